This design comes from an exercise in tuning for small area on the open sky130 flow, not from production work. Function was checked by simulation only, so behaviour that the tests miss may differ from the original. Order is by start time. A run may have started before the one above it ended, and the first run may already hold edits. Not every run is shown, and edits may drop behaviour that the tests do not exercise. Power and IR drop assume default switching activity.

==> flow/design.v <==
module HalfAdder 
  (
   A,
   B,
   sum,
   carry
   );
  input  A;
  input  B;
  output sum;
  output carry;
  assign sum   = A ^ B;   
  assign carry = A & B;   
endmodule  
module FullAdder (input a, b, c, output sum, cout);
  wire w1, w2, w3;
  HalfAdder HA1 (a, b, w2, w1);
  HalfAdder HA2 (w2, c, sum, w3);
  assign cout = w1 | w3; 
endmodule
module WallaceTreeMult(
	input clk,
	input rst,
    input [15:0] P1_in,
    input [13:0] P2_in,
    input [11:0] P3_in,
    input [9:0] P4_in,
    output reg [15:0] Out
);
    reg [15:0] P1, P1_double;
    reg [13:0] P2, P2_double;
    reg [11:0] P3, P3_double;
    reg [9:0] P4, P4_double;
    wire [15:0] sum;
    wire [16:0] carries;  
    wire [15:0] arg1, arg2;
   always @(posedge clk or negedge rst) begin
    	if(!rst) begin
    		P1 <= 0;
    		P2 <= 0;
    		P3 <= 0;
    		P4 <= 0;
    		Out <= 0;
    	end
    	else begin
    		P1 <= P1_in;
    		P2 <= P2_in;
    		P3 <= P3_in;
    		P4 <= P4_in;
    		Out <= sum;
    	end
    end
    reg HA1_sum_reg, HA1_carry_reg, HA1_sum_double_reg, HA1_carry_double_reg;
    wire HA1_sum, HA1_carry;
    reg HA_2_1_sum_reg, HA_2_1_carry_reg;
    wire HA_2_1_sum, HA_2_1_carry;
    wire [10:0] FA_sum;
    reg [10:0] FA_sum_reg;
    wire [10:0] FA_carry;
    reg [10:0] FA_carry_reg;
    wire FA1_sum, FA2_sum, FA3_sum, FA4_sum, FA5_sum, FA6_sum, FA7_sum, FA8_sum, FA9_sum, FA10_sum;
    wire FA1_carry, FA2_carry, FA3_carry, FA4_carry, FA5_carry, FA6_carry, FA7_carry, FA8_carry, FA9_carry, FA10_carry;
    wire FA11_sum, FA11_carry;
    wire [8:0] FA_2_sum;
    wire [8:0] FA_2_carry;
    wire FA_2_1_sum, FA_2_1_carry;
    wire FA_2_2_sum, FA_2_2_carry;
    wire FA_2_3_sum, FA_2_3_carry;
    wire FA_2_4_sum, FA_2_4_carry;
    wire FA_2_5_sum, FA_2_5_carry;
    wire FA_2_6_sum, FA_2_6_carry;
    wire FA_2_7_sum, FA_2_7_carry;
    wire FA_2_8_sum, FA_2_8_carry;
    wire FA_2_9_sum, FA_2_9_carry;
    HalfAdder HA1 (P1[4], P2[2], HA1_sum, HA1_carry);
    FullAdder FA1 (P1[5], P2[3], P3[1], FA_sum[0], FA_carry[0]);
    FullAdder FA2 (P1[6], P2[4], P3[2], FA_sum[1], FA_carry[1]);
    FullAdder FA3 (P1[7], P2[5], P3[3], FA_sum[2],FA_carry[2]);
    FullAdder FA4 (P1[8], P2[6], P3[4], FA_sum[3], FA_carry[3]);
    FullAdder FA5 (P1[9], P2[7], P3[5], FA_sum[4], FA_carry[4]);
    FullAdder FA6 (P1[10], P2[8], P3[6], FA_sum[5], FA_carry[5]);
    FullAdder FA7 (P1[11], P2[9], P3[7], FA_sum[6],FA_carry[6]);
    FullAdder FA8 (P1[12], P2[10], P3[8], FA_sum[7], FA_carry[7]);
    FullAdder FA9 (P1[13], P2[11], P3[9], FA_sum[8], FA_carry[8]);
    FullAdder FA10 (P1[14], P2[12], P3[10], FA_sum[9], FA_carry[9]);
    FullAdder FA11 (P1[15], P2[13], P3[11], FA_sum[10], FA_carry[10]);
	always @(posedge clk or negedge rst) begin
		if(!rst) begin
			FA_sum_reg <= 0;
			FA_carry_reg <= 0;
			HA1_sum_reg <= 0;
			HA1_carry_reg <= 0;
			P1_double <= 0;
			P2_double <= 0;
			P3_double <= 0;
			P4_double <= 0;
		end
		else begin
			P1_double <= P1;
			P2_double <= P2;
			P3_double <= P3;
			P4_double <= P4;
			FA_sum_reg <= FA_sum;
			FA_carry_reg <= FA_carry;
			HA1_sum_reg <= HA1_sum;
			HA1_carry_reg <= HA1_carry;
		end
	end
    HalfAdder HA_2_1  (FA_sum_reg[1],  FA_carry_reg[0],  HA_2_1_sum, HA_2_1_carry);
    FullAdder FA_2_1  (FA_sum_reg[2],  FA_carry_reg[1],  P4_double[1], FA_2_sum[0],  FA_2_carry[0]);
    FullAdder FA_2_2  (FA_sum_reg[3],  FA_carry_reg[2],  P4_double[2], FA_2_sum[1],  FA_2_carry[1]);
    FullAdder FA_2_3  (FA_sum_reg[4],  FA_carry_reg[3],  P4_double[3], FA_2_sum[2],  FA_2_carry[2]);
    FullAdder FA_2_4  (FA_sum_reg[5],  FA_carry_reg[4],  P4_double[4], FA_2_sum[3],  FA_2_carry[3]);
    FullAdder FA_2_5  (FA_sum_reg[6],  FA_carry_reg[5],  P4_double[5], FA_2_sum[4],  FA_2_carry[4]);
    FullAdder FA_2_6  (FA_sum_reg[7],  FA_carry_reg[6],  P4_double[6], FA_2_sum[5],  FA_2_carry[5]);
    FullAdder FA_2_7  (FA_sum_reg[8],  FA_carry_reg[7],  P4_double[7], FA_2_sum[6],  FA_2_carry[6]);
    FullAdder FA_2_8  (FA_sum_reg[9],  FA_carry_reg[8],  P4_double[8], FA_2_sum[7],  FA_2_carry[7]);
    FullAdder FA_2_9  (FA_sum_reg[10], FA_carry_reg[9],  P4_double[9], FA_2_sum[8],  FA_2_carry[8]);
    assign arg1 = {FA_2_sum[8:0], HA_2_1_sum, FA_sum_reg[0], HA1_sum_reg, P1_double[3:0]};
    assign arg2 = {FA_2_carry[7:0], HA_2_1_carry, P4_double[0], HA1_carry_reg, P3_double[0], P2_double[1:0], 2'b0};
    assign carries[0] = 1'b0;
    genvar i;
    generate
      for (i = 0; i < 16; i = i + 1) begin: cpa_loop
        assign sum[i] = arg1[i] ^ arg2[i] ^ carries[i];
        assign carries[i+1] = (arg1[i] & arg2[i]) | (arg1[i] & carries[i]) | (arg2[i] & carries[i]);
      end
    endgenerate
endmodule
module radix4_booth_multiplier #(parameter N = 8) (
    input  signed [N-1:0] a,   
    input  signed [N-1:0] b,   
    input clk, 
    input rst,
    output reg signed [2*N-1:0] Prod  
);
    localparam NUM_PARTIALS = (N + 2) / 2;  
    reg signed [N-1:0] a_reg, b_reg;
    reg signed [2*N:0] partial_products [NUM_PARTIALS-1:0];  
    wire signed [2*N+1:0] accum;  
    wire [N+3:0] Q;
    wire signed [N:0] neg_A;
    wire signed [N:0] x2_A;
    wire signed [N+1:0] x2_neg_A;
    wire signed [N+1:0] x3_A;
    wire signed [N+1:0] x3_neg_A;
    wire signed [N+1:0] x4_A;
    wire signed [N+1:0] x4_neg_A;
    wire signed [N-1:0] A,B;
    wire signed [2*N-1:0] Product;
    integer i;
	always @(*) begin
		for (i = 0; i < NUM_PARTIALS; i = i + 1) begin : booth_encoding
			if (!rst) begin
				partial_products[i] = 0;
			end else begin
				case ({Q[2*i+2], Q[2*i+1], Q[2*i]})
					3'b000, 3'b111: partial_products[i] = 0;
					3'b001, 3'b010: partial_products[i] = {{(2*N+1-N){A[N-1]}}, A};        
					3'b011        : partial_products[i] = {{(2*N+1-(N+1)){x2_A[N]}}, x2_A};   
					3'b100        : partial_products[i] = {{(2*N+1-(N+2)){x2_neg_A[N+1]}}, x2_neg_A};    
					3'b101, 3'b110: partial_products[i] = {{(2*N+1-(N+1)){neg_A[N]}}, neg_A};  
					default:        partial_products[i] = 0;
				endcase
			end
		end
	end
	always @(posedge clk or negedge rst) begin
		if(!rst) begin
			Prod <= 0;
			a_reg <= 0;
			b_reg <= 0;
		end
		else begin
			Prod <= Product;
			a_reg <= a;
			b_reg <= b;
		end
	end
	 WallaceTreeMult mult(
	 	.clk(clk),
	 	.rst(rst),
		.P1_in(partial_products[0][15:0]),
		.P2_in(partial_products[1][13:0]),
		.P3_in(partial_products[2][11:0]),
		.P4_in(partial_products[3][9:0]),
		.Out(Product)
    );
    assign Q = {{3{B[N-1]}},B[N-1:0],1'b0};
    assign A = a_reg;
    assign B = b_reg;
    assign neg_A = ~{A[N-1], A} + 1'b1;  
    assign x2_A = {A[N-1], A} << 1;   
    assign x3_A = ({{2{A[N-1]}}, A} << 1) + {{2{A[N-1]}}, A};  
    assign x4_A = {{2{A[N-1]}}, A} << 2;   
    assign x2_neg_A = (~{{2{A[N-1]}}, A} + 1'b1) << 1;   
    assign x3_neg_A = x2_neg_A + {neg_A[N], neg_A}; 
    assign x4_neg_A = (~{{2{A[N-1]}}, A} + 1'b1) << 2;   
endmodule
module PE #(parameter DATA_WIDTH = 8)(
    input [DATA_WIDTH-1:0] a, b, 
    input clk, rst,
    output reg [DATA_WIDTH-1:0] c, d,
    output reg [2*DATA_WIDTH-1:0] C_out
);
	wire [2*DATA_WIDTH-1:0] multi;
	always @(posedge clk or negedge rst) begin
		if(!rst) begin
			C_out <= 0;
			c <= 0;
			d <= 0;
		end
		else begin
			C_out <= C_out + multi;
			c <= a;
			d <= b;
		end
	end
	radix4_booth_multiplier #(.N(DATA_WIDTH)) mul(
		.a(a),
		.b(b),
		.clk(clk),
		.rst(rst),
		.Prod(multi)
	);
endmodule
module SystolicArray #(parameter SIZE = 4, parameter DATA_WIDTH = 8)(
    input [SIZE*DATA_WIDTH-1:0] A,
    input [SIZE*DATA_WIDTH-1:0] B,
    input clk,
    input rst,
    output reg done,
    output reg [SIZE*SIZE*2*DATA_WIDTH-1:0] C
);
wire [(SIZE*SIZE)*DATA_WIDTH-1:0] c;
wire [(SIZE*SIZE)*DATA_WIDTH-1:0] d;
wire [(SIZE*SIZE)*2*DATA_WIDTH-1:0] C_out;
reg [31:0] count;   
reg [SIZE*DATA_WIDTH -1:0] A_reg, B_reg;
genvar i,j;
generate
	for(i = 0;i <SIZE;i = i+1) begin
		for(j = 0; j< SIZE; j = j+1) begin
			if(i == 0 && j == 0) begin
				PE #(
				.DATA_WIDTH(DATA_WIDTH)
				) p(
				.a(A_reg[0 +: DATA_WIDTH]),
				.b(B_reg[0 +: DATA_WIDTH]),
				.c(c[0 +: DATA_WIDTH]),
				.d(d[0 +: DATA_WIDTH]),
				.clk(clk),
				.rst(rst),
				.C_out(C_out[0 +: (2*DATA_WIDTH)])
				);
			end
			else if(i == 0) begin
				PE #(
				.DATA_WIDTH(DATA_WIDTH)
				) p(
				.a(c[(i*SIZE+(j-1))*DATA_WIDTH +: DATA_WIDTH]),
				.b(B_reg[j*DATA_WIDTH +: DATA_WIDTH]),
				.c(c[(i*SIZE+j)*DATA_WIDTH +: DATA_WIDTH]),
				.d(d[(i*SIZE+j)*DATA_WIDTH +: DATA_WIDTH]),
				.clk(clk),
				.rst(rst),
				.C_out(C_out[(i*SIZE+j)*2*DATA_WIDTH +: (2*DATA_WIDTH)])
				);
			end
			else if(j == 0) begin
				PE #(
				.DATA_WIDTH(DATA_WIDTH)
				) p(
				.a(A_reg[i*DATA_WIDTH +: DATA_WIDTH]),
				.b(d[((i-1)*SIZE+j)*DATA_WIDTH +: DATA_WIDTH]),
				.c(c[(i*SIZE+j)*DATA_WIDTH +: DATA_WIDTH]),
				.d(d[(i*SIZE+j)*DATA_WIDTH +: DATA_WIDTH]),
				.clk(clk),
				.rst(rst),
				.C_out(C_out[(i*SIZE+j)*2*DATA_WIDTH +: (2*DATA_WIDTH)])
				);
			end
			else begin
				PE #(
				.DATA_WIDTH(DATA_WIDTH)
				) p(
				.a(c[(i*SIZE+(j-1))*DATA_WIDTH +: DATA_WIDTH]),
				.b(d[((i-1)*SIZE+j)*DATA_WIDTH +: DATA_WIDTH]),
				.c(c[(i*SIZE+j)*DATA_WIDTH +: DATA_WIDTH]),
				.d(d[(i*SIZE+j)*DATA_WIDTH +: DATA_WIDTH]),
				.clk(clk),
				.rst(rst),
				.C_out(C_out[(i*SIZE+j)*2*DATA_WIDTH +: (2*DATA_WIDTH)])
				);
			end
		end
	end
endgenerate
always @(posedge clk or negedge rst) begin
	if(!rst) begin
		C <= 0;
		A_reg <= 0;
		B_reg <= 0;
	end
	else begin
		A_reg <= A;
		B_reg <= B;
		C <= C_out;
	end
end
always @(posedge clk or negedge rst) begin
    if (!rst) begin
        done <= 0;
        count <= 0;
    end else begin
        if (count == (2*SIZE+1)) begin
            done <= 1;
        end else begin
            done <= 0;
            count <= count + 1;
        end
    end
end
endmodule
==> flow/run.sh <==
#!/bin/bash
# synth_recipe.tcl (not shown) runs the flow's synth.tcl, then flattens the netlist and writes it again
# the make line also repeats each setting of config.mk as NAME=value (left out here)
make -C /OpenROAD-flow-scripts/flow DESIGN_CONFIG=/design/flow/config.mk WORK_HOME=/design/flow/orfs CLKGATE_MAP_FILE= SYNTH_SCRIPT=/design/flow/synth_recipe.tcl finish
==> flow/config.mk <==
export PLATFORM = sky130hd
export DESIGN_NAME = SystolicArray
export DESIGN_NICKNAME = SystolicArray
export VERILOG_FILES = /design/flow/design.v
export SDC_FILE = /design/flow/constraint.sdc
export NUM_CORES = 4
export LEC_CHECK = 0
export CAP_MARGIN = 20
export CORE_MARGIN = 2
export CORE_UTILIZATION = 40
export PLACE_DENSITY = 0.6
export SETUP_SLACK_MARGIN = 0.2
export SLEW_MARGIN = 20
==> flow/constraint.sdc <==
create_clock -name core_clock -period 6.0 [get_ports {clk}]
set_input_delay 1.2000 -clock core_clock [delete_from_list [all_inputs] [get_ports {clk}]]
set_output_delay 1.2000 -clock core_clock [all_outputs]
set_load 0.01 [all_outputs]
==> run summary, run 1 <==
drt drc 0; hold_buf cts 0; internal power about 40 mW; Final Hold Violating Endpoints 0; Setup CP Type reg2reg; DRT met1 WL between 100000 and 150000 um; Root Buffer clkbuf_16; initial core utilization about two fifths; core area about 280000 um^2; fin crit period 5.62 ns; power share of the clock group approximately a third; Reg2Reg Capture Point genblk1[0].genblk1[0].genblk1.p.mul.mult.Out[15]; highest clock rate 178 MHz; PnR worst setup slack 0.383 ns; dominant delay contributor by cell family on the critical path adder cells; port bufs 322; DP HPWL 193000 um; Worst Reg-to-Reg Cells 17; Avg Cell Area, Syn about 12 um^2; top cells by area, synth dfrtp_1, fa_1, ha_1; RSZ-0062 raised after global routing yes; Async SR Flop Fraction 100%; Final setup viols 0; sequential fraction of the synthesis area 57.5%; crit end category flip-flop; metal2 WL 133000 um; Largest register FFs ~260; vias roughly 74000; Synth warnings 6; TritonCTS Buffers ~290; Mapped Cells between 9000 and 10000; Die Wd about 540 um; hold_ws about 0.22 ns; CP required 6.75 ns; sequential power share a little over two fifths; Net Count, Synth a little over 10000; total length of routed wires about 280000 um; status no timing/DRC/antenna violations; unique cell type count in the Yosys netlist 87; synth-to-layout area growth 14.8%; critical path fanouts, max 1; max layer used met5; DIE AREA 288000 um^2; H-tree depth 5; CP arrival roughly 6.4 ns; hold crit path type in2async; metal3 WL about 15000 um; Final nets between 10000 and 15000; CTS tree built; clock tree buffer depth 4; Worst path max stage delay 0.45 ns; Comb pwr share 26.6%; gr ovfl total 0; post-DR wirelength/cell just over 20 um; Reg with most FFs C; post-layout util between 40% and 50%; VDD IR-drop max about 0.00033 V; number of flops mapped to enable cells by yosys 0; Die Y between 500 and 600 um; Crit path buffers/inverters 2; Max-Cap Viols 0; CP max stage cell fa_1; P_leak around 59 nW; GRT Total Usage around a fifth; DR pass1 iterations 6; GP Congestion ~0.9; Synth area leader dfrtp_1; clk slew on worst S/H paths roughly 0.060 ns; fin. max-slew vios 0; sw frac 31.3%; Via-to-Cell Ratio ~5.4; 1st-iter DRT viols 7131; Commonest cells post-synth dfrtp_1, nor2_1, nand2_1; number of global-route vias before repair between 70000 and 80000; share of the synthesized area in the top cell type between 50% and 60%; Sw Pwr ~18 mW; Slew HR around a quarter; share of layout cells above drive strength 1 7.23%; maximum number of pins on one net before global-route repair 181; most frequent cell after synthesis dfrtp_1; fin area roughly 130000 um^2; r2r setup slk 0.38 ns; first-pass GRT wire length about 440000 um; Slew @ Worst Pin ~1.1 ns; setup bufs post-CTS 0; Placement Setup Slack ~0.013 ns; CTS Sinks about 2600; I/O pins about 320; setup TNS 0 ns; Synth Flop Type dfrtp_1; Post-DP Area roughly 120000 um^2; PD cells ~440 nW/um^2; row count about 200; Setup Skew between 0.06 and 0.07 ns; CP Cell Sequence ha_1 -> fa_1 -> fa_1 -> fa_1 -> inv_1 -> fa_2 -> fa_1 -> inv_1 -> fa_2 -> fa_2 -> fa_2 -> fa_2 -> fa_2 -> fa_1 -> fa_1 -> xor2_1 -> xnor2_1; Antenna Nets Post-Route 0; Cell Area, Synth between 100000 and 150000 um^2; final period utilization between 90% and 100%; clock latency on the worst-skew pair roughly 0.9 ns; FF+latch count, synth 2609; CP Launch Type flip-flop; initial antenna violation count 9; Fill cells between 20000 and 30000
metal layers:
layer	up-vias	global-route usage (%)
li1	33200	-
met1	37400	26.9
met2	2472	31.3
met3	511	2.77
met4	2	6.56
met5	-	0
worst register-to-register path, stage by stage, from the launching register on:
cell and delay (ns):
dfrtp_1 0.36, ha_1 0.21, fa_1 0.39, fa_1 0.40
fa_1 0.37, inv_1 0.08, fa_2 0.22, fa_1 0.18
inv_1 0.06, fa_2 0.40, fa_2 0.41, fa_2 0.41
fa_2 0.40, fa_2 0.40, fa_1 0.45, fa_1 0.44
xor2_1 0.17, xnor2_1 0.13
power groups by stage:
stage | Combinational, mW | Clock (mW) | Sequential [mW]
final | 15.4 | 18.1 | 24.2
after floorplan | 10.2 | 0 | 23.6
after global placement | 14.7 | 0 | 24.6
after detailed placement | 15.3 | 0 | 24.6
after CTS | 15.4 | 18.7 | 24.4
after global routing | 17.3 | 19.5 | 24.7
what timing repair did:
| item | in CTS | in global routing |
|---|---|---|
| gates cloned | 0 | 0 |
| gates resized for setup | 32 | 44 |
| pin swaps | 3 | 12 |
| endpoints found under the setup margin | 13 | 13 |
kinds of logic (layout without fill, tap and decap cells):
kind of cell / count (synthesis) / in the layout / synth area share, %
DFF: 2609 / 2609 / 57.5
and+or+nand+nor: 2244 / 2244 / 9.19
AOI/OAI and AO/OA: 2235 / 2235 / 12.5
buffers and inverters: 907 / 1301 / 3.08
adders and majority gates: 802 / 802 / 12.0
xor gates and xnor gates: 603 / 603 / 4.65
muxes: 124 / 124 / 1.13
other: 0 / 7 / 0
per-stage QoR:
step	cells	power [mW]
final	13700	57.7
after global routing	13700	61.4
after floorplan	9524	33.8
after detailed placement	13200	39.9
after global placement	13200	39.3
after CTS	13700	58.5
placed cells by master (no fill, tap or decap), types with 44 or more instances in the layout:
| master | Yosys | layout |
|---|---|---|
| fa_1 | 480 | 405 |
| buf_4 | 9 | 65 |
| and2_1 | 49 | 49 |
| clkdlybuf4s50_1 | 0 | 321 |
| clkbuf_8 | 0 | 54 |
| xor2_1 | 225 | 225 |
| mux2i_1 | 93 | 93 |
| o21a_1 | 44 | 44 |
| or3_1 | 52 | 52 |
| o21ai_0 | 535 | 535 |
| and3_1 | 106 | 106 |
| o22ai_1 | 82 | 82 |
| a22oi_1 | 124 | 124 |
| xnor2_1 | 378 | 378 |
| nand2_1 | 638 | 638 |
| nand2b_1 | 95 | 95 |
| fa_2 | 0 | 75 |
| inv_1 | 376 | 375 |
| o221ai_1 | 49 | 49 |
| a21o_1 | 90 | 90 |
| nor2_1 | 741 | 741 |
| ha_1 | 322 | 322 |
| clkbuf_16 | 0 | 285 |
| clkinv_2 | 0 | 45 |
| a211oi_1 | 137 | 137 |
| a221oi_1 | 148 | 148 |
| a31oi_1 | 120 | 120 |
| nor3_1 | 157 | 157 |
| nor2b_1 | 93 | 93 |
| o211ai_1 | 44 | 44 |
| nand3_1 | 135 | 135 |
| a21oi_1 | 615 | 615 |
| dfrtp_1 | 2609 | 2609 |
how the worst max path moves through the flow:
stage	from	end	depth (start not counted)
6_report	flip-flop	genblk1[0].genblk1[0].genblk1.p.mul.mult.Out[15]	17
5_1_grt	flip-flop	flip-flop	17
3_5_place_dp	flip-flop	genblk1[0].genblk1[0].genblk1.p.mul.mult.Out[15]	17
2_1_floorplan	flip-flop	genblk1[0].genblk1[0].genblk1.p.mul.mult.Out[15]	17
3_3_place_gp	flip-flop	flip-flop	17
4_1_cts	flip-flop	flip-flop	17
area by class of cell:
cell class / instances / area, um^2 / share of cell area (%)
flip-flops and latches: 2609 / 65300 / 50.0
multi-input cells: 6008 / 45000 / 34.5
clock buffers: 382 / 8040 / 6.16
well taps: 3743 / 4680 / 3.59
repair buffers: 403 / 4050 / 3.10
clock inverters: 127 / 1920 / 1.47
inverters: 389 / 1470 / 1.12
diodes: 7 / 17.5 / 0.0134
## Run 2: large edit since run 1, in outline
flow/design.v: 324 -> 3298 lines; modules unchanged: 0
  HalfAdder: edited, 14 -> 4 lines
  FullAdder: edited, 6 -> 4 lines
  BoothSel: new, 3 lines
  SystolicArray: edited, 98 -> 3287 lines, shown in part
  removed: WallaceTreeMult, radix4_booth_multiplier, PE
==> module HalfAdder as of run 2 <==
module HalfAdder (input a, input b, output s, output co);
  assign s = a ^ b;
  assign co = a & b;
endmodule
==> module FullAdder as of run 2 <==
module FullAdder (input a, input b, input c, output s, output co);
  assign s = a ^ b ^ c;
  assign co = (a & b) | (a & c) | (b & c);
endmodule
==> module BoothSel as of run 2 <==
module BoothSel (input one, input two, input neg, input x1, input x0, output p);
  assign p = ((one & x1) | (two & x0)) ^ neg;
endmodule
==> module SystolicArray as of run 2, first 46 of 3287 lines <==
module SystolicArray #(parameter SIZE = 4, parameter DATA_WIDTH = 8)(
    input [SIZE*DATA_WIDTH-1:0] A,
    input [SIZE*DATA_WIDTH-1:0] B,
    input clk,
    input rst,
    output done,
    output [SIZE*SIZE*2*DATA_WIDTH-1:0] C
);
reg [79:0] ad0, ad1, ad2, ad3, bd0, bd1, bd2, bd3;
always @(posedge clk) begin
    ad0 <= {ad0[71:0], A[7:0]};   ad1 <= {ad1[71:0], A[15:8]};
    ad2 <= {ad2[71:0], A[23:16]}; ad3 <= {ad3[71:0], A[31:24]};
    bd0 <= {bd0[71:0], B[7:0]};   bd1 <= {bd1[71:0], B[15:8]};
    bd2 <= {bd2[71:0], B[23:16]}; bd3 <= {bd3[71:0], B[31:24]};
end
reg [10:1] T;
always @(posedge clk or negedge rst) begin
    if (!rst) T <= 10'd0;
    else T <= {T[9:1], 1'b1};
end
assign done = T[10];
wire [3:0] v = T[10:7];
reg [15:0] pe00_acc;
wire [15:0] pe00_sum;
wire [7:0] pe00_a = ad0[55:48];
wire [7:0] pe00_b = bd0[55:48];
always @(posedge clk or negedge rst)
    if (!rst) pe00_acc <= 16'd0; else pe00_acc <= pe00_sum;
assign C[15:0] = pe00_acc;
wire pe00_p1 = (pe00_a[0] & pe00_b[0] & v[0]);
wire pe00_p2 = (pe00_a[0] & pe00_b[1] & v[0]);
wire pe00_p3 = (pe00_a[0] & pe00_b[2] & v[0]);
wire pe00_p4 = (pe00_a[0] & pe00_b[3] & v[0]);
wire pe00_p5 = (pe00_a[0] & pe00_b[4] & v[0]);
wire pe00_p6 = (pe00_a[0] & pe00_b[5] & v[0]);
wire pe00_p7 = (pe00_a[0] & pe00_b[6] & v[0]);
wire pe00_p8 = ~(pe00_a[0] & pe00_b[7] & v[0]);
wire pe00_p9 = (pe00_a[1] & pe00_b[0] & v[0]);
wire pe00_p10 = (pe00_a[1] & pe00_b[1] & v[0]);
wire pe00_p11 = (pe00_a[1] & pe00_b[2] & v[0]);
wire pe00_p12 = (pe00_a[1] & pe00_b[3] & v[0]);
wire pe00_p13 = (pe00_a[1] & pe00_b[4] & v[0]);
wire pe00_p14 = (pe00_a[1] & pe00_b[5] & v[0]);
wire pe00_p15 = (pe00_a[1] & pe00_b[6] & v[0]);
wire pe00_p16 = ~(pe00_a[1] & pe00_b[7] & v[0]);
wire pe00_p17 = (pe00_a[2] & pe00_b[0] & v[0]);
--- a/flow/config.mk
+++ b/flow/config.mk
@@ -13 +13,2 @@
 export SLEW_MARGIN = 20
+export SYNTH_HIERARCHICAL = 1
==> run 2 against run 1 <==
- total power down 36%
- fmax fell by 0.43%
- hold slack improved by 0.098 ns
- critical path type unchanged
- largest cell class is now multi-input gates
- largest power group is now combinational cells
==> run summary, run 2 <==
area occupied by multi-input gates 30200 um^2 (-33%); status no timing/DRC/antenna violations; reg-to-reg startpoint T[10]; hold path depth 0; Slew @ Worst Pin 0.670 ns (-0.455 ns); Synth warnings 7 (+1); VDD IR-drop max 0.000428 V (+29%); unique cell type count in the Yosys netlist 35 (-60%); Synth Flop Type dfxtp_1; CTS Sinks 906 (-65%); Setup CP Type reg2reg; Setup Skew 0.0440 ns (-0.0197 ns); number of global-route vias before repair 33100 (-56%); fin. max-slew vios 0 (unchanged); Placement Setup Slack 0.117 ns (+0.105 ns); CP Launch Type flip-flop; hold_ws 0.320 ns (+0.0978 ns); maximum number of pins on one net before global-route repair 87 (-52%); top cells by area, synth fa_1, dfxtp_1, dfrtp_1; first-pass GRT wire length 192000 um (-56%); Die Wd 359 um (-33%); FF+latch area 19500 um^2 (-70%); total length of routed wires 120000 um (-57%); hold path startpoint bd2[45]; FF+latch count, synth 906 (-65%); r2r setup slk 0.36 ns (-0.02 ns); CTS tree built; critical path fanouts, max 11 (+10); RSZ-0062 raised after global routing yes; drt drc 0 (unchanged); internal power 21.8 mW (-45%); CP arrival 6.28 ns (-0.09 ns); P_leak 28.1 nW (-53%); clk slew on worst S/H paths 0.06 ns (about the same); highest clock rate 177 MHz (-0.43%); DP HPWL 90300 um (-53%); port bufs 322 (unchanged); initial core utilization 40.3% (about the same); Hold EP bd2[53]; sequential fraction of the synthesis area 38.5% (-19 points); H-tree depth 3 (-2); Antenna Nets Post-Route 0 (unchanged); Cell Area, Synth 50500 um^2 (-56%); post-DR wirelength/cell 20.4 um (+0.39%); Net Count, Synth 4985 (-52%); most frequent cells in the layout fa_1, and3_1, dfxtp_1; PD cells 619 nW/um^2 (+40%); sequential power share 24.3% (-18 points); clock tree buffer depth 3 (-1); Async SR Flop Fraction 29.4% (-71 points); synth-to-layout area growth 18.2%; TritonCTS Buffers 99 (-65%); DR pass1 iterations 5 (-1); Reg2Reg Capture Point pe23_acc[14]; number of flops mapped to enable cells by yosys 0 (unchanged); Avg Cell Area, Syn 13.4 um^2 (+12%); commonest non-fill, non-tap cell in the layout fa_1; Max-Cap Viols 0 (unchanged); Post-DP Area 55800 um^2 (-54%); Mapped Cells 3767 (-60%); power share of the clock group 17.3% (-14 points); final period utilization 94.0% (+0.40 points); core area 125000 um^2 (-56%); gr ovfl total 0 (unchanged); fin crit period 5.64 ns (+0.0241 ns); Fill cells 11000 (-56%); row count 130 (-33%); crit end category flip-flop; share of the synthesized area in the top cell type 36.1% (-21 points); initial antenna violation count 2 (-7); Final setup viols 0 (unchanged); Worst Reg-to-Reg Cells 19 (+2); share of layout cells above drive strength 1 6.60% (-0.63 points); clock latency on the worst-skew pair 0.72 ns (-0.18 ns); Final nets 5361 (-49%); crit path from T[10]; GP Congestion 0.877 (-2.8%); GRT Total Usage 19.0% (-0.34 points); most frequent cell after synthesis fa_1; Slew HR 55.4% (+30 points); Via-to-Cell Ratio 5.17 (-4.0%); Commonest cells post-synth fa_1, and3_1, dfxtp_1; hold crit path type reg2reg; Root Buffer clkbuf_16; setup TNS 0 ns (unchanged); 1st-iter DRT viols 1878 (-74%); Comb pwr share 58.4% (+32 points); DIE AREA 129000 um^2 (-55%); Synth area leader fa_1; PnR worst setup slack 0.359 ns (-0.0241 ns); Die Y 359 um (-33%); vias 30400 (-59%); I/O pins 323 (unchanged); Sw Pwr 15.1 mW (-16%); Final Hold Violating Endpoints 0 (unchanged); CP required 6.64 ns (-0.11 ns); fin area 59700 um^2 (-54%); sw frac 40.9% (+9.7 points)
-- run 2: cell types whose count changed after synthesis, sizes merged, moves of 212 or more --
cell	previous run	this run
dfrtp	2609	266
xnor2	378	65
a21oi	615	78
xor2	225	13
inv	378	122
dfxtp	0	640
o21ai	537	25
and3	106	816
clkbuf	441	112
fa	480	912
nor2	741	26
nand2	638	126
-- run 2: power by group through the flow --
stage                     clock (mW)  sequential (mW)  combinational, mW
after CTS                       6.60             9.04               21.6
after global routing            6.84             9.15               24.6
after floorplan                    0             8.96               15.1
final                           6.39             8.96               21.6
after detailed placement           0             9.14               21.4
after global placement             0             9.16               21.0
-- run 2: logic make-up after synthesis --
family                     synth area share (%)
muxes                                    0.0396
adders and majority gates                  42.1
buffers and inverters                      1.83
xor gates and xnor gates                   1.35
other                                   0.00742
AOI/OAI and AO/OA                          2.35
DFF                                        38.5
and+or+nand+nor                            13.8
-- run 2: repair_timing --
action,4_1_cts,5_1_grt
pin swaps,0,1
gates cloned,0,2
hold buffers,0,0
setup buffers,5,9
endpoints found under the setup margin,3,18
resized for setup,0,28
-- run 2: metrics by stage --
step	instances	util (%)	power, mW
after floorplan	3767	-	24.1
after global placement	5676	44.5	30.1
after detailed placement	5676	44.5	30.5
after CTS	5866	47.4	37.3
after global routing	5877	47.6	40.6
final	5879	47.6	36.9
-- run 2: how the worst max path moves through the flow --
stage	endpoint	slack (ns)	cells after the start
finish	pe23_acc[14]	0.36	19
global route	pe03_acc[14]	0.18	18
CTS	pe22_acc[14]	0.22	17
detailed placement	pe31_acc[14]	0.12	17
global placement	pe30_acc[14]	0.24	17
floorplan	pe13_acc[14]	0.33	19
-- run 2: layout make-up --
class	count	share of cell area, %
multi-input combinational	2617	50.6
sequential	906	32.6
timing repair buffer	397	6.66
clock buffer	127	4.74
tap	1650	3.46
clock inverter	58	1.17
inverter	122	0.767
antenna	2	0.00839
-- run 2: per-layer routing --
metal  global-route usage [%]  routed length, um  vias up
li1                         -                  -    13500
met1                     25.4              51600    16000
met2                     31.5              58700      756
met3                     3.81               6740      147
met4                     5.45               3020        0
met5                        0                  0        -
-- run 2: worst max-delay path, stage by stage, from the launching register on --
cell and delay, ns:
dfrtp_4 0.51, buf_12 0.15, buf_4 0.13, buf_4 0.15
and3_1 0.15, ha_1 0.28, fa_1 0.46, fa_2 0.36
fa_1 0.38, fa_1 0.39, fa_1 0.39, fa_2 0.36
fa_2 0.34, fa_1 0.40, inv_1 0.08, fa_1 0.20
nor2b_1 0.06, o31a_1 0.27, or4_1 0.41, nand3_1 0.09
-- run 2: Yosys stat by module (local to each module, per instance) --
module / cells / times used
SystolicArray: 2759 / 1
FullAdder: 1 / 880
HalfAdder: 1 / 128
==> run 3, diff against run 2 <==
--- a/flow/design.v
+++ b/flow/design.v
@@ -233,6 +233,30 @@
 FullAdder pe00_s193_fa(.a(pe00_c160), .b(pe00_s161), .c(pe00_c192), .s(pe00_s193), .co(pe00_c194));
-assign pe00_sum[7:0] = {pe00_s193, pe00_s191, pe00_s189, pe00_s187, pe00_s185, pe00_s183, pe00_s181, pe00_s179};
-wire [7:0] pe00_ux = {pe00_c176, pe00_c174, pe00_c172, pe00_c170, pe00_c168, pe00_c166, pe00_c164, pe00_c162};
-wire [7:0] pe00_uy = {pe00_s177, pe00_s175, pe00_s173, pe00_s171, pe00_s169, pe00_s167, pe00_s165, pe00_s163};
-assign pe00_sum[15:8] = pe00_ux + pe00_uy + pe00_c194;
+wire pe00_s195, pe00_c196;
+FullAdder pe00_s195_fa(.a(pe00_c162), .b(pe00_s163), .c(pe00_c194), .s(pe00_s195), .co(pe00_c196));
+wire pe00_s197, pe00_c198;
+FullAdder pe00_s197_fa(.a(pe00_c164), .b(pe00_s165), .c(pe00_c196), .s(pe00_s197), .co(pe00_c198));
+assign pe00_sum[9:0] = {pe00_s197, pe00_s195, pe00_s193, pe00_s191, pe00_s189, pe00_s187, pe00_s185, pe00_s183, pe00_s181, pe00_s179};
+wire [5:0] pe00_ux = {pe00_c176, pe00_c174, pe00_c172, pe00_c170, pe00_c168, pe00_c166};
+wire [5:0] pe00_uy = {pe00_s177, pe00_s175, pe00_s173, pe00_s171, pe00_s169, pe00_s167};
+wire pe00_s199, pe00_c200;
+HalfAdder pe00_s199_ha(.a(pe00_c166), .b(pe00_s167), .s(pe00_s199), .co(pe00_c200));
+wire pe00_s201, pe00_c202;
+FullAdder pe00_s201_fa(.a(pe00_c168), .b(pe00_s169), .c(pe00_c200), .s(pe00_s201), .co(pe00_c202));
+wire pe00_s203, pe00_c204;
+FullAdder pe00_s203_fa(.a(pe00_s171), .b(pe00_c170), .c(pe00_c202), .s(pe00_s203), .co(pe00_c204));
+wire pe00_s205, pe00_c206;
+FullAdder pe00_s205_fa(.a(pe00_s173), .b(pe00_c172), .c(pe00_c204), .s(pe00_s205), .co(pe00_c206));
+wire pe00_s207, pe00_c208;
+FullAdder pe00_s207_fa(.a(pe00_s175), .b(pe00_c174), .c(pe00_c206), .s(pe00_s207), .co(pe00_c208));
+wire pe00_s209 = pe00_s177 ^ pe00_c176 ^ pe00_c208;
+wire pe00_q211 = pe00_s199 & pe00_s201;
+wire pe00_q212 = pe00_q211 & pe00_s203;
+wire pe00_q213 = pe00_q212 & pe00_s205;
+wire pe00_q214 = pe00_q213 & pe00_s207;
+assign pe00_sum[10] = pe00_s199 ^ pe00_c198;
+assign pe00_sum[11] = pe00_s201 ^ (pe00_c198 & pe00_s199);
+assign pe00_sum[12] = pe00_s203 ^ (pe00_c198 & pe00_q211);
+assign pe00_sum[13] = pe00_s205 ^ (pe00_c198 & pe00_q212);
+assign pe00_sum[14] = pe00_s207 ^ (pe00_c198 & pe00_q213);
+assign pe00_sum[15] = pe00_s209 ^ (pe00_c198 & pe00_q214);
 reg [15:0] pe01_acc;
@@ -437,6 +461,30 @@
 FullAdder pe01_s193_fa(.a(pe01_c160), .b(pe01_s161), .c(pe01_c192), .s(pe01_s193), .co(pe01_c194));
-assign pe01_sum[7:0] = {pe01_s193, pe01_s191, pe01_s189, pe01_s187, pe01_s185, pe01_s183, pe01_s181, pe01_s179};
-wire [7:0] pe01_ux = {pe01_c176, pe01_c174, pe01_c172, pe01_c170, pe01_c168, pe01_c166, pe01_c164, pe01_c162};
-wire [7:0] pe01_uy = {pe01_s177, pe01_s175, pe01_s173, pe01_s171, pe01_s169, pe01_s167, pe01_s165, pe01_s163};
-assign pe01_sum[15:8] = pe01_ux + pe01_uy + pe01_c194;
+wire pe01_s195, pe01_c196;
+FullAdder pe01_s195_fa(.a(pe01_c162), .b(pe01_s163), .c(pe01_c194), .s(pe01_s195), .co(pe01_c196));
+wire pe01_s197, pe01_c198;
+FullAdder pe01_s197_fa(.a(pe01_c164), .b(pe01_s165), .c(pe01_c196), .s(pe01_s197), .co(pe01_c198));
+assign pe01_sum[9:0] = {pe01_s197, pe01_s195, pe01_s193, pe01_s191, pe01_s189, pe01_s187, pe01_s185, pe01_s183, pe01_s181, pe01_s179};
+wire [5:0] pe01_ux = {pe01_c176, pe01_c174, pe01_c172, pe01_c170, pe01_c168, pe01_c166};
+wire [5:0] pe01_uy = {pe01_s177, pe01_s175, pe01_s173, pe01_s171, pe01_s169, pe01_s167};
+wire pe01_s199, pe01_c200;
+HalfAdder pe01_s199_ha(.a(pe01_c166), .b(pe01_s167), .s(pe01_s199), .co(pe01_c200));
+wire pe01_s201, pe01_c202;
+FullAdder pe01_s201_fa(.a(pe01_c168), .b(pe01_s169), .c(pe01_c200), .s(pe01_s201), .co(pe01_c202));
+wire pe01_s203, pe01_c204;
+FullAdder pe01_s203_fa(.a(pe01_s171), .b(pe01_c170), .c(pe01_c202), .s(pe01_s203), .co(pe01_c204));
+wire pe01_s205, pe01_c206;
+FullAdder pe01_s205_fa(.a(pe01_s173), .b(pe01_c172), .c(pe01_c204), .s(pe01_s205), .co(pe01_c206));
+wire pe01_s207, pe01_c208;
+FullAdder pe01_s207_fa(.a(pe01_s175), .b(pe01_c174), .c(pe01_c206), .s(pe01_s207), .co(pe01_c208));
+wire pe01_s209 = pe01_s177 ^ pe01_c176 ^ pe01_c208;
+wire pe01_q211 = pe01_s199 & pe01_s201;
+wire pe01_q212 = pe01_q211 & pe01_s203;
+wire pe01_q213 = pe01_q212 & pe01_s205;
+wire pe01_q214 = pe01_q213 & pe01_s207;
+assign pe01_sum[10] = pe01_s199 ^ pe01_c198;
+assign pe01_sum[11] = pe01_s201 ^ (pe01_c198 & pe01_s199);
+assign pe01_sum[12] = pe01_s203 ^ (pe01_c198 & pe01_q211);
+assign pe01_sum[13] = pe01_s205 ^ (pe01_c198 & pe01_q212);
+assign pe01_sum[14] = pe01_s207 ^ (pe01_c198 & pe01_q213);
+assign pe01_sum[15] = pe01_s209 ^ (pe01_c198 & pe01_q214);
 reg [15:0] pe02_acc;
@@ -641,6 +689,30 @@
 FullAdder pe02_s193_fa(.a(pe02_c160), .b(pe02_s161), .c(pe02_c192), .s(pe02_s193), .co(pe02_c194));
-assign pe02_sum[7:0] = {pe02_s193, pe02_s191, pe02_s189, pe02_s187, pe02_s185, pe02_s183, pe02_s181, pe02_s179};
-wire [7:0] pe02_ux = {pe02_c176, pe02_c174, pe02_c172, pe02_c170, pe02_c168, pe02_c166, pe02_c164, pe02_c162};
-wire [7:0] pe02_uy = {pe02_s177, pe02_s175, pe02_s173, pe02_s171, pe02_s169, pe02_s167, pe02_s165, pe02_s163};
-assign pe02_sum[15:8] = pe02_ux + pe02_uy + pe02_c194;
+wire pe02_s195, pe02_c196;
+FullAdder pe02_s195_fa(.a(pe02_c162), .b(pe02_s163), .c(pe02_c194), .s(pe02_s195), .co(pe02_c196));
+wire pe02_s197, pe02_c198;
+FullAdder pe02_s197_fa(.a(pe02_c164), .b(pe02_s165), .c(pe02_c196), .s(pe02_s197), .co(pe02_c198));
+assign pe02_sum[9:0] = {pe02_s197, pe02_s195, pe02_s193, pe02_s191, pe02_s189, pe02_s187, pe02_s185, pe02_s183, pe02_s181, pe02_s179};
+wire [5:0] pe02_ux = {pe02_c176, pe02_c174, pe02_c172, pe02_c170, pe02_c168, pe02_c166};
+wire [5:0] pe02_uy = {pe02_s177, pe02_s175, pe02_s173, pe02_s171, pe02_s169, pe02_s167};
+wire pe02_s199, pe02_c200;
+HalfAdder pe02_s199_ha(.a(pe02_c166), .b(pe02_s167), .s(pe02_s199), .co(pe02_c200));
+wire pe02_s201, pe02_c202;
+FullAdder pe02_s201_fa(.a(pe02_c168), .b(pe02_s169), .c(pe02_c200), .s(pe02_s201), .co(pe02_c202));
+wire pe02_s203, pe02_c204;
+FullAdder pe02_s203_fa(.a(pe02_s171), .b(pe02_c170), .c(pe02_c202), .s(pe02_s203), .co(pe02_c204));
+wire pe02_s205, pe02_c206;
+FullAdder pe02_s205_fa(.a(pe02_s173), .b(pe02_c172), .c(pe02_c204), .s(pe02_s205), .co(pe02_c206));
+wire pe02_s207, pe02_c208;
+FullAdder pe02_s207_fa(.a(pe02_s175), .b(pe02_c174), .c(pe02_c206), .s(pe02_s207), .co(pe02_c208));
+wire pe02_s209 = pe02_s177 ^ pe02_c176 ^ pe02_c208;
+wire pe02_q211 = pe02_s199 & pe02_s201;
+wire pe02_q212 = pe02_q211 & pe02_s203;
+wire pe02_q213 = pe02_q212 & pe02_s205;
+wire pe02_q214 = pe02_q213 & pe02_s207;
+assign pe02_sum[10] = pe02_s199 ^ pe02_c198;
+assign pe02_sum[11] = pe02_s201 ^ (pe02_c198 & pe02_s199);
+assign pe02_sum[12] = pe02_s203 ^ (pe02_c198 & pe02_q211);
+assign pe02_sum[13] = pe02_s205 ^ (pe02_c198 & pe02_q212);
+assign pe02_sum[14] = pe02_s207 ^ (pe02_c198 & pe02_q213);
+assign pe02_sum[15] = pe02_s209 ^ (pe02_c198 & pe02_q214);
 reg [15:0] pe03_acc;
@@ -845,6 +917,30 @@
 FullAdder pe03_s193_fa(.a(pe03_c160), .b(pe03_s161), .c(pe03_c192), .s(pe03_s193), .co(pe03_c194));
-assign pe03_sum[7:0] = {pe03_s193, pe03_s191, pe03_s189, pe03_s187, pe03_s185, pe03_s183, pe03_s181, pe03_s179};
-wire [7:0] pe03_ux = {pe03_c176, pe03_c174, pe03_c172, pe03_c170, pe03_c168, pe03_c166, pe03_c164, pe03_c162};
-wire [7:0] pe03_uy = {pe03_s177, pe03_s175, pe03_s173, pe03_s171, pe03_s169, pe03_s167, pe03_s165, pe03_s163};
-assign pe03_sum[15:8] = pe03_ux + pe03_uy + pe03_c194;
+wire pe03_s195, pe03_c196;
+FullAdder pe03_s195_fa(.a(pe03_c162), .b(pe03_s163), .c(pe03_c194), .s(pe03_s195), .co(pe03_c196));
+wire pe03_s197, pe03_c198;
+FullAdder pe03_s197_fa(.a(pe03_c164), .b(pe03_s165), .c(pe03_c196), .s(pe03_s197), .co(pe03_c198));
+assign pe03_sum[9:0] = {pe03_s197, pe03_s195, pe03_s193, pe03_s191, pe03_s189, pe03_s187, pe03_s185, pe03_s183, pe03_s181, pe03_s179};
+wire [5:0] pe03_ux = {pe03_c176, pe03_c174, pe03_c172, pe03_c170, pe03_c168, pe03_c166};
+wire [5:0] pe03_uy = {pe03_s177, pe03_s175, pe03_s173, pe03_s171, pe03_s169, pe03_s167};
+wire pe03_s199, pe03_c200;
+HalfAdder pe03_s199_ha(.a(pe03_c166), .b(pe03_s167), .s(pe03_s199), .co(pe03_c200));
+wire pe03_s201, pe03_c202;
+FullAdder pe03_s201_fa(.a(pe03_c168), .b(pe03_s169), .c(pe03_c200), .s(pe03_s201), .co(pe03_c202));
+wire pe03_s203, pe03_c204;
+FullAdder pe03_s203_fa(.a(pe03_s171), .b(pe03_c170), .c(pe03_c202), .s(pe03_s203), .co(pe03_c204));
+wire pe03_s205, pe03_c206;
+FullAdder pe03_s205_fa(.a(pe03_s173), .b(pe03_c172), .c(pe03_c204), .s(pe03_s205), .co(pe03_c206));
+wire pe03_s207, pe03_c208;
+FullAdder pe03_s207_fa(.a(pe03_s175), .b(pe03_c174), .c(pe03_c206), .s(pe03_s207), .co(pe03_c208));
+wire pe03_s209 = pe03_s177 ^ pe03_c176 ^ pe03_c208;
+wire pe03_q211 = pe03_s199 & pe03_s201;
+wire pe03_q212 = pe03_q211 & pe03_s203;
+wire pe03_q213 = pe03_q212 & pe03_s205;
+wire pe03_q214 = pe03_q213 & pe03_s207;
+assign pe03_sum[10] = pe03_s199 ^ pe03_c198;
+assign pe03_sum[11] = pe03_s201 ^ (pe03_c198 & pe03_s199);
+assign pe03_sum[12] = pe03_s203 ^ (pe03_c198 & pe03_q211);
+assign pe03_sum[13] = pe03_s205 ^ (pe03_c198 & pe03_q212);
+assign pe03_sum[14] = pe03_s207 ^ (pe03_c198 & pe03_q213);
+assign pe03_sum[15] = pe03_s209 ^ (pe03_c198 & pe03_q214);
 reg [15:0] pe10_acc;
@@ -1049,6 +1145,30 @@
 FullAdder pe10_s193_fa(.a(pe10_c160), .b(pe10_s161), .c(pe10_c192), .s(pe10_s193), .co(pe10_c194));
-assign pe10_sum[7:0] = {pe10_s193, pe10_s191, pe10_s189, pe10_s187, pe10_s185, pe10_s183, pe10_s181, pe10_s179};
-wire [7:0] pe10_ux = {pe10_c176, pe10_c174, pe10_c172, pe10_c170, pe10_c168, pe10_c166, pe10_c164, pe10_c162};
-wire [7:0] pe10_uy = {pe10_s177, pe10_s175, pe10_s173, pe10_s171, pe10_s169, pe10_s167, pe10_s165, pe10_s163};
-assign pe10_sum[15:8] = pe10_ux + pe10_uy + pe10_c194;
+wire pe10_s195, pe10_c196;
+FullAdder pe10_s195_fa(.a(pe10_c162), .b(pe10_s163), .c(pe10_c194), .s(pe10_s195), .co(pe10_c196));
+wire pe10_s197, pe10_c198;
+FullAdder pe10_s197_fa(.a(pe10_c164), .b(pe10_s165), .c(pe10_c196), .s(pe10_s197), .co(pe10_c198));
+assign pe10_sum[9:0] = {pe10_s197, pe10_s195, pe10_s193, pe10_s191, pe10_s189, pe10_s187, pe10_s185, pe10_s183, pe10_s181, pe10_s179};
+wire [5:0] pe10_ux = {pe10_c176, pe10_c174, pe10_c172, pe10_c170, pe10_c168, pe10_c166};
+wire [5:0] pe10_uy = {pe10_s177, pe10_s175, pe10_s173, pe10_s171, pe10_s169, pe10_s167};
+wire pe10_s199, pe10_c200;
+HalfAdder pe10_s199_ha(.a(pe10_c166), .b(pe10_s167), .s(pe10_s199), .co(pe10_c200));
+wire pe10_s201, pe10_c202;
+FullAdder pe10_s201_fa(.a(pe10_c168), .b(pe10_s169), .c(pe10_c200), .s(pe10_s201), .co(pe10_c202));
+wire pe10_s203, pe10_c204;
+FullAdder pe10_s203_fa(.a(pe10_s171), .b(pe10_c170), .c(pe10_c202), .s(pe10_s203), .co(pe10_c204));
+wire pe10_s205, pe10_c206;
+FullAdder pe10_s205_fa(.a(pe10_s173), .b(pe10_c172), .c(pe10_c204), .s(pe10_s205), .co(pe10_c206));
+wire pe10_s207, pe10_c208;
+FullAdder pe10_s207_fa(.a(pe10_s175), .b(pe10_c174), .c(pe10_c206), .s(pe10_s207), .co(pe10_c208));
+wire pe10_s209 = pe10_s177 ^ pe10_c176 ^ pe10_c208;
+wire pe10_q211 = pe10_s199 & pe10_s201;
+wire pe10_q212 = pe10_q211 & pe10_s203;
+wire pe10_q213 = pe10_q212 & pe10_s205;
+wire pe10_q214 = pe10_q213 & pe10_s207;
+assign pe10_sum[10] = pe10_s199 ^ pe10_c198;
+assign pe10_sum[11] = pe10_s201 ^ (pe10_c198 & pe10_s199);
+assign pe10_sum[12] = pe10_s203 ^ (pe10_c198 & pe10_q211);
+assign pe10_sum[13] = pe10_s205 ^ (pe10_c198 & pe10_q212);
+assign pe10_sum[14] = pe10_s207 ^ (pe10_c198 & pe10_q213);
+assign pe10_sum[15] = pe10_s209 ^ (pe10_c198 & pe10_q214);
 reg [15:0] pe11_acc;
@@ -1253,6 +1373,30 @@
 FullAdder pe11_s193_fa(.a(pe11_c160), .b(pe11_s161), .c(pe11_c192), .s(pe11_s193), .co(pe11_c194));
-assign pe11_sum[7:0] = {pe11_s193, pe11_s191, pe11_s189, pe11_s187, pe11_s185, pe11_s183, pe11_s181, pe11_s179};
-wire [7:0] pe11_ux = {pe11_c176, pe11_c174, pe11_c172, pe11_c170, pe11_c168, pe11_c166, pe11_c164, pe11_c162};
-wire [7:0] pe11_uy = {pe11_s177, pe11_s175, pe11_s173, pe11_s171, pe11_s169, pe11_s167, pe11_s165, pe11_s163};
-assign pe11_sum[15:8] = pe11_ux + pe11_uy + pe11_c194;
+wire pe11_s195, pe11_c196;
+FullAdder pe11_s195_fa(.a(pe11_c162), .b(pe11_s163), .c(pe11_c194), .s(pe11_s195), .co(pe11_c196));
+wire pe11_s197, pe11_c198;
+FullAdder pe11_s197_fa(.a(pe11_c164), .b(pe11_s165), .c(pe11_c196), .s(pe11_s197), .co(pe11_c198));
+assign pe11_sum[9:0] = {pe11_s197, pe11_s195, pe11_s193, pe11_s191, pe11_s189, pe11_s187, pe11_s185, pe11_s183, pe11_s181, pe11_s179};
+wire [5:0] pe11_ux = {pe11_c176, pe11_c174, pe11_c172, pe11_c170, pe11_c168, pe11_c166};
+wire [5:0] pe11_uy = {pe11_s177, pe11_s175, pe11_s173, pe11_s171, pe11_s169, pe11_s167};
+wire pe11_s199, pe11_c200;
+HalfAdder pe11_s199_ha(.a(pe11_c166), .b(pe11_s167), .s(pe11_s199), .co(pe11_c200));
+wire pe11_s201, pe11_c202;
+FullAdder pe11_s201_fa(.a(pe11_c168), .b(pe11_s169), .c(pe11_c200), .s(pe11_s201), .co(pe11_c202));
+wire pe11_s203, pe11_c204;
+FullAdder pe11_s203_fa(.a(pe11_s171), .b(pe11_c170), .c(pe11_c202), .s(pe11_s203), .co(pe11_c204));
+wire pe11_s205, pe11_c206;
+FullAdder pe11_s205_fa(.a(pe11_s173), .b(pe11_c172), .c(pe11_c204), .s(pe11_s205), .co(pe11_c206));
+wire pe11_s207, pe11_c208;
+FullAdder pe11_s207_fa(.a(pe11_s175), .b(pe11_c174), .c(pe11_c206), .s(pe11_s207), .co(pe11_c208));
+wire pe11_s209 = pe11_s177 ^ pe11_c176 ^ pe11_c208;
+wire pe11_q211 = pe11_s199 & pe11_s201;
+wire pe11_q212 = pe11_q211 & pe11_s203;
+wire pe11_q213 = pe11_q212 & pe11_s205;
+wire pe11_q214 = pe11_q213 & pe11_s207;
+assign pe11_sum[10] = pe11_s199 ^ pe11_c198;
+assign pe11_sum[11] = pe11_s201 ^ (pe11_c198 & pe11_s199);
+assign pe11_sum[12] = pe11_s203 ^ (pe11_c198 & pe11_q211);
+assign pe11_sum[13] = pe11_s205 ^ (pe11_c198 & pe11_q212);
+assign pe11_sum[14] = pe11_s207 ^ (pe11_c198 & pe11_q213);
+assign pe11_sum[15] = pe11_s209 ^ (pe11_c198 & pe11_q214);
 reg [15:0] pe12_acc;
@@ -1457,6 +1601,30 @@
 FullAdder pe12_s193_fa(.a(pe12_c160), .b(pe12_s161), .c(pe12_c192), .s(pe12_s193), .co(pe12_c194));
-assign pe12_sum[7:0] = {pe12_s193, pe12_s191, pe12_s189, pe12_s187, pe12_s185, pe12_s183, pe12_s181, pe12_s179};
-wire [7:0] pe12_ux = {pe12_c176, pe12_c174, pe12_c172, pe12_c170, pe12_c168, pe12_c166, pe12_c164, pe12_c162};
-wire [7:0] pe12_uy = {pe12_s177, pe12_s175, pe12_s173, pe12_s171, pe12_s169, pe12_s167, pe12_s165, pe12_s163};
-assign pe12_sum[15:8] = pe12_ux + pe12_uy + pe12_c194;
+wire pe12_s195, pe12_c196;
+FullAdder pe12_s195_fa(.a(pe12_c162), .b(pe12_s163), .c(pe12_c194), .s(pe12_s195), .co(pe12_c196));
+wire pe12_s197, pe12_c198;
+FullAdder pe12_s197_fa(.a(pe12_c164), .b(pe12_s165), .c(pe12_c196), .s(pe12_s197), .co(pe12_c198));
+assign pe12_sum[9:0] = {pe12_s197, pe12_s195, pe12_s193, pe12_s191, pe12_s189, pe12_s187, pe12_s185, pe12_s183, pe12_s181, pe12_s179};
+wire [5:0] pe12_ux = {pe12_c176, pe12_c174, pe12_c172, pe12_c170, pe12_c168, pe12_c166};
+wire [5:0] pe12_uy = {pe12_s177, pe12_s175, pe12_s173, pe12_s171, pe12_s169, pe12_s167};
+wire pe12_s199, pe12_c200;
+HalfAdder pe12_s199_ha(.a(pe12_c166), .b(pe12_s167), .s(pe12_s199), .co(pe12_c200));
+wire pe12_s201, pe12_c202;
+FullAdder pe12_s201_fa(.a(pe12_c168), .b(pe12_s169), .c(pe12_c200), .s(pe12_s201), .co(pe12_c202));
+wire pe12_s203, pe12_c204;
+FullAdder pe12_s203_fa(.a(pe12_s171), .b(pe12_c170), .c(pe12_c202), .s(pe12_s203), .co(pe12_c204));
+wire pe12_s205, pe12_c206;
+FullAdder pe12_s205_fa(.a(pe12_s173), .b(pe12_c172), .c(pe12_c204), .s(pe12_s205), .co(pe12_c206));
+wire pe12_s207, pe12_c208;
+FullAdder pe12_s207_fa(.a(pe12_s175), .b(pe12_c174), .c(pe12_c206), .s(pe12_s207), .co(pe12_c208));
+wire pe12_s209 = pe12_s177 ^ pe12_c176 ^ pe12_c208;
+wire pe12_q211 = pe12_s199 & pe12_s201;
+wire pe12_q212 = pe12_q211 & pe12_s203;
+wire pe12_q213 = pe12_q212 & pe12_s205;
+wire pe12_q214 = pe12_q213 & pe12_s207;
+assign pe12_sum[10] = pe12_s199 ^ pe12_c198;
+assign pe12_sum[11] = pe12_s201 ^ (pe12_c198 & pe12_s199);
+assign pe12_sum[12] = pe12_s203 ^ (pe12_c198 & pe12_q211);
+assign pe12_sum[13] = pe12_s205 ^ (pe12_c198 & pe12_q212);
+assign pe12_sum[14] = pe12_s207 ^ (pe12_c198 & pe12_q213);
+assign pe12_sum[15] = pe12_s209 ^ (pe12_c198 & pe12_q214);
 reg [15:0] pe13_acc;
@@ -1661,6 +1829,30 @@
 FullAdder pe13_s193_fa(.a(pe13_c160), .b(pe13_s161), .c(pe13_c192), .s(pe13_s193), .co(pe13_c194));
-assign pe13_sum[7:0] = {pe13_s193, pe13_s191, pe13_s189, pe13_s187, pe13_s185, pe13_s183, pe13_s181, pe13_s179};
-wire [7:0] pe13_ux = {pe13_c176, pe13_c174, pe13_c172, pe13_c170, pe13_c168, pe13_c166, pe13_c164, pe13_c162};
-wire [7:0] pe13_uy = {pe13_s177, pe13_s175, pe13_s173, pe13_s171, pe13_s169, pe13_s167, pe13_s165, pe13_s163};
-assign pe13_sum[15:8] = pe13_ux + pe13_uy + pe13_c194;
+wire pe13_s195, pe13_c196;
+FullAdder pe13_s195_fa(.a(pe13_c162), .b(pe13_s163), .c(pe13_c194), .s(pe13_s195), .co(pe13_c196));
+wire pe13_s197, pe13_c198;
+FullAdder pe13_s197_fa(.a(pe13_c164), .b(pe13_s165), .c(pe13_c196), .s(pe13_s197), .co(pe13_c198));
+assign pe13_sum[9:0] = {pe13_s197, pe13_s195, pe13_s193, pe13_s191, pe13_s189, pe13_s187, pe13_s185, pe13_s183, pe13_s181, pe13_s179};
+wire [5:0] pe13_ux = {pe13_c176, pe13_c174, pe13_c172, pe13_c170, pe13_c168, pe13_c166};
+wire [5:0] pe13_uy = {pe13_s177, pe13_s175, pe13_s173, pe13_s171, pe13_s169, pe13_s167};
+wire pe13_s199, pe13_c200;
+HalfAdder pe13_s199_ha(.a(pe13_c166), .b(pe13_s167), .s(pe13_s199), .co(pe13_c200));
+wire pe13_s201, pe13_c202;
+FullAdder pe13_s201_fa(.a(pe13_c168), .b(pe13_s169), .c(pe13_c200), .s(pe13_s201), .co(pe13_c202));
+wire pe13_s203, pe13_c204;
+FullAdder pe13_s203_fa(.a(pe13_s171), .b(pe13_c170), .c(pe13_c202), .s(pe13_s203), .co(pe13_c204));
+wire pe13_s205, pe13_c206;
+FullAdder pe13_s205_fa(.a(pe13_s173), .b(pe13_c172), .c(pe13_c204), .s(pe13_s205), .co(pe13_c206));
+wire pe13_s207, pe13_c208;
+FullAdder pe13_s207_fa(.a(pe13_s175), .b(pe13_c174), .c(pe13_c206), .s(pe13_s207), .co(pe13_c208));
+wire pe13_s209 = pe13_s177 ^ pe13_c176 ^ pe13_c208;
+wire pe13_q211 = pe13_s199 & pe13_s201;
+wire pe13_q212 = pe13_q211 & pe13_s203;
+wire pe13_q213 = pe13_q212 & pe13_s205;
+wire pe13_q214 = pe13_q213 & pe13_s207;
+assign pe13_sum[10] = pe13_s199 ^ pe13_c198;
+assign pe13_sum[11] = pe13_s201 ^ (pe13_c198 & pe13_s199);
+assign pe13_sum[12] = pe13_s203 ^ (pe13_c198 & pe13_q211);
+assign pe13_sum[13] = pe13_s205 ^ (pe13_c198 & pe13_q212);
+assign pe13_sum[14] = pe13_s207 ^ (pe13_c198 & pe13_q213);
+assign pe13_sum[15] = pe13_s209 ^ (pe13_c198 & pe13_q214);
 reg [15:0] pe20_acc;
@@ -1865,6 +2057,30 @@
 FullAdder pe20_s193_fa(.a(pe20_c160), .b(pe20_s161), .c(pe20_c192), .s(pe20_s193), .co(pe20_c194));
-assign pe20_sum[7:0] = {pe20_s193, pe20_s191, pe20_s189, pe20_s187, pe20_s185, pe20_s183, pe20_s181, pe20_s179};
-wire [7:0] pe20_ux = {pe20_c176, pe20_c174, pe20_c172, pe20_c170, pe20_c168, pe20_c166, pe20_c164, pe20_c162};
-wire [7:0] pe20_uy = {pe20_s177, pe20_s175, pe20_s173, pe20_s171, pe20_s169, pe20_s167, pe20_s165, pe20_s163};
-assign pe20_sum[15:8] = pe20_ux + pe20_uy + pe20_c194;
+wire pe20_s195, pe20_c196;
+FullAdder pe20_s195_fa(.a(pe20_c162), .b(pe20_s163), .c(pe20_c194), .s(pe20_s195), .co(pe20_c196));
+wire pe20_s197, pe20_c198;
+FullAdder pe20_s197_fa(.a(pe20_c164), .b(pe20_s165), .c(pe20_c196), .s(pe20_s197), .co(pe20_c198));
+assign pe20_sum[9:0] = {pe20_s197, pe20_s195, pe20_s193, pe20_s191, pe20_s189, pe20_s187, pe20_s185, pe20_s183, pe20_s181, pe20_s179};
+wire [5:0] pe20_ux = {pe20_c176, pe20_c174, pe20_c172, pe20_c170, pe20_c168, pe20_c166};
+wire [5:0] pe20_uy = {pe20_s177, pe20_s175, pe20_s173, pe20_s171, pe20_s169, pe20_s167};
+wire pe20_s199, pe20_c200;
+HalfAdder pe20_s199_ha(.a(pe20_c166), .b(pe20_s167), .s(pe20_s199), .co(pe20_c200));
+wire pe20_s201, pe20_c202;
+FullAdder pe20_s201_fa(.a(pe20_c168), .b(pe20_s169), .c(pe20_c200), .s(pe20_s201), .co(pe20_c202));
+wire pe20_s203, pe20_c204;
+FullAdder pe20_s203_fa(.a(pe20_s171), .b(pe20_c170), .c(pe20_c202), .s(pe20_s203), .co(pe20_c204));
+wire pe20_s205, pe20_c206;
+FullAdder pe20_s205_fa(.a(pe20_s173), .b(pe20_c172), .c(pe20_c204), .s(pe20_s205), .co(pe20_c206));
+wire pe20_s207, pe20_c208;
+FullAdder pe20_s207_fa(.a(pe20_s175), .b(pe20_c174), .c(pe20_c206), .s(pe20_s207), .co(pe20_c208));
+wire pe20_s209 = pe20_s177 ^ pe20_c176 ^ pe20_c208;
+wire pe20_q211 = pe20_s199 & pe20_s201;
+wire pe20_q212 = pe20_q211 & pe20_s203;
+wire pe20_q213 = pe20_q212 & pe20_s205;
+wire pe20_q214 = pe20_q213 & pe20_s207;
+assign pe20_sum[10] = pe20_s199 ^ pe20_c198;
+assign pe20_sum[11] = pe20_s201 ^ (pe20_c198 & pe20_s199);
+assign pe20_sum[12] = pe20_s203 ^ (pe20_c198 & pe20_q211);
+assign pe20_sum[13] = pe20_s205 ^ (pe20_c198 & pe20_q212);
+assign pe20_sum[14] = pe20_s207 ^ (pe20_c198 & pe20_q213);
+assign pe20_sum[15] = pe20_s209 ^ (pe20_c198 & pe20_q214);
 reg [15:0] pe21_acc;
@@ -2069,6 +2285,30 @@
 FullAdder pe21_s193_fa(.a(pe21_c160), .b(pe21_s161), .c(pe21_c192), .s(pe21_s193), .co(pe21_c194));
-assign pe21_sum[7:0] = {pe21_s193, pe21_s191, pe21_s189, pe21_s187, pe21_s185, pe21_s183, pe21_s181, pe21_s179};
-wire [7:0] pe21_ux = {pe21_c176, pe21_c174, pe21_c172, pe21_c170, pe21_c168, pe21_c166, pe21_c164, pe21_c162};
-wire [7:0] pe21_uy = {pe21_s177, pe21_s175, pe21_s173, pe21_s171, pe21_s169, pe21_s167, pe21_s165, pe21_s163};
-assign pe21_sum[15:8] = pe21_ux + pe21_uy + pe21_c194;
+wire pe21_s195, pe21_c196;
+FullAdder pe21_s195_fa(.a(pe21_c162), .b(pe21_s163), .c(pe21_c194), .s(pe21_s195), .co(pe21_c196));
+wire pe21_s197, pe21_c198;
+FullAdder pe21_s197_fa(.a(pe21_c164), .b(pe21_s165), .c(pe21_c196), .s(pe21_s197), .co(pe21_c198));
+assign pe21_sum[9:0] = {pe21_s197, pe21_s195, pe21_s193, pe21_s191, pe21_s189, pe21_s187, pe21_s185, pe21_s183, pe21_s181, pe21_s179};
+wire [5:0] pe21_ux = {pe21_c176, pe21_c174, pe21_c172, pe21_c170, pe21_c168, pe21_c166};
+wire [5:0] pe21_uy = {pe21_s177, pe21_s175, pe21_s173, pe21_s171, pe21_s169, pe21_s167};
+wire pe21_s199, pe21_c200;
+HalfAdder pe21_s199_ha(.a(pe21_c166), .b(pe21_s167), .s(pe21_s199), .co(pe21_c200));
+wire pe21_s201, pe21_c202;
+FullAdder pe21_s201_fa(.a(pe21_c168), .b(pe21_s169), .c(pe21_c200), .s(pe21_s201), .co(pe21_c202));
+wire pe21_s203, pe21_c204;
+FullAdder pe21_s203_fa(.a(pe21_s171), .b(pe21_c170), .c(pe21_c202), .s(pe21_s203), .co(pe21_c204));
+wire pe21_s205, pe21_c206;
+FullAdder pe21_s205_fa(.a(pe21_s173), .b(pe21_c172), .c(pe21_c204), .s(pe21_s205), .co(pe21_c206));
+wire pe21_s207, pe21_c208;
+FullAdder pe21_s207_fa(.a(pe21_s175), .b(pe21_c174), .c(pe21_c206), .s(pe21_s207), .co(pe21_c208));
+wire pe21_s209 = pe21_s177 ^ pe21_c176 ^ pe21_c208;
+wire pe21_q211 = pe21_s199 & pe21_s201;
+wire pe21_q212 = pe21_q211 & pe21_s203;
+wire pe21_q213 = pe21_q212 & pe21_s205;
+wire pe21_q214 = pe21_q213 & pe21_s207;
+assign pe21_sum[10] = pe21_s199 ^ pe21_c198;
+assign pe21_sum[11] = pe21_s201 ^ (pe21_c198 & pe21_s199);
+assign pe21_sum[12] = pe21_s203 ^ (pe21_c198 & pe21_q211);
+assign pe21_sum[13] = pe21_s205 ^ (pe21_c198 & pe21_q212);
+assign pe21_sum[14] = pe21_s207 ^ (pe21_c198 & pe21_q213);
+assign pe21_sum[15] = pe21_s209 ^ (pe21_c198 & pe21_q214);
 reg [15:0] pe22_acc;
@@ -2273,6 +2513,30 @@
 FullAdder pe22_s193_fa(.a(pe22_c160), .b(pe22_s161), .c(pe22_c192), .s(pe22_s193), .co(pe22_c194));
-assign pe22_sum[7:0] = {pe22_s193, pe22_s191, pe22_s189, pe22_s187, pe22_s185, pe22_s183, pe22_s181, pe22_s179};
-wire [7:0] pe22_ux = {pe22_c176, pe22_c174, pe22_c172, pe22_c170, pe22_c168, pe22_c166, pe22_c164, pe22_c162};
-wire [7:0] pe22_uy = {pe22_s177, pe22_s175, pe22_s173, pe22_s171, pe22_s169, pe22_s167, pe22_s165, pe22_s163};
-assign pe22_sum[15:8] = pe22_ux + pe22_uy + pe22_c194;
+wire pe22_s195, pe22_c196;
+FullAdder pe22_s195_fa(.a(pe22_c162), .b(pe22_s163), .c(pe22_c194), .s(pe22_s195), .co(pe22_c196));
+wire pe22_s197, pe22_c198;
+FullAdder pe22_s197_fa(.a(pe22_c164), .b(pe22_s165), .c(pe22_c196), .s(pe22_s197), .co(pe22_c198));
+assign pe22_sum[9:0] = {pe22_s197, pe22_s195, pe22_s193, pe22_s191, pe22_s189, pe22_s187, pe22_s185, pe22_s183, pe22_s181, pe22_s179};
+wire [5:0] pe22_ux = {pe22_c176, pe22_c174, pe22_c172, pe22_c170, pe22_c168, pe22_c166};
+wire [5:0] pe22_uy = {pe22_s177, pe22_s175, pe22_s173, pe22_s171, pe22_s169, pe22_s167};
+wire pe22_s199, pe22_c200;
+HalfAdder pe22_s199_ha(.a(pe22_c166), .b(pe22_s167), .s(pe22_s199), .co(pe22_c200));
+wire pe22_s201, pe22_c202;
+FullAdder pe22_s201_fa(.a(pe22_c168), .b(pe22_s169), .c(pe22_c200), .s(pe22_s201), .co(pe22_c202));
+wire pe22_s203, pe22_c204;
+FullAdder pe22_s203_fa(.a(pe22_s171), .b(pe22_c170), .c(pe22_c202), .s(pe22_s203), .co(pe22_c204));
+wire pe22_s205, pe22_c206;
+FullAdder pe22_s205_fa(.a(pe22_s173), .b(pe22_c172), .c(pe22_c204), .s(pe22_s205), .co(pe22_c206));
+wire pe22_s207, pe22_c208;
+FullAdder pe22_s207_fa(.a(pe22_s175), .b(pe22_c174), .c(pe22_c206), .s(pe22_s207), .co(pe22_c208));
+wire pe22_s209 = pe22_s177 ^ pe22_c176 ^ pe22_c208;
+wire pe22_q211 = pe22_s199 & pe22_s201;
+wire pe22_q212 = pe22_q211 & pe22_s203;
+wire pe22_q213 = pe22_q212 & pe22_s205;
+wire pe22_q214 = pe22_q213 & pe22_s207;
+assign pe22_sum[10] = pe22_s199 ^ pe22_c198;
+assign pe22_sum[11] = pe22_s201 ^ (pe22_c198 & pe22_s199);
+assign pe22_sum[12] = pe22_s203 ^ (pe22_c198 & pe22_q211);
+assign pe22_sum[13] = pe22_s205 ^ (pe22_c198 & pe22_q212);
+assign pe22_sum[14] = pe22_s207 ^ (pe22_c198 & pe22_q213);
+assign pe22_sum[15] = pe22_s209 ^ (pe22_c198 & pe22_q214);
 reg [15:0] pe23_acc;
@@ -2477,6 +2741,30 @@
 FullAdder pe23_s193_fa(.a(pe23_c160), .b(pe23_s161), .c(pe23_c192), .s(pe23_s193), .co(pe23_c194));
-assign pe23_sum[7:0] = {pe23_s193, pe23_s191, pe23_s189, pe23_s187, pe23_s185, pe23_s183, pe23_s181, pe23_s179};
-wire [7:0] pe23_ux = {pe23_c176, pe23_c174, pe23_c172, pe23_c170, pe23_c168, pe23_c166, pe23_c164, pe23_c162};
-wire [7:0] pe23_uy = {pe23_s177, pe23_s175, pe23_s173, pe23_s171, pe23_s169, pe23_s167, pe23_s165, pe23_s163};
-assign pe23_sum[15:8] = pe23_ux + pe23_uy + pe23_c194;
+wire pe23_s195, pe23_c196;
+FullAdder pe23_s195_fa(.a(pe23_c162), .b(pe23_s163), .c(pe23_c194), .s(pe23_s195), .co(pe23_c196));
+wire pe23_s197, pe23_c198;
+FullAdder pe23_s197_fa(.a(pe23_c164), .b(pe23_s165), .c(pe23_c196), .s(pe23_s197), .co(pe23_c198));
+assign pe23_sum[9:0] = {pe23_s197, pe23_s195, pe23_s193, pe23_s191, pe23_s189, pe23_s187, pe23_s185, pe23_s183, pe23_s181, pe23_s179};
+wire [5:0] pe23_ux = {pe23_c176, pe23_c174, pe23_c172, pe23_c170, pe23_c168, pe23_c166};
+wire [5:0] pe23_uy = {pe23_s177, pe23_s175, pe23_s173, pe23_s171, pe23_s169, pe23_s167};
+wire pe23_s199, pe23_c200;
+HalfAdder pe23_s199_ha(.a(pe23_c166), .b(pe23_s167), .s(pe23_s199), .co(pe23_c200));
+wire pe23_s201, pe23_c202;
+FullAdder pe23_s201_fa(.a(pe23_c168), .b(pe23_s169), .c(pe23_c200), .s(pe23_s201), .co(pe23_c202));
+wire pe23_s203, pe23_c204;
+FullAdder pe23_s203_fa(.a(pe23_s171), .b(pe23_c170), .c(pe23_c202), .s(pe23_s203), .co(pe23_c204));
+wire pe23_s205, pe23_c206;
+FullAdder pe23_s205_fa(.a(pe23_s173), .b(pe23_c172), .c(pe23_c204), .s(pe23_s205), .co(pe23_c206));
+wire pe23_s207, pe23_c208;
+FullAdder pe23_s207_fa(.a(pe23_s175), .b(pe23_c174), .c(pe23_c206), .s(pe23_s207), .co(pe23_c208));
+wire pe23_s209 = pe23_s177 ^ pe23_c176 ^ pe23_c208;
+wire pe23_q211 = pe23_s199 & pe23_s201;
+wire pe23_q212 = pe23_q211 & pe23_s203;
+wire pe23_q213 = pe23_q212 & pe23_s205;
+wire pe23_q214 = pe23_q213 & pe23_s207;
+assign pe23_sum[10] = pe23_s199 ^ pe23_c198;
+assign pe23_sum[11] = pe23_s201 ^ (pe23_c198 & pe23_s199);
+assign pe23_sum[12] = pe23_s203 ^ (pe23_c198 & pe23_q211);
+assign pe23_sum[13] = pe23_s205 ^ (pe23_c198 & pe23_q212);
+assign pe23_sum[14] = pe23_s207 ^ (pe23_c198 & pe23_q213);
+assign pe23_sum[15] = pe23_s209 ^ (pe23_c198 & pe23_q214);
 reg [15:0] pe30_acc;
@@ -2681,6 +2969,30 @@
 FullAdder pe30_s193_fa(.a(pe30_c160), .b(pe30_s161), .c(pe30_c192), .s(pe30_s193), .co(pe30_c194));
-assign pe30_sum[7:0] = {pe30_s193, pe30_s191, pe30_s189, pe30_s187, pe30_s185, pe30_s183, pe30_s181, pe30_s179};
-wire [7:0] pe30_ux = {pe30_c176, pe30_c174, pe30_c172, pe30_c170, pe30_c168, pe30_c166, pe30_c164, pe30_c162};
-wire [7:0] pe30_uy = {pe30_s177, pe30_s175, pe30_s173, pe30_s171, pe30_s169, pe30_s167, pe30_s165, pe30_s163};
-assign pe30_sum[15:8] = pe30_ux + pe30_uy + pe30_c194;
+wire pe30_s195, pe30_c196;
+FullAdder pe30_s195_fa(.a(pe30_c162), .b(pe30_s163), .c(pe30_c194), .s(pe30_s195), .co(pe30_c196));
+wire pe30_s197, pe30_c198;
+FullAdder pe30_s197_fa(.a(pe30_c164), .b(pe30_s165), .c(pe30_c196), .s(pe30_s197), .co(pe30_c198));
+assign pe30_sum[9:0] = {pe30_s197, pe30_s195, pe30_s193, pe30_s191, pe30_s189, pe30_s187, pe30_s185, pe30_s183, pe30_s181, pe30_s179};
+wire [5:0] pe30_ux = {pe30_c176, pe30_c174, pe30_c172, pe30_c170, pe30_c168, pe30_c166};
+wire [5:0] pe30_uy = {pe30_s177, pe30_s175, pe30_s173, pe30_s171, pe30_s169, pe30_s167};
+wire pe30_s199, pe30_c200;
+HalfAdder pe30_s199_ha(.a(pe30_c166), .b(pe30_s167), .s(pe30_s199), .co(pe30_c200));
+wire pe30_s201, pe30_c202;
+FullAdder pe30_s201_fa(.a(pe30_c168), .b(pe30_s169), .c(pe30_c200), .s(pe30_s201), .co(pe30_c202));
+wire pe30_s203, pe30_c204;
+FullAdder pe30_s203_fa(.a(pe30_s171), .b(pe30_c170), .c(pe30_c202), .s(pe30_s203), .co(pe30_c204));
+wire pe30_s205, pe30_c206;
+FullAdder pe30_s205_fa(.a(pe30_s173), .b(pe30_c172), .c(pe30_c204), .s(pe30_s205), .co(pe30_c206));
+wire pe30_s207, pe30_c208;
+FullAdder pe30_s207_fa(.a(pe30_s175), .b(pe30_c174), .c(pe30_c206), .s(pe30_s207), .co(pe30_c208));
+wire pe30_s209 = pe30_s177 ^ pe30_c176 ^ pe30_c208;
+wire pe30_q211 = pe30_s199 & pe30_s201;
+wire pe30_q212 = pe30_q211 & pe30_s203;
+wire pe30_q213 = pe30_q212 & pe30_s205;
+wire pe30_q214 = pe30_q213 & pe30_s207;
+assign pe30_sum[10] = pe30_s199 ^ pe30_c198;
+assign pe30_sum[11] = pe30_s201 ^ (pe30_c198 & pe30_s199);
+assign pe30_sum[12] = pe30_s203 ^ (pe30_c198 & pe30_q211);
+assign pe30_sum[13] = pe30_s205 ^ (pe30_c198 & pe30_q212);
+assign pe30_sum[14] = pe30_s207 ^ (pe30_c198 & pe30_q213);
+assign pe30_sum[15] = pe30_s209 ^ (pe30_c198 & pe30_q214);
 reg [15:0] pe31_acc;
@@ -2885,6 +3197,30 @@
 FullAdder pe31_s193_fa(.a(pe31_c160), .b(pe31_s161), .c(pe31_c192), .s(pe31_s193), .co(pe31_c194));
-assign pe31_sum[7:0] = {pe31_s193, pe31_s191, pe31_s189, pe31_s187, pe31_s185, pe31_s183, pe31_s181, pe31_s179};
-wire [7:0] pe31_ux = {pe31_c176, pe31_c174, pe31_c172, pe31_c170, pe31_c168, pe31_c166, pe31_c164, pe31_c162};
-wire [7:0] pe31_uy = {pe31_s177, pe31_s175, pe31_s173, pe31_s171, pe31_s169, pe31_s167, pe31_s165, pe31_s163};
-assign pe31_sum[15:8] = pe31_ux + pe31_uy + pe31_c194;
+wire pe31_s195, pe31_c196;
+FullAdder pe31_s195_fa(.a(pe31_c162), .b(pe31_s163), .c(pe31_c194), .s(pe31_s195), .co(pe31_c196));
+wire pe31_s197, pe31_c198;
+FullAdder pe31_s197_fa(.a(pe31_c164), .b(pe31_s165), .c(pe31_c196), .s(pe31_s197), .co(pe31_c198));
+assign pe31_sum[9:0] = {pe31_s197, pe31_s195, pe31_s193, pe31_s191, pe31_s189, pe31_s187, pe31_s185, pe31_s183, pe31_s181, pe31_s179};
+wire [5:0] pe31_ux = {pe31_c176, pe31_c174, pe31_c172, pe31_c170, pe31_c168, pe31_c166};
+wire [5:0] pe31_uy = {pe31_s177, pe31_s175, pe31_s173, pe31_s171, pe31_s169, pe31_s167};
+wire pe31_s199, pe31_c200;
+HalfAdder pe31_s199_ha(.a(pe31_c166), .b(pe31_s167), .s(pe31_s199), .co(pe31_c200));
+wire pe31_s201, pe31_c202;
+FullAdder pe31_s201_fa(.a(pe31_c168), .b(pe31_s169), .c(pe31_c200), .s(pe31_s201), .co(pe31_c202));
+wire pe31_s203, pe31_c204;
+FullAdder pe31_s203_fa(.a(pe31_s171), .b(pe31_c170), .c(pe31_c202), .s(pe31_s203), .co(pe31_c204));
+wire pe31_s205, pe31_c206;
+FullAdder pe31_s205_fa(.a(pe31_s173), .b(pe31_c172), .c(pe31_c204), .s(pe31_s205), .co(pe31_c206));
+wire pe31_s207, pe31_c208;
+FullAdder pe31_s207_fa(.a(pe31_s175), .b(pe31_c174), .c(pe31_c206), .s(pe31_s207), .co(pe31_c208));
+wire pe31_s209 = pe31_s177 ^ pe31_c176 ^ pe31_c208;
+wire pe31_q211 = pe31_s199 & pe31_s201;
+wire pe31_q212 = pe31_q211 & pe31_s203;
+wire pe31_q213 = pe31_q212 & pe31_s205;
+wire pe31_q214 = pe31_q213 & pe31_s207;
+assign pe31_sum[10] = pe31_s199 ^ pe31_c198;
+assign pe31_sum[11] = pe31_s201 ^ (pe31_c198 & pe31_s199);
+assign pe31_sum[12] = pe31_s203 ^ (pe31_c198 & pe31_q211);
+assign pe31_sum[13] = pe31_s205 ^ (pe31_c198 & pe31_q212);
+assign pe31_sum[14] = pe31_s207 ^ (pe31_c198 & pe31_q213);
+assign pe31_sum[15] = pe31_s209 ^ (pe31_c198 & pe31_q214);
 reg [15:0] pe32_acc;
@@ -3089,6 +3425,30 @@
 FullAdder pe32_s193_fa(.a(pe32_c160), .b(pe32_s161), .c(pe32_c192), .s(pe32_s193), .co(pe32_c194));
-assign pe32_sum[7:0] = {pe32_s193, pe32_s191, pe32_s189, pe32_s187, pe32_s185, pe32_s183, pe32_s181, pe32_s179};
-wire [7:0] pe32_ux = {pe32_c176, pe32_c174, pe32_c172, pe32_c170, pe32_c168, pe32_c166, pe32_c164, pe32_c162};
-wire [7:0] pe32_uy = {pe32_s177, pe32_s175, pe32_s173, pe32_s171, pe32_s169, pe32_s167, pe32_s165, pe32_s163};
-assign pe32_sum[15:8] = pe32_ux + pe32_uy + pe32_c194;
+wire pe32_s195, pe32_c196;
+FullAdder pe32_s195_fa(.a(pe32_c162), .b(pe32_s163), .c(pe32_c194), .s(pe32_s195), .co(pe32_c196));
+wire pe32_s197, pe32_c198;
+FullAdder pe32_s197_fa(.a(pe32_c164), .b(pe32_s165), .c(pe32_c196), .s(pe32_s197), .co(pe32_c198));
+assign pe32_sum[9:0] = {pe32_s197, pe32_s195, pe32_s193, pe32_s191, pe32_s189, pe32_s187, pe32_s185, pe32_s183, pe32_s181, pe32_s179};
+wire [5:0] pe32_ux = {pe32_c176, pe32_c174, pe32_c172, pe32_c170, pe32_c168, pe32_c166};
+wire [5:0] pe32_uy = {pe32_s177, pe32_s175, pe32_s173, pe32_s171, pe32_s169, pe32_s167};
+wire pe32_s199, pe32_c200;
+HalfAdder pe32_s199_ha(.a(pe32_c166), .b(pe32_s167), .s(pe32_s199), .co(pe32_c200));
+wire pe32_s201, pe32_c202;
+FullAdder pe32_s201_fa(.a(pe32_c168), .b(pe32_s169), .c(pe32_c200), .s(pe32_s201), .co(pe32_c202));
+wire pe32_s203, pe32_c204;
+FullAdder pe32_s203_fa(.a(pe32_s171), .b(pe32_c170), .c(pe32_c202), .s(pe32_s203), .co(pe32_c204));
+wire pe32_s205, pe32_c206;
+FullAdder pe32_s205_fa(.a(pe32_s173), .b(pe32_c172), .c(pe32_c204), .s(pe32_s205), .co(pe32_c206));
+wire pe32_s207, pe32_c208;
+FullAdder pe32_s207_fa(.a(pe32_s175), .b(pe32_c174), .c(pe32_c206), .s(pe32_s207), .co(pe32_c208));
+wire pe32_s209 = pe32_s177 ^ pe32_c176 ^ pe32_c208;
+wire pe32_q211 = pe32_s199 & pe32_s201;
+wire pe32_q212 = pe32_q211 & pe32_s203;
+wire pe32_q213 = pe32_q212 & pe32_s205;
+wire pe32_q214 = pe32_q213 & pe32_s207;
+assign pe32_sum[10] = pe32_s199 ^ pe32_c198;
+assign pe32_sum[11] = pe32_s201 ^ (pe32_c198 & pe32_s199);
+assign pe32_sum[12] = pe32_s203 ^ (pe32_c198 & pe32_q211);
+assign pe32_sum[13] = pe32_s205 ^ (pe32_c198 & pe32_q212);
+assign pe32_sum[14] = pe32_s207 ^ (pe32_c198 & pe32_q213);
+assign pe32_sum[15] = pe32_s209 ^ (pe32_c198 & pe32_q214);
 reg [15:0] pe33_acc;
@@ -3293,6 +3653,30 @@
 FullAdder pe33_s193_fa(.a(pe33_c160), .b(pe33_s161), .c(pe33_c192), .s(pe33_s193), .co(pe33_c194));
-assign pe33_sum[7:0] = {pe33_s193, pe33_s191, pe33_s189, pe33_s187, pe33_s185, pe33_s183, pe33_s181, pe33_s179};
-wire [7:0] pe33_ux = {pe33_c176, pe33_c174, pe33_c172, pe33_c170, pe33_c168, pe33_c166, pe33_c164, pe33_c162};
-wire [7:0] pe33_uy = {pe33_s177, pe33_s175, pe33_s173, pe33_s171, pe33_s169, pe33_s167, pe33_s165, pe33_s163};
-assign pe33_sum[15:8] = pe33_ux + pe33_uy + pe33_c194;
+wire pe33_s195, pe33_c196;
+FullAdder pe33_s195_fa(.a(pe33_c162), .b(pe33_s163), .c(pe33_c194), .s(pe33_s195), .co(pe33_c196));
+wire pe33_s197, pe33_c198;
+FullAdder pe33_s197_fa(.a(pe33_c164), .b(pe33_s165), .c(pe33_c196), .s(pe33_s197), .co(pe33_c198));
+assign pe33_sum[9:0] = {pe33_s197, pe33_s195, pe33_s193, pe33_s191, pe33_s189, pe33_s187, pe33_s185, pe33_s183, pe33_s181, pe33_s179};
+wire [5:0] pe33_ux = {pe33_c176, pe33_c174, pe33_c172, pe33_c170, pe33_c168, pe33_c166};
+wire [5:0] pe33_uy = {pe33_s177, pe33_s175, pe33_s173, pe33_s171, pe33_s169, pe33_s167};
+wire pe33_s199, pe33_c200;
+HalfAdder pe33_s199_ha(.a(pe33_c166), .b(pe33_s167), .s(pe33_s199), .co(pe33_c200));
+wire pe33_s201, pe33_c202;
+FullAdder pe33_s201_fa(.a(pe33_c168), .b(pe33_s169), .c(pe33_c200), .s(pe33_s201), .co(pe33_c202));
+wire pe33_s203, pe33_c204;
+FullAdder pe33_s203_fa(.a(pe33_s171), .b(pe33_c170), .c(pe33_c202), .s(pe33_s203), .co(pe33_c204));
+wire pe33_s205, pe33_c206;
+FullAdder pe33_s205_fa(.a(pe33_s173), .b(pe33_c172), .c(pe33_c204), .s(pe33_s205), .co(pe33_c206));
+wire pe33_s207, pe33_c208;
+FullAdder pe33_s207_fa(.a(pe33_s175), .b(pe33_c174), .c(pe33_c206), .s(pe33_s207), .co(pe33_c208));
+wire pe33_s209 = pe33_s177 ^ pe33_c176 ^ pe33_c208;
+wire pe33_q211 = pe33_s199 & pe33_s201;
+wire pe33_q212 = pe33_q211 & pe33_s203;
+wire pe33_q213 = pe33_q212 & pe33_s205;
+wire pe33_q214 = pe33_q213 & pe33_s207;
+assign pe33_sum[10] = pe33_s199 ^ pe33_c198;
+assign pe33_sum[11] = pe33_s201 ^ (pe33_c198 & pe33_s199);
+assign pe33_sum[12] = pe33_s203 ^ (pe33_c198 & pe33_q211);
+assign pe33_sum[13] = pe33_s205 ^ (pe33_c198 & pe33_q212);
+assign pe33_sum[14] = pe33_s207 ^ (pe33_c198 & pe33_q213);
+assign pe33_sum[15] = pe33_s209 ^ (pe33_c198 & pe33_q214);
 endmodule
==> flow/flow/run.sh (new file) <==
#!/bin/bash
set -o pipefail
export BUFFER_PORTS_ARGS="-buffer_cell sky130_fd_sc_hd__buf_1"
export CTS_ARGS="-sink_clustering_enable -repair_clock_nets -dont_use_dummy_load"
bash standard.sh > standard_flow.log 2>&1
rc=$?
cp -r orfs/logs flow_logs 2>/dev/null
exit $rc
==> flow/standard.sh (new file) <==
#!/bin/bash
# synth_recipe.tcl (not shown) runs the flow's synth.tcl, then flattens the netlist and writes it again
# the make line also repeats each setting of config.mk as NAME=value (left out here)
make -C /OpenROAD-flow-scripts/flow DESIGN_CONFIG=/design/flow/config.mk WORK_HOME=/design/flow/orfs CLKGATE_MAP_FILE= SYNTH_SCRIPT=/design/flow/synth_recipe.tcl "${@:-finish}"
--- a/flow/config.mk
+++ b/flow/config.mk
@@ -10,2 +10,3 @@
 export CORE_UTILIZATION = 40
+export CTS_BUF_LIST = sky130_fd_sc_hd__clkbuf_4 sky130_fd_sc_hd__clkbuf_8
 export PLACE_DENSITY = 0.6
removed: flow/run.sh
==> run 3 against run 2 <==
- wire length down 5.8%
- flip-flop and latch count unchanged
- combinational power is 15% lower
- fmax up 0.28%
- clock power down 21%
- critical path depth is 4 lower
- hold slack worse by 0.047 ns
- first-iteration DRC count is 8.7% lower
- core utilization is 2.8 points lower
- worst setup slack improved by 0.016 ns
- total power is 12% lower
- critical path type unchanged
==> run summary, run 3 <==
met2 usage in global routing 29.6% (-1.9 points); r2r setup slk 0.37 ns (+0.02 ns); hold path startpoint bd0[16]; maximum number of pins on one net before global-route repair 107 (+23%); Mapped Cells 3445 (-8.5%); FF+latch count, synth 906 (unchanged); Root Buffer clkbuf_16; hold path depth 0 (unchanged); RSZ-0062 raised after global routing no; Die Y 356 um (-1.0%); clock latency on the worst-skew pair 0.71 ns (about the same); Hold EP bd0[24]; I/O pins 323 (unchanged); Fill cells 11100 (+0.51%); Slew @ Worst Pin 0.814 ns (+0.145 ns); setup TNS 0 ns (unchanged); Synth Flop Type dfxtp_1; CP Launch Type flip-flop; hold_buf cts 0 (unchanged); Setup Skew 0.0752 ns (+0.0312 ns); CTS tree built; Async SR Flop Fraction 29.4% (unchanged); Synth warnings 7 (unchanged); hold crit path type reg2reg; synth-to-layout area growth 11.6%; top cells by area, synth fa_1, dfxtp_1, dfrtp_1; Synth area leader fa_1; number of global-route vias before repair 31300 (-5.5%); sequential fraction of the synthesis area 39.3% (+0.80 points); drt drc 0 (unchanged); vias 27700 (-8.7%); Final setup viols 0 (unchanged); CTS Sinks 906 (unchanged); post-DR wirelength/cell 20.8 um (+1.7%); Worst Reg-to-Reg Cells 15 (-4); P_leak 25.9 nW (-7.6%); Final Hold Violating Endpoints 0 (unchanged); row count 129 (-0.77%); GRT Total Usage 18.5% (-0.50 points); core area 123000 um^2 (-1.8%); CP Cell Sequence buf_12 -> and3_1 -> ha_1 -> fa_1 -> fa_1 -> fa_1 -> fa_1 -> fa_1 -> fa_1 -> fa_1 -> fa_1 -> fa_1 -> and4_1 -> nand3_1 -> xnor2_1; Cell Area, Synth 49500 um^2 (-2.0%); H-tree depth 3 (unchanged); critical path fanouts, max 38 (+27); GP Congestion 0.851 (-2.9%); initial antenna violation count 0 (-2); status no timing/DRC/antenna violations; Net Count, Synth 4663 (-6.5%); VDD IR-drop max 0.000552 V (+29%); Antenna Nets Post-Route 0 (unchanged); unique cell type count in the Yosys netlist 20 (-43%); fin crit period 5.63 ns (-0.0159 ns); ANT cells 0 (-2); Commonest cells post-synth fa_1, and3_1, dfxtp_1; CP arrival 6.20 ns (-0.08 ns); Total Power 32.4 mW (-12%); reg-to-reg startpoint T[9]; gr busiest metal met2; initial core utilization 40.2% (-0.096 points); Slew HR 45.7% (-9.7 points); Die Wd 356 um (-1.0%); 1st-iter DRT viols 1715 (-8.7%); Crit path top cell by count fa_1; FF+latch area 19500 um^2 (about the same); Via-to-Cell Ratio 5.09 (-1.5%); port bufs 322 (unchanged); DR pass1 iterations 5 (unchanged); gr ovfl total 0 (unchanged); commonest non-fill, non-tap cell in the layout fa_1; clock tree buffer depth 3 (unchanged); Setup CP Type reg2reg; TritonCTS Buffers 99 (unchanged); final period utilization 93.8% (-0.27 points); highest clock rate 178 MHz (+0.28%); CP required 6.57 ns (-0.07 ns); DIE AREA 127000 um^2 (-2.0%); most frequent cell after synthesis fa_1; PD cells 587 nW/um^2 (-5.2%); Max-Cap Viols 0 (unchanged); Avg Cell Area, Syn 14.4 um^2 (+7.1%); met3 Use GR 4.95% (+1.1 points); fin. max-slew vios 0 (unchanged); DP HPWL 85700 um (-5.0%); area occupied by multi-input gates 29200 um^2 (-3.2%); share of the synthesized area in the top cell type 39.5% (+3.3 points); total length of routed wires 113000 um (-5.8%); crit end category flip-flop; clk slew on worst S/H paths 0.06 ns (about the same); Worst path max stage delay 0.57 ns (+0.06 ns); CP max stage cell dfrtp_4; Reg2Reg Capture Point pe22_acc[15]; first-pass GRT wire length 181000 um (-6.0%); most frequent cells in the layout fa_1, and3_1, dfxtp_1; Final nets 5032 (-6.1%); number of flops mapped to enable cells by yosys 0 (unchanged); share of layout cells above drive strength 1 4.51% (-2.1 points); met1 Use GR 24.7% (-0.74 points)
-- run 3: kinds of logic after synthesis --
family / after synthesis / synth area share, %
xor+xnor: 112 / 1.98
other cells: 1 / 0.00758
simple gates: 1104 / 13.1
buf+inv: 170 / 1.64
fa+ha+maj: 1152 / 43.9
flops: 906 / 39.3
-- run 3: metrics by stage --
stage | setup slack (ns) | utilization [%] | cell area, um^2 | cells | hold slack, ns
after floorplan | 0.733 | - | 49500 | 3445 | 0.310
after global placement | 0.406 | 42.8 | 52700 | 5347 | 0.310
after detailed placement | 0.324 | 42.8 | 52700 | 5347 | 0.312
after CTS | 0.274 | 44.8 | 55200 | 5446 | 0.252
after global routing | 0.203 | 44.8 | 55200 | 5449 | 0.260
final | 0.375 | 44.8 | 55200 | 5449 | 0.273
-- run 3: how the worst max path moves through the flow --
stage	start	end	slack, ns	cells after the start
finish	T[9]	pe22_acc[15]	0.37	15
floorplan	T[10]	pe13_acc[15]	0.73	17
detailed placement	T[9]	pe22_acc[15]	0.32	16
global route	T[9]	pe22_acc[15]	0.20	15
CTS	T[9]	pe22_acc[15]	0.27	16
global placement	T[10]	pe03_acc[15]	0.41	16
-- run 3: power by group --
part	switching [mW]	internal [mW]
clock network	2.22	2.86
logic	9.62	8.75
registers	1.23	7.72
-- run 3: Yosys stat by module (local to each module, per instance) --
module	times used	cell area, um^2	cells
HalfAdder	144	12.5	1
SystolicArray	1	28100	2325
FullAdder	976	20.0	1
-- run 3: repair_timing --
| item | 4_1_cts | 5_1_grt |
|---|---|---|
| buffers inserted | 0 | 3 |
| endpoints found under the setup margin | 0 | 11 |
| gates resized for setup | 0 | 2 |
-- run 3: layout make-up --
class	instances	area share, %
clock buffer	99	4.49
inverter	48	0.326
multi-input combinational	2369	52.9
sequential	906	35.3
tap	1637	3.71
timing repair buffer	390	3.32
-- run 3: worst max-delay path: cells and delay by family (launching register included) --
kind          cells  cell delay (ns)
xor+xnor          1             0.12
fa+ha+maj        10             4.04
buf+inv           1             0.20
flops             1             0.57
simple gates      3             0.54
-- run 3: routing by layer --
metal	up-vias	share of wire, %
li1	12100	-
met1	14700	42
met2	709	48
met3	176	6.9
met4	0	2.8
met5	-	0
==> run 4, diff against run 3 <==
==> flow/run.sh (new file) <==
#!/bin/bash
# synth_recipe.tcl (not shown) runs the flow's synth.tcl, then flattens the netlist and writes it again
# the make line also repeats each setting of config.mk as NAME=value (left out here)
make -C /OpenROAD-flow-scripts/flow DESIGN_CONFIG=/design/flow/config.mk WORK_HOME=/design/flow/orfs CLKGATE_MAP_FILE= SYNTH_SCRIPT=/design/flow/synth_recipe.tcl finish
removed: flow/flow/run.sh
removed: flow/standard.sh
==> run 4 against run 3 <==
- cell count is 3.3% higher
- fmax is 0.83% higher
- core utilization is 2.6 points higher
- total power is 8.1% higher
- global-route usage is 0.35 points higher
- still clean
- die area stayed put
- worst setup slack better by 0.046 ns
- synthesized cell count stayed put
- hold slack better by 0.022 ns
- non-clock buffer count is 19 lower
- flip-flop and latch count stayed put
- clock-buffer cell count is 141 higher
==> run summary, run 4 <==
clock latency on the worst-skew pair 0.89 ns (+0.18 ns); GP Congestion 0.831 (-2.4%); status no timing/DRC/antenna violations; clock tree buffer depth 3 (unchanged); Crit path buffers/inverters 1 (unchanged); Synth Flop Type dfxtp_1; CP required 6.81 ns (+0.24 ns); Die Wd 356 um (unchanged); hold_buf cts 0 (unchanged); unique cell type count in the Yosys netlist 20 (unchanged); DP HPWL 85800 um (about the same); Die Y 356 um (unchanged); Async SR Flop Fraction 29.4% (unchanged); initial core utilization 40.2% (unchanged); Synth warnings 7 (unchanged); GRT Total Usage 18.9% (+0.35 points); Setup CP Type reg2reg; Fill cells 10700 (-3.2%); sequential fraction of the synthesis area 39.3% (unchanged); core area 123000 um^2 (unchanged); fin crit period 5.58 ns (-0.0461 ns); Final Hold Violating Endpoints 0 (unchanged); first-pass GRT wire length 183000 um (+1.4%); DR pass1 iterations 6 (+1); FF+latch count, synth 906 (unchanged); most frequent cells in the layout fa_1, and3_1, dfxtp_1; highest clock rate 179 MHz (+0.83%); VDD IR-drop max 0.000538 V (-2.6%); CTS tree built; Worst path max stage delay 0.64 ns (+0.07 ns); vias 28000 (+0.92%); crit end category flip-flop; fin. max-slew vios 0 (unchanged); Via-to-Cell Ratio 4.97 (-2.3%); P_leak 27.5 nW (+5.9%); r2r setup slk 0.42 ns (+0.05 ns); share of layout cells above drive strength 1 8.82% (+4.3 points); TritonCTS Buffers 161 (+63%); critical path fanouts, max 16 (-58%); post-DR wirelength/cell 20.4 um (-2.0%); dominant delay contributor by cell family on the critical path adder cells; Slew HR 50.6% (+4.9 points); setup TNS 0 ns (unchanged); Antenna Nets Post-Route 0 (unchanged); FF+latch area 19500 um^2 (unchanged); 1st-iter DRT viols 1762 (+2.7%); Synth area leader fa_1; Max-Cap Viols 0 (unchanged); CP arrival 6.39 ns (+0.19 ns); Final setup viols 0 (unchanged); final period utilization 93.0% (-0.77 points); Commonest cells post-synth fa_1, and3_1, dfxtp_1; Placement Setup Slack 0.297 ns (-0.0277 ns); hold_ws 0.295 ns (+0.0222 ns); initial antenna violation count 2 (+2); area occupied by multi-input gates 29200 um^2 (unchanged); gr ovfl total 0 (unchanged); I/O pins 323 (unchanged); port bufs 322 (unchanged); maximum number of pins on one net before global-route repair 98 (-8.4%); DIE AREA 127000 um^2 (unchanged); hold crit path type reg2reg; CP max stage cell dfrtp_4; Setup Skew 0.0534 ns (-0.0218 ns); Slew @ Worst Pin 0.741 ns (-0.0735 ns); Root Buffer clkbuf_8; Crit path top cell by count fa_1; Mapped Cells 3445 (unchanged); clk slew on worst S/H paths 0.06 ns (about the same); commonest non-fill, non-tap cell in the layout fa_1; most frequent cell after synthesis fa_1; share of the synthesized area in the top cell type 39.5% (unchanged); synth-to-layout area growth 18.0%; PD cells 599 nW/um^2 (+2.2%); CP Cell Sequence buf_8 -> and3_1 -> ha_1 -> fa_1 -> fa_1 -> fa_1 -> fa_1 -> fa_1 -> fa_1 -> fa_1 -> fa_1 -> fa_1 -> and4_1 -> nand3_1 -> xnor2_1; top cells by area, synth fa_1, dfxtp_1, dfrtp_1; Cell Area, Synth 49500 um^2 (unchanged); drt drc 0 (unchanged); number of global-route vias before repair 32100 (+2.6%); Avg Cell Area, Syn 14.4 um^2 (unchanged); PnR worst setup slack 0.421 ns (+0.0461 ns); H-tree depth 4 (+1); total length of routed wires 115000 um (+1.3%); number of flops mapped to enable cells by yosys 0 (unchanged); CP Launch Type flip-flop; CTS Sinks 906 (unchanged); row count 129 (unchanged); Net Count, Synth 4663 (unchanged); Final nets 5075 (+0.85%); RSZ-0062 raised after global routing no
## run 4: cell types whose count changed in the layout (fill, tap and decap cells not counted), sizes merged, moves of 8 or more
cell / delta
clkdlybuf4s50: +321
clkbuf: +140
clkinvlp: +8
buf: -339
clkinv: +27
inv: +9
bufinv: +14
## run 4: cells by family after synthesis
kind of cell / count (synthesis) / share of synthesized area [%]
adder cells (fa/ha/maj): 1152 / 43.9
AND/OR/NAND/NOR: 1104 / 13.1
flip-flops: 906 / 39.3
buffers and inverters: 170 / 1.64
XOR/XNOR: 112 / 1.98
other: 1 / 0.00758
## run 4: what timing repair did
action	4_1_cts	5_1_grt
setup endpoints to repair	0	14
gates resized for setup	0	1
setup buffers	0	3
## run 4: worst register-to-register path: cells and delay by family, from the launching register on
kind,cells,cell delay (ns)
flip-flops,1,0.64
buffers and inverters,1,0.23
adder cells (fa/ha/maj),10,3.97
XOR/XNOR,1,0.13
AND/OR/NAND/NOR,3,0.54
## run 4: power by group
group	total [mW]	switching [mW]	internal, mW	leakage, nW
clock	6.57	2.72	3.84	1.97
combinational	19.4	9.57	9.87	17.0
sequential	9.01	1.29	7.72	8.50
total	35.0	13.6	21.4	27.5
## run 4: per-layer routing
layer	vias to the layer above	wire length [um]	track usage [%]	share of wire [%]
li1	12300	-	-	-
met1	14800	48100	24.6	42
met2	687	56000	30.3	49
met3	165	7830	5.69	6.8
met4	2	2730	6.10	2.4
met5	-	13	0	0.011
## run 4: layout make-up
type                       instances  share of cell area, %
antenna                            2                0.00857
clock buffer                     240                   5.09
clock inverter                    58                   1.38
inverter                          48                  0.308
multi-input combinational       2369                   50.0
sequential                       906                   33.4
tap                             1637                   3.51
timing repair buffer             371                   6.36
## run 4: worst paths after layout
path                         start           end  cells after the start
setup reg to reg              T[9]  pe22_acc[15]                     15
min in group asynchronous      rst   pe13_acc[7]                      1
setup / recovery              T[9]  pe22_acc[15]                     15
max in group asynchronous      rst          T[9]                      2
hold / removal             ad2[42]       ad2[50]                      0
hold reg to reg            ad2[42]       ad2[50]                      0
## run 4: through the flow
| stage | power [mW] | cell area (um^2) | instances | util (%) |
|---|---|---|---|---|
| after floorplan | 22.6 | 49500 | 3445 | - |
| after global placement | 28.3 | 54600 | 5328 | 44.3 |
| after detailed placement | 28.8 | 54600 | 5328 | 44.3 |
| after CTS | 35.7 | 58300 | 5626 | 47.4 |
| after global routing | 38.7 | 58400 | 5630 | 47.4 |
| final | 35.0 | 58400 | 5631 | 47.4 |
## run 4: modules after synthesis, one instance, submodules excluded
module	times used	flip-flops and latches
HalfAdder	144	0
FullAdder	976	0
SystolicArray	1	906
==> run 5, diff against run 4 <==
--- a/flow/design.v
+++ b/flow/design.v
@@ -237,9 +237,9 @@
 FullAdder pe00_s197_fa(.a(pe00_c164), .b(pe00_s165), .c(pe00_c196), .s(pe00_s197), .co(pe00_c198));
-assign pe00_sum[9:0] = {pe00_s197, pe00_s195, pe00_s193, pe00_s191, pe00_s189, pe00_s187, pe00_s185, pe00_s183, pe00_s181, pe00_s179};
-wire [5:0] pe00_ux = {pe00_c176, pe00_c174, pe00_c172, pe00_c170, pe00_c168, pe00_c166};
-wire [5:0] pe00_uy = {pe00_s177, pe00_s175, pe00_s173, pe00_s171, pe00_s169, pe00_s167};
 wire pe00_s199, pe00_c200;
-HalfAdder pe00_s199_ha(.a(pe00_c166), .b(pe00_s167), .s(pe00_s199), .co(pe00_c200));
+FullAdder pe00_s199_fa(.a(pe00_c166), .b(pe00_s167), .c(pe00_c198), .s(pe00_s199), .co(pe00_c200));
+assign pe00_sum[10:0] = {pe00_s199, pe00_s197, pe00_s195, pe00_s193, pe00_s191, pe00_s189, pe00_s187, pe00_s185, pe00_s183, pe00_s181, pe00_s179};
+wire [4:0] pe00_ux = {pe00_c176, pe00_c174, pe00_c172, pe00_c170, pe00_c168};
+wire [4:0] pe00_uy = {pe00_s177, pe00_s175, pe00_s173, pe00_s171, pe00_s169};
 wire pe00_s201, pe00_c202;
-FullAdder pe00_s201_fa(.a(pe00_c168), .b(pe00_s169), .c(pe00_c200), .s(pe00_s201), .co(pe00_c202));
+HalfAdder pe00_s201_ha(.a(pe00_c168), .b(pe00_s169), .s(pe00_s201), .co(pe00_c202));
 wire pe00_s203, pe00_c204;
@@ -251,12 +251,10 @@
 wire pe00_s209 = pe00_s177 ^ pe00_c176 ^ pe00_c208;
-wire pe00_q211 = pe00_s199 & pe00_s201;
-wire pe00_q212 = pe00_q211 & pe00_s203;
-wire pe00_q213 = pe00_q212 & pe00_s205;
-wire pe00_q214 = pe00_q213 & pe00_s207;
-assign pe00_sum[10] = pe00_s199 ^ pe00_c198;
-assign pe00_sum[11] = pe00_s201 ^ (pe00_c198 & pe00_s199);
-assign pe00_sum[12] = pe00_s203 ^ (pe00_c198 & pe00_q211);
-assign pe00_sum[13] = pe00_s205 ^ (pe00_c198 & pe00_q212);
-assign pe00_sum[14] = pe00_s207 ^ (pe00_c198 & pe00_q213);
-assign pe00_sum[15] = pe00_s209 ^ (pe00_c198 & pe00_q214);
+wire pe00_q211 = pe00_s201 & pe00_s203;
+wire pe00_q212 = pe00_q211 & pe00_s205;
+wire pe00_q213 = pe00_q212 & pe00_s207;
+assign pe00_sum[11] = pe00_s201 ^ pe00_c200;
+assign pe00_sum[12] = pe00_s203 ^ (pe00_c200 & pe00_s201);
+assign pe00_sum[13] = pe00_s205 ^ (pe00_c200 & pe00_q211);
+assign pe00_sum[14] = pe00_s207 ^ (pe00_c200 & pe00_q212);
+assign pe00_sum[15] = pe00_s209 ^ (pe00_c200 & pe00_q213);
 reg [15:0] pe01_acc;
@@ -465,9 +463,9 @@
 FullAdder pe01_s197_fa(.a(pe01_c164), .b(pe01_s165), .c(pe01_c196), .s(pe01_s197), .co(pe01_c198));
-assign pe01_sum[9:0] = {pe01_s197, pe01_s195, pe01_s193, pe01_s191, pe01_s189, pe01_s187, pe01_s185, pe01_s183, pe01_s181, pe01_s179};
-wire [5:0] pe01_ux = {pe01_c176, pe01_c174, pe01_c172, pe01_c170, pe01_c168, pe01_c166};
-wire [5:0] pe01_uy = {pe01_s177, pe01_s175, pe01_s173, pe01_s171, pe01_s169, pe01_s167};
 wire pe01_s199, pe01_c200;
-HalfAdder pe01_s199_ha(.a(pe01_c166), .b(pe01_s167), .s(pe01_s199), .co(pe01_c200));
+FullAdder pe01_s199_fa(.a(pe01_c166), .b(pe01_s167), .c(pe01_c198), .s(pe01_s199), .co(pe01_c200));
+assign pe01_sum[10:0] = {pe01_s199, pe01_s197, pe01_s195, pe01_s193, pe01_s191, pe01_s189, pe01_s187, pe01_s185, pe01_s183, pe01_s181, pe01_s179};
+wire [4:0] pe01_ux = {pe01_c176, pe01_c174, pe01_c172, pe01_c170, pe01_c168};
+wire [4:0] pe01_uy = {pe01_s177, pe01_s175, pe01_s173, pe01_s171, pe01_s169};
 wire pe01_s201, pe01_c202;
-FullAdder pe01_s201_fa(.a(pe01_c168), .b(pe01_s169), .c(pe01_c200), .s(pe01_s201), .co(pe01_c202));
+HalfAdder pe01_s201_ha(.a(pe01_c168), .b(pe01_s169), .s(pe01_s201), .co(pe01_c202));
 wire pe01_s203, pe01_c204;
@@ -479,12 +477,10 @@
 wire pe01_s209 = pe01_s177 ^ pe01_c176 ^ pe01_c208;
-wire pe01_q211 = pe01_s199 & pe01_s201;
-wire pe01_q212 = pe01_q211 & pe01_s203;
-wire pe01_q213 = pe01_q212 & pe01_s205;
-wire pe01_q214 = pe01_q213 & pe01_s207;
-assign pe01_sum[10] = pe01_s199 ^ pe01_c198;
-assign pe01_sum[11] = pe01_s201 ^ (pe01_c198 & pe01_s199);
-assign pe01_sum[12] = pe01_s203 ^ (pe01_c198 & pe01_q211);
-assign pe01_sum[13] = pe01_s205 ^ (pe01_c198 & pe01_q212);
-assign pe01_sum[14] = pe01_s207 ^ (pe01_c198 & pe01_q213);
-assign pe01_sum[15] = pe01_s209 ^ (pe01_c198 & pe01_q214);
+wire pe01_q211 = pe01_s201 & pe01_s203;
+wire pe01_q212 = pe01_q211 & pe01_s205;
+wire pe01_q213 = pe01_q212 & pe01_s207;
+assign pe01_sum[11] = pe01_s201 ^ pe01_c200;
+assign pe01_sum[12] = pe01_s203 ^ (pe01_c200 & pe01_s201);
+assign pe01_sum[13] = pe01_s205 ^ (pe01_c200 & pe01_q211);
+assign pe01_sum[14] = pe01_s207 ^ (pe01_c200 & pe01_q212);
+assign pe01_sum[15] = pe01_s209 ^ (pe01_c200 & pe01_q213);
 reg [15:0] pe02_acc;
@@ -693,9 +689,9 @@
 FullAdder pe02_s197_fa(.a(pe02_c164), .b(pe02_s165), .c(pe02_c196), .s(pe02_s197), .co(pe02_c198));
-assign pe02_sum[9:0] = {pe02_s197, pe02_s195, pe02_s193, pe02_s191, pe02_s189, pe02_s187, pe02_s185, pe02_s183, pe02_s181, pe02_s179};
-wire [5:0] pe02_ux = {pe02_c176, pe02_c174, pe02_c172, pe02_c170, pe02_c168, pe02_c166};
-wire [5:0] pe02_uy = {pe02_s177, pe02_s175, pe02_s173, pe02_s171, pe02_s169, pe02_s167};
 wire pe02_s199, pe02_c200;
-HalfAdder pe02_s199_ha(.a(pe02_c166), .b(pe02_s167), .s(pe02_s199), .co(pe02_c200));
+FullAdder pe02_s199_fa(.a(pe02_c166), .b(pe02_s167), .c(pe02_c198), .s(pe02_s199), .co(pe02_c200));
+assign pe02_sum[10:0] = {pe02_s199, pe02_s197, pe02_s195, pe02_s193, pe02_s191, pe02_s189, pe02_s187, pe02_s185, pe02_s183, pe02_s181, pe02_s179};
+wire [4:0] pe02_ux = {pe02_c176, pe02_c174, pe02_c172, pe02_c170, pe02_c168};
+wire [4:0] pe02_uy = {pe02_s177, pe02_s175, pe02_s173, pe02_s171, pe02_s169};
 wire pe02_s201, pe02_c202;
-FullAdder pe02_s201_fa(.a(pe02_c168), .b(pe02_s169), .c(pe02_c200), .s(pe02_s201), .co(pe02_c202));
+HalfAdder pe02_s201_ha(.a(pe02_c168), .b(pe02_s169), .s(pe02_s201), .co(pe02_c202));
 wire pe02_s203, pe02_c204;
@@ -707,12 +703,10 @@
 wire pe02_s209 = pe02_s177 ^ pe02_c176 ^ pe02_c208;
-wire pe02_q211 = pe02_s199 & pe02_s201;
-wire pe02_q212 = pe02_q211 & pe02_s203;
-wire pe02_q213 = pe02_q212 & pe02_s205;
-wire pe02_q214 = pe02_q213 & pe02_s207;
-assign pe02_sum[10] = pe02_s199 ^ pe02_c198;
-assign pe02_sum[11] = pe02_s201 ^ (pe02_c198 & pe02_s199);
-assign pe02_sum[12] = pe02_s203 ^ (pe02_c198 & pe02_q211);
-assign pe02_sum[13] = pe02_s205 ^ (pe02_c198 & pe02_q212);
-assign pe02_sum[14] = pe02_s207 ^ (pe02_c198 & pe02_q213);
-assign pe02_sum[15] = pe02_s209 ^ (pe02_c198 & pe02_q214);
+wire pe02_q211 = pe02_s201 & pe02_s203;
+wire pe02_q212 = pe02_q211 & pe02_s205;
+wire pe02_q213 = pe02_q212 & pe02_s207;
+assign pe02_sum[11] = pe02_s201 ^ pe02_c200;
+assign pe02_sum[12] = pe02_s203 ^ (pe02_c200 & pe02_s201);
+assign pe02_sum[13] = pe02_s205 ^ (pe02_c200 & pe02_q211);
+assign pe02_sum[14] = pe02_s207 ^ (pe02_c200 & pe02_q212);
+assign pe02_sum[15] = pe02_s209 ^ (pe02_c200 & pe02_q213);
 reg [15:0] pe03_acc;
@@ -921,9 +915,9 @@
 FullAdder pe03_s197_fa(.a(pe03_c164), .b(pe03_s165), .c(pe03_c196), .s(pe03_s197), .co(pe03_c198));
-assign pe03_sum[9:0] = {pe03_s197, pe03_s195, pe03_s193, pe03_s191, pe03_s189, pe03_s187, pe03_s185, pe03_s183, pe03_s181, pe03_s179};
-wire [5:0] pe03_ux = {pe03_c176, pe03_c174, pe03_c172, pe03_c170, pe03_c168, pe03_c166};
-wire [5:0] pe03_uy = {pe03_s177, pe03_s175, pe03_s173, pe03_s171, pe03_s169, pe03_s167};
 wire pe03_s199, pe03_c200;
-HalfAdder pe03_s199_ha(.a(pe03_c166), .b(pe03_s167), .s(pe03_s199), .co(pe03_c200));
+FullAdder pe03_s199_fa(.a(pe03_c166), .b(pe03_s167), .c(pe03_c198), .s(pe03_s199), .co(pe03_c200));
+assign pe03_sum[10:0] = {pe03_s199, pe03_s197, pe03_s195, pe03_s193, pe03_s191, pe03_s189, pe03_s187, pe03_s185, pe03_s183, pe03_s181, pe03_s179};
+wire [4:0] pe03_ux = {pe03_c176, pe03_c174, pe03_c172, pe03_c170, pe03_c168};
+wire [4:0] pe03_uy = {pe03_s177, pe03_s175, pe03_s173, pe03_s171, pe03_s169};
 wire pe03_s201, pe03_c202;
-FullAdder pe03_s201_fa(.a(pe03_c168), .b(pe03_s169), .c(pe03_c200), .s(pe03_s201), .co(pe03_c202));
+HalfAdder pe03_s201_ha(.a(pe03_c168), .b(pe03_s169), .s(pe03_s201), .co(pe03_c202));
 wire pe03_s203, pe03_c204;
@@ -935,12 +929,10 @@
 wire pe03_s209 = pe03_s177 ^ pe03_c176 ^ pe03_c208;
-wire pe03_q211 = pe03_s199 & pe03_s201;
-wire pe03_q212 = pe03_q211 & pe03_s203;
-wire pe03_q213 = pe03_q212 & pe03_s205;
-wire pe03_q214 = pe03_q213 & pe03_s207;
-assign pe03_sum[10] = pe03_s199 ^ pe03_c198;
-assign pe03_sum[11] = pe03_s201 ^ (pe03_c198 & pe03_s199);
-assign pe03_sum[12] = pe03_s203 ^ (pe03_c198 & pe03_q211);
-assign pe03_sum[13] = pe03_s205 ^ (pe03_c198 & pe03_q212);
-assign pe03_sum[14] = pe03_s207 ^ (pe03_c198 & pe03_q213);
-assign pe03_sum[15] = pe03_s209 ^ (pe03_c198 & pe03_q214);
+wire pe03_q211 = pe03_s201 & pe03_s203;
+wire pe03_q212 = pe03_q211 & pe03_s205;
+wire pe03_q213 = pe03_q212 & pe03_s207;
+assign pe03_sum[11] = pe03_s201 ^ pe03_c200;
+assign pe03_sum[12] = pe03_s203 ^ (pe03_c200 & pe03_s201);
+assign pe03_sum[13] = pe03_s205 ^ (pe03_c200 & pe03_q211);
+assign pe03_sum[14] = pe03_s207 ^ (pe03_c200 & pe03_q212);
+assign pe03_sum[15] = pe03_s209 ^ (pe03_c200 & pe03_q213);
 reg [15:0] pe10_acc;
@@ -1149,9 +1141,9 @@
 FullAdder pe10_s197_fa(.a(pe10_c164), .b(pe10_s165), .c(pe10_c196), .s(pe10_s197), .co(pe10_c198));
-assign pe10_sum[9:0] = {pe10_s197, pe10_s195, pe10_s193, pe10_s191, pe10_s189, pe10_s187, pe10_s185, pe10_s183, pe10_s181, pe10_s179};
-wire [5:0] pe10_ux = {pe10_c176, pe10_c174, pe10_c172, pe10_c170, pe10_c168, pe10_c166};
-wire [5:0] pe10_uy = {pe10_s177, pe10_s175, pe10_s173, pe10_s171, pe10_s169, pe10_s167};
 wire pe10_s199, pe10_c200;
-HalfAdder pe10_s199_ha(.a(pe10_c166), .b(pe10_s167), .s(pe10_s199), .co(pe10_c200));
+FullAdder pe10_s199_fa(.a(pe10_c166), .b(pe10_s167), .c(pe10_c198), .s(pe10_s199), .co(pe10_c200));
+assign pe10_sum[10:0] = {pe10_s199, pe10_s197, pe10_s195, pe10_s193, pe10_s191, pe10_s189, pe10_s187, pe10_s185, pe10_s183, pe10_s181, pe10_s179};
+wire [4:0] pe10_ux = {pe10_c176, pe10_c174, pe10_c172, pe10_c170, pe10_c168};
+wire [4:0] pe10_uy = {pe10_s177, pe10_s175, pe10_s173, pe10_s171, pe10_s169};
 wire pe10_s201, pe10_c202;
-FullAdder pe10_s201_fa(.a(pe10_c168), .b(pe10_s169), .c(pe10_c200), .s(pe10_s201), .co(pe10_c202));
+HalfAdder pe10_s201_ha(.a(pe10_c168), .b(pe10_s169), .s(pe10_s201), .co(pe10_c202));
 wire pe10_s203, pe10_c204;
@@ -1163,12 +1155,10 @@
 wire pe10_s209 = pe10_s177 ^ pe10_c176 ^ pe10_c208;
-wire pe10_q211 = pe10_s199 & pe10_s201;
-wire pe10_q212 = pe10_q211 & pe10_s203;
-wire pe10_q213 = pe10_q212 & pe10_s205;
-wire pe10_q214 = pe10_q213 & pe10_s207;
-assign pe10_sum[10] = pe10_s199 ^ pe10_c198;
-assign pe10_sum[11] = pe10_s201 ^ (pe10_c198 & pe10_s199);
-assign pe10_sum[12] = pe10_s203 ^ (pe10_c198 & pe10_q211);
-assign pe10_sum[13] = pe10_s205 ^ (pe10_c198 & pe10_q212);
-assign pe10_sum[14] = pe10_s207 ^ (pe10_c198 & pe10_q213);
-assign pe10_sum[15] = pe10_s209 ^ (pe10_c198 & pe10_q214);
+wire pe10_q211 = pe10_s201 & pe10_s203;
+wire pe10_q212 = pe10_q211 & pe10_s205;
+wire pe10_q213 = pe10_q212 & pe10_s207;
+assign pe10_sum[11] = pe10_s201 ^ pe10_c200;
+assign pe10_sum[12] = pe10_s203 ^ (pe10_c200 & pe10_s201);
+assign pe10_sum[13] = pe10_s205 ^ (pe10_c200 & pe10_q211);
+assign pe10_sum[14] = pe10_s207 ^ (pe10_c200 & pe10_q212);
+assign pe10_sum[15] = pe10_s209 ^ (pe10_c200 & pe10_q213);
 reg [15:0] pe11_acc;
@@ -1377,9 +1367,9 @@
 FullAdder pe11_s197_fa(.a(pe11_c164), .b(pe11_s165), .c(pe11_c196), .s(pe11_s197), .co(pe11_c198));
-assign pe11_sum[9:0] = {pe11_s197, pe11_s195, pe11_s193, pe11_s191, pe11_s189, pe11_s187, pe11_s185, pe11_s183, pe11_s181, pe11_s179};
-wire [5:0] pe11_ux = {pe11_c176, pe11_c174, pe11_c172, pe11_c170, pe11_c168, pe11_c166};
-wire [5:0] pe11_uy = {pe11_s177, pe11_s175, pe11_s173, pe11_s171, pe11_s169, pe11_s167};
 wire pe11_s199, pe11_c200;
-HalfAdder pe11_s199_ha(.a(pe11_c166), .b(pe11_s167), .s(pe11_s199), .co(pe11_c200));
+FullAdder pe11_s199_fa(.a(pe11_c166), .b(pe11_s167), .c(pe11_c198), .s(pe11_s199), .co(pe11_c200));
+assign pe11_sum[10:0] = {pe11_s199, pe11_s197, pe11_s195, pe11_s193, pe11_s191, pe11_s189, pe11_s187, pe11_s185, pe11_s183, pe11_s181, pe11_s179};
+wire [4:0] pe11_ux = {pe11_c176, pe11_c174, pe11_c172, pe11_c170, pe11_c168};
+wire [4:0] pe11_uy = {pe11_s177, pe11_s175, pe11_s173, pe11_s171, pe11_s169};
 wire pe11_s201, pe11_c202;
-FullAdder pe11_s201_fa(.a(pe11_c168), .b(pe11_s169), .c(pe11_c200), .s(pe11_s201), .co(pe11_c202));
+HalfAdder pe11_s201_ha(.a(pe11_c168), .b(pe11_s169), .s(pe11_s201), .co(pe11_c202));
 wire pe11_s203, pe11_c204;
@@ -1391,12 +1381,10 @@
 wire pe11_s209 = pe11_s177 ^ pe11_c176 ^ pe11_c208;
-wire pe11_q211 = pe11_s199 & pe11_s201;
-wire pe11_q212 = pe11_q211 & pe11_s203;
-wire pe11_q213 = pe11_q212 & pe11_s205;
-wire pe11_q214 = pe11_q213 & pe11_s207;
-assign pe11_sum[10] = pe11_s199 ^ pe11_c198;
-assign pe11_sum[11] = pe11_s201 ^ (pe11_c198 & pe11_s199);
-assign pe11_sum[12] = pe11_s203 ^ (pe11_c198 & pe11_q211);
-assign pe11_sum[13] = pe11_s205 ^ (pe11_c198 & pe11_q212);
-assign pe11_sum[14] = pe11_s207 ^ (pe11_c198 & pe11_q213);
-assign pe11_sum[15] = pe11_s209 ^ (pe11_c198 & pe11_q214);
+wire pe11_q211 = pe11_s201 & pe11_s203;
+wire pe11_q212 = pe11_q211 & pe11_s205;
+wire pe11_q213 = pe11_q212 & pe11_s207;
+assign pe11_sum[11] = pe11_s201 ^ pe11_c200;
+assign pe11_sum[12] = pe11_s203 ^ (pe11_c200 & pe11_s201);
+assign pe11_sum[13] = pe11_s205 ^ (pe11_c200 & pe11_q211);
+assign pe11_sum[14] = pe11_s207 ^ (pe11_c200 & pe11_q212);
+assign pe11_sum[15] = pe11_s209 ^ (pe11_c200 & pe11_q213);
 reg [15:0] pe12_acc;
@@ -1605,9 +1593,9 @@
 FullAdder pe12_s197_fa(.a(pe12_c164), .b(pe12_s165), .c(pe12_c196), .s(pe12_s197), .co(pe12_c198));
-assign pe12_sum[9:0] = {pe12_s197, pe12_s195, pe12_s193, pe12_s191, pe12_s189, pe12_s187, pe12_s185, pe12_s183, pe12_s181, pe12_s179};
-wire [5:0] pe12_ux = {pe12_c176, pe12_c174, pe12_c172, pe12_c170, pe12_c168, pe12_c166};
-wire [5:0] pe12_uy = {pe12_s177, pe12_s175, pe12_s173, pe12_s171, pe12_s169, pe12_s167};
 wire pe12_s199, pe12_c200;
-HalfAdder pe12_s199_ha(.a(pe12_c166), .b(pe12_s167), .s(pe12_s199), .co(pe12_c200));
+FullAdder pe12_s199_fa(.a(pe12_c166), .b(pe12_s167), .c(pe12_c198), .s(pe12_s199), .co(pe12_c200));
+assign pe12_sum[10:0] = {pe12_s199, pe12_s197, pe12_s195, pe12_s193, pe12_s191, pe12_s189, pe12_s187, pe12_s185, pe12_s183, pe12_s181, pe12_s179};
+wire [4:0] pe12_ux = {pe12_c176, pe12_c174, pe12_c172, pe12_c170, pe12_c168};
+wire [4:0] pe12_uy = {pe12_s177, pe12_s175, pe12_s173, pe12_s171, pe12_s169};
 wire pe12_s201, pe12_c202;
-FullAdder pe12_s201_fa(.a(pe12_c168), .b(pe12_s169), .c(pe12_c200), .s(pe12_s201), .co(pe12_c202));
+HalfAdder pe12_s201_ha(.a(pe12_c168), .b(pe12_s169), .s(pe12_s201), .co(pe12_c202));
 wire pe12_s203, pe12_c204;
@@ -1619,12 +1607,10 @@
 wire pe12_s209 = pe12_s177 ^ pe12_c176 ^ pe12_c208;
-wire pe12_q211 = pe12_s199 & pe12_s201;
-wire pe12_q212 = pe12_q211 & pe12_s203;
-wire pe12_q213 = pe12_q212 & pe12_s205;
-wire pe12_q214 = pe12_q213 & pe12_s207;
-assign pe12_sum[10] = pe12_s199 ^ pe12_c198;
-assign pe12_sum[11] = pe12_s201 ^ (pe12_c198 & pe12_s199);
-assign pe12_sum[12] = pe12_s203 ^ (pe12_c198 & pe12_q211);
-assign pe12_sum[13] = pe12_s205 ^ (pe12_c198 & pe12_q212);
-assign pe12_sum[14] = pe12_s207 ^ (pe12_c198 & pe12_q213);
-assign pe12_sum[15] = pe12_s209 ^ (pe12_c198 & pe12_q214);
+wire pe12_q211 = pe12_s201 & pe12_s203;
+wire pe12_q212 = pe12_q211 & pe12_s205;
+wire pe12_q213 = pe12_q212 & pe12_s207;
+assign pe12_sum[11] = pe12_s201 ^ pe12_c200;
+assign pe12_sum[12] = pe12_s203 ^ (pe12_c200 & pe12_s201);
+assign pe12_sum[13] = pe12_s205 ^ (pe12_c200 & pe12_q211);
+assign pe12_sum[14] = pe12_s207 ^ (pe12_c200 & pe12_q212);
+assign pe12_sum[15] = pe12_s209 ^ (pe12_c200 & pe12_q213);
 reg [15:0] pe13_acc;
@@ -1833,9 +1819,9 @@
 FullAdder pe13_s197_fa(.a(pe13_c164), .b(pe13_s165), .c(pe13_c196), .s(pe13_s197), .co(pe13_c198));
-assign pe13_sum[9:0] = {pe13_s197, pe13_s195, pe13_s193, pe13_s191, pe13_s189, pe13_s187, pe13_s185, pe13_s183, pe13_s181, pe13_s179};
-wire [5:0] pe13_ux = {pe13_c176, pe13_c174, pe13_c172, pe13_c170, pe13_c168, pe13_c166};
-wire [5:0] pe13_uy = {pe13_s177, pe13_s175, pe13_s173, pe13_s171, pe13_s169, pe13_s167};
 wire pe13_s199, pe13_c200;
-HalfAdder pe13_s199_ha(.a(pe13_c166), .b(pe13_s167), .s(pe13_s199), .co(pe13_c200));
+FullAdder pe13_s199_fa(.a(pe13_c166), .b(pe13_s167), .c(pe13_c198), .s(pe13_s199), .co(pe13_c200));
+assign pe13_sum[10:0] = {pe13_s199, pe13_s197, pe13_s195, pe13_s193, pe13_s191, pe13_s189, pe13_s187, pe13_s185, pe13_s183, pe13_s181, pe13_s179};
+wire [4:0] pe13_ux = {pe13_c176, pe13_c174, pe13_c172, pe13_c170, pe13_c168};
+wire [4:0] pe13_uy = {pe13_s177, pe13_s175, pe13_s173, pe13_s171, pe13_s169};
 wire pe13_s201, pe13_c202;
-FullAdder pe13_s201_fa(.a(pe13_c168), .b(pe13_s169), .c(pe13_c200), .s(pe13_s201), .co(pe13_c202));
+HalfAdder pe13_s201_ha(.a(pe13_c168), .b(pe13_s169), .s(pe13_s201), .co(pe13_c202));
 wire pe13_s203, pe13_c204;
@@ -1847,12 +1833,10 @@
 wire pe13_s209 = pe13_s177 ^ pe13_c176 ^ pe13_c208;
-wire pe13_q211 = pe13_s199 & pe13_s201;
-wire pe13_q212 = pe13_q211 & pe13_s203;
-wire pe13_q213 = pe13_q212 & pe13_s205;
-wire pe13_q214 = pe13_q213 & pe13_s207;
-assign pe13_sum[10] = pe13_s199 ^ pe13_c198;
-assign pe13_sum[11] = pe13_s201 ^ (pe13_c198 & pe13_s199);
-assign pe13_sum[12] = pe13_s203 ^ (pe13_c198 & pe13_q211);
-assign pe13_sum[13] = pe13_s205 ^ (pe13_c198 & pe13_q212);
-assign pe13_sum[14] = pe13_s207 ^ (pe13_c198 & pe13_q213);
-assign pe13_sum[15] = pe13_s209 ^ (pe13_c198 & pe13_q214);
+wire pe13_q211 = pe13_s201 & pe13_s203;
+wire pe13_q212 = pe13_q211 & pe13_s205;
+wire pe13_q213 = pe13_q212 & pe13_s207;
+assign pe13_sum[11] = pe13_s201 ^ pe13_c200;
+assign pe13_sum[12] = pe13_s203 ^ (pe13_c200 & pe13_s201);
+assign pe13_sum[13] = pe13_s205 ^ (pe13_c200 & pe13_q211);
+assign pe13_sum[14] = pe13_s207 ^ (pe13_c200 & pe13_q212);
+assign pe13_sum[15] = pe13_s209 ^ (pe13_c200 & pe13_q213);
 reg [15:0] pe20_acc;
@@ -2061,9 +2045,9 @@
 FullAdder pe20_s197_fa(.a(pe20_c164), .b(pe20_s165), .c(pe20_c196), .s(pe20_s197), .co(pe20_c198));
-assign pe20_sum[9:0] = {pe20_s197, pe20_s195, pe20_s193, pe20_s191, pe20_s189, pe20_s187, pe20_s185, pe20_s183, pe20_s181, pe20_s179};
-wire [5:0] pe20_ux = {pe20_c176, pe20_c174, pe20_c172, pe20_c170, pe20_c168, pe20_c166};
-wire [5:0] pe20_uy = {pe20_s177, pe20_s175, pe20_s173, pe20_s171, pe20_s169, pe20_s167};
 wire pe20_s199, pe20_c200;
-HalfAdder pe20_s199_ha(.a(pe20_c166), .b(pe20_s167), .s(pe20_s199), .co(pe20_c200));
+FullAdder pe20_s199_fa(.a(pe20_c166), .b(pe20_s167), .c(pe20_c198), .s(pe20_s199), .co(pe20_c200));
+assign pe20_sum[10:0] = {pe20_s199, pe20_s197, pe20_s195, pe20_s193, pe20_s191, pe20_s189, pe20_s187, pe20_s185, pe20_s183, pe20_s181, pe20_s179};
+wire [4:0] pe20_ux = {pe20_c176, pe20_c174, pe20_c172, pe20_c170, pe20_c168};
+wire [4:0] pe20_uy = {pe20_s177, pe20_s175, pe20_s173, pe20_s171, pe20_s169};
 wire pe20_s201, pe20_c202;
-FullAdder pe20_s201_fa(.a(pe20_c168), .b(pe20_s169), .c(pe20_c200), .s(pe20_s201), .co(pe20_c202));
+HalfAdder pe20_s201_ha(.a(pe20_c168), .b(pe20_s169), .s(pe20_s201), .co(pe20_c202));
 wire pe20_s203, pe20_c204;
@@ -2075,12 +2059,10 @@
 wire pe20_s209 = pe20_s177 ^ pe20_c176 ^ pe20_c208;
-wire pe20_q211 = pe20_s199 & pe20_s201;
-wire pe20_q212 = pe20_q211 & pe20_s203;
-wire pe20_q213 = pe20_q212 & pe20_s205;
-wire pe20_q214 = pe20_q213 & pe20_s207;
-assign pe20_sum[10] = pe20_s199 ^ pe20_c198;
-assign pe20_sum[11] = pe20_s201 ^ (pe20_c198 & pe20_s199);
-assign pe20_sum[12] = pe20_s203 ^ (pe20_c198 & pe20_q211);
-assign pe20_sum[13] = pe20_s205 ^ (pe20_c198 & pe20_q212);
-assign pe20_sum[14] = pe20_s207 ^ (pe20_c198 & pe20_q213);
-assign pe20_sum[15] = pe20_s209 ^ (pe20_c198 & pe20_q214);
+wire pe20_q211 = pe20_s201 & pe20_s203;
+wire pe20_q212 = pe20_q211 & pe20_s205;
+wire pe20_q213 = pe20_q212 & pe20_s207;
+assign pe20_sum[11] = pe20_s201 ^ pe20_c200;
+assign pe20_sum[12] = pe20_s203 ^ (pe20_c200 & pe20_s201);
+assign pe20_sum[13] = pe20_s205 ^ (pe20_c200 & pe20_q211);
+assign pe20_sum[14] = pe20_s207 ^ (pe20_c200 & pe20_q212);
+assign pe20_sum[15] = pe20_s209 ^ (pe20_c200 & pe20_q213);
 reg [15:0] pe21_acc;
@@ -2289,9 +2271,9 @@
 FullAdder pe21_s197_fa(.a(pe21_c164), .b(pe21_s165), .c(pe21_c196), .s(pe21_s197), .co(pe21_c198));
-assign pe21_sum[9:0] = {pe21_s197, pe21_s195, pe21_s193, pe21_s191, pe21_s189, pe21_s187, pe21_s185, pe21_s183, pe21_s181, pe21_s179};
-wire [5:0] pe21_ux = {pe21_c176, pe21_c174, pe21_c172, pe21_c170, pe21_c168, pe21_c166};
-wire [5:0] pe21_uy = {pe21_s177, pe21_s175, pe21_s173, pe21_s171, pe21_s169, pe21_s167};
 wire pe21_s199, pe21_c200;
-HalfAdder pe21_s199_ha(.a(pe21_c166), .b(pe21_s167), .s(pe21_s199), .co(pe21_c200));
+FullAdder pe21_s199_fa(.a(pe21_c166), .b(pe21_s167), .c(pe21_c198), .s(pe21_s199), .co(pe21_c200));
+assign pe21_sum[10:0] = {pe21_s199, pe21_s197, pe21_s195, pe21_s193, pe21_s191, pe21_s189, pe21_s187, pe21_s185, pe21_s183, pe21_s181, pe21_s179};
+wire [4:0] pe21_ux = {pe21_c176, pe21_c174, pe21_c172, pe21_c170, pe21_c168};
+wire [4:0] pe21_uy = {pe21_s177, pe21_s175, pe21_s173, pe21_s171, pe21_s169};
 wire pe21_s201, pe21_c202;
-FullAdder pe21_s201_fa(.a(pe21_c168), .b(pe21_s169), .c(pe21_c200), .s(pe21_s201), .co(pe21_c202));
+HalfAdder pe21_s201_ha(.a(pe21_c168), .b(pe21_s169), .s(pe21_s201), .co(pe21_c202));
 wire pe21_s203, pe21_c204;
@@ -2303,12 +2285,10 @@
 wire pe21_s209 = pe21_s177 ^ pe21_c176 ^ pe21_c208;
-wire pe21_q211 = pe21_s199 & pe21_s201;
-wire pe21_q212 = pe21_q211 & pe21_s203;
-wire pe21_q213 = pe21_q212 & pe21_s205;
-wire pe21_q214 = pe21_q213 & pe21_s207;
-assign pe21_sum[10] = pe21_s199 ^ pe21_c198;
-assign pe21_sum[11] = pe21_s201 ^ (pe21_c198 & pe21_s199);
-assign pe21_sum[12] = pe21_s203 ^ (pe21_c198 & pe21_q211);
-assign pe21_sum[13] = pe21_s205 ^ (pe21_c198 & pe21_q212);
-assign pe21_sum[14] = pe21_s207 ^ (pe21_c198 & pe21_q213);
-assign pe21_sum[15] = pe21_s209 ^ (pe21_c198 & pe21_q214);
+wire pe21_q211 = pe21_s201 & pe21_s203;
+wire pe21_q212 = pe21_q211 & pe21_s205;
+wire pe21_q213 = pe21_q212 & pe21_s207;
+assign pe21_sum[11] = pe21_s201 ^ pe21_c200;
+assign pe21_sum[12] = pe21_s203 ^ (pe21_c200 & pe21_s201);
+assign pe21_sum[13] = pe21_s205 ^ (pe21_c200 & pe21_q211);
+assign pe21_sum[14] = pe21_s207 ^ (pe21_c200 & pe21_q212);
+assign pe21_sum[15] = pe21_s209 ^ (pe21_c200 & pe21_q213);
 reg [15:0] pe22_acc;
@@ -2517,9 +2497,9 @@
 FullAdder pe22_s197_fa(.a(pe22_c164), .b(pe22_s165), .c(pe22_c196), .s(pe22_s197), .co(pe22_c198));
-assign pe22_sum[9:0] = {pe22_s197, pe22_s195, pe22_s193, pe22_s191, pe22_s189, pe22_s187, pe22_s185, pe22_s183, pe22_s181, pe22_s179};
-wire [5:0] pe22_ux = {pe22_c176, pe22_c174, pe22_c172, pe22_c170, pe22_c168, pe22_c166};
-wire [5:0] pe22_uy = {pe22_s177, pe22_s175, pe22_s173, pe22_s171, pe22_s169, pe22_s167};
 wire pe22_s199, pe22_c200;
-HalfAdder pe22_s199_ha(.a(pe22_c166), .b(pe22_s167), .s(pe22_s199), .co(pe22_c200));
+FullAdder pe22_s199_fa(.a(pe22_c166), .b(pe22_s167), .c(pe22_c198), .s(pe22_s199), .co(pe22_c200));
+assign pe22_sum[10:0] = {pe22_s199, pe22_s197, pe22_s195, pe22_s193, pe22_s191, pe22_s189, pe22_s187, pe22_s185, pe22_s183, pe22_s181, pe22_s179};
+wire [4:0] pe22_ux = {pe22_c176, pe22_c174, pe22_c172, pe22_c170, pe22_c168};
+wire [4:0] pe22_uy = {pe22_s177, pe22_s175, pe22_s173, pe22_s171, pe22_s169};
 wire pe22_s201, pe22_c202;
-FullAdder pe22_s201_fa(.a(pe22_c168), .b(pe22_s169), .c(pe22_c200), .s(pe22_s201), .co(pe22_c202));
+HalfAdder pe22_s201_ha(.a(pe22_c168), .b(pe22_s169), .s(pe22_s201), .co(pe22_c202));
 wire pe22_s203, pe22_c204;
@@ -2531,12 +2511,10 @@
 wire pe22_s209 = pe22_s177 ^ pe22_c176 ^ pe22_c208;
-wire pe22_q211 = pe22_s199 & pe22_s201;
-wire pe22_q212 = pe22_q211 & pe22_s203;
-wire pe22_q213 = pe22_q212 & pe22_s205;
-wire pe22_q214 = pe22_q213 & pe22_s207;
-assign pe22_sum[10] = pe22_s199 ^ pe22_c198;
-assign pe22_sum[11] = pe22_s201 ^ (pe22_c198 & pe22_s199);
-assign pe22_sum[12] = pe22_s203 ^ (pe22_c198 & pe22_q211);
-assign pe22_sum[13] = pe22_s205 ^ (pe22_c198 & pe22_q212);
-assign pe22_sum[14] = pe22_s207 ^ (pe22_c198 & pe22_q213);
-assign pe22_sum[15] = pe22_s209 ^ (pe22_c198 & pe22_q214);
+wire pe22_q211 = pe22_s201 & pe22_s203;
+wire pe22_q212 = pe22_q211 & pe22_s205;
+wire pe22_q213 = pe22_q212 & pe22_s207;
+assign pe22_sum[11] = pe22_s201 ^ pe22_c200;
+assign pe22_sum[12] = pe22_s203 ^ (pe22_c200 & pe22_s201);
+assign pe22_sum[13] = pe22_s205 ^ (pe22_c200 & pe22_q211);
+assign pe22_sum[14] = pe22_s207 ^ (pe22_c200 & pe22_q212);
+assign pe22_sum[15] = pe22_s209 ^ (pe22_c200 & pe22_q213);
 reg [15:0] pe23_acc;
@@ -2745,9 +2723,9 @@
 FullAdder pe23_s197_fa(.a(pe23_c164), .b(pe23_s165), .c(pe23_c196), .s(pe23_s197), .co(pe23_c198));
-assign pe23_sum[9:0] = {pe23_s197, pe23_s195, pe23_s193, pe23_s191, pe23_s189, pe23_s187, pe23_s185, pe23_s183, pe23_s181, pe23_s179};
-wire [5:0] pe23_ux = {pe23_c176, pe23_c174, pe23_c172, pe23_c170, pe23_c168, pe23_c166};
-wire [5:0] pe23_uy = {pe23_s177, pe23_s175, pe23_s173, pe23_s171, pe23_s169, pe23_s167};
 wire pe23_s199, pe23_c200;
-HalfAdder pe23_s199_ha(.a(pe23_c166), .b(pe23_s167), .s(pe23_s199), .co(pe23_c200));
+FullAdder pe23_s199_fa(.a(pe23_c166), .b(pe23_s167), .c(pe23_c198), .s(pe23_s199), .co(pe23_c200));
+assign pe23_sum[10:0] = {pe23_s199, pe23_s197, pe23_s195, pe23_s193, pe23_s191, pe23_s189, pe23_s187, pe23_s185, pe23_s183, pe23_s181, pe23_s179};
+wire [4:0] pe23_ux = {pe23_c176, pe23_c174, pe23_c172, pe23_c170, pe23_c168};
+wire [4:0] pe23_uy = {pe23_s177, pe23_s175, pe23_s173, pe23_s171, pe23_s169};
 wire pe23_s201, pe23_c202;
-FullAdder pe23_s201_fa(.a(pe23_c168), .b(pe23_s169), .c(pe23_c200), .s(pe23_s201), .co(pe23_c202));
+HalfAdder pe23_s201_ha(.a(pe23_c168), .b(pe23_s169), .s(pe23_s201), .co(pe23_c202));
 wire pe23_s203, pe23_c204;
@@ -2759,12 +2737,10 @@
 wire pe23_s209 = pe23_s177 ^ pe23_c176 ^ pe23_c208;
-wire pe23_q211 = pe23_s199 & pe23_s201;
-wire pe23_q212 = pe23_q211 & pe23_s203;
-wire pe23_q213 = pe23_q212 & pe23_s205;
-wire pe23_q214 = pe23_q213 & pe23_s207;
-assign pe23_sum[10] = pe23_s199 ^ pe23_c198;
-assign pe23_sum[11] = pe23_s201 ^ (pe23_c198 & pe23_s199);
-assign pe23_sum[12] = pe23_s203 ^ (pe23_c198 & pe23_q211);
-assign pe23_sum[13] = pe23_s205 ^ (pe23_c198 & pe23_q212);
-assign pe23_sum[14] = pe23_s207 ^ (pe23_c198 & pe23_q213);
-assign pe23_sum[15] = pe23_s209 ^ (pe23_c198 & pe23_q214);
+wire pe23_q211 = pe23_s201 & pe23_s203;
+wire pe23_q212 = pe23_q211 & pe23_s205;
+wire pe23_q213 = pe23_q212 & pe23_s207;
+assign pe23_sum[11] = pe23_s201 ^ pe23_c200;
+assign pe23_sum[12] = pe23_s203 ^ (pe23_c200 & pe23_s201);
+assign pe23_sum[13] = pe23_s205 ^ (pe23_c200 & pe23_q211);
+assign pe23_sum[14] = pe23_s207 ^ (pe23_c200 & pe23_q212);
+assign pe23_sum[15] = pe23_s209 ^ (pe23_c200 & pe23_q213);
 reg [15:0] pe30_acc;
@@ -2973,9 +2949,9 @@
 FullAdder pe30_s197_fa(.a(pe30_c164), .b(pe30_s165), .c(pe30_c196), .s(pe30_s197), .co(pe30_c198));
-assign pe30_sum[9:0] = {pe30_s197, pe30_s195, pe30_s193, pe30_s191, pe30_s189, pe30_s187, pe30_s185, pe30_s183, pe30_s181, pe30_s179};
-wire [5:0] pe30_ux = {pe30_c176, pe30_c174, pe30_c172, pe30_c170, pe30_c168, pe30_c166};
-wire [5:0] pe30_uy = {pe30_s177, pe30_s175, pe30_s173, pe30_s171, pe30_s169, pe30_s167};
 wire pe30_s199, pe30_c200;
-HalfAdder pe30_s199_ha(.a(pe30_c166), .b(pe30_s167), .s(pe30_s199), .co(pe30_c200));
+FullAdder pe30_s199_fa(.a(pe30_c166), .b(pe30_s167), .c(pe30_c198), .s(pe30_s199), .co(pe30_c200));
+assign pe30_sum[10:0] = {pe30_s199, pe30_s197, pe30_s195, pe30_s193, pe30_s191, pe30_s189, pe30_s187, pe30_s185, pe30_s183, pe30_s181, pe30_s179};
+wire [4:0] pe30_ux = {pe30_c176, pe30_c174, pe30_c172, pe30_c170, pe30_c168};
+wire [4:0] pe30_uy = {pe30_s177, pe30_s175, pe30_s173, pe30_s171, pe30_s169};
 wire pe30_s201, pe30_c202;
-FullAdder pe30_s201_fa(.a(pe30_c168), .b(pe30_s169), .c(pe30_c200), .s(pe30_s201), .co(pe30_c202));
+HalfAdder pe30_s201_ha(.a(pe30_c168), .b(pe30_s169), .s(pe30_s201), .co(pe30_c202));
 wire pe30_s203, pe30_c204;
@@ -2987,12 +2963,10 @@
 wire pe30_s209 = pe30_s177 ^ pe30_c176 ^ pe30_c208;
-wire pe30_q211 = pe30_s199 & pe30_s201;
-wire pe30_q212 = pe30_q211 & pe30_s203;
-wire pe30_q213 = pe30_q212 & pe30_s205;
-wire pe30_q214 = pe30_q213 & pe30_s207;
-assign pe30_sum[10] = pe30_s199 ^ pe30_c198;
-assign pe30_sum[11] = pe30_s201 ^ (pe30_c198 & pe30_s199);
-assign pe30_sum[12] = pe30_s203 ^ (pe30_c198 & pe30_q211);
-assign pe30_sum[13] = pe30_s205 ^ (pe30_c198 & pe30_q212);
-assign pe30_sum[14] = pe30_s207 ^ (pe30_c198 & pe30_q213);
-assign pe30_sum[15] = pe30_s209 ^ (pe30_c198 & pe30_q214);
+wire pe30_q211 = pe30_s201 & pe30_s203;
+wire pe30_q212 = pe30_q211 & pe30_s205;
+wire pe30_q213 = pe30_q212 & pe30_s207;
+assign pe30_sum[11] = pe30_s201 ^ pe30_c200;
+assign pe30_sum[12] = pe30_s203 ^ (pe30_c200 & pe30_s201);
+assign pe30_sum[13] = pe30_s205 ^ (pe30_c200 & pe30_q211);
+assign pe30_sum[14] = pe30_s207 ^ (pe30_c200 & pe30_q212);
+assign pe30_sum[15] = pe30_s209 ^ (pe30_c200 & pe30_q213);
 reg [15:0] pe31_acc;
@@ -3201,9 +3175,9 @@
 FullAdder pe31_s197_fa(.a(pe31_c164), .b(pe31_s165), .c(pe31_c196), .s(pe31_s197), .co(pe31_c198));
-assign pe31_sum[9:0] = {pe31_s197, pe31_s195, pe31_s193, pe31_s191, pe31_s189, pe31_s187, pe31_s185, pe31_s183, pe31_s181, pe31_s179};
-wire [5:0] pe31_ux = {pe31_c176, pe31_c174, pe31_c172, pe31_c170, pe31_c168, pe31_c166};
-wire [5:0] pe31_uy = {pe31_s177, pe31_s175, pe31_s173, pe31_s171, pe31_s169, pe31_s167};
 wire pe31_s199, pe31_c200;
-HalfAdder pe31_s199_ha(.a(pe31_c166), .b(pe31_s167), .s(pe31_s199), .co(pe31_c200));
+FullAdder pe31_s199_fa(.a(pe31_c166), .b(pe31_s167), .c(pe31_c198), .s(pe31_s199), .co(pe31_c200));
+assign pe31_sum[10:0] = {pe31_s199, pe31_s197, pe31_s195, pe31_s193, pe31_s191, pe31_s189, pe31_s187, pe31_s185, pe31_s183, pe31_s181, pe31_s179};
+wire [4:0] pe31_ux = {pe31_c176, pe31_c174, pe31_c172, pe31_c170, pe31_c168};
+wire [4:0] pe31_uy = {pe31_s177, pe31_s175, pe31_s173, pe31_s171, pe31_s169};
 wire pe31_s201, pe31_c202;
-FullAdder pe31_s201_fa(.a(pe31_c168), .b(pe31_s169), .c(pe31_c200), .s(pe31_s201), .co(pe31_c202));
+HalfAdder pe31_s201_ha(.a(pe31_c168), .b(pe31_s169), .s(pe31_s201), .co(pe31_c202));
 wire pe31_s203, pe31_c204;
@@ -3215,12 +3189,10 @@
 wire pe31_s209 = pe31_s177 ^ pe31_c176 ^ pe31_c208;
-wire pe31_q211 = pe31_s199 & pe31_s201;
-wire pe31_q212 = pe31_q211 & pe31_s203;
-wire pe31_q213 = pe31_q212 & pe31_s205;
-wire pe31_q214 = pe31_q213 & pe31_s207;
-assign pe31_sum[10] = pe31_s199 ^ pe31_c198;
-assign pe31_sum[11] = pe31_s201 ^ (pe31_c198 & pe31_s199);
-assign pe31_sum[12] = pe31_s203 ^ (pe31_c198 & pe31_q211);
-assign pe31_sum[13] = pe31_s205 ^ (pe31_c198 & pe31_q212);
-assign pe31_sum[14] = pe31_s207 ^ (pe31_c198 & pe31_q213);
-assign pe31_sum[15] = pe31_s209 ^ (pe31_c198 & pe31_q214);
+wire pe31_q211 = pe31_s201 & pe31_s203;
+wire pe31_q212 = pe31_q211 & pe31_s205;
+wire pe31_q213 = pe31_q212 & pe31_s207;
+assign pe31_sum[11] = pe31_s201 ^ pe31_c200;
+assign pe31_sum[12] = pe31_s203 ^ (pe31_c200 & pe31_s201);
+assign pe31_sum[13] = pe31_s205 ^ (pe31_c200 & pe31_q211);
+assign pe31_sum[14] = pe31_s207 ^ (pe31_c200 & pe31_q212);
+assign pe31_sum[15] = pe31_s209 ^ (pe31_c200 & pe31_q213);
 reg [15:0] pe32_acc;
@@ -3429,9 +3401,9 @@
 FullAdder pe32_s197_fa(.a(pe32_c164), .b(pe32_s165), .c(pe32_c196), .s(pe32_s197), .co(pe32_c198));
-assign pe32_sum[9:0] = {pe32_s197, pe32_s195, pe32_s193, pe32_s191, pe32_s189, pe32_s187, pe32_s185, pe32_s183, pe32_s181, pe32_s179};
-wire [5:0] pe32_ux = {pe32_c176, pe32_c174, pe32_c172, pe32_c170, pe32_c168, pe32_c166};
-wire [5:0] pe32_uy = {pe32_s177, pe32_s175, pe32_s173, pe32_s171, pe32_s169, pe32_s167};
 wire pe32_s199, pe32_c200;
-HalfAdder pe32_s199_ha(.a(pe32_c166), .b(pe32_s167), .s(pe32_s199), .co(pe32_c200));
+FullAdder pe32_s199_fa(.a(pe32_c166), .b(pe32_s167), .c(pe32_c198), .s(pe32_s199), .co(pe32_c200));
+assign pe32_sum[10:0] = {pe32_s199, pe32_s197, pe32_s195, pe32_s193, pe32_s191, pe32_s189, pe32_s187, pe32_s185, pe32_s183, pe32_s181, pe32_s179};
+wire [4:0] pe32_ux = {pe32_c176, pe32_c174, pe32_c172, pe32_c170, pe32_c168};
+wire [4:0] pe32_uy = {pe32_s177, pe32_s175, pe32_s173, pe32_s171, pe32_s169};
 wire pe32_s201, pe32_c202;
-FullAdder pe32_s201_fa(.a(pe32_c168), .b(pe32_s169), .c(pe32_c200), .s(pe32_s201), .co(pe32_c202));
+HalfAdder pe32_s201_ha(.a(pe32_c168), .b(pe32_s169), .s(pe32_s201), .co(pe32_c202));
 wire pe32_s203, pe32_c204;
@@ -3443,12 +3415,10 @@
 wire pe32_s209 = pe32_s177 ^ pe32_c176 ^ pe32_c208;
-wire pe32_q211 = pe32_s199 & pe32_s201;
-wire pe32_q212 = pe32_q211 & pe32_s203;
-wire pe32_q213 = pe32_q212 & pe32_s205;
-wire pe32_q214 = pe32_q213 & pe32_s207;
-assign pe32_sum[10] = pe32_s199 ^ pe32_c198;
-assign pe32_sum[11] = pe32_s201 ^ (pe32_c198 & pe32_s199);
-assign pe32_sum[12] = pe32_s203 ^ (pe32_c198 & pe32_q211);
-assign pe32_sum[13] = pe32_s205 ^ (pe32_c198 & pe32_q212);
-assign pe32_sum[14] = pe32_s207 ^ (pe32_c198 & pe32_q213);
-assign pe32_sum[15] = pe32_s209 ^ (pe32_c198 & pe32_q214);
+wire pe32_q211 = pe32_s201 & pe32_s203;
+wire pe32_q212 = pe32_q211 & pe32_s205;
+wire pe32_q213 = pe32_q212 & pe32_s207;
+assign pe32_sum[11] = pe32_s201 ^ pe32_c200;
+assign pe32_sum[12] = pe32_s203 ^ (pe32_c200 & pe32_s201);
+assign pe32_sum[13] = pe32_s205 ^ (pe32_c200 & pe32_q211);
+assign pe32_sum[14] = pe32_s207 ^ (pe32_c200 & pe32_q212);
+assign pe32_sum[15] = pe32_s209 ^ (pe32_c200 & pe32_q213);
 reg [15:0] pe33_acc;
@@ -3657,9 +3627,9 @@
 FullAdder pe33_s197_fa(.a(pe33_c164), .b(pe33_s165), .c(pe33_c196), .s(pe33_s197), .co(pe33_c198));
-assign pe33_sum[9:0] = {pe33_s197, pe33_s195, pe33_s193, pe33_s191, pe33_s189, pe33_s187, pe33_s185, pe33_s183, pe33_s181, pe33_s179};
-wire [5:0] pe33_ux = {pe33_c176, pe33_c174, pe33_c172, pe33_c170, pe33_c168, pe33_c166};
-wire [5:0] pe33_uy = {pe33_s177, pe33_s175, pe33_s173, pe33_s171, pe33_s169, pe33_s167};
 wire pe33_s199, pe33_c200;
-HalfAdder pe33_s199_ha(.a(pe33_c166), .b(pe33_s167), .s(pe33_s199), .co(pe33_c200));
+FullAdder pe33_s199_fa(.a(pe33_c166), .b(pe33_s167), .c(pe33_c198), .s(pe33_s199), .co(pe33_c200));
+assign pe33_sum[10:0] = {pe33_s199, pe33_s197, pe33_s195, pe33_s193, pe33_s191, pe33_s189, pe33_s187, pe33_s185, pe33_s183, pe33_s181, pe33_s179};
+wire [4:0] pe33_ux = {pe33_c176, pe33_c174, pe33_c172, pe33_c170, pe33_c168};
+wire [4:0] pe33_uy = {pe33_s177, pe33_s175, pe33_s173, pe33_s171, pe33_s169};
 wire pe33_s201, pe33_c202;
-FullAdder pe33_s201_fa(.a(pe33_c168), .b(pe33_s169), .c(pe33_c200), .s(pe33_s201), .co(pe33_c202));
+HalfAdder pe33_s201_ha(.a(pe33_c168), .b(pe33_s169), .s(pe33_s201), .co(pe33_c202));
 wire pe33_s203, pe33_c204;
@@ -3671,12 +3641,10 @@
 wire pe33_s209 = pe33_s177 ^ pe33_c176 ^ pe33_c208;
-wire pe33_q211 = pe33_s199 & pe33_s201;
-wire pe33_q212 = pe33_q211 & pe33_s203;
-wire pe33_q213 = pe33_q212 & pe33_s205;
-wire pe33_q214 = pe33_q213 & pe33_s207;
-assign pe33_sum[10] = pe33_s199 ^ pe33_c198;
-assign pe33_sum[11] = pe33_s201 ^ (pe33_c198 & pe33_s199);
-assign pe33_sum[12] = pe33_s203 ^ (pe33_c198 & pe33_q211);
-assign pe33_sum[13] = pe33_s205 ^ (pe33_c198 & pe33_q212);
-assign pe33_sum[14] = pe33_s207 ^ (pe33_c198 & pe33_q213);
-assign pe33_sum[15] = pe33_s209 ^ (pe33_c198 & pe33_q214);
+wire pe33_q211 = pe33_s201 & pe33_s203;
+wire pe33_q212 = pe33_q211 & pe33_s205;
+wire pe33_q213 = pe33_q212 & pe33_s207;
+assign pe33_sum[11] = pe33_s201 ^ pe33_c200;
+assign pe33_sum[12] = pe33_s203 ^ (pe33_c200 & pe33_s201);
+assign pe33_sum[13] = pe33_s205 ^ (pe33_c200 & pe33_q211);
+assign pe33_sum[14] = pe33_s207 ^ (pe33_c200 & pe33_q212);
+assign pe33_sum[15] = pe33_s209 ^ (pe33_c200 & pe33_q213);
 endmodule
==> flow/flow/run.sh (new file) <==
#!/bin/bash
set -o pipefail
export BUFFER_PORTS_ARGS="-buffer_cell sky130_fd_sc_hd__buf_1"
export CTS_ARGS="-sink_clustering_enable -repair_clock_nets -dont_use_dummy_load -buf_list {sky130_fd_sc_hd__clkbuf_4 sky130_fd_sc_hd__clkbuf_8}"
bash standard.sh > standard_flow.log 2>&1
==> flow/standard.sh (new file) <==
#!/bin/bash
# synth_recipe.tcl (not shown) runs the flow's synth.tcl, then flattens the netlist and writes it again
# the make line also repeats each setting of config.mk as NAME=value (left out here)
make -C /OpenROAD-flow-scripts/flow DESIGN_CONFIG=/design/flow/config.mk WORK_HOME=/design/flow/orfs CLKGATE_MAP_FILE= SYNTH_SCRIPT=/design/flow/synth_recipe.tcl "${@:-finish}"
--- a/flow/config.mk
+++ b/flow/config.mk
@@ -7,2 +7,3 @@
 export LEC_CHECK = 0
+export ABC_AREA = 1
 export CAP_MARGIN = 20
@@ -10,3 +11,2 @@
 export CORE_UTILIZATION = 40
-export CTS_BUF_LIST = sky130_fd_sc_hd__clkbuf_4 sky130_fd_sc_hd__clkbuf_8
 export PLACE_DENSITY = 0.6
removed: flow/run.sh
==> run 5 against run 4 <==
- flip-flop and latch count unchanged
- die area decreased by 2.4%
- clock-buffer cell count decreased by 78
- core utilization decreased by 2.0 points
- design area decreased by 6.9%
- total power decreased by 10%
- synthesized cell count increased by 9.9%
- critical path type unchanged
- critical endpoint is now pe12_acc[12]
- highest routed layer is now met4
==> run summary, run 5 <==
PD cells 577 nW/um^2 (-3.8%); Net Count, Synth 5004 (+7.3%); drt drc 0 (unchanged); DR pass1 iterations 7 (+1); gr ovfl total 0 (unchanged); CP required 6.76 ns (-0.05 ns); Final setup viols 0 (unchanged); setup TNS 0 ns (unchanged); initial antenna violation count 3 (+1); critical path fanouts, max 15 (-1); Mapped Cells 3786 (+9.9%); highest clock rate 176 MHz (-1.7%); VDD IR-drop max 0.000398 V (-26%); WP depth 17 (+2); CTS Sinks 906 (unchanged); number of flops mapped to enable cells by yosys 0 (unchanged); CTS tree built; post-DR wirelength/cell 19.4 um (-4.6%); status no timing/DRC/antenna violations; Commonest cells post-synth fa_1, nor2_1, dfxtp_1; I/O pins 323 (unchanged); Setup CP Type reg2reg; GRT Total Usage 19.8% (+0.94 points); most frequent cells in the layout fa_1, nor2_1, dfxtp_1; clk slew on worst S/H paths 0.06 ns (about the same); 1st-iter DRT viols 1685 (-4.4%); maximum number of pins on one net before global-route repair 85 (-13%); CP Cell Sequence buf_4 -> buf_12 -> nand2_4 -> nor2_1 -> ha_1 -> fa_1 -> fa_1 -> fa_1 -> fa_2 -> fa_1 -> fa_1 -> fa_1 -> fa_1 -> fa_1 -> fa_2 -> ha_1 -> xor2_1; Crit path buffers/inverters 2 (+1); hold_ws 0.276 ns (-0.0190 ns); hold crit path type reg2reg; CP arrival 6.44 ns (+0.05 ns); Max-Cap Viols 0 (unchanged); Via-to-Cell Ratio 4.80 (-3.4%); Final Hold Violating Endpoints 0 (unchanged); RSZ-0062 raised after global routing yes; Setup Skew 0.104 ns (+0.0506 ns); synth-to-layout area growth 12.6%; Cell Area, Synth 48300 um^2 (-2.4%); Synth Flop Type dfxtp_1; Fill cells 11100 (+3.0%); Die Y 352 um (-1.2%); Slew @ Worst Pin 0.639 ns (-0.102 ns); number of global-route vias before repair 32400 (+0.82%); area occupied by multi-input gates 27800 um^2 (-4.8%); H-tree depth 4 (unchanged); Die Wd 352 um (-1.2%); Avg Cell Area, Syn 12.8 um^2 (-11%); Slew HR 57.4% (+6.8 points); dominant delay contributor by cell family on the critical path adder cells; fin. max-slew vios 0 (unchanged); crit path from T[9]; top cells by area, synth fa_1, dfxtp_1, dfrtp_1; DP HPWL 94700 um (+10%); Synth warnings 7 (unchanged); initial core utilization 40.3% (+0.14 points); reg-to-reg startpoint T[9]; Total Power 31.4 mW (-10%); commonest non-fill, non-tap cell in the layout fa_1; Antenna Nets Post-Route 0 (unchanged); crit end category flip-flop; GP Congestion 0.917 (+10%); clock tree buffer depth 3 (unchanged); FF+latch area 19500 um^2 (about the same); final period utilization 94.6% (+1.6 points); hold_buf cts 0 (unchanged); crit path to pe12_acc[12]; unique cell type count in the Yosys netlist 21 (+5.0%); Async SR Flop Fraction 29.4% (unchanged); P_leak 24.8 nW (-9.7%); Crit path top cell by count fa_1; clock latency on the worst-skew pair 0.88 ns (about the same); Root Buffer clkbuf_8; Reg2Reg Capture Point pe12_acc[12]; FF+latch count, synth 906 (unchanged); share of layout cells above drive strength 1 7.54% (-1.3 points); TritonCTS Buffers 162 (+0.62%); DIE AREA 124000 um^2 (-2.4%); row count 127 (-1.6%); CP max stage cell dfrtp_4; vias 28500 (+1.7%); core area 120000 um^2 (-2.7%); fin crit period 5.67 ns (+0.0940 ns); first-pass GRT wire length 184000 um (+0.26%); total length of routed wires 115000 um (+0.43%); port bufs 322 (unchanged); CP Launch Type flip-flop; most frequent cell after synthesis fa_1; Worst path max stage delay 0.54 ns (-0.10 ns); Final nets 5528 (+8.9%); Worst Reg-to-Reg Cells 17 (+2); sequential fraction of the synthesis area 40.3% (+0.96 points); Synth area leader fa_1; r2r setup slk 0.33 ns (-0.09 ns); share of the synthesized area in the top cell type 40.5% (+0.96 points)
-- run 5: modules after synthesis, one instance, submodules excluded --
module / flip-flops and latches / area, um^2
HalfAdder: 0 / 12.5
FullAdder: 0 / 20.0
SystolicArray: 906 / 27000
-- run 5: timing repair --
item | CTS | global route
setup buffers | 6 | 2
gates resized for setup | 14 | 71
pin swaps | 0 | 6
endpoints found under the hold margin | 0 | 0
endpoints found under the setup margin | 44 | 62
-- run 5: cell families after synthesis --
| logic type | share of synthesized area, % |
|---|---|
| and+or+nand+nor | 11.5 |
| adders and majority gates | 45.0 |
| DFF | 40.3 |
| buffers and inverters | 2.63 |
| xor gates and xnor gates | 0.580 |
| other | 0.00776 |
-- run 5: per-stage QoR --
stage               cell area, um^2  setup WS, ns  util, %  instances
finish                        54400         0.327     45.4       5926
global placement              51800         0.145     43.3       5750
floorplan                     48300         0.431        -       3786
detailed placement            51800        0.0318     43.3       5750
CTS                           54100         0.179     45.2       5918
global route                  54400         0.149     45.4       5925
-- run 5: layout make-up --
class | count | share of cell area [%]
Timing Repair Buffer | 391 | 3.38
Inverter | 272 | 1.88
Tap cell | 1612 | 3.71
Multi-Input combinational cell | 2577 | 51.1
Clock buffer | 162 | 4.10
Sequential cell | 906 | 35.8
Antenna cell | 6 | 0.0276
-- run 5: layer usage --
layer	GRT usage [%]	vias up	wire, um
met1	25.2	14700	46100
met3	5.75	246	9270
met4	8.49	0	4530
met5	0	-	0
li1	-	12500	-
met2	31.6	955	55200
-- run 5: how the worst min path moves through the flow --
stage / startpoint / endpoint / slack [ns] / cells after the start
floorplan: ad0[2] / ad0[10] / 0.31 / 0
global placement: ad0[30] / ad0[38] / 0.31 / 0
detailed placement: ad0[6] / ad0[14] / 0.31 / 0
CTS: B[23] / bd2[7] / 0.28 / 1
global route: ad0[42] / ad0[50] / 0.28 / 0
finish: ad0[42] / ad0[50] / 0.28 / 0
-- run 5: power by group --
part	internal (mW)	total, mW	switching [mW]
combinational	8.15	17.9	9.80
clock	2.36	4.57	2.22
sequential	7.70	8.85	1.15
total	18.2	31.4	13.2
==> run 6, diff against run 5 <==
--- a/flow/config.mk
+++ b/flow/config.mk
@@ -10,4 +10,4 @@
 export CORE_MARGIN = 2
-export CORE_UTILIZATION = 40
-export PLACE_DENSITY = 0.6
+export CORE_UTILIZATION = 55
+export PLACE_DENSITY = 0.7
 export SETUP_SLACK_MARGIN = 0.2
==> run 6 against run 5 <==
- still clean on timing, DRC and antenna
- sequential share of layout area increased by 0.47 points
- wire length decreased by 5.1%
- register-to-register slack improved by 0.02 ns
- total power decreased by 0.47%
- die area decreased by 27%
- non-clock buffer count decreased by 12
- fmax increased by 0.41%
- first-iteration DRC count increased by 3.2%
- synthesized cell count unchanged
- highest routed layer is now met5
==> run summary, run 6 <==
Setup Skew 0.0689 ns (-0.0351 ns); clock tree buffer depth 3 (unchanged); row count 108 (-15%); GP Congestion 0.936 (+2.0%); GRT Total Usage 25.8% (+6.0 points); DP HPWL 88000 um (-7.0%); Slew HR 56.1% (-1.3 points); Antenna Nets Post-Route 0 (unchanged); CTS tree built; Crit path buffers/inverters 1 (-1); commonest non-fill, non-tap cell in the layout fa_1; sequential fraction of the synthesis area 40.3% (unchanged); maximum number of pins on one net before global-route repair 97 (+14%); CP Cell Sequence buf_12 -> nand2_2 -> nor2_1 -> ha_1 -> fa_1 -> fa_1 -> fa_1 -> fa_1 -> fa_1 -> fa_1 -> fa_1 -> fa_1 -> fa_1 -> fa_1 -> ha_1 -> xor2_1; PnR worst setup slack 0.350 ns (+0.0230 ns); Reg2Reg Capture Point pe11_acc[12]; post-layout util 61.8% (+16 points); top cells by area, synth fa_1, dfxtp_1, dfrtp_1; total length of routed wires 109000 um (-5.1%); highest clock rate 177 MHz (+0.41%); hold path depth 0 (unchanged); FF+latch count, synth 906 (unchanged); hold crit path type reg2reg; status no timing/DRC/antenna violations; number of global-route vias before repair 32200 (-0.69%); CP max stage cell fa_1; Synth Flop Type dfxtp_1; critical path fanouts, max 12 (-3); Final Hold Violating Endpoints 0 (unchanged); Final nets 5502 (-0.47%); share of layout cells above drive strength 1 7.33% (-0.21 points); TritonCTS Buffers 148 (-8.6%); number of flops mapped to enable cells by yosys 0 (unchanged); Commonest cells post-synth fa_1, nor2_1, dfxtp_1; crit end category flip-flop; CP arrival 6.30 ns (-0.14 ns); most frequent cells in the layout fa_1, nor2_1, dfxtp_1; RSZ-0062 raised after global routing yes; port bufs 322 (unchanged); Slew @ Worst Pin 0.658 ns (+0.0193 ns); H-tree depth 4 (unchanged); fin area 53700 um^2 (-1.3%); drt drc 0 (unchanged); Final setup viols 0 (unchanged); share of the synthesized area in the top cell type 40.5% (unchanged); initial antenna violation count 2 (-1); reg-to-reg startpoint T[8]; clock latency on the worst-skew pair 0.82 ns (-0.06 ns); hold_ws 0.287 ns (+0.0103 ns); r2r setup slk 0.35 ns (+0.02 ns); Die Y 300 um (-15%); Placement Setup Slack 0.0991 ns (+0.0673 ns); Root Buffer clkbuf_8; Synth area leader fa_1; Hold EP bd1[44]; most frequent cell after synthesis fa_1; synth-to-layout area growth 11.2%; Crit path top cell by count fa_1; CTS Sinks 906 (unchanged); vias 28600 (+0.57%); unique cell type count in the Yosys netlist 21 (unchanged); Via-to-Cell Ratio 5.26 (+9.6%); Setup CP Type reg2reg; CP Launch Type flip-flop; 1st-iter DRT viols 1739 (+3.2%); CP required 6.65 ns (-0.11 ns); Max-Cap Viols 0 (unchanged); fin crit period 5.65 ns (-0.0230 ns); DIE AREA 90200 um^2 (-27%); first-pass GRT wire length 175000 um (-4.6%); Cell Area, Synth 48300 um^2 (unchanged); Worst path max stage delay 0.45 ns (-0.09 ns); fin. max-slew vios 0 (unchanged); hold_buf cts 0 (unchanged); Avg Cell Area, Syn 12.8 um^2 (unchanged); final period utilization 94.2% (-0.38 points); DR pass1 iterations 5 (-2); Post-DP Area 51100 um^2 (-1.4%); hold path startpoint bd1[36]; clk slew on worst S/H paths 0.06 ns (about the same); post-DR wirelength/cell 20.1 um (+3.3%); core area 86900 um^2 (-27%); VDD IR-drop max 0.000650 V (+63%); PD cells 581 nW/um^2 (+0.85%); Mapped Cells 3786 (unchanged); P_leak 24.7 nW (-0.44%); dominant delay contributor by cell family on the critical path adder cells; Synth warnings 7 (unchanged); Async SR Flop Fraction 29.4% (unchanged); setup TNS 0 ns (unchanged); I/O pins 323 (unchanged); Net Count, Synth 5004 (unchanged); Die Wd 300 um (-15%); gr ovfl total 0 (unchanged); Worst Reg-to-Reg Cells 16 (-1); initial core utilization 55.6% (+15 points)
[run 6: metrics by stage]
step	instances	power [mW]
4_1_cts	5431	31.5
6_report	5440	31.2
5_1_grt	5438	34.7
3_5_place_dp	5277	26.9
2_1_floorplan	3786	21.8
3_3_place_gp	5277	26.2
[run 6: how the worst max path moves through the flow]
stage	cells past startpoint	endpoint	slack, ns	from
6_report	16	pe11_acc[12]	0.35	T[8]
5_1_grt	17	pe12_acc[12]	0.15	T[9]
4_1_cts	16	pe11_acc[12]	0.20	T[8]
3_5_place_dp	15	pe31_acc[12]	0.1	T[10]
3_3_place_gp	16	pe03_acc[12]	0.20	T[10]
2_1_floorplan	17	pe13_acc[12]	0.43	T[10]
[run 6: routing by layer]
layer / GRT usage (%) / vias to the layer above / share of wire (%)
li1: - / 12500 / -
met2: 40.2 / 1037 / 48
met1: 32.8 / 14800 / 38
met5: 0 / - / 0.010
met3: 7.80 / 296 / 8.3
met4: 13.8 / 2 / 5.5
[run 6: worst register-to-register path: cells and delay by family (launching register included)]
family        cells  cell delay (ns)
xor+xnor          1             0.16
fa+ha+maj        12             4.60
buf+inv           1             0.16
flops             1             0.42
simple gates      2             0.20
[run 6: cell families after synthesis]
kind of cell,Yosys count,synth area share [%]
buffers and inverters,303,2.63
AND/OR/NAND/NOR,1392,11.5
XOR/XNOR,32,0.580
other,1,0.00776
adder cells (fa/ha/maj),1152,45.0
flip-flops,906,40.3
[run 6: modules after synthesis (local to each module, per instance)]
module	flops+latches	cells inside	copies in the design
SystolicArray	906	2666	1
FullAdder	0	1	976
HalfAdder	0	1	144
[run 6: cell type report]
class                      count  area (um^2)
sequential                   906        19500
timing repair buffer         379         1860
multi-input combinational   2577        27900
clock buffer                 148         2040
fill                        6774        33200
tap                         1155         1450
inverter                     272         1020
antenna                        3         7.51
[run 6: power breakdown]
| part | switching (mW) | total (mW) | internal (mW) | leakage (nW) |
|---|---|---|---|---|
| logic | 9.90 | 18.2 | 8.26 | 15.2 |
| registers | 1.09 | 8.79 | 7.70 | 8.50 |
| clock network | 2.12 | 4.28 | 2.16 | 1.06 |
| total | 13.1 | 31.2 | 18.1 | 24.7 |
[run 6: what timing repair did]
item                                    CTS  global route
endpoints found under the setup margin   33            67
setup buffers                             4             3
gates resized for setup                  14            90
cloned                                    2             3
pin swaps                                 0             6
==> run 7, diff against run 6 <==
==> flow/flow/run.sh (replaced) <==
#!/bin/bash
set -o pipefail
export BUFFER_PORTS_ARGS="-buffer_cell sky130_fd_sc_hd__buf_1"
export CTS_ARGS="-sink_clustering_enable -repair_clock_nets -dont_use_dummy_load -buf_list {sky130_fd_sc_hd__clkbuf_8} -sink_clustering_size 16 -sink_clustering_max_diameter 60"
bash standard.sh > standard_flow.log 2>&1
--- a/flow/config.mk
+++ b/flow/config.mk
@@ -10,4 +10,4 @@
 export CORE_MARGIN = 2
-export CORE_UTILIZATION = 55
-export PLACE_DENSITY = 0.7
+export CORE_UTILIZATION = 65
+export PLACE_DENSITY = 0.75
 export SETUP_SLACK_MARGIN = 0.2
==> run 7 against run 6 <==
- still clean on timing, DRC and antenna
- hold slack got worse by 0.0065 ns
- synthesized cell count stayed put
- flip-flop and latch count did not move
- global-route usage grew 2.9 points
- non-clock buffer count is 4 higher
- fmax is 1.4% lower
- clock-buffer cell count decreased by 70
- critical path type unchanged
- largest cell class unchanged
- largest power group unchanged
==> run summary, run 7 <==
status no timing/DRC/antenna violations; H-tree depth 3 (-1); final period utilization 95.5% (+1.3 points); row count 99 (-8.3%); unique cell type count in the Yosys netlist 21 (unchanged); post-layout util 71.5% (+9.7 points); RSZ-0062 raised after global routing yes; Hold EP bd2[13]; sequential fraction of the synthesis area 40.3% (unchanged); first-pass GRT wire length 168000 um (-4.2%); Die Y 277 um (-7.9%); clk slew on worst S/H paths 0.09 ns (+0.03 ns); commonest non-fill, non-tap cell in the layout fa_1; hold_buf cts 0 (unchanged); Mapped Cells 3786 (unchanged); DR pass1 iterations 6 (+1); total length of routed wires 104000 um (-5.2%); critical path fanouts, max 12 (unchanged); CTS Sinks 906 (unchanged); Setup CP Type reg2reg; Net Count, Synth 5004 (unchanged); 1st-iter DRT viols 2110 (+21%); post-DR wirelength/cell 20.0 um (-0.39%); synth-to-layout area growth 8.30%; drt drc 0 (unchanged); Commonest cells post-synth fa_1, nor2_1, dfxtp_1; CP arrival 6.22 ns (-0.08 ns); gr ovfl total 0 (unchanged); Worst Reg-to-Reg Cells 16 (unchanged); Synth area leader fa_1; DIE AREA 76500 um^2 (-15%); most frequent cells in the layout fa_1, nor2_1, dfxtp_1; Synth Flop Type dfxtp_1; Antenna Nets Post-Route 0 (unchanged); fin. max-slew vios 0 (unchanged); GRT Total Usage 28.7% (+2.9 points); GP Congestion 0.946 (+1.1%); Slew @ Worst Pin 0.774 ns (+0.116 ns); most frequent cell after synthesis fa_1; FF+latch count, synth 906 (unchanged); hold crit path type reg2reg; Avg Cell Area, Syn 12.8 um^2 (unchanged); top cells by area, synth fa_1, dfxtp_1, dfrtp_1; Async SR Flop Fraction 29.4% (unchanged); crit end category flip-flop; Via-to-Cell Ratio 5.47 (+3.9%); port bufs 322 (unchanged); Fill cells 4995 (-26%); CP Launch Type flip-flop; initial antenna violation count 3 (+1); CP Cell Sequence buf_12 -> buf_4 -> nand2_4 -> nor2_1 -> fa_1 -> fa_1 -> fa_2 -> fa_1 -> fa_2 -> fa_1 -> fa_1 -> fa_1 -> fa_2 -> fa_2 -> ha_1 -> xor2_1; initial core utilization 66.0% (+10 points); Max-Cap Viols 0 (unchanged); Final nets 5436 (-1.2%); Setup Skew 0.0969 ns (+0.0280 ns); r2r setup slk 0.27 ns (-0.08 ns); DP HPWL 85500 um (-2.8%); Crit path top cell by count fa_1; number of global-route vias before repair 31800 (-1.2%); maximum number of pins on one net before global-route repair 97 (unchanged); PD cells 567 nW/um^2 (-2.5%); Cell Area, Synth 48300 um^2 (unchanged); hold path startpoint bd2[5]; share of layout cells above drive strength 1 5.43% (-1.9 points); Synth warnings 7 (unchanged); Reg2Reg Capture Point pe03_acc[12]; TritonCTS Buffers 78 (-47%); highest clock rate 175 MHz (-1.4%); Slew HR 48.4% (-7.8 points); CP max stage cell fa_1; Die Wd 277 um (-7.9%); share of the synthesized area in the top cell type 40.5% (unchanged); Final Hold Violating Endpoints 0 (unchanged); core area 73200 um^2 (-16%); Root Buffer clkbuf_8; clock tree buffer depth 3 (unchanged); P_leak 24.2 nW (-2.2%); fin crit period 5.73 ns (+0.0787 ns); CTS tree built; vias 28300 (-1.2%); clock latency on the worst-skew pair 0.69 ns (-0.13 ns); Worst path max stage delay 0.58 ns (+0.13 ns); Final setup viols 0 (unchanged); VDD IR-drop max 0.000712 V (+9.5%); I/O pins 323 (unchanged); CP required 6.49 ns (-0.16 ns); setup TNS 0 ns (unchanged); hold path depth 0 (unchanged); hold_ws 0.280 ns (-0.00650 ns); reg-to-reg startpoint T[10]; number of flops mapped to enable cells by yosys 0 (unchanged)
[run 7: changes by cell type in the layout (fill, tap and decap cells not counted), sizes merged]
cell	before	now
diode	3	1
clkbuf	152	80
bufbuf	1	0
buf	374	381
[run 7: worst max path at each step]
stage / slack (ns) / cells past startpoint / from / end
2_1_floorplan: 0.43 / 17 / T[10] / pe13_acc[12]
3_3_place_gp: 0.26 / 16 / T[10] / pe23_acc[12]
3_5_place_dp: 0.07 / 16 / T[10] / pe23_acc[12]
4_1_cts: 0.19 / 15 / T[10] / pe33_acc[12]
5_1_grt: 0.15 / 16 / T[10] / pe03_acc[12]
6_report: 0.27 / 16 / T[10] / pe03_acc[12]
[run 7: worst max-delay path, delay by kind of cell, from the launching register on]
| family | cells | cell delay, ns |
|---|---|---|
| flops | 1 | 0.56 |
| buf+inv | 2 | 0.35 |
| xor+xnor | 1 | 0.16 |
| fa+ha+maj | 11 | 4.32 |
| simple gates | 2 | 0.18 |
[run 7: layout make-up]
class | instances | area (um^2) | area share (%)
Tap cell | 959 | 1200 | 2.29
Clock buffer | 78 | 1070 | 2.05
Multi-Input combinational cell | 2577 | 27800 | 53.1
Antenna cell | 1 | 2.50 | 0.00478
Timing Repair Buffer | 383 | 1770 | 3.38
Sequential cell | 906 | 19500 | 37.2
Inverter | 272 | 1020 | 1.95
[run 7: routing by layer]
layer  up-vias  GRT usage, %  wire length (um)
met1     14500          37.6             39700
li1      12400             -                 -
met4         2          13.6              5640
met3       285          6.39              8220
met5         -             0                28
met2      1178          46.4             49900
[run 7: cell families (layout without fill, tap and decap cells)]
logic type / after synthesis / after routing / share of synthesized area, %
xor+xnor: 32 / 32 / 0.580
fa+ha+maj: 1152 / 1152 / 45.0
buf+inv: 303 / 733 / 2.63
flops: 906 / 906 / 40.3
other cells: 1 / 2 / 0.00776
simple gates: 1392 / 1392 / 11.5
[run 7: what timing repair did]
item / in CTS / in global routing
resized for setup: 8 / 70
pin swaps: 0 / 4
cloned: 0 / 1
endpoints found under the setup margin: 10 / 65
buffers inserted: 3 / 8
[run 7: per-stage QoR]
stage	instance area, um^2	total power, mW	setup WS, ns	instances
floorplan	48300	21.8	0.431	3786
finish	52300	29.7	0.271	5176
global placement	50900	25.7	0.259	5085
global route	52300	33.0	0.153	5176
CTS	52000	29.9	0.189	5166
detailed placement	50900	26.7	0.0683	5085
[run 7: power by group]
group	internal [mW]	leakage (nW)	switching [mW]
logic	8.15	15.1	9.74
registers	7.68	8.50	1.08
clock network	1.16	0.561	1.85
[run 7: per-module statistics from Yosys (local to each module, per instance)]
| module | times used | flops+latches | area, um^2 |
|---|---|---|---|
| FullAdder | 976 | 0 | 20.0 |
| HalfAdder | 144 | 0 | 12.5 |
| SystolicArray | 1 | 906 | 27000 |
==> run 8, diff against run 7 <==
==> flow/flow/run.sh (replaced) <==
#!/bin/bash
set -o pipefail
export BUFFER_PORTS_ARGS="-buffer_cell sky130_fd_sc_hd__buf_1"
export CTS_ARGS="-sink_clustering_enable -repair_clock_nets -dont_use_dummy_load -buf_list {sky130_fd_sc_hd__clkbuf_16} -sink_clustering_size 30 -sink_clustering_max_diameter 100"
bash standard.sh > standard_flow.log 2>&1
==> run 8 against run 7 <==
- critical path depth unchanged
- via count is 0.82% lower
- total power is 0.26% higher
- combinational power is essentially flat
- worst setup slack improved by 0.025 ns
- area after synthesis unchanged
- sequential share of layout area up 0.062 points
- fmax increased by 0.45%
- clock power hardly changed
==> run summary, run 8 <==
status no timing/DRC/antenna violations; clock latency on the worst-skew pair 0.61 ns (-0.08 ns); TritonCTS Buffers 41 (-47%); top cells by area, synth fa_1, dfxtp_1, dfrtp_1; Final nets 5396 (-0.74%); Avg Cell Area, Syn 12.8 um^2 (unchanged); Worst path max stage delay 0.56 ns (-0.02 ns); Final setup viols 0 (unchanged); fin crit period 5.70 ns (-0.0255 ns); VDD IR-drop max 0.000632 V (-11%); Placement Setup Slack 0.0683 ns (unchanged); Total Power 29.7 mW (+0.26%); Die Y 277 um (unchanged); DP HPWL 85500 um (unchanged); Cell Area, Synth 48300 um^2 (unchanged); highest clock rate 175 MHz (+0.45%); DIE AREA 76500 um^2 (unchanged); Hold EP ad2[22]; Setup CP Type reg2reg; DP Cell Count 5085 (unchanged); CP arrival 6.17 ns (-0.05 ns); maximum number of pins on one net before global-route repair 97 (unchanged); critical path fanouts, max 14 (+2); P_leak 24.1 nW (-0.29%); FF+latch count, synth 906 (unchanged); Reg2Reg Capture Point pe03_acc[12]; Synth area leader fa_1; Commonest cells post-synth fa_1, nor2_1, dfxtp_1; Die Wd 277 um (unchanged); Antenna Nets Post-Route 0 (unchanged); row count 99 (unchanged); post-DR wirelength/cell 20.1 um (+0.71%); crit end category flip-flop; ANT cells 0 (-1); Mapped Cells 3786 (unchanged); fin. max-slew vios 0 (unchanged); H-tree depth 2 (-1); Worst Reg-to-Reg Cells 16 (unchanged); most frequent cells in the layout fa_1, nor2_1, dfxtp_1; Slew HR 48.8% (+0.42 points); total length of routed wires 103000 um (about the same); RSZ-0062 raised after global routing yes; Final Hold Violating Endpoints 0 (unchanged); Synth warnings 7 (unchanged); synth-to-layout area growth 8.10%; 1st-iter DRT viols 2051 (-2.8%); non-filler cells, final 5135 (-0.79%); dominant delay contributor by cell family on the critical path adder cells; Crit path buffers/inverters 2 (unchanged); GRT Total Usage 28.7% (about the same); Net Count, Synth 5004 (unchanged); initial core utilization 66.0% (unchanged); final period utilization 95.1% (-0.42 points); Crit path top cell by count fa_1; Max-Cap Viols 0 (unchanged); I/O pins 323 (unchanged); number of flops mapped to enable cells by yosys 0 (unchanged); hold path startpoint ad2[14]; sequential fraction of the synthesis area 40.3% (unchanged); vias 28100 (-0.82%); GP Congestion 0.946 (unchanged); PnR worst setup slack 0.296 ns (+0.0255 ns); core area 73200 um^2 (unchanged); commonest non-fill, non-tap cell in the layout fa_1; CP max stage cell fa_1; PD cells 569 nW/um^2 (+0.44%); hold path depth 0 (unchanged); WP depth 16 (unchanged); CP required 6.47 ns (-0.02 ns); gr ovfl total 0 (unchanged); unique cell type count in the Yosys netlist 21 (unchanged); share of the synthesized area in the top cell type 40.5% (unchanged); hold crit path type reg2reg; CTS Sinks 906 (unchanged); Slew @ Worst Pin 0.768 ns (-0.00623 ns); number of global-route vias before repair 31700 (-0.38%); setup TNS 0 ns (unchanged); share of layout cells above drive strength 1 4.31% (-1.1 points); clock tree buffer depth 3 (unchanged); CP Cell Sequence buf_12 -> buf_4 -> nand2_4 -> nor2_1 -> fa_1 -> fa_1 -> fa_1 -> fa_1 -> fa_2 -> fa_1 -> fa_1 -> fa_1 -> fa_1 -> fa_2 -> ha_1 -> xor2_1; port bufs 322 (unchanged); CTS tree built; Async SR Flop Fraction 29.4% (unchanged); hold_ws 0.295 ns (+0.0145 ns); CP Launch Type flip-flop; Via-to-Cell Ratio 5.46 (about the same); Setup Skew 0.0481 ns (-0.0488 ns); drt drc 0 (unchanged); clk slew on worst S/H paths 0.10 ns (about the same); DR pass1 iterations 5 (-1); first-pass GRT wire length 169000 um (+0.53%); Synth Flop Type dfxtp_1; initial antenna violation count 4 (+1); r2r setup slk 0.30 ns (+0.03 ns); most frequent cell after synthesis fa_1; Root Buffer clkbuf_16; reg-to-reg startpoint T[10]
## run 8: cell counts after synthesis
No cell type changed its count.
## run 8: modules after synthesis, one instance, submodules excluded
| module | flops+latches | cell area [um^2] |
|---|---|---|
| SystolicArray | 906 | 27000 |
| FullAdder | 0 | 20.0 |
| HalfAdder | 0 | 12.5 |
## run 8: final cells by class
| cell class | count | area (um^2) |
|---|---|---|
| Fill cell | 4981 | 21000 |
| Inverter | 272 | 1020 |
| Clock buffer | 41 | 1030 |
| Sequential cell | 906 | 19500 |
| Timing Repair Buffer | 380 | 1760 |
| Tap cell | 959 | 1200 |
| Multi-Input combinational cell | 2577 | 27700 |
## run 8: through the flow
step	util, %	cell area (um^2)
after floorplan	-	48300
after global placement	69.6	50900
after detailed placement	69.6	50900
after CTS	71.0	52000
after global routing	71.3	52200
final	71.3	52200
## run 8: logic make-up (layout without fill, tap and decap cells)
| kind of cell | count (synthesis) | count (layout) | synth area share (%) |
|---|---|---|---|
| buffers and inverters | 303 | 693 | 2.63 |
| xor gates and xnor gates | 32 | 32 | 0.580 |
| DFF | 906 | 906 | 40.3 |
| and+or+nand+nor | 1392 | 1392 | 11.5 |
| adders and majority gates | 1152 | 1152 | 45.0 |
| other | 1 | 1 | 0.00776 |
## run 8: routing by layer
metal,vias to the layer above,routed length (um),global-route usage (%)
met5,-,51,0
met4,6,5470,12.7
met3,254,7380,5.61
met2,1086,50500,47.0
met1,14400,40000,38.0
li1,12300,-,-
## run 8: worst max-delay path by stage
stage	start	to
3_5_place_dp	T[10]	pe23_acc[12]
5_1_grt	T[9]	pe20_acc[14]
6_report	T[10]	pe03_acc[12]
4_1_cts	T[10]	pe23_acc[12]
2_1_floorplan	T[10]	pe13_acc[12]
3_3_place_gp	T[10]	pe23_acc[12]
## run 8: report_power, final
part / total (mW) / leakage, nW / switching (mW) / internal (mW)
combinational: 18.0 / 15.1 / 9.81 / 8.17
clock: 3.00 / 0.505 / 1.78 / 1.23
sequential: 8.75 / 8.50 / 1.07 / 7.68
## run 8: repair_timing
action	4_1_cts	5_1_grt
pin swaps	0	4
hold buffers	0	0
gates resized for setup	3	63
buffers inserted	2	6
cloned	0	1
endpoints found under the setup margin	11	71
## Run 9: large edit since run 8, in outline
flow/design.v: 3650 -> 4574 lines; modules unchanged: 2
  Nor2: new, 3 lines
  Nand2: new, 3 lines
  Inv: new, 3 lines
  Or2: new, 5 lines
  SystolicArray: edited, 3639 -> 4552 lines, shown in part
  removed: BoothSel
==> module Nor2 as of run 9 <==
module Nor2 (input a, input b, output y);
  assign y = ~(a | b);
endmodule
==> module Nand2 as of run 9 <==
module Nand2 (input a, input b, output y);
  assign y = ~(a & b);
endmodule
==> module Inv as of run 9 <==
module Inv (input a, output y);
  assign y = ~a;
endmodule
==> module Or2 as of run 9 <==
module Or2 (input a, input b, output y);
  wire n;
  Nor2 u0 (.a(a), .b(b), .y(n));
  Inv u1 (.a(n), .y(y));
endmodule
==> module SystolicArray as of run 9, first 48 of 4552 lines <==
module SystolicArray #(parameter SIZE = 4, parameter DATA_WIDTH = 8)(
    input [SIZE*DATA_WIDTH-1:0] A,
    input [SIZE*DATA_WIDTH-1:0] B,
    input clk,
    input rst,
    output done,
    output [SIZE*SIZE*2*DATA_WIDTH-1:0] C
);
reg [79:0] ad0, ad1, ad2, ad3, bd0, bd1, bd2, bd3;
always @(posedge clk) begin
    ad0 <= {ad0[71:0], ~A[7:0]};   ad1 <= {ad1[71:0], ~A[15:8]};
    ad2 <= {ad2[71:0], ~A[23:16]}; ad3 <= {ad3[71:0], ~A[31:24]};
    bd0 <= {bd0[71:0], B[7:0]};   bd1 <= {bd1[71:0], B[15:8]};
    bd2 <= {bd2[71:0], B[23:16]}; bd3 <= {bd3[71:0], B[31:24]};
end
reg [10:1] T;
always @(posedge clk or negedge rst) begin
    if (!rst) T <= 10'd0;
    else T <= {T[9:1], 1'b1};
end
assign done = T[10];
wire [3:0] v = T[10:7];
wire [3:0] vn = ~v;
reg [15:0] pe00_acc;
wire [15:0] pe00_sum;
wire [7:0] pe00_a = ad0[55:48];
wire [7:0] pe00_b = bd0[55:48];
always @(posedge clk or negedge rst)
    if (!rst) pe00_acc <= 16'd0; else pe00_acc <= pe00_sum;
assign C[15:0] = pe00_acc;
wire [7:0] pe00_g1;
Nand2 pe00_g1_0(.a(pe00_b[0]), .b(v[0]), .y(pe00_g1[0]));
Nand2 pe00_g1_1(.a(pe00_b[1]), .b(v[0]), .y(pe00_g1[1]));
Nand2 pe00_g1_2(.a(pe00_b[2]), .b(v[0]), .y(pe00_g1[2]));
Nand2 pe00_g1_3(.a(pe00_b[3]), .b(v[0]), .y(pe00_g1[3]));
Nand2 pe00_g1_4(.a(pe00_b[4]), .b(v[0]), .y(pe00_g1[4]));
Nand2 pe00_g1_5(.a(pe00_b[5]), .b(v[0]), .y(pe00_g1[5]));
Nand2 pe00_g1_6(.a(pe00_b[6]), .b(v[0]), .y(pe00_g1[6]));
Nand2 pe00_g1_7(.a(pe00_b[7]), .b(v[0]), .y(pe00_g1[7]));
wire pe00_p2;
Nor2 pe00_p2_m(.a(pe00_a[0]), .b(pe00_g1[0]), .y(pe00_p2));
wire pe00_p3;
Nor2 pe00_p3_m(.a(pe00_a[0]), .b(pe00_g1[1]), .y(pe00_p3));
wire pe00_p4;
Nor2 pe00_p4_m(.a(pe00_a[0]), .b(pe00_g1[2]), .y(pe00_p4));
wire pe00_p5;
Nor2 pe00_p5_m(.a(pe00_a[0]), .b(pe00_g1[3]), .y(pe00_p5));
wire pe00_p6;
==> flow/flow/run.sh (replaced) <==
#!/bin/bash
set -o pipefail
export BUFFER_PORTS_ARGS="-buffer_cell sky130_fd_sc_hd__buf_1"
export CTS_ARGS="-sink_clustering_enable -repair_clock_nets -dont_use_dummy_load -buf_list {sky130_fd_sc_hd__clkbuf_8} -sink_clustering_size 16 -sink_clustering_max_diameter 60"
bash standard.sh > standard_flow.log 2>&1
--- a/flow/config.mk
+++ b/flow/config.mk
@@ -12,3 +12,3 @@
 export PLACE_DENSITY = 0.75
-export SETUP_SLACK_MARGIN = 0.2
+export SETUP_SLACK_MARGIN = 0.05
 export SLEW_MARGIN = 20
==> run 9 against run 8 <==
- flip-flop and latch count did not move
- die area is 1.1% lower
- worst setup slack got worse by 0.14 ns
- synthesized cell count is 5.5% lower
- largest power group unchanged
- non-clock buffer count up 154
- highest routed layer is now met4
- area after synthesis down 1.1%
- critical path depth rose by 1
- core utilization increased by 1.9 points
- global-route usage down 0.28 points
==> run summary, run 9 <==
CP required 6.58 ns (+0.11 ns); highest clock rate 171 MHz (-2.4%); DP Cell Count 5052 (-0.65%); crit end category flip-flop; Synth area leader fa_1; CP max stage cell dfrtp_4; Via-to-Cell Ratio 5.44 (-0.49%); Die Y 275 um (-0.54%); Max-Cap Viols 0 (unchanged); VDD IR-drop max 0.000481 V (-24%); DP HPWL 81200 um (-5.0%); Total Power 28.9 mW (-2.7%); Net Count, Synth 4797 (-4.1%); Final setup viols 0 (unchanged); H-tree depth 3 (+1); DR pass1 iterations 5 (unchanged); TritonCTS Buffers 80 (+95%); P_leak 23.7 nW (-1.8%); hold_buf cts 0 (unchanged); CP Launch Type flip-flop; final period utilization 97.4% (+2.4 points); Slew @ Worst Pin 0.889 ns (+0.121 ns); Final nets 5413 (+0.32%); unique cell type count in the Yosys netlist 13 (-38%); Synth warnings 7 (unchanged); commonest non-fill, non-tap cell in the layout fa_1; hold path depth 0 (unchanged); Avg Cell Area, Syn 13.3 um^2 (+4.6%); most frequent cells in the layout fa_1, nor2_1, dfxtp_1; clock tree buffer depth 3 (unchanged); status no timing/DRC/antenna violations; Cell Area, Synth 47800 um^2 (-1.1%); non-filler cells, final 5153 (+0.35%); clk slew on worst S/H paths 0.09 ns (about the same); Worst path max stage delay 0.58 ns (+0.02 ns); Setup Skew 0.0867 ns (+0.0386 ns); Setup CP Type reg2reg; most frequent cell after synthesis fa_1; Crit path top cell by count fa_2; Mapped Cells 3579 (-5.5%); Commonest cells post-synth fa_1, nor2_1, dfxtp_1; Root Buffer clkbuf_8; Antenna Nets Post-Route 0 (unchanged); FF+latch count, synth 906 (unchanged); RSZ-0062 raised after global routing yes; Placement Setup Slack -0.405 ns (-0.473 ns); share of layout cells above drive strength 1 15.9% (+12 points); total length of routed wires 101000 um (-1.9%); maximum number of pins on one net before global-route repair 120 (+24%); clock latency on the worst-skew pair 0.71 ns (+0.10 ns); gr ovfl total 0 (unchanged); port bufs 322 (unchanged); hold crit path type reg2reg; I/O pins 323 (unchanged); 1st-iter DRT viols 2047 (-0.20%); PnR worst setup slack 0.154 ns (-0.142 ns); core area 72800 um^2 (-0.51%); fin. max-slew vios 0 (unchanged); fin crit period 5.85 ns (+0.142 ns); GRT Total Usage 28.4% (-0.28 points); GP Congestion 0.961 (+1.6%); post-DR wirelength/cell 19.7 um (-2.3%); post-layout util 73.2% (+1.9 points); CTS tree built; CP Cell Sequence buf_4 -> nand2_1 -> buf_4 -> nor2_1 -> fa_1 -> fa_1 -> fa_2 -> fa_2 -> fa_2 -> fa_1 -> fa_2 -> fa_1 -> fa_2 -> fa_1 -> fa_2 -> ha_1 -> xor2_1; DIE AREA 75700 um^2 (-1.1%); initial antenna violation count 2 (-2); CTS Sinks 906 (unchanged); Worst Reg-to-Reg Cells 17 (+1); sequential fraction of the synthesis area 40.7% (+0.44 points); r2r setup slk 0.15 ns (-0.14 ns); Die Wd 275 um (-0.54%); synth-to-layout area growth 11.6%; Synth Flop Type dfxtp_1; vias 28000 (-0.15%); share of the synthesized area in the top cell type 40.9% (+0.44 points); first-pass GRT wire length 164000 um (-3.1%); Async SR Flop Fraction 29.4% (unchanged); CP arrival 6.43 ns (+0.26 ns); critical path fanouts, max 7 (-7); PD cells 542 nW/um^2 (-4.8%); top cells by area, synth fa_1, dfxtp_1, dfrtp_1; number of global-route vias before repair 31100 (-1.9%); Slew HR 40.8% (-8.0 points); number of flops mapped to enable cells by yosys 0 (unchanged); drt drc 0 (unchanged); row count 99 (unchanged); Final Hold Violating Endpoints 0 (unchanged); initial core utilization 65.6% (-0.38 points)
-- run 9: what timing repair did --
item	CTS	global route
pin swaps	6	12
setup buffers	11	9
resized for setup	68	70
setup endpoints to repair	54	51
-- run 9: Yosys stat by module (local to each module, per instance) --
module | cells inside | cell area (um^2)
Nor2 | 1 | 3.75
HalfAdder | 1 | 12.5
FullAdder | 1 | 20.0
SystolicArray | 1531 | 23000
Nand2 | 1 | 3.75
-- run 9: path summary, 6_finish.rpt --
path                       startpoint      endpoint
setup / recovery                T[10]  pe13_acc[13]
hold / removal                bd3[17]       bd3[25]
setup reg to reg                T[10]  pe13_acc[13]
hold reg to reg               bd3[17]       bd3[25]
max in group asynchronous         rst   pe20_acc[4]
min in group asynchronous         rst   pe03_acc[4]
-- run 9: final cells by class --
cell class | instances | area, um^2
fill | 4898 | 19500
inverter | 160 | 601
clock buffer | 80 | 1100
sequential | 906 | 19500
timing repair buffer | 534 | 2910
multi-input combinational | 2513 | 28000
tap | 959 | 1200
antenna | 1 | 2.50
-- run 9: cells by family (layout without fill, tap and decap cells) --
family                     Yosys count  count (layout)  share of synthesized area [%]
and+or+nand+nor                   1328            1328                           11.9
xor gates and xnor gates            32              32                          0.587
buffers and inverters              160             774                           1.26
other                                1               2                        0.00785
adders and majority gates         1152            1152                           45.5
DFF                                906             906                           40.7
-- run 9: worst max-delay path: cells and delay by family, from the launching register on --
family	cells	cell delay, ns
xor+xnor	1	0.15
flops	1	0.58
fa+ha+maj	12	4.58
simple gates	2	0.14
buf+inv	2	0.29
-- run 9: stage by stage --
step | setup TNS (ns) | area (um^2) | hold slack [ns]
after global placement | -2.26 | 51700 | 0.310
after floorplan | -0.213 | 47800 | 0.310
after global routing | 0 | 53300 | 0.289
final | 0 | 53300 | 0.282
after CTS | 0 | 53100 | 0.283
after detailed placement | -6.16 | 51700 | 0.312
-- run 9: metal layers --
| layer | track usage, % | part of all wire, % | up-vias |
|---|---|---|---|
| li1 | - | - | 12100 |
| met5 | 0 | 0 | - |
| met1 | 37.8 | 39 | 14500 |
| met3 | 5.57 | 6.8 | 325 |
| met4 | 13.3 | 5.5 | 0 |
| met2 | 45.8 | 49 | 1105 |
-- run 9: where the power goes --
group | total (mW) | leakage, nW | internal [mW] | switching, mW
clock network | 3.03 | 0.575 | 1.19 | 1.84
registers | 8.78 | 8.50 | 7.68 | 1.10
logic | 17.1 | 14.6 | 7.83 | 9.29
total | 28.9 | 23.7 | 16.7 | 12.2
==> run 10, diff against run 9 <==
--- a/flow/design.v
+++ b/flow/design.v
@@ -308,11 +308,11 @@
 FullAdder pe00_s198_fa(.a(pe00_c165), .b(pe00_s166), .c(pe00_c197), .s(pe00_s198), .co(pe00_c199));
+assign pe00_sum[9:0] = {pe00_s198, pe00_s196, pe00_s194, pe00_s192, pe00_s190, pe00_s188, pe00_s186, pe00_s184, pe00_s182, pe00_s180};
+wire [5:0] pe00_ux = {pe00_c177, pe00_c175, pe00_c173, pe00_c171, pe00_c169, pe00_c167};
+wire [5:0] pe00_uy = {pe00_s178, pe00_s176, pe00_s174, pe00_s172, pe00_s170, pe00_s168};
 wire pe00_s200, pe00_c201;
-FullAdder pe00_s200_fa(.a(pe00_c167), .b(pe00_s168), .c(pe00_c199), .s(pe00_s200), .co(pe00_c201));
+HalfAdder pe00_s200_ha(.a(pe00_c167), .b(pe00_s168), .s(pe00_s200), .co(pe00_c201));
 wire pe00_s202, pe00_c203;
 FullAdder pe00_s202_fa(.a(pe00_c169), .b(pe00_s170), .c(pe00_c201), .s(pe00_s202), .co(pe00_c203));
-assign pe00_sum[11:0] = {pe00_s202, pe00_s200, pe00_s198, pe00_s196, pe00_s194, pe00_s192, pe00_s190, pe00_s188, pe00_s186, pe00_s184, pe00_s182, pe00_s180};
-wire [3:0] pe00_ux = {pe00_c177, pe00_c175, pe00_c173, pe00_c171};
-wire [3:0] pe00_uy = {pe00_s178, pe00_s176, pe00_s174, pe00_s172};
 wire pe00_s204, pe00_c205;
-HalfAdder pe00_s204_ha(.a(pe00_s172), .b(pe00_c171), .s(pe00_s204), .co(pe00_c205));
+FullAdder pe00_s204_fa(.a(pe00_s172), .b(pe00_c171), .c(pe00_c203), .s(pe00_s204), .co(pe00_c205));
 wire pe00_s206, pe00_c207;
@@ -322,8 +322,12 @@
 wire pe00_s210 = pe00_s178 ^ pe00_c177 ^ pe00_c209;
-wire pe00_q212 = pe00_s204 & pe00_s206;
-wire pe00_q213 = pe00_q212 & pe00_s208;
-assign pe00_sum[12] = pe00_s204 ^ pe00_c203;
-assign pe00_sum[13] = pe00_s206 ^ (pe00_c203 & pe00_s204);
-assign pe00_sum[14] = pe00_s208 ^ (pe00_c203 & pe00_q212);
-assign pe00_sum[15] = pe00_s210 ^ (pe00_c203 & pe00_q213);
+wire pe00_q212 = pe00_s200 & pe00_s202;
+wire pe00_q213 = pe00_q212 & pe00_s204;
+wire pe00_q214 = pe00_q213 & pe00_s206;
+wire pe00_q215 = pe00_q214 & pe00_s208;
+assign pe00_sum[10] = pe00_s200 ^ pe00_c199;
+assign pe00_sum[11] = pe00_s202 ^ (pe00_c199 & pe00_s200);
+assign pe00_sum[12] = pe00_s204 ^ (pe00_c199 & pe00_q212);
+assign pe00_sum[13] = pe00_s206 ^ (pe00_c199 & pe00_q213);
+assign pe00_sum[14] = pe00_s208 ^ (pe00_c199 & pe00_q214);
+assign pe00_sum[15] = pe00_s210 ^ (pe00_c199 & pe00_q215);
 reg [15:0] pe01_acc;
@@ -591,11 +595,11 @@
 FullAdder pe01_s198_fa(.a(pe01_c165), .b(pe01_s166), .c(pe01_c197), .s(pe01_s198), .co(pe01_c199));
+assign pe01_sum[9:0] = {pe01_s198, pe01_s196, pe01_s194, pe01_s192, pe01_s190, pe01_s188, pe01_s186, pe01_s184, pe01_s182, pe01_s180};
+wire [5:0] pe01_ux = {pe01_c177, pe01_c175, pe01_c173, pe01_c171, pe01_c169, pe01_c167};
+wire [5:0] pe01_uy = {pe01_s178, pe01_s176, pe01_s174, pe01_s172, pe01_s170, pe01_s168};
 wire pe01_s200, pe01_c201;
-FullAdder pe01_s200_fa(.a(pe01_c167), .b(pe01_s168), .c(pe01_c199), .s(pe01_s200), .co(pe01_c201));
+HalfAdder pe01_s200_ha(.a(pe01_c167), .b(pe01_s168), .s(pe01_s200), .co(pe01_c201));
 wire pe01_s202, pe01_c203;
 FullAdder pe01_s202_fa(.a(pe01_c169), .b(pe01_s170), .c(pe01_c201), .s(pe01_s202), .co(pe01_c203));
-assign pe01_sum[11:0] = {pe01_s202, pe01_s200, pe01_s198, pe01_s196, pe01_s194, pe01_s192, pe01_s190, pe01_s188, pe01_s186, pe01_s184, pe01_s182, pe01_s180};
-wire [3:0] pe01_ux = {pe01_c177, pe01_c175, pe01_c173, pe01_c171};
-wire [3:0] pe01_uy = {pe01_s178, pe01_s176, pe01_s174, pe01_s172};
 wire pe01_s204, pe01_c205;
-HalfAdder pe01_s204_ha(.a(pe01_s172), .b(pe01_c171), .s(pe01_s204), .co(pe01_c205));
+FullAdder pe01_s204_fa(.a(pe01_s172), .b(pe01_c171), .c(pe01_c203), .s(pe01_s204), .co(pe01_c205));
 wire pe01_s206, pe01_c207;
@@ -605,8 +609,12 @@
 wire pe01_s210 = pe01_s178 ^ pe01_c177 ^ pe01_c209;
-wire pe01_q212 = pe01_s204 & pe01_s206;
-wire pe01_q213 = pe01_q212 & pe01_s208;
-assign pe01_sum[12] = pe01_s204 ^ pe01_c203;
-assign pe01_sum[13] = pe01_s206 ^ (pe01_c203 & pe01_s204);
-assign pe01_sum[14] = pe01_s208 ^ (pe01_c203 & pe01_q212);
-assign pe01_sum[15] = pe01_s210 ^ (pe01_c203 & pe01_q213);
+wire pe01_q212 = pe01_s200 & pe01_s202;
+wire pe01_q213 = pe01_q212 & pe01_s204;
+wire pe01_q214 = pe01_q213 & pe01_s206;
+wire pe01_q215 = pe01_q214 & pe01_s208;
+assign pe01_sum[10] = pe01_s200 ^ pe01_c199;
+assign pe01_sum[11] = pe01_s202 ^ (pe01_c199 & pe01_s200);
+assign pe01_sum[12] = pe01_s204 ^ (pe01_c199 & pe01_q212);
+assign pe01_sum[13] = pe01_s206 ^ (pe01_c199 & pe01_q213);
+assign pe01_sum[14] = pe01_s208 ^ (pe01_c199 & pe01_q214);
+assign pe01_sum[15] = pe01_s210 ^ (pe01_c199 & pe01_q215);
 reg [15:0] pe02_acc;
@@ -874,11 +882,11 @@
 FullAdder pe02_s198_fa(.a(pe02_c165), .b(pe02_s166), .c(pe02_c197), .s(pe02_s198), .co(pe02_c199));
+assign pe02_sum[9:0] = {pe02_s198, pe02_s196, pe02_s194, pe02_s192, pe02_s190, pe02_s188, pe02_s186, pe02_s184, pe02_s182, pe02_s180};
+wire [5:0] pe02_ux = {pe02_c177, pe02_c175, pe02_c173, pe02_c171, pe02_c169, pe02_c167};
+wire [5:0] pe02_uy = {pe02_s178, pe02_s176, pe02_s174, pe02_s172, pe02_s170, pe02_s168};
 wire pe02_s200, pe02_c201;
-FullAdder pe02_s200_fa(.a(pe02_c167), .b(pe02_s168), .c(pe02_c199), .s(pe02_s200), .co(pe02_c201));
+HalfAdder pe02_s200_ha(.a(pe02_c167), .b(pe02_s168), .s(pe02_s200), .co(pe02_c201));
 wire pe02_s202, pe02_c203;
 FullAdder pe02_s202_fa(.a(pe02_c169), .b(pe02_s170), .c(pe02_c201), .s(pe02_s202), .co(pe02_c203));
-assign pe02_sum[11:0] = {pe02_s202, pe02_s200, pe02_s198, pe02_s196, pe02_s194, pe02_s192, pe02_s190, pe02_s188, pe02_s186, pe02_s184, pe02_s182, pe02_s180};
-wire [3:0] pe02_ux = {pe02_c177, pe02_c175, pe02_c173, pe02_c171};
-wire [3:0] pe02_uy = {pe02_s178, pe02_s176, pe02_s174, pe02_s172};
 wire pe02_s204, pe02_c205;
-HalfAdder pe02_s204_ha(.a(pe02_s172), .b(pe02_c171), .s(pe02_s204), .co(pe02_c205));
+FullAdder pe02_s204_fa(.a(pe02_s172), .b(pe02_c171), .c(pe02_c203), .s(pe02_s204), .co(pe02_c205));
 wire pe02_s206, pe02_c207;
@@ -888,8 +896,12 @@
 wire pe02_s210 = pe02_s178 ^ pe02_c177 ^ pe02_c209;
-wire pe02_q212 = pe02_s204 & pe02_s206;
-wire pe02_q213 = pe02_q212 & pe02_s208;
-assign pe02_sum[12] = pe02_s204 ^ pe02_c203;
-assign pe02_sum[13] = pe02_s206 ^ (pe02_c203 & pe02_s204);
-assign pe02_sum[14] = pe02_s208 ^ (pe02_c203 & pe02_q212);
-assign pe02_sum[15] = pe02_s210 ^ (pe02_c203 & pe02_q213);
+wire pe02_q212 = pe02_s200 & pe02_s202;
+wire pe02_q213 = pe02_q212 & pe02_s204;
+wire pe02_q214 = pe02_q213 & pe02_s206;
+wire pe02_q215 = pe02_q214 & pe02_s208;
+assign pe02_sum[10] = pe02_s200 ^ pe02_c199;
+assign pe02_sum[11] = pe02_s202 ^ (pe02_c199 & pe02_s200);
+assign pe02_sum[12] = pe02_s204 ^ (pe02_c199 & pe02_q212);
+assign pe02_sum[13] = pe02_s206 ^ (pe02_c199 & pe02_q213);
+assign pe02_sum[14] = pe02_s208 ^ (pe02_c199 & pe02_q214);
+assign pe02_sum[15] = pe02_s210 ^ (pe02_c199 & pe02_q215);
 reg [15:0] pe03_acc;
@@ -1157,11 +1169,11 @@
 FullAdder pe03_s198_fa(.a(pe03_c165), .b(pe03_s166), .c(pe03_c197), .s(pe03_s198), .co(pe03_c199));
+assign pe03_sum[9:0] = {pe03_s198, pe03_s196, pe03_s194, pe03_s192, pe03_s190, pe03_s188, pe03_s186, pe03_s184, pe03_s182, pe03_s180};
+wire [5:0] pe03_ux = {pe03_c177, pe03_c175, pe03_c173, pe03_c171, pe03_c169, pe03_c167};
+wire [5:0] pe03_uy = {pe03_s178, pe03_s176, pe03_s174, pe03_s172, pe03_s170, pe03_s168};
 wire pe03_s200, pe03_c201;
-FullAdder pe03_s200_fa(.a(pe03_c167), .b(pe03_s168), .c(pe03_c199), .s(pe03_s200), .co(pe03_c201));
+HalfAdder pe03_s200_ha(.a(pe03_c167), .b(pe03_s168), .s(pe03_s200), .co(pe03_c201));
 wire pe03_s202, pe03_c203;
 FullAdder pe03_s202_fa(.a(pe03_c169), .b(pe03_s170), .c(pe03_c201), .s(pe03_s202), .co(pe03_c203));
-assign pe03_sum[11:0] = {pe03_s202, pe03_s200, pe03_s198, pe03_s196, pe03_s194, pe03_s192, pe03_s190, pe03_s188, pe03_s186, pe03_s184, pe03_s182, pe03_s180};
-wire [3:0] pe03_ux = {pe03_c177, pe03_c175, pe03_c173, pe03_c171};
-wire [3:0] pe03_uy = {pe03_s178, pe03_s176, pe03_s174, pe03_s172};
 wire pe03_s204, pe03_c205;
-HalfAdder pe03_s204_ha(.a(pe03_s172), .b(pe03_c171), .s(pe03_s204), .co(pe03_c205));
+FullAdder pe03_s204_fa(.a(pe03_s172), .b(pe03_c171), .c(pe03_c203), .s(pe03_s204), .co(pe03_c205));
 wire pe03_s206, pe03_c207;
@@ -1171,8 +1183,12 @@
 wire pe03_s210 = pe03_s178 ^ pe03_c177 ^ pe03_c209;
-wire pe03_q212 = pe03_s204 & pe03_s206;
-wire pe03_q213 = pe03_q212 & pe03_s208;
-assign pe03_sum[12] = pe03_s204 ^ pe03_c203;
-assign pe03_sum[13] = pe03_s206 ^ (pe03_c203 & pe03_s204);
-assign pe03_sum[14] = pe03_s208 ^ (pe03_c203 & pe03_q212);
-assign pe03_sum[15] = pe03_s210 ^ (pe03_c203 & pe03_q213);
+wire pe03_q212 = pe03_s200 & pe03_s202;
+wire pe03_q213 = pe03_q212 & pe03_s204;
+wire pe03_q214 = pe03_q213 & pe03_s206;
+wire pe03_q215 = pe03_q214 & pe03_s208;
+assign pe03_sum[10] = pe03_s200 ^ pe03_c199;
+assign pe03_sum[11] = pe03_s202 ^ (pe03_c199 & pe03_s200);
+assign pe03_sum[12] = pe03_s204 ^ (pe03_c199 & pe03_q212);
+assign pe03_sum[13] = pe03_s206 ^ (pe03_c199 & pe03_q213);
+assign pe03_sum[14] = pe03_s208 ^ (pe03_c199 & pe03_q214);
+assign pe03_sum[15] = pe03_s210 ^ (pe03_c199 & pe03_q215);
 reg [15:0] pe10_acc;
@@ -1440,11 +1456,11 @@
 FullAdder pe10_s198_fa(.a(pe10_c165), .b(pe10_s166), .c(pe10_c197), .s(pe10_s198), .co(pe10_c199));
+assign pe10_sum[9:0] = {pe10_s198, pe10_s196, pe10_s194, pe10_s192, pe10_s190, pe10_s188, pe10_s186, pe10_s184, pe10_s182, pe10_s180};
+wire [5:0] pe10_ux = {pe10_c177, pe10_c175, pe10_c173, pe10_c171, pe10_c169, pe10_c167};
+wire [5:0] pe10_uy = {pe10_s178, pe10_s176, pe10_s174, pe10_s172, pe10_s170, pe10_s168};
 wire pe10_s200, pe10_c201;
-FullAdder pe10_s200_fa(.a(pe10_c167), .b(pe10_s168), .c(pe10_c199), .s(pe10_s200), .co(pe10_c201));
+HalfAdder pe10_s200_ha(.a(pe10_c167), .b(pe10_s168), .s(pe10_s200), .co(pe10_c201));
 wire pe10_s202, pe10_c203;
 FullAdder pe10_s202_fa(.a(pe10_c169), .b(pe10_s170), .c(pe10_c201), .s(pe10_s202), .co(pe10_c203));
-assign pe10_sum[11:0] = {pe10_s202, pe10_s200, pe10_s198, pe10_s196, pe10_s194, pe10_s192, pe10_s190, pe10_s188, pe10_s186, pe10_s184, pe10_s182, pe10_s180};
-wire [3:0] pe10_ux = {pe10_c177, pe10_c175, pe10_c173, pe10_c171};
-wire [3:0] pe10_uy = {pe10_s178, pe10_s176, pe10_s174, pe10_s172};
 wire pe10_s204, pe10_c205;
-HalfAdder pe10_s204_ha(.a(pe10_s172), .b(pe10_c171), .s(pe10_s204), .co(pe10_c205));
+FullAdder pe10_s204_fa(.a(pe10_s172), .b(pe10_c171), .c(pe10_c203), .s(pe10_s204), .co(pe10_c205));
 wire pe10_s206, pe10_c207;
@@ -1454,8 +1470,12 @@
 wire pe10_s210 = pe10_s178 ^ pe10_c177 ^ pe10_c209;
-wire pe10_q212 = pe10_s204 & pe10_s206;
-wire pe10_q213 = pe10_q212 & pe10_s208;
-assign pe10_sum[12] = pe10_s204 ^ pe10_c203;
-assign pe10_sum[13] = pe10_s206 ^ (pe10_c203 & pe10_s204);
-assign pe10_sum[14] = pe10_s208 ^ (pe10_c203 & pe10_q212);
-assign pe10_sum[15] = pe10_s210 ^ (pe10_c203 & pe10_q213);
+wire pe10_q212 = pe10_s200 & pe10_s202;
+wire pe10_q213 = pe10_q212 & pe10_s204;
+wire pe10_q214 = pe10_q213 & pe10_s206;
+wire pe10_q215 = pe10_q214 & pe10_s208;
+assign pe10_sum[10] = pe10_s200 ^ pe10_c199;
+assign pe10_sum[11] = pe10_s202 ^ (pe10_c199 & pe10_s200);
+assign pe10_sum[12] = pe10_s204 ^ (pe10_c199 & pe10_q212);
+assign pe10_sum[13] = pe10_s206 ^ (pe10_c199 & pe10_q213);
+assign pe10_sum[14] = pe10_s208 ^ (pe10_c199 & pe10_q214);
+assign pe10_sum[15] = pe10_s210 ^ (pe10_c199 & pe10_q215);
 reg [15:0] pe11_acc;
@@ -1723,11 +1743,11 @@
 FullAdder pe11_s198_fa(.a(pe11_c165), .b(pe11_s166), .c(pe11_c197), .s(pe11_s198), .co(pe11_c199));
+assign pe11_sum[9:0] = {pe11_s198, pe11_s196, pe11_s194, pe11_s192, pe11_s190, pe11_s188, pe11_s186, pe11_s184, pe11_s182, pe11_s180};
+wire [5:0] pe11_ux = {pe11_c177, pe11_c175, pe11_c173, pe11_c171, pe11_c169, pe11_c167};
+wire [5:0] pe11_uy = {pe11_s178, pe11_s176, pe11_s174, pe11_s172, pe11_s170, pe11_s168};
 wire pe11_s200, pe11_c201;
-FullAdder pe11_s200_fa(.a(pe11_c167), .b(pe11_s168), .c(pe11_c199), .s(pe11_s200), .co(pe11_c201));
+HalfAdder pe11_s200_ha(.a(pe11_c167), .b(pe11_s168), .s(pe11_s200), .co(pe11_c201));
 wire pe11_s202, pe11_c203;
 FullAdder pe11_s202_fa(.a(pe11_c169), .b(pe11_s170), .c(pe11_c201), .s(pe11_s202), .co(pe11_c203));
-assign pe11_sum[11:0] = {pe11_s202, pe11_s200, pe11_s198, pe11_s196, pe11_s194, pe11_s192, pe11_s190, pe11_s188, pe11_s186, pe11_s184, pe11_s182, pe11_s180};
-wire [3:0] pe11_ux = {pe11_c177, pe11_c175, pe11_c173, pe11_c171};
-wire [3:0] pe11_uy = {pe11_s178, pe11_s176, pe11_s174, pe11_s172};
 wire pe11_s204, pe11_c205;
-HalfAdder pe11_s204_ha(.a(pe11_s172), .b(pe11_c171), .s(pe11_s204), .co(pe11_c205));
+FullAdder pe11_s204_fa(.a(pe11_s172), .b(pe11_c171), .c(pe11_c203), .s(pe11_s204), .co(pe11_c205));
 wire pe11_s206, pe11_c207;
@@ -1737,8 +1757,12 @@
 wire pe11_s210 = pe11_s178 ^ pe11_c177 ^ pe11_c209;
-wire pe11_q212 = pe11_s204 & pe11_s206;
-wire pe11_q213 = pe11_q212 & pe11_s208;
-assign pe11_sum[12] = pe11_s204 ^ pe11_c203;
-assign pe11_sum[13] = pe11_s206 ^ (pe11_c203 & pe11_s204);
-assign pe11_sum[14] = pe11_s208 ^ (pe11_c203 & pe11_q212);
-assign pe11_sum[15] = pe11_s210 ^ (pe11_c203 & pe11_q213);
+wire pe11_q212 = pe11_s200 & pe11_s202;
+wire pe11_q213 = pe11_q212 & pe11_s204;
+wire pe11_q214 = pe11_q213 & pe11_s206;
+wire pe11_q215 = pe11_q214 & pe11_s208;
+assign pe11_sum[10] = pe11_s200 ^ pe11_c199;
+assign pe11_sum[11] = pe11_s202 ^ (pe11_c199 & pe11_s200);
+assign pe11_sum[12] = pe11_s204 ^ (pe11_c199 & pe11_q212);
+assign pe11_sum[13] = pe11_s206 ^ (pe11_c199 & pe11_q213);
+assign pe11_sum[14] = pe11_s208 ^ (pe11_c199 & pe11_q214);
+assign pe11_sum[15] = pe11_s210 ^ (pe11_c199 & pe11_q215);
 reg [15:0] pe12_acc;
@@ -2006,11 +2030,11 @@
 FullAdder pe12_s198_fa(.a(pe12_c165), .b(pe12_s166), .c(pe12_c197), .s(pe12_s198), .co(pe12_c199));
+assign pe12_sum[9:0] = {pe12_s198, pe12_s196, pe12_s194, pe12_s192, pe12_s190, pe12_s188, pe12_s186, pe12_s184, pe12_s182, pe12_s180};
+wire [5:0] pe12_ux = {pe12_c177, pe12_c175, pe12_c173, pe12_c171, pe12_c169, pe12_c167};
+wire [5:0] pe12_uy = {pe12_s178, pe12_s176, pe12_s174, pe12_s172, pe12_s170, pe12_s168};
 wire pe12_s200, pe12_c201;
-FullAdder pe12_s200_fa(.a(pe12_c167), .b(pe12_s168), .c(pe12_c199), .s(pe12_s200), .co(pe12_c201));
+HalfAdder pe12_s200_ha(.a(pe12_c167), .b(pe12_s168), .s(pe12_s200), .co(pe12_c201));
 wire pe12_s202, pe12_c203;
 FullAdder pe12_s202_fa(.a(pe12_c169), .b(pe12_s170), .c(pe12_c201), .s(pe12_s202), .co(pe12_c203));
-assign pe12_sum[11:0] = {pe12_s202, pe12_s200, pe12_s198, pe12_s196, pe12_s194, pe12_s192, pe12_s190, pe12_s188, pe12_s186, pe12_s184, pe12_s182, pe12_s180};
-wire [3:0] pe12_ux = {pe12_c177, pe12_c175, pe12_c173, pe12_c171};
-wire [3:0] pe12_uy = {pe12_s178, pe12_s176, pe12_s174, pe12_s172};
 wire pe12_s204, pe12_c205;
-HalfAdder pe12_s204_ha(.a(pe12_s172), .b(pe12_c171), .s(pe12_s204), .co(pe12_c205));
+FullAdder pe12_s204_fa(.a(pe12_s172), .b(pe12_c171), .c(pe12_c203), .s(pe12_s204), .co(pe12_c205));
 wire pe12_s206, pe12_c207;
@@ -2020,8 +2044,12 @@
 wire pe12_s210 = pe12_s178 ^ pe12_c177 ^ pe12_c209;
-wire pe12_q212 = pe12_s204 & pe12_s206;
-wire pe12_q213 = pe12_q212 & pe12_s208;
-assign pe12_sum[12] = pe12_s204 ^ pe12_c203;
-assign pe12_sum[13] = pe12_s206 ^ (pe12_c203 & pe12_s204);
-assign pe12_sum[14] = pe12_s208 ^ (pe12_c203 & pe12_q212);
-assign pe12_sum[15] = pe12_s210 ^ (pe12_c203 & pe12_q213);
+wire pe12_q212 = pe12_s200 & pe12_s202;
+wire pe12_q213 = pe12_q212 & pe12_s204;
+wire pe12_q214 = pe12_q213 & pe12_s206;
+wire pe12_q215 = pe12_q214 & pe12_s208;
+assign pe12_sum[10] = pe12_s200 ^ pe12_c199;
+assign pe12_sum[11] = pe12_s202 ^ (pe12_c199 & pe12_s200);
+assign pe12_sum[12] = pe12_s204 ^ (pe12_c199 & pe12_q212);
+assign pe12_sum[13] = pe12_s206 ^ (pe12_c199 & pe12_q213);
+assign pe12_sum[14] = pe12_s208 ^ (pe12_c199 & pe12_q214);
+assign pe12_sum[15] = pe12_s210 ^ (pe12_c199 & pe12_q215);
 reg [15:0] pe13_acc;
@@ -2289,11 +2317,11 @@
 FullAdder pe13_s198_fa(.a(pe13_c165), .b(pe13_s166), .c(pe13_c197), .s(pe13_s198), .co(pe13_c199));
+assign pe13_sum[9:0] = {pe13_s198, pe13_s196, pe13_s194, pe13_s192, pe13_s190, pe13_s188, pe13_s186, pe13_s184, pe13_s182, pe13_s180};
+wire [5:0] pe13_ux = {pe13_c177, pe13_c175, pe13_c173, pe13_c171, pe13_c169, pe13_c167};
+wire [5:0] pe13_uy = {pe13_s178, pe13_s176, pe13_s174, pe13_s172, pe13_s170, pe13_s168};
 wire pe13_s200, pe13_c201;
-FullAdder pe13_s200_fa(.a(pe13_c167), .b(pe13_s168), .c(pe13_c199), .s(pe13_s200), .co(pe13_c201));
+HalfAdder pe13_s200_ha(.a(pe13_c167), .b(pe13_s168), .s(pe13_s200), .co(pe13_c201));
 wire pe13_s202, pe13_c203;
 FullAdder pe13_s202_fa(.a(pe13_c169), .b(pe13_s170), .c(pe13_c201), .s(pe13_s202), .co(pe13_c203));
-assign pe13_sum[11:0] = {pe13_s202, pe13_s200, pe13_s198, pe13_s196, pe13_s194, pe13_s192, pe13_s190, pe13_s188, pe13_s186, pe13_s184, pe13_s182, pe13_s180};
-wire [3:0] pe13_ux = {pe13_c177, pe13_c175, pe13_c173, pe13_c171};
-wire [3:0] pe13_uy = {pe13_s178, pe13_s176, pe13_s174, pe13_s172};
 wire pe13_s204, pe13_c205;
-HalfAdder pe13_s204_ha(.a(pe13_s172), .b(pe13_c171), .s(pe13_s204), .co(pe13_c205));
+FullAdder pe13_s204_fa(.a(pe13_s172), .b(pe13_c171), .c(pe13_c203), .s(pe13_s204), .co(pe13_c205));
 wire pe13_s206, pe13_c207;
@@ -2303,8 +2331,12 @@
 wire pe13_s210 = pe13_s178 ^ pe13_c177 ^ pe13_c209;
-wire pe13_q212 = pe13_s204 & pe13_s206;
-wire pe13_q213 = pe13_q212 & pe13_s208;
-assign pe13_sum[12] = pe13_s204 ^ pe13_c203;
-assign pe13_sum[13] = pe13_s206 ^ (pe13_c203 & pe13_s204);
-assign pe13_sum[14] = pe13_s208 ^ (pe13_c203 & pe13_q212);
-assign pe13_sum[15] = pe13_s210 ^ (pe13_c203 & pe13_q213);
+wire pe13_q212 = pe13_s200 & pe13_s202;
+wire pe13_q213 = pe13_q212 & pe13_s204;
+wire pe13_q214 = pe13_q213 & pe13_s206;
+wire pe13_q215 = pe13_q214 & pe13_s208;
+assign pe13_sum[10] = pe13_s200 ^ pe13_c199;
+assign pe13_sum[11] = pe13_s202 ^ (pe13_c199 & pe13_s200);
+assign pe13_sum[12] = pe13_s204 ^ (pe13_c199 & pe13_q212);
+assign pe13_sum[13] = pe13_s206 ^ (pe13_c199 & pe13_q213);
+assign pe13_sum[14] = pe13_s208 ^ (pe13_c199 & pe13_q214);
+assign pe13_sum[15] = pe13_s210 ^ (pe13_c199 & pe13_q215);
 reg [15:0] pe20_acc;
@@ -2572,11 +2604,11 @@
 FullAdder pe20_s198_fa(.a(pe20_c165), .b(pe20_s166), .c(pe20_c197), .s(pe20_s198), .co(pe20_c199));
+assign pe20_sum[9:0] = {pe20_s198, pe20_s196, pe20_s194, pe20_s192, pe20_s190, pe20_s188, pe20_s186, pe20_s184, pe20_s182, pe20_s180};
+wire [5:0] pe20_ux = {pe20_c177, pe20_c175, pe20_c173, pe20_c171, pe20_c169, pe20_c167};
+wire [5:0] pe20_uy = {pe20_s178, pe20_s176, pe20_s174, pe20_s172, pe20_s170, pe20_s168};
 wire pe20_s200, pe20_c201;
-FullAdder pe20_s200_fa(.a(pe20_c167), .b(pe20_s168), .c(pe20_c199), .s(pe20_s200), .co(pe20_c201));
+HalfAdder pe20_s200_ha(.a(pe20_c167), .b(pe20_s168), .s(pe20_s200), .co(pe20_c201));
 wire pe20_s202, pe20_c203;
 FullAdder pe20_s202_fa(.a(pe20_c169), .b(pe20_s170), .c(pe20_c201), .s(pe20_s202), .co(pe20_c203));
-assign pe20_sum[11:0] = {pe20_s202, pe20_s200, pe20_s198, pe20_s196, pe20_s194, pe20_s192, pe20_s190, pe20_s188, pe20_s186, pe20_s184, pe20_s182, pe20_s180};
-wire [3:0] pe20_ux = {pe20_c177, pe20_c175, pe20_c173, pe20_c171};
-wire [3:0] pe20_uy = {pe20_s178, pe20_s176, pe20_s174, pe20_s172};
 wire pe20_s204, pe20_c205;
-HalfAdder pe20_s204_ha(.a(pe20_s172), .b(pe20_c171), .s(pe20_s204), .co(pe20_c205));
+FullAdder pe20_s204_fa(.a(pe20_s172), .b(pe20_c171), .c(pe20_c203), .s(pe20_s204), .co(pe20_c205));
 wire pe20_s206, pe20_c207;
@@ -2586,8 +2618,12 @@
 wire pe20_s210 = pe20_s178 ^ pe20_c177 ^ pe20_c209;
-wire pe20_q212 = pe20_s204 & pe20_s206;
-wire pe20_q213 = pe20_q212 & pe20_s208;
-assign pe20_sum[12] = pe20_s204 ^ pe20_c203;
-assign pe20_sum[13] = pe20_s206 ^ (pe20_c203 & pe20_s204);
-assign pe20_sum[14] = pe20_s208 ^ (pe20_c203 & pe20_q212);
-assign pe20_sum[15] = pe20_s210 ^ (pe20_c203 & pe20_q213);
+wire pe20_q212 = pe20_s200 & pe20_s202;
+wire pe20_q213 = pe20_q212 & pe20_s204;
+wire pe20_q214 = pe20_q213 & pe20_s206;
+wire pe20_q215 = pe20_q214 & pe20_s208;
+assign pe20_sum[10] = pe20_s200 ^ pe20_c199;
+assign pe20_sum[11] = pe20_s202 ^ (pe20_c199 & pe20_s200);
+assign pe20_sum[12] = pe20_s204 ^ (pe20_c199 & pe20_q212);
+assign pe20_sum[13] = pe20_s206 ^ (pe20_c199 & pe20_q213);
+assign pe20_sum[14] = pe20_s208 ^ (pe20_c199 & pe20_q214);
+assign pe20_sum[15] = pe20_s210 ^ (pe20_c199 & pe20_q215);
 reg [15:0] pe21_acc;
@@ -2855,11 +2891,11 @@
 FullAdder pe21_s198_fa(.a(pe21_c165), .b(pe21_s166), .c(pe21_c197), .s(pe21_s198), .co(pe21_c199));
+assign pe21_sum[9:0] = {pe21_s198, pe21_s196, pe21_s194, pe21_s192, pe21_s190, pe21_s188, pe21_s186, pe21_s184, pe21_s182, pe21_s180};
+wire [5:0] pe21_ux = {pe21_c177, pe21_c175, pe21_c173, pe21_c171, pe21_c169, pe21_c167};
+wire [5:0] pe21_uy = {pe21_s178, pe21_s176, pe21_s174, pe21_s172, pe21_s170, pe21_s168};
 wire pe21_s200, pe21_c201;
-FullAdder pe21_s200_fa(.a(pe21_c167), .b(pe21_s168), .c(pe21_c199), .s(pe21_s200), .co(pe21_c201));
+HalfAdder pe21_s200_ha(.a(pe21_c167), .b(pe21_s168), .s(pe21_s200), .co(pe21_c201));
 wire pe21_s202, pe21_c203;
 FullAdder pe21_s202_fa(.a(pe21_c169), .b(pe21_s170), .c(pe21_c201), .s(pe21_s202), .co(pe21_c203));
-assign pe21_sum[11:0] = {pe21_s202, pe21_s200, pe21_s198, pe21_s196, pe21_s194, pe21_s192, pe21_s190, pe21_s188, pe21_s186, pe21_s184, pe21_s182, pe21_s180};
-wire [3:0] pe21_ux = {pe21_c177, pe21_c175, pe21_c173, pe21_c171};
-wire [3:0] pe21_uy = {pe21_s178, pe21_s176, pe21_s174, pe21_s172};
 wire pe21_s204, pe21_c205;
-HalfAdder pe21_s204_ha(.a(pe21_s172), .b(pe21_c171), .s(pe21_s204), .co(pe21_c205));
+FullAdder pe21_s204_fa(.a(pe21_s172), .b(pe21_c171), .c(pe21_c203), .s(pe21_s204), .co(pe21_c205));
 wire pe21_s206, pe21_c207;
@@ -2869,8 +2905,12 @@
 wire pe21_s210 = pe21_s178 ^ pe21_c177 ^ pe21_c209;
-wire pe21_q212 = pe21_s204 & pe21_s206;
-wire pe21_q213 = pe21_q212 & pe21_s208;
-assign pe21_sum[12] = pe21_s204 ^ pe21_c203;
-assign pe21_sum[13] = pe21_s206 ^ (pe21_c203 & pe21_s204);
-assign pe21_sum[14] = pe21_s208 ^ (pe21_c203 & pe21_q212);
-assign pe21_sum[15] = pe21_s210 ^ (pe21_c203 & pe21_q213);
+wire pe21_q212 = pe21_s200 & pe21_s202;
+wire pe21_q213 = pe21_q212 & pe21_s204;
+wire pe21_q214 = pe21_q213 & pe21_s206;
+wire pe21_q215 = pe21_q214 & pe21_s208;
+assign pe21_sum[10] = pe21_s200 ^ pe21_c199;
+assign pe21_sum[11] = pe21_s202 ^ (pe21_c199 & pe21_s200);
+assign pe21_sum[12] = pe21_s204 ^ (pe21_c199 & pe21_q212);
+assign pe21_sum[13] = pe21_s206 ^ (pe21_c199 & pe21_q213);
+assign pe21_sum[14] = pe21_s208 ^ (pe21_c199 & pe21_q214);
+assign pe21_sum[15] = pe21_s210 ^ (pe21_c199 & pe21_q215);
 reg [15:0] pe22_acc;
@@ -3138,11 +3178,11 @@
 FullAdder pe22_s198_fa(.a(pe22_c165), .b(pe22_s166), .c(pe22_c197), .s(pe22_s198), .co(pe22_c199));
+assign pe22_sum[9:0] = {pe22_s198, pe22_s196, pe22_s194, pe22_s192, pe22_s190, pe22_s188, pe22_s186, pe22_s184, pe22_s182, pe22_s180};
+wire [5:0] pe22_ux = {pe22_c177, pe22_c175, pe22_c173, pe22_c171, pe22_c169, pe22_c167};
+wire [5:0] pe22_uy = {pe22_s178, pe22_s176, pe22_s174, pe22_s172, pe22_s170, pe22_s168};
 wire pe22_s200, pe22_c201;
-FullAdder pe22_s200_fa(.a(pe22_c167), .b(pe22_s168), .c(pe22_c199), .s(pe22_s200), .co(pe22_c201));
+HalfAdder pe22_s200_ha(.a(pe22_c167), .b(pe22_s168), .s(pe22_s200), .co(pe22_c201));
 wire pe22_s202, pe22_c203;
 FullAdder pe22_s202_fa(.a(pe22_c169), .b(pe22_s170), .c(pe22_c201), .s(pe22_s202), .co(pe22_c203));
-assign pe22_sum[11:0] = {pe22_s202, pe22_s200, pe22_s198, pe22_s196, pe22_s194, pe22_s192, pe22_s190, pe22_s188, pe22_s186, pe22_s184, pe22_s182, pe22_s180};
-wire [3:0] pe22_ux = {pe22_c177, pe22_c175, pe22_c173, pe22_c171};
-wire [3:0] pe22_uy = {pe22_s178, pe22_s176, pe22_s174, pe22_s172};
 wire pe22_s204, pe22_c205;
-HalfAdder pe22_s204_ha(.a(pe22_s172), .b(pe22_c171), .s(pe22_s204), .co(pe22_c205));
+FullAdder pe22_s204_fa(.a(pe22_s172), .b(pe22_c171), .c(pe22_c203), .s(pe22_s204), .co(pe22_c205));
 wire pe22_s206, pe22_c207;
@@ -3152,8 +3192,12 @@
 wire pe22_s210 = pe22_s178 ^ pe22_c177 ^ pe22_c209;
-wire pe22_q212 = pe22_s204 & pe22_s206;
-wire pe22_q213 = pe22_q212 & pe22_s208;
-assign pe22_sum[12] = pe22_s204 ^ pe22_c203;
-assign pe22_sum[13] = pe22_s206 ^ (pe22_c203 & pe22_s204);
-assign pe22_sum[14] = pe22_s208 ^ (pe22_c203 & pe22_q212);
-assign pe22_sum[15] = pe22_s210 ^ (pe22_c203 & pe22_q213);
+wire pe22_q212 = pe22_s200 & pe22_s202;
+wire pe22_q213 = pe22_q212 & pe22_s204;
+wire pe22_q214 = pe22_q213 & pe22_s206;
+wire pe22_q215 = pe22_q214 & pe22_s208;
+assign pe22_sum[10] = pe22_s200 ^ pe22_c199;
+assign pe22_sum[11] = pe22_s202 ^ (pe22_c199 & pe22_s200);
+assign pe22_sum[12] = pe22_s204 ^ (pe22_c199 & pe22_q212);
+assign pe22_sum[13] = pe22_s206 ^ (pe22_c199 & pe22_q213);
+assign pe22_sum[14] = pe22_s208 ^ (pe22_c199 & pe22_q214);
+assign pe22_sum[15] = pe22_s210 ^ (pe22_c199 & pe22_q215);
 reg [15:0] pe23_acc;
@@ -3421,11 +3465,11 @@
 FullAdder pe23_s198_fa(.a(pe23_c165), .b(pe23_s166), .c(pe23_c197), .s(pe23_s198), .co(pe23_c199));
+assign pe23_sum[9:0] = {pe23_s198, pe23_s196, pe23_s194, pe23_s192, pe23_s190, pe23_s188, pe23_s186, pe23_s184, pe23_s182, pe23_s180};
+wire [5:0] pe23_ux = {pe23_c177, pe23_c175, pe23_c173, pe23_c171, pe23_c169, pe23_c167};
+wire [5:0] pe23_uy = {pe23_s178, pe23_s176, pe23_s174, pe23_s172, pe23_s170, pe23_s168};
 wire pe23_s200, pe23_c201;
-FullAdder pe23_s200_fa(.a(pe23_c167), .b(pe23_s168), .c(pe23_c199), .s(pe23_s200), .co(pe23_c201));
+HalfAdder pe23_s200_ha(.a(pe23_c167), .b(pe23_s168), .s(pe23_s200), .co(pe23_c201));
 wire pe23_s202, pe23_c203;
 FullAdder pe23_s202_fa(.a(pe23_c169), .b(pe23_s170), .c(pe23_c201), .s(pe23_s202), .co(pe23_c203));
-assign pe23_sum[11:0] = {pe23_s202, pe23_s200, pe23_s198, pe23_s196, pe23_s194, pe23_s192, pe23_s190, pe23_s188, pe23_s186, pe23_s184, pe23_s182, pe23_s180};
-wire [3:0] pe23_ux = {pe23_c177, pe23_c175, pe23_c173, pe23_c171};
-wire [3:0] pe23_uy = {pe23_s178, pe23_s176, pe23_s174, pe23_s172};
 wire pe23_s204, pe23_c205;
-HalfAdder pe23_s204_ha(.a(pe23_s172), .b(pe23_c171), .s(pe23_s204), .co(pe23_c205));
+FullAdder pe23_s204_fa(.a(pe23_s172), .b(pe23_c171), .c(pe23_c203), .s(pe23_s204), .co(pe23_c205));
 wire pe23_s206, pe23_c207;
@@ -3435,8 +3479,12 @@
 wire pe23_s210 = pe23_s178 ^ pe23_c177 ^ pe23_c209;
-wire pe23_q212 = pe23_s204 & pe23_s206;
-wire pe23_q213 = pe23_q212 & pe23_s208;
-assign pe23_sum[12] = pe23_s204 ^ pe23_c203;
-assign pe23_sum[13] = pe23_s206 ^ (pe23_c203 & pe23_s204);
-assign pe23_sum[14] = pe23_s208 ^ (pe23_c203 & pe23_q212);
-assign pe23_sum[15] = pe23_s210 ^ (pe23_c203 & pe23_q213);
+wire pe23_q212 = pe23_s200 & pe23_s202;
+wire pe23_q213 = pe23_q212 & pe23_s204;
+wire pe23_q214 = pe23_q213 & pe23_s206;
+wire pe23_q215 = pe23_q214 & pe23_s208;
+assign pe23_sum[10] = pe23_s200 ^ pe23_c199;
+assign pe23_sum[11] = pe23_s202 ^ (pe23_c199 & pe23_s200);
+assign pe23_sum[12] = pe23_s204 ^ (pe23_c199 & pe23_q212);
+assign pe23_sum[13] = pe23_s206 ^ (pe23_c199 & pe23_q213);
+assign pe23_sum[14] = pe23_s208 ^ (pe23_c199 & pe23_q214);
+assign pe23_sum[15] = pe23_s210 ^ (pe23_c199 & pe23_q215);
 reg [15:0] pe30_acc;
@@ -3704,11 +3752,11 @@
 FullAdder pe30_s198_fa(.a(pe30_c165), .b(pe30_s166), .c(pe30_c197), .s(pe30_s198), .co(pe30_c199));
+assign pe30_sum[9:0] = {pe30_s198, pe30_s196, pe30_s194, pe30_s192, pe30_s190, pe30_s188, pe30_s186, pe30_s184, pe30_s182, pe30_s180};
+wire [5:0] pe30_ux = {pe30_c177, pe30_c175, pe30_c173, pe30_c171, pe30_c169, pe30_c167};
+wire [5:0] pe30_uy = {pe30_s178, pe30_s176, pe30_s174, pe30_s172, pe30_s170, pe30_s168};
 wire pe30_s200, pe30_c201;
-FullAdder pe30_s200_fa(.a(pe30_c167), .b(pe30_s168), .c(pe30_c199), .s(pe30_s200), .co(pe30_c201));
+HalfAdder pe30_s200_ha(.a(pe30_c167), .b(pe30_s168), .s(pe30_s200), .co(pe30_c201));
 wire pe30_s202, pe30_c203;
 FullAdder pe30_s202_fa(.a(pe30_c169), .b(pe30_s170), .c(pe30_c201), .s(pe30_s202), .co(pe30_c203));
-assign pe30_sum[11:0] = {pe30_s202, pe30_s200, pe30_s198, pe30_s196, pe30_s194, pe30_s192, pe30_s190, pe30_s188, pe30_s186, pe30_s184, pe30_s182, pe30_s180};
-wire [3:0] pe30_ux = {pe30_c177, pe30_c175, pe30_c173, pe30_c171};
-wire [3:0] pe30_uy = {pe30_s178, pe30_s176, pe30_s174, pe30_s172};
 wire pe30_s204, pe30_c205;
-HalfAdder pe30_s204_ha(.a(pe30_s172), .b(pe30_c171), .s(pe30_s204), .co(pe30_c205));
+FullAdder pe30_s204_fa(.a(pe30_s172), .b(pe30_c171), .c(pe30_c203), .s(pe30_s204), .co(pe30_c205));
 wire pe30_s206, pe30_c207;
@@ -3718,8 +3766,12 @@
 wire pe30_s210 = pe30_s178 ^ pe30_c177 ^ pe30_c209;
-wire pe30_q212 = pe30_s204 & pe30_s206;
-wire pe30_q213 = pe30_q212 & pe30_s208;
-assign pe30_sum[12] = pe30_s204 ^ pe30_c203;
-assign pe30_sum[13] = pe30_s206 ^ (pe30_c203 & pe30_s204);
-assign pe30_sum[14] = pe30_s208 ^ (pe30_c203 & pe30_q212);
-assign pe30_sum[15] = pe30_s210 ^ (pe30_c203 & pe30_q213);
+wire pe30_q212 = pe30_s200 & pe30_s202;
+wire pe30_q213 = pe30_q212 & pe30_s204;
+wire pe30_q214 = pe30_q213 & pe30_s206;
+wire pe30_q215 = pe30_q214 & pe30_s208;
+assign pe30_sum[10] = pe30_s200 ^ pe30_c199;
+assign pe30_sum[11] = pe30_s202 ^ (pe30_c199 & pe30_s200);
+assign pe30_sum[12] = pe30_s204 ^ (pe30_c199 & pe30_q212);
+assign pe30_sum[13] = pe30_s206 ^ (pe30_c199 & pe30_q213);
+assign pe30_sum[14] = pe30_s208 ^ (pe30_c199 & pe30_q214);
+assign pe30_sum[15] = pe30_s210 ^ (pe30_c199 & pe30_q215);
 reg [15:0] pe31_acc;
@@ -3987,11 +4039,11 @@
 FullAdder pe31_s198_fa(.a(pe31_c165), .b(pe31_s166), .c(pe31_c197), .s(pe31_s198), .co(pe31_c199));
+assign pe31_sum[9:0] = {pe31_s198, pe31_s196, pe31_s194, pe31_s192, pe31_s190, pe31_s188, pe31_s186, pe31_s184, pe31_s182, pe31_s180};
+wire [5:0] pe31_ux = {pe31_c177, pe31_c175, pe31_c173, pe31_c171, pe31_c169, pe31_c167};
+wire [5:0] pe31_uy = {pe31_s178, pe31_s176, pe31_s174, pe31_s172, pe31_s170, pe31_s168};
 wire pe31_s200, pe31_c201;
-FullAdder pe31_s200_fa(.a(pe31_c167), .b(pe31_s168), .c(pe31_c199), .s(pe31_s200), .co(pe31_c201));
+HalfAdder pe31_s200_ha(.a(pe31_c167), .b(pe31_s168), .s(pe31_s200), .co(pe31_c201));
 wire pe31_s202, pe31_c203;
 FullAdder pe31_s202_fa(.a(pe31_c169), .b(pe31_s170), .c(pe31_c201), .s(pe31_s202), .co(pe31_c203));
-assign pe31_sum[11:0] = {pe31_s202, pe31_s200, pe31_s198, pe31_s196, pe31_s194, pe31_s192, pe31_s190, pe31_s188, pe31_s186, pe31_s184, pe31_s182, pe31_s180};
-wire [3:0] pe31_ux = {pe31_c177, pe31_c175, pe31_c173, pe31_c171};
-wire [3:0] pe31_uy = {pe31_s178, pe31_s176, pe31_s174, pe31_s172};
 wire pe31_s204, pe31_c205;
-HalfAdder pe31_s204_ha(.a(pe31_s172), .b(pe31_c171), .s(pe31_s204), .co(pe31_c205));
+FullAdder pe31_s204_fa(.a(pe31_s172), .b(pe31_c171), .c(pe31_c203), .s(pe31_s204), .co(pe31_c205));
 wire pe31_s206, pe31_c207;
@@ -4001,8 +4053,12 @@
 wire pe31_s210 = pe31_s178 ^ pe31_c177 ^ pe31_c209;
-wire pe31_q212 = pe31_s204 & pe31_s206;
-wire pe31_q213 = pe31_q212 & pe31_s208;
-assign pe31_sum[12] = pe31_s204 ^ pe31_c203;
-assign pe31_sum[13] = pe31_s206 ^ (pe31_c203 & pe31_s204);
-assign pe31_sum[14] = pe31_s208 ^ (pe31_c203 & pe31_q212);
-assign pe31_sum[15] = pe31_s210 ^ (pe31_c203 & pe31_q213);
+wire pe31_q212 = pe31_s200 & pe31_s202;
+wire pe31_q213 = pe31_q212 & pe31_s204;
+wire pe31_q214 = pe31_q213 & pe31_s206;
+wire pe31_q215 = pe31_q214 & pe31_s208;
+assign pe31_sum[10] = pe31_s200 ^ pe31_c199;
+assign pe31_sum[11] = pe31_s202 ^ (pe31_c199 & pe31_s200);
+assign pe31_sum[12] = pe31_s204 ^ (pe31_c199 & pe31_q212);
+assign pe31_sum[13] = pe31_s206 ^ (pe31_c199 & pe31_q213);
+assign pe31_sum[14] = pe31_s208 ^ (pe31_c199 & pe31_q214);
+assign pe31_sum[15] = pe31_s210 ^ (pe31_c199 & pe31_q215);
 reg [15:0] pe32_acc;
@@ -4270,11 +4326,11 @@
 FullAdder pe32_s198_fa(.a(pe32_c165), .b(pe32_s166), .c(pe32_c197), .s(pe32_s198), .co(pe32_c199));
+assign pe32_sum[9:0] = {pe32_s198, pe32_s196, pe32_s194, pe32_s192, pe32_s190, pe32_s188, pe32_s186, pe32_s184, pe32_s182, pe32_s180};
+wire [5:0] pe32_ux = {pe32_c177, pe32_c175, pe32_c173, pe32_c171, pe32_c169, pe32_c167};
+wire [5:0] pe32_uy = {pe32_s178, pe32_s176, pe32_s174, pe32_s172, pe32_s170, pe32_s168};
 wire pe32_s200, pe32_c201;
-FullAdder pe32_s200_fa(.a(pe32_c167), .b(pe32_s168), .c(pe32_c199), .s(pe32_s200), .co(pe32_c201));
+HalfAdder pe32_s200_ha(.a(pe32_c167), .b(pe32_s168), .s(pe32_s200), .co(pe32_c201));
 wire pe32_s202, pe32_c203;
 FullAdder pe32_s202_fa(.a(pe32_c169), .b(pe32_s170), .c(pe32_c201), .s(pe32_s202), .co(pe32_c203));
-assign pe32_sum[11:0] = {pe32_s202, pe32_s200, pe32_s198, pe32_s196, pe32_s194, pe32_s192, pe32_s190, pe32_s188, pe32_s186, pe32_s184, pe32_s182, pe32_s180};
-wire [3:0] pe32_ux = {pe32_c177, pe32_c175, pe32_c173, pe32_c171};
-wire [3:0] pe32_uy = {pe32_s178, pe32_s176, pe32_s174, pe32_s172};
 wire pe32_s204, pe32_c205;
-HalfAdder pe32_s204_ha(.a(pe32_s172), .b(pe32_c171), .s(pe32_s204), .co(pe32_c205));
+FullAdder pe32_s204_fa(.a(pe32_s172), .b(pe32_c171), .c(pe32_c203), .s(pe32_s204), .co(pe32_c205));
 wire pe32_s206, pe32_c207;
@@ -4284,8 +4340,12 @@
 wire pe32_s210 = pe32_s178 ^ pe32_c177 ^ pe32_c209;
-wire pe32_q212 = pe32_s204 & pe32_s206;
-wire pe32_q213 = pe32_q212 & pe32_s208;
-assign pe32_sum[12] = pe32_s204 ^ pe32_c203;
-assign pe32_sum[13] = pe32_s206 ^ (pe32_c203 & pe32_s204);
-assign pe32_sum[14] = pe32_s208 ^ (pe32_c203 & pe32_q212);
-assign pe32_sum[15] = pe32_s210 ^ (pe32_c203 & pe32_q213);
+wire pe32_q212 = pe32_s200 & pe32_s202;
+wire pe32_q213 = pe32_q212 & pe32_s204;
+wire pe32_q214 = pe32_q213 & pe32_s206;
+wire pe32_q215 = pe32_q214 & pe32_s208;
+assign pe32_sum[10] = pe32_s200 ^ pe32_c199;
+assign pe32_sum[11] = pe32_s202 ^ (pe32_c199 & pe32_s200);
+assign pe32_sum[12] = pe32_s204 ^ (pe32_c199 & pe32_q212);
+assign pe32_sum[13] = pe32_s206 ^ (pe32_c199 & pe32_q213);
+assign pe32_sum[14] = pe32_s208 ^ (pe32_c199 & pe32_q214);
+assign pe32_sum[15] = pe32_s210 ^ (pe32_c199 & pe32_q215);
 reg [15:0] pe33_acc;
@@ -4553,11 +4613,11 @@
 FullAdder pe33_s198_fa(.a(pe33_c165), .b(pe33_s166), .c(pe33_c197), .s(pe33_s198), .co(pe33_c199));
+assign pe33_sum[9:0] = {pe33_s198, pe33_s196, pe33_s194, pe33_s192, pe33_s190, pe33_s188, pe33_s186, pe33_s184, pe33_s182, pe33_s180};
+wire [5:0] pe33_ux = {pe33_c177, pe33_c175, pe33_c173, pe33_c171, pe33_c169, pe33_c167};
+wire [5:0] pe33_uy = {pe33_s178, pe33_s176, pe33_s174, pe33_s172, pe33_s170, pe33_s168};
 wire pe33_s200, pe33_c201;
-FullAdder pe33_s200_fa(.a(pe33_c167), .b(pe33_s168), .c(pe33_c199), .s(pe33_s200), .co(pe33_c201));
+HalfAdder pe33_s200_ha(.a(pe33_c167), .b(pe33_s168), .s(pe33_s200), .co(pe33_c201));
 wire pe33_s202, pe33_c203;
 FullAdder pe33_s202_fa(.a(pe33_c169), .b(pe33_s170), .c(pe33_c201), .s(pe33_s202), .co(pe33_c203));
-assign pe33_sum[11:0] = {pe33_s202, pe33_s200, pe33_s198, pe33_s196, pe33_s194, pe33_s192, pe33_s190, pe33_s188, pe33_s186, pe33_s184, pe33_s182, pe33_s180};
-wire [3:0] pe33_ux = {pe33_c177, pe33_c175, pe33_c173, pe33_c171};
-wire [3:0] pe33_uy = {pe33_s178, pe33_s176, pe33_s174, pe33_s172};
 wire pe33_s204, pe33_c205;
-HalfAdder pe33_s204_ha(.a(pe33_s172), .b(pe33_c171), .s(pe33_s204), .co(pe33_c205));
+FullAdder pe33_s204_fa(.a(pe33_s172), .b(pe33_c171), .c(pe33_c203), .s(pe33_s204), .co(pe33_c205));
 wire pe33_s206, pe33_c207;
@@ -4567,8 +4627,12 @@
 wire pe33_s210 = pe33_s178 ^ pe33_c177 ^ pe33_c209;
-wire pe33_q212 = pe33_s204 & pe33_s206;
-wire pe33_q213 = pe33_q212 & pe33_s208;
-assign pe33_sum[12] = pe33_s204 ^ pe33_c203;
-assign pe33_sum[13] = pe33_s206 ^ (pe33_c203 & pe33_s204);
-assign pe33_sum[14] = pe33_s208 ^ (pe33_c203 & pe33_q212);
-assign pe33_sum[15] = pe33_s210 ^ (pe33_c203 & pe33_q213);
+wire pe33_q212 = pe33_s200 & pe33_s202;
+wire pe33_q213 = pe33_q212 & pe33_s204;
+wire pe33_q214 = pe33_q213 & pe33_s206;
+wire pe33_q215 = pe33_q214 & pe33_s208;
+assign pe33_sum[10] = pe33_s200 ^ pe33_c199;
+assign pe33_sum[11] = pe33_s202 ^ (pe33_c199 & pe33_s200);
+assign pe33_sum[12] = pe33_s204 ^ (pe33_c199 & pe33_q212);
+assign pe33_sum[13] = pe33_s206 ^ (pe33_c199 & pe33_q213);
+assign pe33_sum[14] = pe33_s208 ^ (pe33_c199 & pe33_q214);
+assign pe33_sum[15] = pe33_s210 ^ (pe33_c199 & pe33_q215);
 endmodule
--- a/flow/config.mk
+++ b/flow/config.mk
@@ -10,4 +10,4 @@
 export CORE_MARGIN = 2
-export CORE_UTILIZATION = 65
-export PLACE_DENSITY = 0.75
+export CORE_UTILIZATION = 55
+export PLACE_DENSITY = 0.7
 export SETUP_SLACK_MARGIN = 0.05
==> run 10 against run 9 <==
- still clean on timing, DRC and antenna
- first-iteration DRC count decreased by 37%
- die area increased by 19%
- clock skew increased by 0.013 ns
- area after synthesis increased by 1.2%
- synthesized cell count increased by 3.1%
- design area decreased by 1.9%
- sequential power increased by 0.7%
- global-route usage decreased by 4.4 points
- critical path type unchanged
- largest cell class unchanged
- highest routed layer unchanged
==> run summary, run 10 <==
status no timing/DRC/antenna violations; Root Buffer clkbuf_8; Setup Skew 0.0993 ns (+0.0126 ns); CP required 6.58 ns (about the same); Final setup viols 0 (unchanged); power share of the clock group 10.1% (-0.4 points); internal power 17.5 mW (+5.0%); met3 Use GR 5.31% (-0.26 points); fin. max-slew vios 0 (unchanged); PostCTS Resize Cnt 0 (-100%); Async SR Flop Fraction 29.4% (unchanged); DP Cell Count 5183 (+2.6%); fin area 52300 um^2 (-1.9%); CP Cell Sequence buf_4 -> nand2_1 -> nor2_1 -> ha_1 -> fa_1 -> fa_1 -> fa_1 -> fa_1 -> fa_1 -> fa_1 -> fa_1 -> fa_1 -> fa_1 -> nand3_2 -> clkinv_1 -> a21oi_1 -> nor2_1; H-tree depth 3 (unchanged); GRT Total Usage 24.1% (-4.4 points); post-layout util 60.2% (-13 points); clock latency on the worst-skew pair 0.76 ns (+0.05 ns); Die Wd 301 um (+9.2%); Max-Cap Viols 0 (unchanged); hold_ws 0.271 ns (-0.0111 ns); Final Hold Violating Endpoints 0 (unchanged); unique cell type count in the Yosys netlist 19 (+6); Worst path max stage delay 0.45 ns (-0.13 ns); Die Y 301 um (+9.2%); critical path fanouts, max 23 (+16); synth-to-layout area growth 8.24%; initial core utilization 55.7% (-9.9 points); Synth Flop Type dfxtp_1; I/O pins 323 (unchanged); post-DR wirelength/cell 19.4 um (-1.6%); share of the synthesized area in the top cell type 40.4% (-0.49 points); Via-to-Cell Ratio 5.22 (-4.1%); Crit path top cell by count fa_1; share of layout cells above drive strength 1 4.64% (-11 points); met1 Use GR 31.6% (-6.3 points); setup bufs post-CTS 0 (-11); top cells by area, synth fa_1, dfxtp_1, dfrtp_1; PD cells 597 nW/um^2 (+10%); CP max stage cell fa_1; met2 usage in global routing 39.3% (-6.6 points); number of global-route vias before repair 31000 (-0.38%); GP Congestion 0.892 (-7.2%); port bufs 322 (unchanged); Crit path buffers/inverters 2 (unchanged); core area 86900 um^2 (+19%); FF+latch count, synth 906 (unchanged); most frequent cells in the layout fa_1, nor2_1, dfxtp_1; Commonest cells post-synth fa_1, nor2_1, dfxtp_1; maximum number of pins on one net before global-route repair 122 (+1.7%); initial antenna violation count 1 (-1); Slew HR 43.3% (+2.5 points); Setup CP Type reg2reg; gr busiest metal met2; total length of routed wires 102000 um (+0.65%); drt drc 0 (unchanged); Avg Cell Area, Syn 13.1 um^2 (-1.9%); highest clock rate 176 MHz (+3.0%); Mapped Cells 3691 (+3.1%); RSZ-0062 raised after global routing no; PnR worst setup slack 0.323 ns (+0.169 ns); DR pass1 iterations 5 (unchanged); CP arrival 6.26 ns (-0.17 ns); Synth area leader fa_1; CTS Sinks 906 (unchanged); Placement Setup Slack 0.359 ns (+0.764 ns); crit end category flip-flop; dominant delay contributor by cell family on the critical path adder cells; setup TNS 0 ns (unchanged); Final nets 5334 (-1.5%); sw frac 43.9% (+1.7 points); most frequent cell after synthesis fa_1; 1st-iter DRT viols 1287 (-37%); hold_buf cts 0 (unchanged); fin crit period 5.68 ns (-0.169 ns); Post-DP Area 51200 um^2 (-1.1%); P_leak 23.2 nW (-2.3%); DIE AREA 90300 um^2 (+19%); non-filler cells, final 5270 (+2.3%); Antenna Nets Post-Route 0 (unchanged); first-pass GRT wire length 167000 um (+2.1%); Synth warnings 7 (unchanged); CP Launch Type flip-flop; Comb pwr share 61.6% (+2.4 points); Total Power 31.3 mW (+8.1%); Slew @ Worst Pin 0.851 ns (-0.0376 ns); sequential fraction of the synthesis area 40.3% (-0.49 points); row count 108 (+9.1%); gr ovfl total 0 (unchanged); Fill cells 6915 (+41%); final period utilization 94.6% (-2.8 points); Sw Pwr 13.7 mW (+12%); sequential power share 28.3% (-2.0 points); Net Count, Synth 4909 (+2.3%); vias 27500 (-1.9%); CTS tree built; clock tree buffer depth 3 (unchanged); clk slew on worst S/H paths 0.10 ns (about the same); Cell Area, Synth 48400 um^2 (+1.2%); commonest non-fill, non-tap cell in the layout fa_1; VDD IR-drop max 0.000729 V (+52%); number of flops mapped to enable cells by yosys 0 (unchanged); hold crit path type reg2reg; DP HPWL 81100 um (-0.19%); TritonCTS Buffers 86 (+7.5%)
==> run 10: cell count changes in the layout (fill, tap and decap cells not counted), moves of 16 or more <==
cell	before	now
fa_2	98	0
xor2_1	32	16
or2_2	208	24
nor3_2	0	16
buf_4	200	13
a21oi_1	0	16
or2_1	0	184
xnor2_1	0	16
fa_1	878	976
nand2_1	212	256
nor2_1	815	864
==> run 10: logic make-up (layout without fill, tap and decap cells) <==
| kind of cell | Yosys count | after routing | share of synthesized area (%) |
|---|---|---|---|
| AO/OA/AOI/OAI | 16 | 16 | 0.166 |
| XOR/XNOR | 32 | 32 | 0.580 |
| adder cells (fa/ha/maj) | 1152 | 1152 | 45.0 |
| buffers and inverters | 160 | 583 | 1.24 |
| flip-flops | 906 | 906 | 40.3 |
| other | 1 | 2 | 0.00775 |
| AND/OR/NAND/NOR | 1424 | 1424 | 12.8 |
==> run 10: power groups by stage <==
| stage | clock, mW | combinational, mW | sequential, mW |
|---|---|---|---|
| finish | 3.17 | 19.3 | 8.84 |
| CTS | 3.31 | 19.7 | 8.87 |
| detailed placement | 0 | 19.6 | 8.97 |
| global placement | 0 | 18.7 | 8.98 |
| global route | 3.54 | 22.4 | 9.00 |
| floorplan | 0 | 14.6 | 8.98 |
==> run 10: final cells by class <==
cell class	instances	area (um^2)	share of cell area (%)
inverter	160	601	1.15
antenna	1	2.50	0.00478
sequential	906	19500	37.2
tap	1155	1450	2.76
clock buffer	86	1180	2.26
multi-input combinational	2625	28300	54.0
timing repair buffer	337	1350	2.58
==> run 10: final timing paths <==
kind                       slack (ns)    start      endpoint  cells past startpoint
setup / recovery                 0.32     T[9]  pe22_acc[13]                     17
hold / removal                   0.27  bd2[33]       bd2[41]                      0
setup reg to reg                 0.32     T[9]  pe22_acc[13]                     17
hold reg to reg                  0.27  bd2[33]       bd2[41]                      0
max in group asynchronous        4.23      rst  pe20_acc[11]                      2
min in group asynchronous        0.50      rst  pe13_acc[15]                      1
==> run 10: worst register-to-register path: stages, from the launching register on <==
cell and delay (ns):
dfrtp_1 0.35, buf_4 0.30, nand2_1 0.33, nor2_1 0.22, ha_1 0.26, fa_1 0.45, fa_1 0.39, fa_1 0.39
fa_1 0.40, fa_1 0.40, fa_1 0.39, fa_1 0.38, fa_1 0.39, fa_1 0.43, nand3_2 0.16, clkinv_1 0.08
a21oi_1 0.13, nor2_1 0.05
==> run 10: metal layers <==
layer	vias to the layer above	wire length [um]
met1	14400	40900
li1	12100	-
met3	210	6640
met4	0	4270
met2	794	50200
met5	-	0
==> run 10: Yosys stat by module (local to each module, per instance) <==
module,flops+latches,times used,cell area [um^2]
FullAdder,0,976,20.0
HalfAdder,0,144,12.5
Nor2,0,800,3.75
Nand2,0,128,3.75
SystolicArray,906,1,23500
==> run 11, diff against run 10 <==
--- a/flow/design.v
+++ b/flow/design.v
@@ -308,9 +308,9 @@
 FullAdder pe00_s198_fa(.a(pe00_c165), .b(pe00_s166), .c(pe00_c197), .s(pe00_s198), .co(pe00_c199));
-assign pe00_sum[9:0] = {pe00_s198, pe00_s196, pe00_s194, pe00_s192, pe00_s190, pe00_s188, pe00_s186, pe00_s184, pe00_s182, pe00_s180};
-wire [5:0] pe00_ux = {pe00_c177, pe00_c175, pe00_c173, pe00_c171, pe00_c169, pe00_c167};
-wire [5:0] pe00_uy = {pe00_s178, pe00_s176, pe00_s174, pe00_s172, pe00_s170, pe00_s168};
 wire pe00_s200, pe00_c201;
-HalfAdder pe00_s200_ha(.a(pe00_c167), .b(pe00_s168), .s(pe00_s200), .co(pe00_c201));
+FullAdder pe00_s200_fa(.a(pe00_c167), .b(pe00_s168), .c(pe00_c199), .s(pe00_s200), .co(pe00_c201));
+assign pe00_sum[10:0] = {pe00_s200, pe00_s198, pe00_s196, pe00_s194, pe00_s192, pe00_s190, pe00_s188, pe00_s186, pe00_s184, pe00_s182, pe00_s180};
+wire [4:0] pe00_ux = {pe00_c177, pe00_c175, pe00_c173, pe00_c171, pe00_c169};
+wire [4:0] pe00_uy = {pe00_s178, pe00_s176, pe00_s174, pe00_s172, pe00_s170};
 wire pe00_s202, pe00_c203;
-FullAdder pe00_s202_fa(.a(pe00_c169), .b(pe00_s170), .c(pe00_c201), .s(pe00_s202), .co(pe00_c203));
+HalfAdder pe00_s202_ha(.a(pe00_c169), .b(pe00_s170), .s(pe00_s202), .co(pe00_c203));
 wire pe00_s204, pe00_c205;
@@ -322,12 +322,10 @@
 wire pe00_s210 = pe00_s178 ^ pe00_c177 ^ pe00_c209;
-wire pe00_q212 = pe00_s200 & pe00_s202;
-wire pe00_q213 = pe00_q212 & pe00_s204;
-wire pe00_q214 = pe00_q213 & pe00_s206;
-wire pe00_q215 = pe00_q214 & pe00_s208;
-assign pe00_sum[10] = pe00_s200 ^ pe00_c199;
-assign pe00_sum[11] = pe00_s202 ^ (pe00_c199 & pe00_s200);
-assign pe00_sum[12] = pe00_s204 ^ (pe00_c199 & pe00_q212);
-assign pe00_sum[13] = pe00_s206 ^ (pe00_c199 & pe00_q213);
-assign pe00_sum[14] = pe00_s208 ^ (pe00_c199 & pe00_q214);
-assign pe00_sum[15] = pe00_s210 ^ (pe00_c199 & pe00_q215);
+wire pe00_q212 = pe00_s202 & pe00_s204;
+wire pe00_q213 = pe00_q212 & pe00_s206;
+wire pe00_q214 = pe00_q213 & pe00_s208;
+assign pe00_sum[11] = pe00_s202 ^ pe00_c201;
+assign pe00_sum[12] = pe00_s204 ^ (pe00_c201 & pe00_s202);
+assign pe00_sum[13] = pe00_s206 ^ (pe00_c201 & pe00_q212);
+assign pe00_sum[14] = pe00_s208 ^ (pe00_c201 & pe00_q213);
+assign pe00_sum[15] = pe00_s210 ^ (pe00_c201 & pe00_q214);
 reg [15:0] pe01_acc;
@@ -595,9 +593,9 @@
 FullAdder pe01_s198_fa(.a(pe01_c165), .b(pe01_s166), .c(pe01_c197), .s(pe01_s198), .co(pe01_c199));
-assign pe01_sum[9:0] = {pe01_s198, pe01_s196, pe01_s194, pe01_s192, pe01_s190, pe01_s188, pe01_s186, pe01_s184, pe01_s182, pe01_s180};
-wire [5:0] pe01_ux = {pe01_c177, pe01_c175, pe01_c173, pe01_c171, pe01_c169, pe01_c167};
-wire [5:0] pe01_uy = {pe01_s178, pe01_s176, pe01_s174, pe01_s172, pe01_s170, pe01_s168};
 wire pe01_s200, pe01_c201;
-HalfAdder pe01_s200_ha(.a(pe01_c167), .b(pe01_s168), .s(pe01_s200), .co(pe01_c201));
+FullAdder pe01_s200_fa(.a(pe01_c167), .b(pe01_s168), .c(pe01_c199), .s(pe01_s200), .co(pe01_c201));
+assign pe01_sum[10:0] = {pe01_s200, pe01_s198, pe01_s196, pe01_s194, pe01_s192, pe01_s190, pe01_s188, pe01_s186, pe01_s184, pe01_s182, pe01_s180};
+wire [4:0] pe01_ux = {pe01_c177, pe01_c175, pe01_c173, pe01_c171, pe01_c169};
+wire [4:0] pe01_uy = {pe01_s178, pe01_s176, pe01_s174, pe01_s172, pe01_s170};
 wire pe01_s202, pe01_c203;
-FullAdder pe01_s202_fa(.a(pe01_c169), .b(pe01_s170), .c(pe01_c201), .s(pe01_s202), .co(pe01_c203));
+HalfAdder pe01_s202_ha(.a(pe01_c169), .b(pe01_s170), .s(pe01_s202), .co(pe01_c203));
 wire pe01_s204, pe01_c205;
@@ -609,12 +607,10 @@
 wire pe01_s210 = pe01_s178 ^ pe01_c177 ^ pe01_c209;
-wire pe01_q212 = pe01_s200 & pe01_s202;
-wire pe01_q213 = pe01_q212 & pe01_s204;
-wire pe01_q214 = pe01_q213 & pe01_s206;
-wire pe01_q215 = pe01_q214 & pe01_s208;
-assign pe01_sum[10] = pe01_s200 ^ pe01_c199;
-assign pe01_sum[11] = pe01_s202 ^ (pe01_c199 & pe01_s200);
-assign pe01_sum[12] = pe01_s204 ^ (pe01_c199 & pe01_q212);
-assign pe01_sum[13] = pe01_s206 ^ (pe01_c199 & pe01_q213);
-assign pe01_sum[14] = pe01_s208 ^ (pe01_c199 & pe01_q214);
-assign pe01_sum[15] = pe01_s210 ^ (pe01_c199 & pe01_q215);
+wire pe01_q212 = pe01_s202 & pe01_s204;
+wire pe01_q213 = pe01_q212 & pe01_s206;
+wire pe01_q214 = pe01_q213 & pe01_s208;
+assign pe01_sum[11] = pe01_s202 ^ pe01_c201;
+assign pe01_sum[12] = pe01_s204 ^ (pe01_c201 & pe01_s202);
+assign pe01_sum[13] = pe01_s206 ^ (pe01_c201 & pe01_q212);
+assign pe01_sum[14] = pe01_s208 ^ (pe01_c201 & pe01_q213);
+assign pe01_sum[15] = pe01_s210 ^ (pe01_c201 & pe01_q214);
 reg [15:0] pe02_acc;
@@ -882,9 +878,9 @@
 FullAdder pe02_s198_fa(.a(pe02_c165), .b(pe02_s166), .c(pe02_c197), .s(pe02_s198), .co(pe02_c199));
-assign pe02_sum[9:0] = {pe02_s198, pe02_s196, pe02_s194, pe02_s192, pe02_s190, pe02_s188, pe02_s186, pe02_s184, pe02_s182, pe02_s180};
-wire [5:0] pe02_ux = {pe02_c177, pe02_c175, pe02_c173, pe02_c171, pe02_c169, pe02_c167};
-wire [5:0] pe02_uy = {pe02_s178, pe02_s176, pe02_s174, pe02_s172, pe02_s170, pe02_s168};
 wire pe02_s200, pe02_c201;
-HalfAdder pe02_s200_ha(.a(pe02_c167), .b(pe02_s168), .s(pe02_s200), .co(pe02_c201));
+FullAdder pe02_s200_fa(.a(pe02_c167), .b(pe02_s168), .c(pe02_c199), .s(pe02_s200), .co(pe02_c201));
+assign pe02_sum[10:0] = {pe02_s200, pe02_s198, pe02_s196, pe02_s194, pe02_s192, pe02_s190, pe02_s188, pe02_s186, pe02_s184, pe02_s182, pe02_s180};
+wire [4:0] pe02_ux = {pe02_c177, pe02_c175, pe02_c173, pe02_c171, pe02_c169};
+wire [4:0] pe02_uy = {pe02_s178, pe02_s176, pe02_s174, pe02_s172, pe02_s170};
 wire pe02_s202, pe02_c203;
-FullAdder pe02_s202_fa(.a(pe02_c169), .b(pe02_s170), .c(pe02_c201), .s(pe02_s202), .co(pe02_c203));
+HalfAdder pe02_s202_ha(.a(pe02_c169), .b(pe02_s170), .s(pe02_s202), .co(pe02_c203));
 wire pe02_s204, pe02_c205;
@@ -896,12 +892,10 @@
 wire pe02_s210 = pe02_s178 ^ pe02_c177 ^ pe02_c209;
-wire pe02_q212 = pe02_s200 & pe02_s202;
-wire pe02_q213 = pe02_q212 & pe02_s204;
-wire pe02_q214 = pe02_q213 & pe02_s206;
-wire pe02_q215 = pe02_q214 & pe02_s208;
-assign pe02_sum[10] = pe02_s200 ^ pe02_c199;
-assign pe02_sum[11] = pe02_s202 ^ (pe02_c199 & pe02_s200);
-assign pe02_sum[12] = pe02_s204 ^ (pe02_c199 & pe02_q212);
-assign pe02_sum[13] = pe02_s206 ^ (pe02_c199 & pe02_q213);
-assign pe02_sum[14] = pe02_s208 ^ (pe02_c199 & pe02_q214);
-assign pe02_sum[15] = pe02_s210 ^ (pe02_c199 & pe02_q215);
+wire pe02_q212 = pe02_s202 & pe02_s204;
+wire pe02_q213 = pe02_q212 & pe02_s206;
+wire pe02_q214 = pe02_q213 & pe02_s208;
+assign pe02_sum[11] = pe02_s202 ^ pe02_c201;
+assign pe02_sum[12] = pe02_s204 ^ (pe02_c201 & pe02_s202);
+assign pe02_sum[13] = pe02_s206 ^ (pe02_c201 & pe02_q212);
+assign pe02_sum[14] = pe02_s208 ^ (pe02_c201 & pe02_q213);
+assign pe02_sum[15] = pe02_s210 ^ (pe02_c201 & pe02_q214);
 reg [15:0] pe03_acc;
@@ -1169,9 +1163,9 @@
 FullAdder pe03_s198_fa(.a(pe03_c165), .b(pe03_s166), .c(pe03_c197), .s(pe03_s198), .co(pe03_c199));
-assign pe03_sum[9:0] = {pe03_s198, pe03_s196, pe03_s194, pe03_s192, pe03_s190, pe03_s188, pe03_s186, pe03_s184, pe03_s182, pe03_s180};
-wire [5:0] pe03_ux = {pe03_c177, pe03_c175, pe03_c173, pe03_c171, pe03_c169, pe03_c167};
-wire [5:0] pe03_uy = {pe03_s178, pe03_s176, pe03_s174, pe03_s172, pe03_s170, pe03_s168};
 wire pe03_s200, pe03_c201;
-HalfAdder pe03_s200_ha(.a(pe03_c167), .b(pe03_s168), .s(pe03_s200), .co(pe03_c201));
+FullAdder pe03_s200_fa(.a(pe03_c167), .b(pe03_s168), .c(pe03_c199), .s(pe03_s200), .co(pe03_c201));
+assign pe03_sum[10:0] = {pe03_s200, pe03_s198, pe03_s196, pe03_s194, pe03_s192, pe03_s190, pe03_s188, pe03_s186, pe03_s184, pe03_s182, pe03_s180};
+wire [4:0] pe03_ux = {pe03_c177, pe03_c175, pe03_c173, pe03_c171, pe03_c169};
+wire [4:0] pe03_uy = {pe03_s178, pe03_s176, pe03_s174, pe03_s172, pe03_s170};
 wire pe03_s202, pe03_c203;
-FullAdder pe03_s202_fa(.a(pe03_c169), .b(pe03_s170), .c(pe03_c201), .s(pe03_s202), .co(pe03_c203));
+HalfAdder pe03_s202_ha(.a(pe03_c169), .b(pe03_s170), .s(pe03_s202), .co(pe03_c203));
 wire pe03_s204, pe03_c205;
@@ -1183,12 +1177,10 @@
 wire pe03_s210 = pe03_s178 ^ pe03_c177 ^ pe03_c209;
-wire pe03_q212 = pe03_s200 & pe03_s202;
-wire pe03_q213 = pe03_q212 & pe03_s204;
-wire pe03_q214 = pe03_q213 & pe03_s206;
-wire pe03_q215 = pe03_q214 & pe03_s208;
-assign pe03_sum[10] = pe03_s200 ^ pe03_c199;
-assign pe03_sum[11] = pe03_s202 ^ (pe03_c199 & pe03_s200);
-assign pe03_sum[12] = pe03_s204 ^ (pe03_c199 & pe03_q212);
-assign pe03_sum[13] = pe03_s206 ^ (pe03_c199 & pe03_q213);
-assign pe03_sum[14] = pe03_s208 ^ (pe03_c199 & pe03_q214);
-assign pe03_sum[15] = pe03_s210 ^ (pe03_c199 & pe03_q215);
+wire pe03_q212 = pe03_s202 & pe03_s204;
+wire pe03_q213 = pe03_q212 & pe03_s206;
+wire pe03_q214 = pe03_q213 & pe03_s208;
+assign pe03_sum[11] = pe03_s202 ^ pe03_c201;
+assign pe03_sum[12] = pe03_s204 ^ (pe03_c201 & pe03_s202);
+assign pe03_sum[13] = pe03_s206 ^ (pe03_c201 & pe03_q212);
+assign pe03_sum[14] = pe03_s208 ^ (pe03_c201 & pe03_q213);
+assign pe03_sum[15] = pe03_s210 ^ (pe03_c201 & pe03_q214);
 reg [15:0] pe10_acc;
@@ -1456,9 +1448,9 @@
 FullAdder pe10_s198_fa(.a(pe10_c165), .b(pe10_s166), .c(pe10_c197), .s(pe10_s198), .co(pe10_c199));
-assign pe10_sum[9:0] = {pe10_s198, pe10_s196, pe10_s194, pe10_s192, pe10_s190, pe10_s188, pe10_s186, pe10_s184, pe10_s182, pe10_s180};
-wire [5:0] pe10_ux = {pe10_c177, pe10_c175, pe10_c173, pe10_c171, pe10_c169, pe10_c167};
-wire [5:0] pe10_uy = {pe10_s178, pe10_s176, pe10_s174, pe10_s172, pe10_s170, pe10_s168};
 wire pe10_s200, pe10_c201;
-HalfAdder pe10_s200_ha(.a(pe10_c167), .b(pe10_s168), .s(pe10_s200), .co(pe10_c201));
+FullAdder pe10_s200_fa(.a(pe10_c167), .b(pe10_s168), .c(pe10_c199), .s(pe10_s200), .co(pe10_c201));
+assign pe10_sum[10:0] = {pe10_s200, pe10_s198, pe10_s196, pe10_s194, pe10_s192, pe10_s190, pe10_s188, pe10_s186, pe10_s184, pe10_s182, pe10_s180};
+wire [4:0] pe10_ux = {pe10_c177, pe10_c175, pe10_c173, pe10_c171, pe10_c169};
+wire [4:0] pe10_uy = {pe10_s178, pe10_s176, pe10_s174, pe10_s172, pe10_s170};
 wire pe10_s202, pe10_c203;
-FullAdder pe10_s202_fa(.a(pe10_c169), .b(pe10_s170), .c(pe10_c201), .s(pe10_s202), .co(pe10_c203));
+HalfAdder pe10_s202_ha(.a(pe10_c169), .b(pe10_s170), .s(pe10_s202), .co(pe10_c203));
 wire pe10_s204, pe10_c205;
@@ -1470,12 +1462,10 @@
 wire pe10_s210 = pe10_s178 ^ pe10_c177 ^ pe10_c209;
-wire pe10_q212 = pe10_s200 & pe10_s202;
-wire pe10_q213 = pe10_q212 & pe10_s204;
-wire pe10_q214 = pe10_q213 & pe10_s206;
-wire pe10_q215 = pe10_q214 & pe10_s208;
-assign pe10_sum[10] = pe10_s200 ^ pe10_c199;
-assign pe10_sum[11] = pe10_s202 ^ (pe10_c199 & pe10_s200);
-assign pe10_sum[12] = pe10_s204 ^ (pe10_c199 & pe10_q212);
-assign pe10_sum[13] = pe10_s206 ^ (pe10_c199 & pe10_q213);
-assign pe10_sum[14] = pe10_s208 ^ (pe10_c199 & pe10_q214);
-assign pe10_sum[15] = pe10_s210 ^ (pe10_c199 & pe10_q215);
+wire pe10_q212 = pe10_s202 & pe10_s204;
+wire pe10_q213 = pe10_q212 & pe10_s206;
+wire pe10_q214 = pe10_q213 & pe10_s208;
+assign pe10_sum[11] = pe10_s202 ^ pe10_c201;
+assign pe10_sum[12] = pe10_s204 ^ (pe10_c201 & pe10_s202);
+assign pe10_sum[13] = pe10_s206 ^ (pe10_c201 & pe10_q212);
+assign pe10_sum[14] = pe10_s208 ^ (pe10_c201 & pe10_q213);
+assign pe10_sum[15] = pe10_s210 ^ (pe10_c201 & pe10_q214);
 reg [15:0] pe11_acc;
@@ -1743,9 +1733,9 @@
 FullAdder pe11_s198_fa(.a(pe11_c165), .b(pe11_s166), .c(pe11_c197), .s(pe11_s198), .co(pe11_c199));
-assign pe11_sum[9:0] = {pe11_s198, pe11_s196, pe11_s194, pe11_s192, pe11_s190, pe11_s188, pe11_s186, pe11_s184, pe11_s182, pe11_s180};
-wire [5:0] pe11_ux = {pe11_c177, pe11_c175, pe11_c173, pe11_c171, pe11_c169, pe11_c167};
-wire [5:0] pe11_uy = {pe11_s178, pe11_s176, pe11_s174, pe11_s172, pe11_s170, pe11_s168};
 wire pe11_s200, pe11_c201;
-HalfAdder pe11_s200_ha(.a(pe11_c167), .b(pe11_s168), .s(pe11_s200), .co(pe11_c201));
+FullAdder pe11_s200_fa(.a(pe11_c167), .b(pe11_s168), .c(pe11_c199), .s(pe11_s200), .co(pe11_c201));
+assign pe11_sum[10:0] = {pe11_s200, pe11_s198, pe11_s196, pe11_s194, pe11_s192, pe11_s190, pe11_s188, pe11_s186, pe11_s184, pe11_s182, pe11_s180};
+wire [4:0] pe11_ux = {pe11_c177, pe11_c175, pe11_c173, pe11_c171, pe11_c169};
+wire [4:0] pe11_uy = {pe11_s178, pe11_s176, pe11_s174, pe11_s172, pe11_s170};
 wire pe11_s202, pe11_c203;
-FullAdder pe11_s202_fa(.a(pe11_c169), .b(pe11_s170), .c(pe11_c201), .s(pe11_s202), .co(pe11_c203));
+HalfAdder pe11_s202_ha(.a(pe11_c169), .b(pe11_s170), .s(pe11_s202), .co(pe11_c203));
 wire pe11_s204, pe11_c205;
@@ -1757,12 +1747,10 @@
 wire pe11_s210 = pe11_s178 ^ pe11_c177 ^ pe11_c209;
-wire pe11_q212 = pe11_s200 & pe11_s202;
-wire pe11_q213 = pe11_q212 & pe11_s204;
-wire pe11_q214 = pe11_q213 & pe11_s206;
-wire pe11_q215 = pe11_q214 & pe11_s208;
-assign pe11_sum[10] = pe11_s200 ^ pe11_c199;
-assign pe11_sum[11] = pe11_s202 ^ (pe11_c199 & pe11_s200);
-assign pe11_sum[12] = pe11_s204 ^ (pe11_c199 & pe11_q212);
-assign pe11_sum[13] = pe11_s206 ^ (pe11_c199 & pe11_q213);
-assign pe11_sum[14] = pe11_s208 ^ (pe11_c199 & pe11_q214);
-assign pe11_sum[15] = pe11_s210 ^ (pe11_c199 & pe11_q215);
+wire pe11_q212 = pe11_s202 & pe11_s204;
+wire pe11_q213 = pe11_q212 & pe11_s206;
+wire pe11_q214 = pe11_q213 & pe11_s208;
+assign pe11_sum[11] = pe11_s202 ^ pe11_c201;
+assign pe11_sum[12] = pe11_s204 ^ (pe11_c201 & pe11_s202);
+assign pe11_sum[13] = pe11_s206 ^ (pe11_c201 & pe11_q212);
+assign pe11_sum[14] = pe11_s208 ^ (pe11_c201 & pe11_q213);
+assign pe11_sum[15] = pe11_s210 ^ (pe11_c201 & pe11_q214);
 reg [15:0] pe12_acc;
@@ -2030,9 +2018,9 @@
 FullAdder pe12_s198_fa(.a(pe12_c165), .b(pe12_s166), .c(pe12_c197), .s(pe12_s198), .co(pe12_c199));
-assign pe12_sum[9:0] = {pe12_s198, pe12_s196, pe12_s194, pe12_s192, pe12_s190, pe12_s188, pe12_s186, pe12_s184, pe12_s182, pe12_s180};
-wire [5:0] pe12_ux = {pe12_c177, pe12_c175, pe12_c173, pe12_c171, pe12_c169, pe12_c167};
-wire [5:0] pe12_uy = {pe12_s178, pe12_s176, pe12_s174, pe12_s172, pe12_s170, pe12_s168};
 wire pe12_s200, pe12_c201;
-HalfAdder pe12_s200_ha(.a(pe12_c167), .b(pe12_s168), .s(pe12_s200), .co(pe12_c201));
+FullAdder pe12_s200_fa(.a(pe12_c167), .b(pe12_s168), .c(pe12_c199), .s(pe12_s200), .co(pe12_c201));
+assign pe12_sum[10:0] = {pe12_s200, pe12_s198, pe12_s196, pe12_s194, pe12_s192, pe12_s190, pe12_s188, pe12_s186, pe12_s184, pe12_s182, pe12_s180};
+wire [4:0] pe12_ux = {pe12_c177, pe12_c175, pe12_c173, pe12_c171, pe12_c169};
+wire [4:0] pe12_uy = {pe12_s178, pe12_s176, pe12_s174, pe12_s172, pe12_s170};
 wire pe12_s202, pe12_c203;
-FullAdder pe12_s202_fa(.a(pe12_c169), .b(pe12_s170), .c(pe12_c201), .s(pe12_s202), .co(pe12_c203));
+HalfAdder pe12_s202_ha(.a(pe12_c169), .b(pe12_s170), .s(pe12_s202), .co(pe12_c203));
 wire pe12_s204, pe12_c205;
@@ -2044,12 +2032,10 @@
 wire pe12_s210 = pe12_s178 ^ pe12_c177 ^ pe12_c209;
-wire pe12_q212 = pe12_s200 & pe12_s202;
-wire pe12_q213 = pe12_q212 & pe12_s204;
-wire pe12_q214 = pe12_q213 & pe12_s206;
-wire pe12_q215 = pe12_q214 & pe12_s208;
-assign pe12_sum[10] = pe12_s200 ^ pe12_c199;
-assign pe12_sum[11] = pe12_s202 ^ (pe12_c199 & pe12_s200);
-assign pe12_sum[12] = pe12_s204 ^ (pe12_c199 & pe12_q212);
-assign pe12_sum[13] = pe12_s206 ^ (pe12_c199 & pe12_q213);
-assign pe12_sum[14] = pe12_s208 ^ (pe12_c199 & pe12_q214);
-assign pe12_sum[15] = pe12_s210 ^ (pe12_c199 & pe12_q215);
+wire pe12_q212 = pe12_s202 & pe12_s204;
+wire pe12_q213 = pe12_q212 & pe12_s206;
+wire pe12_q214 = pe12_q213 & pe12_s208;
+assign pe12_sum[11] = pe12_s202 ^ pe12_c201;
+assign pe12_sum[12] = pe12_s204 ^ (pe12_c201 & pe12_s202);
+assign pe12_sum[13] = pe12_s206 ^ (pe12_c201 & pe12_q212);
+assign pe12_sum[14] = pe12_s208 ^ (pe12_c201 & pe12_q213);
+assign pe12_sum[15] = pe12_s210 ^ (pe12_c201 & pe12_q214);
 reg [15:0] pe13_acc;
@@ -2317,9 +2303,9 @@
 FullAdder pe13_s198_fa(.a(pe13_c165), .b(pe13_s166), .c(pe13_c197), .s(pe13_s198), .co(pe13_c199));
-assign pe13_sum[9:0] = {pe13_s198, pe13_s196, pe13_s194, pe13_s192, pe13_s190, pe13_s188, pe13_s186, pe13_s184, pe13_s182, pe13_s180};
-wire [5:0] pe13_ux = {pe13_c177, pe13_c175, pe13_c173, pe13_c171, pe13_c169, pe13_c167};
-wire [5:0] pe13_uy = {pe13_s178, pe13_s176, pe13_s174, pe13_s172, pe13_s170, pe13_s168};
 wire pe13_s200, pe13_c201;
-HalfAdder pe13_s200_ha(.a(pe13_c167), .b(pe13_s168), .s(pe13_s200), .co(pe13_c201));
+FullAdder pe13_s200_fa(.a(pe13_c167), .b(pe13_s168), .c(pe13_c199), .s(pe13_s200), .co(pe13_c201));
+assign pe13_sum[10:0] = {pe13_s200, pe13_s198, pe13_s196, pe13_s194, pe13_s192, pe13_s190, pe13_s188, pe13_s186, pe13_s184, pe13_s182, pe13_s180};
+wire [4:0] pe13_ux = {pe13_c177, pe13_c175, pe13_c173, pe13_c171, pe13_c169};
+wire [4:0] pe13_uy = {pe13_s178, pe13_s176, pe13_s174, pe13_s172, pe13_s170};
 wire pe13_s202, pe13_c203;
-FullAdder pe13_s202_fa(.a(pe13_c169), .b(pe13_s170), .c(pe13_c201), .s(pe13_s202), .co(pe13_c203));
+HalfAdder pe13_s202_ha(.a(pe13_c169), .b(pe13_s170), .s(pe13_s202), .co(pe13_c203));
 wire pe13_s204, pe13_c205;
@@ -2331,12 +2317,10 @@
 wire pe13_s210 = pe13_s178 ^ pe13_c177 ^ pe13_c209;
-wire pe13_q212 = pe13_s200 & pe13_s202;
-wire pe13_q213 = pe13_q212 & pe13_s204;
-wire pe13_q214 = pe13_q213 & pe13_s206;
-wire pe13_q215 = pe13_q214 & pe13_s208;
-assign pe13_sum[10] = pe13_s200 ^ pe13_c199;
-assign pe13_sum[11] = pe13_s202 ^ (pe13_c199 & pe13_s200);
-assign pe13_sum[12] = pe13_s204 ^ (pe13_c199 & pe13_q212);
-assign pe13_sum[13] = pe13_s206 ^ (pe13_c199 & pe13_q213);
-assign pe13_sum[14] = pe13_s208 ^ (pe13_c199 & pe13_q214);
-assign pe13_sum[15] = pe13_s210 ^ (pe13_c199 & pe13_q215);
+wire pe13_q212 = pe13_s202 & pe13_s204;
+wire pe13_q213 = pe13_q212 & pe13_s206;
+wire pe13_q214 = pe13_q213 & pe13_s208;
+assign pe13_sum[11] = pe13_s202 ^ pe13_c201;
+assign pe13_sum[12] = pe13_s204 ^ (pe13_c201 & pe13_s202);
+assign pe13_sum[13] = pe13_s206 ^ (pe13_c201 & pe13_q212);
+assign pe13_sum[14] = pe13_s208 ^ (pe13_c201 & pe13_q213);
+assign pe13_sum[15] = pe13_s210 ^ (pe13_c201 & pe13_q214);
 reg [15:0] pe20_acc;
@@ -2604,9 +2588,9 @@
 FullAdder pe20_s198_fa(.a(pe20_c165), .b(pe20_s166), .c(pe20_c197), .s(pe20_s198), .co(pe20_c199));
-assign pe20_sum[9:0] = {pe20_s198, pe20_s196, pe20_s194, pe20_s192, pe20_s190, pe20_s188, pe20_s186, pe20_s184, pe20_s182, pe20_s180};
-wire [5:0] pe20_ux = {pe20_c177, pe20_c175, pe20_c173, pe20_c171, pe20_c169, pe20_c167};
-wire [5:0] pe20_uy = {pe20_s178, pe20_s176, pe20_s174, pe20_s172, pe20_s170, pe20_s168};
 wire pe20_s200, pe20_c201;
-HalfAdder pe20_s200_ha(.a(pe20_c167), .b(pe20_s168), .s(pe20_s200), .co(pe20_c201));
+FullAdder pe20_s200_fa(.a(pe20_c167), .b(pe20_s168), .c(pe20_c199), .s(pe20_s200), .co(pe20_c201));
+assign pe20_sum[10:0] = {pe20_s200, pe20_s198, pe20_s196, pe20_s194, pe20_s192, pe20_s190, pe20_s188, pe20_s186, pe20_s184, pe20_s182, pe20_s180};
+wire [4:0] pe20_ux = {pe20_c177, pe20_c175, pe20_c173, pe20_c171, pe20_c169};
+wire [4:0] pe20_uy = {pe20_s178, pe20_s176, pe20_s174, pe20_s172, pe20_s170};
 wire pe20_s202, pe20_c203;
-FullAdder pe20_s202_fa(.a(pe20_c169), .b(pe20_s170), .c(pe20_c201), .s(pe20_s202), .co(pe20_c203));
+HalfAdder pe20_s202_ha(.a(pe20_c169), .b(pe20_s170), .s(pe20_s202), .co(pe20_c203));
 wire pe20_s204, pe20_c205;
@@ -2618,12 +2602,10 @@
 wire pe20_s210 = pe20_s178 ^ pe20_c177 ^ pe20_c209;
-wire pe20_q212 = pe20_s200 & pe20_s202;
-wire pe20_q213 = pe20_q212 & pe20_s204;
-wire pe20_q214 = pe20_q213 & pe20_s206;
-wire pe20_q215 = pe20_q214 & pe20_s208;
-assign pe20_sum[10] = pe20_s200 ^ pe20_c199;
-assign pe20_sum[11] = pe20_s202 ^ (pe20_c199 & pe20_s200);
-assign pe20_sum[12] = pe20_s204 ^ (pe20_c199 & pe20_q212);
-assign pe20_sum[13] = pe20_s206 ^ (pe20_c199 & pe20_q213);
-assign pe20_sum[14] = pe20_s208 ^ (pe20_c199 & pe20_q214);
-assign pe20_sum[15] = pe20_s210 ^ (pe20_c199 & pe20_q215);
+wire pe20_q212 = pe20_s202 & pe20_s204;
+wire pe20_q213 = pe20_q212 & pe20_s206;
+wire pe20_q214 = pe20_q213 & pe20_s208;
+assign pe20_sum[11] = pe20_s202 ^ pe20_c201;
+assign pe20_sum[12] = pe20_s204 ^ (pe20_c201 & pe20_s202);
+assign pe20_sum[13] = pe20_s206 ^ (pe20_c201 & pe20_q212);
+assign pe20_sum[14] = pe20_s208 ^ (pe20_c201 & pe20_q213);
+assign pe20_sum[15] = pe20_s210 ^ (pe20_c201 & pe20_q214);
 reg [15:0] pe21_acc;
@@ -2891,9 +2873,9 @@
 FullAdder pe21_s198_fa(.a(pe21_c165), .b(pe21_s166), .c(pe21_c197), .s(pe21_s198), .co(pe21_c199));
-assign pe21_sum[9:0] = {pe21_s198, pe21_s196, pe21_s194, pe21_s192, pe21_s190, pe21_s188, pe21_s186, pe21_s184, pe21_s182, pe21_s180};
-wire [5:0] pe21_ux = {pe21_c177, pe21_c175, pe21_c173, pe21_c171, pe21_c169, pe21_c167};
-wire [5:0] pe21_uy = {pe21_s178, pe21_s176, pe21_s174, pe21_s172, pe21_s170, pe21_s168};
 wire pe21_s200, pe21_c201;
-HalfAdder pe21_s200_ha(.a(pe21_c167), .b(pe21_s168), .s(pe21_s200), .co(pe21_c201));
+FullAdder pe21_s200_fa(.a(pe21_c167), .b(pe21_s168), .c(pe21_c199), .s(pe21_s200), .co(pe21_c201));
+assign pe21_sum[10:0] = {pe21_s200, pe21_s198, pe21_s196, pe21_s194, pe21_s192, pe21_s190, pe21_s188, pe21_s186, pe21_s184, pe21_s182, pe21_s180};
+wire [4:0] pe21_ux = {pe21_c177, pe21_c175, pe21_c173, pe21_c171, pe21_c169};
+wire [4:0] pe21_uy = {pe21_s178, pe21_s176, pe21_s174, pe21_s172, pe21_s170};
 wire pe21_s202, pe21_c203;
-FullAdder pe21_s202_fa(.a(pe21_c169), .b(pe21_s170), .c(pe21_c201), .s(pe21_s202), .co(pe21_c203));
+HalfAdder pe21_s202_ha(.a(pe21_c169), .b(pe21_s170), .s(pe21_s202), .co(pe21_c203));
 wire pe21_s204, pe21_c205;
@@ -2905,12 +2887,10 @@
 wire pe21_s210 = pe21_s178 ^ pe21_c177 ^ pe21_c209;
-wire pe21_q212 = pe21_s200 & pe21_s202;
-wire pe21_q213 = pe21_q212 & pe21_s204;
-wire pe21_q214 = pe21_q213 & pe21_s206;
-wire pe21_q215 = pe21_q214 & pe21_s208;
-assign pe21_sum[10] = pe21_s200 ^ pe21_c199;
-assign pe21_sum[11] = pe21_s202 ^ (pe21_c199 & pe21_s200);
-assign pe21_sum[12] = pe21_s204 ^ (pe21_c199 & pe21_q212);
-assign pe21_sum[13] = pe21_s206 ^ (pe21_c199 & pe21_q213);
-assign pe21_sum[14] = pe21_s208 ^ (pe21_c199 & pe21_q214);
-assign pe21_sum[15] = pe21_s210 ^ (pe21_c199 & pe21_q215);
+wire pe21_q212 = pe21_s202 & pe21_s204;
+wire pe21_q213 = pe21_q212 & pe21_s206;
+wire pe21_q214 = pe21_q213 & pe21_s208;
+assign pe21_sum[11] = pe21_s202 ^ pe21_c201;
+assign pe21_sum[12] = pe21_s204 ^ (pe21_c201 & pe21_s202);
+assign pe21_sum[13] = pe21_s206 ^ (pe21_c201 & pe21_q212);
+assign pe21_sum[14] = pe21_s208 ^ (pe21_c201 & pe21_q213);
+assign pe21_sum[15] = pe21_s210 ^ (pe21_c201 & pe21_q214);
 reg [15:0] pe22_acc;
@@ -3178,9 +3158,9 @@
 FullAdder pe22_s198_fa(.a(pe22_c165), .b(pe22_s166), .c(pe22_c197), .s(pe22_s198), .co(pe22_c199));
-assign pe22_sum[9:0] = {pe22_s198, pe22_s196, pe22_s194, pe22_s192, pe22_s190, pe22_s188, pe22_s186, pe22_s184, pe22_s182, pe22_s180};
-wire [5:0] pe22_ux = {pe22_c177, pe22_c175, pe22_c173, pe22_c171, pe22_c169, pe22_c167};
-wire [5:0] pe22_uy = {pe22_s178, pe22_s176, pe22_s174, pe22_s172, pe22_s170, pe22_s168};
 wire pe22_s200, pe22_c201;
-HalfAdder pe22_s200_ha(.a(pe22_c167), .b(pe22_s168), .s(pe22_s200), .co(pe22_c201));
+FullAdder pe22_s200_fa(.a(pe22_c167), .b(pe22_s168), .c(pe22_c199), .s(pe22_s200), .co(pe22_c201));
+assign pe22_sum[10:0] = {pe22_s200, pe22_s198, pe22_s196, pe22_s194, pe22_s192, pe22_s190, pe22_s188, pe22_s186, pe22_s184, pe22_s182, pe22_s180};
+wire [4:0] pe22_ux = {pe22_c177, pe22_c175, pe22_c173, pe22_c171, pe22_c169};
+wire [4:0] pe22_uy = {pe22_s178, pe22_s176, pe22_s174, pe22_s172, pe22_s170};
 wire pe22_s202, pe22_c203;
-FullAdder pe22_s202_fa(.a(pe22_c169), .b(pe22_s170), .c(pe22_c201), .s(pe22_s202), .co(pe22_c203));
+HalfAdder pe22_s202_ha(.a(pe22_c169), .b(pe22_s170), .s(pe22_s202), .co(pe22_c203));
 wire pe22_s204, pe22_c205;
@@ -3192,12 +3172,10 @@
 wire pe22_s210 = pe22_s178 ^ pe22_c177 ^ pe22_c209;
-wire pe22_q212 = pe22_s200 & pe22_s202;
-wire pe22_q213 = pe22_q212 & pe22_s204;
-wire pe22_q214 = pe22_q213 & pe22_s206;
-wire pe22_q215 = pe22_q214 & pe22_s208;
-assign pe22_sum[10] = pe22_s200 ^ pe22_c199;
-assign pe22_sum[11] = pe22_s202 ^ (pe22_c199 & pe22_s200);
-assign pe22_sum[12] = pe22_s204 ^ (pe22_c199 & pe22_q212);
-assign pe22_sum[13] = pe22_s206 ^ (pe22_c199 & pe22_q213);
-assign pe22_sum[14] = pe22_s208 ^ (pe22_c199 & pe22_q214);
-assign pe22_sum[15] = pe22_s210 ^ (pe22_c199 & pe22_q215);
+wire pe22_q212 = pe22_s202 & pe22_s204;
+wire pe22_q213 = pe22_q212 & pe22_s206;
+wire pe22_q214 = pe22_q213 & pe22_s208;
+assign pe22_sum[11] = pe22_s202 ^ pe22_c201;
+assign pe22_sum[12] = pe22_s204 ^ (pe22_c201 & pe22_s202);
+assign pe22_sum[13] = pe22_s206 ^ (pe22_c201 & pe22_q212);
+assign pe22_sum[14] = pe22_s208 ^ (pe22_c201 & pe22_q213);
+assign pe22_sum[15] = pe22_s210 ^ (pe22_c201 & pe22_q214);
 reg [15:0] pe23_acc;
@@ -3465,9 +3443,9 @@
 FullAdder pe23_s198_fa(.a(pe23_c165), .b(pe23_s166), .c(pe23_c197), .s(pe23_s198), .co(pe23_c199));
-assign pe23_sum[9:0] = {pe23_s198, pe23_s196, pe23_s194, pe23_s192, pe23_s190, pe23_s188, pe23_s186, pe23_s184, pe23_s182, pe23_s180};
-wire [5:0] pe23_ux = {pe23_c177, pe23_c175, pe23_c173, pe23_c171, pe23_c169, pe23_c167};
-wire [5:0] pe23_uy = {pe23_s178, pe23_s176, pe23_s174, pe23_s172, pe23_s170, pe23_s168};
 wire pe23_s200, pe23_c201;
-HalfAdder pe23_s200_ha(.a(pe23_c167), .b(pe23_s168), .s(pe23_s200), .co(pe23_c201));
+FullAdder pe23_s200_fa(.a(pe23_c167), .b(pe23_s168), .c(pe23_c199), .s(pe23_s200), .co(pe23_c201));
+assign pe23_sum[10:0] = {pe23_s200, pe23_s198, pe23_s196, pe23_s194, pe23_s192, pe23_s190, pe23_s188, pe23_s186, pe23_s184, pe23_s182, pe23_s180};
+wire [4:0] pe23_ux = {pe23_c177, pe23_c175, pe23_c173, pe23_c171, pe23_c169};
+wire [4:0] pe23_uy = {pe23_s178, pe23_s176, pe23_s174, pe23_s172, pe23_s170};
 wire pe23_s202, pe23_c203;
-FullAdder pe23_s202_fa(.a(pe23_c169), .b(pe23_s170), .c(pe23_c201), .s(pe23_s202), .co(pe23_c203));
+HalfAdder pe23_s202_ha(.a(pe23_c169), .b(pe23_s170), .s(pe23_s202), .co(pe23_c203));
 wire pe23_s204, pe23_c205;
@@ -3479,12 +3457,10 @@
 wire pe23_s210 = pe23_s178 ^ pe23_c177 ^ pe23_c209;
-wire pe23_q212 = pe23_s200 & pe23_s202;
-wire pe23_q213 = pe23_q212 & pe23_s204;
-wire pe23_q214 = pe23_q213 & pe23_s206;
-wire pe23_q215 = pe23_q214 & pe23_s208;
-assign pe23_sum[10] = pe23_s200 ^ pe23_c199;
-assign pe23_sum[11] = pe23_s202 ^ (pe23_c199 & pe23_s200);
-assign pe23_sum[12] = pe23_s204 ^ (pe23_c199 & pe23_q212);
-assign pe23_sum[13] = pe23_s206 ^ (pe23_c199 & pe23_q213);
-assign pe23_sum[14] = pe23_s208 ^ (pe23_c199 & pe23_q214);
-assign pe23_sum[15] = pe23_s210 ^ (pe23_c199 & pe23_q215);
+wire pe23_q212 = pe23_s202 & pe23_s204;
+wire pe23_q213 = pe23_q212 & pe23_s206;
+wire pe23_q214 = pe23_q213 & pe23_s208;
+assign pe23_sum[11] = pe23_s202 ^ pe23_c201;
+assign pe23_sum[12] = pe23_s204 ^ (pe23_c201 & pe23_s202);
+assign pe23_sum[13] = pe23_s206 ^ (pe23_c201 & pe23_q212);
+assign pe23_sum[14] = pe23_s208 ^ (pe23_c201 & pe23_q213);
+assign pe23_sum[15] = pe23_s210 ^ (pe23_c201 & pe23_q214);
 reg [15:0] pe30_acc;
@@ -3752,9 +3728,9 @@
 FullAdder pe30_s198_fa(.a(pe30_c165), .b(pe30_s166), .c(pe30_c197), .s(pe30_s198), .co(pe30_c199));
-assign pe30_sum[9:0] = {pe30_s198, pe30_s196, pe30_s194, pe30_s192, pe30_s190, pe30_s188, pe30_s186, pe30_s184, pe30_s182, pe30_s180};
-wire [5:0] pe30_ux = {pe30_c177, pe30_c175, pe30_c173, pe30_c171, pe30_c169, pe30_c167};
-wire [5:0] pe30_uy = {pe30_s178, pe30_s176, pe30_s174, pe30_s172, pe30_s170, pe30_s168};
 wire pe30_s200, pe30_c201;
-HalfAdder pe30_s200_ha(.a(pe30_c167), .b(pe30_s168), .s(pe30_s200), .co(pe30_c201));
+FullAdder pe30_s200_fa(.a(pe30_c167), .b(pe30_s168), .c(pe30_c199), .s(pe30_s200), .co(pe30_c201));
+assign pe30_sum[10:0] = {pe30_s200, pe30_s198, pe30_s196, pe30_s194, pe30_s192, pe30_s190, pe30_s188, pe30_s186, pe30_s184, pe30_s182, pe30_s180};
+wire [4:0] pe30_ux = {pe30_c177, pe30_c175, pe30_c173, pe30_c171, pe30_c169};
+wire [4:0] pe30_uy = {pe30_s178, pe30_s176, pe30_s174, pe30_s172, pe30_s170};
 wire pe30_s202, pe30_c203;
-FullAdder pe30_s202_fa(.a(pe30_c169), .b(pe30_s170), .c(pe30_c201), .s(pe30_s202), .co(pe30_c203));
+HalfAdder pe30_s202_ha(.a(pe30_c169), .b(pe30_s170), .s(pe30_s202), .co(pe30_c203));
 wire pe30_s204, pe30_c205;
@@ -3766,12 +3742,10 @@
 wire pe30_s210 = pe30_s178 ^ pe30_c177 ^ pe30_c209;
-wire pe30_q212 = pe30_s200 & pe30_s202;
-wire pe30_q213 = pe30_q212 & pe30_s204;
-wire pe30_q214 = pe30_q213 & pe30_s206;
-wire pe30_q215 = pe30_q214 & pe30_s208;
-assign pe30_sum[10] = pe30_s200 ^ pe30_c199;
-assign pe30_sum[11] = pe30_s202 ^ (pe30_c199 & pe30_s200);
-assign pe30_sum[12] = pe30_s204 ^ (pe30_c199 & pe30_q212);
-assign pe30_sum[13] = pe30_s206 ^ (pe30_c199 & pe30_q213);
-assign pe30_sum[14] = pe30_s208 ^ (pe30_c199 & pe30_q214);
-assign pe30_sum[15] = pe30_s210 ^ (pe30_c199 & pe30_q215);
+wire pe30_q212 = pe30_s202 & pe30_s204;
+wire pe30_q213 = pe30_q212 & pe30_s206;
+wire pe30_q214 = pe30_q213 & pe30_s208;
+assign pe30_sum[11] = pe30_s202 ^ pe30_c201;
+assign pe30_sum[12] = pe30_s204 ^ (pe30_c201 & pe30_s202);
+assign pe30_sum[13] = pe30_s206 ^ (pe30_c201 & pe30_q212);
+assign pe30_sum[14] = pe30_s208 ^ (pe30_c201 & pe30_q213);
+assign pe30_sum[15] = pe30_s210 ^ (pe30_c201 & pe30_q214);
 reg [15:0] pe31_acc;
@@ -4039,9 +4013,9 @@
 FullAdder pe31_s198_fa(.a(pe31_c165), .b(pe31_s166), .c(pe31_c197), .s(pe31_s198), .co(pe31_c199));
-assign pe31_sum[9:0] = {pe31_s198, pe31_s196, pe31_s194, pe31_s192, pe31_s190, pe31_s188, pe31_s186, pe31_s184, pe31_s182, pe31_s180};
-wire [5:0] pe31_ux = {pe31_c177, pe31_c175, pe31_c173, pe31_c171, pe31_c169, pe31_c167};
-wire [5:0] pe31_uy = {pe31_s178, pe31_s176, pe31_s174, pe31_s172, pe31_s170, pe31_s168};
 wire pe31_s200, pe31_c201;
-HalfAdder pe31_s200_ha(.a(pe31_c167), .b(pe31_s168), .s(pe31_s200), .co(pe31_c201));
+FullAdder pe31_s200_fa(.a(pe31_c167), .b(pe31_s168), .c(pe31_c199), .s(pe31_s200), .co(pe31_c201));
+assign pe31_sum[10:0] = {pe31_s200, pe31_s198, pe31_s196, pe31_s194, pe31_s192, pe31_s190, pe31_s188, pe31_s186, pe31_s184, pe31_s182, pe31_s180};
+wire [4:0] pe31_ux = {pe31_c177, pe31_c175, pe31_c173, pe31_c171, pe31_c169};
+wire [4:0] pe31_uy = {pe31_s178, pe31_s176, pe31_s174, pe31_s172, pe31_s170};
 wire pe31_s202, pe31_c203;
-FullAdder pe31_s202_fa(.a(pe31_c169), .b(pe31_s170), .c(pe31_c201), .s(pe31_s202), .co(pe31_c203));
+HalfAdder pe31_s202_ha(.a(pe31_c169), .b(pe31_s170), .s(pe31_s202), .co(pe31_c203));
 wire pe31_s204, pe31_c205;
@@ -4053,12 +4027,10 @@
 wire pe31_s210 = pe31_s178 ^ pe31_c177 ^ pe31_c209;
-wire pe31_q212 = pe31_s200 & pe31_s202;
-wire pe31_q213 = pe31_q212 & pe31_s204;
-wire pe31_q214 = pe31_q213 & pe31_s206;
-wire pe31_q215 = pe31_q214 & pe31_s208;
-assign pe31_sum[10] = pe31_s200 ^ pe31_c199;
-assign pe31_sum[11] = pe31_s202 ^ (pe31_c199 & pe31_s200);
-assign pe31_sum[12] = pe31_s204 ^ (pe31_c199 & pe31_q212);
-assign pe31_sum[13] = pe31_s206 ^ (pe31_c199 & pe31_q213);
-assign pe31_sum[14] = pe31_s208 ^ (pe31_c199 & pe31_q214);
-assign pe31_sum[15] = pe31_s210 ^ (pe31_c199 & pe31_q215);
+wire pe31_q212 = pe31_s202 & pe31_s204;
+wire pe31_q213 = pe31_q212 & pe31_s206;
+wire pe31_q214 = pe31_q213 & pe31_s208;
+assign pe31_sum[11] = pe31_s202 ^ pe31_c201;
+assign pe31_sum[12] = pe31_s204 ^ (pe31_c201 & pe31_s202);
+assign pe31_sum[13] = pe31_s206 ^ (pe31_c201 & pe31_q212);
+assign pe31_sum[14] = pe31_s208 ^ (pe31_c201 & pe31_q213);
+assign pe31_sum[15] = pe31_s210 ^ (pe31_c201 & pe31_q214);
 reg [15:0] pe32_acc;
@@ -4326,9 +4298,9 @@
 FullAdder pe32_s198_fa(.a(pe32_c165), .b(pe32_s166), .c(pe32_c197), .s(pe32_s198), .co(pe32_c199));
-assign pe32_sum[9:0] = {pe32_s198, pe32_s196, pe32_s194, pe32_s192, pe32_s190, pe32_s188, pe32_s186, pe32_s184, pe32_s182, pe32_s180};
-wire [5:0] pe32_ux = {pe32_c177, pe32_c175, pe32_c173, pe32_c171, pe32_c169, pe32_c167};
-wire [5:0] pe32_uy = {pe32_s178, pe32_s176, pe32_s174, pe32_s172, pe32_s170, pe32_s168};
 wire pe32_s200, pe32_c201;
-HalfAdder pe32_s200_ha(.a(pe32_c167), .b(pe32_s168), .s(pe32_s200), .co(pe32_c201));
+FullAdder pe32_s200_fa(.a(pe32_c167), .b(pe32_s168), .c(pe32_c199), .s(pe32_s200), .co(pe32_c201));
+assign pe32_sum[10:0] = {pe32_s200, pe32_s198, pe32_s196, pe32_s194, pe32_s192, pe32_s190, pe32_s188, pe32_s186, pe32_s184, pe32_s182, pe32_s180};
+wire [4:0] pe32_ux = {pe32_c177, pe32_c175, pe32_c173, pe32_c171, pe32_c169};
+wire [4:0] pe32_uy = {pe32_s178, pe32_s176, pe32_s174, pe32_s172, pe32_s170};
 wire pe32_s202, pe32_c203;
-FullAdder pe32_s202_fa(.a(pe32_c169), .b(pe32_s170), .c(pe32_c201), .s(pe32_s202), .co(pe32_c203));
+HalfAdder pe32_s202_ha(.a(pe32_c169), .b(pe32_s170), .s(pe32_s202), .co(pe32_c203));
 wire pe32_s204, pe32_c205;
@@ -4340,12 +4312,10 @@
 wire pe32_s210 = pe32_s178 ^ pe32_c177 ^ pe32_c209;
-wire pe32_q212 = pe32_s200 & pe32_s202;
-wire pe32_q213 = pe32_q212 & pe32_s204;
-wire pe32_q214 = pe32_q213 & pe32_s206;
-wire pe32_q215 = pe32_q214 & pe32_s208;
-assign pe32_sum[10] = pe32_s200 ^ pe32_c199;
-assign pe32_sum[11] = pe32_s202 ^ (pe32_c199 & pe32_s200);
-assign pe32_sum[12] = pe32_s204 ^ (pe32_c199 & pe32_q212);
-assign pe32_sum[13] = pe32_s206 ^ (pe32_c199 & pe32_q213);
-assign pe32_sum[14] = pe32_s208 ^ (pe32_c199 & pe32_q214);
-assign pe32_sum[15] = pe32_s210 ^ (pe32_c199 & pe32_q215);
+wire pe32_q212 = pe32_s202 & pe32_s204;
+wire pe32_q213 = pe32_q212 & pe32_s206;
+wire pe32_q214 = pe32_q213 & pe32_s208;
+assign pe32_sum[11] = pe32_s202 ^ pe32_c201;
+assign pe32_sum[12] = pe32_s204 ^ (pe32_c201 & pe32_s202);
+assign pe32_sum[13] = pe32_s206 ^ (pe32_c201 & pe32_q212);
+assign pe32_sum[14] = pe32_s208 ^ (pe32_c201 & pe32_q213);
+assign pe32_sum[15] = pe32_s210 ^ (pe32_c201 & pe32_q214);
 reg [15:0] pe33_acc;
@@ -4613,9 +4583,9 @@
 FullAdder pe33_s198_fa(.a(pe33_c165), .b(pe33_s166), .c(pe33_c197), .s(pe33_s198), .co(pe33_c199));
-assign pe33_sum[9:0] = {pe33_s198, pe33_s196, pe33_s194, pe33_s192, pe33_s190, pe33_s188, pe33_s186, pe33_s184, pe33_s182, pe33_s180};
-wire [5:0] pe33_ux = {pe33_c177, pe33_c175, pe33_c173, pe33_c171, pe33_c169, pe33_c167};
-wire [5:0] pe33_uy = {pe33_s178, pe33_s176, pe33_s174, pe33_s172, pe33_s170, pe33_s168};
 wire pe33_s200, pe33_c201;
-HalfAdder pe33_s200_ha(.a(pe33_c167), .b(pe33_s168), .s(pe33_s200), .co(pe33_c201));
+FullAdder pe33_s200_fa(.a(pe33_c167), .b(pe33_s168), .c(pe33_c199), .s(pe33_s200), .co(pe33_c201));
+assign pe33_sum[10:0] = {pe33_s200, pe33_s198, pe33_s196, pe33_s194, pe33_s192, pe33_s190, pe33_s188, pe33_s186, pe33_s184, pe33_s182, pe33_s180};
+wire [4:0] pe33_ux = {pe33_c177, pe33_c175, pe33_c173, pe33_c171, pe33_c169};
+wire [4:0] pe33_uy = {pe33_s178, pe33_s176, pe33_s174, pe33_s172, pe33_s170};
 wire pe33_s202, pe33_c203;
-FullAdder pe33_s202_fa(.a(pe33_c169), .b(pe33_s170), .c(pe33_c201), .s(pe33_s202), .co(pe33_c203));
+HalfAdder pe33_s202_ha(.a(pe33_c169), .b(pe33_s170), .s(pe33_s202), .co(pe33_c203));
 wire pe33_s204, pe33_c205;
@@ -4627,12 +4597,10 @@
 wire pe33_s210 = pe33_s178 ^ pe33_c177 ^ pe33_c209;
-wire pe33_q212 = pe33_s200 & pe33_s202;
-wire pe33_q213 = pe33_q212 & pe33_s204;
-wire pe33_q214 = pe33_q213 & pe33_s206;
-wire pe33_q215 = pe33_q214 & pe33_s208;
-assign pe33_sum[10] = pe33_s200 ^ pe33_c199;
-assign pe33_sum[11] = pe33_s202 ^ (pe33_c199 & pe33_s200);
-assign pe33_sum[12] = pe33_s204 ^ (pe33_c199 & pe33_q212);
-assign pe33_sum[13] = pe33_s206 ^ (pe33_c199 & pe33_q213);
-assign pe33_sum[14] = pe33_s208 ^ (pe33_c199 & pe33_q214);
-assign pe33_sum[15] = pe33_s210 ^ (pe33_c199 & pe33_q215);
+wire pe33_q212 = pe33_s202 & pe33_s204;
+wire pe33_q213 = pe33_q212 & pe33_s206;
+wire pe33_q214 = pe33_q213 & pe33_s208;
+assign pe33_sum[11] = pe33_s202 ^ pe33_c201;
+assign pe33_sum[12] = pe33_s204 ^ (pe33_c201 & pe33_s202);
+assign pe33_sum[13] = pe33_s206 ^ (pe33_c201 & pe33_q212);
+assign pe33_sum[14] = pe33_s208 ^ (pe33_c201 & pe33_q213);
+assign pe33_sum[15] = pe33_s210 ^ (pe33_c201 & pe33_q214);
 endmodule
--- a/flow/config.mk
+++ b/flow/config.mk
@@ -10,4 +10,4 @@
 export CORE_MARGIN = 2
-export CORE_UTILIZATION = 55
-export PLACE_DENSITY = 0.7
+export CORE_UTILIZATION = 75
+export PLACE_DENSITY = 0.85
 export SETUP_SLACK_MARGIN = 0.05
==> run 11 against run 10 <==
- first-iteration DRC count is 69% higher
- clock skew is 0.026 ns lower
- die area is 27% lower
- still clean on timing, DRC and antenna
- worst setup slack worse by 0.16 ns
- largest power group unchanged
- largest cell class unchanged
==> run summary, run 11 <==
setup TNS 0 ns (unchanged); post-DR wirelength/cell 21.2 um (+9.4%); commonest non-fill, non-tap cell in the layout fa_1; Total Power 30.5 mW (-2.6%); Placement Setup Slack 0.124 ns (-0.235 ns); GRT Total Usage 33.7% (+9.6 points); most frequent cell after synthesis fa_1; r2r setup slk 0.17 ns (-0.16 ns); share of layout cells above drive strength 1 9.57% (+4.9 points); Die Y 257 um (-14%); crit end category flip-flop; Setup Skew 0.0733 ns (-0.0260 ns); share of the synthesized area in the top cell type 40.6% (+0.24 points); Worst path max stage delay 0.52 ns (+0.07 ns); final period utilization 97.2% (+2.6 points); Synth Flop Type dfxtp_1; RSZ-0062 raised after global routing yes; PD cells 588 nW/um^2 (-1.6%); Async SR Flop Fraction 29.4% (unchanged); hold crit path type reg2reg; DR pass1 iterations 8 (+3); Crit path top cell by count fa_1; status no timing/DRC/antenna violations; row count 92 (-15%); initial antenna violation count 1 (unchanged); reg-to-reg startpoint T[9]; first-pass GRT wire length 170000 um (+1.8%); clock tree buffer depth 3 (unchanged); drt drc 0 (unchanged); Final setup viols 0 (unchanged); Root Buffer clkbuf_8; Final Hold Violating Endpoints 0 (unchanged); Post-DP Area 50700 um^2 (-0.96%); Slew HR 47.8% (+4.5 points); port bufs 322 (unchanged); core area 63200 um^2 (-27%); PnR worst setup slack 0.168 ns (-0.156 ns); clock latency on the worst-skew pair 0.69 ns (-0.07 ns); Cell Area, Synth 48100 um^2 (-0.58%); CTS tree built; unique cell type count in the Yosys netlist 14 (-5); Synth area leader fa_1; number of flops mapped to enable cells by yosys 0 (unchanged); synth-to-layout area growth 7.77%; vias 28600 (+3.9%); hold_ws 0.266 ns (-0.00455 ns); dominant delay contributor by cell family on the critical path adder cells; clk slew on worst S/H paths 0.11 ns (about the same); maximum number of pins on one net before global-route repair 116 (-4.9%); crit path to pe12_acc[12]; 1st-iter DRT viols 2173 (+69%); initial core utilization 76.1% (+20 points); Worst Reg-to-Reg Cells 16 (-1); critical path fanouts, max 9 (-61%); fin crit period 5.83 ns (+0.156 ns); Final nets 5296 (-0.71%); FF+latch count, synth 906 (unchanged); Die Wd 257 um (-14%); Via-to-Cell Ratio 5.80 (+11%); total length of routed wires 104000 um (+2.2%); Setup CP Type reg2reg; Slew @ Worst Pin 0.784 ns (-0.0674 ns); CP arrival 6.38 ns (+0.12 ns); CTS Sinks 906 (unchanged); Mapped Cells 3643 (-1.3%); fin. max-slew vios 0 (unchanged); P_leak 23.3 nW (+0.53%); fin area 51800 um^2 (-1.0%); GP Congestion 0.944 (+5.9%); Crit path buffers/inverters 1 (-1); DP HPWL 82200 um (+1.4%); Reg2Reg Capture Point pe12_acc[12]; Fill cells 3439 (-50%); CP Cell Sequence buf_12 -> nand2_2 -> nor2_1 -> ha_1 -> fa_1 -> fa_1 -> fa_1 -> fa_1 -> fa_1 -> fa_1 -> fa_1 -> fa_1 -> fa_1 -> fa_2 -> ha_1 -> xor2_1; sequential fraction of the synthesis area 40.5% (+0.23 points); TritonCTS Buffers 74 (-14%); VDD IR-drop max 0.000535 V (-27%); I/O pins 323 (unchanged); H-tree depth 3 (unchanged); CP required 6.55 ns (-0.03 ns); crit path from T[9]; number of global-route vias before repair 32400 (+4.5%); top cells by area, synth fa_1, dfxtp_1, dfrtp_1; gr ovfl total 0 (unchanged); CP max stage cell dfrtp_2; Commonest cells post-synth fa_1, nor2_1, dfxtp_1; highest clock rate 171 MHz (-2.7%); Avg Cell Area, Syn 13.2 um^2 (+0.73%); Max-Cap Viols 0 (unchanged); most frequent cells in the layout fa_1, nor2_1, dfxtp_1; WP depth 16 (-1); CP Launch Type flip-flop; Synth warnings 7 (unchanged); hold_buf cts 0 (unchanged); Antenna Nets Post-Route 0 (unchanged); Net Count, Synth 4861 (-0.98%); DIE AREA 66100 um^2 (-27%)
[run 11: what timing repair did]
| action | in CTS | in global routing |
|---|---|---|
| setup endpoints to repair | 0 | 53 |
| setup buffers | 0 | 1 |
| gates resized for setup | 0 | 38 |
[run 11: cells by family (layout without fill, tap and decap cells)]
group                      after synthesis  count (layout)  share of synthesized area, %
xor gates and xnor gates                32              32                         0.583
and+or+nand+nor                       1392            1392                          12.4
DFF                                    906             906                          40.5
adders and majority gates             1152            1152                          45.2
buffers and inverters                  160             593                          1.25
other                                    1               2                       0.00780
[run 11: worst min path at each step]
stage             from      end  slack (ns)  cells after the start
2_1_floorplan   ad0[2]  ad0[10]        0.31                      0
3_3_place_gp   ad1[29]  ad1[37]        0.31                      0
3_5_place_dp   ad2[15]  ad2[23]        0.31                      0
4_1_cts         ad0[4]  ad0[12]        0.27                      0
5_1_grt         ad0[4]  ad0[12]        0.27                      0
6_report        ad0[4]  ad0[12]        0.27                      0
[run 11: worst reg2reg max path: cells and delay by family, from the launching register on]
family,cells,cell delay (ns)
buffers and inverters,1,0.19
adders and majority gates,12,4.59
DFF,1,0.52
and+or+nand+nor,2,0.23
xor gates and xnor gates,1,0.16
[run 11: stage by stage]
step	utilization, %	instances
2_1_floorplan	-	3643
3_3_place_gp	80.2	4846
3_5_place_dp	80.2	4846
4_1_cts	81.8	4920
5_1_grt	82.0	4923
6_report	82.0	4923
[run 11: report_power, final]
group	internal (mW)	switching (mW)	leakage, nW
sequential	7.68	1.19	8.50
combinational	8.38	10.3	14.2
clock	1.11	1.85	0.532
total	17.2	13.3	23.3
[run 11: final cells by class]
cell class	instances	area [um^2]	area share [%]
Multi-Input combinational cell	2577	28100	54.2
Sequential cell	906	19500	37.6
Antenna cell	1	2.50	0.00483
Timing Repair Buffer	359	1560	3.01
Inverter	160	601	1.16
Tap cell	846	1060	2.04
Clock buffer	74	1020	1.97
[run 11: layer usage]
layer / GRT usage (%) / wire (um)
met1: 43.4 / 37800
met2: 54.9 / 51900
met3: 7.38 / 8270
met4: 17.1 / 6340
met5: 0 / 0
[run 11: per-module statistics from Yosys (local to each module, per instance)]
module / flip-flops and latches / cell area, um^2
FullAdder: 0 / 20.0
SystolicArray: 906 / 23300
Nor2: 0 / 3.75
HalfAdder: 0 / 12.5
Nand2: 0 / 3.75
==> run 12, diff against run 11 <==
==> flow/design.v: back to that of run 10 <==
==> flow/flow/run.sh (replaced) <==
#!/bin/bash
set -o pipefail
export BUFFER_PORTS_ARGS="-buffer_cell sky130_fd_sc_hd__buf_1"
export CTS_ARGS="-sink_clustering_enable -repair_clock_nets -dont_use_dummy_load -buf_list {sky130_fd_sc_hd__clkbuf_8} -sink_clustering_size 22 -sink_clustering_max_diameter 50"
bash standard.sh > standard_flow.log 2>&1
--- a/flow/config.mk
+++ b/flow/config.mk
@@ -10,4 +10,4 @@
 export CORE_MARGIN = 2
-export CORE_UTILIZATION = 75
-export PLACE_DENSITY = 0.85
+export CORE_UTILIZATION = 55
+export PLACE_DENSITY = 0.7
 export SETUP_SLACK_MARGIN = 0.05
==> run 12 against run 11 <==
- still clean on timing, DRC and antenna
- global-route usage fell by 9.7 points
- fmax rose by 3.1%
- via count fell by 3.9%
==> run summary, run 12 <==
status no timing/DRC/antenna violations; Via-to-Cell Ratio 5.20 (-10%); r2r setup slk 0.34 ns (+0.18 ns); Root Buffer clkbuf_8; Synth Flop Type dfxtp_1; PostCTS Resize Cnt 0 (unchanged); Avg Cell Area, Syn 13.1 um^2 (-0.73%); number of flops mapped to enable cells by yosys 0 (unchanged); post-DR wirelength/cell 19.3 um (-9.0%); Slew HR 43.4% (-4.4 points); CP arrival 6.20 ns (-0.18 ns); Commonest cells post-synth fa_1, nor2_1, dfxtp_1; DIE AREA 90300 um^2 (+37%); Net Count, Synth 4909 (+0.99%); commonest non-fill, non-tap cell in the layout fa_1; PD cells 598 nW/um^2 (+1.7%); Synth Area in Compound Gates 0.166% (+0.17 points); Synth Area in Simple Gates 12.8% (+0.34 points); post-synthesis xor/xnor area fraction 0.580% (-0.0034 points); fin. max-slew vios 0 (unchanged); Die Wd 301 um (+17%); Fill cells 6904 (+100%); Final Hold Violating Endpoints 0 (unchanged); Synth area leader fa_1; Max-Cap Viols 0 (unchanged); hold_ws 0.255 ns (-0.0109 ns); most frequent cell after synthesis fa_1; H-tree depth 3 (unchanged); hold crit path type reg2reg; Slew @ Worst Pin 0.850 ns (+0.0660 ns); maximum number of pins on one net before global-route repair 122 (+5.2%); GP Congestion 0.892 (-5.6%); Mapped Cells 3691 (+1.3%); CP required 6.54 ns (about the same); non-filler cells, final 5274 (+7.1%); port bufs 322 (unchanged); most frequent cells in the layout fa_1, nor2_1, dfxtp_1; number of global-route vias before repair 30900 (-4.4%); highest clock rate 177 MHz (+3.1%); Synth warnings 7 (unchanged); top cells by area, synth fa_1, dfxtp_1, dfrtp_1; Final nets 5338 (+0.79%); FF+latch area 19500 um^2 (about the same); FF+latch count, synth 906 (unchanged); largest family of logic cells by synthesized area adder cells; vias 27500 (-3.9%); synth-to-layout area growth 8.35%; Total Power 31.3 mW (+2.8%); 1st-iter DRT viols 1297 (-40%); unique cell type count in the Yosys netlist 19 (+5); DR pass1 iterations 5 (-3); core area 86900 um^2 (+37%); TritonCTS Buffers 90 (+22%); share of the synthesized area in the top cell type 40.4% (-0.24 points); total length of routed wires 102000 um (-2.5%); VDD IR-drop max 0.000629 V (+18%); Cell Area, Synth 48400 um^2 (+0.58%); Setup Skew 0.0913 ns (+0.0181 ns); reg-to-reg startpoint T[9]; DP Cell Count 5183 (+7.0%); area occupied by multi-input gates 28300 um^2 (+0.67%); Async SR Flop Fraction 29.4% (unchanged); share of layout cells above drive strength 1 4.74% (-4.8 points); GRT Total Usage 24.0% (-9.7 points); Reg2Reg Capture Point pe22_acc[11]; first-pass GRT wire length 167000 um (-2.1%); CTS tree built; Post-Synth Adder-Cell Area 45.0% (-0.26 points); crit end category flip-flop; hold path depth 0 (unchanged); hold path startpoint bd1[8]; P_leak 23.2 nW (-0.41%); Die Y 301 um (+17%); DP HPWL 81100 um (-1.4%); row count 108 (+17%); Setup CP Type reg2reg; Hold EP bd1[16]; gr ovfl total 0 (unchanged); drt drc 0 (unchanged); multiplexer share of the synthesized area 0% (unchanged); hold_buf cts 0 (unchanged); CP Launch Type flip-flop; fin crit period 5.66 ns (-0.176 ns); I/O pins 323 (unchanged); sequential fraction of the synthesis area 40.3% (-0.23 points); final period utilization 94.3% (-2.9 points); Worst Reg-to-Reg Cells 15 (-1); CTS Sinks 906 (unchanged); initial core utilization 55.7% (-20 points); Antenna Nets Post-Route 0 (unchanged); RSZ-0062 raised after global routing no; setup bufs post-CTS 0 (unchanged); clock tree buffer depth 3 (unchanged); Final setup viols 0 (unchanged); clk slew on worst S/H paths 0.12 ns (about the same); clock latency on the worst-skew pair 0.77 ns (+0.08 ns); post-layout util 60.3% (-22 points); initial antenna violation count 1 (unchanged); setup TNS 0 ns (unchanged); critical path fanouts, max 23 (+14)
[run 12: changes by cell type after synthesis, sizes merged]
cell | before | now
inv | 160 | 159
nand2 | 256 | 272
nor3 | 0 | 16
a21oi | 0 | 16
nor2 | 864 | 880
nand4 | 16 | 0
clkinv | 0 | 1
[run 12: worst max-delay path: stages, from the launching register on]
cell and delay, ns:
dfrtp_1 0.34, buf_4 0.30, nand2_1 0.33, nor2_1 0.21, ha_1 0.26, fa_1 0.45
fa_1 0.39, fa_1 0.40, fa_1 0.40, fa_1 0.40, fa_1 0.39, fa_1 0.38
fa_1 0.39, fa_1 0.43, ha_1 0.23, xor2_1 0.17
[run 12: cell type report]
cell class	count	share of cell area, %
sequential	906	37.2
timing repair buffer	337	2.58
inverter	160	1.15
tap	1155	2.76
clock buffer	90	2.36
antenna	1	0.00478
multi-input combinational	2625	54.0
[run 12: kinds of logic after synthesis]
group                    after synthesis
AO/OA/AOI/OAI                         16
XOR/XNOR                              32
adder cells (fa/ha/maj)             1152
buffers and inverters                160
flip-flops                           906
other                                  1
AND/OR/NAND/NOR                     1424
[run 12: metal layers]
| metal | routed length [um] | vias up | GRT usage [%] |
|---|---|---|---|
| li1 | - | 12100 | - |
| met1 | 40900 | 14300 | 31.5 |
| met2 | 49900 | 813 | 39.1 |
| met3 | 6410 | 212 | 5.32 |
| met4 | 4570 | 0 | 9.88 |
| met5 | 0 | - | 0 |
[run 12: how the worst max path moves through the flow]
| stage | start | endpoint | slack [ns] | depth (start not counted) |
|---|---|---|---|---|
| CTS | T[9] | pe22_acc[11] | 0.32 | 15 |
| detailed placement | T[9] | pe22_acc[13] | 0.36 | 17 |
| finish | T[9] | pe22_acc[11] | 0.34 | 15 |
| global placement | T[9] | pe22_acc[13] | 0.51 | 17 |
| global route | T[9] | pe22_acc[11] | 0.11 | 15 |
| floorplan | T[10] | pe03_acc[11] | 0.1 | 14 |
[run 12: where the power goes]
group | total, mW | switching, mW | internal (mW)
sequential | 8.84 | 1.16 | 7.68
clock | 3.23 | 1.90 | 1.33
combinational | 19.2 | 10.7 | 8.58
total | 31.3 | 13.7 | 17.6
[run 12: through the flow]
step	instance area, um^2	worst slack [ns]
2_1_floorplan	48400	0.0965
3_3_place_gp	51200	0.509
3_5_place_dp	51200	0.359
4_1_cts	52400	0.318
5_1_grt	52400	0.108
6_report	52400	0.344
[run 12: modules after synthesis (local to each module, per instance)]
| module | cells inside | area [um^2] | times used | flops+latches |
|---|---|---|---|---|
| Nand2 | 1 | 3.75 | 128 | 0 |
| HalfAdder | 1 | 12.5 | 144 | 0 |
| SystolicArray | 1643 | 23500 | 1 | 906 |
| FullAdder | 1 | 20.0 | 976 | 0 |
| Nor2 | 1 | 3.75 | 800 | 0 |
==> run 13, diff against run 12 <==
==> flow/flow/run.sh (replaced) <==
#!/bin/bash
set -o pipefail
export BUFFER_PORTS_ARGS="-buffer_cell sky130_fd_sc_hd__buf_1"
export CTS_ARGS="-sink_clustering_enable -repair_clock_nets -dont_use_dummy_load -buf_list {sky130_fd_sc_hd__clkbuf_8} -sink_clustering_size 16 -sink_clustering_max_diameter 60"
bash standard.sh > standard_flow.log 2>&1
--- a/flow/config.mk
+++ b/flow/config.mk
@@ -10,4 +10,4 @@
 export CORE_MARGIN = 2
-export CORE_UTILIZATION = 55
-export PLACE_DENSITY = 0.7
+export CORE_UTILIZATION = 75
+export PLACE_DENSITY = 0.85
 export SETUP_SLACK_MARGIN = 0.05
==> run 13 against run 12 <==
- die area is 26% lower
- core utilization is 20 points higher
- global-route usage is 9.6 points higher
- wire length is 3.1% higher
- design area is 1.2% lower
- cell count is 6.1% lower
- combinational power is 5% higher
- area after synthesis stayed put
==> run summary, run 13 <==
drt drc 0 (unchanged); Avg Cell Area, Syn 13.1 um^2 (unchanged); CP Launch Type flip-flop; DP HPWL 81800 um (+0.96%); number of global-route vias before repair 32900 (+6.2%); Slew @ Worst Pin 0.871 ns (+0.0209 ns); clock latency on the worst-skew pair 0.70 ns (-0.07 ns); Mapped Cells 3691 (unchanged); crit end category flip-flop; CP arrival 6.12 ns (-0.08 ns); Die Y 258 um (-14%); fin. max-slew vios 0 (unchanged); CP required 6.54 ns (about the same); commonest non-fill, non-tap cell in the layout fa_1; Setup Skew 0.105 ns (+0.0136 ns); hold_buf cts 0 (unchanged); share of the synthesized area in the top cell type 40.4% (unchanged); Comb pwr share 63.0% (+1.5 points); GP Congestion 0.947 (+6.2%); 1st-iter DRT viols 2113 (+63%); most frequent cells in the layout fa_1, nor2_1, dfxtp_1; PD cells 617 nW/um^2 (+3.3%); post-DR wirelength/cell 21.2 um (+9.7%); Net Count, Synth 4909 (unchanged); vias 28700 (+4.7%); CTS tree built; clock tree buffer depth 3 (unchanged); most frequent cell after synthesis fa_1; top cells by area, synth fa_1, dfxtp_1, dfrtp_1; Final Hold Violating Endpoints 0 (unchanged); Synth warnings 7 (unchanged); RSZ-0062 raised after global routing no; Root Buffer clkbuf_8; Antenna Nets Post-Route 0 (unchanged); Slew HR 42.0% (-1.4 points); hold crit path type reg2reg; DP Cell Count 4878 (-5.9%); CTS Sinks 906 (unchanged); PostCTS Resize Cnt 0 (unchanged); sequential power share 27.7% (-0.5 points); Sw Pwr 14.4 mW (+4.7%); Total Power 32.0 mW (+2.1%); H-tree depth 3 (unchanged); core area 64100 um^2 (-26%); sw frac 44.9% (+1.1 points); synth-to-layout area growth 7.09%; DIE AREA 66500 um^2 (-26%); post-layout util 80.8% (+20 points); Final setup viols 0 (unchanged); Fill cells 3547 (-49%); TritonCTS Buffers 74 (-18%); first-pass GRT wire length 171000 um (+2.6%); Via-to-Cell Ratio 5.80 (+12%); P_leak 23.0 nW (-0.56%); setup bufs post-CTS 0 (unchanged); VDD IR-drop max 0.000552 V (-12%); Setup CP Type reg2reg; initial antenna violation count 1 (unchanged); power share of the clock group 9.2% (-1.1 points); final period utilization 92.9% (-1.4 points); gr ovfl total 0 (unchanged); Die Wd 258 um (-14%); internal power 17.6 mW (+0.12%); port bufs 322 (unchanged); Commonest cells post-synth fa_1, nor2_1, dfxtp_1; GRT Total Usage 33.6% (+9.6 points); unique cell type count in the Yosys netlist 19 (unchanged); area occupied by multi-input gates 28300 um^2 (unchanged); Synth area leader fa_1; setup TNS 0 ns (unchanged); non-filler cells, final 4953 (-6.1%); row count 93 (-14%); share of layout cells above drive strength 1 4.25% (-0.49 points); status no timing/DRC/antenna violations; clk slew on worst S/H paths 0.10 ns (-0.02 ns); number of flops mapped to enable cells by yosys 0 (unchanged); DR pass1 iterations 7 (+2); highest clock rate 179 MHz (+1.5%); FF+latch area 19500 um^2 (unchanged); Synth Flop Type dfxtp_1; I/O pins 323 (unchanged); critical path fanouts, max 41 (+78%); fin crit period 5.57 ns (-0.0818 ns); Max-Cap Viols 0 (unchanged); maximum number of pins on one net before global-route repair 97 (-20%); sequential fraction of the synthesis area 40.3% (unchanged); initial core utilization 75.4% (+20 points); FF+latch count, synth 906 (unchanged); Async SR Flop Fraction 29.4% (unchanged); total length of routed wires 105000 um (+3.1%); Cell Area, Synth 48400 um^2 (unchanged); Final nets 5317 (-0.39%)
==> run 13: cell counts after synthesis <==
No cell type changed its count.
==> run 13: worst paths after layout <==
kind	startpoint	endpoint	slack [ns]	depth (start not counted)
max	T[10]	pe23_acc[11]	0.43	15
min	bd0[8]	bd0[16]	0.30	0
max reg2reg	T[10]	pe23_acc[11]	0.43	15
min reg2reg	bd0[8]	bd0[16]	0.30	0
max in group asynchronous	rst	pe23_acc[7]	4.40	2
min in group asynchronous	rst	pe13_acc[0]	0.40	1
==> run 13: metrics by stage <==
step	cell area [um^2]	hold WS (ns)	setup slack, ns
floorplan	48400	0.310	0.0965
global placement	50800	0.309	0.640
detailed placement	50800	0.312	0.460
CTS	51800	0.306	0.459
global route	51800	0.317	0.197
finish	51800	0.301	0.426
==> run 13: modules after synthesis, one instance, submodules excluded <==
| module | cells | copies in the design |
|---|---|---|
| SystolicArray | 1643 | 1 |
| Nand2 | 1 | 128 |
| FullAdder | 1 | 976 |
| Nor2 | 1 | 800 |
| HalfAdder | 1 | 144 |
==> run 13: kinds of logic after synthesis <==
logic type / synth area share, %
simple gates: 12.8
fa+ha+maj: 45.0
flops: 40.3
buf+inv: 1.24
xor+xnor: 0.580
compound gates: 0.166
other cells: 0.00775
==> run 13: metal layers <==
| metal | routed length [um] | track usage [%] | vias to the layer above | part of all wire (%) |
|---|---|---|---|---|
| met1 | 38000 | 43.0 | 14900 | 36 |
| li1 | - | - | 12100 | - |
| met2 | 52600 | 55.0 | 1429 | 50 |
| met5 | 0 | 0 | - | 0 |
| met3 | 7900 | 6.90 | 392 | 7.5 |
| met4 | 6380 | 18.4 | 0 | 6.1 |
==> run 13: layout make-up <==
cell class | instances | share of cell area, %
clock buffer | 74 | 1.97
sequential | 906 | 37.6
tap | 855 | 2.07
antenna | 1 | 0.00483
timing repair buffer | 332 | 2.58
inverter | 160 | 1.16
multi-input combinational | 2625 | 54.6
==> run 13: critical path, cell delays in order (launching register included) <==
cell and delay, ns:
dfrtp_2 0.40, buf_12 0.23, nand2_1 0.23, nor2_1 0.20
ha_1 0.26, fa_1 0.47, fa_1 0.40, fa_1 0.39
fa_1 0.40, fa_1 0.40, fa_1 0.42, fa_1 0.41
fa_1 0.40, fa_1 0.43, ha_1 0.24, xor2_1 0.16
==> run 13: power groups by stage <==
stage / clock, mW / sequential [mW] / combinational (mW)
after CTS: 3.01 / 8.86 / 20.2
after floorplan: 0 / 8.98 / 14.6
after global placement: 0 / 8.96 / 18.4
after global routing: 3.22 / 9.00 / 22.8
final: 2.95 / 8.87 / 20.2
after detailed placement: 0 / 8.96 / 20.0

## afterwards: timing with drivers on the ports
How much do the figures lean on ideal ports? The routed layouts below were timed once more, with nothing changed but the port constraints.
Step 1 (the two cells are an assumption about what drives the block):
set clk [get_ports {clk}]
set_driving_cell -lib_cell sky130_fd_sc_hd__clkbuf_16 $clk
set_driving_cell -lib_cell sky130_fd_sc_hd__buf_2 [delete_from_list [all_inputs] $clk]
Step 2 also shifts input and output timing later by t, the mid clock arrival at the registers, as if the neighbouring blocks saw the same clock.
Slacks: ideal / step 1 / step 2; pairs: ideal / step 1.
run | shift t [ns] | setup slack, ns | hold WS [ns] | worst register clock-pin slew, ns | worst data-port slew with drivers (ns)
run 1 | 0.969 | 0.383 / 0.383 / 0.383 | 0.222 / 0.239 / 0.307 | 0.07 / 0.07 | 0.11
run 2 | 0.775 | 0.359 / 0.359 / 0.359 | 0.320 / 0.320 / 0.320 | 0.07 / 0.07 | 0.05
run 3 | 0.751 | 0.375 / 0.375 / 0.375 | 0.273 / 0.273 / 0.273 | 0.06 / 0.06 | 0.04
run 4 | 0.943 | 0.421 / 0.421 / 0.421 | 0.295 / 0.295 / 0.295 | 0.07 / 0.07 | 0.05
run 5 | 0.903 | 0.327 / 0.327 / 0.327 | 0.276 / 0.276 / 0.276 | 0.06 / 0.06 | 0.04
run 6 | 0.847 | 0.350 / 0.350 / 0.350 | 0.287 / 0.287 / 0.287 | 0.06 / 0.06 | 0.04
run 7 | 0.709 | 0.271 / 0.271 / 0.271 | 0.280 / 0.280 / 0.280 | 0.10 / 0.10 | 0.04
run 8 | 0.646 | 0.296 / 0.296 / 0.296 | 0.295 / 0.295 / 0.295 | 0.12 / 0.12 | 0.04
run 9 | 0.733 | 0.154 / 0.154 / 0.154 | 0.282 / 0.282 / 0.282 | 0.10 / 0.10 | 0.06
run 10 | 0.777 | 0.323 / 0.323 / 0.323 | 0.271 / 0.271 / 0.271 | 0.10 / 0.10 | 0.04
run 11 | 0.731 | 0.168 / 0.168 / 0.168 | 0.266 / 0.266 / 0.266 | 0.11 / 0.11 | 0.05
run 12 | 0.769 | 0.344 / 0.344 / 0.344 | 0.255 / 0.255 / 0.255 | 0.12 / 0.12 | 0.04
run 13 | 0.708 | 0.426 / 0.426 / 0.426 | 0.301 / 0.301 / 0.301 | 0.11 / 0.11 | 0.04
After both steps setup and hold are still met in every run listed.
